Background: an optimization exercise with open tools, aiming at small area. Do not read the settings as production practice.
RTL that was checked went through simulation tests only; none was proved equivalent to the original.
Order is by start time. A run may have started before the one above it ended, and the first run may already hold edits.
The series may have gaps, and a smaller design here may also do less where the tests do not look.
Function not checked in runs 6, 8 to 11, 25 and 34: the RTL went through the layout flow alone.
Power and IR drop assume default switching activity.

**flow/design.v**
```verilog
module iobus(
	input clk_sys,
	input rst,
	input rxd,
	output txd,
	output zg,
	input zw,
	input rcl,
	output dpa,
	input rs,
	input rf,
	input rok,
	input rpe,
	input rqb,
	input rpn,
	input [0:3] rnb,
	input [0:15] rad,
	input [0:15] rdt,
	output dw,
	output dr,
	output din,
	output dok,
	output den,
	output dpe,
	output dpn,
	output [0:3] dnb,
	output [0:15] dad,
	output [0:15] ddt,
	input [0:15] w,
	input [0:3] rotary_pos,
	input [0:9] indicators,
	output [0:3] rotary_out,
	output rotary_trig,
	output [0:15] keys,
	output keys_trig,
	output [0:3] fn,
	output fn_v,
	output fn_trig
);
	parameter CLK_UART_HZ = 50_000_000;
	parameter UART_BAUD = 1_000_000;
	wire uart_tx_ready;
	wire uart_rx_ready;
	wire uart_tx_send;
	wire [0:7] uart_rx_byte;
	wire [0:7] uart_tx_byte;
	uart #(
		.baud(UART_BAUD),
		.clk_speed(CLK_UART_HZ)
	) UART_IOB(
		.clk(clk_sys),
		.rst(rst),
		.rx_byte(uart_rx_byte),
		.rx_ready(uart_rx_ready),
		.rxd(rxd),
		.send(uart_tx_send),
		.tx_byte(uart_tx_byte),
		.tx_ready(uart_tx_ready),
		.txd(txd)
	);
	wire rx_ready;
	wire rx_r, rx_w, rx_in, rx_pa, rx_ok, rx_pe, rx_en;
	wire rx_cpd, rx_cpr, rx_cpf, rx_cps;
	wire [0:7] rx_a1;
	wire [0:15] rx_a2;
	wire [0:15] rx_a3;
	msg_rx MSG_RX(
		.clk_sys(clk_sys),
		.rst(rst),
		.data_in(uart_rx_byte),
		.data_in_ready(uart_rx_ready),
		.ready(rx_ready),
		.r(rx_r),
		.w(rx_w),
		.in(rx_in),
		.pa(rx_pa),
		.ok(rx_ok),
		.pe(rx_pe),
		.en(rx_en),
		.cpd(rx_cpd),
		.cpr(rx_cpr),
		.cpf(rx_cpf),
		.cps(rx_cps),
		.a1(rx_a1),
		.a2(rx_a2),
		.a3(rx_a3)
	);
	assign dpa = rx_ready & rx_pa;
	drv_cp_in DRV_CP_IN(
		.ready(rx_ready),
		.cpd(rx_cpd),
		.cpr(rx_cpr),
		.cpf(rx_cpf),
		.a1(rx_a1),
		.a3(rx_a3),
		.rotary_out(rotary_out),
		.rotary_trig(rotary_trig),
		.keys(keys),
		.keys_trig(keys_trig),
		.fn(fn),
		.fn_v(fn_v),
		.fn_trig(fn_trig)
	);
	wire send_cp = rx_ready & rx_cps;
	reg [0:4] timeout_cnt;
	always @ (posedge clk_sys) begin
		if (rst) begin
			timeout_cnt <= 5'd0;
		end else if (rok) begin
			timeout_cnt <= 5'd0;
		end else if (dw | dr | din) begin
			if (timeout_cnt != 5'b11111) begin
				timeout_cnt <= timeout_cnt + 1'd1;
			end
		end else begin
			timeout_cnt <= 5'd0;
		end
	end
	wire timeout = (timeout_cnt == 5'b11111);
	wire [0:15] ddt_req;
	drv_bus_req DRV_BUS_REQ(
		.clk_sys(clk_sys),
		.rst(rst),
		.ready(rx_ready),
		.r(rx_r),
		.w(rx_w),
		.in(rx_in),
		.a1(rx_a1),
		.a2(rx_a2),
		.a3(rx_a3),
		.zw(zw),
		.zg(zg),
		.ans_any(rok | timeout),
		.dw(dw),
		.dr(dr),
		.din(din),
		.dpn(dpn),
		.dnb(dnb),
		.dad(dad),
		.ddt(ddt_req)
	);
	wire io_req = (rs | rf) & ~rad[15];
	wire [0:15] ddt_resp;
	drv_bus_resp DRV_BUS_RESP(
		.clk_sys(clk_sys),
		.rst(rst),
		.ready(rx_ready),
		.ok(rx_ok),
		.en(rx_en),
		.pe(rx_pe),
		.a3(rx_a3),
		.req(io_req),
		.dok(dok),
		.den(den),
		.dpe(dpe),
		.ddt(ddt_resp)
	);
	wire [0:7] enc_cmd;
	msg_cmd_enc MSG_CMD_ENC(
		.cmd(enc_cmd),
		.f(rf),
		.s(rs),
		.r(dr),
		.w(dw),
		.in(din),
		.ok(rok),
		.timeout(timeout),
		.pe(rpe)
	);
	wire send_req = io_req;
	wire send_resp = (rok | timeout) & (dw | dr | din);
	wire tx_ena_bus;
	wire tx_trig_bus;
	wire [0:7] tx_bus_cmd;
	wire [0:7] tx_bus_a1;
	wire [0:15] tx_bus_a2;
	wire [0:15] tx_bus_a3;
	recv_bus RECV_BUS(
		.clk_sys(clk_sys),
		.rst(rst),
		.send_req(send_req),
		.send_resp(send_resp),
		.tx_ena_bus(tx_ena_bus),
		.tx_trig_bus(tx_trig_bus),
		.rqb(rqb),
		.rpn(rpn),
		.rnb(rnb),
		.rad(rad),
		.rdt(rdt),
		.enc_cmd(enc_cmd),
		.tx_bus_cmd(tx_bus_cmd),
		.tx_bus_a1(tx_bus_a1),
		.tx_bus_a2(tx_bus_a2),
		.tx_bus_a3(tx_bus_a3)
	);
	wire tx_ena_cp;
	wire tx_trig_cp;
	wire [0:7] tx_cp_cmd;
	wire [0:15] tx_cp_a2;
	wire [0:15] tx_cp_a3;
	recv_cp RECV_CP(
		.clk_sys(clk_sys),
		.rst(rst),
		.send_cp(send_cp),
		.tx_ena_cp(tx_ena_cp),
		.w(w),
		.indicators(indicators),
		.rotary_pos(rotary_pos),
		.tx_trig_cp(tx_trig_cp),
		.tx_cp_cmd(tx_cp_cmd),
		.tx_cp_a2(tx_cp_a2),
		.tx_cp_a3(tx_cp_a3)
	);
	wire tx_ena_cl;
	wire tx_trig_cl;
	wire [0:7] tx_reset_cmd;
	recv_cl RECV_CL(
		.clk_sys(clk_sys),
		.rst(rst),
		.rcl(rcl),
		.tx_ena_cl(tx_ena_cl),
		.tx_trig_cl(tx_trig_cl),
		.tx_reset_cmd(tx_reset_cmd)
	);
	wire [0:7] tx_cmd = tx_bus_cmd | tx_cp_cmd | tx_reset_cmd;
	wire [0:7]  tx_a1 = tx_bus_a1;
	wire [0:15] tx_a2 = tx_bus_a2 | tx_cp_a2;
	wire [0:15] tx_a3 = tx_bus_a3 | tx_cp_a3;
	msg_tx MSG_TX(
		.clk_sys(clk_sys),
		.rst(rst),
		.uart_data(uart_tx_byte),
		.uart_send(uart_tx_send),
		.uart_ready(uart_tx_ready),
		.trig({tx_trig_cl, tx_trig_cp, tx_trig_bus}),
		.ena({tx_ena_cl, tx_ena_cp, tx_ena_bus}),
		.cmd(tx_cmd),
		.a1(tx_a1),
		.a2(tx_a2),
		.a3(tx_a3)
	);
	assign ddt = ddt_req | ddt_resp;
endmodule
module uart(
	input clk,
	input rst,
	input send,
	input [7:0] tx_byte,
	output [7:0] rx_byte,
	output tx_ready,
	output rx_ready,
	output txd,
	input rxd
);
	parameter baud = 1_000_000;
	parameter clk_speed = 50_000_000;
	localparam prescale = clk_speed/baud;
	localparam width = $clog2(prescale+1);
	localparam [width-1:0] period = prescale[width-1:0] - 1'b1;
	uart_tx #(
		.width(width),
		.period(period)
	) tx(
		.clk(clk),
		.rst(rst),
		.d(tx_byte),
		.txd(txd),
		.send(send),
		.ready(tx_ready)
	);
	uart_rx #(
		.width(width),
		.period(period)
	) rx(
		.clk(clk),
		.rst(rst),
		.d(rx_byte),
		.rxd(rxd),
		.ready(rx_ready)
	);
endmodule
module uart_tx(
	input clk,
	input rst,
	input [7:0] d,
	input send,
	output reg ready,
	output txd
);
	parameter width = 6;
	parameter period = 49;
	localparam TX_IDLE	= 2'd0;
	localparam TX_SEND	= 2'd1;
	localparam TX_WAIT	= 2'd2;
	reg [1:0] txstate;
	reg [width-1:0] divcnt;
	reg [3:0] bitcnt;
	reg [0:10] txbuf;
	always @ (posedge clk) begin
		if (rst) begin
			txstate <= TX_IDLE;
			divcnt <= 0;
			bitcnt <= 4'd0;
			txbuf <= 11'b11111111111;
			ready <= 0;
		end else begin
			ready <= 0;
			case (txstate)
				TX_IDLE:
					if (send) begin
						bitcnt <= 4'd10;
						txbuf <= {1'b1, 1'b1, d, 1'b0};
						divcnt <= period;
						txstate <= TX_WAIT;
					end
				TX_SEND: begin
					txbuf <= {1'b1, txbuf[0:9]};
					divcnt <= period;
					txstate <= TX_WAIT;
				end
				TX_WAIT:
					if (divcnt != 0) begin
						divcnt <= divcnt - 1'd1;
					end else begin
						if (bitcnt == 1) begin
							ready <= 1;
							txstate <= TX_IDLE;
						end else begin
							bitcnt <= bitcnt - 1'd1;
							txstate <= TX_SEND;
						end
					end
			endcase
		end
	end
	assign txd = txbuf[10];
endmodule
module uart_rx(
	input clk,
	input rst,
	output reg [7:0] d,
	output reg ready,
	input rxd
);
	parameter width = 6;
	parameter period = 49;
	localparam halfperiod = period / 2;
	localparam RX_IDLE	= 2'd0;
	localparam RX_START	= 2'd1;
	localparam RX_DATA	= 2'd3;
	reg [1:0] rxstate;
	reg [width-1:0] divcnt;
	reg [3:0] bitcnt;
	reg [8:0] rxbuf;
	always @ (posedge clk) begin
		if (rst) begin
			rxstate <= RX_IDLE;
			divcnt <= 0;
			bitcnt <= 4'd0;
			rxbuf <= 9'd0;
			d <= 8'd0;
			ready <= 0;
		end else begin
			ready <= 0;
			case (rxstate)
				RX_IDLE:
					if (!rxd) begin
						divcnt <= period;
						rxstate <= RX_START;
					end
				RX_START:
					if (rxd) begin  
						rxstate <= RX_IDLE;
					end else if (divcnt > halfperiod) begin
						divcnt <= divcnt - 1'd1;
					end else begin
						divcnt <= period;
						bitcnt <= 4'd9;
						rxstate <= RX_DATA;
					end
				RX_DATA:
					if (bitcnt == 0) begin
						rxstate <= RX_IDLE;
						if (rxd) begin  
							d <= rxbuf[7:0];
							ready <= 1;
						end
					end else if (divcnt != 0) begin
						divcnt <= divcnt - 1'd1;
					end else begin
						divcnt <= period;
						bitcnt <= bitcnt - 1'd1;
						rxbuf <= {rxd, rxbuf[8:1]};
					end
			endcase
		end
	end
endmodule
module msg_cmd_dec(
	input [0:7] cmd,
	output r, w, in, pa, ok, pe, en,
	output cpd, cpr, cpf, cps
);
	reg [0:10] bus;
	always @ (*) begin
		case (cmd)
			{ 1'b1,  4'b0011,   3'b110 } : bus = 11'b10000000000;
			{ 1'b1,  4'b0010,   3'b111 } : bus = 11'b01000000000;
			{ 1'b1,  4'b0110,  3'b101 } : bus = 11'b00100000000;
			{ 1'b1,  4'b0000,  3'b000 } : bus = 11'b00010000000;
			{ 1'b0, 4'b0010,  3'b000 } : bus = 11'b00001000000;
			{ 1'b0, 4'b0010,  3'b001 } : bus = 11'b00001000000;
			{ 1'b0, 4'b0011,  3'b000 } : bus = 11'b00001100000;
			{ 1'b0, 4'b0011,  3'b001 } : bus = 11'b00001100000;
			{ 1'b0, 4'b0001,  3'b000 } : bus = 11'b00000010000;
			{ 1'b1,  4'b1000, 3'b001 } : bus = 11'b00000001000;
			{ 1'b1,  4'b1001, 3'b100 } : bus = 11'b00000000100;
			{ 1'b1,  4'b1010, 3'b100 } : bus = 11'b00000000010;
			{ 1'b1,  4'b1011, 3'b000 } : bus = 11'b00000000001;
			default: bus = 11'd0;
		endcase
	end
	assign { r, w, in, pa, ok, pe, en, cpd, cpr, cpf, cps } = bus;
endmodule
module msg_rx(
	input clk_sys,
	input rst,
	input [0:7] data_in,
	input data_in_ready,
	output reg ready,
	output reg r,
	output reg w,
	output reg in,
	output reg pa,
	output reg ok,
	output reg pe,
	output reg en,
	output reg cpd,
	output reg cpr,
	output reg cpf,
	output reg cps,
	output reg [0:7] a1,
	output reg [0:15] a2,
	output reg [0:15] a3
);
	reg [0:7] tcmd;
	reg [0:7] ta1;
	reg [0:15] ta2;
	reg [0:15] ta3;
	wire [1:3] arg = tcmd[5:7];
	wire xr, xw, xin, xpa, xok, xpe, xen, xcpd, xcpr, xcpf, xcps;
	msg_cmd_dec MSG_CMD_DEC(
		.cmd(tcmd),
		.r(xr),
		.w(xw),
		.in(xin),
		.pa(xpa),
		.ok(xok),
		.pe(xpe),
		.en(xen),
		.cpd(xcpd),
		.cpr(xcpr),
		.cpf(xcpf),
		.cps(xcps)
	);
	localparam IDLE = 4'd0;
	localparam ARG  = 4'd1;
	localparam A1   = 4'd2;
	localparam A2H  = 4'd3;
	localparam A2L  = 4'd4;
	localparam A3H  = 4'd5;
	localparam A3L  = 4'd6;
	localparam DONE	= 4'd7;
	reg [0:2] state;
	always @ (posedge clk_sys) begin
		if (rst) begin
			state <= IDLE;
			ready <= 0;
			{ r, w, in, pa, ok, pe, en } <= 7'd0;
			{ cpd, cpr, cpf, cps } <= 4'd0;
			a1 <= 8'd0;
			a2 <= 16'd0;
			a3 <= 16'd0;
			tcmd <= 8'd0;
			ta1 <= 8'd0;
			ta2 <= 16'd0;
			ta3 <= 16'd0;
		end else begin
			ready <= 0;
			case (state)
				IDLE: begin
					if (data_in_ready) begin
						tcmd <= data_in;
						state <= ARG;
					end
				end
				ARG: begin
					if (arg[1]) state <= A1;
					else if (arg[2]) state <= A2H;
					else if (arg[3]) state <= A3H;
					else state <= DONE;
				end
				A1: begin
					if (data_in_ready) begin
						ta1 <= data_in;
						if (arg[2]) state <= A2H;
						else if (arg[3]) state <= A3H;
						else state <= DONE;
					end
				end
				A2H: begin
					if (data_in_ready) begin
						ta2[0:7] <= data_in;
						state <= A2L;
					end
				end
				A2L: begin
					if (data_in_ready) begin
						ta2[8:15] <= data_in;
						if (arg[3]) state <= A3H;
						else state <= DONE;
					end
				end
				A3H: begin
					if (data_in_ready) begin
						ta3[0:7] <= data_in;
						state <= A3L;
					end
				end
				A3L: begin
					if (data_in_ready) begin
						ta3[8:15] <= data_in;
						state <= DONE;
					end
				end
				DONE: begin
					{ r, w, in, pa, ok, pe, en } <= { xr, xw, xin, xpa, xok, xpe, xen };
					{ cpd, cpr, cpf, cps } <= { xcpd, xcpr, xcpf, xcps };
					a1 <= ta1;
					a2 <= ta2;
					a3 <= ta3;
					ready <= 1;
					state <= IDLE;
				end
			endcase
		end
	end
endmodule
module msg_tx(
	input clk_sys,
	input rst,
	output reg [0:7] uart_data,
	output reg uart_send,
	input uart_ready,
	input [0:2] trig,
	output reg [0:2] ena,
	input [0:7] cmd,
	input [0:7] a1,
	input [0:15] a2,
	input [0:15] a3
);
	localparam IDLE	= 3'd0;
	localparam LOAD	= 3'd1;
	localparam A1	  = 3'd2;
	localparam A2H	= 3'd3;
	localparam A2L	= 3'd4;
	localparam A3H	= 3'd5;
	localparam A3L	= 3'd6;
	localparam WAIT	= 3'd7;
	reg [0:2] state;
	reg [1:3] a;
	reg [0:7] ia1;
	reg [0:15] ia2;
	reg [0:15] ia3;
	always @ (posedge clk_sys) begin
		if (rst) begin
			state <= IDLE;
			a <= 3'd0;
			ia1 <= 8'd0;
			ia2 <= 16'd0;
			ia3 <= 16'd0;
			uart_data <= 8'd0;
			uart_send <= 0;
			ena <= 3'd0;
		end else begin
			uart_send <= 0;
			case (state)
				IDLE: begin
					if (trig != 3'b0) begin
						ena[0] <= trig[0];
						ena[1] <= trig[1] & ~trig[0];
						ena[2] <= trig[2] & ~trig[1] & ~trig[0];
						state <= LOAD;
					end
				end
				LOAD: begin
					a <= cmd[5:7];
					ia1 <= a1;
					ia2 <= a2;
					ia3 <= a3;
					uart_data <= cmd;
					uart_send <= 1;
					if (cmd[5]) state <= A1;
					else if (cmd[6]) state <= A2H;
					else if (cmd[7]) state <= A3H;
					else state <= WAIT;
				end
				A1: begin
					if (uart_ready) begin
						uart_data <= ia1;
						uart_send <= 1;
						if (a[2]) state <= A2H;
						else if (a[3]) state <= A3H;
						else state <= WAIT;
					end
				end
				A2H: begin
					if (uart_ready) begin
						uart_data <= ia2[0:7];
						uart_send <= 1;
						state <= A2L;
					end
				end
				A2L: begin
					if (uart_ready) begin
						uart_data <= ia2[8:15];
						uart_send <= 1;
						if (a[3]) state <= A3H;
						else state <= WAIT;
					end
				end
				A3H: begin
					if (uart_ready) begin
						uart_data <= ia3[0:7];
						uart_send <= 1;
						state <= A3L;
					end
				end
				A3L: begin
					if (uart_ready) begin
						uart_data <= ia3[8:15];
						uart_send <= 1;
						state <= WAIT;
					end
				end
				WAIT: begin
					if (uart_ready) begin
						ena <= 3'd0;
						state <= IDLE;
					end
				end
			endcase
		end
	end
endmodule
module msg_cmd_enc(
	input f, s, r, w, in, ok, timeout, pe,
	output reg [0:7] cmd
);
	always @ (*) begin
		case ({f, s, r, w, in, ok, timeout, pe})
			8'b10000000 : cmd = { 1'b1,  4'b0101,  3'b110 };  
			8'b01000000 : cmd = { 1'b1,  4'b0100,  3'b111 };  
			8'b00100100 : cmd = { 1'b0, 4'b0010, 3'b001 };  
			8'b00100101 : cmd = { 1'b0, 4'b0011, 3'b000 };  
			8'b00010100 : cmd = { 1'b0, 4'b0010, 3'b000 };  
			8'b00001100 : cmd = { 1'b0, 4'b0010, 3'b000 };  
			8'b00100010 : cmd = { 1'b0, 4'b0100, 3'b000 };  
			8'b00010010 : cmd = { 1'b0, 4'b0100, 3'b000 };  
			8'b00001010 : cmd = { 1'b0, 4'b0100, 3'b000 };  
			default     : cmd = 8'd0;
		endcase
	end
endmodule
module drv_cp_in(
	input ready,
	input cpd,
	input cpr,
	input cpf,
	input [0:7] a1,
	input [0:15] a3,
	output [0:3] rotary_out,
	output rotary_trig,
	output [0:15] keys,
	output keys_trig,
	output [0:3] fn,
	output fn_v,
	output fn_trig
);
	assign keys = a3;
	assign rotary_out = a1[4:7];
	assign fn = a1[4:7];
	assign fn_v = a1[3];
	assign fn_trig = ready & cpf;
	assign rotary_trig = ready & cpr;
	assign keys_trig = ready & cpd;
endmodule
module drv_bus_req(
	input clk_sys,
	input rst,
	input ready,
	input r,
	input w,
	input in,
	input [0:7] a1,
	input [0:15] a2,
	input [0:15] a3,
	input zw,
	output reg zg,
	input ans_any,
	output dw,
	output dr,
	output din,
	output dpn,
	output [0:3] dnb,
	output [0:15] dad,
	output [0:15] ddt
);
	reg ir, iw, iin;
	reg [0:7] ia1;
	reg [0:15] ia2;
	reg [0:15] ia3;
	wire req = ready & (r | w | in);
	localparam IDLE = 4'd0;
	localparam REQ  = 4'd1;
	reg [0:0] state;
	always @ (posedge clk_sys) begin
		if (rst) begin
			state <= IDLE;
			{ir, iw, iin} <= 3'd0;
			ia1 <= 8'd0;
			ia2 <= 16'd0;
			ia3 <= 16'd0;
			zg <= 0;
		end else begin
			case (state)
				IDLE: begin
					if (req) begin
						ir <= r;
						iw <= w;
						iin <= in;
						ia1 <= a1;
						ia2 <= a2;
						ia3 <= a3;
						zg <= 1;
						state <= REQ;
					end
				end
				REQ: begin
					if (zw & ans_any) begin
						zg <= 0;
						state <= IDLE;
					end
				end
			endcase
		end
	end
	wire zwzg = zw & zg;
	assign dw  = zwzg ? iw       :  1'd0;
	assign dr  = zwzg ? ir       :  1'd0;
	assign din = zwzg ? iin      :  1'd0;
	assign dpn = zwzg ? ia1[3]   :  1'd0;
	assign dnb = zwzg ? ia1[4:7] :  4'd0;
	assign dad = zwzg ? ia2      : 16'd0;
	assign ddt = zwzg ? ia3      : 16'd0;
endmodule
module drv_bus_resp(
	input clk_sys,
	input rst,
	input ready,
	input ok,
	input en,
	input pe,
	input [0:15] a3,
	input req,
	output reg dok,
	output reg den,
	output reg dpe,
	output reg [0:15] ddt
);
	wire resp = req & ready & (ok | en);
	localparam IDLE = 4'd0;
	localparam RESP = 4'd1;
	reg [0:0] state;
	always @ (posedge clk_sys) begin
		if (rst) begin
			state <= IDLE;
			dok <= 0;
			den <= 0;
			dpe <= 0;
			ddt <= 16'd0;
		end else begin
			case (state)
				IDLE: begin
					if (resp) begin
						dok <= ok;
						den <= en;
						dpe <= pe;
						ddt <= a3;
						state <= RESP;
					end
				end
				RESP: begin
					if (!req) begin
						dok <= 0;
						den <= 0;
						dpe <= 0;
						ddt <= 16'd0;
						state <= IDLE;
					end
				end
			endcase
		end
	end
endmodule
module recv_bus(
	input clk_sys,
	input rst,
	input send_req,
	input send_resp,
	input tx_ena_bus,
	output reg tx_trig_bus,
	input rqb,
	input rpn,
	input [0:3] rnb,
	input [0:15] rad,
	input [0:15] rdt,
	input [0:7] enc_cmd,
	output [0:7] tx_bus_cmd,
	output [0:7] tx_bus_a1,
	output [0:15] tx_bus_a2,
	output [0:15] tx_bus_a3
);
	reg [0:7] reg_cmd;
	reg [0:7] reg_a1;
	reg [0:15] reg_a2;
	reg [0:15] reg_a3;
	localparam IDLE = 2'd0;
	localparam ACCESS = 2'd1;
	localparam WAIT = 2'd2;
	reg [0:1] bus_state;
	reg is_req;
	always @ (posedge clk_sys) begin
		if (rst) begin
			bus_state <= IDLE;
			is_req <= 0;
			reg_cmd <= 8'd0;
			reg_a1 <= 8'd0;
			reg_a2 <= 16'd0;
			reg_a3 <= 16'd0;
			tx_trig_bus <= 0;
		end else begin
			case (bus_state)
				IDLE: begin
					if (send_req | send_resp) begin
						is_req <= send_req;
						reg_cmd <= enc_cmd;
						reg_a1 <= {2'd0, rqb, rpn, rnb};
						reg_a2 <= rad;
						reg_a3 <= rdt;
						tx_trig_bus <= 1;
						bus_state <= ACCESS;
					end
				end
				ACCESS: begin
					if (tx_ena_bus) begin
						tx_trig_bus <= 0;
						bus_state <= WAIT;
					end
				end
				WAIT: begin
					if (!tx_ena_bus && ((!send_req && is_req) || (!send_resp && !is_req))) begin
						bus_state <= IDLE;
					end
				end
			endcase
		end
	end
	assign tx_bus_cmd= tx_ena_bus ? reg_cmd : 8'd0;
	assign tx_bus_a1 = tx_ena_bus ? reg_a1  : 8'd0;
	assign tx_bus_a2 = tx_ena_bus ? reg_a2  : 16'd0;
	assign tx_bus_a3 = tx_ena_bus ? reg_a3  : 16'd0;
endmodule
module recv_cp(
	input clk_sys,
	input rst,
	input send_cp,
	input tx_ena_cp,
	input [0:15] w,
	input [0:9] indicators,
	input [0:3] rotary_pos,
	output reg tx_trig_cp,
	output [0:7] tx_cp_cmd,
	output [0:15] tx_cp_a2,
	output [0:15] tx_cp_a3
);
	localparam IDLE = 2'd0;
	localparam ACCESS = 2'd1;
	localparam WAIT = 2'd2;
	reg [0:1] cp_state;
	always @ (posedge clk_sys) begin
		if (rst) begin
			cp_state <= IDLE;
			tx_trig_cp <= 0;
		end else begin
			case (cp_state)
				IDLE: begin
					if (send_cp) begin
						tx_trig_cp <= 1;
						cp_state <= ACCESS;
					end
				end
				ACCESS: begin
					if (tx_ena_cp) begin
						tx_trig_cp <= 0;
						cp_state <= WAIT;
					end
				end
				WAIT: begin
					if (!tx_ena_cp & !send_cp) begin
						cp_state <= IDLE;
					end
				end
			endcase
		end
	end
	assign tx_cp_cmd = tx_ena_cp ? { 1'b0, 4'b0010, 3'b011 } : 8'd0;
	assign tx_cp_a2  = tx_ena_cp ? w : 16'd0;
	assign tx_cp_a3  = tx_ena_cp ? { indicators, 2'b00, rotary_pos } : 16'd0;
endmodule
module recv_cl(
	input clk_sys,
	input rst,
	input rcl,
	input tx_ena_cl,
	output reg tx_trig_cl,
	output [0:7] tx_reset_cmd
);
	localparam IDLE = 2'd0;
	localparam ACCESS = 2'd1;
	localparam WAIT = 2'd2;
	reg [0:1] rstate;
	always @ (posedge clk_sys) begin
		if (rst) begin
			rstate <= IDLE;
			tx_trig_cl <= 0;
		end else begin
			case (rstate)
				IDLE: begin
					if (rcl) begin
						tx_trig_cl <= 1;
						rstate <= ACCESS;
					end
				end
				ACCESS: begin
					if (tx_ena_cl) begin
						tx_trig_cl <= 0;
						rstate <= WAIT;
					end
				end
				WAIT: begin
					if (!tx_ena_cl & !rcl) begin
						rstate <= IDLE;
					end
				end
			endcase
		end
	end
	assign tx_reset_cmd = tx_ena_cl ? { 1'b1, 4'b0001, 3'b000 } : 8'd0;
endmodule
```
**flow/run.sh**
```bash
#!/bin/bash
# synth_recipe.tcl (not shown) runs the flow's synth.tcl, then flattens the netlist and writes it again
# the make line also repeats each setting of config.mk as NAME=value (left out here)
make -C /OpenROAD-flow-scripts/flow DESIGN_CONFIG=/design/flow/config.mk WORK_HOME=/design/flow/orfs CLKGATE_MAP_FILE= SYNTH_SCRIPT=/design/flow/synth_recipe.tcl finish
```
**flow/config.mk**
```make
export PLATFORM = sky130hd
export DESIGN_NAME = iobus
export DESIGN_NICKNAME = iobus
export VERILOG_FILES = /design/flow/design.v
export SDC_FILE = /design/flow/constraint.sdc
export NUM_CORES = 4
export LEC_CHECK = 0
export CAP_MARGIN = 20
export CORE_MARGIN = 2
export CORE_UTILIZATION = 40
export SLEW_MARGIN = 20
```
**flow/constraint.sdc**
```tcl
create_clock -name core_clock -period 10.0 [get_ports {clk_sys}]
set_input_delay 2.0000 -clock core_clock [delete_from_list [all_inputs] [get_ports {clk_sys}]]
set_output_delay 2.0000 -clock core_clock [all_outputs]
set_load 0.01 [all_outputs]
```
==> summary.txt, run 1 <==
Clock tree
  • Root Buffer: clkbuf_16
  • CTS Buf Count: 36
  • Clock buffer depth: 3
  • Clock sinks: ~320
  • Worst-skew pair later-pin latency: 0.51 ns
  • H-tree levels: 2
  • Post-CTS setup buffer count: 0
  • CTS Hold Buffers Added: 0
  • Clock Pin Slew Worst Setup and Hold Paths: 0.06 ns
  • CTS tree: done
  • Post_cts resized: 0

STA
  • Worst Max-Slew Pin Slew: 1.036 ns
  • Fmax: 150.6 MHz
  • Hold Worst Slack: 0.4460 ns
  • Minimum clock period: 6.638 ns
  • Final setup vio count: 0
  • TNS Setup: 0 ns
  • Final Hold Vio Count: 0
  • Setup Skew: about 0.022 ns
  • Slew Viols, Final: 0
  • Rel. slew slack: between 30% and 40%
  • Final Cycle Share: 66.38%
  • RSZ-0062 raised after global routing: no

Synth
  • Number of flops mapped to enable cells by yosys: 0
  • Fraction of registers with async set/reset: 0%
  • Yosys reg bits: roughly 320
  • Syn avg cell area: 8.165 sq um
  • Yosys top cell area share: 47.68%
  • Synthesis warning total: 12
  • Distinct cells, synth: 76
  • Top cells by area, synth: dfxtp_1, nand2_1, a21oi_1
  • Sequential-to-total area share from yosys stat: between 40% and 50%
  • Yosys top cell by area: dfxtp_1
  • Post-synth top cells: nand2_1, dfxtp_1, a21oi_1
  • Prevailing post-synth register cell: dfxtp_1
  • Cells after Synth: 1666
  • Mapped Area: 0.01360 sq mm
  • Most common cell in the netlist: nand2_1

GRT
  • First-pass GRT wire length: 55800 um
  • GRT Residual Overflow: 0
  • Antenna violations before repair: 0
  • Largest net degree at the start of global routing: 125
  • M3 GR Usage: around 2.9%
  • Total GRT Usage: 18.78%
  • Most used routing layer: met2
  • GR Util met1: 26.80%
  • Vias in the first global route: 10.98k
  • Routing usage on met2: a little under a third

Critical path
  • Crit path kind: in -> out
  • Worst Path Arrival: 4.64 ns
  • WP data required: 8.00 ns
  • Crit-path max FO: 28
  • Crit end category: output pin
  • Critical path startpoint category: primary input

Cells and area
  • Ant. Diodes: 0
  • Layout Area Growth over Synthesis: 20.40%
  • Layout cells sized above 1: 5.385%
  • Post-layout util: approximately half
  • Final-layout fill cell count: 3305
  • Final #Nets: 1844

Die
  • Die Ht: approximately 190 um
  • I/O pin cnt: 151
  • Starting Density: 40.57%
  • Area of the core: 0.03353 sq mm
  • Die X: roughly 190 um
  • Die area: 0.03550 sq mm
  • # rows: 67

Power and ir drop
  • Leak pwr: 5.838 nW
  • Peak VDD IR: ~0.14 mV
  • Power density over the cells: 220.5 mW/mm^2

Outcome
  • Outcome: timing/DRC/antenna clean

Route
  • # DRC: 0
  • DR vias/cell: between 5 and 6
  • Post-DRT Antenna Nets: 0
  • Via count: around 12k
  • DR WL/cell: 15.26 um
  • WL final: 33750 um
  • Drt initial violations: 742
  • Drt first pass iters: 4

Flow run
  • Max-Cap Viols: 0

Place
  • Routability Congestion: around 0.8
  • Detail Placement HPWL: ~21000 um
  • Port Buf Inserts: 150

Min path
  • Hold Path Class: reg -> reg
## final cells by class
cell class | count | area (sq um) | area share (%)
inverter | 30 | 112.6 | 0.6875
clock buffer | 54 | 1070 | 6.532
tap | 448 | 560.5 | 3.422
sequential | 324 | 6486 | 39.60
multi-input combinational | 1184 | 6462 | 39.46
clock inverter | 7 | 67.56 | 0.4125
timing repair buffer | 165 | 1619 | 9.885
## where the power goes
part	switching [W]	internal, W
clock	0.000509	0.000763
sequential	0.000138	0.00144
combinational	0.000449	0.000311
total	0.00110	0.00252
## critical path: stages
cell	delay, ns
clkdlybuf4s50_1	1.11
and2_1	0.76
a21o_1	0.22
clkdlybuf4s50_1	0.53
## state kept, by name, indices dropped and copies added, names as in the netlist, 6 cells and up
register / flops
MSG_TX.ia3: 16
UART_IOB.rx.d: 8
UART_IOB.rx.rxbuf: 9
MSG_TX.ia2: 16
MSG_RX.ta3: 16
RECV_BUS.reg_a3: 16
UART_IOB.tx.txbuf: 9
UART_IOB.rx.divcnt: 6
DRV_BUS_REQ.ia2: 16
MSG_RX.tcmd: 8
MSG_RX.a2: 16
UART_IOB.tx.divcnt: 6
MSG_RX.a3: 16
RECV_BUS.reg_a2: 16
DRV_BUS_REQ.ia3: 16
MSG_TX.uart_data: 8
MSG_TX.ia1: 6
MSG_RX.ta2: 16
RECV_BUS.reg_a1: 6
DRV_BUS_RESP.ddt: 16
## worst paths after layout
path,cells past startpoint,to,startpoint,slack (ns)
max,4,ddt[1],zw,3.36
min reg2reg,2,MSG_RX.cpr$_SDFFE_PP0P_,MSG_RX.cpr$_SDFFE_PP0P_,0.45
max reg2reg,6,RECV_BUS.reg_a2[13]$_SDFFE_PP0P_,DRV_BUS_REQ.zg$_SDFFE_PP0P_,7.26
min,2,MSG_RX.cpr$_SDFFE_PP0P_,MSG_RX.cpr$_SDFFE_PP0P_,0.45
## routing by layer
metal / vias up / part of all wire [%]
met3: 36 / 3.8
li1: 5858 / -
met5: - / 0
met4: 0 / 1.3
met1: 5461 / 50
met2: 197 / 45
## cell usage in the layout, fill, tap and decap left out, types with 4 or more instances in the layout
cell type | Yosys | final
nand2_1 | 360 | 360
dfxtp_1 | 324 | 324
a21oi_1 | 213 | 213
nor2_1 | 160 | 160
clkdlybuf4s50_1 | 0 | 149
nor3_1 | 51 | 50
mux2i_1 | 42 | 42
o21ai_0 | 37 | 37
clkbuf_16 | 0 | 37
a221oi_1 | 35 | 35
a22oi_1 | 33 | 33
and3_1 | 28 | 28
inv_1 | 28 | 28
ha_1 | 26 | 26
nand3_1 | 24 | 24
a21o_1 | 17 | 17
buf_4 | 9 | 15
nor2b_1 | 14 | 14
nand2b_1 | 14 | 14
a211oi_1 | 12 | 12
and2_1 | 9 | 9
clkbuf_1 | 81 | 9
clkbuf_8 | 0 | 8
xor2_1 | 6 | 6
or3_1 | 5 | 5
a211o_1 | 5 | 5
o22ai_1 | 5 | 5
nand4_1 | 5 | 5
or2_2 | 4 | 4
mux2_2 | 4 | 4
xnor2_1 | 4 | 4
nor3b_1 | 4 | 4
a2bb2oi_1 | 4 | 4
clkinv_2 | 0 | 4
## cells by family (layout without fill, tap and decap cells)
| group | Yosys count | in the layout | share of synthesized area (%) |
|---|---|---|---|
| adder cells (fa/ha/maj) | 26 | 26 | 2.391 |
| AND/OR/NAND/NOR | 702 | 702 | 22.63 |
| buffers and inverters | 158 | 256 | 4.948 |
| AO/OA/AOI/OAI | 399 | 399 | 18.20 |
| flip-flops | 324 | 324 | 47.68 |
| multiplexers | 47 | 47 | 3.504 |
| XOR/XNOR | 10 | 10 | 0.6438 |
## stage by stage
| stage | std cells | power (W) | worst slack [ns] | cell area [sq um] |
|---|---|---|---|---|
| 4_1_cts | 2212 | 0.003646 | 3.405 | 16380 |
| 3_5_place_dp | 2151 | 0.002361 | 3.416 | 15240 |
| 3_3_place_gp | 2151 | 0.002345 | 3.483 | 15240 |
| 2_1_floorplan | 1666 | 0.002165 | 5.103 | 13600 |
| 5_1_grt | 2212 | 0.003826 | 3.222 | 16380 |
| 6_report | 2212 | 0.003611 | 3.362 | 16380 |
==> run 2, diff against run 1 <==
==> flow/design.v (replaced) <==
module iobus(
	input clk_sys,
	input rst,
	input rxd,
	output txd,
	output zg,
	input zw,
	input rcl,
	output dpa,
	input rs,
	input rf,
	input rok,
	input rpe,
	input rqb,
	input rpn,
	input [0:3] rnb,
	input [0:15] rad,
	input [0:15] rdt,
	output dw,
	output dr,
	output din,
	output dok,
	output den,
	output dpe,
	output dpn,
	output [0:3] dnb,
	output [0:15] dad,
	output [0:15] ddt,
	input [0:15] w,
	input [0:3] rotary_pos,
	input [0:9] indicators,
	output [0:3] rotary_out,
	output rotary_trig,
	output [0:15] keys,
	output keys_trig,
	output [0:3] fn,
	output fn_v,
	output fn_trig
);
	reg [1:0] rxs;
	reg [5:0] rdiv;
	reg [8:0] rsr;		 
	reg rx_rdy;
	always @ (posedge clk_sys) begin
		if (rst) begin
			rxs <= 2'd0;
			rx_rdy <= 1'b0;
		end else begin
			rx_rdy <= 1'b0;
			case (rxs)
				2'd0: begin
					rsr <= 9'h100;
					if (!rxd) begin
						rdiv <= 6'd49;
						rxs <= 2'd1;
					end
				end
				2'd1: begin
					if (rxd) rxs <= 2'd0;
					else if (rdiv != 6'd24) rdiv <= rdiv - 1'b1;
					else begin
						rdiv <= 6'd49;
						rxs <= 2'd2;
					end
				end
				2'd2: begin
					if (rdiv != 6'd0) rdiv <= rdiv - 1'b1;
					else begin
						rdiv <= 6'd49;
						if (rsr[0]) rxs <= 2'd3;
						else rsr <= {rxd, rsr[8:1]};
					end
				end
				2'd3: begin
					rxs <= 2'd0;
					rx_rdy <= rxd;
				end
			endcase
		end
	end
	wire [7:0] rbyte = rsr[8:1];
	localparam M_IDLE = 3'd0;
	localparam M_ARG  = 3'd1;
	localparam M_A1   = 3'd2;
	localparam M_A2H  = 3'd3;
	localparam M_A2L  = 3'd4;
	localparam M_A3H  = 3'd5;
	localparam M_A3L  = 3'd6;
	localparam M_DONE = 3'd7;
	reg [2:0] ms;
	reg m_rdy;
	reg [7:0] tcmd;
	reg [4:0] ta1;
	reg [15:0] ta2;
	reg [15:0] ta3;
	always @ (posedge clk_sys) begin
		if (rst) begin
			ms <= M_IDLE;
			m_rdy <= 1'b0;
			ta2 <= 16'd0;
			ta3 <= 16'd0;
		end else begin
			m_rdy <= (ms == M_DONE);
			case (ms)
				M_IDLE: if (rx_rdy) begin
					tcmd <= rbyte;
					ms <= M_ARG;
				end
				M_ARG: ms <= tcmd[2] ? M_A1 : tcmd[1] ? M_A2H : tcmd[0] ? M_A3H : M_DONE;
				M_A1: if (rx_rdy) begin
					ta1 <= rbyte[4:0];
					ms <= tcmd[1] ? M_A2H : tcmd[0] ? M_A3H : M_DONE;
				end
				M_A2H: if (rx_rdy) begin
					ta2[15:8] <= rbyte;
					ms <= M_A2L;
				end
				M_A2L: if (rx_rdy) begin
					ta2[7:0] <= rbyte;
					ms <= tcmd[0] ? M_A3H : M_DONE;
				end
				M_A3H: if (rx_rdy) begin
					ta3[15:8] <= rbyte;
					ms <= M_A3L;
				end
				M_A3L: if (rx_rdy) begin
					ta3[7:0] <= rbyte;
					ms <= M_DONE;
				end
				M_DONE: ms <= M_IDLE;
			endcase
		end
	end
	wire c_r   = (tcmd == 8'h9e);
	wire c_w   = (tcmd == 8'h97);
	wire c_in  = (tcmd == 8'hb5);
	wire c_pa  = (tcmd == 8'h80);
	wire c_pe  = (tcmd[7:1] == 7'b0001100);
	wire c_ok  = (tcmd[7:1] == 7'b0001000) | c_pe;
	wire c_en  = (tcmd == 8'h08);
	wire c_cpd = (tcmd == 8'hc1);
	wire c_cpr = (tcmd == 8'hcc);
	wire c_cpf = (tcmd == 8'hd4);
	wire c_cps = (tcmd == 8'hd8);
	assign dpa = m_rdy & c_pa;
	assign keys = ta3;
	assign rotary_out = ta1[3:0];
	assign fn = ta1[3:0];
	assign fn_v = ta1[4];
	assign keys_trig = m_rdy & c_cpd;
	assign rotary_trig = m_rdy & c_cpr;
	assign fn_trig = m_rdy & c_cpf;
	reg zg_r;
	reg ir, iw;
	reg [4:0] ia1;
	reg [15:0] ia2;
	reg [15:0] ia3;
	reg [4:0] tcnt5;
	wire timeout = &tcnt5;
	wire zwzg = zw & zg_r;
	always @ (posedge clk_sys) begin
		if (rst) begin
			zg_r <= 1'b0;
		end else if (!zg_r) begin
			if (m_rdy & (c_r | c_w | c_in)) begin
				zg_r <= 1'b1;
				ir <= c_r;
				iw <= c_w;
				ia1 <= ta1;
				ia2 <= ta2;
				ia3 <= ta3;
			end
		end else if (zw & (rok | timeout)) begin
			zg_r <= 1'b0;
		end
	end
	always @ (posedge clk_sys) begin
		if (rst | rok | !zwzg) tcnt5 <= 5'd0;
		else if (!timeout) tcnt5 <= tcnt5 + 1'b1;
	end
	assign zg = zg_r;
	assign dr = zwzg & ir;
	assign dw = zwzg & iw;
	assign din = zwzg & ~ir & ~iw;
	assign dpn = zwzg & ia1[4];
	assign dnb = zwzg ? ia1[3:0] : 4'd0;
	assign dad = zwzg ? ia2 : 16'd0;
	wire io_req = (rs | rf) & ~rad[15];
	reg dok_r, den_r, dpe_r;
	reg [15:0] rddt;
	wire resp_act = dok_r | den_r;
	always @ (posedge clk_sys) begin
		if (rst) begin
			dok_r <= 1'b0;
			den_r <= 1'b0;
			dpe_r <= 1'b0;
		end else if (!resp_act) begin
			if (io_req & m_rdy & (c_ok | c_en)) begin
				dok_r <= c_ok;
				den_r <= c_en;
				dpe_r <= c_pe;
				rddt <= ta3;
			end
		end else if (!io_req) begin
			dok_r <= 1'b0;
			den_r <= 1'b0;
			dpe_r <= 1'b0;
		end
	end
	assign dok = dok_r;
	assign den = den_r;
	assign dpe = dpe_r;
	assign ddt = (zwzg ? ia3 : 16'd0) | (resp_act ? rddt : 16'd0);
	reg ena_cl, ena_cp, ena_bus;
	reg [7:0] enc_cmd;
	always @ (*) begin
		case ({rf, rs, dr, dw, din, rok, timeout, rpe})
			8'b10000000 : enc_cmd = { 1'b1,  4'b0101,  3'b110 };
			8'b01000000 : enc_cmd = { 1'b1,  4'b0100,  3'b111 };
			8'b00100100 : enc_cmd = { 1'b0, 4'b0010, 3'b001 };
			8'b00100101 : enc_cmd = { 1'b0, 4'b0011, 3'b000 };
			8'b00010100 : enc_cmd = { 1'b0, 4'b0010, 3'b000 };
			8'b00001100 : enc_cmd = { 1'b0, 4'b0010, 3'b000 };
			8'b00100010 : enc_cmd = { 1'b0, 4'b0100, 3'b000 };
			8'b00010010 : enc_cmd = { 1'b0, 4'b0100, 3'b000 };
			8'b00001010 : enc_cmd = { 1'b0, 4'b0100, 3'b000 };
			default     : enc_cmd = 8'd0;
		endcase
	end
	wire send_req = io_req;
	wire send_resp = (rok | timeout) & zwzg;
	reg [1:0] bst;		 
	reg is_req;
	reg [4:0] bc;		 
	reg [5:0] ba1;
	reg [15:0] ba2;
	reg [15:0] ba3;
	always @ (posedge clk_sys) begin
		if (rst) begin
			bst <= 2'd0;
		end else begin
			case (bst)
				2'd0: if (send_req | send_resp) begin
					is_req <= send_req;
					bc <= {enc_cmd[7], enc_cmd[5], enc_cmd[4], enc_cmd[3], enc_cmd[0]};
					ba1 <= {rqb, rpn, rnb};
					ba2 <= rad;
					ba3 <= rdt;
					bst <= 2'd1;
				end
				2'd1: if (ena_bus) bst <= 2'd2;
				default: if (!ena_bus && (is_req ? !send_req : !send_resp)) bst <= 2'd0;
			endcase
		end
	end
	wire [7:0] bcmd = {bc[4], 1'b0, bc[3], bc[2], bc[1], bc[4], bc[4], bc[0]};
	wire trig_bus = (bst == 2'd1);
	wire send_cp = m_rdy & c_cps;
	reg [1:0] cst;
	always @ (posedge clk_sys) begin
		if (rst) begin
			cst <= 2'd0;
		end else begin
			case (cst)
				2'd0: if (send_cp) cst <= 2'd1;
				2'd1: if (ena_cp) cst <= 2'd2;
				default: if (!ena_cp & !send_cp) cst <= 2'd0;
			endcase
		end
	end
	wire trig_cp = (cst == 2'd1);
	reg [1:0] lst;
	always @ (posedge clk_sys) begin
		if (rst) begin
			lst <= 2'd0;
		end else begin
			case (lst)
				2'd0: if (rcl) lst <= 2'd1;
				2'd1: if (ena_cl) lst <= 2'd2;
				default: if (!ena_cl & !rcl) lst <= 2'd0;
			endcase
		end
	end
	wire trig_cl = (lst == 2'd1);
	localparam T_STOP = 4'd0;
	localparam T_RDY  = 4'd1;
	localparam T_IDLE = 4'd4;
	localparam T_LOAD = 4'd5;
	localparam T_SEND = 4'd6;
	localparam T_START = 4'd7;
	reg [3:0] tp;
	reg [5:0] tdiv;
	reg [2:0] idx;
	reg [15:0] sw;
	reg [9:0] sind;
	reg [3:0] srot;
	wire [2:0] targ = ena_bus ? {bc[4], bc[4], bc[0]} : {1'b0, ena_cp, ena_cp};
	reg [2:0] nidx;
	reg nlast;
	always @ (*) begin
		nidx = 3'd0;
		nlast = 1'b0;
		case (idx)
			3'd0: if (targ[2]) nidx = 3'd1; else if (targ[1]) nidx = 3'd2; else if (targ[0]) nidx = 3'd4; else nlast = 1'b1;
			3'd1: if (targ[1]) nidx = 3'd2; else if (targ[0]) nidx = 3'd4; else nlast = 1'b1;
			3'd2: nidx = 3'd3;
			3'd3: if (targ[0]) nidx = 3'd4; else nlast = 1'b1;
			3'd4: nidx = 3'd5;
			default: nlast = 1'b1;
		endcase
	end
	always @ (posedge clk_sys) begin
		if (rst) begin
			tp <= T_IDLE;
			ena_cl <= 1'b0;
			ena_cp <= 1'b0;
			ena_bus <= 1'b0;
		end else begin
			case (tp)
				T_IDLE: if (trig_cl | trig_cp | trig_bus) begin
					ena_cl <= trig_cl;
					ena_cp <= trig_cp & ~trig_cl;
					ena_bus <= trig_bus & ~trig_cp & ~trig_cl;
					tp <= T_LOAD;
				end
				T_LOAD: begin
					sw <= w;
					sind <= indicators;
					srot <= rotary_pos;
					idx <= 3'd0;
					tp <= T_SEND;
				end
				T_SEND: begin
					tdiv <= 6'd0;
					tp <= T_START;
				end
				T_STOP: begin
					if (tdiv == 6'd49) tp <= T_RDY;
					else tdiv <= tdiv + 1'b1;
				end
				T_RDY: begin
					if (nlast) begin
						ena_cl <= 1'b0;
						ena_cp <= 1'b0;
						ena_bus <= 1'b0;
						tp <= T_IDLE;
					end else begin
						idx <= nidx;
						tp <= T_SEND;
					end
				end
				default: begin		 
					if (tdiv == 6'd50) begin
						tdiv <= 6'd0;
						tp <= tp + 1'b1;
					end else tdiv <= tdiv + 1'b1;
				end
			endcase
		end
	end
	wire [15:0] a2 = ena_bus ? ba2 : sw;
	wire [15:0] a3 = ena_bus ? ba3 : {sind, 2'b00, srot};
	wire [7:0] cmdb = ena_bus ? bcmd : ena_cp ? 8'h13 : 8'h88;
	reg [7:0] tbyte;
	always @ (*) begin
		case (idx)
			3'd0: tbyte = cmdb;
			3'd1: tbyte = {2'b00, ba1};
			3'd2: tbyte = a2[15:8];
			3'd3: tbyte = a2[7:0];
			3'd4: tbyte = a3[15:8];
			default: tbyte = a3[7:0];
		endcase
	end
	assign txd = tp[3] ? tbyte[tp[2:0]] : (tp != T_START);
endmodule
==> run 2 against run 1 <==
  * Register-to-register slack worse by 0.08 ns
  * Die area down 28%
  * Worst setup slack better by 0.092 ns
  * Area after synthesis fell by 29%
  * Worst hold slack got worse by 0.011 ns
  * Final cell count decreased by 41%
  * Critical endpoint is now ddt[11]
  * Largest cell class unchanged
==> summary.txt, run 2 <==
Outcome
  • Outcome: timing/DRC/antenna clean (unchanged)

Clock tree
  • CTS Buf Count: 25 (was 36)
  • Post_cts resized: 0 (unchanged)
  • Worst-skew pair later-pin latency: 0.53 ns (was 0.51 ns)
  • Clock buffer depth: 3 (unchanged)
  • Clock Pin Slew Worst Setup and Hold Paths: 0.06 ns (about the same)
  • CTS Hold Buffers Added: 0 (unchanged)
  • Root Buffer: clkbuf_16 (unchanged)
  • Clock sinks: 227 (was 324)
  • Post-CTS setup buffer count: 0 (unchanged)
  • H-tree levels: 1 (was 2)
  • CTS tree: done (unchanged)

Die
  • Die area: 0.02543 sq mm (was 0.03550 sq mm)
  • Starting Density: 40.95% (was 40.57%)
  • # rows: 56 (was 67)
  • I/O pin cnt: 151 (unchanged)
  • Area of the core: 0.02361 sq mm (was 0.03353 sq mm)
  • Die X: 159.5 um (was 188.4 um)
  • Die Ht: 159.5 um (was 188.4 um)

Synth
  • Sequential-to-total area share from yosys stat: 64.18% (was 47.68%)
  • Cells after Synth: 819 (was 1666)
  • Yosys reg bits: 227 (was 324)
  • Synthesis warning total: 1 (was 12)
  • Top cells by area, synth: edfxtp_1, dfxtp_1, nand2_1 (was dfxtp_1, nand2_1, a21oi_1)
  • Fraction of registers with async set/reset: 0% (unchanged)
  • Syn avg cell area: 11.81 sq um (was 8.165 sq um)
  • Most common cell in the netlist: edfxtp_1 (was nand2_1)
  • Yosys top cell by area: edfxtp_1 (was dfxtp_1)
  • Prevailing post-synth register cell: edfxtp_1 (was dfxtp_1)
  • Number of flops mapped to enable cells by yosys: 166 (was 0)
  • Yosys top cell area share: 51.55% (was 47.68%)
  • Distinct cells, synth: 64 (was 76)
  • Mapped Area: 0.009669 sq mm (was 0.01360 sq mm)
  • Post-synth top cells: edfxtp_1, nand2_1, a21oi_1 (was nand2_1, dfxtp_1, a21oi_1)

Critical path
  • Crit path kind: in -> out (unchanged)
  • CP Buf/Inv Count: 2 (unchanged)
  • Crit-path slowest cell: clkdlybuf4s50_1 (unchanged)
  • Crit-path max FO: 26 (was 28)
  • CP max stage delay: 1.02 ns (was 1.11 ns)
  • Critical path's most frequent cell: clkdlybuf4s50_1 (unchanged)
  • Critical path startpoint category: primary input (unchanged)
  • Worst Path Arrival: 4.55 ns (was 4.64 ns)
  • Crit end category: output pin (unchanged)
  • WP data required: 8.00 ns (about the same)
  • CP Cell Sequence: clkdlybuf4s50_1 -> and2_1 -> a22o_1 -> clkdlybuf4s50_1 (was clkdlybuf4s50_1 -> and2_1 -> a21o_1 -> clkdlybuf4s50_1)
  • Delay-heaviest family, CP: buffers and inverters (unchanged)

Route
  • Via count: 6745 (was 11.55k)
  • WL final: 23170 um (was 33750 um)
  • DR vias/cell: 5.188 (was 5.222)
  • Drt first pass iters: 4 (unchanged)
  • # DRC: 0 (unchanged)
  • Post-DRT Antenna Nets: 0 (unchanged)
  • Drt initial violations: 365 (was 742)
  • DR WL/cell: 17.82 um (was 15.26 um)

STA
  • Fmax: 152.8 MHz (was 150.6 MHz)
  • Final Hold Vio Count: 0 (unchanged)
  • Final setup vio count: 0 (unchanged)
  • Rel. slew slack: 43.48% (was 30.92%)
  • RSZ-0062 raised after global routing: no (unchanged)
  • TNS Setup: 0 ns (unchanged)
  • Slew Viols, Final: 0 (unchanged)
  • Hold Worst Slack: 0.4354 ns (was 0.4460 ns)
  • Minimum clock period: 6.546 ns (was 6.638 ns)
  • Final Cycle Share: 65.46% (was 66.38%)
  • Worst Max-Slew Pin Slew: 0.8451 ns (was 1.036 ns)
  • Setup Skew: 0.01581 ns (was 0.02176 ns)

Power and ir drop
  • Leak pwr: 4.183 nW (was 5.838 nW)
  • Peak VDD IR: 0.1544 mV (was 0.1378 mV)
  • Power density over the cells: 188.8 mW/mm^2 (was 220.5 mW/mm^2)

Cells and area
  • Layout cells sized above 1: 6.932% (was 5.385%)
  • Most common cell after layout, fill and taps aside: edfxtp_1 (was nand2_1)
  • Final #Nets: 1054 (was 1844)
  • Final-layout fill cell count: 2140 (was 3305)
  • Most frequent cells in the layout: edfxtp_1, clkdlybuf4s50_1, nand2_1, a21oi_1 (was nand2_1, dfxtp_1, a21oi_1, nor2_1, clkdlybuf4s50_1)
  • Layout Area Growth over Synthesis: 26.94% (was 20.40%)
  • Post-route non-filler standard cell count: 1300 (was 2212)
  • Ant. Diodes: 0 (unchanged)

Place
  • Port Buf Inserts: 150 (unchanged)
  • Routability Congestion: 0.8400 (was 0.7977)
  • Detail Placement HPWL: 15850 um (was 21490 um)
  • Placed cells: 1254 (was 2151)

GRT
  • Total GRT Usage: 18.01% (was 18.78%)
  • Antenna violations before repair: 0 (unchanged)
  • Largest net degree at the start of global routing: 62 (was 125)
  • Vias in the first global route: 6748 (was 10.98k)
  • First-pass GRT wire length: 36850 um (was 55800 um)
  • GRT Residual Overflow: 0 (unchanged)

Flow run
  • Max-Cap Viols: 0 (unchanged)

Min path
  • Hold Path Class: reg -> reg (unchanged)
[run 2: cell count changes after synthesis, moves of 25 or more]
cell,previous run,this run
a21oi_1,213,70
a221oi_1,35,2
edfxtp_1,0,166
clkbuf_1,81,26
dfxtp_1,324,61
buf_2,31,6
nand2_1,360,98
nor2_1,160,60
a22oi_1,33,3
nor3_1,51,15
[run 2: metrics by stage]
stage	area (sq um)	power [W]	utilization (%)	worst slack, ns
3_3_place_gp	11450	0.001419	48.50	3.431
4_1_cts	12270	0.002338	51.98	3.374
2_1_floorplan	9671	0.001323	-	2.167
6_report	12270	0.002317	51.98	3.454
3_5_place_dp	11450	0.001422	48.50	3.379
5_1_grt	12270	0.002416	51.98	3.271
[run 2: power by group]
group | leakage [nW] | total, W | switching (W) | internal (W)
registers | 2.03 | 0.00112 | 0.0000480 | 0.00107
logic | 1.75 | 0.000280 | 0.000156 | 0.000125
clock network | 0.407 | 0.000917 | 0.000373 | 0.000543
total | 4.18 | 0.00232 | 0.000577 | 0.00174
[run 2: path summary, 6_finish.rpt]
kind	startpoint	slack, ns	to	cells after the start
worst max-delay path	zw	3.45	ddt[11]	4
worst min-delay path	ta2[9]$_SDFFE_PP0P_	0.44	ia2[9]$_DFFE_PP_	0
worst max register to register	tcnt5[0]$_SDFFE_PP0N_	7.18	ba1[3]$_DFFE_PP_	6
worst min register to register	ta2[9]$_SDFFE_PP0P_	0.44	ia2[9]$_DFFE_PP_	0
[run 2: layout make-up]
| class | instances | area [sq um] | share of cell area, % |
|---|---|---|---|
| timing repair buffer | 158 | 1556 | 12.68 |
| sequential | 227 | 6207 | 50.57 |
| inverter | 22 | 82.58 | 0.6728 |
| clock inverter | 15 | 173.9 | 1.417 |
| clock buffer | 31 | 648.1 | 5.280 |
| multi-input combinational | 528 | 3207 | 26.13 |
| tap | 319 | 399.1 | 3.252 |
[run 2: cells by family (layout without fill, tap and decap cells)]
| family | count (synthesis) | count (layout) | synth area share (%) |
|---|---|---|---|
| fa+ha+maj | 15 | 15 | 1.941 |
| mux | 34 | 34 | 3.753 |
| xor+xnor | 13 | 13 | 1.178 |
| flops | 227 | 227 | 64.18 |
| simple gates | 292 | 292 | 14.80 |
| compound gates | 174 | 174 | 11.27 |
| buf+inv | 64 | 226 | 2.873 |
[run 2: routing by layer]
| metal | part of all wire [%] | track usage, % | wire length (um) | vias up |
|---|---|---|---|---|
| li1 | - | - | - | 3306 |
| met1 | 43 | 22.58 | 9947 | 3252 |
| met2 | 50 | 32.19 | 11690 | 141 |
| met3 | 3.9 | 2.709 | 900 | 46 |
| met4 | 2.7 | 5.248 | 631 | 0 |
| met5 | 0 | 0 | 0 | - |
[run 2: worst register-to-register path: cells and delay by family (launching register included)]
kind / cells / cell delay, ns
compound gates: 2 / 0.74
fa+ha+maj: 2 / 0.60
buf+inv: 1 / 0.57
flops: 1 / 0.37
simple gates: 1 / 0.15
==> run 3, diff against run 2 <==
--- a/flow/config.mk
+++ b/flow/config.mk
@@ -8,4 +8,7 @@
 export CAP_MARGIN = 20
 export CORE_MARGIN = 2
 export CORE_UTILIZATION = 40
+export CTS_BUF_LIST = sky130_fd_sc_hd__clkbuf_16
+export CTS_CLUSTER_DIAMETER = 80
+export CTS_CLUSTER_SIZE = 30
 export SLEW_MARGIN = 20
==> run 3 against run 2 <==
  * Core utilization is 1.6 points lower
  * Count of clock-buffer cells in the layout is 18 lower
  * Final cell count is 1.9% lower
  * Via count is 0.86% lower
  * Clock power is 35% lower
  * Critical path depth stayed put
  * Largest power group unchanged
  * Design area is 3.1% lower
==> summary.txt, run 3 <==
Die
  • Die Ht: 159.5 um (unchanged)
  • # rows: 56 (unchanged)
  • Die area: 0.02543 sq mm (unchanged)
  • Starting Density: 40.95% (unchanged)
  • Area of the core: 0.02361 sq mm (unchanged)
  • Die X: 159.5 um (unchanged)
  • I/O pin cnt: 151 (unchanged)

Synth
  • Most common cell in the netlist: edfxtp_1 (unchanged)
  • Prevailing post-synth register cell: edfxtp_1 (unchanged)
  • Post-synth top cells: edfxtp_1, nand2_1, a21oi_1 (unchanged)
  • Syn avg cell area: 11.81 sq um (unchanged)
  • Distinct cells, synth: 64 (unchanged)
  • Largest family of logic cells by synthesized area: simple AND/OR/NAND/NOR gates (unchanged)
  • Compound-gate portion of the synthesized area: 11.27% (unchanged)
  • Simple-Gate Fraction of Synth Area: 14.80% (unchanged)
  • Multiplexer share of the synthesized area: 3.753% (unchanged)
  • Synthesis warning total: 1 (unchanged)
  • Top cells by area, synth: edfxtp_1, dfxtp_1, nand2_1 (unchanged)
  • Yosys top cell area share: 51.55% (unchanged)
  • Yosys reg bits: 227 (unchanged)
  • Cells after Synth: 819 (unchanged)
  • Post-Synth XOR/XNOR Area: 1.178% (unchanged)
  • Number of flops mapped to enable cells by yosys: 166 (unchanged)
  • Fraction of registers with async set/reset: 0% (unchanged)
  • Adder-cell share of the synthesized area: 1.941% (unchanged)
  • Mapped Area: 0.009669 sq mm (unchanged)
  • Yosys top cell by area: edfxtp_1 (unchanged)
  • Sequential-to-total area share from yosys stat: 64.18% (unchanged)

Critical path
  • Critical path's most frequent cell: clkdlybuf4s50_1 (unchanged)
  • Crit end category: output pin (unchanged)
  • Worst Path Arrival: 4.55 ns (about the same)
  • R2R Path End: ba2[9]$_DFFE_PP_ (was ba1[3]$_DFFE_PP_)
  • Internal reg-to-reg setup slack: 7.15 ns (was 7.18 ns)
  • Crit-path slowest cell: clkdlybuf4s50_1 (unchanged)
  • CP Cell Sequence: clkdlybuf4s50_1 -> and2_1 -> a22o_1 -> clkdlybuf4s50_1 (unchanged)
  • Critical R2R Launch: tcnt5[0]$_SDFFE_PP0N_ (unchanged)
  • Critical path startpoint category: primary input (unchanged)
  • Crit path kind: in -> out (unchanged)
  • Crit-path max FO: 26 (unchanged)
  • WP data required: 8.00 ns (about the same)
  • CP max stage delay: 1.02 ns (about the same)
  • Worst reg2reg path depth: 6 (unchanged)

Route
  • DR WL/cell: 18.04 um (was 17.82 um)
  • Drt initial violations: 427 (was 365)
  • # DRC: 0 (unchanged)
  • Drt first pass iters: 4 (unchanged)
  • Via count: 6687 (was 6745)
  • DR vias/cell: 5.245 (was 5.188)
  • WL final: 23010 um (was 23170 um)
  • Post-DRT Antenna Nets: 0 (unchanged)

Clock tree
  • CTS tree: done (unchanged)
  • CTS Hold Buffers Added: 0 (unchanged)
  • Clock sinks: 227 (unchanged)
  • Clock buffer depth: 3 (unchanged)
  • H-tree levels: 1 (unchanged)
  • Worst-skew pair later-pin latency: 0.48 ns (was 0.53 ns)
  • Post-CTS setup buffer count: 0 (unchanged)
  • CTS Buf Count: 13 (was 25)
  • Root Buffer: clkbuf_16 (unchanged)
  • Post_cts resized: 0 (unchanged)
  • Clock Pin Slew Worst Setup and Hold Paths: 0.11 ns (was 0.06 ns)

STA
  • RSZ-0062 raised after global routing: no (unchanged)
  • Setup Skew: 0.03181 ns (was 0.01581 ns)
  • Final setup vio count: 0 (unchanged)
  • Rel. slew slack: 44.10% (was 43.48%)
  • Minimum clock period: 6.551 ns (was 6.546 ns)
  • Final Cycle Share: 65.51% (was 65.46%)
  • Worst Max-Slew Pin Slew: 0.8359 ns (was 0.8451 ns)
  • TNS Setup: 0 ns (unchanged)
  • Slew Viols, Final: 0 (unchanged)
  • Final Hold Vio Count: 0 (unchanged)
  • Fmax: 152.6 MHz (was 152.8 MHz)

Cells and area
  • Final #Nets: 1042 (was 1054)
  • Post-layout util: 50.37% (was 51.98%)
  • Post-route non-filler standard cell count: 1275 (was 1300)
  • Layout cells sized above 1: 5.230% (was 6.932%)
  • Most frequent cells in the layout: edfxtp_1, clkdlybuf4s50_1, nand2_1, a21oi_1 (unchanged)
  • Most common cell after layout, fill and taps aside: edfxtp_1 (unchanged)
  • Final-layout fill cell count: 2167 (was 2140)
  • Layout Area Growth over Synthesis: 23.01% (was 26.94%)
  • Ant. Diodes: 0 (unchanged)

Min path
  • Hold path depth: 0 (unchanged)
  • Hold Path Class: reg -> reg (unchanged)
  • Worst Min Path Start: ta2[7]$_SDFFE_PP0P_ (was ta2[9]$_SDFFE_PP0P_)
  • Hold EP: ia2[7]$_DFFE_PP_ (was ia2[9]$_DFFE_PP_)

GRT
  • Vias in the first global route: 6654 (was 6748)
  • Antenna violations before repair: 0 (unchanged)
  • First-pass GRT wire length: 36600 um (was 36850 um)
  • Total GRT Usage: 17.87% (was 18.01%)
  • Largest net degree at the start of global routing: 62 (unchanged)
  • GRT Residual Overflow: 0 (unchanged)

Power and ir drop
  • Power density over the cells: 167.9 mW/mm^2 (was 188.8 mW/mm^2)
  • Leak pwr: 3.993 nW (was 4.183 nW)
  • Peak VDD IR: 0.09626 mV (was 0.1544 mV)

Place
  • Routability Congestion: 0.8400 (unchanged)
  • Placed cells: 1254 (unchanged)
  • Detail Placement HPWL: 15850 um (unchanged)
  • Port Buf Inserts: 150 (unchanged)

Flow run
  • Max-Cap Viols: 0 (unchanged)

Outcome
  • Outcome: timing/DRC/antenna clean (unchanged)
run 3: kinds of logic after synthesis:
group	Yosys count
AO/OA/AOI/OAI	174
XOR/XNOR	13
adder cells (fa/ha/maj)	15
buffers and inverters	64
flip-flops	227
multiplexers	34
AND/OR/NAND/NOR	292
run 3: where the power goes:
part           internal, W  switching (W)  total, W
logic             0.000125       0.000155  0.000280
clock network     0.000279       0.000320  0.000599
registers          0.00107      0.0000482   0.00112
run 3: per-stage QoR:
| step | worst slack, ns | power (W) | hold WS, ns | cell area, sq um |
|---|---|---|---|---|
| floorplan | 2.167 | 0.001323 | 0.4081 | 9671 |
| global placement | 3.431 | 0.001419 | 0.4164 | 11450 |
| detailed placement | 3.379 | 0.001422 | 0.4190 | 11450 |
| CTS | 3.374 | 0.002024 | 0.4460 | 11890 |
| global route | 3.271 | 0.002093 | 0.4581 | 11890 |
| finish | 3.449 | 0.001997 | 0.4425 | 11890 |
run 3: worst max-delay path, delay by kind of cell:
kind / cells / cell delay, ns
buf+inv: 2 / 1.56
simple gates: 1 / 0.73
compound gates: 1 / 0.26
run 3: worst max-delay path by stage:
stage | from | end | depth (start not counted)
floorplan | rf | ba1[0]$_DFFE_PP_ | 4
global placement | zw | ddt[10] | 4
detailed placement | zw | ddt[15] | 4
CTS | zw | ddt[12] | 4
global route | zw | ddt[7] | 4
finish | zw | ddt[11] | 4
run 3: metal layers:
layer  global-route usage, %  wire [um]
met1                   22.70      10060
met2                   32.31      11700
met3                   2.084        792
met4                   4.669        460
met5                       0          0
run 3: area by class of cell:
type	count	area [sq um]	share of cell area, %
clock buffers	13	325.3	2.735
clock inverters	8	116.4	0.9783
inverters	22	82.58	0.6943
multi-input cells	528	3207	26.96
flip-flops and latches	227	6207	52.19
well taps	319	399.1	3.356
repair buffers	158	1556	13.09
==> run 4, diff against run 3 <==
--- a/flow/config.mk
+++ b/flow/config.mk
@@ -8,7 +8,7 @@
 export CAP_MARGIN = 20
 export CORE_MARGIN = 2
 export CORE_UTILIZATION = 40
-export CTS_BUF_LIST = sky130_fd_sc_hd__clkbuf_16
-export CTS_CLUSTER_DIAMETER = 80
-export CTS_CLUSTER_SIZE = 30
+export CTS_BUF_LIST = sky130_fd_sc_hd__clkbuf_8
+export CTS_CLUSTER_DIAMETER = 60
+export CTS_CLUSTER_SIZE = 16
 export SLEW_MARGIN = 20
==> run 4 against run 3 <==
  * Largest power group unchanged
  * Sequential cell count unchanged
  * Combinational power is essentially flat
  * Register-to-register slack is essentially flat
  * Final cell count up 1.2%
==> summary.txt, run 4 <==
Place
  • Port Buf Inserts: 150 (unchanged)
  • Detail Placement HPWL: 15850 um (unchanged)
  • Setup WS pre-CTS: 3.379 ns (unchanged)
  • Placed cells: 1254 (unchanged)
  • Routability Congestion: 0.8400 (unchanged)

Critical path
  • Crit-path max FO: 26 (unchanged)
  • Crit end category: output pin (unchanged)
  • Worst Path Arrival: 4.55 ns (about the same)
  • Critical path startpoint category: primary input (unchanged)
  • Crit path kind: in -> out (unchanged)
  • WP data required: 8.00 ns (about the same)

Clock tree
  • Post-CTS setup buffer count: 0 (unchanged)
  • CTS Buf Count: 21 (was 13)
  • Clock buffer depth: 3 (unchanged)
  • Worst-skew pair later-pin latency: 0.54 ns (was 0.48 ns)
  • CTS Hold Buffers Added: 0 (unchanged)
  • H-tree levels: 1 (unchanged)
  • Clock sinks: 227 (unchanged)
  • Clock Pin Slew Worst Setup and Hold Paths: 0.10 ns (was 0.11 ns)
  • Post_cts resized: 0 (unchanged)
  • Root Buffer: clkbuf_8 (was clkbuf_16)
  • CTS tree: done (unchanged)

Cells and area
  • Post-route non-filler standard cell count: 1290 (was 1275)
  • Most frequent cells in the layout: edfxtp_1, clkdlybuf4s50_1, nand2_1, a21oi_1 (unchanged)
  • Final #Nets: 1050 (was 1042)
  • Layout cells sized above 1: 6.282% (was 5.230%)
  • Most common cell after layout, fill and taps aside: edfxtp_1 (unchanged)
  • Ant. Diodes: 0 (unchanged)
  • Layout Area Growth over Synthesis: 23.02% (was 23.01%)

STA
  • TNS Setup: 0 ns (unchanged)
  • Worst Max-Slew Pin Slew: 0.8467 ns (was 0.8359 ns)
  • Fmax: 152.8 MHz (was 152.6 MHz)
  • Minimum clock period: 6.547 ns (was 6.551 ns)
  • Slew Viols, Final: 0 (unchanged)
  • Fin worst setup slack: 3.453 ns (was 3.449 ns)
  • RSZ-0062 raised after global routing: no (unchanged)
  • Final Cycle Share: 65.47% (was 65.51%)
  • Final setup vio count: 0 (unchanged)
  • Hold Worst Slack: 0.4198 ns (was 0.4425 ns)
  • Setup Skew: 0.02192 ns (was 0.03181 ns)
  • Rel. slew slack: 43.38% (was 44.10%)
  • Final Hold Vio Count: 0 (unchanged)

Synth
  • Fraction of registers with async set/reset: 0% (unchanged)
  • Mapped Area: 0.009669 sq mm (unchanged)
  • Yosys reg bits: 227 (unchanged)
  • Yosys top cell area share: 51.55% (unchanged)
  • Most common cell in the netlist: edfxtp_1 (unchanged)
  • Number of flops mapped to enable cells by yosys: 166 (unchanged)
  • Synthesis warning total: 1 (unchanged)
  • Cells after Synth: 819 (unchanged)
  • Distinct cells, synth: 64 (unchanged)
  • Post-synth top cells: edfxtp_1, nand2_1, a21oi_1 (unchanged)
  • Sequential-to-total area share from yosys stat: 64.18% (unchanged)
  • Syn avg cell area: 11.81 sq um (unchanged)
  • Prevailing post-synth register cell: edfxtp_1 (unchanged)
  • Top cells by area, synth: edfxtp_1, dfxtp_1, nand2_1 (unchanged)
  • Yosys top cell by area: edfxtp_1 (unchanged)

GRT
  • Total GRT Usage: 17.96% (was 17.87%)
  • First-pass GRT wire length: 36690 um (was 36600 um)
  • GRT Residual Overflow: 0 (unchanged)
  • Antenna violations before repair: 0 (unchanged)
  • Largest net degree at the start of global routing: 62 (unchanged)
  • Vias in the first global route: 6690 (was 6654)

Route
  • DR vias/cell: 5.193 (was 5.245)
  • Drt initial violations: 374 (was 427)
  • Post-DRT Antenna Nets: 0 (unchanged)
  • # DRC: 0 (unchanged)
  • DR WL/cell: 17.93 um (was 18.04 um)
  • Via count: 6699 (was 6687)
  • Drt first pass iters: 4 (unchanged)
  • WL final: 23130 um (was 23010 um)

Power and ir drop
  • Power density over the cells: 167.9 mW/mm^2 (about the same)
  • Leak pwr: 4.013 nW (was 3.993 nW)
  • Peak VDD IR: 0.09247 mV (was 0.09626 mV)

Outcome
  • Outcome: timing/DRC/antenna clean (unchanged)

Die
  • Die Ht: 159.5 um (unchanged)
  • # rows: 56 (unchanged)
  • I/O pin cnt: 151 (unchanged)
  • Die area: 0.02543 sq mm (unchanged)
  • Die X: 159.5 um (unchanged)
  • Starting Density: 40.95% (unchanged)
  • Area of the core: 0.02361 sq mm (unchanged)

Flow run
  • Max-Cap Viols: 0 (unchanged)

Min path
  • Hold Path Class: reg -> reg (unchanged)
[run 4: cell counts after synthesis]
Identical to the previous run, type by type.
[run 4: power by group]
part	internal, W	switching, W	leakage (nW)
clock network	0.000262	0.000337	0.238
logic	0.000125	0.000156	1.75
registers	0.00107	0.0000481	2.03
total	0.00146	0.000540	4.01
[run 4: worst paths after layout]
kind	start	to	slack, ns	cells after the start
max reg2reg	tcnt5[0]$_SDFFE_PP0N_	ba1[3]$_DFFE_PP_	7.16	6
min reg2reg	ta2[9]$_SDFFE_PP0P_	ia2[9]$_DFFE_PP_	0.42	0
max	zw	ddt[12]	3.45	4
min	ta2[9]$_SDFFE_PP0P_	ia2[9]$_DFFE_PP_	0.42	0
[run 4: final cells by class]
type | instances | area, sq um
sequential | 227 | 6207
fill | 2174 | 11720
clock buffer | 21 | 289.0
clock inverter | 15 | 153.9
multi-input combinational | 528 | 3207
tap | 319 | 399.1
timing repair buffer | 158 | 1556
inverter | 22 | 82.58
[run 4: cell families after synthesis]
| family | count (synthesis) | synth area share [%] |
|---|---|---|
| mux | 34 | 3.753 |
| compound gates | 174 | 11.27 |
| xor+xnor | 13 | 1.178 |
| flops | 227 | 64.18 |
| buf+inv | 64 | 2.873 |
| simple gates | 292 | 14.80 |
| fa+ha+maj | 15 | 1.941 |
[run 4: routing by layer]
metal,track usage [%],vias up,wire [um]
met5,0,-,0
met4,4.917,0,566
met3,2.605,37,823
met2,32.21,133,11660
met1,22.62,3237,10070
li1,-,3292,-
[run 4: worst max-delay path, stage by stage]
cell and delay (ns):
clkdlybuf4s50_1 1.02, and2_1 0.72, a22o_1 0.25, clkdlybuf4s50_1 0.53
[run 4: stage by stage]
stage	cell area (sq um)	utilization, %	power, W
3_5_place_dp	11450	48.50	0.001422
6_report	11900	50.38	0.001997
4_1_cts	11900	50.38	0.002018
3_3_place_gp	11450	48.50	0.001419
2_1_floorplan	9671	-	0.001323
5_1_grt	11900	50.38	0.002094
==> run 5, diff against run 4 <==
==> flow/flow/run.sh (new file) <==
#!/bin/bash
# Standard layout, with smaller port buffers and no CTS dummy loads.
set -e
cp standard.sh flow/standard.sh.copy 2>/dev/null || true
export BUFFER_PORTS_ARGS="-buffer_cell sky130_fd_sc_hd__buf_1"
bash standard.sh > standard.log 2>&1
==> flow/flow/standard.sh.copy (new file) <==
#!/bin/bash
# The standard flow's own layout of this design, on the ORFS make targets given (by default finish). After
# finish it leaves the final layout's DEF at /design/flow/out/final.def.
set -euo pipefail
make -C /OpenROAD-flow-scripts/flow DESIGN_CONFIG=/design/flow/config.mk WORK_HOME=/design/flow/orfs CLKGATE_MAP_FILE= SYNTH_SCRIPT=/design/flow/synth_recipe.tcl CAP_MARGIN=20 CORE_MARGIN=2 CORE_UTILIZATION=40 SLEW_MARGIN=20 "${@:-finish}"
if [[ -f /design/flow/orfs/results/sky130hd/iobus/base/6_final.odb ]]; then
  : # left out here: write the final layout as DEF
fi
==> flow/standard.sh (new file) <==
#!/bin/bash
# synth_recipe.tcl (not shown) runs the flow's synth.tcl, then flattens the netlist and writes it again
# the make line also repeats each setting of config.mk as NAME=value (left out here)
make -C /OpenROAD-flow-scripts/flow DESIGN_CONFIG=/design/flow/config.mk WORK_HOME=/design/flow/orfs CLKGATE_MAP_FILE= SYNTH_SCRIPT=/design/flow/synth_recipe.tcl "${@:-finish}"
--- a/flow/config.mk
+++ b/flow/config.mk
@@ -8,7 +8,4 @@
 export CAP_MARGIN = 20
 export CORE_MARGIN = 2
 export CORE_UTILIZATION = 40
-export CTS_BUF_LIST = sky130_fd_sc_hd__clkbuf_8
-export CTS_CLUSTER_DIAMETER = 60
-export CTS_CLUSTER_SIZE = 16
 export SLEW_MARGIN = 20
removed: flow/run.sh
==> run 5 against run 4 <==
  * Still clean on timing, DRC and antenna
  * First-iteration DRC count rose by 2.7%
  * Combinational power fell by 7%
  * Via count rose by 0.52%
  * Register-to-register slack barely moved
  * Clock skew fell by 0.016 ns
  * Design area fell by 3.7%
  * Count of clock-buffer cells in the layout rose by 10
  * Synthesized cell count did not move
  * Sequential cell count did not move
  * Die area did not move
  * Largest cell class unchanged
==> summary.txt, run 5 <==
Synth
  • Syn avg cell area: 11.81 sq um (unchanged)
  • Mapped Area: 0.009669 sq mm (unchanged)
  • Distinct cells, synth: 64 (unchanged)
  • Fraction of registers with async set/reset: 0% (unchanged)
  • Prevailing post-synth register cell: edfxtp_1 (unchanged)
  • Number of flops mapped to enable cells by yosys: 166 (unchanged)
  • Yosys top cell area share: 51.55% (unchanged)
  • Sequential-to-total area share from yosys stat: 64.18% (unchanged)
  • Post-synth top cells: edfxtp_1, nand2_1, a21oi_1 (unchanged)
  • Synthesis warning total: 1 (unchanged)
  • Top cells by area, synth: edfxtp_1, dfxtp_1, nand2_1 (unchanged)
  • Yosys reg bits: 227 (unchanged)
  • Cells after Synth: 819 (unchanged)
  • Yosys top cell by area: edfxtp_1 (unchanged)
  • Most common cell in the netlist: edfxtp_1 (unchanged)

Cells and area
  • Final #Nets: 1054 (was 1050)
  • Most frequent cells in the layout: edfxtp_1, buf_1, nand2_1, a21oi_1 (was edfxtp_1, clkdlybuf4s50_1, nand2_1, a21oi_1)
  • Layout cells sized above 1: 7.332% (was 6.282%)
  • Ant. Diodes: 0 (unchanged)
  • Most common cell after layout, fill and taps aside: edfxtp_1 (unchanged)
  • Layout Area Growth over Synthesis: 18.52% (was 23.02%)

Route
  • Drt first pass iters: 5 (was 4)
  • Post-DRT Antenna Nets: 0 (unchanged)
  • Via count: 6734 (was 6699)
  • DR WL/cell: 17.29 um (was 17.93 um)
  • # DRC: 0 (unchanged)
  • Drt initial violations: 384 (was 374)
  • DR vias/cell: 5.176 (was 5.193)
  • WL final: 22500 um (was 23130 um)

STA
  • Hold Worst Slack: 0.4320 ns (was 0.4198 ns)
  • Slew Viols, Final: 0 (unchanged)
  • TNS Setup: 0 ns (unchanged)
  • Rel. slew slack: 35.54% (was 43.38%)
  • Fmax: 170.0 MHz (was 152.8 MHz)
  • Worst Max-Slew Pin Slew: 0.9670 ns (was 0.8467 ns)
  • Setup Skew: 0.005644 ns (was 0.02192 ns)
  • Minimum clock period: 5.882 ns (was 6.547 ns)
  • RSZ-0062 raised after global routing: no (unchanged)
  • Final Cycle Share: 58.82% (was 65.47%)
  • Final setup vio count: 0 (unchanged)
  • Final Hold Vio Count: 0 (unchanged)

Clock tree
  • CTS Hold Buffers Added: 0 (unchanged)
  • Worst-skew pair later-pin latency: 0.51 ns (was 0.54 ns)
  • Clock Pin Slew Worst Setup and Hold Paths: 0.06 ns (was 0.10 ns)
  • Post-CTS setup buffer count: 0 (unchanged)
  • CTS tree: done (unchanged)
  • CTS Buf Count: 26 (was 21)
  • Root Buffer: clkbuf_16 (was clkbuf_8)
  • Post_cts resized: 0 (unchanged)
  • Clock sinks: 227 (unchanged)
  • H-tree levels: 1 (unchanged)
  • Clock buffer depth: 3 (unchanged)

Power and ir drop
  • Power density over the cells: 210.1 mW/mm^2 (was 167.9 mW/mm^2)
  • Peak VDD IR: 0.1284 mV (was 0.09247 mV)
  • Leak pwr: 3.849 nW (was 4.013 nW)

GRT
  • Largest net degree at the start of global routing: 62 (unchanged)
  • GRT Residual Overflow: 0 (unchanged)
  • Antenna violations before repair: 0 (unchanged)
  • Total GRT Usage: 17.26% (was 17.96%)
  • First-pass GRT wire length: 35520 um (was 36690 um)
  • Vias in the first global route: 6641 (was 6690)

Place
  • Routability Congestion: 0.8200 (was 0.8400)
  • Port Buf Inserts: 150 (unchanged)
  • Detail Placement HPWL: 15230 um (was 15850 um)

Critical path
  • Crit-path max FO: 26 (unchanged)
  • Crit end category: output pin (unchanged)
  • Critical path's most frequent cell: buf_1 (was clkdlybuf4s50_1)
  • Worst Path Arrival: 3.88 ns (was 4.55 ns)
  • Crit-path slowest cell: and2_1 (was clkdlybuf4s50_1)
  • WP data required: 8.00 ns (about the same)
  • CP Cell Sequence: buf_1 -> and2_1 -> a22o_1 -> buf_1 (was clkdlybuf4s50_1 -> and2_1 -> a22o_1 -> clkdlybuf4s50_1)
  • CP max stage delay: 0.76 ns (was 1.02 ns)
  • Critical path startpoint category: primary input (unchanged)
  • Crit path kind: in -> out (unchanged)

Die
  • Area of the core: 0.02361 sq mm (unchanged)
  • # rows: 56 (unchanged)
  • Die area: 0.02543 sq mm (unchanged)
  • Die Ht: 159.5 um (unchanged)
  • I/O pin cnt: 151 (unchanged)
  • Die X: 159.5 um (unchanged)
  • Starting Density: 40.95% (unchanged)

Min path
  • Hold Path Class: reg -> reg (unchanged)

Flow run
  • Max-Cap Viols: 0 (unchanged)

Outcome
  • Outcome: timing/DRC/antenna clean (unchanged)
run 5: where the power goes:
part	internal, W	switching [W]	total (W)
Clock	0.000650	0.000377	0.00103
Combinational	0.000105	0.000156	0.000261
Sequential	0.00107	0.0000480	0.00112
Total	0.00183	0.000581	0.00241
run 5: layout make-up:
| type | count | area, sq um |
|---|---|---|
| flip-flops and latches | 227 | 6207 |
| fillers | 2163 | 12150 |
| clock buffers | 31 | 690.7 |
| multi-input cells | 528 | 3213 |
| well taps | 319 | 399.1 |
| clock inverters | 17 | 250.2 |
| repair buffers | 157 | 616.8 |
| inverters | 22 | 82.58 |
run 5: worst max-delay path, delay by kind of cell:
kind                   cells  cell delay [ns]
AOI/OAI and AO/OA          1             0.25
buffers and inverters      2             0.86
and+or+nand+nor            1             0.76
run 5: kinds of logic (layout without fill, tap and decap cells):
logic type,after synthesis,in the layout,share of synthesized area [%]
AND/OR/NAND/NOR,292,292,14.80
flip-flops,227,227,64.18
AO/OA/AOI/OAI,174,174,11.27
buffers and inverters,64,227,2.873
multiplexers,34,34,3.753
adder cells (fa/ha/maj),15,15,1.941
XOR/XNOR,13,13,1.178
run 5: per-stage QoR:
| step | total power, W | worst slack (ns) | cells | instance area [sq um] | util, % |
|---|---|---|---|---|---|
| 2_1_floorplan | 0.001323 | 2.167 | 819 | 9671 | - |
| 3_3_place_gp | 0.001398 | 4.142 | 1253 | 10510 | 44.52 |
| 3_5_place_dp | 0.001402 | 4.031 | 1253 | 10510 | 44.52 |
| 4_1_cts | 0.002432 | 4.022 | 1301 | 11450 | 48.51 |
| 5_1_grt | 0.002511 | 3.947 | 1301 | 11460 | 48.53 |
| 6_report | 0.002408 | 4.118 | 1301 | 11460 | 48.53 |
run 5: final timing paths:
check                                      startpoint                to  slack (ns)  cells after the start
worst min register to register    ta2[6]$_SDFFE_PP0P_  ia2[6]$_DFFE_PP_        0.43                      0
worst min-delay path              ta2[6]$_SDFFE_PP0P_  ia2[6]$_DFFE_PP_        0.43                      0
worst max register to register  tcnt5[0]$_SDFFE_PP0N_  ba3[4]$_DFFE_PP_        7.15                      6
worst max-delay path                               zw           ddt[12]        4.12                      4
run 5: routing by layer:
metal / part of all wire (%) / track usage, %
met2: 49 / 30.36
met1: 42 / 21.69
met4: 2.6 / 5.207
met3: 5.7 / 3.100
met5: 0 / 0
==> run 6, diff against run 5 <==
--- a/flow/design.v
+++ b/flow/design.v
@@ -37,8 +37,12 @@
 	output fn_v,
 	output fn_trig
 );
+	localparam [5:0] L25 = 6'b100001;
+	localparam [5:0] L49 = 6'b001001;
+	localparam [5:0] L50 = 6'b010011;
 	reg [1:0] rxs;
 	reg [5:0] rdiv;
+	wire [5:0] rdiv_nx = {rdiv[4:0], ~(rdiv[5] ^ rdiv[4])};
 	reg [8:0] rsr;		 
 	reg rx_rdy;
 	always @ (posedge clk_sys) begin
@@ -51,22 +55,22 @@
 				2'd0: begin
 					rsr <= 9'h100;
 					if (!rxd) begin
-						rdiv <= 6'd49;
+						rdiv <= 6'd0;
 						rxs <= 2'd1;
 					end
 				end
 				2'd1: begin
 					if (rxd) rxs <= 2'd0;
-					else if (rdiv != 6'd24) rdiv <= rdiv - 1'b1;
+					else if (rdiv != L25) rdiv <= rdiv_nx;
 					else begin
-						rdiv <= 6'd49;
+						rdiv <= 6'd0;
 						rxs <= 2'd2;
 					end
 				end
 				2'd2: begin
-					if (rdiv != 6'd0) rdiv <= rdiv - 1'b1;
+					if (rdiv != L49) rdiv <= rdiv_nx;
 					else begin
-						rdiv <= 6'd49;
+						rdiv <= 6'd0;
 						if (rsr[0]) rxs <= 2'd3;
 						else rsr <= {rxd, rsr[8:1]};
 					end
@@ -78,7 +82,7 @@
 			endcase
 		end
 	end
-	wire [7:0] rbyte = rsr[8:1];
+	wire [7:0] rbyte = rsr[8:1] & {8{~rst}};
 	localparam M_IDLE = 3'd0;
 	localparam M_ARG  = 3'd1;
 	localparam M_A1   = 3'd2;
@@ -97,8 +101,6 @@
 		if (rst) begin
 			ms <= M_IDLE;
 			m_rdy <= 1'b0;
-			ta2 <= 16'd0;
-			ta3 <= 16'd0;
 		end else begin
 			m_rdy <= (ms == M_DONE);
 			case (ms)
@@ -112,25 +114,31 @@
 					ms <= tcmd[1] ? M_A2H : tcmd[0] ? M_A3H : M_DONE;
 				end
 				M_A2H: if (rx_rdy) begin
-					ta2[15:8] <= rbyte;
 					ms <= M_A2L;
 				end
 				M_A2L: if (rx_rdy) begin
-					ta2[7:0] <= rbyte;
 					ms <= tcmd[0] ? M_A3H : M_DONE;
 				end
 				M_A3H: if (rx_rdy) begin
-					ta3[15:8] <= rbyte;
 					ms <= M_A3L;
 				end
 				M_A3L: if (rx_rdy) begin
-					ta3[7:0] <= rbyte;
 					ms <= M_DONE;
 				end
 				M_DONE: ms <= M_IDLE;
 			endcase
 		end
 	end
+	wire rx_a2h = rst | (rx_rdy & (ms == M_A2H));
+	wire rx_a2l = rst | (rx_rdy & (ms == M_A2L));
+	wire rx_a3h = rst | (rx_rdy & (ms == M_A3H));
+	wire rx_a3l = rst | (rx_rdy & (ms == M_A3L));
+	always @ (posedge clk_sys) begin
+		if (rx_a2h) ta2[15:8] <= rbyte;
+		if (rx_a2l) ta2[7:0] <= rbyte;
+		if (rx_a3h) ta3[15:8] <= rbyte;
+		if (rx_a3l) ta3[7:0] <= rbyte;
+	end
 	wire c_r   = (tcmd == 8'h9e);
 	wire c_w   = (tcmd == 8'h97);
 	wire c_in  = (tcmd == 8'hb5);
@@ -290,6 +298,7 @@
 	localparam T_START = 4'd7;
 	reg [3:0] tp;
 	reg [5:0] tdiv;
+	wire [5:0] tdiv_nx = {tdiv[4:0], ~(tdiv[5] ^ tdiv[4])};
 	reg [2:0] idx;
 	reg [15:0] sw;
 	reg [9:0] sind;
@@ -335,8 +344,8 @@
 					tp <= T_START;
 				end
 				T_STOP: begin
-					if (tdiv == 6'd49) tp <= T_RDY;
-					else tdiv <= tdiv + 1'b1;
+					if (tdiv == L49) tp <= T_RDY;
+					else tdiv <= tdiv_nx;
 				end
 				T_RDY: begin
 					if (nlast) begin
@@ -350,10 +359,10 @@
 					end
 				end
 				default: begin		 
-					if (tdiv == 6'd50) begin
+					if (tdiv == L50) begin
 						tdiv <= 6'd0;
 						tp <= tp + 1'b1;
-					end else tdiv <= tdiv + 1'b1;
+					end else tdiv <= tdiv_nx;
 				end
 			endcase
 		end
==> flow/flow/run.sh (replaced) <==
#!/bin/bash
# The standard layout (standard.sh, standard synthesis unchanged), with two changes:
# - every input and output port still gets its own buffer, but a buf_1 instead of the
#   larger cell buffer_ports picks by default;
# - clock tree synthesis clusters the registers under clkbuf_16 buffers and adds no
#   dummy loads.
# make's full output goes to standard.log in this folder; ORFS keeps its per-step logs
# under orfs/logs.
set -euo pipefail
bash standard.sh \
  BUFFER_PORTS_ARGS="-buffer_cell sky130_fd_sc_hd__buf_1" \
  CTS_ARGS="-sink_clustering_enable -repair_clock_nets -dont_use_dummy_load -sink_clustering_size 30 -sink_clustering_max_diameter 80 -buf_list sky130_fd_sc_hd__clkbuf_16" \
  finish > standard.log 2>&1
removed: flow/flow/standard.sh.copy
==> run 6 against run 5 <==
  * Final cell count down 11%
  * Critical endpoint is now ddt[7]
  * Sequential cell count unchanged
  * Die area down 0.29%
  * Routed wire length down 9.6%
  * Critical path type unchanged
==> summary.txt, run 6 <==
Clock tree
  • CTS tree: done (unchanged)
  • CTS Buf Count: 14 (was 26)
  • Clock sinks: 227 (unchanged)
  • CTS Hold Buffers Added: 0 (unchanged)
  • Root Buffer: clkbuf_16 (unchanged)
  • Worst-skew pair later-pin latency: 0.48 ns (was 0.51 ns)
  • Clock Pin Slew Worst Setup and Hold Paths: 0.10 ns (was 0.06 ns)
  • Post_cts resized: 0 (unchanged)
  • H-tree levels: 1 (unchanged)
  • Clock buffer depth: 3 (unchanged)
  • Post-CTS setup buffer count: 0 (unchanged)

Synth
  • Largest family of logic cells by synthesized area: simple AND/OR/NAND/NOR gates (unchanged)
  • Synthesis warning total: 1 (unchanged)
  • Syn avg cell area: 13.71 sq um (was 11.81 sq um)
  • Prevailing post-synth register cell: edfxtp_1 (unchanged)
  • Top cells by area, synth: edfxtp_1, dfxtp_1, mux2i_1 (was edfxtp_1, dfxtp_1, nand2_1)
  • Yosys top cell area share: 61.67% (was 51.55%)
  • Sequential-to-total area share from yosys stat: 67.70% (was 64.18%)
  • Post-synth top cells: edfxtp_1, nor2_1, a21oi_1 (was edfxtp_1, nand2_1, a21oi_1)
  • Cells after Synth: 703 (was 819)
  • Mapped Area: 0.009640 sq mm (was 0.009669 sq mm)
  • Yosys top cell by area: edfxtp_1 (unchanged)
  • Fraction of registers with async set/reset: 0% (unchanged)
  • Yosys reg bits: 227 (unchanged)
  • Number of flops mapped to enable cells by yosys: 198 (was 166)
  • Distinct cells, synth: 79 (was 64)
  • Post-Synth XOR/XNOR Area: 0.2726% (was 1.178%)
  • Compound-gate portion of the synthesized area: 10.23% (was 11.27%)
  • Multiplexer share of the synthesized area: 4.568% (was 3.753%)
  • Adder-cell share of the synthesized area: 1.817% (was 1.941%)
  • Most common cell in the netlist: edfxtp_1 (unchanged)
  • Simple-Gate Fraction of Synth Area: 12.13% (was 14.80%)

GRT
  • Total GRT Usage: 15.54% (was 17.26%)
  • Largest net degree at the start of global routing: 46 (was 62)
  • First-pass GRT wire length: 31270 um (was 35520 um)
  • GRT Residual Overflow: 0 (unchanged)
  • Vias in the first global route: 5587 (was 6641)
  • Antenna violations before repair: 1 (was 0)

Die
  • Die X: 159.2 um (was 159.5 um)
  • Starting Density: 40.95% (about the same)
  • Die area: 0.02536 sq mm (was 0.02543 sq mm)
  • # rows: 56 (unchanged)
  • I/O pin cnt: 151 (unchanged)
  • Die Ht: 159.2 um (was 159.5 um)
  • Area of the core: 0.02354 sq mm (was 0.02361 sq mm)

Route
  • Drt initial violations: 404 (was 384)
  • # DRC: 0 (unchanged)
  • DR WL/cell: 17.57 um (was 17.29 um)
  • Post-DRT Antenna Nets: 0 (unchanged)
  • DR vias/cell: 5.149 (was 5.176)
  • Drt first pass iters: 6 (was 5)
  • Via count: 5963 (was 6734)
  • WL final: 20340 um (was 22500 um)

Critical path
  • Crit-path max FO: 25 (was 26)
  • Worst Path Arrival: 3.58 ns (was 3.88 ns)
  • Crit end category: output pin (unchanged)
  • Crit path kind: in -> out (unchanged)
  • CP Cell Sequence: buf_1 -> and2_1 -> a22o_1 -> buf_1 (unchanged)
  • WP data required: 8.00 ns (about the same)
  • Internal reg-to-reg setup slack: 6.85 ns (was 7.15 ns)
  • Critical path's most frequent cell: buf_1 (unchanged)
  • Delay-heaviest family, CP: simple AND/OR/NAND/NOR gates (was buffers and inverters)
  • CP Buf/Inv Count: 2 (unchanged)
  • Critical path startpoint category: primary input (unchanged)
  • Crit-path slowest cell: and2_1 (unchanged)
  • CP max stage delay: 0.69 ns (was 0.76 ns)

Cells and area
  • Most common cell after layout, fill and taps aside: edfxtp_1 (unchanged)
  • Layout cells sized above 1: 5.728% (was 7.332%)
  • Most frequent cells in the layout: edfxtp_1, buf_1, nor2_1, a21oi_1, nand2_1 (was edfxtp_1, buf_1, nand2_1, a21oi_1)
  • Final-layout fill cell count: 2228 (was 2163)
  • Final #Nets: 931 (was 1054)
  • Seq. cell area: 0.006528 sq mm (was 0.006207 sq mm)
  • Post-layout util: 46.00% (was 48.53%)
  • Final instance area: 0.01083 sq mm (was 0.01146 sq mm)
  • Multi-input logic area: 0.002820 sq mm (was 0.003213 sq mm)
  • Layout Area Growth over Synthesis: 12.33% (was 18.52%)

STA
  • Setup Skew: 0.05155 ns (was 0.005644 ns)
  • Worst Max-Slew Pin Slew: 0.8332 ns (was 0.9670 ns)
  • Final Hold Vio Count: 0 (unchanged)
  • Minimum clock period: 5.580 ns (was 5.882 ns)
  • RSZ-0062 raised after global routing: no (unchanged)
  • Final setup vio count: 0 (unchanged)
  • Slew Viols, Final: 0 (unchanged)
  • Final Cycle Share: 55.80% (was 58.82%)
  • TNS Setup: 0 ns (unchanged)
  • Fmax: 179.2 MHz (was 170.0 MHz)
  • Hold Worst Slack: 0.3933 ns (was 0.4320 ns)
  • Rel. slew slack: 44.45% (was 35.54%)

Place
  • Post-Place Cell Area: 0.01048 sq mm (was 0.01051 sq mm)
  • Routability Congestion: 0.8093 (was 0.8200)
  • Detail Placement HPWL: 14370 um (was 15230 um)
  • Port Buf Inserts: 150 (unchanged)

Power and ir drop
  • Leak pwr: 3.604 nW (was 3.849 nW)
  • Power density over the cells: 185.2 mW/mm^2 (was 210.1 mW/mm^2)
  • Peak VDD IR: 0.09768 mV (was 0.1284 mV)

Flow run
  • Max-Cap Viols: 0 (unchanged)

Min path
  • Hold Path Class: reg -> reg (unchanged)

Outcome
  • Outcome: timing/DRC/antenna clean (unchanged)
run 6: worst register-to-register path, stage by stage (launching register included):
cell and delay, ns:
dfxtp_1 0.81, and2_1 0.70, o21ai_1 0.26, a2111oi_2 0.40, buf_4 0.54
run 6: path summary, 6_finish.rpt:
| path | from | to | cells past startpoint |
|---|---|---|---|
| setup / recovery | zw | ddt[7] | 4 |
| hold / removal | ta2[6]$_DFFE_PP_ | ia2[6]$_DFFE_PP_ | 0 |
| setup reg to reg | zg_r$_SDFF_PP0_ | ba3[14]$_DFFE_PP_ | 4 |
| hold reg to reg | ta2[6]$_DFFE_PP_ | ia2[6]$_DFFE_PP_ | 0 |
run 6: logic make-up (layout without fill, tap and decap cells):
| kind of cell | after synthesis | after routing |
|---|---|---|
| adder cells (fa/ha/maj) | 14 | 14 |
| other | 0 | 1 |
| AO/OA/AOI/OAI | 140 | 140 |
| AND/OR/NAND/NOR | 215 | 215 |
| buffers and inverters | 64 | 199 |
| multiplexers | 40 | 40 |
| XOR/XNOR | 3 | 3 |
| flip-flops | 227 | 227 |
run 6: per-layer routing:
metal	part of all wire, %	vias to the layer above	track usage [%]	routed length [um]
li1	-	2928	-	-
met1	46	2905	22.28	9452
met2	48	109	24.51	9667
met3	4.7	21	3.152	954
met4	1.3	0	3.554	267
met5	0	-	0	0
run 6: layout make-up:
class,instances,area share [%]
Sequential cell,227,60.28
Inverter,26,0.9012
Tap cell,319,3.686
Multi-Input combinational cell,412,26.04
Antenna cell,1,0.02311
Clock buffer,14,3.235
Timing Repair Buffer,159,5.835
run 6: where the power goes:
part	switching [W]	internal, W	total [W]
Clock	0.000280	0.000251	0.000530
Sequential	0.0000475	0.00112	0.00117
Combinational	0.000187	0.000121	0.000308
run 6: per-stage QoR:
stage | setup WS [ns] | total power (W) | instances
CTS | 4.364 | 0.002031 | 1157
detailed placement | 4.371 | 0.001498 | 1143
finish | 4.420 | 0.002005 | 1158
global route | 4.198 | 0.002104 | 1157
global placement | 4.476 | 0.001493 | 1143
floorplan | 2.018 | 0.001408 | 703
==> run 7, diff against run 6 <==
--- a/flow/design.v
+++ b/flow/design.v
@@ -194,30 +194,27 @@
 	assign dnb = zwzg ? ia1[3:0] : 4'd0;
 	assign dad = zwzg ? ia2 : 16'd0;
 	wire io_req = (rs | rf) & ~rad[15];
-	reg dok_r, den_r, dpe_r;
+	reg rsa, rsb;
 	reg [15:0] rddt;
-	wire resp_act = dok_r | den_r;
+	wire resp_act = rsa | rsb;
 	always @ (posedge clk_sys) begin
 		if (rst) begin
-			dok_r <= 1'b0;
-			den_r <= 1'b0;
-			dpe_r <= 1'b0;
+			rsa <= 1'b0;
+			rsb <= 1'b0;
 		end else if (!resp_act) begin
 			if (io_req & m_rdy & (c_ok | c_en)) begin
-				dok_r <= c_ok;
-				den_r <= c_en;
-				dpe_r <= c_pe;
+				rsa <= c_ok;
+				rsb <= c_en | c_pe;
 				rddt <= ta3;
 			end
 		end else if (!io_req) begin
-			dok_r <= 1'b0;
-			den_r <= 1'b0;
-			dpe_r <= 1'b0;
+			rsa <= 1'b0;
+			rsb <= 1'b0;
 		end
 	end
-	assign dok = dok_r;
-	assign den = den_r;
-	assign dpe = dpe_r;
+	assign dok = rsa;
+	assign den = ~rsa & rsb;
+	assign dpe = rsa & rsb;
 	assign ddt = (zwzg ? ia3 : 16'd0) | (resp_act ? rddt : 16'd0);
 	reg ena_cl, ena_cp, ena_bus;
 	reg [7:0] enc_cmd;
@@ -238,19 +235,30 @@
 	wire send_req = io_req;
 	wire send_resp = (rok | timeout) & zwzg;
 	reg [1:0] bst;		 
-	reg is_req;
-	reg [4:0] bc;		 
+	reg [2:0] bk;
 	reg [5:0] ba1;
 	reg [15:0] ba2;
 	reg [15:0] ba3;
+	reg [2:0] bk_nx;
+	always @ (*) begin
+		case (enc_cmd)
+			8'h10: bk_nx = 3'd1;
+			8'h11: bk_nx = 3'd2;
+			8'h18: bk_nx = 3'd3;
+			8'h20: bk_nx = 3'd4;
+			8'hae: bk_nx = 3'd6;
+			8'ha7: bk_nx = 3'd7;
+			default: bk_nx = send_req ? 3'd5 : 3'd0;
+		endcase
+	end
+	wire is_req = bk[2] & (bk[1] | bk[0]);
 	always @ (posedge clk_sys) begin
 		if (rst) begin
 			bst <= 2'd0;
 		end else begin
 			case (bst)
 				2'd0: if (send_req | send_resp) begin
-					is_req <= send_req;
-					bc <= {enc_cmd[7], enc_cmd[5], enc_cmd[4], enc_cmd[3], enc_cmd[0]};
+					bk <= bk_nx;
 					ba1 <= {rqb, rpn, rnb};
 					ba2 <= rad;
 					ba3 <= rdt;
@@ -261,7 +269,18 @@
 			endcase
 		end
 	end
-	wire [7:0] bcmd = {bc[4], 1'b0, bc[3], bc[2], bc[1], bc[4], bc[4], bc[0]};
+	reg [7:0] bcmd;
+	always @ (*) begin
+		case (bk)
+			3'd1: bcmd = 8'h10;
+			3'd2: bcmd = 8'h11;
+			3'd3: bcmd = 8'h18;
+			3'd4: bcmd = 8'h20;
+			3'd6: bcmd = 8'hae;
+			3'd7: bcmd = 8'ha7;
+			default: bcmd = 8'h00;
+		endcase
+	end
 	wire trig_bus = (bst == 2'd1);
 	wire send_cp = m_rdy & c_cps;
 	reg [1:0] cst;
@@ -303,7 +322,7 @@
 	reg [15:0] sw;
 	reg [9:0] sind;
 	reg [3:0] srot;
-	wire [2:0] targ = ena_bus ? {bc[4], bc[4], bc[0]} : {1'b0, ena_cp, ena_cp};
+	wire [2:0] targ = ena_bus ? bcmd[2:0] : {1'b0, ena_cp, ena_cp};
 	reg [2:0] nidx;
 	reg nlast;
 	always @ (*) begin
==> run 7 against run 6 <==
  * Largest cell class unchanged
  * Largest power group unchanged
  * Total power shrank 1.0%
  * Synthesized cell count decreased by 0.43%
  * Highest routed layer unchanged
  * Sequential share of layout area fell by 0.39 points
==> summary.txt, run 7 <==
Cells and area
  • Layout Area Growth over Synthesis: 11.86% (was 12.33%)
  • Final-layout fill cell count: 2108 (was 2228)
  • Most frequent cells in the layout: edfxtp_1, buf_1, nor2_1, inv_1, and3_1 (was edfxtp_1, buf_1, nor2_1, a21oi_1, nand2_1)
  • Seq. cell area: 0.006417 sq mm (was 0.006528 sq mm)
  • Most common cell after layout, fill and taps aside: edfxtp_1 (unchanged)
  • Layout cells sized above 1: 5.415% (was 5.728%)
  • Multi-input logic area: 0.002854 sq mm (was 0.002820 sq mm)
  • Final #Nets: 924 (was 931)
  • Final instance area: 0.01072 sq mm (was 0.01083 sq mm)

Clock tree
  • Clock sinks: 223 (was 227)
  • Worst-skew pair later-pin latency: 0.50 ns (was 0.48 ns)
  • Root Buffer: clkbuf_16 (unchanged)
  • Clock buffer depth: 3 (unchanged)
  • Clock Pin Slew Worst Setup and Hold Paths: 0.09 ns (was 0.10 ns)
  • H-tree levels: 1 (unchanged)
  • Post-CTS setup buffer count: 0 (unchanged)
  • CTS Buf Count: 13 (was 14)
  • CTS Hold Buffers Added: 0 (unchanged)
  • CTS tree: done (unchanged)
  • Post_cts resized: 0 (unchanged)

Synth
  • Sequential-to-total area share from yosys stat: 66.97% (was 67.70%)
  • Prevailing post-synth register cell: edfxtp_1 (unchanged)
  • Cells after Synth: 700 (was 703)
  • Distinct cells, synth: 79 (unchanged)
  • Syn avg cell area: 13.69 sq um (was 13.71 sq um)
  • Simple-Gate Fraction of Synth Area: 12.37% (was 12.13%)
  • Post-Synth XOR/XNOR Area: 0.4571% (was 0.2726%)
  • Multiplexer share of the synthesized area: 3.918% (was 4.568%)
  • Synthesis warning total: 1 (unchanged)
  • Most common cell in the netlist: edfxtp_1 (unchanged)
  • Post-synth top cells: edfxtp_1, nor2_1, inv_1 (was edfxtp_1, nor2_1, a21oi_1)
  • Largest family of logic cells by synthesized area: simple AND/OR/NAND/NOR gates (unchanged)
  • Mapped Area: 0.009580 sq mm (was 0.009640 sq mm)
  • Number of flops mapped to enable cells by yosys: 195 (was 198)
  • Fraction of registers with async set/reset: 0% (unchanged)
  • Yosys top cell area share: 61.12% (was 61.67%)
  • Top cells by area, synth: edfxtp_1, dfxtp_1, and3_1 (was edfxtp_1, dfxtp_1, mux2i_1)
  • Yosys top cell by area: edfxtp_1 (unchanged)
  • Yosys reg bits: 223 (was 227)
  • Compound-gate portion of the synthesized area: 11.00% (was 10.23%)
  • Adder-cell share of the synthesized area: 1.933% (was 1.817%)

Place
  • Setup WS pre-CTS: 4.410 ns (was 4.371 ns)
  • Port Buf Inserts: 150 (unchanged)
  • Detail Placement HPWL: 13680 um (was 14370 um)
  • Routability Congestion: 0.8707 (was 0.8093)
  • Post-Place Cell Area: 0.01039 sq mm (was 0.01048 sq mm)

Power and ir drop
  • Total power: 0.001985 W (was 0.002005 W)
  • Leak pwr: 3.560 nW (was 3.604 nW)
  • Peak VDD IR: 0.1318 mV (was 0.09768 mV)
  • Power density over the cells: 185.2 mW/mm^2 (about the same)

GRT
  • Total GRT Usage: 15.08% (was 15.54%)
  • Vias in the first global route: 5694 (was 5587)
  • First-pass GRT wire length: 30870 um (was 31270 um)
  • Largest net degree at the start of global routing: 43 (was 46)
  • GRT Residual Overflow: 0 (unchanged)
  • Antenna violations before repair: 1 (unchanged)

STA
  • Setup Skew: 0.09163 ns (was 0.05155 ns)
  • Final setup vio count: 0 (unchanged)
  • Fmax: 180.1 MHz (was 179.2 MHz)
  • Rel. slew slack: 34.55% (was 44.45%)
  • TNS Setup: 0 ns (unchanged)
  • Slew Viols, Final: 0 (unchanged)
  • Final Cycle Share: 55.54% (was 55.80%)
  • RSZ-0062 raised after global routing: no (unchanged)
  • Worst Max-Slew Pin Slew: 0.9817 ns (was 0.8332 ns)
  • Hold Worst Slack: 0.3940 ns (was 0.3933 ns)
  • Fin worst setup slack: 4.446 ns (was 4.420 ns)
  • Final Hold Vio Count: 0 (unchanged)
  • Minimum clock period: 5.554 ns (was 5.580 ns)

Min path
  • Worst Min Path Start: ta2[11]$_DFFE_PP_ (was ta2[6]$_DFFE_PP_)
  • Hold Path Class: reg -> reg (unchanged)
  • Hold path depth: 0 (unchanged)

Die
  • # rows: 56 (unchanged)
  • Die area: 0.02520 sq mm (was 0.02536 sq mm)
  • I/O pin cnt: 151 (unchanged)
  • Die X: 158.8 um (was 159.2 um)
  • Die Ht: 158.8 um (was 159.2 um)
  • Area of the core: 0.02347 sq mm (was 0.02354 sq mm)
  • Starting Density: 40.82% (was 40.95%)

Route
  • DR vias/cell: 5.263 (was 5.149)
  • Drt initial violations: 490 (was 404)
  • Post-DRT Antenna Nets: 0 (unchanged)
  • Via count: 6058 (was 5963)
  • Drt first pass iters: 4 (was 6)
  • # DRC: 0 (unchanged)
  • DR WL/cell: 17.02 um (was 17.57 um)
  • WL final: 19590 um (was 20340 um)

Critical path
  • CP Cell Sequence: buf_1 -> and2_1 -> a22o_1 -> buf_1 (unchanged)
  • Critical R2R Launch: tcnt5[0]$_SDFFE_PP0N_ (was zg_r$_SDFF_PP0_)
  • Crit-path slowest cell: and2_1 (unchanged)
  • Critical path startpoint category: primary input (unchanged)
  • CP max stage delay: 0.66 ns (was 0.69 ns)
  • WP data required: 8.00 ns (about the same)
  • Worst reg2reg path depth: 8 (was 4)
  • Worst Path Arrival: 3.55 ns (was 3.58 ns)
  • Crit-path max FO: 24 (was 25)
  • CP startpoint: zw (unchanged)
  • Critical path's most frequent cell: buf_1 (unchanged)
  • Crit path kind: in -> out (unchanged)
  • Crit end category: output pin (unchanged)

Outcome
  • Outcome: timing/DRC/antenna clean (unchanged)

Flow run
  • Max-Cap Viols: 0 (unchanged)
## run 7: through the flow
step	util, %	instances
finish	45.66	1151
CTS	45.65	1150
detailed placement	44.26	1137
global placement	44.26	1137
global route	45.65	1150
floorplan	-	700
## run 7: final cells by class
| type | count | area share, % |
|---|---|---|
| flip-flops and latches | 223 | 59.88 |
| multi-input cells | 409 | 26.63 |
| repair buffers | 155 | 5.616 |
| well taps | 319 | 3.724 |
| clock buffers | 13 | 3.036 |
| inverters | 31 | 1.086 |
| diodes | 1 | 0.02335 |
## run 7: critical path: cells and delay by family
| kind | cells | cell delay [ns] |
|---|---|---|
| AO/OA/AOI/OAI | 1 | 0.25 |
| buffers and inverters | 2 | 0.63 |
| AND/OR/NAND/NOR | 1 | 0.66 |
## run 7: cells by family after synthesis
kind of cell             Yosys count
XOR/XNOR                           5
AO/OA/AOI/OAI                    143
adder cells (fa/ha/maj)           15
AND/OR/NAND/NOR                  215
flip-flops                       223
buffers and inverters             68
multiplexers                      31
## run 7: power breakdown
group / switching (W) / internal [W] / leakage (nW)
Clock: 0.000274 / 0.000233 / 0.160
Combinational: 0.000186 / 0.000129 / 1.35
Sequential: 0.0000595 / 0.00110 / 2.05
Total: 0.000519 / 0.00147 / 3.56
## run 7: final timing paths
| path | to | slack (ns) |
|---|---|---|
| setup / recovery | ddt[12] | 4.45 |
| hold / removal | ia2[11]$_DFFE_PP_ | 0.39 |
| setup reg to reg | ba3[8]$_DFFE_PP_ | 7.37 |
| hold reg to reg | ia2[11]$_DFFE_PP_ | 0.39 |
## run 7: layer usage
metal / global-route usage [%] / part of all wire (%) / vias to the layer above
li1: - / - / 2933
met1: 21.79 / 47 / 2933
met2: 23.72 / 46 / 176
met3: 3.030 / 5.8 / 16
met4: 3.128 / 1.4 / 0
met5: 0 / 0 / -
==> run 8, diff against run 7 <==
--- a/flow/design.v
+++ b/flow/design.v
@@ -43,8 +43,10 @@
 	reg [1:0] rxs;
 	reg [5:0] rdiv;
 	wire [5:0] rdiv_nx = {rdiv[4:0], ~(rdiv[5] ^ rdiv[4])};
-	reg [8:0] rsr;		 
+	reg [3:0] rcnt;		 
 	reg rx_rdy;
+	wire rx_smp = (rxs == 2'd2) & (rdiv == L49);
+	wire rx_bit = rx_smp & ~rcnt[3];
 	always @ (posedge clk_sys) begin
 		if (rst) begin
 			rxs <= 2'd0;
@@ -53,7 +55,6 @@
 			rx_rdy <= 1'b0;
 			case (rxs)
 				2'd0: begin
-					rsr <= 9'h100;
 					if (!rxd) begin
 						rdiv <= 6'd0;
 						rxs <= 2'd1;
@@ -64,6 +65,7 @@
 					else if (rdiv != L25) rdiv <= rdiv_nx;
 					else begin
 						rdiv <= 6'd0;
+						rcnt <= 4'd0;
 						rxs <= 2'd2;
 					end
 				end
@@ -71,8 +73,8 @@
 					if (rdiv != L49) rdiv <= rdiv_nx;
 					else begin
 						rdiv <= 6'd0;
-						if (rsr[0]) rxs <= 2'd3;
-						else rsr <= {rxd, rsr[8:1]};
+						rcnt <= rcnt + 1'b1;
+						if (rcnt[3]) rxs <= 2'd3;
 					end
 				end
 				2'd3: begin
@@ -82,7 +84,6 @@
 			endcase
 		end
 	end
-	wire [7:0] rbyte = rsr[8:1] & {8{~rst}};
 	localparam M_IDLE = 3'd0;
 	localparam M_ARG  = 3'd1;
 	localparam M_A1   = 3'd2;
@@ -104,15 +105,9 @@
 		end else begin
 			m_rdy <= (ms == M_DONE);
 			case (ms)
-				M_IDLE: if (rx_rdy) begin
-					tcmd <= rbyte;
-					ms <= M_ARG;
-				end
+				M_IDLE: if (rx_rdy) ms <= M_ARG;
 				M_ARG: ms <= tcmd[2] ? M_A1 : tcmd[1] ? M_A2H : tcmd[0] ? M_A3H : M_DONE;
-				M_A1: if (rx_rdy) begin
-					ta1 <= rbyte[4:0];
-					ms <= tcmd[1] ? M_A2H : tcmd[0] ? M_A3H : M_DONE;
-				end
+				M_A1: if (rx_rdy) ms <= tcmd[1] ? M_A2H : tcmd[0] ? M_A3H : M_DONE;
 				M_A2H: if (rx_rdy) begin
 					ms <= M_A2L;
 				end
@@ -129,15 +124,24 @@
 			endcase
 		end
 	end
-	wire rx_a2h = rst | (rx_rdy & (ms == M_A2H));
-	wire rx_a2l = rst | (rx_rdy & (ms == M_A2L));
-	wire rx_a3h = rst | (rx_rdy & (ms == M_A3H));
-	wire rx_a3l = rst | (rx_rdy & (ms == M_A3L));
+	wire sh_cmd = rx_bit & (ms == M_IDLE);
+	wire sh_a1  = rx_bit & (ms == M_A1) & (rcnt < 4'd5);
+	wire sh_a2h = rx_bit & (ms == M_A2H);
+	wire sh_a2l = rx_bit & (ms == M_A2L);
+	wire sh_a3h = rx_bit & (ms == M_A3H);
+	wire sh_a3l = rx_bit & (ms == M_A3L);
 	always @ (posedge clk_sys) begin
-		if (rx_a2h) ta2[15:8] <= rbyte;
-		if (rx_a2l) ta2[7:0] <= rbyte;
-		if (rx_a3h) ta3[15:8] <= rbyte;
-		if (rx_a3l) ta3[7:0] <= rbyte;
+		if (sh_cmd) tcmd <= {rxd, tcmd[7:1]};
+		if (sh_a1) ta1 <= {rxd, ta1[4:1]};
+		if (rst) begin
+			ta2 <= 16'd0;
+			ta3 <= 16'd0;
+		end else begin
+			if (sh_a2h) ta2[15:8] <= {rxd, ta2[15:9]};
+			if (sh_a2l) ta2[7:0] <= {rxd, ta2[7:1]};
+			if (sh_a3h) ta3[15:8] <= {rxd, ta3[15:9]};
+			if (sh_a3l) ta3[7:0] <= {rxd, ta3[7:1]};
+		end
 	end
 	wire c_r   = (tcmd == 8'h9e);
 	wire c_w   = (tcmd == 8'h97);
==> run 8 against run 7 <==
  * Still clean on timing, DRC and antenna
  * Register-to-register slack got worse by 0.78 ns
  * Clock power is 4% higher
  * Combinational power fell by 9.8%
  * Worst hold slack better by 0.047 ns
  * Final cell count rose by 4.2%
  * Sequential power decreased by 8%
  * Area after synthesis shrank 1.9%
  * Clock skew is 0.055 ns lower
  * Highest routed layer unchanged
==> summary.txt, run 8 <==
GRT
  • Vias in the first global route: 5965 (was 5694)
  • GRT Residual Overflow: 0 (unchanged)
  • Largest net degree at the start of global routing: 55 (was 43)
  • Routing usage on met2: 25.04% (was 23.72%)
  • GR Util met1: 22.79% (was 21.79%)
  • M3 GR Usage: 3.579% (was 3.030%)
  • Most used routing layer: met2 (unchanged)
  • First-pass GRT wire length: 31830 um (was 30870 um)
  • Total GRT Usage: 16.20% (was 15.08%)
  • Antenna violations before repair: 2 (was 1)

Route
  • Drt first pass iters: 5 (was 4)
  • Via count: 6267 (was 6058)
  • # DRC: 0 (unchanged)
  • DR WL/cell: 17.14 um (was 17.02 um)
  • Post-DRT Antenna Nets: 0 (unchanged)
  • DR vias/cell: 5.227 (was 5.263)
  • WL final: 20550 um (was 19590 um)
  • Drt initial violations: 351 (was 490)

STA
  • RSZ-0062 raised after global routing: no (unchanged)
  • Rel. slew slack: 29.09% (was 34.55%)
  • Slew Viols, Final: 0 (unchanged)
  • Setup Skew: 0.03693 ns (was 0.09163 ns)
  • Final Cycle Share: 57.46% (was 55.54%)
  • Final setup vio count: 0 (unchanged)
  • Fin worst setup slack: 4.254 ns (was 4.446 ns)
  • Worst Max-Slew Pin Slew: 1.056 ns (was 0.9817 ns)
  • Minimum clock period: 5.746 ns (was 5.554 ns)
  • Hold Worst Slack: 0.4407 ns (was 0.3940 ns)
  • Final Hold Vio Count: 0 (unchanged)
  • Fmax: 174.0 MHz (was 180.1 MHz)
  • TNS Setup: 0 ns (unchanged)

Synth
  • Post-synth top cells: edfxtp_1, nor2_1, dfxtp_1 (was edfxtp_1, nor2_1, inv_1)
  • Most common cell in the netlist: edfxtp_1 (unchanged)
  • Mapped Area: 0.009394 sq mm (was 0.009580 sq mm)
  • Fraction of registers with async set/reset: 0% (unchanged)
  • Cells after Synth: 747 (was 700)
  • Synthesis warning total: 1 (unchanged)
  • Yosys reg bits: 218 (was 223)
  • Number of flops mapped to enable cells by yosys: 158 (was 195)
  • Top cells by area, synth: edfxtp_1, dfxtp_1, mux2i_1 (was edfxtp_1, dfxtp_1, and3_1)
  • Syn avg cell area: 12.58 sq um (was 13.69 sq um)
  • Yosys top cell area share: 50.51% (was 61.12%)
  • Distinct cells, synth: 71 (was 79)
  • Sequential-to-total area share from yosys stat: 63.29% (was 66.97%)
  • Yosys top cell by area: edfxtp_1 (unchanged)
  • Prevailing post-synth register cell: edfxtp_1 (unchanged)

Min path
  • Hold Path Class: reg -> reg (unchanged)
  • Hold path depth: 0 (unchanged)
  • Hold EP: ia2[0]$_DFFE_PP_ (was ia2[11]$_DFFE_PP_)
  • Worst Min Path Start: ta2[0]$_SDFFE_PP0P_ (was ta2[11]$_DFFE_PP_)

Critical path
  • Crit-path max FO: 25 (was 24)
  • Worst Path Arrival: 3.75 ns (was 3.55 ns)
  • Critical R2R Launch: zg_r$_SDFF_PP0_ (was tcnt5[0]$_SDFFE_PP0N_)
  • WP data required: 8.00 ns (about the same)
  • Critical path startpoint category: primary input (unchanged)
  • Internal reg-to-reg setup slack: 6.59 ns (was 7.37 ns)
  • Worst reg2reg path depth: 4 (was 8)
  • Crit end category: output pin (unchanged)
  • Crit path kind: in -> out (unchanged)
  • R2R Path End: ba1[5]$_DFFE_PP_ (was ba3[8]$_DFFE_PP_)

Die
  • Die Ht: 157.3 um (was 158.8 um)
  • Starting Density: 40.38% (was 40.82%)
  • Die X: 157.3 um (was 158.8 um)
  • I/O pin cnt: 151 (unchanged)
  • # rows: 56 (unchanged)
  • Area of the core: 0.02326 sq mm (was 0.02347 sq mm)
  • Die area: 0.02473 sq mm (was 0.02520 sq mm)

Clock tree
  • Clock Pin Slew Worst Setup and Hold Paths: 0.09 ns (about the same)
  • Clock sinks: 218 (was 223)
  • Worst-skew pair later-pin latency: 0.49 ns (was 0.50 ns)
  • Root Buffer: clkbuf_16 (unchanged)
  • Post_cts resized: 0 (unchanged)
  • CTS Hold Buffers Added: 0 (unchanged)
  • Post-CTS setup buffer count: 0 (unchanged)
  • H-tree levels: 1 (unchanged)
  • CTS tree: done (unchanged)
  • Clock buffer depth: 3 (unchanged)
  • CTS Buf Count: 14 (was 13)

Power and ir drop
  • Peak VDD IR: 0.1063 mV (was 0.1318 mV)
  • Power density over the cells: 176.9 mW/mm^2 (was 185.2 mW/mm^2)
  • Leak pwr: 3.635 nW (was 3.560 nW)

Cells and area
  • Most common cell after layout, fill and taps aside: edfxtp_1 (unchanged)
  • Layout Area Growth over Synthesis: 12.88% (was 11.86%)
  • Layout cells sized above 1: 5.581% (was 5.415%)
  • Most frequent cells in the layout: edfxtp_1, buf_1, nor2_1, dfxtp_1, mux2i_1 (was edfxtp_1, buf_1, nor2_1, inv_1, and3_1)
  • Final #Nets: 973 (was 924)

Place
  • Setup WS pre-CTS: 4.234 ns (was 4.410 ns)
  • Routability Congestion: 0.7975 (was 0.8707)
  • Detail Placement HPWL: 14010 um (was 13680 um)
  • Port Buf Inserts: 150 (unchanged)

Flow run
  • Max-Cap Viols: 0 (unchanged)

Outcome
  • Outcome: timing/DRC/antenna clean (unchanged)
[run 8: cell types whose count changed after synthesis, moves of 8 or more]
| cell | previous run | this run |
|---|---|---|
| edfxtp_1 | 195 | 158 |
| dfxtp_1 | 28 | 60 |
| mux2i_1 | 18 | 49 |
| nor2_1 | 44 | 71 |
| nand2_1 | 27 | 37 |
| a21oi_1 | 19 | 27 |
[run 8: worst max-delay path, cell delays in order]
cell    delay [ns]
buf_1         0.51
and2_1        0.79
a22o_1        0.27
buf_1         0.15
[run 8: logic make-up (layout without fill, tap and decap cells)]
family | Yosys count | after routing | synth area share (%)
AOI/OAI and AO/OA | 149 | 149 | 11.39
xor gates and xnor gates | 7 | 7 | 0.6526
adders and majority gates | 16 | 16 | 2.131
buffers and inverters | 65 | 196 | 2.957
DFF | 218 | 218 | 63.29
muxes | 57 | 57 | 6.420
other | 0 | 2 | 0
and+or+nand+nor | 235 | 235 | 13.16
[run 8: metal layers]
| layer | wire (um) | vias to the layer above |
|---|---|---|
| met2 | 9278 | 149 |
| met1 | 9509 | 3029 |
| li1 | - | 3058 |
| met3 | 1122 | 31 |
| met4 | 634 | 0 |
| met5 | 0 | - |
[run 8: where the power goes]
group / switching (W) / internal, W / total, W / leakage [nW]
clock: 0.000274 / 0.000250 / 0.000525 / 0.173
sequential: 0.0000378 / 0.00103 / 0.00107 / 1.94
combinational: 0.000174 / 0.000110 / 0.000284 / 1.52
total: 0.000486 / 0.00139 / 0.00188 / 3.64
[run 8: layout make-up]
class | instances | area, sq um
Timing Repair Buffer | 158 | 624.3
Inverter | 24 | 90.09
Tap cell | 319 | 399.1
Antenna cell | 2 | 5.005
Clock buffer | 14 | 350.3
Sequential cell | 218 | 5947
Fill cell | 2182 | 12660
Multi-Input combinational cell | 464 | 3188
[run 8: metrics by stage]
| step | instance area (sq um) | util, % | instances | power (W) |
|---|---|---|---|---|
| 2_1_floorplan | 9394 | - | 747 | 0.001292 |
| 3_3_place_gp | 10250 | 44.06 | 1183 | 0.001370 |
| 3_5_place_dp | 10250 | 44.06 | 1183 | 0.001370 |
| 4_1_cts | 10600 | 45.56 | 1197 | 0.001897 |
| 5_1_grt | 10600 | 45.57 | 1198 | 0.001961 |
| 6_report | 10600 | 45.58 | 1199 | 0.001875 |
[run 8: worst max path at each step]
stage | startpoint | to | slack (ns) | cells past startpoint
2_1_floorplan | zw | ba1[0]$_DFFE_PP_ | 0.30 | 4
3_3_place_gp | zw | ddt[9] | 4.29 | 4
3_5_place_dp | zw | ddt[7] | 4.23 | 4
4_1_cts | zw | ddt[7] | 4.23 | 4
5_1_grt | zw | ddt[9] | 3.99 | 4
6_report | zw | ddt[9] | 4.25 | 4
==> run 9, diff against run 8 <==
==> flow/flow/run.sh (replaced) <==
#!/bin/bash
# The standard layout (standard.sh, standard synthesis unchanged), with two changes:
# - every input and output port still gets its own buffer, but a buf_1 instead of the
#   larger cell buffer_ports picks by default;
# - clock tree synthesis adds no dummy loads and uses the clustering given below.
# make's full output goes to standard.log in this folder; ORFS keeps its per-step logs
# under orfs/logs.
set -euo pipefail
bash standard.sh \
  BUFFER_PORTS_ARGS="-buffer_cell sky130_fd_sc_hd__buf_1" \
  CTS_ARGS="-sink_clustering_enable -repair_clock_nets -dont_use_dummy_load -sink_clustering_size 18 -sink_clustering_max_diameter 60 -buf_list sky130_fd_sc_hd__clkbuf_8" \
   finish > standard.log 2>&1
==> run 9 against run 8 <==
  * Count of clock-buffer cells in the layout increased by 5
  * Non-clock buffer count is the same
  * Global-route usage grew 0.18 points
  * Sequential power about the same
  * Register-to-register slack about the same
  * Core utilization fell by 0.38 points
  * Final cell count is 0.42% higher
  * Sequential share of layout area is 0.47 points higher
  * Sequential cell count did not move
  * Maximum frequency down 0.25%
  * First-iteration DRC count is 37% higher
==> summary.txt, run 9 <==
Clock tree
  • Clock sinks: 218 (unchanged)
  • Clock Pin Slew Worst Setup and Hold Paths: 0.08 ns (was 0.09 ns)
  • Worst-skew pair later-pin latency: 0.54 ns (was 0.49 ns)
  • CTS Hold Buffers Added: 0 (unchanged)
  • Clock buffer depth: 3 (unchanged)
  • H-tree levels: 1 (unchanged)
  • CTS tree: done (unchanged)
  • Post_cts resized: 0 (unchanged)
  • CTS Buf Count: 19 (was 14)
  • Root Buffer: clkbuf_8 (was clkbuf_16)
  • Post-CTS setup buffer count: 0 (unchanged)

Route
  • DR WL/cell: 17.15 um (was 17.14 um)
  • Drt initial violations: 480 (was 351)
  • Via count: 6292 (was 6267)
  • Drt first pass iters: 5 (unchanged)
  • # DRC: 0 (unchanged)
  • Post-DRT Antenna Nets: 0 (unchanged)
  • WL final: 20650 um (was 20550 um)
  • DR vias/cell: 5.226 (was 5.227)

STA
  • Slew Viols, Final: 0 (unchanged)
  • Final Cycle Share: 57.61% (was 57.46%)
  • Final Hold Vio Count: 0 (unchanged)
  • Fmax: 173.6 MHz (was 174.0 MHz)
  • TNS Setup: 0 ns (unchanged)
  • Minimum clock period: 5.761 ns (was 5.746 ns)
  • Final setup vio count: 0 (unchanged)
  • Rel. slew slack: 29.36% (was 29.09%)
  • Worst Max-Slew Pin Slew: 1.052 ns (was 1.056 ns)
  • RSZ-0062 raised after global routing: no (unchanged)
  • Setup Skew: 0.05172 ns (was 0.03693 ns)

Critical path
  • Critical path startpoint category: primary input (unchanged)
  • Crit-path slowest cell: and2_1 (unchanged)
  • Crit end category: output pin (unchanged)
  • WP data required: 8.00 ns (about the same)
  • Crit path kind: in -> out (unchanged)
  • Critical path's most frequent cell: buf_1 (unchanged)
  • CP Cell Sequence: buf_1 -> and2_1 -> a22o_1 -> buf_1 (unchanged)
  • Crit-path max FO: 25 (unchanged)
  • Worst Path Arrival: 3.76 ns (was 3.75 ns)
  • CP max stage delay: 0.80 ns (was 0.79 ns)

Min path
  • Hold Path Class: reg -> reg (unchanged)

Cells and area
  • Final #Nets: 978 (was 973)
  • Seq. cell area: 0.005947 sq mm (unchanged)
  • Most common cell after layout, fill and taps aside: edfxtp_1 (unchanged)
  • Final-layout fill cell count: 2198 (was 2182)
  • Layout cells sized above 1: 6.116% (was 5.581%)
  • Multi-input logic area: 0.003188 sq mm (unchanged)
  • Most frequent cells in the layout: edfxtp_1, buf_1, nor2_1, dfxtp_1, mux2i_1 (unchanged)
  • Layout Area Growth over Synthesis: 11.93% (was 12.88%)

GRT
  • Vias in the first global route: 6071 (was 5965)
  • Antenna violations before repair: 2 (unchanged)
  • Largest net degree at the start of global routing: 55 (unchanged)
  • GRT Residual Overflow: 0 (unchanged)
  • Total GRT Usage: 16.38% (was 16.20%)
  • First-pass GRT wire length: 32120 um (was 31830 um)

Die
  • Die Ht: 157.3 um (unchanged)
  • Die X: 157.3 um (unchanged)
  • Starting Density: 40.38% (unchanged)
  • Area of the core: 0.02326 sq mm (unchanged)
  • Die area: 0.02473 sq mm (unchanged)
  • I/O pin cnt: 151 (unchanged)
  • # rows: 56 (unchanged)

Synth
  • Number of flops mapped to enable cells by yosys: 158 (unchanged)
  • Cells after Synth: 747 (unchanged)
  • Top cells by area, synth: edfxtp_1, dfxtp_1, mux2i_1 (unchanged)
  • Yosys reg bits: 218 (unchanged)
  • Most common cell in the netlist: edfxtp_1 (unchanged)
  • Mapped Area: 0.009394 sq mm (unchanged)
  • Fraction of registers with async set/reset: 0% (unchanged)
  • Yosys top cell area share: 50.51% (unchanged)
  • Post-synth top cells: edfxtp_1, nor2_1, dfxtp_1 (unchanged)
  • Prevailing post-synth register cell: edfxtp_1 (unchanged)
  • Syn avg cell area: 12.58 sq um (unchanged)
  • Synthesis warning total: 1 (unchanged)
  • Yosys top cell by area: edfxtp_1 (unchanged)
  • Sequential-to-total area share from yosys stat: 63.29% (unchanged)
  • Distinct cells, synth: 71 (unchanged)

Place
  • Routability Congestion: 0.7975 (unchanged)
  • Port Buf Inserts: 150 (unchanged)
  • Detail Placement HPWL: 14010 um (unchanged)

Power and ir drop
  • P_int: 0.001309 W (was 0.001389 W)
  • Net Switching: 0.0004838 W (was 0.0004865 W)
  • Clock share of power: 24.7% (was 28.0%)
  • Register share of total power: 59.5% (was 56.9%)
  • Power density over the cells: 170.5 mW/mm^2 (was 176.9 mW/mm^2)
  • Total power: 0.001793 W (was 0.001875 W)
  • Peak VDD IR: 0.09990 mV (was 0.1063 mV)
  • Leak pwr: 3.599 nW (was 3.635 nW)
  • Logic gate share of total power: 15.8% (was 15.1%)
  • Sw Ratio: 26.98% (was 25.94%)

Outcome
  • Outcome: timing/DRC/antenna clean (unchanged)

Flow run
  • Max-Cap Viols: 0 (unchanged)
[run 9: changes by cell type in the layout (fill, tap and decap cells not counted), sizes merged]
cell / change
clkbuf: +5
[run 9: area by class of cell]
| cell class | count | share of cell area, % |
|---|---|---|
| timing repair buffer | 158 | 5.938 |
| sequential | 218 | 56.56 |
| antenna | 2 | 0.04760 |
| tap | 319 | 3.796 |
| inverter | 24 | 0.8567 |
| clock buffer | 19 | 2.487 |
| multi-input combinational | 464 | 30.32 |
[run 9: power groups by stage]
stage | Clock, W | Sequential [W] | Combinational [W]
after floorplan | 0 | 0.00107 | 0.000219
after global placement | 0 | 0.00109 | 0.000283
after detailed placement | 0 | 0.00109 | 0.000282
after CTS | 0.000464 | 0.00107 | 0.000285
after global routing | 0.000493 | 0.00107 | 0.000316
final | 0.000443 | 0.00107 | 0.000284
[run 9: kinds of logic after synthesis]
family                     after synthesis  share of synthesized area [%]
and+or+nand+nor                        235                          13.16
DFF                                    218                          63.29
AOI/OAI and AO/OA                      149                          11.39
buffers and inverters                   65                          2.957
muxes                                   57                          6.420
adders and majority gates               16                          2.131
xor gates and xnor gates                 7                         0.6526
[run 9: final timing paths]
kind | from | end | slack (ns) | depth (start not counted)
worst max-delay path | zw | ddt[7] | 4.24 | 4
worst min-delay path | ta2[0]$_SDFFE_PP0P_ | ia2[0]$_DFFE_PP_ | 0.44 | 0
worst max register to register | zg_r$_SDFF_PP0_ | ba3[0]$_DFFE_PP_ | 6.59 | 4
worst min register to register | ta2[0]$_SDFFE_PP0P_ | ia2[0]$_DFFE_PP_ | 0.44 | 0
[run 9: critical path: cells and delay by family]
family                 cells  cell delay [ns]
AO/OA/AOI/OAI              1             0.27
buffers and inverters      2             0.68
AND/OR/NAND/NOR            1             0.80
[run 9: layer usage]
| layer | wire [um] | track usage, % | part of all wire [%] |
|---|---|---|---|
| met5 | 0 | 0 | 0 |
| met4 | 638 | 5.455 | 3.1 |
| met3 | 1312 | 3.937 | 6.4 |
| met2 | 9304 | 25.22 | 45 |
| met1 | 9392 | 22.79 | 45 |
[run 9: through the flow]
step | area [sq um] | utilization [%] | cells | setup slack, ns | hold WS, ns
5_1_grt | 10510 | 45.19 | 1203 | 3.992 | 0.4613
6_report | 10520 | 45.20 | 1204 | 4.239 | 0.4387
4_1_cts | 10510 | 45.18 | 1202 | 4.224 | 0.4394
3_3_place_gp | 10250 | 44.06 | 1183 | 4.293 | 0.4178
2_1_floorplan | 9394 | - | 747 | 0.2982 | 0.4076
3_5_place_dp | 10250 | 44.06 | 1183 | 4.234 | 0.4164
==> run 10, diff against run 9 <==
--- a/flow/flow/run.sh
+++ b/flow/flow/run.sh
@@ -8,5 +8,5 @@
 set -euo pipefail
 bash standard.sh \
   BUFFER_PORTS_ARGS="-buffer_cell sky130_fd_sc_hd__buf_1" \
-  CTS_ARGS="-sink_clustering_enable -repair_clock_nets -dont_use_dummy_load -sink_clustering_size 18 -sink_clustering_max_diameter 60 -buf_list sky130_fd_sc_hd__clkbuf_8" \
+  CTS_ARGS="-sink_clustering_enable -repair_clock_nets -dont_use_dummy_load -sink_clustering_size 10 -sink_clustering_max_diameter 50 -buf_list sky130_fd_sc_hd__clkbuf_4" \
    finish > standard.log 2>&1
==> run 10 against run 9 <==
  * Maximum frequency increased by 0.34%
  * Count of clock-buffer cells in the layout increased by 9
  * Sequential share of layout area increased by 0.26 points
  * Routed wire length increased by 0.76%
  * Critical path type unchanged
  * Final cell count increased by 0.83%
  * Non-clock buffer count unchanged
  * First-iteration DRC count decreased by 14%
  * Worst hold slack got worse by 0.027 ns
  * Core utilization decreased by 0.21 points
==> summary.txt, run 10 <==
Power and ir drop
  • Leak pwr: 3.592 nW (was 3.599 nW)
  • Peak VDD IR: 0.09211 mV (was 0.09990 mV)
  • Total power: 0.001752 W (was 0.001793 W)
  • Power density over the cells: 167.4 mW/mm^2 (was 170.5 mW/mm^2)

Clock tree
  • H-tree levels: 1 (unchanged)
  • CTS Hold Buffers Added: 0 (unchanged)
  • Clock sinks: 218 (unchanged)
  • Post_cts resized: 0 (unchanged)
  • Clock buffer depth: 3 (unchanged)
  • Worst-skew pair later-pin latency: 0.70 ns (was 0.54 ns)
  • CTS Buf Count: 28 (was 19)
  • Post-CTS setup buffer count: 0 (unchanged)
  • CTS tree: done (unchanged)
  • Root Buffer: clkbuf_4 (was clkbuf_8)
  • Clock Pin Slew Worst Setup and Hold Paths: 0.10 ns (was 0.08 ns)

Min path
  • Hold EP: ia2[0]$_DFFE_PP_ (unchanged)
  • Worst Min Path Start: ta2[0]$_SDFFE_PP0P_ (unchanged)
  • Hold Path Class: reg -> reg (unchanged)
  • Hold path depth: 0 (unchanged)

Synth
  • Sequential-to-total area share from yosys stat: 63.29% (unchanged)
  • Post-synth top cells: edfxtp_1, nor2_1, dfxtp_1 (unchanged)
  • Number of flops mapped to enable cells by yosys: 158 (unchanged)
  • Yosys top cell area share: 50.51% (unchanged)
  • Synthesis warning total: 1 (unchanged)
  • Distinct cells, synth: 71 (unchanged)
  • Fraction of registers with async set/reset: 0% (unchanged)
  • Yosys top cell by area: edfxtp_1 (unchanged)
  • Most common cell in the netlist: edfxtp_1 (unchanged)
  • Cells after Synth: 747 (unchanged)
  • Yosys reg bits: 218 (unchanged)
  • Mapped Area: 0.009394 sq mm (unchanged)
  • Syn avg cell area: 12.58 sq um (unchanged)
  • Prevailing post-synth register cell: edfxtp_1 (unchanged)
  • Top cells by area, synth: edfxtp_1, dfxtp_1, mux2i_1 (unchanged)

Cells and area
  • Post-route non-filler standard cell count: 1214 (was 1204)
  • Most frequent cells in the layout: edfxtp_1, buf_1, nor2_1, dfxtp_1, mux2i_1 (unchanged)
  • Final #Nets: 987 (was 978)
  • Layout Area Growth over Synthesis: 11.41% (was 11.93%)
  • Most common cell after layout, fill and taps aside: edfxtp_1 (unchanged)
  • Final instance area: 0.01047 sq mm (was 0.01052 sq mm)
  • Layout cells sized above 1: 7.063% (was 6.116%)

Critical path
  • Critical path startpoint category: primary input (unchanged)
  • WP data required: 8.00 ns (about the same)
  • Crit-path max FO: 25 (unchanged)
  • Critical R2R Launch: zg_r$_SDFF_PP0_ (unchanged)
  • Crit path kind: in -> out (unchanged)
  • Worst Path Arrival: 3.74 ns (was 3.76 ns)
  • Internal reg-to-reg setup slack: 6.58 ns (was 6.59 ns)
  • Crit end category: output pin (unchanged)
  • Worst reg2reg path depth: 4 (unchanged)
  • R2R Path End: ba2[13]$_DFFE_PP_ (was ba3[0]$_DFFE_PP_)

Die
  • Starting Density: 40.38% (unchanged)
  • # rows: 56 (unchanged)
  • Die Ht: 157.3 um (unchanged)
  • Area of the core: 0.02326 sq mm (unchanged)
  • I/O pin cnt: 151 (unchanged)
  • Die area: 0.02473 sq mm (unchanged)
  • Die X: 157.3 um (unchanged)

STA
  • Hold Worst Slack: 0.4113 ns (was 0.4387 ns)
  • Final Hold Vio Count: 0 (unchanged)
  • Final setup vio count: 0 (unchanged)
  • Minimum clock period: 5.741 ns (was 5.761 ns)
  • Slew Viols, Final: 0 (unchanged)
  • TNS Setup: 0 ns (unchanged)
  • Fmax: 174.2 MHz (was 173.6 MHz)
  • Final Cycle Share: 57.41% (was 57.61%)
  • RSZ-0062 raised after global routing: no (unchanged)
  • Worst Max-Slew Pin Slew: 1.027 ns (was 1.052 ns)
  • Setup Skew: 0.07819 ns (was 0.05172 ns)
  • Rel. slew slack: 31.03% (was 29.36%)

GRT
  • Total GRT Usage: 16.49% (was 16.38%)
  • Vias in the first global route: 6118 (was 6071)
  • First-pass GRT wire length: 32380 um (was 32120 um)
  • Antenna violations before repair: 3 (was 2)
  • Largest net degree at the start of global routing: 55 (unchanged)
  • GRT Residual Overflow: 0 (unchanged)

Route
  • Post-DRT Antenna Nets: 0 (unchanged)
  • Drt initial violations: 414 (was 480)
  • WL final: 20810 um (was 20650 um)
  • DR WL/cell: 17.14 um (was 17.15 um)
  • Via count: 6334 (was 6292)
  • Drt first pass iters: 5 (unchanged)
  • DR vias/cell: 5.217 (was 5.226)
  • # DRC: 0 (unchanged)

Flow run
  • Max-Cap Viols: 0 (unchanged)

Place
  • Detail Placement HPWL: 14010 um (unchanged)
  • Placed cells: 1183 (unchanged)
  • Routability Congestion: 0.7975 (unchanged)
  • Port Buf Inserts: 150 (unchanged)
  • Post-Place Cell Area: 0.01025 sq mm (unchanged)

Outcome
  • Outcome: timing/DRC/antenna clean (unchanged)
-- run 10: cell counts after synthesis --
No cell type changed its count.
-- run 10: cells by family (layout without fill, tap and decap cells) --
kind of cell               Yosys count  in the layout  share of synthesized area, %
AOI/OAI and AO/OA                  149            149                         11.39
xor gates and xnor gates             7              7                        0.6526
adders and majority gates           16             16                         2.131
buffers and inverters               65            210                         2.957
DFF                                218            218                         63.29
muxes                               57             57                         6.420
other                                0              3                             0
and+or+nand+nor                    235            235                         13.16
-- run 10: how the worst max path moves through the flow --
stage | start | end | slack [ns] | cells past startpoint
2_1_floorplan | zw | ba1[0]$_DFFE_PP_ | 0.30 | 4
3_3_place_gp | zw | ddt[9] | 4.29 | 4
3_5_place_dp | zw | ddt[7] | 4.23 | 4
4_1_cts | zw | ddt[7] | 4.23 | 4
5_1_grt | zw | ddt[9] | 3.99 | 4
6_report | zw | ddt[5] | 4.26 | 4
-- run 10: final cells by class --
cell class                 count  area, sq um
antenna                        3        7.507
clock buffer                  28        210.2
fill                        2215        12800
inverter                      24        90.09
multi-input combinational    464         3188
sequential                   218         5947
tap                          319        399.1
timing repair buffer         158        624.3
-- run 10: worst max-delay path, cell delays in order --
cell and delay, ns:
buf_1 0.51, and2_1 0.79, a22o_1 0.28, buf_1 0.15
-- run 10: power by group --
part	internal (W)	switching, W
registers	0.00103	0.0000377
logic	0.000110	0.000174
clock network	0.000128	0.000274
-- run 10: stage by stage --
stage          utilization [%]  setup slack (ns)
2_1_floorplan                -            0.2982
5_1_grt                  44.98             3.990
3_3_place_gp             44.06             4.293
4_1_cts                  44.96             4.226
6_report                 44.99             4.259
3_5_place_dp             44.06             4.234
-- run 10: layer usage --
metal	vias up	track usage (%)	share of wire (%)
met5	-	0	0
met4	0	5.758	3.4
met3	48	3.882	6.0
met2	176	25.56	45
met1	3017	22.75	46
li1	3093	-	-
==> run 11, diff against run 10 <==
--- a/flow/design.v
+++ b/flow/design.v
@@ -366,10 +366,6 @@
 					tdiv <= 6'd0;
 					tp <= T_START;
 				end
-				T_STOP: begin
-					if (tdiv == L49) tp <= T_RDY;
-					else tdiv <= tdiv_nx;
-				end
 				T_RDY: begin
 					if (nlast) begin
 						ena_cl <= 1'b0;
@@ -383,26 +379,49 @@
 				end
 				default: begin		 
 					if (tdiv == L50) begin
-						tdiv <= 6'd0;
+						tdiv <= {5'd0, tp == 4'd15};
 						tp <= tp + 1'b1;
 					end else tdiv <= tdiv_nx;
 				end
 			endcase
 		end
 	end
-	wire [15:0] a2 = ena_bus ? ba2 : sw;
-	wire [15:0] a3 = ena_bus ? ba3 : {sind, 2'b00, srot};
+	wire [3:0] wsel = {~idx[0], tp[2:0]};
+	wire [15:0] s3 = {sind, 2'b00, srot};
+	wire b2, b3, c2, c3;
+	tx_sel16 SEL_B2(.d(ba2), .s(wsel), .y(b2));
+	tx_sel16 SEL_B3(.d(ba3), .s(wsel), .y(b3));
+	tx_sel16 SEL_C2(.d(sw), .s(wsel), .y(c2));
+	tx_sel16 SEL_C3(.d(s3), .s(wsel), .y(c3));
 	wire [7:0] cmdb = ena_bus ? bcmd : ena_cp ? 8'h13 : 8'h88;
-	reg [7:0] tbyte;
-	always @ (*) begin
-		case (idx)
-			3'd0: tbyte = cmdb;
-			3'd1: tbyte = {2'b00, ba1};
-			3'd2: tbyte = a2[15:8];
-			3'd3: tbyte = a2[7:0];
-			3'd4: tbyte = a3[15:8];
-			default: tbyte = a3[7:0];
-		endcase
-	end
-	assign txd = tp[3] ? tbyte[tp[2:0]] : (tp != T_START);
+	wire [7:0] a1b = {2'b00, ba1};
+	wire k0, k1, ka0, wsel23;
+	tx_mux4 SEL_K0(.d(cmdb[3:0]), .s(tp[1:0]), .y(k0));
+	tx_mux4 SEL_K1(.d(cmdb[7:4]), .s(tp[1:0]), .y(k1));
+	tx_mux4 SEL_A0(.d(a1b[3:0]), .s(tp[1:0]), .y(ka0));
+	wire ka1 = ~tp[1] & (tp[0] ? a1b[5] : a1b[4]);
+	wire w01 = idx[0] ? (tp[2] ? ka1 : ka0) : (tp[2] ? k1 : k0);
+	wire tbit;
+	tx_mux4 SEL_W(.d({b3, c3, b2, c2} ), .s({idx[2], ena_bus}), .y(wsel23));
+	assign tbit = (idx[2] | idx[1]) ? wsel23 : w01;
+	assign txd = tp[3] ? tbit : (tp != T_START);
+endmodule
+module tx_mux4(
+	input [3:0] d,
+	input [1:0] s,
+	output y
+);
+	assign y = d[s];
+endmodule
+module tx_sel16(
+	input [15:0] d,
+	input [3:0] s,
+	output y
+);
+	wire [3:0] m;
+	tx_mux4 M0(.d(d[3:0]), .s(s[1:0]), .y(m[0]));
+	tx_mux4 M1(.d(d[7:4]), .s(s[1:0]), .y(m[1]));
+	tx_mux4 M2(.d(d[11:8]), .s(s[1:0]), .y(m[2]));
+	tx_mux4 M3(.d(d[15:12]), .s(s[1:0]), .y(m[3]));
+	tx_mux4 M4(.d(m), .s(s[3:2]), .y(y));
 endmodule
--- a/flow/flow/run.sh
+++ b/flow/flow/run.sh
@@ -8,5 +8,5 @@
 set -euo pipefail
 bash standard.sh \
   BUFFER_PORTS_ARGS="-buffer_cell sky130_fd_sc_hd__buf_1" \
-  CTS_ARGS="-sink_clustering_enable -repair_clock_nets -dont_use_dummy_load -sink_clustering_size 10 -sink_clustering_max_diameter 50 -buf_list sky130_fd_sc_hd__clkbuf_4" \
+  CTS_ARGS="-sink_clustering_enable -repair_clock_nets -dont_use_dummy_load -sink_clustering_size 18 -sink_clustering_max_diameter 60 -buf_list sky130_fd_sc_hd__clkbuf_8" \
    finish > standard.log 2>&1
--- a/flow/config.mk
+++ b/flow/config.mk
@@ -9,3 +9,4 @@
 export CORE_MARGIN = 2
 export CORE_UTILIZATION = 40
 export SLEW_MARGIN = 20
+export SYNTH_HIERARCHICAL = 1
==> run 11 against run 10 <==
  * Non-clock buffer count is 3 higher
  * Still clean
  * Sequential cell count is the same
  * Critical path type unchanged
  * Routed wire length fell by 17%
  * Via count is 8.4% lower
  * Largest power group unchanged
  * Clock power rose by 9.0%
==> summary.txt, run 11 <==
Outcome
  • Outcome: timing/DRC/antenna clean (unchanged)

STA
  • Slew Viols, Final: 0 (unchanged)
  • Final Hold Vio Count: 0 (unchanged)
  • RSZ-0062 raised after global routing: no (unchanged)
  • Fmax: 178.1 MHz (was 174.2 MHz)
  • Worst Max-Slew Pin Slew: 0.7552 ns (was 1.027 ns)
  • Rel. slew slack: 49.59% (was 31.03%)
  • Setup Skew: 0.05867 ns (was 0.07819 ns)
  • Final Cycle Share: 56.14% (was 57.41%)
  • Final setup vio count: 0 (unchanged)
  • Fin worst setup slack: 4.386 ns (was 4.259 ns)
  • TNS Setup: 0 ns (unchanged)
  • Minimum clock period: 5.614 ns (was 5.741 ns)

GRT
  • Antenna violations before repair: 0 (was 3)
  • First-pass GRT wire length: 27310 um (was 32380 um)
  • Largest net degree at the start of global routing: 58 (was 55)
  • Vias in the first global route: 5328 (was 6118)
  • GRT Residual Overflow: 0 (unchanged)
  • Total GRT Usage: 13.78% (was 16.49%)

Route
  • Drt initial violations: 343 (was 414)
  • WL final: 17240 um (was 20810 um)
  • Drt first pass iters: 5 (unchanged)
  • Post-DRT Antenna Nets: 0 (unchanged)
  • DR vias/cell: 5.170 (was 5.217)
  • Via count: 5801 (was 6334)
  • DR WL/cell: 15.37 um (was 17.14 um)
  • # DRC: 0 (unchanged)

Power and ir drop
  • Leak pwr: 3.549 nW (was 3.592 nW)
  • Power density over the cells: 176.0 mW/mm^2 (was 167.4 mW/mm^2)
  • Peak VDD IR: 0.1127 mV (was 0.09211 mV)

Synth
  • Syn avg cell area: 13.46 sq um (was 12.58 sq um)
  • Post-synth top cells: edfxtp_1, nor2_1, dfxtp_1 (unchanged)
  • Most common cell in the netlist: edfxtp_1 (unchanged)
  • Yosys reg bits: 218 (unchanged)
  • Cells after Synth: 688 (was 747)
  • Number of flops mapped to enable cells by yosys: 158 (unchanged)
  • Distinct cells, synth: 55 (was 71)
  • Yosys top cell area share: 51.22% (was 50.51%)
  • Synthesis warning total: 7 (was 1)
  • Fraction of registers with async set/reset: 0% (unchanged)
  • Mapped Area: 0.009264 sq mm (was 0.009394 sq mm)
  • Top cells by area, synth: edfxtp_1, dfxtp_1, mux4_2 (was edfxtp_1, dfxtp_1, mux2i_1)
  • Yosys top cell by area: edfxtp_1 (unchanged)
  • Prevailing post-synth register cell: edfxtp_1 (unchanged)
  • Sequential-to-total area share from yosys stat: 64.18% (was 63.29%)

Critical path
  • CP startpoint: zw (unchanged)
  • Critical path's most frequent cell: buf_1 (unchanged)
  • Worst Path Arrival: 3.61 ns (was 3.74 ns)
  • CP max stage delay: 0.67 ns (was 0.79 ns)
  • Crit end category: output pin (unchanged)
  • CP Cell Sequence: buf_1 -> and2_1 -> a22o_1 -> buf_1 (unchanged)
  • WP data required: 8.00 ns (about the same)
  • Crit-path max FO: 24 (was 25)
  • Crit-path slowest cell: and2_1 (unchanged)
  • Critical path startpoint category: primary input (unchanged)
  • Critical R2R Launch: tp[0]$_SDFFE_PP0P_ (was zg_r$_SDFF_PP0_)
  • Crit path kind: in -> out (unchanged)

Place
  • Setup WS pre-CTS: 4.393 ns (was 4.234 ns)
  • Routability Congestion: 0.7909 (was 0.7975)
  • Detail Placement HPWL: 11890 um (was 14010 um)
  • Port Buf Inserts: 150 (unchanged)

Clock tree
  • H-tree levels: 1 (unchanged)
  • CTS Buf Count: 19 (was 28)
  • CTS Hold Buffers Added: 0 (unchanged)
  • Worst-skew pair later-pin latency: 0.52 ns (was 0.70 ns)
  • CTS tree: done (unchanged)
  • Clock Pin Slew Worst Setup and Hold Paths: 0.10 ns (about the same)
  • Clock buffer depth: 3 (unchanged)
  • Post_cts resized: 0 (unchanged)
  • Root Buffer: clkbuf_8 (was clkbuf_4)
  • Clock sinks: 218 (unchanged)
  • Post-CTS setup buffer count: 0 (unchanged)

Cells and area
  • Most common cell after layout, fill and taps aside: edfxtp_1 (unchanged)
  • Layout Area Growth over Synthesis: 12.56% (was 11.41%)
  • Final-layout fill cell count: 2094 (was 2215)
  • Most frequent cells in the layout: edfxtp_1, buf_1, nor2_1, dfxtp_1, mux2i_1 (unchanged)
  • Seq. cell area: 0.005946 sq mm (was 0.005947 sq mm)
  • Multi-input logic area: 0.003127 sq mm (was 0.003188 sq mm)
  • Layout cells sized above 1: 8.363% (was 7.063%)
  • Final #Nets: 931 (was 987)
  • Post-layout util: 45.92% (was 44.99%)
  • Ant. Diodes: 0 (was 3)

Die
  • Die X: 156.2 um (was 157.3 um)
  • Die area: 0.02439 sq mm (was 0.02473 sq mm)
  • Area of the core: 0.02271 sq mm (was 0.02326 sq mm)
  • Die Ht: 156.2 um (was 157.3 um)
  • Starting Density: 40.79% (was 40.38%)
  • I/O pin cnt: 151 (unchanged)
  • # rows: 55 (was 56)

Min path
  • Hold Path Class: reg -> reg (unchanged)
  • Worst Min Path Start: ta2[12]$_SDFFE_PP0P_ (was ta2[0]$_SDFFE_PP0P_)

Flow run
  • Max-Cap Viols: 0 (unchanged)
run 11: per-stage QoR:
| stage | std cells | instance area (sq um) | total power (W) | hold slack (ns) |
|---|---|---|---|---|
| after global placement | 1103 | 10160 | 0.001419 | 0.4190 |
| final | 1122 | 10430 | 0.001835 | 0.4032 |
| after floorplan | 690 | 9271 | 0.001337 | 0.4076 |
| after CTS | 1122 | 10420 | 0.001865 | 0.4050 |
| after detailed placement | 1103 | 10160 | 0.001422 | 0.4172 |
| after global routing | 1122 | 10430 | 0.001937 | 0.4196 |
run 11: worst paths after layout:
path,endpoint,cells after the start,slack (ns)
setup / recovery,ddt[1],4,4.39
setup reg to reg,ena_cl$_SDFFE_PP0P_,7,7.26
hold / removal,ia2[12]$_DFFE_PP_,0,0.40
hold reg to reg,ia2[12]$_DFFE_PP_,0,0.40
run 11: kinds of logic (layout without fill, tap and decap cells):
logic type                 after synthesis  count (layout)  synth area share (%)
AOI/OAI and AO/OA                       96              96                 6.929
other                                    1               3               0.04048
and+or+nand+nor                        227             227                 13.05
DFF                                    218             218                 64.18
xor gates and xnor gates                 9               9                0.8508
muxes                                   65              65                 10.40
adders and majority gates               15              15                 2.026
buffers and inverters                   57             204                 2.526
run 11: final cells by class:
| class | instances | share of cell area [%] |
|---|---|---|
| Inverter | 24 | 0.8639 |
| Tap cell | 285 | 3.420 |
| Multi-Input combinational cell | 415 | 29.99 |
| Timing Repair Buffer | 161 | 6.204 |
| Clock buffer | 19 | 2.508 |
| Sequential cell | 218 | 57.02 |
run 11: modules after synthesis (local to each module, per instance), a selection:
module,area (sq um),cells
iobus,8723,664
tx_mux4,22.52,1
run 11: worst max-delay path, delay by kind of cell:
family / cells / cell delay [ns]
compound gates: 1 / 0.25
buf+inv: 2 / 0.68
simple gates: 1 / 0.67
run 11: report_power, final:
part           leakage [nW]  total [W]  switching (W)  internal, W
clock network         0.137   0.000438       0.000267     0.000171
registers              1.94    0.00107      0.0000359      0.00103
logic                  1.47   0.000330       0.000171     0.000159
total                  3.55    0.00183       0.000474      0.00136
run 11: routing by layer:
| metal | routed length (um) | track usage [%] | vias up |
|---|---|---|---|
| met5 | 0 | 0 | - |
| met2 | 7647 | 20.67 | 154 |
| li1 | - | - | 2864 |
| met3 | 990 | 2.667 | 15 |
| met4 | 208 | 3.014 | 0 |
| met1 | 8396 | 20.81 | 2768 |
==> run 12, diff against run 11 <==
--- a/flow/design.v
+++ b/flow/design.v
@@ -37,50 +37,58 @@
 	output fn_v,
 	output fn_trig
 );
+	localparam [5:0] L8  = 6'b111011;
 	localparam [5:0] L25 = 6'b100001;
 	localparam [5:0] L49 = 6'b001001;
 	localparam [5:0] L50 = 6'b010011;
-	reg [1:0] rxs;
+	localparam [3:0] R_STOP  = 4'd9;
+	localparam [3:0] R_IDLE  = 4'd10;
+	localparam [3:0] R_START = 4'd11;
+	reg [3:0] rxs;
 	reg [5:0] rdiv;
 	wire [5:0] rdiv_nx = {rdiv[4:0], ~(rdiv[5] ^ rdiv[4])};
-	reg [3:0] rcnt;		 
 	reg rx_rdy;
-	wire rx_smp = (rxs == 2'd2) & (rdiv == L49);
-	wire rx_bit = rx_smp & ~rcnt[3];
+	reg clr;		 
+	wire rx_data = ~rxs[3] | (rxs == 4'd8);
+	wire rx_smp = rx_data & (rdiv == L49);
+	wire rx_bit = rx_smp & ~rxs[3];	 
 	always @ (posedge clk_sys) begin
 		if (rst) begin
-			rxs <= 2'd0;
+			rxs <= R_IDLE;
+			rdiv <= 6'd0;
+			clr <= 1'b1;
 			rx_rdy <= 1'b0;
 		end else begin
 			rx_rdy <= 1'b0;
+			if (rdiv == L8) clr <= 1'b0;
 			case (rxs)
-				2'd0: begin
+				R_IDLE: begin
 					if (!rxd) begin
 						rdiv <= 6'd0;
-						rxs <= 2'd1;
-					end
+						rxs <= R_START;
+					end else rdiv <= rdiv_nx;
 				end
-				2'd1: begin
-					if (rxd) rxs <= 2'd0;
-					else if (rdiv != L25) rdiv <= rdiv_nx;
+				R_START: begin
+					if (rxd) begin
+						rxs <= R_IDLE;
+						rdiv <= rdiv_nx;
+					end else if (rdiv != L25) rdiv <= rdiv_nx;
 					else begin
 						rdiv <= 6'd0;
-						rcnt <= 4'd0;
-						rxs <= 2'd2;
+						rxs <= 4'd0;
 					end
 				end
-				2'd2: begin
+				R_STOP: begin
+					rxs <= R_IDLE;
+					rx_rdy <= rxd;
+				end
+				default: begin
 					if (rdiv != L49) rdiv <= rdiv_nx;
 					else begin
 						rdiv <= 6'd0;
-						rcnt <= rcnt + 1'b1;
-						if (rcnt[3]) rxs <= 2'd3;
+						rxs <= rxs + 1'b1;
 					end
 				end
-				2'd3: begin
-					rxs <= 2'd0;
-					rx_rdy <= rxd;
-				end
 			endcase
 		end
 	end
@@ -125,23 +133,19 @@
 		end
 	end
 	wire sh_cmd = rx_bit & (ms == M_IDLE);
-	wire sh_a1  = rx_bit & (ms == M_A1) & (rcnt < 4'd5);
+	wire sh_a1  = rx_bit & (ms == M_A1) & (rxs < 4'd5);
 	wire sh_a2h = rx_bit & (ms == M_A2H);
 	wire sh_a2l = rx_bit & (ms == M_A2L);
 	wire sh_a3h = rx_bit & (ms == M_A3H);
 	wire sh_a3l = rx_bit & (ms == M_A3L);
+	wire rx_in = rxd & ~clr;
 	always @ (posedge clk_sys) begin
 		if (sh_cmd) tcmd <= {rxd, tcmd[7:1]};
 		if (sh_a1) ta1 <= {rxd, ta1[4:1]};
-		if (rst) begin
-			ta2 <= 16'd0;
-			ta3 <= 16'd0;
-		end else begin
-			if (sh_a2h) ta2[15:8] <= {rxd, ta2[15:9]};
-			if (sh_a2l) ta2[7:0] <= {rxd, ta2[7:1]};
-			if (sh_a3h) ta3[15:8] <= {rxd, ta3[15:9]};
-			if (sh_a3l) ta3[7:0] <= {rxd, ta3[7:1]};
-		end
+		if (sh_a2h | clr) ta2[15:8] <= {rx_in, ta2[15:9]};
+		if (sh_a2l | clr) ta2[7:0] <= {rx_in, ta2[7:1]};
+		if (sh_a3h | clr) ta3[15:8] <= {rx_in, ta3[15:9]};
+		if (sh_a3l | clr) ta3[7:0] <= {rx_in, ta3[7:1]};
 	end
 	wire c_r   = (tcmd == 8'h9e);
 	wire c_w   = (tcmd == 8'h97);
--- a/flow/flow/run.sh
+++ b/flow/flow/run.sh
@@ -8,5 +8,5 @@
 set -euo pipefail
 bash standard.sh \
   BUFFER_PORTS_ARGS="-buffer_cell sky130_fd_sc_hd__buf_1" \
-  CTS_ARGS="-sink_clustering_enable -repair_clock_nets -dont_use_dummy_load -sink_clustering_size 18 -sink_clustering_max_diameter 60 -buf_list sky130_fd_sc_hd__clkbuf_8" \
+  CTS_ARGS="-sink_clustering_enable -repair_clock_nets -dont_use_dummy_load -sink_clustering_size 8 -sink_clustering_max_diameter 40 -buf_list sky130_fd_sc_hd__clkbuf_4" \
    finish > standard.log 2>&1
==> run 12 against run 11 <==
  * Synthesized cell count fell by 9.0%
  * Worst hold slack improved by 0.025 ns
  * Sequential cell count fell by 1
  * Largest cell class unchanged
  * Critical endpoint is now ddt[8]
  * Clock skew rose by 0.031 ns
  * Still clean
  * First-iteration DRC count rose by 19%
==> summary.txt, run 12 <==
Clock tree
  • CTS Buf Count: 37 (was 19)
  • Clock buffer depth: 3 (unchanged)
  • Clock sinks: 217 (was 218)
  • CTS Hold Buffers Added: 0 (unchanged)
  • CTS tree: done (unchanged)
  • Worst-skew pair later-pin latency: 0.62 ns (was 0.52 ns)
  • Post_cts resized: 0 (unchanged)
  • H-tree levels: 2 (was 1)
  • Clock Pin Slew Worst Setup and Hold Paths: 0.08 ns (was 0.10 ns)
  • Root Buffer: clkbuf_4 (was clkbuf_8)
  • Post-CTS setup buffer count: 0 (unchanged)

Synth
  • Cells after Synth: 626 (was 688)
  • Fraction of registers with async set/reset: 0% (unchanged)
  • Number of flops mapped to enable cells by yosys: 180 (was 158)
  • Top cells by area, synth: edfxtp_1, dfxtp_1, mux4_2 (unchanged)
  • Post-synth top cells: edfxtp_1, nor2_1, dfxtp_1 (unchanged)
  • Prevailing post-synth register cell: edfxtp_1 (unchanged)
  • Syn avg cell area: 14.51 sq um (was 13.46 sq um)
  • Synthesis warning total: 7 (unchanged)
  • Yosys top cell by area: edfxtp_1 (unchanged)
  • Most common cell in the netlist: edfxtp_1 (unchanged)
  • Yosys top cell area share: 59.50% (was 51.22%)
  • Mapped Area: 0.009084 sq mm (was 0.009264 sq mm)
  • Yosys reg bits: 217 (was 218)
  • Sequential-to-total area share from yosys stat: 67.66% (was 64.18%)
  • Distinct cells, synth: 65 (was 55)

Die
  • I/O pin cnt: 151 (unchanged)
  • Die X: 154.7 um (was 156.2 um)
  • Die Ht: 154.7 um (was 156.2 um)
  • Area of the core: 0.02243 sq mm (was 0.02271 sq mm)
  • Starting Density: 40.49% (was 40.79%)
  • Die area: 0.02393 sq mm (was 0.02439 sq mm)
  • # rows: 55 (unchanged)

Flow run
  • Max-Cap Viols: 0 (unchanged)

GRT
  • Total GRT Usage: 14.07% (was 13.78%)
  • Largest net degree at the start of global routing: 43 (was 58)
  • GRT Residual Overflow: 0 (unchanged)
  • Vias in the first global route: 5376 (was 5328)
  • First-pass GRT wire length: 27300 um (was 27310 um)
  • Antenna violations before repair: 2 (was 0)

Cells and area
  • Final #Nets: 893 (was 931)
  • Layout cells sized above 1: 11.38% (was 8.363%)
  • Most common cell after layout, fill and taps aside: edfxtp_1 (unchanged)
  • Final instance area: 0.01027 sq mm (was 0.01043 sq mm)
  • Layout Area Growth over Synthesis: 13.09% (was 12.56%)
  • Most frequent cells in the layout: edfxtp_1, buf_1, nor2_1, dfxtp_1, clkbuf_4 (was edfxtp_1, buf_1, nor2_1, dfxtp_1, mux2i_1)
  • Post-route non-filler standard cell count: 1086 (was 1122)
  • Final-layout fill cell count: 2013 (was 2094)

STA
  • Final setup vio count: 0 (unchanged)
  • RSZ-0062 raised after global routing: no (unchanged)
  • TNS Setup: 0 ns (unchanged)
  • Minimum clock period: 5.328 ns (was 5.614 ns)
  • Slew Viols, Final: 0 (unchanged)
  • Final Hold Vio Count: 0 (unchanged)
  • Rel. slew slack: 47.22% (was 49.59%)
  • Worst Max-Slew Pin Slew: 0.7907 ns (was 0.7552 ns)
  • Fmax: 187.7 MHz (was 178.1 MHz)
  • Setup Skew: 0.08957 ns (was 0.05867 ns)
  • Final Cycle Share: 53.28% (was 56.14%)

Critical path
  • WP data required: 8.00 ns (about the same)
  • Critical path's most frequent cell: buf_1 (unchanged)
  • Critical path startpoint category: primary input (unchanged)
  • CP max stage delay: 0.62 ns (was 0.67 ns)
  • Worst Path Arrival: 3.33 ns (was 3.61 ns)
  • Crit-path slowest cell: and2_1 (unchanged)
  • Crit end category: output pin (unchanged)
  • Worst reg2reg path depth: 4 (was 7)
  • CP Cell Sequence: buf_1 -> buf_4 -> and2_1 -> a22o_1 -> buf_1 (was buf_1 -> and2_1 -> a22o_1 -> buf_1)
  • Crit-path max FO: 25 (was 24)
  • Crit path kind: in -> out (unchanged)
  • Critical R2R Launch: zg_r$_SDFF_PP0_ (was tp[0]$_SDFFE_PP0P_)
  • CP startpoint: zw (unchanged)

Place
  • Port Buf Inserts: 150 (unchanged)
  • Post-Place Cell Area: 0.009992 sq mm (was 0.01016 sq mm)
  • Detail Placement HPWL: 11510 um (was 11890 um)
  • Routability Congestion: 0.7854 (was 0.7909)
  • Placed cells: 1048 (was 1103)

Power and ir drop
  • Clock share of power: 23.9% (about the same)
  • Leak pwr: 3.557 nW (was 3.549 nW)
  • Logic gate share of total power: 18.3% (was 18.0%)
  • Sw Ratio: 26.14% (was 25.84%)
  • P_int: 0.001366 W (was 0.001361 W)
  • Total power: 0.001849 W (was 0.001835 W)
  • Peak VDD IR: 0.1081 mV (was 0.1127 mV)
  • Net Switching: 0.0004834 W (was 0.0004741 W)
  • Power density over the cells: 180.0 mW/mm^2 (was 176.0 mW/mm^2)
  • Register share of total power: 57.8% (was 58.2%)

Min path
  • Worst Min Path Start: ta2[8]$_DFFE_PP_ (was ta2[12]$_SDFFE_PP0P_)
  • Hold Path Class: reg -> reg (unchanged)
  • Hold path depth: 0 (unchanged)

Route
  • Drt initial violations: 407 (was 343)
  • Post-DRT Antenna Nets: 0 (unchanged)
  • Via count: 5618 (was 5801)
  • # DRC: 0 (unchanged)
  • DR vias/cell: 5.173 (was 5.170)
  • WL final: 16730 um (was 17240 um)
  • Drt first pass iters: 4 (was 5)
  • DR WL/cell: 15.41 um (was 15.37 um)

Outcome
  • Outcome: timing/DRC/antenna clean (unchanged)
## run 12: modules after synthesis (local to each module, per instance), a selection
module / area (sq um) / cells
iobus: 8543 / 602
tx_mux4: 22.52 / 1
## run 12: critical path, delay by kind of cell
kind | cells | cell delay (ns)
AND/OR/NAND/NOR | 1 | 0.62
buffers and inverters | 3 | 0.44
AO/OA/AOI/OAI | 1 | 0.25
## run 12: logic make-up (layout without fill, tap and decap cells)
family | Yosys count | after routing | share of synthesized area (%)
compound gates | 108 | 108 | 8.416
xor+xnor | 7 | 7 | 0.6749
fa+ha+maj | 14 | 14 | 1.928
buf+inv | 46 | 218 | 2.162
flops | 217 | 217 | 67.66
mux | 33 | 33 | 7.094
other cells | 1 | 4 | 0.04128
simple gates | 200 | 200 | 12.02
## run 12: final timing paths
kind / to / slack, ns
setup reg to reg: bk[0]$_DFFE_PP_ / 7.31
hold reg to reg: ia2[8]$_DFFE_PP_ / 0.43
setup / recovery: ddt[8] / 4.67
hold / removal: ia2[8]$_DFFE_PP_ / 0.43
## run 12: cell type report
type / count / area, sq um / area share [%]
Sequential cell: 217 / 6146 / 59.83
Multi-Input combinational cell: 365 / 2773 / 26.99
Timing Repair Buffer: 160 / 638.1 / 6.212
Tap cell: 285 / 356.6 / 3.471
Clock buffer: 37 / 277.8 / 2.704
Inverter: 21 / 78.83 / 0.7674
Antenna cell: 1 / 2.502 / 0.02436
## run 12: through the flow
step / hold WS [ns] / utilization [%] / setup slack [ns]
2_1_floorplan: 0.4003 / - / 3.020
3_5_place_dp: 0.4065 / 44.54 / 4.650
6_report: 0.4285 / 45.79 / 4.672
5_1_grt: 0.4478 / 45.79 / 4.515
3_3_place_gp: 0.4029 / 44.54 / 4.721
4_1_cts: 0.4257 / 45.78 / 4.624
## run 12: power by group through the flow
stage / sequential, W / combinational (W) / clock, W
final: 0.00107 / 0.000339 / 0.000442
after global routing: 0.00108 / 0.000379 / 0.000502
after CTS: 0.00107 / 0.000345 / 0.000464
after detailed placement: 0.00109 / 0.000343 / 0
after global placement: 0.00109 / 0.000342 / 0
after floorplan: 0.00110 / 0.000251 / 0
## run 12: metal layers
| layer | wire [um] | up-vias | global-route usage [%] | part of all wire [%] |
|---|---|---|---|---|
| li1 | - | 2763 | - | - |
| met1 | 7933 | 2650 | 19.82 | 47 |
| met2 | 7506 | 170 | 21.39 | 45 |
| met3 | 935 | 33 | 3.334 | 5.6 |
| met4 | 344 | 2 | 5.159 | 2.1 |
| met5 | 13 | - | 0 | 0.078 |
==> run 13, diff against run 12 <==
--- a/flow/flow/run.sh
+++ b/flow/flow/run.sh
@@ -8,5 +8,5 @@
 set -euo pipefail
 bash standard.sh \
   BUFFER_PORTS_ARGS="-buffer_cell sky130_fd_sc_hd__buf_1" \
-  CTS_ARGS="-sink_clustering_enable -repair_clock_nets -dont_use_dummy_load -sink_clustering_size 8 -sink_clustering_max_diameter 40 -buf_list sky130_fd_sc_hd__clkbuf_4" \
+  CTS_ARGS="-sink_clustering_enable -repair_clock_nets -dont_use_dummy_load -sink_clustering_size 10 -sink_clustering_max_diameter 50 -buf_list sky130_fd_sc_hd__clkbuf_4" \
    finish > standard.log 2>&1
==> run 13 against run 12 <==
  * Total power shrank 2.2%
  * Final cell count shrank 0.64%
  * Core utilization shrank 0.23 points
  * Register-to-register slack gained 0.04 ns
  * Still clean on timing, DRC and antenna
  * Worst hold slack gained 0.0019 ns
  * Synthesized cell count is the same
  * Sequential power is essentially flat
  * First-iteration DRC count shrank 8.8%
==> summary.txt, run 13 <==
Critical path
  • Worst Path Arrival: 3.32 ns (was 3.33 ns)
  • Crit-path max FO: 25 (unchanged)
  • R2R Path End: bk[0]$_DFFE_PP_ (unchanged)
  • Internal reg-to-reg setup slack: 7.35 ns (was 7.31 ns)
  • Crit-path slowest cell: and2_1 (unchanged)
  • Critical path's most frequent cell: buf_1 (unchanged)
  • CP Buf/Inv Count: 3 (unchanged)
  • Crit path kind: in -> out (unchanged)
  • Delay-heaviest family, CP: simple AND/OR/NAND/NOR gates (unchanged)
  • Crit end category: output pin (unchanged)
  • Worst reg2reg path depth: 4 (unchanged)
  • WP data required: 8.00 ns (about the same)
  • CP max stage delay: 0.62 ns (about the same)
  • CP Cell Sequence: buf_1 -> buf_4 -> and2_1 -> a22o_1 -> buf_1 (unchanged)
  • Critical R2R Launch: zg_r$_SDFF_PP0_ (unchanged)
  • Critical path startpoint category: primary input (unchanged)

Synth
  • Sequential-to-total area share from yosys stat: 67.66% (unchanged)
  • Yosys reg bits: 217 (unchanged)
  • Fraction of registers with async set/reset: 0% (unchanged)
  • Prevailing post-synth register cell: edfxtp_1 (unchanged)
  • Distinct cells, synth: 65 (unchanged)
  • Most common cell in the netlist: edfxtp_1 (unchanged)
  • Post-synth top cells: edfxtp_1, nor2_1, dfxtp_1 (unchanged)
  • Yosys top cell area share: 59.50% (unchanged)
  • Cells after Synth: 626 (unchanged)
  • Mapped Area: 0.009084 sq mm (unchanged)
  • Syn avg cell area: 14.51 sq um (unchanged)
  • Number of flops mapped to enable cells by yosys: 180 (unchanged)
  • Yosys top cell by area: edfxtp_1 (unchanged)
  • Top cells by area, synth: edfxtp_1, dfxtp_1, mux4_2 (unchanged)
  • Synthesis warning total: 7 (unchanged)

Min path
  • Hold EP: ia2[8]$_DFFE_PP_ (unchanged)
  • Hold path depth: 0 (unchanged)
  • Hold Path Class: reg -> reg (unchanged)
  • Worst Min Path Start: ta2[8]$_DFFE_PP_ (unchanged)

STA
  • TNS Setup: 0 ns (unchanged)
  • Final Cycle Share: 53.21% (was 53.28%)
  • Rel. slew slack: 48.26% (was 47.22%)
  • Slew Viols, Final: 0 (unchanged)
  • Fmax: 187.9 MHz (was 187.7 MHz)
  • Final setup vio count: 0 (unchanged)
  • Final Hold Vio Count: 0 (unchanged)
  • Minimum clock period: 5.321 ns (was 5.328 ns)
  • Setup Skew: 0.05327 ns (was 0.08957 ns)
  • Worst Max-Slew Pin Slew: 0.7750 ns (was 0.7907 ns)
  • RSZ-0062 raised after global routing: no (unchanged)

Cells and area
  • Seq. cell area: 0.006146 sq mm (unchanged)
  • Layout Area Growth over Synthesis: 12.51% (was 13.09%)
  • Most frequent cells in the layout: edfxtp_1, buf_1, nor2_1, dfxtp_1 (was edfxtp_1, buf_1, nor2_1, dfxtp_1, clkbuf_4)
  • Layout cells sized above 1: 10.59% (was 11.38%)
  • Final-layout fill cell count: 2019 (was 2013)
  • Most common cell after layout, fill and taps aside: edfxtp_1 (unchanged)
  • Final #Nets: 886 (was 893)
  • Multi-input logic area: 0.002773 sq mm (unchanged)

Place
  • Routability Congestion: 0.7854 (unchanged)
  • Detail Placement HPWL: 11510 um (unchanged)
  • Port Buf Inserts: 150 (unchanged)

GRT
  • First-pass GRT wire length: 27310 um (was 27300 um)
  • Total GRT Usage: 13.93% (was 14.07%)
  • Largest net degree at the start of global routing: 43 (unchanged)
  • GRT Residual Overflow: 0 (unchanged)
  • Antenna violations before repair: 2 (unchanged)
  • Vias in the first global route: 5335 (was 5376)

Power and ir drop
  • Peak VDD IR: 0.1156 mV (was 0.1081 mV)
  • Register share of total power: 59.1% (was 57.8%)
  • Power density over the cells: 176.9 mW/mm^2 (was 180.0 mW/mm^2)
  • Leak pwr: 3.524 nW (was 3.557 nW)
  • Net Switching: 0.0004760 W (was 0.0004834 W)
  • P_int: 0.001332 W (was 0.001366 W)
  • Logic gate share of total power: 18.7% (was 18.3%)
  • Total power: 0.001808 W (was 0.001849 W)
  • Clock share of power: 22.2% (was 23.9%)
  • Sw Ratio: 26.32% (was 26.14%)

Route
  • Post-DRT Antenna Nets: 0 (unchanged)
  • Drt first pass iters: 4 (unchanged)
  • Drt initial violations: 371 (was 407)
  • WL final: 16690 um (was 16730 um)
  • DR vias/cell: 5.150 (was 5.173)
  • Via count: 5557 (was 5618)
  • DR WL/cell: 15.47 um (was 15.41 um)
  • # DRC: 0 (unchanged)

Clock tree
  • CTS Buf Count: 30 (was 37)
  • Clock Pin Slew Worst Setup and Hold Paths: 0.09 ns (was 0.08 ns)
  • Worst-skew pair later-pin latency: 0.65 ns (was 0.62 ns)
  • Clock sinks: 217 (unchanged)
  • CTS tree: done (unchanged)
  • Post-CTS setup buffer count: 0 (unchanged)
  • Root Buffer: clkbuf_4 (unchanged)
  • Post_cts resized: 0 (unchanged)
  • Clock buffer depth: 3 (unchanged)
  • H-tree levels: 1 (was 2)
  • CTS Hold Buffers Added: 0 (unchanged)

Die
  • # rows: 55 (unchanged)
  • Die Ht: 154.7 um (unchanged)
  • Area of the core: 0.02243 sq mm (unchanged)
  • Starting Density: 40.49% (unchanged)
  • Die area: 0.02393 sq mm (unchanged)
  • I/O pin cnt: 151 (unchanged)
  • Die X: 154.7 um (unchanged)

Flow run
  • Max-Cap Viols: 0 (unchanged)

Outcome
  • Outcome: timing/DRC/antenna clean (unchanged)
[run 13: cell counts after synthesis]
No cell type changed its count.
[run 13: power by group through the flow]
stage | clock network (W) | registers (W) | logic [W]
floorplan | 0 | 0.00110 | 0.000251
global placement | 0 | 0.00109 | 0.000342
detailed placement | 0 | 0.00109 | 0.000343
CTS | 0.000425 | 0.00107 | 0.000345
global route | 0.000461 | 0.00108 | 0.000380
finish | 0.000402 | 0.00107 | 0.000339
[run 13: how the worst max path moves through the flow]
stage                       startpoint               end  slack, ns  cells after the start
finish                              zw            ddt[8]       4.68                      5
detailed placement                  zw            ddt[8]       4.65                      5
global route        tp[0]$_SDFFE_PP0P_               txd       4.45                      7
CTS                 tp[0]$_SDFFE_PP0P_               txd       4.56                      7
floorplan                           rf  ba1[0]$_DFFE_PP_       3.02                      5
global placement                    zw            ddt[7]       4.72                      5
[run 13: final cells by class]
cell class              count  area share [%]
diodes                      1         0.02449
multi-input cells         365           27.13
clock buffers              30           2.204
flip-flops and latches    217           60.14
repair buffers            160           6.244
inverters                  21          0.7713
well taps                 285           3.489
[run 13: worst reg2reg max path, cell delays in order (launching register included)]
cell	delay [ns]
dfxtp_1	0.82
and2_1	0.69
nand4b_1	0.19
a2111oi_1	0.51
o21ai_0	0.15
[run 13: metrics by stage]
stage / setup WS (ns) / area, sq um / hold WS [ns] / util, % / instances
final: 4.679 / 10220 / 0.4304 / 45.55 / 1079
after floorplan: 3.020 / 9091 / 0.4003 / - / 628
after global routing: 4.447 / 10220 / 0.4507 / 45.55 / 1079
after detailed placement: 4.650 / 9992 / 0.4065 / 44.54 / 1048
after CTS: 4.561 / 10220 / 0.4285 / 45.54 / 1078
after global placement: 4.721 / 9992 / 0.4029 / 44.54 / 1048
[run 13: Yosys stat by module, one instance, submodules excluded, a selection]
module	flip-flops and latches	cell area, sq um	cells	times used
tx_mux4	0	22.52	1	24
iobus	217	8543	602	1
[run 13: layer usage]
| layer | vias to the layer above | track usage (%) | wire, um |
|---|---|---|---|
| li1 | 2748 | - | - |
| met1 | 2602 | 20.05 | 7833 |
| met2 | 178 | 21.39 | 7460 |
| met3 | 27 | 3.138 | 1058 |
| met4 | 2 | 3.924 | 327 |
| met5 | - | 0 | 13 |
[run 13: logic make-up (layout without fill, tap and decap cells)]
| kind of cell | count (synthesis) | in the layout | share of synthesized area [%] |
|---|---|---|---|
| simple gates | 200 | 200 | 12.02 |
| buf+inv | 46 | 211 | 2.162 |
| fa+ha+maj | 14 | 14 | 1.928 |
| other cells | 1 | 4 | 0.04128 |
| compound gates | 108 | 108 | 8.416 |
| flops | 217 | 217 | 67.66 |
| mux | 33 | 33 | 7.094 |
| xor+xnor | 7 | 7 | 0.6749 |
==> run 14, diff against run 13 <==
--- a/flow/design.v
+++ b/flow/design.v
@@ -104,7 +104,7 @@
 	reg m_rdy;
 	reg [7:0] tcmd;
 	reg [4:0] ta1;
-	reg [15:0] ta2;
+	reg [15:0] ta2n;		 
 	reg [15:0] ta3;
 	always @ (posedge clk_sys) begin
 		if (rst) begin
@@ -142,8 +142,8 @@
 	always @ (posedge clk_sys) begin
 		if (sh_cmd) tcmd <= {rxd, tcmd[7:1]};
 		if (sh_a1) ta1 <= {rxd, ta1[4:1]};
-		if (sh_a2h | clr) ta2[15:8] <= {rx_in, ta2[15:9]};
-		if (sh_a2l | clr) ta2[7:0] <= {rx_in, ta2[7:1]};
+		if (sh_a2h | clr) ta2n[15:8] <= {~rx_in, ta2n[15:9]};
+		if (sh_a2l | clr) ta2n[7:0] <= {~rx_in, ta2n[7:1]};
 		if (sh_a3h | clr) ta3[15:8] <= {rx_in, ta3[15:9]};
 		if (sh_a3l | clr) ta3[7:0] <= {rx_in, ta3[7:1]};
 	end
@@ -169,7 +169,7 @@
 	reg zg_r;
 	reg ir, iw;
 	reg [4:0] ia1;
-	reg [15:0] ia2;
+	reg [15:0] ia2n;		 
 	reg [15:0] ia3;
 	reg [4:0] tcnt5;
 	wire timeout = &tcnt5;
@@ -183,7 +183,7 @@
 				ir <= c_r;
 				iw <= c_w;
 				ia1 <= ta1;
-				ia2 <= ta2;
+				ia2n <= ta2n;
 				ia3 <= ta3;
 			end
 		end else if (zw & (rok | timeout)) begin
@@ -200,7 +200,7 @@
 	assign din = zwzg & ~ir & ~iw;
 	assign dpn = zwzg & ia1[4];
 	assign dnb = zwzg ? ia1[3:0] : 4'd0;
-	assign dad = zwzg ? ia2 : 16'd0;
+	assign dad = ~(ia2n | {16{~zwzg}});
 	wire io_req = (rs | rf) & ~rad[15];
 	reg rsa, rsb;
 	reg [15:0] rddt;
==> flow/flow/run.sh (replaced) <==
#!/bin/bash
# The standard layout (standard.sh) with these changes:
# - synthesis is ORFS's (through synth_recipe.tcl, so without the fsm and share passes,
#   then flattened and renamed as standard.sh does), but ABC maps the combinational
#   logic with flow/abc.script, an area-oriented script, in place of ORFS's
#   abc_speed.script; flip-flops are mapped before ABC runs, so the registers, their
#   names and cell types are those of the standard synthesis;
# - every input and output port still gets its own buffer, but a buf_1 instead of the
#   larger cell buffer_ports picks by default;
# - clock tree synthesis adds no dummy loads and uses the clustering given below.
# make's full output goes to standard.log in this folder; ORFS keeps its per-step logs
# under orfs/logs.
set -euo pipefail
here=$(pwd)
rm -rf "$here/orfs_scripts"
cp -r "$FLOW_HOME/scripts" "$here/orfs_scripts"
cp "$here/flow/abc.script" "$here/orfs_scripts/abc_speed.script"
bash standard.sh \
  SCRIPTS_DIR="$here/orfs_scripts" \
  BUFFER_PORTS_ARGS="-buffer_cell sky130_fd_sc_hd__buf_1" \
  CTS_ARGS="-sink_clustering_enable -repair_clock_nets -dont_use_dummy_load -sink_clustering_size 10 -sink_clustering_max_diameter 50 -buf_list sky130_fd_sc_hd__clkbuf_4" \
  finish > standard.log 2>&1
==> flow/flow/abc.script (new file) <==
strash
dc2
&get -n
&dch -f
&nf -R 1000 -p
&put
mfs3 -a
topo
==> run 14 against run 13 <==
  * Worst hold slack worse by 0.048 ns
  * Sequential share of layout area up 1.7 points
  * Maximum frequency is 3.1% lower
  * Area after synthesis decreased by 3.6%
  * Critical path type unchanged
  * Highest routed layer is now met4
==> summary.txt, run 14 <==
Clock tree
  • CTS tree: done (unchanged)
  • CTS Hold Buffers Added: 0 (unchanged)
  • Post-CTS setup buffer count: 0 (unchanged)
  • H-tree levels: 1 (unchanged)
  • Clock sinks: 217 (unchanged)
  • CTS Buf Count: 28 (was 30)
  • Clock Pin Slew Worst Setup and Hold Paths: 0.10 ns (was 0.09 ns)
  • Post_cts resized: 0 (unchanged)
  • Worst-skew pair later-pin latency: 0.64 ns (was 0.65 ns)
  • Clock buffer depth: 3 (unchanged)
  • Root Buffer: clkbuf_4 (unchanged)

Synth
  • Top cells by area, synth: edfxtp_1, dfxtp_1, mux4_2 (unchanged)
  • Prevailing post-synth register cell: edfxtp_1 (unchanged)
  • Number of flops mapped to enable cells by yosys: 180 (unchanged)
  • Yosys top cell by area: edfxtp_1 (unchanged)
  • Fraction of registers with async set/reset: 0% (unchanged)
  • Sequential-to-total area share from yosys stat: 70.16% (was 67.66%)
  • Most common cell in the netlist: edfxtp_1 (unchanged)
  • Syn avg cell area: 14.60 sq um (was 14.51 sq um)
  • Yosys top cell area share: 61.71% (was 59.50%)
  • Post-synth top cells: edfxtp_1, nor2_1, nand2_1 (was edfxtp_1, nor2_1, dfxtp_1)
  • Distinct cells, synth: 46 (was 65)
  • Mapped Area: 0.008760 sq mm (was 0.009084 sq mm)
  • Yosys reg bits: 217 (unchanged)
  • Cells after Synth: 600 (was 626)
  • Synthesis warning total: 7 (unchanged)

STA
  • Setup Skew: 0.06507 ns (was 0.05327 ns)
  • TNS Setup: 0 ns (unchanged)
  • Rel. slew slack: 36.19% (was 48.26%)
  • Final Hold Vio Count: 0 (unchanged)
  • Slew Viols, Final: 0 (unchanged)
  • Final Cycle Share: 54.90% (was 53.21%)
  • Minimum clock period: 5.490 ns (was 5.321 ns)
  • Worst Max-Slew Pin Slew: 0.9572 ns (was 0.7750 ns)
  • Fmax: 182.2 MHz (was 187.9 MHz)
  • Final setup vio count: 0 (unchanged)
  • RSZ-0062 raised after global routing: no (unchanged)

Power and ir drop
  • Leak pwr: 3.277 nW (was 3.524 nW)
  • Power density over the cells: 187.4 mW/mm^2 (was 176.9 mW/mm^2)
  • Peak VDD IR: 0.1072 mV (was 0.1156 mV)

Route
  • Drt initial violations: 379 (was 371)
  • WL final: 17630 um (was 16690 um)
  • DR vias/cell: 5.237 (was 5.150)
  • DR WL/cell: 16.55 um (was 15.47 um)
  • Drt first pass iters: 4 (unchanged)
  • Post-DRT Antenna Nets: 0 (unchanged)
  • Via count: 5577 (was 5557)
  • # DRC: 0 (unchanged)

Cells and area
  • Final-layout fill cell count: 1948 (was 2019)
  • Layout cells sized above 1: 8.174% (was 10.59%)
  • Post-layout util: 45.82% (was 45.55%)
  • Seq. cell area: 0.006146 sq mm (unchanged)
  • Multi-input logic area: 0.002539 sq mm (was 0.002773 sq mm)
  • Final instance area: 0.009937 sq mm (was 0.01022 sq mm)
  • Most common cell after layout, fill and taps aside: edfxtp_1 (unchanged)
  • Most frequent cells in the layout: edfxtp_1, buf_1, nor2_1, nand2_1, dfxtp_1 (was edfxtp_1, buf_1, nor2_1, dfxtp_1)
  • Layout Area Growth over Synthesis: 13.44% (was 12.51%)
  • Final #Nets: 876 (was 886)

Outcome
  • Outcome: timing/DRC/antenna clean (unchanged)

Critical path
  • R2R Path End: tp[2]$_SDFFE_PP1P_ (was bk[0]$_DFFE_PP_)
  • WP data required: 8.00 ns (about the same)
  • Crit end category: output pin (unchanged)
  • Critical R2R Launch: tp[2]$_SDFFE_PP1P_ (was zg_r$_SDFF_PP0_)
  • Crit-path max FO: 16 (was 25)
  • CP startpoint: zw (unchanged)
  • Crit path capture: ddt[10] (was ddt[8])
  • Critical path startpoint category: primary input (unchanged)
  • Worst reg2reg path depth: 8 (was 4)
  • Crit path kind: in -> out (unchanged)
  • Internal reg-to-reg setup slack: 7.29 ns (was 7.35 ns)
  • Worst Path Arrival: 3.49 ns (was 3.32 ns)

Min path
  • Hold Path Class: reg -> reg (unchanged)

GRT
  • GRT Residual Overflow: 0 (unchanged)
  • First-pass GRT wire length: 28190 um (was 27310 um)
  • Total GRT Usage: 14.95% (was 13.93%)
  • Antenna violations before repair: 1 (was 2)
  • Vias in the first global route: 5601 (was 5335)
  • Largest net degree at the start of global routing: 43 (unchanged)

Die
  • # rows: 54 (was 55)
  • Area of the core: 0.02169 sq mm (was 0.02243 sq mm)
  • I/O pin cnt: 151 (unchanged)
  • Die area: 0.02310 sq mm (was 0.02393 sq mm)
  • Die Ht: 152.0 um (was 154.7 um)
  • Die X: 152.0 um (was 154.7 um)
  • Starting Density: 40.39% (was 40.49%)

Place
  • Port Buf Inserts: 150 (unchanged)
  • Post-Place Cell Area: 0.009722 sq mm (was 0.009992 sq mm)
  • Detail Placement HPWL: 12440 um (was 11510 um)
  • Routability Congestion: 0.7898 (was 0.7854)

Flow run
  • Max-Cap Viols: 0 (unchanged)
run 14: cell types whose count changed in the layout (fill, tap and decap cells not counted), sizes merged, moves of 9 or more:
cell and change:
nor2 +26, inv -20, and3 -19, clkinv +18, nand2 +9, nand3 +9
run 14: per-layer routing:
layer	global-route usage (%)	vias to the layer above	routed length (um)
met5	0	-	0
met3	2.824	25	878
met2	25.76	155	8890
met4	4.584	0	346
met1	19.28	2704	7514
li1	-	2693	-
run 14: cell families (layout without fill, tap and decap cells):
| logic type | after synthesis | in the layout | share of synthesized area [%] |
|---|---|---|---|
| mux | 29 | 29 | 6.899 |
| buf+inv | 23 | 204 | 1.157 |
| fa+ha+maj | 14 | 14 | 2.000 |
| other cells | 1 | 5 | 0.04281 |
| simple gates | 213 | 213 | 11.70 |
| xor+xnor | 6 | 6 | 0.6000 |
| flops | 217 | 217 | 70.16 |
| compound gates | 97 | 97 | 7.442 |
run 14: worst min path at each step:
stage / startpoint / endpoint / depth (start not counted) / slack, ns
2_1_floorplan: ta2n[0]$_DFFE_PP_ / ia2n[0]$_DFFE_PP_ / 0 / 0.40
3_3_place_gp: ta2n[8]$_DFFE_PP_ / ia2n[8]$_DFFE_PP_ / 0 / 0.40
3_5_place_dp: ta2n[8]$_DFFE_PP_ / ia2n[8]$_DFFE_PP_ / 0 / 0.43
4_1_cts: ta2n[11]$_DFFE_PP_ / ia2n[11]$_DFFE_PP_ / 0 / 0.38
5_1_grt: ta2n[11]$_DFFE_PP_ / ia2n[11]$_DFFE_PP_ / 0 / 0.38
6_report: ta2n[11]$_DFFE_PP_ / ia2n[11]$_DFFE_PP_ / 0 / 0.38
run 14: area by class of cell:
type                    count  area share [%]
flip-flops and latches    217           61.85
multi-input cells         362           25.55
repair buffers            157           6.195
well taps                 280           3.526
clock buffers              28           2.115
inverters                  19          0.7177
diodes                      2         0.05037
run 14: through the flow:
stage	total power [W]	std cells	worst slack [ns]	hold slack, ns
after floorplan	0.001393	602	2.900	0.4003
after global placement	0.001485	1035	4.570	0.4036
after detailed placement	0.001502	1035	4.459	0.4261
after CTS	0.001890	1063	4.455	0.3791
after global routing	0.001974	1065	4.315	0.3785
final	0.001862	1065	4.510	0.3820
run 14: worst max-delay path: stages:
cell and delay (ns):
buf_1 0.26, and2_0 0.79, a22o_1 0.28, buf_1 0.15
run 14: per-module statistics from Yosys (local to each module, per instance), excerpt:
module | cell area [sq um] | cells | copies in the design
iobus | 8219 | 576 | 1
tx_mux4 | 22.52 | 1 | 24
run 14: power by group:
part	internal (W)	switching [W]	leakage [nW]
clock network	0.000128	0.000256	0.129
logic	0.000185	0.000221	1.17
registers	0.00104	0.0000338	1.98
total	0.00135	0.000511	3.28
==> run 15, diff against run 14 <==
==> flow/flow/abc.script (replaced) <==
strash
dc2
&get -n
&dch -f
&nf -R 1000 -p
&put
mfs3 -ae
strash
dc2
&get -n
&dch -f
&nf -R 1000 -p
&put
mfs3 -ae
topo
==> run 15 against run 14 <==
  * Still clean
  * Sequential cell count unchanged
  * Via count increased by 0.27%
  * Count of clock-buffer cells in the layout did not move
  * Design area fell by 0.38%
  * Global-route usage is 0.30 points higher
  * Register-to-register slack worse by 0.59 ns
  * Critical path depth stayed put
  * Maximum frequency decreased by 1.5%
  * Worst setup slack got worse by 0.082 ns
  * Synthesized cell count down 1.7%
  * Largest power group unchanged
==> summary.txt, run 15 <==
Cells and area
  • Most common cell after layout, fill and taps aside: edfxtp_1 (unchanged)
  • Post-route non-filler standard cell count: 1056 (was 1065)
  • Final #Nets: 867 (was 876)
  • Layout cells sized above 1: 8.398% (was 8.174%)
  • Most frequent cells in the layout: edfxtp_1, buf_1, nor2_1, dfxtp_1, nand2_1 (was edfxtp_1, buf_1, nor2_1, nand2_1, dfxtp_1)
  • Layout Area Growth over Synthesis: 13.60% (was 13.44%)

GRT
  • Antenna violations before repair: 1 (unchanged)
  • Total GRT Usage: 15.26% (was 14.95%)
  • GRT Residual Overflow: 0 (unchanged)
  • Vias in the first global route: 5479 (was 5601)
  • First-pass GRT wire length: 27620 um (was 28190 um)
  • Largest net degree at the start of global routing: 43 (unchanged)

Critical path
  • Crit end category: output pin (unchanged)
  • Crit-path max FO: 18 (was 16)
  • Worst Path Arrival: 3.57 ns (was 3.49 ns)
  • CP Cell Sequence: buf_1 -> and2_0 -> a22o_1 -> buf_1 (unchanged)
  • Crit-path slowest cell: and2_0 (unchanged)
  • Delay-heaviest family, CP: simple AND/OR/NAND/NOR gates (unchanged)
  • Internal reg-to-reg setup slack: 6.70 ns (was 7.29 ns)
  • Critical path startpoint category: primary input (unchanged)
  • Crit path kind: in -> out (unchanged)
  • WP data required: 8.00 ns (about the same)
  • CP Buf/Inv Count: 2 (unchanged)
  • CP max stage delay: 0.90 ns (was 0.79 ns)
  • Critical path's most frequent cell: buf_1 (unchanged)

Synth
  • Post-synth top cells: edfxtp_1, nor2_1, dfxtp_1 (was edfxtp_1, nor2_1, nand2_1)
  • Sequential-to-total area share from yosys stat: 70.52% (was 70.16%)
  • Fraction of registers with async set/reset: 0% (unchanged)
  • Mapped Area: 0.008715 sq mm (was 0.008760 sq mm)
  • Distinct cells, synth: 44 (was 46)
  • Yosys top cell by area: edfxtp_1 (unchanged)
  • Most common cell in the netlist: edfxtp_1 (unchanged)
  • Synthesis warning total: 7 (unchanged)
  • Prevailing post-synth register cell: edfxtp_1 (unchanged)
  • Cells after Synth: 590 (was 600)
  • Top cells by area, synth: edfxtp_1, dfxtp_1, mux4_2 (unchanged)
  • Syn avg cell area: 14.77 sq um (was 14.60 sq um)
  • Yosys reg bits: 217 (unchanged)
  • Number of flops mapped to enable cells by yosys: 180 (unchanged)
  • Yosys top cell area share: 62.02% (was 61.71%)

Route
  • Post-DRT Antenna Nets: 0 (unchanged)
  • # DRC: 0 (unchanged)
  • Via count: 5592 (was 5577)
  • Drt initial violations: 371 (was 379)
  • DR vias/cell: 5.295 (was 5.237)
  • WL final: 17860 um (was 17630 um)
  • Drt first pass iters: 5 (was 4)
  • DR WL/cell: 16.91 um (was 16.55 um)

Power and ir drop
  • Leak pwr: 3.256 nW (was 3.277 nW)
  • Peak VDD IR: 0.1143 mV (was 0.1072 mV)
  • Power density over the cells: 184.4 mW/mm^2 (was 187.4 mW/mm^2)

Clock tree
  • Clock sinks: 217 (unchanged)
  • Worst-skew pair later-pin latency: 0.65 ns (was 0.64 ns)
  • Post-CTS setup buffer count: 0 (unchanged)
  • H-tree levels: 1 (unchanged)
  • CTS Hold Buffers Added: 0 (unchanged)
  • Clock buffer depth: 3 (unchanged)
  • CTS tree: done (unchanged)
  • Post_cts resized: 0 (unchanged)
  • Clock Pin Slew Worst Setup and Hold Paths: 0.11 ns (was 0.10 ns)
  • CTS Buf Count: 28 (unchanged)
  • Root Buffer: clkbuf_4 (unchanged)

Place
  • Port Buf Inserts: 150 (unchanged)
  • Placed cells: 1026 (was 1035)
  • Routability Congestion: 0.8523 (was 0.7898)
  • Detail Placement HPWL: 12610 um (was 12440 um)

STA
  • Fmax: 179.5 MHz (was 182.2 MHz)
  • TNS Setup: 0 ns (unchanged)
  • RSZ-0062 raised after global routing: no (unchanged)
  • Slew Viols, Final: 0 (unchanged)
  • Final setup vio count: 0 (unchanged)
  • Final Cycle Share: 55.72% (was 54.90%)
  • Setup Skew: 0.04542 ns (was 0.06507 ns)
  • Rel. slew slack: 26.76% (was 36.19%)
  • Minimum clock period: 5.572 ns (was 5.490 ns)
  • Worst Max-Slew Pin Slew: 1.098 ns (was 0.9572 ns)
  • Final Hold Vio Count: 0 (unchanged)

Min path
  • Hold Path Class: reg -> reg (unchanged)

Die
  • Die Ht: 151.6 um (was 152.0 um)
  • Area of the core: 0.02162 sq mm (was 0.02169 sq mm)
  • I/O pin cnt: 151 (unchanged)
  • Starting Density: 40.31% (was 40.39%)
  • # rows: 54 (unchanged)
  • Die area: 0.02298 sq mm (was 0.02310 sq mm)
  • Die X: 151.6 um (was 152.0 um)

Outcome
  • Outcome: timing/DRC/antenna clean (unchanged)

Flow run
  • Max-Cap Viols: 0 (unchanged)
run 15: changes by cell type after synthesis, sizes merged, moves of 3 or more:
cell / before / now
nand2: 40 / 35
a211oi: 11 / 3
nor2b: 9 / 12
nor2: 73 / 59
a21oi: 21 / 25
o21ai: 22 / 31
run 15: cells by family (layout without fill, tap and decap cells):
family          count (synthesis)  count (layout)  share of synthesized area [%]
flops                         217             217                          70.52
buf+inv                        23             205                          1.163
compound gates                105             105                          7.854
other cells                     1               5                        0.04303
simple gates                  198             198                          11.20
mux                            28              28                          6.805
fa+ha+maj                      14              14                          2.010
xor+xnor                        4               4                         0.4021
run 15: layer usage:
| layer | track usage (%) | vias to the layer above | part of all wire (%) |
|---|---|---|---|
| met3 | 2.814 | 28 | 5.3 |
| met1 | 20.02 | 2733 | 42 |
| met5 | 0 | - | 0 |
| li1 | - | 2660 | - |
| met4 | 5.278 | 0 | 2.0 |
| met2 | 25.63 | 171 | 50 |
run 15: Yosys stat by module (local to each module, per instance), excerpt:
module | flops+latches | cell area, sq um | times used
tx_mux4 | 0 | 22.52 | 24
iobus | 217 | 8174 | 1
run 15: stage by stage:
step           worst slack, ns  hold slack, ns  area [sq um]  util (%)  power [W]
2_1_floorplan            1.939          0.4003          8723         -   0.001358
3_3_place_gp             4.541          0.4066          9684     44.79   0.001440
3_5_place_dp             4.442          0.4113          9684     44.79   0.001457
4_1_cts                  4.442          0.4114          9894     45.76   0.001850
5_1_grt                  4.365          0.4273          9897     45.78   0.001931
6_report                 4.428          0.4081          9899     45.79   0.001826
run 15: where the power goes:
group | internal [W] | switching, W
logic | 0.000161 | 0.000200
registers | 0.00104 | 0.0000361
clock network | 0.000128 | 0.000261
run 15: area by class of cell:
type | instances | area (sq um)
flip-flops and latches | 217 | 6146
well taps | 280 | 350.3
inverters | 19 | 71.32
repair buffers | 158 | 623.1
multi-input cells | 352 | 2494
clock buffers | 28 | 210.2
fillers | 1924 | 11720
diodes | 2 | 5.005
run 15: worst paths after layout:
kind | start | end | depth (start not counted)
max | zw | ddt[4] | 4
min | ta2n[11]$_DFFE_PP_ | ia2n[11]$_DFFE_PP_ | 0
min reg2reg | ta2n[11]$_DFFE_PP_ | ia2n[11]$_DFFE_PP_ | 0
max reg2reg | zg_r$_SDFF_PP0_ | ba2[2]$_DFFE_PP_ | 4
run 15: worst reg2reg max path: cells and delay by family, from the launching register on:
family                 cells  cell delay, ns
buffers and inverters      1            0.50
AOI/OAI and AO/OA          2            0.89
DFF                        1            0.56
and+or+nand+nor            1            0.91
==> run 16, diff against run 15 <==
--- a/flow/config.mk
+++ b/flow/config.mk
@@ -9,4 +9,3 @@
 export CORE_MARGIN = 2
 export CORE_UTILIZATION = 40
 export SLEW_MARGIN = 20
-export SYNTH_HIERARCHICAL = 1
==> run 16 against run 15 <==
  * Design area decreased by 0.34%
  * Sequential cell count unchanged
  * Sequential power about the same
  * Largest cell class unchanged
  * Worst hold slack improved by 0.030 ns
  * Critical endpoint is now txd
  * Core utilization increased by 0.85 points
  * Routed wire length increased by 1.9%
  * Largest power group unchanged
  * Final cell count increased by 3.2%
  * Worst setup slack improved by 0.17 ns
  * First-iteration DRC count decreased by 4.0%
==> summary.txt, run 16 <==
Route
  • Highest routed layer: met4 (unchanged)
  • Met1 wire length: 8209 um (was 7531 um)
  • Via count: 5683 (was 5592)
  • Met3 routed WL: 716 um (was 953 um)
  • DR WL/cell: 16.69 um (was 16.91 um)
  • WL final: 18190 um (was 17860 um)
  • Drt initial violations: 356 (was 371)
  • # DRC: 0 (unchanged)
  • Metal2 WL: 8913 um (was 9007 um)
  • Post-DRT Antenna Nets: 0 (unchanged)
  • Drt first pass iters: 4 (was 5)
  • DR vias/cell: 5.214 (was 5.295)

Critical path
  • Crit-path slowest cell: dfxtp_1 (was and2_0)
  • Worst Path Arrival: 3.40 ns (was 3.57 ns)
  • Crit end category: output pin (unchanged)
  • WP data required: 8.00 ns (about the same)
  • Worst reg2reg path depth: 4 (unchanged)
  • Critical path's most frequent cell: o311a_1 (was buf_1)
  • Crit path kind: reg -> out (was in -> out)
  • CP Cell Sequence: nand2_1 -> clkinv_1 -> o21ai_0 -> o22ai_1 -> a211o_1 -> o311ai_0 -> o311a_1 -> o311a_1 -> a21oi_1 -> buf_1 (was buf_1 -> and2_0 -> a22o_1 -> buf_1)
  • CP max stage delay: 0.86 ns (was 0.90 ns)
  • Critical path startpoint category: flip-flop (was primary input)
  • Crit-path max FO: 16 (was 18)

Power and ir drop
  • Sw Ratio: 29.40% (was 27.26%)
  • Clock share of power: 21.2% (was 21.3%)
  • Power density over the cells: 188.5 mW/mm^2 (was 184.4 mW/mm^2)
  • Peak VDD IR: 0.07922 mV (was 0.1143 mV)
  • Register share of total power: 58.8% (was 58.9%)
  • P_int: 0.001313 W (was 0.001328 W)
  • Logic gate share of total power: 20.0% (was 19.8%)
  • Leak pwr: 3.277 nW (was 3.256 nW)
  • Net Switching: 0.0005467 W (was 0.0004976 W)

Synth
  • Top cells by area, synth: edfxtp_1, dfxtp_1, nor2_1 (was edfxtp_1, dfxtp_1, mux4_2)
  • Syn avg cell area: 13.82 sq um (was 14.77 sq um)
  • Yosys reg bits: 217 (unchanged)
  • Yosys top cell by area: edfxtp_1 (unchanged)
  • Mapped Area: 0.008693 sq mm (was 0.008715 sq mm)
  • Post-synth top cells: edfxtp_1, nor2_1, nand2_1 (was edfxtp_1, nor2_1, dfxtp_1)
  • Largest family of logic cells by synthesized area: simple AND/OR/NAND/NOR gates (unchanged)
  • Sequential-to-total area share from yosys stat: 70.70% (was 70.52%)
  • Post-Synth XOR/XNOR Area: 0.6045% (was 0.4020%)
  • Synthesis warning total: 1 (was 7)
  • Number of flops mapped to enable cells by yosys: 180 (unchanged)
  • Most common cell in the netlist: edfxtp_1 (unchanged)
  • Fraction of registers with async set/reset: 0% (unchanged)
  • Multiplexer share of the synthesized area: 3.253% (was 6.805%)
  • Yosys top cell area share: 62.18% (was 62.02%)
  • Distinct cells, synth: 52 (was 44)
  • Adder-cell share of the synthesized area: 2.015% (was 2.010%)
  • Prevailing post-synth register cell: edfxtp_1 (unchanged)
  • Compound-gate portion of the synthesized area: 10.46% (was 7.854%)
  • Simple-Gate Fraction of Synth Area: 11.67% (was 11.20%)
  • Cells after Synth: 629 (was 590)

GRT
  • First-pass GRT wire length: 27950 um (was 27620 um)
  • Antenna violations before repair: 1 (unchanged)
  • Vias in the first global route: 5341 (was 5479)
  • GRT Residual Overflow: 0 (unchanged)
  • Largest net degree at the start of global routing: 43 (unchanged)
  • Total GRT Usage: 15.57% (was 15.26%)

Place
  • Detail Placement HPWL: 12690 um (was 12610 um)
  • Routability Congestion: 0.8473 (was 0.8523)
  • Port Buf Inserts: 150 (unchanged)
  • Post-Place Cell Area: 0.009643 sq mm (was 0.009684 sq mm)
  • Setup WS pre-CTS: 4.381 ns (was 4.442 ns)
  • Placed cells: 1057 (was 1026)

Cells and area
  • Layout cells sized above 1: 5.926% (was 8.398%)
  • Most common cell after layout, fill and taps aside: edfxtp_1 (unchanged)
  • Post-route non-filler standard cell count: 1090 (was 1056)
  • Final instance area: 0.009866 sq mm (was 0.009899 sq mm)
  • Final #Nets: 903 (was 867)
  • Most frequent cells in the layout: edfxtp_1, buf_1, nor2_1, nand2_1, dfxtp_1 (was edfxtp_1, buf_1, nor2_1, dfxtp_1, nand2_1)
  • Layout Area Growth over Synthesis: 13.49% (was 13.60%)

STA
  • Final Hold Vio Count: 0 (unchanged)
  • Final setup vio count: 0 (unchanged)
  • Minimum clock period: 5.401 ns (was 5.572 ns)
  • TNS Setup: 0 ns (unchanged)
  • Hold Worst Slack: 0.4377 ns (was 0.4081 ns)
  • RSZ-0062 raised after global routing: no (unchanged)
  • Rel. slew slack: 42.11% (was 26.76%)
  • Final Cycle Share: 54.01% (was 55.72%)
  • Slew Viols, Final: 0 (unchanged)
  • Fin worst setup slack: 4.599 ns (was 4.428 ns)
  • Fmax: 185.1 MHz (was 179.5 MHz)
  • Setup Skew: 0.05840 ns (was 0.04542 ns)
  • Worst Max-Slew Pin Slew: 0.8666 ns (was 1.098 ns)

Clock tree
  • Clock buffer depth: 3 (unchanged)
  • Post-CTS setup buffer count: 0 (unchanged)
  • Post_cts resized: 0 (unchanged)
  • CTS tree: done (unchanged)
  • CTS Buf Count: 28 (unchanged)
  • Worst-skew pair later-pin latency: 0.66 ns (was 0.65 ns)
  • CTS Hold Buffers Added: 0 (unchanged)
  • Clock Pin Slew Worst Setup and Hold Paths: 0.10 ns (was 0.11 ns)
  • H-tree levels: 1 (unchanged)
  • Clock sinks: 217 (unchanged)
  • Root Buffer: clkbuf_4 (unchanged)

Die
  • Die X: 151.4 um (was 151.6 um)
  • I/O pin cnt: 151 (unchanged)
  • Die Ht: 151.4 um (was 151.6 um)
  • # rows: 53 (was 54)
  • Die area: 0.02293 sq mm (was 0.02298 sq mm)
  • Area of the core: 0.02115 sq mm (was 0.02162 sq mm)
  • Starting Density: 41.10% (was 40.31%)

Min path
  • Hold path depth: 0 (unchanged)
  • Hold Path Class: reg -> reg (unchanged)

Outcome
  • Outcome: timing/DRC/antenna clean (unchanged)

Flow run
  • Max-Cap Viols: 0 (unchanged)
==> run 16: changes by cell type after synthesis, sizes merged, moves of 5 or more <==
cell,previous run,this run
nor2,59,70
nand3,16,22
a21oi,25,36
mux4,25,9
mux2i,3,8
a211oi,3,8
nand2,35,41
o22ai,0,5
==> run 16: cells by family (layout without fill, tap and decap cells) <==
| family | count (synthesis) | count (layout) |
|---|---|---|
| AO/OA/AOI/OAI | 137 | 137 |
| other | 0 | 5 |
| flip-flops | 217 | 217 |
| adder cells (fa/ha/maj) | 14 | 14 |
| XOR/XNOR | 6 | 6 |
| AND/OR/NAND/NOR | 212 | 212 |
| buffers and inverters | 26 | 207 |
| multiplexers | 17 | 17 |
==> run 16: final timing paths <==
kind                                    startpoint           endpoint  slack [ns]
worst max-delay path            tp[1]$_SDFFE_PP0P_                txd        4.60
worst min register to register   ta2n[8]$_DFFE_PP_  ia2n[8]$_DFFE_PP_        0.44
worst min-delay path             ta2n[8]$_DFFE_PP_  ia2n[8]$_DFFE_PP_        0.44
worst max register to register     zg_r$_SDFF_PP0_   ba2[1]$_DFFE_PP_        7.04
==> run 16: per-layer routing <==
layer	track usage [%]	vias up
met5	0	-
met2	24.80	104
met3	2.922	28
met4	3.692	0
met1	22.22	2756
li1	-	2795
==> run 16: worst max-delay path: cells and delay by family (launching register included) <==
kind,cells,cell delay [ns]
AOI/OAI and AO/OA,7,1.26
DFF,1,0.86
and+or+nand+nor,1,0.23
buffers and inverters,2,0.42
==> run 16: power by group through the flow <==
stage	clock, W	sequential, W	combinational [W]
global route	0.000448	0.00110	0.000422
floorplan	0	0.00111	0.000261
global placement	0	0.00111	0.000371
finish	0.000395	0.00109	0.000372
CTS	0.000417	0.00109	0.000375
detailed placement	0	0.00111	0.000374
==> run 16: stage by stage <==
step,total power (W),util [%]
2_1_floorplan,0.001374,-
3_3_place_gp,0.001483,45.58
3_5_place_dp,0.001486,45.58
4_1_cts,0.001885,46.58
5_1_grt,0.001972,46.64
6_report,0.001859,46.64
==> run 16: layout make-up <==
class	count	area (sq um)
sequential	217	6146
clock buffer	28	210.2
fill	1958	11290
tap	275	344.1
timing repair buffer	157	615.6
multi-input combinational	386	2455
antenna	5	12.51
inverter	22	82.58
==> run 17, diff against run 16 <==
--- a/flow/design.v
+++ b/flow/design.v
@@ -172,6 +172,7 @@
 	reg [15:0] ia2n;		 
 	reg [15:0] ia3;
 	reg [4:0] tcnt5;
+	wire [4:0] tcnt5_nx = {tcnt5[3:0], ~(tcnt5[4] ^ tcnt5[2])} | {5{tcnt5 == 5'b10000}};
 	wire timeout = &tcnt5;
 	wire zwzg = zw & zg_r;
 	always @ (posedge clk_sys) begin
@@ -192,7 +193,7 @@
 	end
 	always @ (posedge clk_sys) begin
 		if (rst | rok | !zwzg) tcnt5 <= 5'd0;
-		else if (!timeout) tcnt5 <= tcnt5 + 1'b1;
+		else tcnt5 <= tcnt5_nx;
 	end
 	assign zg = zg_r;
 	assign dr = zwzg & ir;
==> flow/flow/run.sh (replaced) <==
#!/bin/bash
# The standard layout (standard.sh) with these changes:
# - synthesis is ORFS's, run through standard.sh and synth_recipe.tcl (so without the fsm
#   and share passes, then flattened and renamed as standard.sh does), but ABC maps the
#   combinational logic with an area-oriented script: each flow/abc_*.script is tried in
#   place of ORFS's abc_speed.script, and the one giving the smallest synthesized area is
#   kept (ORFS's own script is the fallback if none of them completes). Flip-flops are
#   mapped before ABC runs, so the registers, their names and cell types are those of the
#   standard synthesis;
# - every input and output port still gets its own buffer, but a buf_1 instead of the
#   larger cell buffer_ports picks by default;
# - clock tree synthesis adds no dummy loads and uses the clustering given below.
# Each make run's full output goes to a log in this folder (synth_*.log for the trial
# syntheses, standard.log for the final run); ORFS keeps its per-step logs under orfs/logs.
set -uo pipefail
here=$(pwd)
stat="$here/orfs/reports/sky130hd/iobus/base/synth_stat.txt"
best=""
best_area=""
for f in "$here"/flow/abc_*.script; do
  name=$(basename "$f" .script)
  dir="$here/scripts_$name"
  rm -rf "$dir" "$here/orfs"
  cp -r "$FLOW_HOME/scripts" "$dir"
  cp "$f" "$dir/abc_speed.script"
  if bash standard.sh SCRIPTS_DIR="$dir" synth > "$here/synth_$name.log" 2>&1 && [[ -f "$stat" ]]; then
    area=$(awk '/Chip area for/ {print $NF}' "$stat" | head -1)
    echo "$name: $area" >> "$here/synth_areas.log"
    if [[ -z "$best" ]] || awk -v a="$area" -v b="$best_area" 'BEGIN {exit !(a < b)}'; then
      best="$dir"
      best_area="$area"
    fi
  else
    echo "$name: failed" >> "$here/synth_areas.log"
  fi
done
rm -rf "$here/orfs"
args=()
if [[ -n "$best" ]]; then
  args+=(SCRIPTS_DIR="$best")
fi
echo "chosen: ${best:-ORFS default}" >> "$here/synth_areas.log"
set -e
bash standard.sh "${args[@]}" \
  BUFFER_PORTS_ARGS="-buffer_cell sky130_fd_sc_hd__buf_1" \
  CTS_ARGS="-sink_clustering_enable -repair_clock_nets -dont_use_dummy_load -sink_clustering_size 10 -sink_clustering_max_diameter 50 -buf_list sky130_fd_sc_hd__clkbuf_4" \
  finish > "$here/standard.log" 2>&1
==> flow/flow/abc_s10.script (new file) <==
strash
dc2
&get -n
&dch -f
&nf -R 1000 -p
&put
mfs3 -ae
strash
dc2
&get -n
&dch -f
&nf -R 1000 -p
&put
mfs3 -ae
topo
==> flow/flow/abc_t3.script (new file) <==
strash
&get -n
&dch -f
&nf -R 1000
&put
mfs3 -ae
strash
&get -n
&dch -f
&nf -R 1000
&put
mfs3 -ae
topo
==> flow/flow/abc_t4.script (new file) <==
strash
&get -n
&dch -f
&nf -R 1000
&put
mfs3 -ae
strash
&get -n
&dch -f
&nf -R 1000
&put
mfs3 -ae
strash
&get -n
&dch -f
&nf -R 1000
&put
mfs3 -ae
topo
==> flow/flow/abc_t5.script (new file) <==
strash
&get -n
&dch -f
&nf -R 1000 -p
&put
mfs3 -ae
strash
&get -n
&dch -f
&nf -R 1000 -p
&put
mfs3 -ae
topo
--- a/flow/config.mk
+++ b/flow/config.mk
@@ -5,7 +5,7 @@
 export SDC_FILE = /design/flow/constraint.sdc
 export NUM_CORES = 4
 export LEC_CHECK = 0
-export CAP_MARGIN = 20
+export CAP_MARGIN = 0
 export CORE_MARGIN = 2
 export CORE_UTILIZATION = 40
-export SLEW_MARGIN = 20
+export SLEW_MARGIN = 0
removed: flow/flow/abc.script
==> run 17 against run 16 <==
  * Via count is 1.6% lower
  * Die area is 0.57% lower
  * Synthesized cell count shrank 6.4%
  * Final cell count shrank 4.0%
  * Routed wire length fell by 4.8%
  * Worst setup slack worse by 0.16 ns
  * Sequential cell count did not move
  * Maximum frequency down 2.9%
  * Highest routed layer unchanged
==> summary.txt, run 17 <==
Min path
  • Hold Path Class: reg -> reg (unchanged)

Clock tree
  • Worst-skew pair later-pin latency: 0.65 ns (was 0.66 ns)
  • Root Buffer: clkbuf_4 (unchanged)
  • Post-CTS setup buffer count: 0 (unchanged)
  • Post_cts resized: 0 (unchanged)
  • Clock Pin Slew Worst Setup and Hold Paths: 0.10 ns (about the same)
  • Clock sinks: 217 (unchanged)
  • Clock buffer depth: 3 (unchanged)
  • CTS Buf Count: 27 (was 28)
  • H-tree levels: 1 (unchanged)
  • CTS tree: done (unchanged)
  • CTS Hold Buffers Added: 0 (unchanged)

Synth
  • Fraction of registers with async set/reset: 0% (unchanged)
  • Syn avg cell area: 14.67 sq um (was 13.82 sq um)
  • Yosys top cell area share: 62.55% (was 62.18%)
  • Yosys top cell by area: edfxtp_1 (unchanged)
  • Prevailing post-synth register cell: edfxtp_1 (unchanged)
  • Mapped Area: 0.008642 sq mm (was 0.008693 sq mm)
  • Top cells by area, synth: edfxtp_1, dfxtp_1, mux4_2 (was edfxtp_1, dfxtp_1, nor2_1)
  • Distinct cells, synth: 49 (was 52)
  • Post-synth top cells: edfxtp_1, nor2_1, nand2_1 (unchanged)
  • Synthesis warning total: 1 (unchanged)
  • Cells after Synth: 589 (was 629)
  • Number of flops mapped to enable cells by yosys: 180 (unchanged)
  • Sequential-to-total area share from yosys stat: 71.12% (was 70.70%)
  • Most common cell in the netlist: edfxtp_1 (unchanged)
  • Yosys reg bits: 217 (unchanged)

Cells and area
  • Final #Nets: 861 (was 903)
  • Most common cell after layout, fill and taps aside: edfxtp_1 (unchanged)
  • Layout cells sized above 1: 7.792% (was 5.926%)
  • Layout Area Growth over Synthesis: 13.45% (was 13.49%)
  • Post-route non-filler standard cell count: 1046 (was 1090)
  • Most frequent cells in the layout: edfxtp_1, buf_1, nor2_1, nand2_1, dfxtp_1 (unchanged)
  • Final-layout fill cell count: 1925 (was 1958)

Place
  • Routability Congestion: 0.8163 (was 0.8473)
  • Detail Placement HPWL: 12220 um (was 12690 um)
  • Setup WS pre-CTS: 4.505 ns (was 4.381 ns)
  • Port Buf Inserts: 150 (unchanged)
  • Placed cells: 1018 (was 1057)

Critical path
  • Critical path startpoint category: flip-flop (unchanged)
  • Crit-path max FO: 24 (was 16)
  • Critical path's most frequent cell: mux4_2 (was o311a_1)
  • Crit path kind: reg -> out (unchanged)
  • CP Cell Sequence: mux4_2 -> mux4_2 -> mux4_2 -> o21ai_0 -> a32oi_1 -> buf_1 (was nand2_1 -> clkinv_1 -> o21ai_0 -> o22ai_1 -> a211o_1 -> o311ai_0 -> o311a_1 -> o311a_1 -> a21oi_1 -> buf_1)
  • Crit-path slowest cell: dfxtp_1 (unchanged)
  • Crit end category: output pin (unchanged)
  • CP max stage delay: 1.09 ns (was 0.86 ns)
  • WP data required: 8.00 ns (about the same)
  • Worst Path Arrival: 3.56 ns (was 3.40 ns)

STA
  • RSZ-0062 raised after global routing: no (unchanged)
  • Final Hold Vio Count: 0 (unchanged)
  • Final setup vio count: 0 (unchanged)
  • Fmax: 179.7 MHz (was 185.1 MHz)
  • Minimum clock period: 5.565 ns (was 5.401 ns)
  • Setup Skew: 0.03209 ns (was 0.05840 ns)
  • Slew Viols, Final: 0 (unchanged)
  • Rel. slew slack: 23.82% (was 42.11%)
  • Final Cycle Share: 55.65% (was 54.01%)
  • Worst Max-Slew Pin Slew: 1.141 ns (was 0.8666 ns)
  • TNS Setup: 0 ns (unchanged)
  • Fin worst setup slack: 4.435 ns (was 4.599 ns)

Power and ir drop
  • Sw Ratio: 27.87% (was 29.40%)
  • Clock share of power: 20.9% (was 21.2%)
  • Net Switching: 0.0005116 W (was 0.0005467 W)
  • P_int: 0.001324 W (was 0.001313 W)
  • Leak pwr: 3.184 nW (was 3.277 nW)
  • Power density over the cells: 187.2 mW/mm^2 (was 188.5 mW/mm^2)
  • Logic gate share of total power: 19.2% (was 20.0%)
  • Register share of total power: 59.8% (was 58.8%)
  • Peak VDD IR: 0.09266 mV (was 0.07922 mV)

Route
  • DR WL/cell: 16.55 um (was 16.69 um)
  • WL final: 17310 um (was 18190 um)
  • Drt initial violations: 394 (was 356)
  • # DRC: 0 (unchanged)
  • Post-DRT Antenna Nets: 0 (unchanged)
  • DR vias/cell: 5.347 (was 5.214)
  • Drt first pass iters: 5 (was 4)
  • Via count: 5593 (was 5683)

GRT
  • GRT Residual Overflow: 0 (unchanged)
  • Antenna violations before repair: 1 (unchanged)
  • Vias in the first global route: 5507 (was 5341)
  • Total GRT Usage: 14.97% (was 15.57%)
  • First-pass GRT wire length: 27120 um (was 27950 um)
  • Largest net degree at the start of global routing: 40 (was 43)

Die
  • Die area: 0.02280 sq mm (was 0.02293 sq mm)
  • # rows: 53 (unchanged)
  • Area of the core: 0.02109 sq mm (was 0.02115 sq mm)
  • Die X: 151.0 um (was 151.4 um)
  • I/O pin cnt: 151 (unchanged)
  • Die Ht: 151.0 um (was 151.4 um)
  • Starting Density: 40.98% (was 41.10%)

Flow run
  • Max-Cap Viols: 0 (unchanged)

Outcome
  • Outcome: timing/DRC/antenna clean (unchanged)
## run 17: changes by cell type after synthesis, moves of 4 or more
| cell | delta |
|---|---|
| nor4_1 | +4 |
| and3_1 | -5 |
| a21oi_1 | -7 |
| o21a_1 | +4 |
| nand3_1 | -6 |
| clkinv_1 | -5 |
| o22ai_1 | -5 |
| mux4_2 | +12 |
| nor2_1 | -10 |
| nor2b_1 | +6 |
| mux2i_1 | -5 |
| o21ai_0 | -9 |
## run 17: final cells by class
| type | instances | area [sq um] | share of cell area, % |
|---|---|---|---|
| well taps | 275 | 344.1 | 3.509 |
| clock buffers | 27 | 202.7 | 2.067 |
| repair buffers | 158 | 623.1 | 6.355 |
| flip-flops and latches | 217 | 6146 | 62.69 |
| multi-input cells | 351 | 2422 | 24.71 |
| inverters | 17 | 63.81 | 0.6508 |
| diodes | 1 | 2.502 | 0.02552 |
## run 17: critical path, delay by kind of cell, from the launching register on
kind	cells	cell delay (ns)
buffers and inverters	1	0.16
multiplexers	3	1.44
AO/OA/AOI/OAI	2	0.22
flip-flops	1	1.09
## run 17: power groups by stage
stage / registers (W) / logic, W / clock network [W]
global route: 0.00111 / 0.000393 / 0.000440
floorplan: 0.00112 / 0.000251 / 0
global placement: 0.00111 / 0.000336 / 0
CTS: 0.00110 / 0.000354 / 0.000405
detailed placement: 0.00112 / 0.000352 / 0
finish: 0.00110 / 0.000353 / 0.000384
## run 17: per-layer routing
metal / vias up / GRT usage, % / part of all wire (%) / wire (um)
met5: - / 0 / 0 / 0
met3: 33 / 2.982 / 6.6 / 1146
met4: 0 / 4.813 / 2.1 / 369
li1: 2645 / - / - / -
met2: 203 / 25.57 / 47 / 8192
met1: 2712 / 19.27 / 44 / 7605
## run 17: worst paths after layout
kind | startpoint | to | slack (ns) | cells past startpoint
setup / recovery | tp[1]$_SDFFE_PP0P_ | txd | 4.44 | 6
hold / removal | ta2n[8]$_DFFE_PP_ | ia2n[8]$_DFFE_PP_ | 0.44 | 0
setup reg to reg | zg_r$_SDFF_PP0_ | ba2[9]$_DFFE_PP_ | 6.98 | 5
hold reg to reg | ta2n[8]$_DFFE_PP_ | ia2n[8]$_DFFE_PP_ | 0.44 | 0
## run 17: stage by stage
| stage | power (W) | cell area (sq um) | utilization [%] | hold slack (ns) |
|---|---|---|---|---|
| after floorplan | 0.001366 | 8642 | - | 0.4003 |
| after global placement | 0.001450 | 9599 | 45.52 | 0.4032 |
| after detailed placement | 0.001471 | 9599 | 45.52 | 0.4257 |
| after CTS | 0.001858 | 9802 | 46.48 | 0.4393 |
| after global routing | 0.001940 | 9804 | 46.49 | 0.4477 |
| final | 0.001835 | 9804 | 46.49 | 0.4373 |
## run 17: cells by family after synthesis
logic type / count (synthesis) / synth area share (%)
DFF: 217 / 71.12
and+or+nand+nor: 203 / 11.41
AOI/OAI and AO/OA: 108 / 8.397
muxes: 25 / 5.950
buffers and inverters: 21 / 1.086
adders and majority gates: 12 / 1.737
xor gates and xnor gates: 3 / 0.3041
==> run 18, diff against run 17 <==
--- a/flow/config.mk
+++ b/flow/config.mk
@@ -5,7 +5,7 @@
 export SDC_FILE = /design/flow/constraint.sdc
 export NUM_CORES = 4
 export LEC_CHECK = 0
-export CAP_MARGIN = 0
+export CAP_MARGIN = 20
 export CORE_MARGIN = 2
 export CORE_UTILIZATION = 40
-export SLEW_MARGIN = 0
+export SLEW_MARGIN = 20
==> run 18 against run 17 <==
  * Synthesized cell count is the same
  * Still clean on timing, DRC and antenna
  * Sequential share of layout area is essentially flat
  * Clock power is essentially flat
  * Maximum frequency grew 1.9%
  * Area after synthesis is the same
  * Critical path type is now in -> out
  * Worst setup slack gained 0.10 ns
  * Routed wire length is the same
==> summary.txt, run 18 <==
GRT
  • First-pass GRT wire length: 27120 um (unchanged)
  • Largest net degree at the start of global routing: 40 (unchanged)
  • Antenna violations before repair: 1 (unchanged)
  • GRT Residual Overflow: 0 (unchanged)
  • Vias in the first global route: 5507 (unchanged)
  • Total GRT Usage: 14.97% (unchanged)

Synth
  • Mapped Area: 0.008642 sq mm (unchanged)
  • Cells after Synth: 589 (unchanged)
  • Post-synth top cells: edfxtp_1, nor2_1, nand2_1 (unchanged)
  • Yosys top cell by area: edfxtp_1 (unchanged)
  • Largest family of logic cells by synthesized area: simple AND/OR/NAND/NOR gates (unchanged)
  • Syn avg cell area: 14.67 sq um (unchanged)
  • Post-Synth XOR/XNOR Area: 0.3040% (unchanged)
  • Distinct cells, synth: 49 (unchanged)
  • Adder-cell share of the synthesized area: 1.737% (unchanged)
  • Simple-Gate Fraction of Synth Area: 11.41% (unchanged)
  • Top cells by area, synth: edfxtp_1, dfxtp_1, mux4_2 (unchanged)
  • Sequential-to-total area share from yosys stat: 71.12% (unchanged)
  • Yosys top cell area share: 62.55% (unchanged)
  • Multiplexer share of the synthesized area: 5.950% (unchanged)
  • Fraction of registers with async set/reset: 0% (unchanged)
  • Most common cell in the netlist: edfxtp_1 (unchanged)
  • Prevailing post-synth register cell: edfxtp_1 (unchanged)
  • Compound-gate portion of the synthesized area: 8.397% (unchanged)
  • Number of flops mapped to enable cells by yosys: 180 (unchanged)
  • Synthesis warning total: 1 (unchanged)
  • Yosys reg bits: 217 (unchanged)

Clock tree
  • CTS Buf Count: 27 (unchanged)
  • Clock sinks: 217 (unchanged)
  • H-tree levels: 1 (unchanged)
  • CTS Hold Buffers Added: 0 (unchanged)
  • Root Buffer: clkbuf_4 (unchanged)
  • Worst-skew pair later-pin latency: 0.65 ns (about the same)
  • Post-CTS setup buffer count: 0 (unchanged)
  • Clock buffer depth: 3 (unchanged)
  • Post_cts resized: 0 (unchanged)
  • CTS tree: done (unchanged)
  • Clock Pin Slew Worst Setup and Hold Paths: 0.10 ns (about the same)

Place
  • Detail Placement HPWL: 12220 um (unchanged)
  • Port Buf Inserts: 150 (unchanged)
  • Routability Congestion: 0.8163 (unchanged)

Cells and area
  • Final-layout fill cell count: 1924 (was 1925)
  • Most common cell after layout, fill and taps aside: edfxtp_1 (unchanged)
  • Final #Nets: 861 (unchanged)
  • Most frequent cells in the layout: edfxtp_1, buf_1, nor2_1, nand2_1, dfxtp_1 (unchanged)
  • Layout cells sized above 1: 7.922% (was 7.792%)
  • Layout Area Growth over Synthesis: 13.46% (was 13.45%)

Critical path
  • Critical path startpoint category: primary input (was flip-flop)
  • Critical path depth: 4 (was 6)
  • WP data required: 8.00 ns (about the same)
  • Critical path's most frequent cell: buf_1 (was mux4_2)
  • Crit path kind: in -> out (was reg -> out)
  • Crit-path max FO: 16 (was 24)
  • Delay-heaviest family, CP: simple AND/OR/NAND/NOR gates (was multiplexers)
  • CP Buf/Inv Count: 2 (was 1)
  • Worst Path Arrival: 3.46 ns (was 3.56 ns)
  • CP Cell Sequence: buf_1 -> and2_0 -> a22o_1 -> buf_1 (was mux4_2 -> mux4_2 -> mux4_2 -> o21ai_0 -> a32oi_1 -> buf_1)
  • CP max stage delay: 0.74 ns (was 1.09 ns)
  • Crit end category: output pin (unchanged)
  • Crit-path slowest cell: and2_0 (was dfxtp_1)
  • Worst reg2reg path depth: 5 (unchanged)

Flow run
  • Max-Cap Viols: 0 (unchanged)

STA
  • TNS Setup: 0 ns (unchanged)
  • Minimum clock period: 5.462 ns (was 5.565 ns)
  • Final setup vio count: 0 (unchanged)
  • Rel. slew slack: 30.61% (was 23.82%)
  • Worst Max-Slew Pin Slew: 1.041 ns (was 1.141 ns)
  • Final Cycle Share: 54.62% (was 55.65%)
  • Hold Worst Slack: 0.4373 ns (unchanged)
  • Fmax: 183.1 MHz (was 179.7 MHz)
  • Slew Viols, Final: 0 (unchanged)
  • Final Hold Vio Count: 0 (unchanged)
  • RSZ-0062 raised after global routing: no (unchanged)
  • Setup Skew: 0.03209 ns (unchanged)

Min path
  • Hold path depth: 0 (unchanged)
  • Hold Path Class: reg -> reg (unchanged)

Die
  • # rows: 53 (unchanged)
  • Die Ht: 151.0 um (unchanged)
  • Area of the core: 0.02109 sq mm (unchanged)
  • Die X: 151.0 um (unchanged)
  • Starting Density: 40.98% (unchanged)
  • I/O pin cnt: 151 (unchanged)
  • Die area: 0.02280 sq mm (unchanged)

Route
  • Post-DRT Antenna Nets: 0 (unchanged)
  • Drt first pass iters: 5 (unchanged)
  • DR vias/cell: 5.347 (unchanged)
  • Drt initial violations: 394 (unchanged)
  • Via count: 5593 (unchanged)
  • DR WL/cell: 16.55 um (unchanged)
  • WL final: 17310 um (unchanged)
  • # DRC: 0 (unchanged)

Power and ir drop
  • Power density over the cells: 187.1 mW/mm^2 (was 187.2 mW/mm^2)
  • Peak VDD IR: 0.09253 mV (was 0.09266 mV)
  • Leak pwr: 3.184 nW (about the same)

Outcome
  • Outcome: timing/DRC/antenna clean (unchanged)
[run 18: cell counts after synthesis]
Identical to the previous run, type by type.
[run 18: cells by family (layout without fill, tap and decap cells)]
| logic type | after synthesis | count (layout) |
|---|---|---|
| buffers and inverters | 21 | 202 |
| AND/OR/NAND/NOR | 203 | 203 |
| multiplexers | 25 | 25 |
| flip-flops | 217 | 217 |
| XOR/XNOR | 3 | 3 |
| adder cells (fa/ha/maj) | 12 | 12 |
| other | 0 | 1 |
| AO/OA/AOI/OAI | 108 | 108 |
[run 18: metrics by stage]
| stage | power, W | setup slack (ns) | cell area [sq um] | util, % | cells |
|---|---|---|---|---|---|
| final | 0.001835 | 4.538 | 9806 | 46.50 | 1046 |
| after global placement | 0.001450 | 4.616 | 9599 | 45.52 | 1018 |
| after global routing | 0.001939 | 4.355 | 9806 | 46.50 | 1046 |
| after floorplan | 0.001366 | 2.891 | 8642 | - | 589 |
| after detailed placement | 0.001471 | 4.505 | 9599 | 45.52 | 1018 |
| after CTS | 0.001858 | 4.327 | 9802 | 46.48 | 1045 |
[run 18: final cells by class]
type	instances	area (sq um)	share of cell area, %
sequential	217	6147	62.69
multi-input combinational	351	2422	24.70
timing repair buffer	158	623.1	6.354
tap	275	344.1	3.509
clock buffer	27	202.7	2.067
inverter	17	63.81	0.6508
antenna	1	2.502	0.02552
[run 18: final timing paths]
check                     from           endpoint  slack, ns
min reg2reg  ta2n[8]$_DFFE_PP_  ia2n[8]$_DFFE_PP_       0.44
max reg2reg    zg_r$_SDFF_PP0_   ba2[9]$_DFFE_PP_       6.98
max                         zw            ddt[13]       4.54
min          ta2n[8]$_DFFE_PP_  ia2n[8]$_DFFE_PP_       0.44
[run 18: report_power, final]
group / total [W] / switching, W / internal [W]
registers: 0.00110 / 0.0000543 / 0.00104
clock network: 0.000384 / 0.000260 / 0.000124
logic: 0.000352 / 0.000197 / 0.000155
total: 0.00183 / 0.000512 / 0.00132
[run 18: routing by layer]
layer / share of wire [%] / wire [um] / GRT usage [%]
met1: 44 / 7605 / 19.27
met2: 47 / 8192 / 25.57
met3: 6.6 / 1146 / 2.982
met4: 2.1 / 369 / 4.813
met5: 0 / 0 / 0
==> run 19, diff against run 18 <==
--- a/flow/design.v
+++ b/flow/design.v
@@ -37,8 +37,7 @@
 	output fn_v,
 	output fn_trig
 );
-	localparam [5:0] L8  = 6'b111011;
-	localparam [5:0] L25 = 6'b100001;
+	localparam [5:0] L24 = 6'b110000;
 	localparam [5:0] L49 = 6'b001001;
 	localparam [5:0] L50 = 6'b010011;
 	localparam [3:0] R_STOP  = 4'd9;
@@ -46,49 +45,37 @@
 	localparam [3:0] R_START = 4'd11;
 	reg [3:0] rxs;
 	reg [5:0] rdiv;
-	wire [5:0] rdiv_nx = {rdiv[4:0], ~(rdiv[5] ^ rdiv[4])};
+	wire rdiv_end = (rdiv == L49);
 	reg rx_rdy;
 	reg clr;		 
 	wire rx_data = ~rxs[3] | (rxs == 4'd8);
-	wire rx_smp = rx_data & (rdiv == L49);
+	wire rx_smp = rx_data & rdiv_end;
 	wire rx_bit = rx_smp & ~rxs[3];	 
 	always @ (posedge clk_sys) begin
+		if (rst) rdiv <= 6'd0;
+		else if ((rxs == R_IDLE) & ~rxd) rdiv <= L24;
+		else if (rdiv_end) rdiv <= 6'd0;
+		else rdiv <= {rdiv[4:0], ~(rdiv[5] ^ rdiv[4])};
+	end
+	always @ (posedge clk_sys) begin
 		if (rst) begin
 			rxs <= R_IDLE;
-			rdiv <= 6'd0;
 			clr <= 1'b1;
 			rx_rdy <= 1'b0;
 		end else begin
 			rx_rdy <= 1'b0;
-			if (rdiv == L8) clr <= 1'b0;
+			if (rdiv_end) clr <= 1'b0;
 			case (rxs)
-				R_IDLE: begin
-					if (!rxd) begin
-						rdiv <= 6'd0;
-						rxs <= R_START;
-					end else rdiv <= rdiv_nx;
-				end
+				R_IDLE: if (!rxd) rxs <= R_START;
 				R_START: begin
-					if (rxd) begin
-						rxs <= R_IDLE;
-						rdiv <= rdiv_nx;
-					end else if (rdiv != L25) rdiv <= rdiv_nx;
-					else begin
-						rdiv <= 6'd0;
-						rxs <= 4'd0;
-					end
+					if (rxd) rxs <= R_IDLE;
+					else if (rdiv_end) rxs <= 4'd0;
 				end
 				R_STOP: begin
 					rxs <= R_IDLE;
 					rx_rdy <= rxd;
 				end
-				default: begin
-					if (rdiv != L49) rdiv <= rdiv_nx;
-					else begin
-						rdiv <= 6'd0;
-						rxs <= rxs + 1'b1;
-					end
-				end
+				default: if (rdiv_end) rxs <= rxs + 1'b1;
 			endcase
 		end
 	end
--- a/flow/config.mk
+++ b/flow/config.mk
@@ -7,5 +7,5 @@
 export LEC_CHECK = 0
 export CAP_MARGIN = 20
 export CORE_MARGIN = 2
-export CORE_UTILIZATION = 40
+export CORE_UTILIZATION = 60
 export SLEW_MARGIN = 20
==> run 19 against run 18 <==
  * Via count shrank 1.9%
  * First-iteration DRC count shrank 7.9%
  * Die area shrank 33%
  * Critical path type unchanged
  * Critical endpoint is now ddt[12]
  * Largest power group unchanged
  * Highest routed layer unchanged
==> summary.txt, run 19 <==
GRT
  • GR Util met1: 32.84% (was 19.27%)
  • Vias in the first global route: 5387 (was 5507)
  • GRT Residual Overflow: 0 (unchanged)
  • M3 GR Usage: 4.059% (was 2.982%)
  • Antenna violations before repair: 0 (was 1)
  • Largest net degree at the start of global routing: 43 (was 40)
  • Routing usage on met2: 34.75% (was 25.57%)
  • Total GRT Usage: 22.27% (was 14.97%)
  • Most used routing layer: met2 (unchanged)
  • First-pass GRT wire length: 26380 um (was 27120 um)

Critical path
  • Critical R2R Launch: zg_r$_SDFF_PP0_ (unchanged)
  • Crit-path max FO: 17 (was 16)
  • Crit end category: output pin (unchanged)
  • Crit path kind: in -> out (unchanged)
  • Worst Path Arrival: 3.64 ns (was 3.46 ns)
  • WP data required: 8.00 ns (about the same)
  • Critical path startpoint category: primary input (unchanged)
  • CP startpoint: zw (unchanged)

STA
  • RSZ-0062 raised after global routing: no (unchanged)
  • Worst Max-Slew Pin Slew: 1.077 ns (was 1.041 ns)
  • Rel. slew slack: 28.19% (was 30.61%)
  • Final setup vio count: 0 (unchanged)
  • TNS Setup: 0 ns (unchanged)
  • Setup Skew: 0.06449 ns (was 0.03209 ns)
  • Final Hold Vio Count: 0 (unchanged)
  • Fin worst setup slack: 4.359 ns (was 4.538 ns)
  • Final Cycle Share: 56.41% (was 54.62%)
  • Minimum clock period: 5.641 ns (was 5.462 ns)
  • Slew Viols, Final: 0 (unchanged)
  • Fmax: 177.3 MHz (was 183.1 MHz)

Synth
  • Cells after Synth: 584 (was 589)
  • Yosys reg bits: 217 (unchanged)
  • Compound-gate portion of the synthesized area: 8.521% (was 8.397%)
  • Multiplexer share of the synthesized area: 5.142% (was 5.950%)
  • Simple-Gate Fraction of Synth Area: 10.93% (was 11.41%)
  • Yosys top cell by area: edfxtp_1 (unchanged)
  • Distinct cells, synth: 46 (was 49)
  • Yosys top cell area share: 63.46% (was 62.55%)
  • Adder-cell share of the synthesized area: 1.469% (was 1.737%)
  • Post-Synth XOR/XNOR Area: 0.4113% (was 0.3040%)
  • Syn avg cell area: 14.58 sq um (was 14.67 sq um)
  • Mapped Area: 0.008517 sq mm (was 0.008642 sq mm)
  • Prevailing post-synth register cell: edfxtp_1 (unchanged)
  • Synthesis warning total: 1 (unchanged)
  • Most common cell in the netlist: edfxtp_1 (unchanged)
  • Sequential-to-total area share from yosys stat: 72.16% (was 71.12%)
  • Number of flops mapped to enable cells by yosys: 180 (unchanged)
  • Largest family of logic cells by synthesized area: simple AND/OR/NAND/NOR gates (unchanged)
  • Fraction of registers with async set/reset: 0% (unchanged)
  • Top cells by area, synth: edfxtp_1, dfxtp_1, mux4_2 (unchanged)
  • Post-synth top cells: edfxtp_1, nor2_1, nand2_1 (unchanged)

Power and ir drop
  • Net Switching: 0.0005027 W (was 0.0005116 W)
  • Leak pwr: 3.154 nW (was 3.184 nW)
  • Logic gate share of total power: 18.9% (was 19.2%)
  • Power density over the cells: 191.0 mW/mm^2 (was 187.1 mW/mm^2)
  • P_int: 0.001322 W (was 0.001323 W)
  • Sw Ratio: 27.56% (was 27.88%)
  • Register share of total power: 60.5% (was 59.9%)
  • Peak VDD IR: 0.09345 mV (was 0.09253 mV)
  • Clock share of power: 20.5% (was 20.9%)

Cells and area
  • Layout Area Growth over Synthesis: 12.12% (was 13.46%)
  • Final instance area: 0.009549 sq mm (was 0.009806 sq mm)
  • Post-layout util: 68.79% (was 46.50%)
  • Most frequent cells in the layout: edfxtp_1, buf_1, nor2_1, nand2_1, dfxtp_1 (unchanged)
  • Final-layout fill cell count: 1019 (was 1924)
  • Final #Nets: 853 (was 861)
  • Most common cell after layout, fill and taps aside: edfxtp_1 (unchanged)
  • Ant. Diodes: 0 (was 1)
  • Layout cells sized above 1: 7.461% (was 7.922%)

Route
  • Drt initial violations: 363 (was 394)
  • WL final: 16540 um (was 17310 um)
  • DR WL/cell: 17.52 um (was 16.55 um)
  • Drt first pass iters: 5 (unchanged)
  • DR vias/cell: 5.815 (was 5.347)
  • # DRC: 0 (unchanged)
  • Post-DRT Antenna Nets: 0 (unchanged)
  • Via count: 5489 (was 5593)

Die
  • Area of the core: 0.01388 sq mm (was 0.02109 sq mm)
  • Die Ht: 123.1 um (was 151.0 um)
  • Die X: 123.1 um (was 151.0 um)
  • I/O pin cnt: 151 (unchanged)
  • Starting Density: 61.36% (was 40.98%)
  • # rows: 43 (was 53)
  • Die area: 0.01516 sq mm (was 0.02280 sq mm)

Clock tree
  • Worst-skew pair later-pin latency: 0.62 ns (was 0.65 ns)
  • Clock sinks: 217 (unchanged)
  • Post-CTS setup buffer count: 0 (unchanged)
  • CTS Hold Buffers Added: 0 (unchanged)
  • CTS Buf Count: 26 (was 27)
  • CTS tree: done (unchanged)
  • Root Buffer: clkbuf_4 (unchanged)
  • Post_cts resized: 0 (unchanged)
  • H-tree levels: 1 (unchanged)
  • Clock Pin Slew Worst Setup and Hold Paths: 0.10 ns (about the same)
  • Clock buffer depth: 3 (unchanged)

Place
  • Port Buf Inserts: 150 (unchanged)
  • Detail Placement HPWL: 11510 um (was 12220 um)
  • Setup WS pre-CTS: 4.331 ns (was 4.505 ns)
  • Routability Congestion: 0.8767 (was 0.8163)
  • Post-Place Cell Area: 0.009354 sq mm (was 0.009599 sq mm)

Flow run
  • Max-Cap Viols: 0 (unchanged)

Min path
  • Worst Min Path Start: ta2n[8]$_DFFE_PP_ (unchanged)
  • Hold Path Class: reg -> reg (unchanged)

Outcome
  • Outcome: timing/DRC/antenna clean (unchanged)
-- run 19: cell count changes in the layout (fill, tap and decap cells not counted), sizes merged, moves of 4 or more --
cell    delta
nor2b      -5
clkinv     +6
a211oi     -4
nor3       +7
nor4       -4
o22ai      +4
nor2       -6
nand2      +5
o21ai      +4
-- run 19: area by class of cell --
| cell class | count | area (sq um) | area share [%] |
|---|---|---|---|
| clock buffers | 26 | 195.2 | 2.044 |
| inverters | 23 | 86.33 | 0.9041 |
| multi-input cells | 340 | 2273 | 23.81 |
| repair buffers | 158 | 623.1 | 6.525 |
| flip-flops and latches | 217 | 6146 | 64.36 |
| well taps | 180 | 225.2 | 2.358 |
-- run 19: worst max-delay path, cell delays in order --
cell and delay [ns]:
buf_1 0.29, and2_0 0.90, a22o_1 0.28, buf_1 0.16
-- run 19: cell families (layout without fill, tap and decap cells) --
family / count (synthesis) / after routing
AO/OA/AOI/OAI: 110 / 110
AND/OR/NAND/NOR: 196 / 196
multiplexers: 20 / 20
XOR/XNOR: 4 / 4
buffers and inverters: 27 / 207
adder cells (fa/ha/maj): 10 / 10
flip-flops: 217 / 217
-- run 19: power by group through the flow --
stage / Clock [W] / Sequential (W) / Combinational [W]
2_1_floorplan: 0 / 0.00113 / 0.000237
4_1_cts: 0.000391 / 0.00110 / 0.000345
5_1_grt: 0.000422 / 0.00112 / 0.000391
3_5_place_dp: 0 / 0.00113 / 0.000342
6_report: 0.000375 / 0.00110 / 0.000345
3_3_place_gp: 0 / 0.00112 / 0.000332
-- run 19: through the flow --
step / instances / hold WS (ns) / power [W]
after CTS: 944 / 0.4327 / 0.001841
after floorplan: 584 / 0.4003 / 0.001366
after global routing: 944 / 0.4526 / 0.001929
final: 944 / 0.4417 / 0.001824
after global placement: 918 / 0.4051 / 0.001453
after detailed placement: 918 / 0.4061 / 0.001468
-- run 19: routing by layer --
metal  vias to the layer above  share of wire, %
li1                       2602                 -
met3                        30               6.0
met4                         0               2.2
met1                      2660                45
met2                       197                47
met5                         -                 0
-- run 19: path summary, 6_finish.rpt --
kind	endpoint	slack [ns]	depth (start not counted)
worst max-delay path	ddt[12]	4.36	4
worst min-delay path	ia2n[8]$_DFFE_PP_	0.44	0
worst max register to register	ba3[5]$_DFFE_PP_	7.27	5
worst min register to register	ia2n[8]$_DFFE_PP_	0.44	0
==> run 20, diff against run 19 <==
--- a/flow/config.mk
+++ b/flow/config.mk
@@ -7,5 +7,5 @@
 export LEC_CHECK = 0
 export CAP_MARGIN = 20
 export CORE_MARGIN = 2
-export CORE_UTILIZATION = 60
+export CORE_UTILIZATION = 40
 export SLEW_MARGIN = 20
==> run 20 against run 19 <==
  * Design area grew 1.3%
  * Non-clock buffer count shrank 1
  * First-iteration DRC count shrank 6.9%
  * Total power grew 0.17%
  * Final cell count grew 10%
  * Core utilization shrank 23 points
  * Die area grew 48%
  * Sequential share of layout area shrank 0.81 points
  * Still clean on timing, DRC and antenna
  * Critical path depth grew 2
  * Register-to-register slack lost 0.64 ns
==> summary.txt, run 20 <==
Power and ir drop
  • Peak VDD IR: 0.08023 mV (was 0.09345 mV)
  • Power density over the cells: 189.0 mW/mm^2 (was 191.0 mW/mm^2)
  • Leak pwr: 3.154 nW (about the same)

Die
  • Die area: 0.02248 sq mm (was 0.01516 sq mm)
  • Die Ht: 149.9 um (was 123.1 um)
  • Die X: 149.9 um (was 123.1 um)
  • Area of the core: 0.02096 sq mm (was 0.01388 sq mm)
  • Starting Density: 40.64% (was 61.36%)
  • I/O pin cnt: 151 (unchanged)
  • # rows: 53 (was 43)

Synth
  • Yosys top cell by area: edfxtp_1 (unchanged)
  • Post-synth top cells: edfxtp_1, nor2_1, nand2_1 (unchanged)
  • Fraction of registers with async set/reset: 0% (unchanged)
  • Syn avg cell area: 14.58 sq um (unchanged)
  • Sequential-to-total area share from yosys stat: 72.16% (unchanged)
  • Distinct cells, synth: 46 (unchanged)
  • Number of flops mapped to enable cells by yosys: 180 (unchanged)
  • Yosys reg bits: 217 (unchanged)
  • Yosys top cell area share: 63.46% (unchanged)
  • Cells after Synth: 584 (unchanged)
  • Prevailing post-synth register cell: edfxtp_1 (unchanged)
  • Mapped Area: 0.008517 sq mm (unchanged)
  • Synthesis warning total: 1 (unchanged)
  • Most common cell in the netlist: edfxtp_1 (unchanged)
  • Top cells by area, synth: edfxtp_1, dfxtp_1, mux4_2 (unchanged)

Cells and area
  • Final-layout fill cell count: 1893 (was 1019)
  • Most frequent cells in the layout: edfxtp_1, buf_1, nor2_1, nand2_1, dfxtp_1 (unchanged)
  • Most common cell after layout, fill and taps aside: edfxtp_1 (unchanged)
  • Layout Area Growth over Synthesis: 13.54% (was 12.12%)
  • Multi-input logic area: 0.002273 sq mm (unchanged)
  • Seq. cell area: 0.006146 sq mm (unchanged)
  • Final #Nets: 853 (unchanged)
  • Post-layout util: 46.15% (was 68.79%)
  • Layout cells sized above 1: 7.461% (unchanged)
  • Final instance area: 0.009671 sq mm (was 0.009549 sq mm)
  • Post-route non-filler standard cell count: 1040 (was 944)

GRT
  • First-pass GRT wire length: 27340 um (was 26380 um)
  • GRT Residual Overflow: 0 (unchanged)
  • Total GRT Usage: 15.25% (was 22.27%)
  • Antenna violations before repair: 1 (was 0)
  • Largest net degree at the start of global routing: 43 (unchanged)
  • Vias in the first global route: 5397 (was 5387)

STA
  • Final setup vio count: 0 (unchanged)
  • Final Cycle Share: 54.09% (was 56.41%)
  • Slew Viols, Final: 0 (unchanged)
  • RSZ-0062 raised after global routing: no (unchanged)
  • Final Hold Vio Count: 0 (unchanged)
  • Rel. slew slack: 32.12% (was 28.19%)
  • Setup Skew: 0.04477 ns (was 0.06449 ns)
  • Fmax: 184.9 MHz (was 177.3 MHz)
  • TNS Setup: 0 ns (unchanged)
  • Worst Max-Slew Pin Slew: 1.017 ns (was 1.077 ns)
  • Minimum clock period: 5.409 ns (was 5.641 ns)
  • Fin worst setup slack: 4.591 ns (was 4.359 ns)

Place
  • Placed cells: 1012 (was 918)
  • Detail Placement HPWL: 12330 um (was 11510 um)
  • Routability Congestion: 0.8603 (was 0.8767)
  • Port Buf Inserts: 150 (unchanged)
  • Post-Place Cell Area: 0.009465 sq mm (was 0.009354 sq mm)
  • Setup WS pre-CTS: 4.333 ns (was 4.331 ns)

Clock tree
  • Post-CTS setup buffer count: 0 (unchanged)
  • Root Buffer: clkbuf_4 (unchanged)
  • CTS tree: done (unchanged)
  • H-tree levels: 1 (unchanged)
  • Clock Pin Slew Worst Setup and Hold Paths: 0.10 ns (about the same)
  • Clock sinks: 217 (unchanged)
  • Worst-skew pair later-pin latency: 0.63 ns (was 0.62 ns)
  • CTS Buf Count: 27 (was 26)
  • Clock buffer depth: 3 (unchanged)
  • CTS Hold Buffers Added: 0 (unchanged)
  • Post_cts resized: 0 (unchanged)

Critical path
  • Worst Path Arrival: 3.41 ns (was 3.64 ns)
  • Crit-path max FO: 21 (was 17)
  • Critical path startpoint category: flip-flop (was primary input)
  • Crit end category: output pin (unchanged)
  • WP data required: 8.00 ns (about the same)
  • Crit path kind: reg -> out (was in -> out)

Flow run
  • Max-Cap Viols: 0 (unchanged)

Outcome
  • Outcome: timing/DRC/antenna clean (unchanged)

Route
  • Via count: 5406 (was 5489)
  • Drt first pass iters: 5 (unchanged)
  • DR vias/cell: 5.198 (was 5.815)
  • Drt initial violations: 338 (was 363)
  • WL final: 17270 um (was 16540 um)
  • # DRC: 0 (unchanged)
  • Post-DRT Antenna Nets: 0 (unchanged)
  • DR WL/cell: 16.61 um (was 17.52 um)

Min path
  • Hold Path Class: reg -> reg (unchanged)
-- run 20: worst paths after layout --
path                    endpoint  slack (ns)                from  depth (start not counted)
max                          txd        4.59  tp[1]$_SDFFE_PP0P_                          6
min            ia2n[8]$_DFFE_PP_        0.43   ta2n[8]$_DFFE_PP_                          0
max reg2reg  ena_cp$_SDFFE_PP0P_        6.63  tp[1]$_SDFFE_PP0P_                         10
min reg2reg    ia2n[8]$_DFFE_PP_        0.43   ta2n[8]$_DFFE_PP_                          0
-- run 20: worst max-delay path, cell delays in order, from the launching register on --
cell and delay (ns):
dfxtp_1 1.00, mux4_2 0.42, mux4_2 0.50, mux4_2 0.45, o21ai_0 0.10, a32oi_1 0.13
buf_1 0.16
-- run 20: logic make-up after synthesis --
logic type	synth area share (%)
flops	72.16
compound gates	8.521
mux	5.142
simple gates	10.93
buf+inv	1.366
xor+xnor	0.4114
fa+ha+maj	1.469
-- run 20: power breakdown --
part | leakage [nW] | switching, W | total [W] | internal (W)
combinational | 1.05 | 0.000186 | 0.000334 | 0.000148
sequential | 1.98 | 0.0000579 | 0.00111 | 0.00105
clock | 0.124 | 0.000258 | 0.000382 | 0.000124
total | 3.15 | 0.000502 | 0.00183 | 0.00133
-- run 20: through the flow --
| stage | hold slack, ns | total power (W) |
|---|---|---|
| floorplan | 0.4003 | 0.001366 |
| global placement | 0.4045 | 0.001453 |
| detailed placement | 0.4063 | 0.001466 |
| CTS | 0.4301 | 0.001853 |
| global route | 0.4441 | 0.001942 |
| finish | 0.4279 | 0.001827 |
-- run 20: per-layer routing --
metal	track usage (%)	vias to the layer above	part of all wire (%)
li1	-	2602	-
met1	20.25	2625	43
met2	25.55	162	50
met3	3.567	17	6.3
met4	3.538	0	1.3
met5	0	-	0
-- run 20: cell type report --
type | count | share of cell area [%]
flip-flops and latches | 217 | 63.55
multi-input cells | 340 | 23.51
repair buffers | 157 | 6.366
well taps | 275 | 3.558
clock buffers | 27 | 2.096
inverters | 23 | 0.8927
diodes | 1 | 0.02588
==> run 21, diff against run 20 <==
--- a/flow/flow/run.sh
+++ b/flow/flow/run.sh
@@ -43,5 +43,5 @@
 set -e
 bash standard.sh "${args[@]}" \
   BUFFER_PORTS_ARGS="-buffer_cell sky130_fd_sc_hd__buf_1" \
-  CTS_ARGS="-sink_clustering_enable -repair_clock_nets -dont_use_dummy_load -sink_clustering_size 10 -sink_clustering_max_diameter 50 -buf_list sky130_fd_sc_hd__clkbuf_4" \
+  CTS_ARGS="-sink_clustering_enable -repair_clock_nets -dont_use_dummy_load -sink_clustering_size 12 -sink_clustering_max_diameter 50 -buf_list sky130_fd_sc_hd__clkbuf_4" \
   finish > "$here/standard.log" 2>&1
==> run 21 against run 20 <==
  * Non-clock buffer count unchanged
  * Synthesized cell count unchanged
  * Core utilization down 0.11 points
  * Sequential share of layout area up 0.15 points
  * Critical endpoint unchanged
==> summary.txt, run 21 <==
Synth
  • Post-synth top cells: edfxtp_1, nor2_1, nand2_1 (unchanged)
  • Distinct cells, synth: 46 (unchanged)
  • Fraction of registers with async set/reset: 0% (unchanged)
  • Number of flops mapped to enable cells by yosys: 180 (unchanged)
  • Post-Synth XOR/XNOR Area: 0.4113% (unchanged)
  • Cells after Synth: 584 (unchanged)
  • Compound-gate portion of the synthesized area: 8.521% (unchanged)
  • Top cells by area, synth: edfxtp_1, dfxtp_1, mux4_2 (unchanged)
  • Adder-cell share of the synthesized area: 1.469% (unchanged)
  • Simple-Gate Fraction of Synth Area: 10.93% (unchanged)
  • Prevailing post-synth register cell: edfxtp_1 (unchanged)
  • Mapped Area: 0.008517 sq mm (unchanged)
  • Sequential-to-total area share from yosys stat: 72.16% (unchanged)
  • Yosys top cell area share: 63.46% (unchanged)
  • Largest family of logic cells by synthesized area: simple AND/OR/NAND/NOR gates (unchanged)
  • Multiplexer share of the synthesized area: 5.142% (unchanged)
  • Yosys top cell by area: edfxtp_1 (unchanged)
  • Most common cell in the netlist: edfxtp_1 (unchanged)
  • Syn avg cell area: 14.58 sq um (unchanged)
  • Yosys reg bits: 217 (unchanged)
  • Synthesis warning total: 1 (unchanged)

Power and ir drop
  • P_int: 0.001312 W (was 0.001325 W)
  • Sw Ratio: 27.71% (was 27.48%)
  • Logic gate share of total power: 18.4% (was 18.3%)
  • Net Switching: 0.0005028 W (was 0.0005022 W)
  • Clock share of power: 20.4% (was 20.9%)
  • Register share of total power: 61.2% (was 60.8%)
  • Power density over the cells: 188.1 mW/mm^2 (was 189.0 mW/mm^2)
  • Peak VDD IR: 0.07765 mV (was 0.08023 mV)
  • Leak pwr: 3.140 nW (was 3.154 nW)

Route
  • Post-DRT Antenna Nets: 0 (unchanged)
  • Drt initial violations: 420 (was 338)
  • Drt first pass iters: 5 (unchanged)
  • WL final: 17260 um (was 17270 um)
  • DR vias/cell: 5.208 (was 5.198)
  • # DRC: 0 (unchanged)
  • Via count: 5401 (was 5406)
  • DR WL/cell: 16.64 um (was 16.61 um)

Die
  • Starting Density: 40.64% (unchanged)
  • # rows: 53 (unchanged)
  • Die area: 0.02248 sq mm (unchanged)
  • Die Ht: 149.9 um (unchanged)
  • I/O pin cnt: 151 (unchanged)
  • Area of the core: 0.02096 sq mm (unchanged)
  • Die X: 149.9 um (unchanged)

STA
  • Final Hold Vio Count: 0 (unchanged)
  • Setup Skew: 0.06335 ns (was 0.04477 ns)
  • TNS Setup: 0 ns (unchanged)
  • Rel. slew slack: 32.08% (was 32.12%)
  • Minimum clock period: 5.421 ns (was 5.409 ns)
  • Final Cycle Share: 54.21% (was 54.09%)
  • Fin worst setup slack: 4.579 ns (was 4.591 ns)
  • Final setup vio count: 0 (unchanged)
  • Worst Max-Slew Pin Slew: 1.017 ns (about the same)
  • RSZ-0062 raised after global routing: no (unchanged)
  • Slew Viols, Final: 0 (unchanged)
  • Fmax: 184.5 MHz (was 184.9 MHz)

GRT
  • GRT Residual Overflow: 0 (unchanged)
  • Total GRT Usage: 15.26% (was 15.25%)
  • Largest net degree at the start of global routing: 43 (unchanged)
  • First-pass GRT wire length: 27320 um (was 27340 um)
  • Vias in the first global route: 5342 (was 5397)
  • Antenna violations before repair: 1 (unchanged)

Clock tree
  • CTS tree: done (unchanged)
  • CTS Hold Buffers Added: 0 (unchanged)
  • Post_cts resized: 0 (unchanged)
  • CTS Buf Count: 24 (was 27)
  • Clock sinks: 217 (unchanged)
  • Clock buffer depth: 3 (unchanged)
  • Worst-skew pair later-pin latency: 0.64 ns (was 0.63 ns)
  • H-tree levels: 1 (unchanged)
  • Root Buffer: clkbuf_4 (unchanged)
  • Post-CTS setup buffer count: 0 (unchanged)
  • Clock Pin Slew Worst Setup and Hold Paths: 0.12 ns (was 0.10 ns)

Critical path
  • CP Buf/Inv Count: 1 (unchanged)
  • Critical path's most frequent cell: mux4_2 (unchanged)
  • WP data required: 8.00 ns (about the same)
  • Delay-heaviest family, CP: multiplexers (unchanged)
  • Crit path kind: reg -> out (unchanged)
  • Crit-path max FO: 21 (unchanged)
  • CP Cell Sequence: mux4_2 -> mux4_2 -> mux4_2 -> o21ai_0 -> a32oi_1 -> buf_1 (unchanged)
  • Crit end category: output pin (unchanged)
  • Internal reg-to-reg setup slack: 6.62 ns (was 6.63 ns)
  • CP max stage delay: 1.01 ns (was 1.00 ns)
  • Worst Path Arrival: 3.42 ns (was 3.41 ns)
  • Crit-path slowest cell: dfxtp_1 (unchanged)
  • Critical path startpoint category: flip-flop (unchanged)

Place
  • Port Buf Inserts: 150 (unchanged)
  • Routability Congestion: 0.8603 (unchanged)
  • Detail Placement HPWL: 12330 um (unchanged)
  • Setup WS pre-CTS: 4.333 ns (unchanged)

Cells and area
  • Seq. cell area: 0.006146 sq mm (unchanged)
  • Multi-input logic area: 0.002273 sq mm (unchanged)
  • Layout cells sized above 1: 7.096% (was 7.461%)
  • Final-layout fill cell count: 1899 (was 1893)
  • Most frequent cells in the layout: edfxtp_1, buf_1, nor2_1, nand2_1, dfxtp_1 (unchanged)
  • Final #Nets: 850 (was 853)
  • Most common cell after layout, fill and taps aside: edfxtp_1 (unchanged)
  • Post-layout util: 46.04% (was 46.15%)
  • Layout Area Growth over Synthesis: 13.28% (was 13.54%)

Flow run
  • Max-Cap Viols: 0 (unchanged)

Outcome
  • Outcome: timing/DRC/antenna clean (unchanged)

Min path
  • Hold Path Class: reg -> reg (unchanged)
==> run 21: layout make-up <==
type | count | share of cell area, %
diodes | 1 | 0.02594
clock buffers | 24 | 1.867
inverters | 23 | 0.8948
multi-input cells | 340 | 23.56
flip-flops and latches | 217 | 63.70
well taps | 275 | 3.566
repair buffers | 157 | 6.380
==> run 21: cells by family after synthesis <==
group	count (synthesis)
compound gates	110
xor+xnor	4
fa+ha+maj	10
buf+inv	27
flops	217
mux	20
simple gates	196
==> run 21: final timing paths <==
path | from | to | cells past startpoint
worst min register to register | ta2n[8]$_DFFE_PP_ | ia2n[8]$_DFFE_PP_ | 0
worst max register to register | tp[1]$_SDFFE_PP0P_ | ena_cp$_SDFFE_PP0P_ | 10
worst max-delay path | tp[1]$_SDFFE_PP0P_ | txd | 6
worst min-delay path | ta2n[8]$_DFFE_PP_ | ia2n[8]$_DFFE_PP_ | 0
==> run 21: worst reg2reg max path, cell delays in order (launching register included) <==
cell and delay [ns]:
dfxtp_1 1.01, clkinv_1 0.49, ha_1 0.34, nand2b_1 0.18, nand2b_1 0.23, clkinv_1 0.12, nand2_1 0.12, nor2_1 0.07
a21oi_1 0.33, o21ai_0 0.16, o211a_1 0.16
==> run 21: metrics by stage <==
step                instances  hold slack (ns)  power [W]  instance area [sq um]
finish                   1037           0.4156   0.001815                   9648
global placement         1012           0.4045   0.001453                   9465
global route             1037           0.4381   0.001926                   9648
floorplan                 584           0.4003   0.001366                   8517
CTS                      1036           0.4240   0.001836                   9646
detailed placement       1012           0.4063   0.001466                   9465
==> run 21: power groups by stage <==
stage / combinational (W) / clock, W / sequential [W]
6_report: 0.000333 / 0.000370 / 0.00111
2_1_floorplan: 0.000237 / 0 / 0.00113
4_1_cts: 0.000336 / 0.000388 / 0.00111
3_5_place_dp: 0.000334 / 0 / 0.00113
5_1_grt: 0.000380 / 0.000424 / 0.00112
3_3_place_gp: 0.000325 / 0 / 0.00113
==> run 21: layer usage <==
metal | GRT usage (%) | up-vias | share of wire [%]
met2 | 25.59 | 148 | 49
met5 | 0 | - | 0
met4 | 3.868 | 0 | 1.8
met3 | 3.232 | 26 | 5.7
met1 | 20.32 | 2633 | 43
li1 | - | 2594 | -
==> run 22, diff against run 21 <==
--- a/flow/flow/run.sh
+++ b/flow/flow/run.sh
@@ -4,9 +4,10 @@
 #   and share passes, then flattened and renamed as standard.sh does), but ABC maps the
 #   combinational logic with an area-oriented script: each flow/abc_*.script is tried in
 #   place of ORFS's abc_speed.script, and the one giving the smallest synthesized area is
-#   kept (ORFS's own script is the fallback if none of them completes). Flip-flops are
-#   mapped before ABC runs, so the registers, their names and cell types are those of the
-#   standard synthesis;
+#   kept (ORFS's own script is the fallback if none of them completes). These syntheses
+#   also leave adders to ABC instead of mapping them to the platform's adder cells first
+#   (ADDER_MAP_FILE empty). Flip-flops are mapped before either step, so the registers,
+#   their names and cell types are those of the standard synthesis;
 # - every input and output port still gets its own buffer, but a buf_1 instead of the
 #   larger cell buffer_ports picks by default;
 # - clock tree synthesis adds no dummy loads and uses the clustering given below.
@@ -23,7 +24,7 @@
   rm -rf "$dir" "$here/orfs"
   cp -r "$FLOW_HOME/scripts" "$dir"
   cp "$f" "$dir/abc_speed.script"
-  if bash standard.sh SCRIPTS_DIR="$dir" synth > "$here/synth_$name.log" 2>&1 && [[ -f "$stat" ]]; then
+  if bash standard.sh SCRIPTS_DIR="$dir" ADDER_MAP_FILE= synth > "$here/synth_$name.log" 2>&1 && [[ -f "$stat" ]]; then
     area=$(awk '/Chip area for/ {print $NF}' "$stat" | head -1)
     echo "$name: $area" >> "$here/synth_areas.log"
     if [[ -z "$best" ]] || awk -v a="$area" -v b="$best_area" 'BEGIN {exit !(a < b)}'; then
@@ -37,11 +38,11 @@
 rm -rf "$here/orfs"
 args=()
 if [[ -n "$best" ]]; then
-  args+=(SCRIPTS_DIR="$best")
+  args+=(SCRIPTS_DIR="$best" ADDER_MAP_FILE=)
 fi
 echo "chosen: ${best:-ORFS default}" >> "$here/synth_areas.log"
 set -e
 bash standard.sh "${args[@]}" \
   BUFFER_PORTS_ARGS="-buffer_cell sky130_fd_sc_hd__buf_1" \
-  CTS_ARGS="-sink_clustering_enable -repair_clock_nets -dont_use_dummy_load -sink_clustering_size 12 -sink_clustering_max_diameter 50 -buf_list sky130_fd_sc_hd__clkbuf_4" \
+  CTS_ARGS="-sink_clustering_enable -repair_clock_nets -dont_use_dummy_load -sink_clustering_size 10 -sink_clustering_max_diameter 50 -buf_list sky130_fd_sc_hd__clkbuf_4" \
   finish > "$here/standard.log" 2>&1
==> run 22 against run 21 <==
  * Register-to-register slack improved by 0.51 ns
  * Core utilization rose by 0.69 points
  * Clock skew about the same
  * Non-clock buffer count rose by 2
  * Highest routed layer unchanged
  * Via count is 3.9% higher
  * Clock power increased by 4%
==> summary.txt, run 22 <==
Clock tree
  • Post_cts resized: 0 (unchanged)
  • Root Buffer: clkbuf_4 (unchanged)
  • Clock sinks: 217 (unchanged)
  • Worst-skew pair later-pin latency: 0.65 ns (was 0.64 ns)
  • Clock Pin Slew Worst Setup and Hold Paths: 0.11 ns (was 0.12 ns)
  • CTS tree: done (unchanged)
  • Post-CTS setup buffer count: 0 (unchanged)
  • CTS Hold Buffers Added: 0 (unchanged)
  • Clock buffer depth: 3 (unchanged)
  • H-tree levels: 1 (unchanged)
  • CTS Buf Count: 27 (was 24)

Place
  • Placed cells: 1012 (unchanged)
  • Setup WS pre-CTS: 4.413 ns (was 4.333 ns)
  • Routability Congestion: 0.8225 (was 0.8603)
  • Port Buf Inserts: 150 (unchanged)
  • Detail Placement HPWL: 12440 um (was 12330 um)

Route
  • DR vias/cell: 5.395 (was 5.208)
  • Met3 routed WL: 1401 um (was 984 um)
  • Post-DRT Antenna Nets: 0 (unchanged)
  • # DRC: 0 (unchanged)
  • Drt first pass iters: 5 (unchanged)
  • WL final: 18390 um (was 17260 um)
  • Met1 wire length: 7629 um (was 7461 um)
  • DR WL/cell: 17.68 um (was 16.64 um)
  • Drt initial violations: 497 (was 420)
  • Highest routed layer: met4 (unchanged)
  • Via count: 5611 (was 5401)
  • Metal2 WL: 8944 um (was 8502 um)

Synth
  • Yosys reg bits: 217 (unchanged)
  • Post-synth top cells: edfxtp_1, nor2_1, nand2_1 (unchanged)
  • Syn avg cell area: 14.06 sq um (was 14.58 sq um)
  • Fraction of registers with async set/reset: 0% (unchanged)
  • Yosys top cell by area: edfxtp_1 (unchanged)
  • Most common cell in the netlist: edfxtp_1 (unchanged)
  • Top cells by area, synth: edfxtp_1, dfxtp_1, nor2_1 (was edfxtp_1, dfxtp_1, mux4_2)
  • Mapped Area: 0.008267 sq mm (was 0.008517 sq mm)
  • Sequential-to-total area share from yosys stat: 74.35% (was 72.16%)
  • Number of flops mapped to enable cells by yosys: 180 (unchanged)
  • Synthesis warning total: 1 (unchanged)
  • Prevailing post-synth register cell: edfxtp_1 (unchanged)
  • Distinct cells, synth: 47 (was 46)
  • Yosys top cell area share: 65.39% (was 63.46%)
  • Cells after Synth: 588 (was 584)

Critical path
  • WP data required: 8.00 ns (about the same)
  • Critical path's most frequent cell: buf_1 (was mux4_2)
  • Crit path kind: in -> out (was reg -> out)
  • Crit-path max FO: 16 (was 21)
  • Crit-path slowest cell: and2_0 (was dfxtp_1)
  • Internal reg-to-reg setup slack: 7.13 ns (was 6.62 ns)
  • CP Cell Sequence: buf_1 -> and2_0 -> a22o_1 -> buf_1 (was mux4_2 -> mux4_2 -> mux4_2 -> o21ai_0 -> a32oi_1 -> buf_1)
  • Crit end category: output pin (unchanged)
  • CP max stage delay: 0.85 ns (was 1.01 ns)
  • Critical path startpoint category: primary input (was flip-flop)
  • Worst Path Arrival: 3.55 ns (was 3.42 ns)

Die
  • Die X: 147.8 um (was 149.9 um)
  • Area of the core: 0.02023 sq mm (was 0.02096 sq mm)
  • Die area: 0.02183 sq mm (was 0.02248 sq mm)
  • Die Ht: 147.8 um (was 149.9 um)
  • Starting Density: 40.85% (was 40.64%)
  • I/O pin cnt: 151 (unchanged)
  • # rows: 52 (was 53)

STA
  • Final Hold Vio Count: 0 (unchanged)
  • Fin worst setup slack: 4.453 ns (was 4.579 ns)
  • Fmax: 180.3 MHz (was 184.5 MHz)
  • RSZ-0062 raised after global routing: no (unchanged)
  • Final Cycle Share: 55.47% (was 54.21%)
  • Rel. slew slack: 32.10% (was 32.08%)
  • Hold Worst Slack: 0.4022 ns (was 0.4156 ns)
  • Final setup vio count: 0 (unchanged)
  • Slew Viols, Final: 0 (unchanged)
  • TNS Setup: 0 ns (unchanged)
  • Worst Max-Slew Pin Slew: 1.018 ns (was 1.017 ns)
  • Minimum clock period: 5.547 ns (was 5.421 ns)
  • Setup Skew: 0.06347 ns (was 0.06335 ns)

Min path
  • Hold Path Class: reg -> reg (unchanged)

Flow run
  • Max-Cap Viols: 0 (unchanged)

GRT
  • Total GRT Usage: 16.70% (was 15.26%)
  • First-pass GRT wire length: 29240 um (was 27320 um)
  • Antenna violations before repair: 0 (was 1)
  • Vias in the first global route: 5740 (was 5342)
  • GRT Residual Overflow: 0 (unchanged)
  • Largest net degree at the start of global routing: 42 (was 43)

Cells and area
  • Ant. Diodes: 0 (was 1)
  • Layout Area Growth over Synthesis: 14.38% (was 13.28%)
  • Final #Nets: 849 (was 850)
  • Final-layout fill cell count: 1840 (was 1899)
  • Most common cell after layout, fill and taps aside: edfxtp_1 (unchanged)
  • Layout cells sized above 1: 5.455% (was 7.096%)
  • Most frequent cells in the layout: edfxtp_1, buf_1, nor2_1, nand2_1, dfxtp_1 (unchanged)
  • Post-route non-filler standard cell count: 1040 (was 1037)

Outcome
  • Outcome: timing/DRC/antenna clean (unchanged)

Power and ir drop
  • Peak VDD IR: 0.07828 mV (was 0.07765 mV)
  • Total power: 0.001767 W (was 0.001815 W)
  • Power density over the cells: 186.9 mW/mm^2 (was 188.1 mW/mm^2)
  • Leak pwr: 3.022 nW (was 3.140 nW)
## run 22: cell count changes in the layout (fill, tap and decap cells not counted), sizes merged, moves of 7 or more
| cell | before | now |
|---|---|---|
| nor3 | 27 | 20 |
| nor2 | 54 | 64 |
| clkinv | 23 | 11 |
| a22oi | 2 | 11 |
| ha | 10 | 0 |
| a222oi | 0 | 10 |
| mux4 | 19 | 0 |
## run 22: final cells by class
type	count	area (sq um)	share of cell area [%]
Timing Repair Buffer	159	650.6	6.881
Inverter	11	41.29	0.4367
Clock buffer	27	202.7	2.144
Multi-Input combinational cell	356	2076	21.95
Tap cell	270	337.8	3.573
Sequential cell	217	6147	65.01
## run 22: kinds of logic after synthesis
| family | synth area share [%] |
|---|---|
| xor gates and xnor gates | 0.3179 |
| AOI/OAI and AO/OA | 12.11 |
| muxes | 0.1362 |
| buffers and inverters | 0.8627 |
| and+or+nand+nor | 12.23 |
| DFF | 74.35 |
## run 22: path summary, 6_finish.rpt
path / start / to / depth (start not counted)
max: zw / ddt[3] / 4
min: ta2n[0]$_DFFE_PP_ / ia2n[0]$_DFFE_PP_ / 0
max reg2reg: tp[1]$_SDFFE_PP0P_ / tp[3]$_SDFFE_PP0P_ / 10
min reg2reg: ta2n[0]$_DFFE_PP_ / ia2n[0]$_DFFE_PP_ / 0
## run 22: critical path, delay by kind of cell
kind	cells	cell delay (ns)
AND/OR/NAND/NOR	1	0.85
AO/OA/AOI/OAI	1	0.28
buffers and inverters	2	0.40
## run 22: power breakdown
part	switching, W	internal (W)
sequential	0.0000485	0.00104
clock	0.000263	0.000124
combinational	0.000178	0.000113
total	0.000489	0.00128
## run 22: stage by stage
stage	utilization (%)	area (sq um)
3_5_place_dp	45.59	9224
6_report	46.73	9455
5_1_grt	46.73	9455
4_1_cts	46.59	9427
2_1_floorplan	-	8267
3_3_place_gp	45.59	9224
## run 22: layer usage
metal  GRT usage, %  up-vias
met2          29.16      206
met4          4.519        0
met1          20.97     2706
li1               -     2662
met3          3.827       37
met5              0        -
==> run 23, diff against run 22 <==
--- a/flow/config.mk
+++ b/flow/config.mk
@@ -8,4 +8,5 @@
 export CAP_MARGIN = 20
 export CORE_MARGIN = 2
 export CORE_UTILIZATION = 40
+export PLACE_DENSITY = 0.8
 export SLEW_MARGIN = 20
==> run 23 against run 22 <==
  * Non-clock buffer count up 1
  * Critical path depth did not move
  * Count of clock-buffer cells in the layout is 1 higher
  * Worst hold slack better by 0.028 ns
  * Critical path type unchanged
  * Largest cell class unchanged
==> summary.txt, run 23 <==
GRT
  • Vias in the first global route: 5635 (was 5740)
  • Antenna violations before repair: 0 (unchanged)
  • Largest net degree at the start of global routing: 42 (unchanged)
  • GRT Residual Overflow: 0 (unchanged)
  • First-pass GRT wire length: 28440 um (was 29240 um)
  • Total GRT Usage: 16.27% (was 16.70%)

Clock tree
  • Clock Pin Slew Worst Setup and Hold Paths: 0.09 ns (was 0.11 ns)
  • Clock sinks: 217 (unchanged)
  • Post_cts resized: 0 (unchanged)
  • CTS Hold Buffers Added: 0 (unchanged)
  • CTS Buf Count: 28 (was 27)
  • H-tree levels: 1 (unchanged)
  • CTS tree: done (unchanged)
  • Worst-skew pair later-pin latency: 0.66 ns (was 0.65 ns)
  • Post-CTS setup buffer count: 0 (unchanged)
  • Root Buffer: clkbuf_4 (unchanged)
  • Clock buffer depth: 3 (unchanged)

Place
  • Post-Place Cell Area: 0.009235 sq mm (was 0.009224 sq mm)
  • Setup WS pre-CTS: 4.370 ns (was 4.413 ns)
  • Routability Congestion: 0.8274 (was 0.8225)
  • Port Buf Inserts: 150 (unchanged)
  • Detail Placement HPWL: 12360 um (was 12440 um)

Synth
  • Post-synth top cells: edfxtp_1, nor2_1, nand2_1 (unchanged)
  • Multiplexer share of the synthesized area: 0.1362% (unchanged)
  • Cells after Synth: 588 (unchanged)
  • Prevailing post-synth register cell: edfxtp_1 (unchanged)
  • Simple-Gate Fraction of Synth Area: 12.23% (unchanged)
  • Yosys top cell by area: edfxtp_1 (unchanged)
  • Number of flops mapped to enable cells by yosys: 180 (unchanged)
  • Most common cell in the netlist: edfxtp_1 (unchanged)
  • Post-Synth XOR/XNOR Area: 0.3178% (unchanged)
  • Top cells by area, synth: edfxtp_1, dfxtp_1, nor2_1 (unchanged)
  • Yosys top cell area share: 65.39% (unchanged)
  • Sequential-to-total area share from yosys stat: 74.35% (unchanged)
  • Fraction of registers with async set/reset: 0% (unchanged)
  • Syn avg cell area: 14.06 sq um (unchanged)
  • Distinct cells, synth: 47 (unchanged)
  • Compound-gate portion of the synthesized area: 12.11% (unchanged)
  • Mapped Area: 0.008267 sq mm (unchanged)
  • Adder-cell share of the synthesized area: 0% (unchanged)
  • Largest family of logic cells by synthesized area: simple AND/OR/NAND/NOR gates (unchanged)
  • Yosys reg bits: 217 (unchanged)
  • Synthesis warning total: 1 (unchanged)

Cells and area
  • Seq. cell area: 0.006146 sq mm (was 0.006147 sq mm)
  • Final #Nets: 851 (was 849)
  • Most frequent cells in the layout: edfxtp_1, buf_1, nor2_1, nand2_1, dfxtp_1 (unchanged)
  • Most common cell after layout, fill and taps aside: edfxtp_1 (unchanged)
  • Layout Area Growth over Synthesis: 14.59% (was 14.38%)
  • Final-layout fill cell count: 1854 (was 1840)
  • Ant. Diodes: 0 (unchanged)
  • Final instance area: 0.009473 sq mm (was 0.009455 sq mm)
  • Multi-input logic area: 0.002079 sq mm (was 0.002076 sq mm)
  • Post-layout util: 46.82% (was 46.73%)
  • Layout cells sized above 1: 5.570% (was 5.455%)

Outcome
  • Outcome: timing/DRC/antenna clean (unchanged)

Min path
  • Hold path depth: 0 (unchanged)
  • Hold Path Class: reg -> reg (unchanged)

Route
  • Metal2 WL: 8440 um (was 8944 um)
  • WL final: 17910 um (was 18390 um)
  • DR WL/cell: 17.19 um (was 17.68 um)
  • Post-DRT Antenna Nets: 0 (unchanged)
  • Met1 wire length: 7497 um (was 7629 um)
  • Met3 routed WL: 1597 um (was 1401 um)
  • Drt initial violations: 351 (was 497)
  • Highest routed layer: met4 (unchanged)
  • Drt first pass iters: 7 (was 5)
  • Via count: 5607 (was 5611)
  • DR vias/cell: 5.381 (was 5.395)
  • # DRC: 0 (unchanged)

Die
  • Die Ht: 147.8 um (unchanged)
  • Die X: 147.8 um (unchanged)
  • Die area: 0.02183 sq mm (unchanged)
  • # rows: 52 (unchanged)
  • Area of the core: 0.02023 sq mm (unchanged)
  • I/O pin cnt: 151 (unchanged)
  • Starting Density: 40.85% (unchanged)

Critical path
  • Worst reg2reg path depth: 6 (was 10)
  • Crit end category: output pin (unchanged)
  • Worst Path Arrival: 3.34 ns (was 3.55 ns)
  • Critical path startpoint category: primary input (unchanged)
  • Crit path kind: in -> out (unchanged)
  • Crit-path max FO: 16 (unchanged)
  • WP data required: 8.00 ns (about the same)

Power and ir drop
  • Total power: 0.001771 W (was 0.001767 W)
  • Peak VDD IR: 0.09335 mV (was 0.07828 mV)
  • Power density over the cells: 186.9 mW/mm^2 (about the same)
  • Leak pwr: 3.032 nW (was 3.022 nW)

STA
  • Final Hold Vio Count: 0 (unchanged)
  • Setup Skew: 0.08526 ns (was 0.06347 ns)
  • Slew Viols, Final: 0 (unchanged)
  • Worst Max-Slew Pin Slew: 0.9809 ns (was 1.018 ns)
  • RSZ-0062 raised after global routing: no (unchanged)
  • Fin worst setup slack: 4.658 ns (was 4.453 ns)
  • Final setup vio count: 0 (unchanged)
  • Rel. slew slack: 34.06% (was 32.10%)
  • Fmax: 187.2 MHz (was 180.3 MHz)
  • Final Cycle Share: 53.42% (was 55.47%)
  • Minimum clock period: 5.342 ns (was 5.547 ns)
  • TNS Setup: 0 ns (unchanged)

Flow run
  • Max-Cap Viols: 0 (unchanged)
[run 23: cell count changes in the layout (fill, tap and decap cells not counted), sizes merged]
cell / before / now
buf: 159 / 160
clkbuf: 27 / 28
[run 23: path summary, 6_finish.rpt]
kind,to,from,slack [ns]
min reg2reg,ta2n[1]$_DFFE_PP_,ta2n[2]$_DFFE_PP_,0.43
max reg2reg,ia2n[4]$_DFFE_PP_,tcmd[6]$_DFFE_PP_,6.98
max,ddt[11],zw,4.66
min,ta2n[1]$_DFFE_PP_,ta2n[2]$_DFFE_PP_,0.43
[run 23: power breakdown]
part	leakage, nW	total [W]	internal [W]	switching [W]
sequential	1.98	0.00109	0.00104	0.0000436
combinational	0.926	0.000298	0.000116	0.000182
clock	0.129	0.000387	0.000128	0.000259
total	3.03	0.00177	0.00129	0.000485
[run 23: logic make-up after synthesis]
| kind of cell | Yosys count |
|---|---|
| AOI/OAI and AO/OA | 141 |
| xor gates and xnor gates | 3 |
| buffers and inverters | 15 |
| DFF | 217 |
| muxes | 1 |
| and+or+nand+nor | 211 |
[run 23: metal layers]
layer  global-route usage (%)  vias up
met4                    4.279        0
met1                    20.86     2704
met5                        0        -
met3                    4.259       33
li1                         -     2669
met2                    27.58      201
[run 23: worst max-delay path, cell delays in order]
cell	delay [ns]
buf_1	0.21
and2_1	0.68
a22o_1	0.28
buf_1	0.16
[run 23: area by class of cell]
cell class | instances | area share, %
sequential | 217 | 64.88
multi-input combinational | 356 | 21.95
timing repair buffer | 160 | 6.948
tap | 270 | 3.566
clock buffer | 28 | 2.219
inverter | 11 | 0.4359
[run 23: metrics by stage]
| stage | hold WS (ns) | cells |
|---|---|---|
| after floorplan | 0.4003 | 588 |
| after global placement | 0.4003 | 1013 |
| after detailed placement | 0.4137 | 1013 |
| after CTS | 0.4294 | 1041 |
| after global routing | 0.4240 | 1042 |
| final | 0.4297 | 1042 |
==> run 24, diff against run 23 <==
--- a/flow/flow/run.sh
+++ b/flow/flow/run.sh
@@ -44,5 +44,5 @@
 set -e
 bash standard.sh "${args[@]}" \
   BUFFER_PORTS_ARGS="-buffer_cell sky130_fd_sc_hd__buf_1" \
-  CTS_ARGS="-sink_clustering_enable -repair_clock_nets -dont_use_dummy_load -sink_clustering_size 10 -sink_clustering_max_diameter 50 -buf_list sky130_fd_sc_hd__clkbuf_4" \
+  CTS_ARGS="-sink_clustering_enable -repair_clock_nets -dont_use_dummy_load -sink_clustering_size 12 -sink_clustering_max_diameter 40 -buf_list sky130_fd_sc_hd__clkbuf_4" \
   finish > "$here/standard.log" 2>&1
==> run 24 against run 23 <==
  * First-iteration DRC count increased by 2.8%
  * Register-to-register slack hardly changed
  * Maximum frequency up 0.16%
  * Still clean on timing, DRC and antenna
  * Largest power group unchanged
  * Core utilization is 0.11 points higher
  * Clock power grew 5.2%
  * Worst setup slack improved by 0.0084 ns
  * Highest routed layer unchanged
  * Design area grew 0.24%
  * Final cell count is 0.29% higher
  * Non-clock buffer count is the same
==> summary.txt, run 24 <==
Outcome
  • Outcome: timing/DRC/antenna clean (unchanged)

Clock tree
  • Clock Pin Slew Worst Setup and Hold Paths: 0.11 ns (was 0.09 ns)
  • Worst-skew pair later-pin latency: 0.70 ns (was 0.66 ns)
  • Post_cts resized: 0 (unchanged)
  • Root Buffer: clkbuf_4 (unchanged)
  • CTS Hold Buffers Added: 0 (unchanged)
  • Clock buffer depth: 3 (unchanged)
  • CTS Buf Count: 31 (was 28)
  • CTS tree: done (unchanged)
  • Clock sinks: 217 (unchanged)
  • H-tree levels: 1 (unchanged)
  • Post-CTS setup buffer count: 0 (unchanged)

GRT
  • Vias in the first global route: 5687 (was 5635)
  • Largest net degree at the start of global routing: 42 (unchanged)
  • Total GRT Usage: 16.30% (was 16.27%)
  • First-pass GRT wire length: 28560 um (was 28440 um)
  • Antenna violations before repair: 0 (unchanged)
  • GRT Residual Overflow: 0 (unchanged)

Critical path
  • CP Cell Sequence: buf_1 -> and2_1 -> a22o_1 -> buf_1 (unchanged)
  • Worst Path Arrival: 3.33 ns (was 3.34 ns)
  • Crit path kind: in -> out (unchanged)
  • Crit-path max FO: 16 (unchanged)
  • Critical path's most frequent cell: buf_1 (unchanged)
  • Crit end category: output pin (unchanged)
  • Critical path startpoint category: primary input (unchanged)
  • Critical R2R Launch: tcmd[6]$_DFFE_PP_ (unchanged)
  • Crit-path slowest cell: and2_1 (unchanged)
  • Internal reg-to-reg setup slack: 6.98 ns (about the same)
  • Worst reg2reg path depth: 6 (unchanged)
  • WP data required: 8.00 ns (about the same)
  • R2R Path End: ia2n[1]$_DFFE_PP_ (was ia2n[4]$_DFFE_PP_)
  • CP max stage delay: 0.67 ns (was 0.68 ns)

Cells and area
  • Layout Area Growth over Synthesis: 14.86% (was 14.59%)
  • Ant. Diodes: 0 (unchanged)
  • Post-layout util: 46.93% (was 46.82%)
  • Most common cell after layout, fill and taps aside: edfxtp_1 (unchanged)
  • Most frequent cells in the layout: edfxtp_1, buf_1, nor2_1, nand2_1, dfxtp_1 (unchanged)
  • Layout cells sized above 1: 5.935% (was 5.570%)
  • Final #Nets: 854 (was 851)

Synth
  • Post-synth top cells: edfxtp_1, nor2_1, nand2_1 (unchanged)
  • Synthesis warning total: 1 (unchanged)
  • Adder-cell share of the synthesized area: 0% (unchanged)
  • Largest family of logic cells by synthesized area: simple AND/OR/NAND/NOR gates (unchanged)
  • Most common cell in the netlist: edfxtp_1 (unchanged)
  • Number of flops mapped to enable cells by yosys: 180 (unchanged)
  • Yosys top cell area share: 65.39% (unchanged)
  • Cells after Synth: 588 (unchanged)
  • Distinct cells, synth: 47 (unchanged)
  • Yosys reg bits: 217 (unchanged)
  • Syn avg cell area: 14.06 sq um (unchanged)
  • Sequential-to-total area share from yosys stat: 74.35% (unchanged)
  • Post-Synth XOR/XNOR Area: 0.3178% (unchanged)
  • Compound-gate portion of the synthesized area: 12.11% (unchanged)
  • Yosys top cell by area: edfxtp_1 (unchanged)
  • Simple-Gate Fraction of Synth Area: 12.23% (unchanged)
  • Multiplexer share of the synthesized area: 0.1362% (unchanged)
  • Prevailing post-synth register cell: edfxtp_1 (unchanged)
  • Fraction of registers with async set/reset: 0% (unchanged)
  • Top cells by area, synth: edfxtp_1, dfxtp_1, nor2_1 (unchanged)
  • Mapped Area: 0.008267 sq mm (unchanged)

Route
  • DR vias/cell: 5.356 (was 5.381)
  • Via count: 5597 (was 5607)
  • DR WL/cell: 17.21 um (was 17.19 um)
  • Drt initial violations: 361 (was 351)
  • WL final: 17980 um (was 17910 um)
  • # DRC: 0 (unchanged)
  • Post-DRT Antenna Nets: 0 (unchanged)
  • Drt first pass iters: 5 (was 7)

STA
  • Rel. slew slack: 32.92% (was 34.06%)
  • Final Hold Vio Count: 0 (unchanged)
  • Fmax: 187.5 MHz (was 187.2 MHz)
  • TNS Setup: 0 ns (unchanged)
  • Worst Max-Slew Pin Slew: 0.9978 ns (was 0.9809 ns)
  • Final setup vio count: 0 (unchanged)
  • Slew Viols, Final: 0 (unchanged)
  • RSZ-0062 raised after global routing: no (unchanged)
  • Hold Worst Slack: 0.4023 ns (was 0.4297 ns)
  • Minimum clock period: 5.334 ns (was 5.342 ns)
  • Final Cycle Share: 53.34% (was 53.42%)
  • Setup Skew: 0.08412 ns (was 0.08526 ns)

Flow run
  • Max-Cap Viols: 0 (unchanged)

Power and ir drop
  • Leak pwr: 3.046 nW (was 3.032 nW)
  • Peak VDD IR: 0.08735 mV (was 0.09335 mV)
  • Power density over the cells: 188.6 mW/mm^2 (was 186.9 mW/mm^2)

Die
  • Die Ht: 147.8 um (unchanged)
  • Die X: 147.8 um (unchanged)
  • I/O pin cnt: 151 (unchanged)
  • Area of the core: 0.02023 sq mm (unchanged)
  • Starting Density: 40.85% (unchanged)
  • # rows: 52 (unchanged)
  • Die area: 0.02183 sq mm (unchanged)

Place
  • Detail Placement HPWL: 12360 um (unchanged)
  • Port Buf Inserts: 150 (unchanged)
  • Routability Congestion: 0.8274 (unchanged)

Min path
  • Hold path depth: 0 (unchanged)
  • Hold EP: ta2n[0]$_DFFE_PP_ (was ta2n[1]$_DFFE_PP_)
  • Hold Path Class: reg -> reg (unchanged)
  • Worst Min Path Start: ta2n[1]$_DFFE_PP_ (was ta2n[2]$_DFFE_PP_)
## run 24: cell types whose count changed in the layout (fill, tap and decap cells not counted)
cell      before  now
clkbuf_4      28   31
## run 24: layer usage
metal | vias up | wire length, um | track usage (%)
met5 | - | 0 | 0
met4 | 0 | 413 | 4.760
met3 | 32 | 1655 | 4.167
met2 | 206 | 8474 | 27.51
met1 | 2686 | 7440 | 20.88
li1 | 2673 | - | -
## run 24: logic make-up after synthesis
logic type | after synthesis
compound gates | 141
buf+inv | 15
flops | 217
mux | 1
xor+xnor | 3
simple gates | 211
## run 24: worst max-delay path: cells and delay by family
| kind | cells | cell delay (ns) |
|---|---|---|
| AO/OA/AOI/OAI | 1 | 0.27 |
| buffers and inverters | 2 | 0.37 |
| AND/OR/NAND/NOR | 1 | 0.67 |
## run 24: layout make-up
cell class                 instances  area (sq um)
tap                              270         337.8
fill                            1843         10740
multi-input combinational        356          2079
timing repair buffer             160         658.1
sequential                       217          6146
clock buffer                      31         232.7
inverter                          11         41.29
## run 24: report_power, final
group	leakage, nW	total, W	internal, W	switching, W
clock	0.143	0.000407	0.000141	0.000266
combinational	0.926	0.000298	0.000116	0.000182
sequential	1.98	0.00109	0.00104	0.0000439
## run 24: through the flow
step | power (W) | setup slack [ns] | cells | area [sq um]
2_1_floorplan | 0.001296 | 4.803 | 588 | 8267
3_3_place_gp | 0.001389 | 4.454 | 1013 | 9235
3_5_place_dp | 0.001403 | 4.370 | 1013 | 9235
4_1_cts | 0.001812 | 4.359 | 1044 | 9468
5_1_grt | 0.001892 | 4.431 | 1045 | 9495
6_report | 0.001791 | 4.666 | 1045 | 9495
## run 24: how the worst max path moves through the flow
stage	startpoint	slack, ns	depth (start not counted)	to
3_3_place_gp	zw	4.45	4	ddt[0]
4_1_cts	zw	4.36	4	ddt[11]
6_report	zw	4.67	4	ddt[11]
5_1_grt	tp[0]$_SDFFE_PP0P_	4.43	11	txd
3_5_place_dp	zw	4.37	4	ddt[11]
2_1_floorplan	rst	4.80	1	ia1[0]$_DFFE_PP_
==> run 25, diff against run 24 <==
--- a/flow/design.v
+++ b/flow/design.v
@@ -212,7 +212,10 @@
 	assign den = ~rsa & rsb;
 	assign dpe = rsa & rsb;
 	assign ddt = (zwzg ? ia3 : 16'd0) | (resp_act ? rddt : 16'd0);
-	reg ena_cl, ena_cp, ena_bus;
+	reg [1:0] ena;
+	wire ena_cl = ~ena[1] & ena[0];
+	wire ena_cp = ena[1] & ~ena[0];
+	wire ena_bus = ena[1] & ena[0];
 	reg [7:0] enc_cmd;
 	always @ (*) begin
 		case ({rf, rs, dr, dw, din, rok, timeout, rpe})
@@ -260,7 +263,7 @@
 					ba3 <= rdt;
 					bst <= 2'd1;
 				end
-				2'd1: if (ena_bus) bst <= 2'd2;
+				2'd1, 2'd3: if (ena_bus) bst <= 2'd2;
 				default: if (!ena_bus && (is_req ? !send_req : !send_resp)) bst <= 2'd0;
 			endcase
 		end
@@ -277,7 +280,7 @@
 			default: bcmd = 8'h00;
 		endcase
 	end
-	wire trig_bus = (bst == 2'd1);
+	wire trig_bus = bst[0];
 	wire send_cp = m_rdy & c_cps;
 	reg [1:0] cst;
 	always @ (posedge clk_sys) begin
@@ -286,12 +289,12 @@
 		end else begin
 			case (cst)
 				2'd0: if (send_cp) cst <= 2'd1;
-				2'd1: if (ena_cp) cst <= 2'd2;
+				2'd1, 2'd3: if (ena_cp) cst <= 2'd2;
 				default: if (!ena_cp & !send_cp) cst <= 2'd0;
 			endcase
 		end
 	end
-	wire trig_cp = (cst == 2'd1);
+	wire trig_cp = cst[0];
 	reg [1:0] lst;
 	always @ (posedge clk_sys) begin
 		if (rst) begin
@@ -299,18 +302,18 @@
 		end else begin
 			case (lst)
 				2'd0: if (rcl) lst <= 2'd1;
-				2'd1: if (ena_cl) lst <= 2'd2;
+				2'd1, 2'd3: if (ena_cl) lst <= 2'd2;
 				default: if (!ena_cl & !rcl) lst <= 2'd0;
 			endcase
 		end
 	end
-	wire trig_cl = (lst == 2'd1);
-	localparam T_STOP = 4'd0;
-	localparam T_RDY  = 4'd1;
-	localparam T_IDLE = 4'd4;
-	localparam T_LOAD = 4'd5;
-	localparam T_SEND = 4'd6;
-	localparam T_START = 4'd7;
+	wire trig_cl = lst[0];
+	localparam T_STOP = 4'd8;
+	localparam T_RDY  = 4'd9;
+	localparam T_IDLE = 4'd12;
+	localparam T_LOAD = 4'd13;
+	localparam T_SEND = 4'd14;
+	localparam T_START = 4'd15;
 	reg [3:0] tp;
 	reg [5:0] tdiv;
 	wire [5:0] tdiv_nx = {tdiv[4:0], ~(tdiv[5] ^ tdiv[4])};
@@ -336,15 +339,11 @@
 	always @ (posedge clk_sys) begin
 		if (rst) begin
 			tp <= T_IDLE;
-			ena_cl <= 1'b0;
-			ena_cp <= 1'b0;
-			ena_bus <= 1'b0;
+			ena <= 2'b00;
 		end else begin
 			case (tp)
 				T_IDLE: if (trig_cl | trig_cp | trig_bus) begin
-					ena_cl <= trig_cl;
-					ena_cp <= trig_cp & ~trig_cl;
-					ena_bus <= trig_bus & ~trig_cp & ~trig_cl;
+					ena <= trig_cl ? 2'b01 : trig_cp ? 2'b10 : 2'b11;
 					tp <= T_LOAD;
 				end
 				T_LOAD: begin
@@ -360,9 +359,7 @@
 				end
 				T_RDY: begin
 					if (nlast) begin
-						ena_cl <= 1'b0;
-						ena_cp <= 1'b0;
-						ena_bus <= 1'b0;
+						ena <= 2'b00;
 						tp <= T_IDLE;
 					end else begin
 						idx <= nidx;
@@ -371,7 +368,7 @@
 				end
 				default: begin		 
 					if (tdiv == L50) begin
-						tdiv <= {5'd0, tp == 4'd15};
+						tdiv <= {5'd0, tp == 4'd7};
 						tp <= tp + 1'b1;
 					end else tdiv <= tdiv_nx;
 				end
@@ -396,7 +393,7 @@
 	wire tbit;
 	tx_mux4 SEL_W(.d({b3, c3, b2, c2} ), .s({idx[2], ena_bus}), .y(wsel23));
 	assign tbit = (idx[2] | idx[1]) ? wsel23 : w01;
-	assign txd = tp[3] ? tbit : (tp != T_START);
+	assign txd = ~tp[3] ? tbit : (tp != T_START);
 endmodule
 module tx_mux4(
 	input [3:0] d,
--- a/flow/flow/run.sh
+++ b/flow/flow/run.sh
@@ -44,5 +44,5 @@
 set -e
 bash standard.sh "${args[@]}" \
   BUFFER_PORTS_ARGS="-buffer_cell sky130_fd_sc_hd__buf_1" \
-  CTS_ARGS="-sink_clustering_enable -repair_clock_nets -dont_use_dummy_load -sink_clustering_size 12 -sink_clustering_max_diameter 40 -buf_list sky130_fd_sc_hd__clkbuf_4" \
+  CTS_ARGS="-sink_clustering_enable -repair_clock_nets -dont_use_dummy_load -sink_clustering_size 10 -sink_clustering_max_diameter 50 -buf_list sky130_fd_sc_hd__clkbuf_4" \
   finish > "$here/standard.log" 2>&1
--- a/flow/config.mk
+++ b/flow/config.mk
@@ -8,5 +8,4 @@
 export CAP_MARGIN = 20
 export CORE_MARGIN = 2
 export CORE_UTILIZATION = 40
-export PLACE_DENSITY = 0.8
 export SLEW_MARGIN = 20
==> run 25 against run 24 <==
  * Design area shrank 1.1%
  * Via count shrank 1.8%
  * Maximum frequency down 4.0%
  * Clock skew is 0.055 ns lower
  * Critical path type unchanged
  * Largest power group unchanged
  * Highest routed layer unchanged
==> summary.txt, run 25 <==
Outcome
  • Outcome: timing/DRC/antenna clean (unchanged)

Synth
  • Yosys top cell area share: 65.94% (was 65.39%)
  • Top cells by area, synth: edfxtp_1, dfxtp_1, nor2_1 (unchanged)
  • Syn avg cell area: 14.16 sq um (was 14.06 sq um)
  • Cells after Synth: 579 (was 588)
  • Prevailing post-synth register cell: edfxtp_1 (unchanged)
  • Yosys top cell by area: edfxtp_1 (unchanged)
  • Yosys reg bits: 216 (was 217)
  • Post-synth top cells: edfxtp_1, nor2_1, nand2_1 (unchanged)
  • Number of flops mapped to enable cells by yosys: 180 (unchanged)
  • Sequential-to-total area share from yosys stat: 74.74% (was 74.35%)
  • Fraction of registers with async set/reset: 0% (unchanged)
  • Mapped Area: 0.008197 sq mm (was 0.008267 sq mm)
  • Synthesis warning total: 1 (unchanged)
  • Distinct cells, synth: 47 (unchanged)
  • Most common cell in the netlist: edfxtp_1 (unchanged)

STA
  • Hold Worst Slack: 0.4352 ns (was 0.4023 ns)
  • RSZ-0062 raised after global routing: no (unchanged)
  • Fmax: 180.0 MHz (was 187.5 MHz)
  • TNS Setup: 0 ns (unchanged)
  • Minimum clock period: 5.557 ns (was 5.334 ns)
  • Final Hold Vio Count: 0 (unchanged)
  • Setup Skew: 0.02925 ns (was 0.08412 ns)
  • Final Cycle Share: 55.57% (was 53.34%)
  • Slew Viols, Final: 0 (unchanged)
  • Final setup vio count: 0 (unchanged)
  • Fin worst setup slack: 4.443 ns (was 4.666 ns)
  • Rel. slew slack: 34.35% (was 32.92%)
  • Worst Max-Slew Pin Slew: 0.9842 ns (was 0.9978 ns)

Place
  • Port Buf Inserts: 150 (unchanged)
  • Placed cells: 1004 (was 1013)
  • Setup WS pre-CTS: 4.440 ns (was 4.370 ns)
  • Routability Congestion: 0.8646 (was 0.8274)
  • Detail Placement HPWL: 12200 um (was 12360 um)

Die
  • # rows: 52 (unchanged)
  • Die X: 147.2 um (was 147.8 um)
  • Die area: 0.02165 sq mm (was 0.02183 sq mm)
  • Starting Density: 40.64% (was 40.85%)
  • Die Ht: 147.2 um (was 147.8 um)
  • Area of the core: 0.02017 sq mm (was 0.02023 sq mm)
  • I/O pin cnt: 151 (unchanged)

Clock tree
  • CTS Hold Buffers Added: 0 (unchanged)
  • Post_cts resized: 0 (unchanged)
  • Clock buffer depth: 3 (unchanged)
  • Root Buffer: clkbuf_4 (unchanged)
  • H-tree levels: 1 (unchanged)
  • Worst-skew pair later-pin latency: 0.64 ns (was 0.70 ns)
  • Post-CTS setup buffer count: 0 (unchanged)
  • Clock Pin Slew Worst Setup and Hold Paths: 0.10 ns (was 0.11 ns)
  • Clock sinks: 216 (was 217)
  • CTS Buf Count: 26 (was 31)
  • CTS tree: done (unchanged)

Route
  • Drt initial violations: 460 (was 361)
  • Met3 routed WL: 967 um (was 1655 um)
  • Highest routed layer: met4 (unchanged)
  • Metal2 WL: 8686 um (was 8474 um)
  • Drt first pass iters: 7 (was 5)
  • Post-DRT Antenna Nets: 0 (unchanged)
  • WL final: 17720 um (was 17980 um)
  • DR WL/cell: 17.17 um (was 17.21 um)
  • Via count: 5498 (was 5597)
  • # DRC: 0 (unchanged)
  • DR vias/cell: 5.328 (was 5.356)
  • Met1 wire length: 7681 um (was 7440 um)

GRT
  • Vias in the first global route: 5548 (was 5687)
  • Total GRT Usage: 15.86% (was 16.30%)
  • Antenna violations before repair: 1 (was 0)
  • First-pass GRT wire length: 27890 um (was 28560 um)
  • GRT Residual Overflow: 0 (unchanged)
  • Largest net degree at the start of global routing: 42 (unchanged)

Flow run
  • Max-Cap Viols: 0 (unchanged)

Cells and area
  • Layout Area Growth over Synthesis: 14.56% (was 14.86%)
  • Post-route non-filler standard cell count: 1032 (was 1045)
  • Most frequent cells in the layout: edfxtp_1, buf_1, nor2_1, nand2_1, dfxtp_1 (unchanged)
  • Most common cell after layout, fill and taps aside: edfxtp_1 (unchanged)
  • Layout cells sized above 1: 5.388% (was 5.935%)
  • Final #Nets: 840 (was 854)

Power and ir drop
  • Sw Ratio: 26.14% (was 27.48%)
  • Leak pwr: 2.993 nW (was 3.046 nW)
  • Logic gate share of total power: 14.2% (was 16.7%)
  • Clock share of power: 22.6% (was 22.7%)
  • Net Switching: 0.0004365 W (was 0.0004921 W)
  • Power density over the cells: 177.9 mW/mm^2 (was 188.6 mW/mm^2)
  • Peak VDD IR: 0.08516 mV (was 0.08735 mV)
  • Total power: 0.001670 W (was 0.001791 W)
  • Register share of total power: 63.2% (was 60.6%)
  • P_int: 0.001234 W (was 0.001299 W)

Min path
  • Worst Min Path Start: ta2n[0]$_DFFE_PP_ (was ta2n[1]$_DFFE_PP_)
  • Hold Path Class: reg -> reg (unchanged)

Critical path
  • Crit path kind: in -> out (unchanged)
  • Critical R2R Launch: tp[1]$_SDFFE_PP0P_ (was tcmd[6]$_DFFE_PP_)
  • Crit-path max FO: 16 (unchanged)
  • Critical path startpoint category: primary input (unchanged)
  • CP startpoint: zw (unchanged)
  • Worst Path Arrival: 3.56 ns (was 3.33 ns)
  • Crit end category: output pin (unchanged)
  • WP data required: 8.00 ns (about the same)
run 25: path summary, 6_finish.rpt:
path / to / slack [ns] / cells past startpoint
min: ia2n[0]$_DFFE_PP_ / 0.44 / 0
min reg2reg: ia2n[0]$_DFFE_PP_ / 0.44 / 0
max: ddt[12] / 4.44 / 4
max reg2reg: tp[2]$_SDFFE_PP1P_ / 7.23 / 8
run 25: power groups by stage:
stage,Combinational [W],Sequential [W],Clock (W)
after floorplan,0.000157,0.00107,0
after global placement,0.000224,0.00107,0
after detailed placement,0.000233,0.00108,0
after CTS,0.000234,0.00106,0.000396
after global routing,0.000262,0.00106,0.000433
final,0.000237,0.00106,0.000377
run 25: stage by stage:
step	utilization (%)	area (sq um)
finish	46.56	9390
detailed placement	45.41	9159
floorplan	-	8197
global route	46.56	9390
CTS	46.38	9354
global placement	45.41	9159
run 25: cells by family (layout without fill, tap and decap cells):
logic type	after synthesis	after routing	synth area share, %
AND/OR/NAND/NOR	211	211	12.46
AO/OA/AOI/OAI	137	137	11.74
buffers and inverters	12	194	0.7327
multiplexers	1	1	0.1221
flip-flops	216	216	74.74
XOR/XNOR	2	2	0.2137
other	0	1	0
run 25: area by class of cell:
type	instances	area (sq um)
Inverter	8	30.03
Multi-Input combinational cell	351	2041
Clock buffer	26	195.2
Fill cell	1860	10780
Tap cell	270	337.8
Antenna cell	1	2.502
Sequential cell	216	6126
Timing Repair Buffer	160	658.1
run 25: critical path: stages:
cell and delay, ns:
buf_1 0.28, and2_0 0.83, a22o_1 0.28, buf_1 0.15
run 25: per-layer routing:
layer	GRT usage (%)	vias to the layer above
li1	-	2628
met1	20.64	2678
met2	26.71	159
met3	3.261	33
met4	5.240	0
met5	0	-
==> run 26, diff against run 25 <==
--- a/flow/design.v
+++ b/flow/design.v
@@ -316,7 +316,12 @@
 	localparam T_START = 4'd15;
 	reg [3:0] tp;
 	reg [5:0] tdiv;
-	wire [5:0] tdiv_nx = {tdiv[4:0], ~(tdiv[5] ^ tdiv[4])};
+	wire tdiv_end = (tdiv == L50);
+	always @ (posedge clk_sys) begin
+		if (tp == T_SEND) tdiv <= 6'd0;
+		else if (tdiv_end) tdiv <= {5'd0, tp == 4'd7};
+		else tdiv <= {tdiv[4:0], ~(tdiv[5] ^ tdiv[4])};
+	end
 	reg [2:0] idx;
 	reg [15:0] sw;
 	reg [9:0] sind;
@@ -354,7 +359,6 @@
 					tp <= T_SEND;
 				end
 				T_SEND: begin
-					tdiv <= 6'd0;
 					tp <= T_START;
 				end
 				T_RDY: begin
@@ -367,10 +371,7 @@
 					end
 				end
 				default: begin		 
-					if (tdiv == L50) begin
-						tdiv <= {5'd0, tp == 4'd7};
-						tp <= tp + 1'b1;
-					end else tdiv <= tdiv_nx;
+					if (tdiv_end) tp <= tp + 1'b1;
 				end
 			endcase
 		end
==> run 26 against run 25 <==
  * Maximum frequency is 0.28% higher
  * Global-route usage is 1.1 points higher
  * Total power is 5.1% higher
  * Final cell count is 0.19% lower
  * Sequential cell count stayed put
  * Design area is 0.64% lower
  * Synthesized cell count is 1.2% lower
  * Critical endpoint unchanged
  * First-iteration DRC count is 4.1% lower
  * Routed wire length is 3.6% higher
  * Still clean
  * Count of clock-buffer cells in the layout is 1 higher
  * Area after synthesis is 1.1% lower
  * Core utilization hardly changed
==> summary.txt, run 26 <==
STA
  • Final Cycle Share: 55.42% (was 55.57%)
  • RSZ-0062 raised after global routing: no (unchanged)
  • Hold Worst Slack: 0.4160 ns (was 0.4352 ns)
  • Final Hold Vio Count: 0 (unchanged)
  • Slew Viols, Final: 0 (unchanged)
  • Worst Max-Slew Pin Slew: 1.032 ns (was 0.9842 ns)
  • Minimum clock period: 5.542 ns (was 5.557 ns)
  • Final setup vio count: 0 (unchanged)
  • Setup Skew: 0.07114 ns (was 0.02925 ns)
  • Rel. slew slack: 31.16% (was 34.35%)
  • Fmax: 180.4 MHz (was 180.0 MHz)
  • TNS Setup: 0 ns (unchanged)

Route
  • DR vias/cell: 5.371 (was 5.328)
  • Drt first pass iters: 7 (unchanged)
  • Highest routed layer: met4 (unchanged)
  • WL final: 18360 um (was 17720 um)
  • Post-DRT Antenna Nets: 0 (unchanged)
  • Met1 wire length: 7932 um (was 7681 um)
  • Drt initial violations: 441 (was 460)
  • Via count: 5532 (was 5498)
  • Metal2 WL: 8709 um (was 8686 um)
  • # DRC: 0 (unchanged)
  • Met3 routed WL: 1217 um (was 967 um)
  • DR WL/cell: 17.82 um (was 17.17 um)

Synth
  • Synthesis warning total: 1 (unchanged)
  • Post-synth top cells: edfxtp_1, nor2_1, dfxtp_1 (was edfxtp_1, nor2_1, nand2_1)
  • Fraction of registers with async set/reset: 0% (unchanged)
  • Prevailing post-synth register cell: edfxtp_1 (unchanged)
  • Top cells by area, synth: edfxtp_1, dfxtp_1, nor2_1 (unchanged)
  • Distinct cells, synth: 44 (was 47)
  • Number of flops mapped to enable cells by yosys: 174 (was 180)
  • Most common cell in the netlist: edfxtp_1 (unchanged)
  • Yosys reg bits: 216 (unchanged)
  • Syn avg cell area: 14.17 sq um (was 14.16 sq um)
  • Sequential-to-total area share from yosys stat: 74.81% (was 74.74%)
  • Mapped Area: 0.008108 sq mm (was 0.008197 sq mm)
  • Yosys top cell by area: edfxtp_1 (unchanged)
  • Cells after Synth: 572 (was 579)
  • Yosys top cell area share: 64.44% (was 65.94%)

Cells and area
  • Most common cell after layout, fill and taps aside: edfxtp_1 (unchanged)
  • Ant. Diodes: 0 (was 1)
  • Final instance area: 0.009330 sq mm (was 0.009390 sq mm)
  • Final-layout fill cell count: 1844 (was 1860)
  • Layout cells sized above 1: 6.053% (was 5.388%)
  • Most frequent cells in the layout: edfxtp_1, buf_1, nor2_1, dfxtp_1, nand2_1 (was edfxtp_1, buf_1, nor2_1, nand2_1, dfxtp_1)
  • Layout Area Growth over Synthesis: 15.08% (was 14.56%)
  • Seq. cell area: 0.006066 sq mm (was 0.006126 sq mm)
  • Multi-input logic area: 0.001987 sq mm (was 0.002041 sq mm)
  • Final #Nets: 839 (was 840)

Critical path
  • Delay-heaviest family, CP: simple AND/OR/NAND/NOR gates (unchanged)
  • Crit-path max FO: 18 (was 16)
  • Crit path capture: ddt[12] (unchanged)
  • CP max stage delay: 0.86 ns (was 0.83 ns)
  • CP Cell Sequence: buf_1 -> and2_0 -> a22o_1 -> buf_1 (unchanged)
  • CP startpoint: zw (unchanged)
  • R2R Path End: ba2[10]$_DFFE_PP_ (was tp[2]$_SDFFE_PP1P_)
  • Critical path startpoint category: primary input (unchanged)
  • Critical path's most frequent cell: buf_1 (unchanged)
  • Worst reg2reg path depth: 5 (was 8)
  • WP data required: 8.00 ns (about the same)
  • Critical R2R Launch: zg_r$_SDFF_PP0_ (was tp[1]$_SDFFE_PP0P_)
  • Internal reg-to-reg setup slack: 7.27 ns (was 7.23 ns)
  • Critical path depth: 4 (unchanged)
  • Crit end category: output pin (unchanged)
  • CP Buf/Inv Count: 2 (unchanged)
  • Crit-path slowest cell: and2_0 (unchanged)
  • Crit path kind: in -> out (unchanged)
  • Worst Path Arrival: 3.54 ns (was 3.56 ns)

Die
  • I/O pin cnt: 151 (unchanged)
  • # rows: 52 (unchanged)
  • Area of the core: 0.02004 sq mm (was 0.02017 sq mm)
  • Die Ht: 146.4 um (was 147.2 um)
  • Die X: 146.4 um (was 147.2 um)
  • Starting Density: 40.46% (was 40.64%)
  • Die area: 0.02142 sq mm (was 0.02165 sq mm)

GRT
  • Total GRT Usage: 17.00% (was 15.86%)
  • Vias in the first global route: 5706 (was 5548)
  • First-pass GRT wire length: 29550 um (was 27890 um)
  • Largest net degree at the start of global routing: 42 (unchanged)
  • Antenna violations before repair: 0 (was 1)
  • GRT Residual Overflow: 0 (unchanged)

Outcome
  • Outcome: timing/DRC/antenna clean (unchanged)

Clock tree
  • Clock buffer depth: 3 (unchanged)
  • H-tree levels: 1 (unchanged)
  • Clock sinks: 216 (unchanged)
  • Post_cts resized: 0 (unchanged)
  • Post-CTS setup buffer count: 0 (unchanged)
  • Root Buffer: clkbuf_4 (unchanged)
  • CTS Hold Buffers Added: 0 (unchanged)
  • CTS tree: done (unchanged)
  • Worst-skew pair later-pin latency: 0.68 ns (was 0.64 ns)
  • Clock Pin Slew Worst Setup and Hold Paths: 0.10 ns (about the same)
  • CTS Buf Count: 27 (was 26)

Place
  • Detail Placement HPWL: 12620 um (was 12200 um)
  • Port Buf Inserts: 150 (unchanged)
  • Post-Place Cell Area: 0.009107 sq mm (was 0.009159 sq mm)
  • Routability Congestion: 0.8475 (was 0.8646)

Power and ir drop
  • Peak VDD IR: 0.07983 mV (was 0.08516 mV)
  • Power density over the cells: 188.1 mW/mm^2 (was 177.9 mW/mm^2)
  • Total power: 0.001755 W (was 0.001670 W)
  • Leak pwr: 3.007 nW (was 2.993 nW)

Min path
  • Worst Min Path Start: ta2n[4]$_DFFE_PP_ (was ta2n[0]$_DFFE_PP_)
  • Hold Path Class: reg -> reg (unchanged)

Flow run
  • Max-Cap Viols: 0 (unchanged)
[run 26: stage by stage]
step / setup slack [ns] / utilization [%] / instances
floorplan: 4.803 / - / 572
global placement: 4.483 / 45.45 / 1002
detailed placement: 4.416 / 45.45 / 1002
CTS: 4.412 / 46.46 / 1029
global route: 4.323 / 46.56 / 1030
finish: 4.458 / 46.56 / 1030
[run 26: cell families after synthesis]
logic type      synth area share (%)
compound gates                 11.71
xor+xnor                      0.5401
buf+inv                       0.9723
flops                          74.81
mux                           0.1235
simple gates                   11.84
[run 26: where the power goes]
| part | internal [W] | switching [W] |
|---|---|---|
| sequential | 0.00104 | 0.0000436 |
| combinational | 0.000108 | 0.000176 |
| clock | 0.000124 | 0.000267 |
| total | 0.00127 | 0.000486 |
[run 26: worst min path at each step]
| stage | endpoint | slack, ns | cells after the start |
|---|---|---|---|
| after floorplan | ia2n[0]$_DFFE_PP_ | 0.40 | 0 |
| after global placement | ia2n[8]$_DFFE_PP_ | 0.41 | 0 |
| after detailed placement | ia2n[8]$_DFFE_PP_ | 0.42 | 0 |
| after CTS | ta2n[3]$_DFFE_PP_ | 0.41 | 0 |
| after global routing | ia2n[4]$_DFFE_PP_ | 0.42 | 0 |
| final | ia2n[4]$_DFFE_PP_ | 0.42 | 0 |
[run 26: per-layer routing]
| layer | vias up | GRT usage (%) |
|---|---|---|
| li1 | 2624 | - |
| met1 | 2669 | 21.92 |
| met2 | 199 | 29.34 |
| met3 | 40 | 3.344 |
| met4 | 0 | 4.951 |
| met5 | - | 0 |
[run 26: layout make-up]
cell class | instances | share of cell area [%]
flip-flops and latches | 216 | 65.01
well taps | 270 | 3.621
clock buffers | 27 | 2.172
repair buffers | 165 | 7.376
multi-input cells | 339 | 21.30
inverters | 13 | 0.5230
[run 26: worst register-to-register path, delay by kind of cell (launching register included)]
kind,cells,cell delay (ns)
AOI/OAI and AO/OA,1,0.23
and+or+nand+nor,3,1.32
DFF,1,0.56
buffers and inverters,1,0.26
==> run 27, diff against run 26 <==
--- a/flow/flow/run.sh
+++ b/flow/flow/run.sh
@@ -10,11 +10,15 @@
 #   their names and cell types are those of the standard synthesis;
 # - every input and output port still gets its own buffer, but a buf_1 instead of the
 #   larger cell buffer_ports picks by default;
-# - clock tree synthesis adds no dummy loads and uses the clustering given below.
+# - clock tree synthesis adds no dummy loads and uses the clustering given below;
+# - the platform's don't-use list is extended with the largest buffers, so that repairs
+#   of high-fanout nets use several small buffers instead (DONT_USE_CELLS below repeats
+#   the platform's list and adds these).
 # Each make run's full output goes to a log in this folder (synth_*.log for the trial
 # syntheses, standard.log for the final run); ORFS keeps its per-step logs under orfs/logs.
 set -uo pipefail
 here=$(pwd)
+dont_use="sky130_fd_sc_hd__probe_p_8 sky130_fd_sc_hd__probec_p_8 sky130_fd_sc_hd__lpflow_bleeder_1 sky130_fd_sc_hd__lpflow_clkbufkapwr_1 sky130_fd_sc_hd__lpflow_clkbufkapwr_16 sky130_fd_sc_hd__lpflow_clkbufkapwr_2 sky130_fd_sc_hd__lpflow_clkbufkapwr_4 sky130_fd_sc_hd__lpflow_clkbufkapwr_8 sky130_fd_sc_hd__lpflow_clkinvkapwr_1 sky130_fd_sc_hd__lpflow_clkinvkapwr_16 sky130_fd_sc_hd__lpflow_clkinvkapwr_2 sky130_fd_sc_hd__lpflow_clkinvkapwr_4 sky130_fd_sc_hd__lpflow_clkinvkapwr_8 sky130_fd_sc_hd__lpflow_decapkapwr_12 sky130_fd_sc_hd__lpflow_decapkapwr_3 sky130_fd_sc_hd__lpflow_decapkapwr_4 sky130_fd_sc_hd__lpflow_decapkapwr_6 sky130_fd_sc_hd__lpflow_decapkapwr_8 sky130_fd_sc_hd__lpflow_inputiso0n_1 sky130_fd_sc_hd__lpflow_inputiso0p_1 sky130_fd_sc_hd__lpflow_inputiso1n_1 sky130_fd_sc_hd__lpflow_inputiso1p_1 sky130_fd_sc_hd__lpflow_inputisolatch_1 sky130_fd_sc_hd__lpflow_isobufsrc_1 sky130_fd_sc_hd__lpflow_isobufsrc_16 sky130_fd_sc_hd__lpflow_isobufsrc_2 sky130_fd_sc_hd__lpflow_isobufsrc_4 sky130_fd_sc_hd__lpflow_isobufsrc_8 sky130_fd_sc_hd__lpflow_isobufsrckapwr_16 sky130_fd_sc_hd__lpflow_lsbuf_lh_hl_isowell_tap_1 sky130_fd_sc_hd__lpflow_lsbuf_lh_hl_isowell_tap_2 sky130_fd_sc_hd__lpflow_lsbuf_lh_hl_isowell_tap_4 sky130_fd_sc_hd__lpflow_lsbuf_lh_isowell_4 sky130_fd_sc_hd__lpflow_lsbuf_lh_isowell_tap_1 sky130_fd_sc_hd__lpflow_lsbuf_lh_isowell_tap_2 sky130_fd_sc_hd__lpflow_lsbuf_lh_isowell_tap_4 sky130_fd_sc_hd__buf_6 sky130_fd_sc_hd__buf_8 sky130_fd_sc_hd__buf_12 sky130_fd_sc_hd__buf_16 sky130_fd_sc_hd__bufbuf_8 sky130_fd_sc_hd__bufbuf_16"
 stat="$here/orfs/reports/sky130hd/iobus/base/synth_stat.txt"
 best=""
 best_area=""
@@ -24,7 +28,7 @@
   rm -rf "$dir" "$here/orfs"
   cp -r "$FLOW_HOME/scripts" "$dir"
   cp "$f" "$dir/abc_speed.script"
-  if bash standard.sh SCRIPTS_DIR="$dir" ADDER_MAP_FILE= synth > "$here/synth_$name.log" 2>&1 && [[ -f "$stat" ]]; then
+  if bash standard.sh SCRIPTS_DIR="$dir" ADDER_MAP_FILE= DONT_USE_CELLS="$dont_use" synth > "$here/synth_$name.log" 2>&1 && [[ -f "$stat" ]]; then
     area=$(awk '/Chip area for/ {print $NF}' "$stat" | head -1)
     echo "$name: $area" >> "$here/synth_areas.log"
     if [[ -z "$best" ]] || awk -v a="$area" -v b="$best_area" 'BEGIN {exit !(a < b)}'; then
@@ -42,7 +46,7 @@
 fi
 echo "chosen: ${best:-ORFS default}" >> "$here/synth_areas.log"
 set -e
-bash standard.sh "${args[@]}" \
+bash standard.sh "${args[@]}" DONT_USE_CELLS="$dont_use" \
   BUFFER_PORTS_ARGS="-buffer_cell sky130_fd_sc_hd__buf_1" \
   CTS_ARGS="-sink_clustering_enable -repair_clock_nets -dont_use_dummy_load -sink_clustering_size 10 -sink_clustering_max_diameter 50 -buf_list sky130_fd_sc_hd__clkbuf_4" \
   finish > "$here/standard.log" 2>&1
==> run 27 against run 26 <==
  * Register-to-register slack worse by 0.30 ns
  * Via count is 0.16% lower
  * Largest cell class unchanged
  * Core utilization is 0.18 points lower
  * Sequential share of layout area is 0.25 points higher
  * Still clean
==> summary.txt, run 27 <==
Outcome
  • Outcome: timing/DRC/antenna clean (unchanged)

STA
  • RSZ-0062 raised after global routing: no (unchanged)
  • TNS Setup: 0 ns (unchanged)
  • Worst Max-Slew Pin Slew: 1.070 ns (was 1.032 ns)
  • Minimum clock period: 5.540 ns (was 5.542 ns)
  • Final Hold Vio Count: 0 (unchanged)
  • Final Cycle Share: 55.40% (was 55.42%)
  • Rel. slew slack: 28.65% (was 31.16%)
  • Slew Viols, Final: 0 (unchanged)
  • Setup Skew: 0.1016 ns (was 0.07114 ns)
  • Hold Worst Slack: 0.4296 ns (was 0.4160 ns)
  • Fmax: 180.5 MHz (was 180.4 MHz)
  • Final setup vio count: 0 (unchanged)

Synth
  • Syn avg cell area: 14.17 sq um (unchanged)
  • Most common cell in the netlist: edfxtp_1 (unchanged)
  • Synthesis warning total: 1 (unchanged)
  • Distinct cells, synth: 44 (unchanged)
  • Yosys top cell by area: edfxtp_1 (unchanged)
  • Number of flops mapped to enable cells by yosys: 174 (unchanged)
  • Prevailing post-synth register cell: edfxtp_1 (unchanged)
  • Fraction of registers with async set/reset: 0% (unchanged)
  • Yosys reg bits: 216 (unchanged)
  • Yosys top cell area share: 64.44% (unchanged)
  • Cells after Synth: 572 (unchanged)
  • Top cells by area, synth: edfxtp_1, dfxtp_1, nor2_1 (unchanged)
  • Post-synth top cells: edfxtp_1, nor2_1, dfxtp_1 (unchanged)
  • Mapped Area: 0.008108 sq mm (unchanged)
  • Sequential-to-total area share from yosys stat: 74.81% (unchanged)

Power and ir drop
  • Power density over the cells: 187.4 mW/mm^2 (was 188.1 mW/mm^2)
  • P_int: 0.001263 W (was 0.001268 W)
  • Sw Ratio: 27.45% (was 27.73%)
  • Peak VDD IR: 0.09690 mV (was 0.07983 mV)
  • Clock share of power: 22.0% (was 22.3%)
  • Net Switching: 0.0004781 W (was 0.0004865 W)
  • Logic gate share of total power: 16.0% (was 16.2%)
  • Register share of total power: 62.0% (was 61.6%)
  • Leak pwr: 2.976 nW (was 3.007 nW)

Critical path
  • Critical path startpoint category: primary input (unchanged)
  • Worst Path Arrival: 3.54 ns (about the same)
  • Internal reg-to-reg setup slack: 6.97 ns (was 7.27 ns)
  • WP data required: 8.00 ns (about the same)
  • Crit path kind: in -> out (unchanged)
  • Crit-path max FO: 18 (unchanged)
  • Critical R2R Launch: tp[2]$_SDFFE_PP1P_ (was zg_r$_SDFF_PP0_)
  • Crit-path slowest cell: and2_0 (unchanged)
  • CP Cell Sequence: buf_1 -> and2_0 -> a22o_1 -> buf_1 (unchanged)
  • CP Buf/Inv Count: 2 (unchanged)
  • CP max stage delay: 0.88 ns (was 0.86 ns)
  • Worst reg2reg path depth: 3 (was 5)
  • R2R Path End: srot[2]$_DFFE_PP_ (was ba2[10]$_DFFE_PP_)
  • Delay-heaviest family, CP: simple AND/OR/NAND/NOR gates (unchanged)
  • Critical path's most frequent cell: buf_1 (unchanged)
  • Crit end category: output pin (unchanged)

Min path
  • Hold EP: ia2n[0]$_DFFE_PP_ (was ia2n[4]$_DFFE_PP_)
  • Hold Path Class: reg -> reg (unchanged)
  • Hold path depth: 0 (unchanged)
  • Worst Min Path Start: ta2n[0]$_DFFE_PP_ (was ta2n[4]$_DFFE_PP_)

Clock tree
  • Root Buffer: clkbuf_4 (unchanged)
  • Post_cts resized: 0 (unchanged)
  • CTS Buf Count: 27 (unchanged)
  • Clock sinks: 216 (unchanged)
  • Clock buffer depth: 3 (unchanged)
  • Post-CTS setup buffer count: 0 (unchanged)
  • CTS tree: done (unchanged)
  • Worst-skew pair later-pin latency: 0.67 ns (was 0.68 ns)
  • CTS Hold Buffers Added: 0 (unchanged)
  • H-tree levels: 1 (unchanged)
  • Clock Pin Slew Worst Setup and Hold Paths: 0.10 ns (about the same)

Cells and area
  • Final #Nets: 839 (unchanged)
  • Most common cell after layout, fill and taps aside: edfxtp_1 (unchanged)
  • Layout Area Growth over Synthesis: 14.63% (was 15.08%)
  • Layout cells sized above 1: 4.868% (was 6.053%)
  • Final instance area: 0.009294 sq mm (was 0.009330 sq mm)
  • Most frequent cells in the layout: edfxtp_1, buf_1, nor2_1, dfxtp_1, nand2_1 (unchanged)
  • Post-route non-filler standard cell count: 1032 (was 1030)

Die
  • Die Ht: 146.4 um (unchanged)
  • Area of the core: 0.02004 sq mm (unchanged)
  • # rows: 52 (unchanged)
  • Starting Density: 40.46% (unchanged)
  • Die area: 0.02142 sq mm (unchanged)
  • Die X: 146.4 um (unchanged)
  • I/O pin cnt: 151 (unchanged)

Flow run
  • Max-Cap Viols: 0 (unchanged)

Route
  • # DRC: 0 (unchanged)
  • DR vias/cell: 5.352 (was 5.371)
  • Via count: 5523 (was 5532)
  • Drt initial violations: 466 (was 441)
  • Drt first pass iters: 4 (was 7)
  • Post-DRT Antenna Nets: 0 (unchanged)
  • DR WL/cell: 17.58 um (was 17.82 um)
  • WL final: 18140 um (was 18360 um)

Place
  • Routability Congestion: 0.8429 (was 0.8475)
  • Detail Placement HPWL: 12370 um (was 12620 um)
  • Post-Place Cell Area: 0.009057 sq mm (was 0.009107 sq mm)
  • Placed cells: 1002 (unchanged)
  • Port Buf Inserts: 150 (unchanged)

GRT
  • First-pass GRT wire length: 28260 um (was 29550 um)
  • Total GRT Usage: 16.49% (was 17.00%)
  • Antenna violations before repair: 2 (was 0)
  • Largest net degree at the start of global routing: 42 (unchanged)
  • GRT Residual Overflow: 0 (unchanged)
  • Vias in the first global route: 5445 (was 5706)
==> run 27: stage by stage <==
stage | setup WS [ns] | power (W) | utilization [%]
2_1_floorplan | 4.803 | 0.001280 | -
3_3_place_gp | 4.501 | 0.001363 | 45.20
3_5_place_dp | 4.394 | 0.001379 | 45.20
4_1_cts | 4.395 | 0.001765 | 46.21
5_1_grt | 4.210 | 0.001844 | 46.38
6_report | 4.460 | 0.001742 | 46.38
==> run 27: layout make-up <==
type | instances | area, sq um
Antenna cell | 2 | 5.005
Clock buffer | 27 | 202.7
Fill cell | 1878 | 10750
Inverter | 13 | 48.80
Multi-Input combinational cell | 339 | 1987
Sequential cell | 216 | 6066
Tap cell | 270 | 337.8
Timing Repair Buffer | 165 | 646.9
==> run 27: logic make-up after synthesis <==
group | after synthesis | synth area share [%]
compound gates | 134 | 11.71
xor+xnor | 5 | 0.5401
buf+inv | 17 | 0.9723
flops | 216 | 74.81
mux | 1 | 0.1235
simple gates | 199 | 11.84
==> run 27: worst register-to-register path, stage by stage (launching register included) <==
cell and delay, ns:
dfxtp_1 0.56, buf_1 0.78, nor3b_2 0.81, clkbuf_2 0.56
==> run 27: power groups by stage <==
stage               sequential [W]  clock, W  combinational, W
global placement           0.00110         0          0.000267
CTS                        0.00108  0.000404          0.000280
floorplan                  0.00109         0          0.000189
detailed placement         0.00110         0          0.000278
global route               0.00109  0.000442          0.000313
finish                     0.00108  0.000383          0.000278
==> run 27: how the worst max path moves through the flow <==
stage | from | to | slack, ns | cells past startpoint
after CTS | zw | ddt[6] | 4.39 | 4
after global routing | tp[0]$_SDFFE_PP0P_ | txd | 4.21 | 11
after floorplan | rst | ia1[0]$_DFFE_PP_ | 4.80 | 1
after global placement | zw | ddt[0] | 4.50 | 4
final | zw | ddt[6] | 4.46 | 4
after detailed placement | zw | ddt[6] | 4.39 | 4
==> run 27: layer usage <==
metal,track usage [%],wire length [um],vias to the layer above,share of wire (%)
met4,5.340,382,0,2.1
met3,3.031,1300,36,7.2
met5,0,0,-,0
met1,22.00,7867,2665,43
li1,-,-,2629,-
met2,27.55,8587,193,47
==> run 28, diff against run 27 <==
--- a/flow/flow/run.sh
+++ b/flow/flow/run.sh
@@ -18,7 +18,7 @@
 # syntheses, standard.log for the final run); ORFS keeps its per-step logs under orfs/logs.
 set -uo pipefail
 here=$(pwd)
-dont_use="sky130_fd_sc_hd__probe_p_8 sky130_fd_sc_hd__probec_p_8 sky130_fd_sc_hd__lpflow_bleeder_1 sky130_fd_sc_hd__lpflow_clkbufkapwr_1 sky130_fd_sc_hd__lpflow_clkbufkapwr_16 sky130_fd_sc_hd__lpflow_clkbufkapwr_2 sky130_fd_sc_hd__lpflow_clkbufkapwr_4 sky130_fd_sc_hd__lpflow_clkbufkapwr_8 sky130_fd_sc_hd__lpflow_clkinvkapwr_1 sky130_fd_sc_hd__lpflow_clkinvkapwr_16 sky130_fd_sc_hd__lpflow_clkinvkapwr_2 sky130_fd_sc_hd__lpflow_clkinvkapwr_4 sky130_fd_sc_hd__lpflow_clkinvkapwr_8 sky130_fd_sc_hd__lpflow_decapkapwr_12 sky130_fd_sc_hd__lpflow_decapkapwr_3 sky130_fd_sc_hd__lpflow_decapkapwr_4 sky130_fd_sc_hd__lpflow_decapkapwr_6 sky130_fd_sc_hd__lpflow_decapkapwr_8 sky130_fd_sc_hd__lpflow_inputiso0n_1 sky130_fd_sc_hd__lpflow_inputiso0p_1 sky130_fd_sc_hd__lpflow_inputiso1n_1 sky130_fd_sc_hd__lpflow_inputiso1p_1 sky130_fd_sc_hd__lpflow_inputisolatch_1 sky130_fd_sc_hd__lpflow_isobufsrc_1 sky130_fd_sc_hd__lpflow_isobufsrc_16 sky130_fd_sc_hd__lpflow_isobufsrc_2 sky130_fd_sc_hd__lpflow_isobufsrc_4 sky130_fd_sc_hd__lpflow_isobufsrc_8 sky130_fd_sc_hd__lpflow_isobufsrckapwr_16 sky130_fd_sc_hd__lpflow_lsbuf_lh_hl_isowell_tap_1 sky130_fd_sc_hd__lpflow_lsbuf_lh_hl_isowell_tap_2 sky130_fd_sc_hd__lpflow_lsbuf_lh_hl_isowell_tap_4 sky130_fd_sc_hd__lpflow_lsbuf_lh_isowell_4 sky130_fd_sc_hd__lpflow_lsbuf_lh_isowell_tap_1 sky130_fd_sc_hd__lpflow_lsbuf_lh_isowell_tap_2 sky130_fd_sc_hd__lpflow_lsbuf_lh_isowell_tap_4 sky130_fd_sc_hd__buf_6 sky130_fd_sc_hd__buf_8 sky130_fd_sc_hd__buf_12 sky130_fd_sc_hd__buf_16 sky130_fd_sc_hd__bufbuf_8 sky130_fd_sc_hd__bufbuf_16"
+dont_use="sky130_fd_sc_hd__probe_p_8 sky130_fd_sc_hd__probec_p_8 sky130_fd_sc_hd__lpflow_bleeder_1 sky130_fd_sc_hd__lpflow_clkbufkapwr_1 sky130_fd_sc_hd__lpflow_clkbufkapwr_16 sky130_fd_sc_hd__lpflow_clkbufkapwr_2 sky130_fd_sc_hd__lpflow_clkbufkapwr_4 sky130_fd_sc_hd__lpflow_clkbufkapwr_8 sky130_fd_sc_hd__lpflow_clkinvkapwr_1 sky130_fd_sc_hd__lpflow_clkinvkapwr_16 sky130_fd_sc_hd__lpflow_clkinvkapwr_2 sky130_fd_sc_hd__lpflow_clkinvkapwr_4 sky130_fd_sc_hd__lpflow_clkinvkapwr_8 sky130_fd_sc_hd__lpflow_decapkapwr_12 sky130_fd_sc_hd__lpflow_decapkapwr_3 sky130_fd_sc_hd__lpflow_decapkapwr_4 sky130_fd_sc_hd__lpflow_decapkapwr_6 sky130_fd_sc_hd__lpflow_decapkapwr_8 sky130_fd_sc_hd__lpflow_inputiso0n_1 sky130_fd_sc_hd__lpflow_inputiso0p_1 sky130_fd_sc_hd__lpflow_inputiso1n_1 sky130_fd_sc_hd__lpflow_inputiso1p_1 sky130_fd_sc_hd__lpflow_inputisolatch_1 sky130_fd_sc_hd__lpflow_isobufsrc_1 sky130_fd_sc_hd__lpflow_isobufsrc_16 sky130_fd_sc_hd__lpflow_isobufsrc_2 sky130_fd_sc_hd__lpflow_isobufsrc_4 sky130_fd_sc_hd__lpflow_isobufsrc_8 sky130_fd_sc_hd__lpflow_isobufsrckapwr_16 sky130_fd_sc_hd__lpflow_lsbuf_lh_hl_isowell_tap_1 sky130_fd_sc_hd__lpflow_lsbuf_lh_hl_isowell_tap_2 sky130_fd_sc_hd__lpflow_lsbuf_lh_hl_isowell_tap_4 sky130_fd_sc_hd__lpflow_lsbuf_lh_isowell_4 sky130_fd_sc_hd__lpflow_lsbuf_lh_isowell_tap_1 sky130_fd_sc_hd__lpflow_lsbuf_lh_isowell_tap_2 sky130_fd_sc_hd__lpflow_lsbuf_lh_isowell_tap_4 sky130_fd_sc_hd__buf_6 sky130_fd_sc_hd__buf_8 sky130_fd_sc_hd__buf_12 sky130_fd_sc_hd__buf_16 sky130_fd_sc_hd__bufbuf_8 sky130_fd_sc_hd__bufbuf_16 sky130_fd_sc_hd__clkbuf_8 sky130_fd_sc_hd__clkbuf_16"
 stat="$here/orfs/reports/sky130hd/iobus/base/synth_stat.txt"
 best=""
 best_area=""
==> run 28 against run 27 <==
  * Core utilization shrank 0.087 points
  * Register-to-register slack lost 0.04 ns
  * Area after synthesis is the same
  * Still clean
  * Largest power group unchanged
  * Total power is essentially flat
  * Critical path depth is the same
  * First-iteration DRC count shrank 0.64%
  * Worst setup slack lost 0.014 ns
  * Design area shrank 0.19%
  * Highest routed layer unchanged
  * Routed wire length grew 0.19%
  * Non-clock buffer count is the same
  * Via count grew 0.76%
==> summary.txt, run 28 <==
Outcome
  • Outcome: timing/DRC/antenna clean (unchanged)

Synth
  • Multiplexer share of the synthesized area: 0.1235% (unchanged)
  • Most common cell in the netlist: edfxtp_1 (unchanged)
  • Yosys top cell area share: 64.44% (unchanged)
  • Top cells by area, synth: edfxtp_1, dfxtp_1, nor2_1 (unchanged)
  • Number of flops mapped to enable cells by yosys: 174 (unchanged)
  • Compound-gate portion of the synthesized area: 11.71% (unchanged)
  • Mapped Area: 0.008108 sq mm (unchanged)
  • Distinct cells, synth: 44 (unchanged)
  • Post-Synth XOR/XNOR Area: 0.5401% (unchanged)
  • Largest family of logic cells by synthesized area: simple AND/OR/NAND/NOR gates (unchanged)
  • Yosys reg bits: 216 (unchanged)
  • Simple-Gate Fraction of Synth Area: 11.84% (unchanged)
  • Adder-cell share of the synthesized area: 0% (unchanged)
  • Post-synth top cells: edfxtp_1, nor2_1, dfxtp_1 (unchanged)
  • Yosys top cell by area: edfxtp_1 (unchanged)
  • Synthesis warning total: 1 (unchanged)
  • Syn avg cell area: 14.17 sq um (unchanged)
  • Sequential-to-total area share from yosys stat: 74.81% (unchanged)
  • Prevailing post-synth register cell: edfxtp_1 (unchanged)
  • Fraction of registers with async set/reset: 0% (unchanged)
  • Cells after Synth: 572 (unchanged)

Route
  • DR WL/cell: 17.61 um (was 17.58 um)
  • WL final: 18170 um (was 18140 um)
  • DR vias/cell: 5.392 (was 5.352)
  • Via count: 5565 (was 5523)
  • Post-DRT Antenna Nets: 0 (unchanged)
  • Drt first pass iters: 5 (was 4)
  • # DRC: 0 (unchanged)
  • Drt initial violations: 463 (was 466)

Critical path
  • Crit end category: output pin (unchanged)
  • Delay-heaviest family, CP: simple AND/OR/NAND/NOR gates (unchanged)
  • WP data required: 8.00 ns (about the same)
  • Critical path's most frequent cell: buf_1 (unchanged)
  • Crit-path max FO: 18 (unchanged)
  • CP Buf/Inv Count: 2 (unchanged)
  • Worst Path Arrival: 3.55 ns (was 3.54 ns)
  • CP max stage delay: 0.88 ns (about the same)
  • Critical path startpoint category: primary input (unchanged)
  • Crit-path slowest cell: and2_0 (unchanged)
  • CP Cell Sequence: buf_1 -> and2_0 -> a22o_1 -> buf_1 (unchanged)
  • Crit path kind: in -> out (unchanged)

GRT
  • GRT Residual Overflow: 0 (unchanged)
  • Antenna violations before repair: 2 (unchanged)
  • First-pass GRT wire length: 28260 um (unchanged)
  • Vias in the first global route: 5445 (unchanged)
  • Total GRT Usage: 16.49% (unchanged)
  • Largest net degree at the start of global routing: 42 (unchanged)

STA
  • Final Hold Vio Count: 0 (unchanged)
  • Fmax: 180.0 MHz (was 180.5 MHz)
  • Slew Viols, Final: 0 (unchanged)
  • RSZ-0062 raised after global routing: no (unchanged)
  • Setup Skew: 0.09223 ns (was 0.1016 ns)
  • Final setup vio count: 0 (unchanged)
  • Final Cycle Share: 55.54% (was 55.40%)
  • Worst Max-Slew Pin Slew: 1.075 ns (was 1.070 ns)
  • Minimum clock period: 5.554 ns (was 5.540 ns)
  • Rel. slew slack: 28.33% (was 28.65%)
  • TNS Setup: 0 ns (unchanged)

Die
  • # rows: 52 (unchanged)
  • Die Ht: 146.4 um (unchanged)
  • Die area: 0.02142 sq mm (unchanged)
  • Starting Density: 40.46% (unchanged)
  • Area of the core: 0.02004 sq mm (unchanged)
  • Die X: 146.4 um (unchanged)
  • I/O pin cnt: 151 (unchanged)

Clock tree
  • Post-CTS setup buffer count: 0 (unchanged)
  • CTS Buf Count: 27 (unchanged)
  • CTS tree: done (unchanged)
  • Root Buffer: clkbuf_4 (unchanged)
  • Clock Pin Slew Worst Setup and Hold Paths: 0.10 ns (about the same)
  • H-tree levels: 1 (unchanged)
  • Clock sinks: 216 (unchanged)
  • Worst-skew pair later-pin latency: 0.67 ns (about the same)
  • Post_cts resized: 0 (unchanged)
  • Clock buffer depth: 3 (unchanged)
  • CTS Hold Buffers Added: 0 (unchanged)

Place
  • Routability Congestion: 0.8429 (unchanged)
  • Post-Place Cell Area: 0.009057 sq mm (unchanged)
  • Detail Placement HPWL: 12370 um (unchanged)
  • Port Buf Inserts: 150 (unchanged)

Power and ir drop
  • Leak pwr: 2.970 nW (was 2.976 nW)
  • Clock share of power: 22.0% (about the same)
  • Net Switching: 0.0004800 W (was 0.0004781 W)
  • P_int: 0.001263 W (about the same)
  • Power density over the cells: 187.9 mW/mm^2 (was 187.4 mW/mm^2)
  • Peak VDD IR: 0.09576 mV (was 0.09690 mV)
  • Sw Ratio: 27.54% (was 27.45%)
  • Register share of total power: 62.0% (about the same)
  • Logic gate share of total power: 16.0% (about the same)

Flow run
  • Max-Cap Viols: 0 (unchanged)

Cells and area
  • Final #Nets: 839 (unchanged)
  • Layout Area Growth over Synthesis: 14.41% (was 14.63%)
  • Most frequent cells in the layout: edfxtp_1, buf_1, nor2_1, dfxtp_1, nand2_1 (unchanged)
  • Layout cells sized above 1: 4.868% (unchanged)
  • Final-layout fill cell count: 1881 (was 1878)
  • Most common cell after layout, fill and taps aside: edfxtp_1 (unchanged)
  • Final instance area: 0.009276 sq mm (was 0.009294 sq mm)

Min path
  • Hold Path Class: reg -> reg (unchanged)
run 28: cell counts after synthesis:
Identical to the previous run, type by type.
run 28: final timing paths:
kind,startpoint,to,slack (ns),cells after the start
worst min register to register,ta2n[0]$_DFFE_PP_,ia2n[0]$_DFFE_PP_,0.43,0
worst max register to register,tp[2]$_SDFFE_PP1P_,srot[2]$_DFFE_PP_,6.93,3
worst max-delay path,zw,ddt[6],4.45,4
worst min-delay path,ta2n[0]$_DFFE_PP_,ia2n[0]$_DFFE_PP_,0.43,0
run 28: per-layer routing:
metal	global-route usage, %	vias up	routed length, um
li1	-	2625	-
met1	22.00	2687	7785
met2	27.55	216	8656
met3	3.031	37	1348
met4	5.340	0	381
met5	0	-	0
run 28: stage by stage:
| step | worst slack (ns) | total power, W | instances | utilization, % | hold slack (ns) |
|---|---|---|---|---|---|
| global route | 4.210 | 0.001843 | 1032 | 46.29 | 0.4462 |
| detailed placement | 4.394 | 0.001379 | 1002 | 45.20 | 0.4061 |
| global placement | 4.501 | 0.001363 | 1002 | 45.20 | 0.4064 |
| CTS | 4.395 | 0.001765 | 1029 | 46.21 | 0.4315 |
| finish | 4.446 | 0.001743 | 1032 | 46.29 | 0.4319 |
| floorplan | 4.803 | 0.001280 | 572 | - | 0.4003 |
run 28: area by class of cell:
type                            instances  area [sq um]  area share [%]
Sequential cell                       216          6066           65.39
Antenna cell                            2         5.005         0.05395
Clock buffer                           27         202.7           2.185
Tap cell                              270         337.8           3.642
Timing Repair Buffer                  165         629.4           6.784
Inverter                               13         48.80          0.5260
Multi-Input combinational cell        339          1987           21.42
run 28: cells by family after synthesis:
family                    Yosys count
AOI/OAI and AO/OA                 134
xor gates and xnor gates            5
buffers and inverters              17
DFF                               216
muxes                               1
and+or+nand+nor                   199
run 28: power by group through the flow:
| stage | combinational, W | clock [W] | sequential (W) |
|---|---|---|---|
| global route | 0.000312 | 0.000442 | 0.00109 |
| finish | 0.000279 | 0.000383 | 0.00108 |
| global placement | 0.000267 | 0 | 0.00110 |
| CTS | 0.000280 | 0.000404 | 0.00108 |
| detailed placement | 0.000278 | 0 | 0.00110 |
| floorplan | 0.000189 | 0 | 0.00109 |
==> run 29, diff against run 28 <==
--- a/flow/design.v
+++ b/flow/design.v
@@ -370,9 +370,7 @@
 						tp <= T_SEND;
 					end
 				end
-				default: begin		 
-					if (tdiv_end) tp <= tp + 1'b1;
-				end
+				default: if (tdiv_end) tp <= tp + 1'b1;	 
 			endcase
 		end
 	end
--- a/flow/flow/run.sh
+++ b/flow/flow/run.sh
@@ -46,7 +46,7 @@
 fi
 echo "chosen: ${best:-ORFS default}" >> "$here/synth_areas.log"
 set -e
-bash standard.sh "${args[@]}" DONT_USE_CELLS="$dont_use" \
+bash standard.sh ${args[@]+"${args[@]}"} DONT_USE_CELLS="$dont_use" \
   BUFFER_PORTS_ARGS="-buffer_cell sky130_fd_sc_hd__buf_1" \
   CTS_ARGS="-sink_clustering_enable -repair_clock_nets -dont_use_dummy_load -sink_clustering_size 10 -sink_clustering_max_diameter 50 -buf_list sky130_fd_sc_hd__clkbuf_4" \
   finish > "$here/standard.log" 2>&1
==> run 29 against run 28 <==
  * Synthesized cell count unchanged
  * Via count unchanged
  * Worst setup slack unchanged
  * Die area unchanged
  * Combinational power about the same
  * Non-clock buffer count unchanged
  * Clock power about the same
  * Global-route usage unchanged
  * Worst hold slack unchanged
  * Critical path depth unchanged
  * Largest power group unchanged
==> summary.txt, run 29 <==
Power and ir drop
  • Leak pwr: 2.970 nW (unchanged)
  • Peak VDD IR: 0.09576 mV (unchanged)
  • Net Switching: 0.0004800 W (unchanged)
  • Sw Ratio: 27.54% (unchanged)
  • P_int: 0.001263 W (unchanged)
  • Total power: 0.001743 W (unchanged)
  • Power density over the cells: 187.9 mW/mm^2 (unchanged)
  • Logic gate share of total power: 16.0% (about the same)
  • Clock share of power: 22.0% (about the same)
  • Register share of total power: 62.0% (about the same)

Critical path
  • Critical R2R Launch: tp[2]$_SDFFE_PP1P_ (unchanged)
  • Crit path kind: in -> out (unchanged)
  • CP startpoint: zw (unchanged)
  • WP data required: 8.00 ns (about the same)
  • Crit end category: output pin (unchanged)
  • Crit-path max FO: 18 (unchanged)
  • Critical path startpoint category: primary input (unchanged)
  • Worst Path Arrival: 3.55 ns (about the same)

Die
  • I/O pin cnt: 151 (unchanged)
  • Area of the core: 0.02004 sq mm (unchanged)
  • Die Ht: 146.4 um (unchanged)
  • Die X: 146.4 um (unchanged)
  • Die area: 0.02142 sq mm (unchanged)
  • # rows: 52 (unchanged)
  • Starting Density: 40.46% (unchanged)

Route
  • # DRC: 0 (unchanged)
  • WL final: 18170 um (unchanged)
  • DR WL/cell: 17.61 um (unchanged)
  • Drt initial violations: 463 (unchanged)
  • Post-DRT Antenna Nets: 0 (unchanged)
  • DR vias/cell: 5.392 (unchanged)
  • Via count: 5565 (unchanged)
  • Drt first pass iters: 5 (unchanged)

Place
  • Port Buf Inserts: 150 (unchanged)
  • Detail Placement HPWL: 12370 um (unchanged)
  • Routability Congestion: 0.8429 (unchanged)

Clock tree
  • Root Buffer: clkbuf_4 (unchanged)
  • H-tree levels: 1 (unchanged)
  • Post-CTS setup buffer count: 0 (unchanged)
  • Clock Pin Slew Worst Setup and Hold Paths: 0.10 ns (about the same)
  • Clock buffer depth: 3 (unchanged)
  • Post_cts resized: 0 (unchanged)
  • Clock sinks: 216 (unchanged)
  • CTS tree: done (unchanged)
  • CTS Buf Count: 27 (unchanged)
  • CTS Hold Buffers Added: 0 (unchanged)
  • Worst-skew pair later-pin latency: 0.67 ns (about the same)

Cells and area
  • Layout cells sized above 1: 4.868% (unchanged)
  • Layout Area Growth over Synthesis: 14.41% (unchanged)
  • Most frequent cells in the layout: edfxtp_1, buf_1, nor2_1, dfxtp_1, nand2_1 (unchanged)
  • Most common cell after layout, fill and taps aside: edfxtp_1 (unchanged)
  • Final #Nets: 839 (unchanged)
  • Final-layout fill cell count: 1881 (unchanged)

GRT
  • GRT Residual Overflow: 0 (unchanged)
  • Largest net degree at the start of global routing: 42 (unchanged)
  • Vias in the first global route: 5445 (unchanged)
  • First-pass GRT wire length: 28260 um (unchanged)
  • Antenna violations before repair: 2 (unchanged)
  • Total GRT Usage: 16.49% (unchanged)

Min path
  • Hold Path Class: reg -> reg (unchanged)
  • Worst Min Path Start: ta2n[0]$_DFFE_PP_ (unchanged)

Synth
  • Post-synth top cells: edfxtp_1, nor2_1, dfxtp_1 (unchanged)
  • Most common cell in the netlist: edfxtp_1 (unchanged)
  • Sequential-to-total area share from yosys stat: 74.81% (unchanged)
  • Number of flops mapped to enable cells by yosys: 174 (unchanged)
  • Yosys top cell area share: 64.44% (unchanged)
  • Prevailing post-synth register cell: edfxtp_1 (unchanged)
  • Yosys top cell by area: edfxtp_1 (unchanged)
  • Yosys reg bits: 216 (unchanged)
  • Fraction of registers with async set/reset: 0% (unchanged)
  • Distinct cells, synth: 44 (unchanged)
  • Mapped Area: 0.008108 sq mm (unchanged)
  • Top cells by area, synth: edfxtp_1, dfxtp_1, nor2_1 (unchanged)
  • Cells after Synth: 572 (unchanged)
  • Synthesis warning total: 1 (unchanged)
  • Syn avg cell area: 14.17 sq um (unchanged)

STA
  • Setup Skew: 0.09223 ns (unchanged)
  • Final Hold Vio Count: 0 (unchanged)
  • Final Cycle Share: 55.54% (unchanged)
  • Worst Max-Slew Pin Slew: 1.075 ns (unchanged)
  • TNS Setup: 0 ns (unchanged)
  • Minimum clock period: 5.554 ns (unchanged)
  • Fmax: 180.0 MHz (unchanged)
  • Rel. slew slack: 28.33% (unchanged)
  • RSZ-0062 raised after global routing: no (unchanged)
  • Slew Viols, Final: 0 (unchanged)
  • Final setup vio count: 0 (unchanged)

Flow run
  • Max-Cap Viols: 0 (unchanged)

Outcome
  • Outcome: timing/DRC/antenna clean (unchanged)
==> run 29: metrics by stage <==
| step | cell area, sq um | utilization [%] | hold WS (ns) | cells | setup WS [ns] |
|---|---|---|---|---|---|
| 6_report | 9276 | 46.29 | 0.4319 | 1032 | 4.446 |
| 5_1_grt | 9276 | 46.29 | 0.4462 | 1032 | 4.210 |
| 4_1_cts | 9260 | 46.21 | 0.4315 | 1029 | 4.395 |
| 3_5_place_dp | 9057 | 45.20 | 0.4061 | 1002 | 4.394 |
| 3_3_place_gp | 9057 | 45.20 | 0.4064 | 1002 | 4.501 |
| 2_1_floorplan | 8108 | - | 0.4003 | 572 | 4.803 |
==> run 29: power groups by stage <==
stage | Sequential [W] | Combinational, W | Clock, W
5_1_grt | 0.00109 | 0.000312 | 0.000442
3_5_place_dp | 0.00110 | 0.000278 | 0
3_3_place_gp | 0.00110 | 0.000267 | 0
2_1_floorplan | 0.00109 | 0.000189 | 0
4_1_cts | 0.00108 | 0.000280 | 0.000404
6_report | 0.00108 | 0.000279 | 0.000383
==> run 29: layer usage <==
layer  share of wire (%)  global-route usage (%)
met5                   0                       0
met4                 2.1                   5.340
met3                 7.4                   3.031
met2                  48                   27.55
met1                  43                   22.00
==> run 29: cell families after synthesis <==
logic type	count (synthesis)	synth area share [%]
buf+inv	17	0.9723
compound gates	134	11.71
flops	216	74.81
mux	1	0.1235
simple gates	199	11.84
xor+xnor	5	0.5401
==> run 29: area by class of cell <==
cell class,count,area [sq um],share of cell area [%]
inverters,13,48.80,0.5260
repair buffers,165,629.4,6.784
multi-input cells,339,1987,21.42
flip-flops and latches,216,6066,65.39
well taps,270,337.8,3.642
clock buffers,27,202.7,2.185
diodes,2,5.005,0.05395
==> run 29: final timing paths <==
| kind | end | slack [ns] | cells after the start |
|---|---|---|---|
| worst max-delay path | ddt[6] | 4.45 | 4 |
| worst min register to register | ia2n[0]$_DFFE_PP_ | 0.43 | 0 |
| worst min-delay path | ia2n[0]$_DFFE_PP_ | 0.43 | 0 |
| worst max register to register | srot[2]$_DFFE_PP_ | 6.93 | 3 |
==> run 29: critical path: stages <==
cell,delay (ns)
buf_1,0.23
and2_0,0.88
a22o_1,0.27
buf_1,0.16
==> run 30, diff against run 29 <==
--- a/flow/flow/run.sh
+++ b/flow/flow/run.sh
@@ -48,5 +48,5 @@
 set -e
 bash standard.sh ${args[@]+"${args[@]}"} DONT_USE_CELLS="$dont_use" \
   BUFFER_PORTS_ARGS="-buffer_cell sky130_fd_sc_hd__buf_1" \
-  CTS_ARGS="-sink_clustering_enable -repair_clock_nets -dont_use_dummy_load -sink_clustering_size 10 -sink_clustering_max_diameter 50 -buf_list sky130_fd_sc_hd__clkbuf_4" \
+  CTS_ARGS="-sink_clustering_enable -repair_clock_nets -dont_use_dummy_load -sink_clustering_size 11 -sink_clustering_max_diameter 50 -buf_list sky130_fd_sc_hd__clkbuf_4" \
   finish > "$here/standard.log" 2>&1
==> run 30 against run 29 <==
  * Still clean
  * Worst setup slack better by 0.011 ns
  * Worst hold slack lost 0.0065 ns
  * Count of clock-buffer cells in the layout fell by 1
  * Core utilization hardly changed
  * Total power decreased by 0.46%
  * Critical path depth is 5 higher
  * Maximum frequency rose by 0.20%
  * Final cell count about the same
  * Non-clock buffer count stayed put
  * Sequential share of layout area grew 0.053 points
  * Global-route usage down 0.068 points
  * Sequential power about the same
  * Largest cell class unchanged
==> summary.txt, run 30 <==
Place
  • Detail Placement HPWL: 12370 um (unchanged)
  • Placed cells: 1002 (unchanged)
  • Port Buf Inserts: 150 (unchanged)
  • Routability Congestion: 0.8429 (unchanged)

Clock tree
  • Root Buffer: clkbuf_4 (unchanged)
  • Worst-skew pair later-pin latency: 0.66 ns (was 0.67 ns)
  • Post_cts resized: 0 (unchanged)
  • CTS tree: done (unchanged)
  • CTS Hold Buffers Added: 0 (unchanged)
  • Clock buffer depth: 3 (unchanged)
  • Clock sinks: 216 (unchanged)
  • Post-CTS setup buffer count: 0 (unchanged)
  • Clock Pin Slew Worst Setup and Hold Paths: 0.11 ns (was 0.10 ns)
  • H-tree levels: 1 (unchanged)
  • CTS Buf Count: 26 (was 27)

STA
  • Final setup vio count: 0 (unchanged)
  • Minimum clock period: 5.543 ns (was 5.554 ns)
  • Worst Max-Slew Pin Slew: 1.056 ns (was 1.075 ns)
  • Fmax: 180.4 MHz (was 180.0 MHz)
  • Final Cycle Share: 55.43% (was 55.54%)
  • Hold Worst Slack: 0.4253 ns (was 0.4319 ns)
  • Final Hold Vio Count: 0 (unchanged)
  • TNS Setup: 0 ns (unchanged)
  • Slew Viols, Final: 0 (unchanged)
  • Rel. slew slack: 29.58% (was 28.33%)
  • Setup Skew: 0.07469 ns (was 0.09223 ns)
  • RSZ-0062 raised after global routing: no (unchanged)

Synth
  • Fraction of registers with async set/reset: 0% (unchanged)
  • Most common cell in the netlist: edfxtp_1 (unchanged)
  • Number of flops mapped to enable cells by yosys: 174 (unchanged)
  • Syn avg cell area: 14.17 sq um (unchanged)
  • Distinct cells, synth: 44 (unchanged)
  • Post-synth top cells: edfxtp_1, nor2_1, dfxtp_1 (unchanged)
  • Synthesis warning total: 1 (unchanged)
  • Yosys reg bits: 216 (unchanged)
  • Yosys top cell by area: edfxtp_1 (unchanged)
  • Mapped Area: 0.008108 sq mm (unchanged)
  • Cells after Synth: 572 (unchanged)
  • Yosys top cell area share: 64.44% (unchanged)
  • Prevailing post-synth register cell: edfxtp_1 (unchanged)
  • Top cells by area, synth: edfxtp_1, dfxtp_1, nor2_1 (unchanged)
  • Sequential-to-total area share from yosys stat: 74.81% (unchanged)

Cells and area
  • Final-layout fill cell count: 1879 (was 1881)
  • Layout cells sized above 1: 4.743% (was 4.868%)
  • Most frequent cells in the layout: edfxtp_1, buf_1, nor2_1, dfxtp_1, nand2_1 (unchanged)
  • Layout Area Growth over Synthesis: 14.32% (was 14.41%)
  • Final #Nets: 838 (was 839)
  • Most common cell after layout, fill and taps aside: edfxtp_1 (unchanged)
  • Post-route non-filler standard cell count: 1031 (was 1032)

Critical path
  • CP Buf/Inv Count: 2 (unchanged)
  • Critical R2R Launch: tp[2]$_SDFFE_PP1P_ (unchanged)
  • Worst Path Arrival: 3.54 ns (was 3.55 ns)
  • R2R Path End: srot[2]$_DFFE_PP_ (unchanged)
  • Crit-path max FO: 11 (was 18)
  • Internal reg-to-reg setup slack: 6.96 ns (was 6.93 ns)
  • Critical path's most frequent cell: buf_1 (unchanged)
  • Worst reg2reg path depth: 3 (unchanged)
  • Delay-heaviest family, CP: compound AO/OA/AOI/OAI gates (was simple AND/OR/NAND/NOR gates)
  • Crit path kind: reg -> out (was in -> out)
  • Critical path startpoint category: flip-flop (was primary input)
  • WP data required: 8.00 ns (about the same)
  • Crit-path slowest cell: nor2b_1 (was and2_0)
  • Crit end category: output pin (unchanged)
  • CP startpoint: tp[1]$_SDFFE_PP0P_ (was zw)
  • CP max stage delay: 0.68 ns (was 0.88 ns)
  • CP Cell Sequence: nor2b_1 -> buf_1 -> a222oi_1 -> a31oi_1 -> a221oi_1 -> o21ai_0 -> nand2_1 -> a32oi_1 -> buf_1 (was buf_1 -> and2_0 -> a22o_1 -> buf_1)

GRT
  • First-pass GRT wire length: 28100 um (was 28260 um)
  • Total GRT Usage: 16.43% (was 16.49%)
  • GRT Residual Overflow: 0 (unchanged)
  • Antenna violations before repair: 1 (was 2)
  • Vias in the first global route: 5397 (was 5445)
  • Largest net degree at the start of global routing: 42 (unchanged)

Min path
  • Hold EP: ia2n[0]$_DFFE_PP_ (unchanged)
  • Hold path depth: 0 (unchanged)
  • Hold Path Class: reg -> reg (unchanged)
  • Worst Min Path Start: ta2n[0]$_DFFE_PP_ (unchanged)

Power and ir drop
  • Peak VDD IR: 0.08911 mV (was 0.09576 mV)
  • Net Switching: 0.0004766 W (was 0.0004800 W)
  • Logic gate share of total power: 16.0% (about the same)
  • Leak pwr: 2.965 nW (was 2.970 nW)
  • Clock share of power: 21.7% (was 22.0%)
  • Register share of total power: 62.3% (was 62.0%)
  • Sw Ratio: 27.48% (was 27.54%)
  • Power density over the cells: 187.2 mW/mm^2 (was 187.9 mW/mm^2)
  • P_int: 0.001258 W (was 0.001263 W)

Die
  • Die area: 0.02142 sq mm (unchanged)
  • # rows: 52 (unchanged)
  • I/O pin cnt: 151 (unchanged)
  • Die X: 146.4 um (unchanged)
  • Die Ht: 146.4 um (unchanged)
  • Area of the core: 0.02004 sq mm (unchanged)
  • Starting Density: 40.46% (unchanged)

Route
  • Drt first pass iters: 6 (was 5)
  • DR vias/cell: 5.402 (was 5.392)
  • DR WL/cell: 17.59 um (was 17.61 um)
  • Via count: 5569 (was 5565)
  • Drt initial violations: 442 (was 463)
  • Post-DRT Antenna Nets: 0 (unchanged)
  • # DRC: 0 (unchanged)
  • WL final: 18140 um (was 18170 um)

Outcome
  • Outcome: timing/DRC/antenna clean (unchanged)

Flow run
  • Max-Cap Viols: 0 (unchanged)
run 30: worst max-delay path by stage:
stage / to / slack [ns] / depth (start not counted)
after global placement: ddt[0] / 4.50 / 4
after global routing: txd / 4.22 / 9
final: txd / 4.46 / 9
after detailed placement: ddt[6] / 4.39 / 4
after CTS: txd / 4.39 / 9
after floorplan: ia1[0]$_DFFE_PP_ / 4.80 / 1
run 30: routing by layer:
layer	global-route usage, %	wire [um]	vias to the layer above
li1	-	-	2625
met1	21.73	7800	2691
met2	27.78	8559	212
met3	3.031	1261	41
met4	5.000	514	0
met5	0	0	-
run 30: final cells by class:
cell class	count	area, sq um	share of cell area [%]
Inverter	13	48.80	0.5265
Multi-Input combinational cell	339	1987	21.44
Antenna cell	2	5.005	0.05400
Timing Repair Buffer	165	629.4	6.790
Sequential cell	216	6066	65.44
Clock buffer	26	195.2	2.106
Tap cell	270	337.8	3.645
run 30: logic make-up (layout without fill, tap and decap cells):
kind of cell / Yosys count / in the layout / share of synthesized area (%)
AOI/OAI and AO/OA: 134 / 134 / 11.71
other: 0 / 2 / 0
muxes: 1 / 1 / 0.1235
buffers and inverters: 17 / 204 / 0.9723
xor gates and xnor gates: 5 / 5 / 0.5401
DFF: 216 / 216 / 74.81
and+or+nand+nor: 199 / 199 / 11.84
run 30: power by group through the flow:
stage | clock network [W] | registers (W) | logic (W)
6_report | 0.000376 | 0.00108 | 0.000278
3_3_place_gp | 0 | 0.00110 | 0.000267
3_5_place_dp | 0 | 0.00110 | 0.000278
2_1_floorplan | 0 | 0.00109 | 0.000189
4_1_cts | 0.000398 | 0.00108 | 0.000280
5_1_grt | 0.000428 | 0.00109 | 0.000312
run 30: stage by stage:
| step | utilization, % | total power [W] | setup slack [ns] | instance area [sq um] |
|---|---|---|---|---|
| floorplan | - | 0.001280 | 4.803 | 8108 |
| global placement | 45.20 | 0.001363 | 4.501 | 9057 |
| detailed placement | 45.20 | 0.001379 | 4.394 | 9057 |
| CTS | 46.17 | 0.001758 | 4.392 | 9253 |
| global route | 46.25 | 0.001829 | 4.220 | 9269 |
| finish | 46.25 | 0.001735 | 4.457 | 9269 |
==> run 31, diff against run 30 <==
--- a/flow/flow/run.sh
+++ b/flow/flow/run.sh
@@ -48,5 +48,5 @@
 set -e
 bash standard.sh ${args[@]+"${args[@]}"} DONT_USE_CELLS="$dont_use" \
   BUFFER_PORTS_ARGS="-buffer_cell sky130_fd_sc_hd__buf_1" \
-  CTS_ARGS="-sink_clustering_enable -repair_clock_nets -dont_use_dummy_load -sink_clustering_size 11 -sink_clustering_max_diameter 50 -buf_list sky130_fd_sc_hd__clkbuf_4" \
+  CTS_ARGS="-sink_clustering_enable -repair_clock_nets -dont_use_dummy_load -sink_clustering_size 10 -sink_clustering_max_diameter 90 -buf_list sky130_fd_sc_hd__clkbuf_4" \
   finish > "$here/standard.log" 2>&1
==> run 31 against run 30 <==
  * Still clean
  * Design area shrank 0.11%
  * Synthesized cell count is the same
  * Critical path depth decreased by 5
  * Maximum frequency shrank 0.53%
  * Register-to-register slack worse by 0.05 ns
  * Worst hold slack got worse by 0.0059 ns
  * Critical path type is now in -> out
  * Critical endpoint is now ddt[6]
  * Largest cell class unchanged
  * Highest routed layer unchanged
==> summary.txt, run 31 <==
Outcome
  • Outcome: timing/DRC/antenna clean (unchanged)

GRT
  • First-pass GRT wire length: 28080 um (was 28100 um)
  • Largest net degree at the start of global routing: 42 (unchanged)
  • Vias in the first global route: 5385 (was 5397)
  • Total GRT Usage: 16.45% (was 16.43%)
  • GRT Residual Overflow: 0 (unchanged)
  • Antenna violations before repair: 1 (unchanged)

Clock tree
  • Clock buffer depth: 3 (unchanged)
  • CTS Hold Buffers Added: 0 (unchanged)
  • Post-CTS setup buffer count: 0 (unchanged)
  • Post_cts resized: 0 (unchanged)
  • Worst-skew pair later-pin latency: 0.66 ns (about the same)
  • CTS Buf Count: 25 (was 26)
  • CTS tree: done (unchanged)
  • Clock sinks: 216 (unchanged)
  • Clock Pin Slew Worst Setup and Hold Paths: 0.11 ns (about the same)
  • H-tree levels: 1 (unchanged)
  • Root Buffer: clkbuf_4 (unchanged)

STA
  • Final Hold Vio Count: 0 (unchanged)
  • RSZ-0062 raised after global routing: no (unchanged)
  • Minimum clock period: 5.573 ns (was 5.543 ns)
  • Fmax: 179.5 MHz (was 180.4 MHz)
  • Final setup vio count: 0 (unchanged)
  • Setup Skew: 0.06847 ns (was 0.07469 ns)
  • Final Cycle Share: 55.73% (was 55.43%)
  • Hold Worst Slack: 0.4195 ns (was 0.4253 ns)
  • Worst Max-Slew Pin Slew: 1.111 ns (was 1.056 ns)
  • TNS Setup: 0 ns (unchanged)
  • Slew Viols, Final: 0 (unchanged)
  • Rel. slew slack: 25.91% (was 29.58%)

Synth
  • Number of flops mapped to enable cells by yosys: 174 (unchanged)
  • Multiplexer share of the synthesized area: 0.1235% (unchanged)
  • Most common cell in the netlist: edfxtp_1 (unchanged)
  • Largest family of logic cells by synthesized area: simple AND/OR/NAND/NOR gates (unchanged)
  • Syn avg cell area: 14.17 sq um (unchanged)
  • Yosys reg bits: 216 (unchanged)
  • Synthesis warning total: 1 (unchanged)
  • Prevailing post-synth register cell: edfxtp_1 (unchanged)
  • Sequential-to-total area share from yosys stat: 74.81% (unchanged)
  • Distinct cells, synth: 44 (unchanged)
  • Compound-gate portion of the synthesized area: 11.71% (unchanged)
  • Post-Synth XOR/XNOR Area: 0.5401% (unchanged)
  • Adder-cell share of the synthesized area: 0% (unchanged)
  • Mapped Area: 0.008108 sq mm (unchanged)
  • Top cells by area, synth: edfxtp_1, dfxtp_1, nor2_1 (unchanged)
  • Yosys top cell area share: 64.44% (unchanged)
  • Simple-Gate Fraction of Synth Area: 11.84% (unchanged)
  • Post-synth top cells: edfxtp_1, nor2_1, dfxtp_1 (unchanged)
  • Cells after Synth: 572 (unchanged)
  • Fraction of registers with async set/reset: 0% (unchanged)
  • Yosys top cell by area: edfxtp_1 (unchanged)

Route
  • Post-DRT Antenna Nets: 0 (unchanged)
  • # DRC: 0 (unchanged)
  • DR vias/cell: 5.355 (was 5.402)
  • Drt initial violations: 415 (was 442)
  • Drt first pass iters: 5 (was 6)
  • DR WL/cell: 17.68 um (was 17.59 um)
  • WL final: 18190 um (was 18140 um)
  • Via count: 5510 (was 5569)

Die
  • Starting Density: 40.46% (unchanged)
  • Area of the core: 0.02004 sq mm (unchanged)
  • Die X: 146.4 um (unchanged)
  • I/O pin cnt: 151 (unchanged)
  • Die Ht: 146.4 um (unchanged)
  • # rows: 52 (unchanged)
  • Die area: 0.02142 sq mm (unchanged)

Critical path
  • Worst Path Arrival: 3.57 ns (was 3.54 ns)
  • WP data required: 8.00 ns (about the same)
  • Crit end category: output pin (unchanged)
  • Crit-path max FO: 18 (was 11)
  • Critical path startpoint category: primary input (was flip-flop)
  • Crit path kind: in -> out (was reg -> out)

Cells and area
  • Final-layout fill cell count: 1885 (was 1879)
  • Most common cell after layout, fill and taps aside: edfxtp_1 (unchanged)
  • Final #Nets: 837 (was 838)
  • Multi-input logic area: 0.001987 sq mm (unchanged)
  • Seq. cell area: 0.006066 sq mm (unchanged)
  • Most frequent cells in the layout: edfxtp_1, buf_1, nor2_1, dfxtp_1, nand2_1 (unchanged)
  • Layout cells sized above 1: 4.617% (was 4.743%)
  • Layout Area Growth over Synthesis: 14.20% (was 14.32%)

Place
  • Detail Placement HPWL: 12370 um (unchanged)
  • Routability Congestion: 0.8429 (unchanged)
  • Port Buf Inserts: 150 (unchanged)

Flow run
  • Max-Cap Viols: 0 (unchanged)

Min path
  • Hold Path Class: reg -> reg (unchanged)

Power and ir drop
  • Leak pwr: 2.961 nW (was 2.965 nW)
  • Power density over the cells: 187.0 mW/mm^2 (was 187.2 mW/mm^2)
  • Peak VDD IR: 0.1063 mV (was 0.08911 mV)
-- run 31: cell counts after synthesis --
Identical to the previous run, type by type.
-- run 31: area by class of cell --
cell class                      count  area share [%]
Multi-Input combinational cell    339           21.46
Tap cell                          270           3.649
Clock buffer                       25           2.027
Sequential cell                   216           65.51
Antenna cell                        1         0.02703
Inverter                           13          0.5270
Timing Repair Buffer              165           6.797
-- run 31: path summary, 6_finish.rpt --
path / startpoint / end / slack [ns] / cells past startpoint
setup / recovery: zw / ddt[6] / 4.43 / 4
hold / removal: ta2n[15]$_DFFE_PP_ / ta2n[14]$_DFFE_PP_ / 0.42 / 0
hold reg to reg: ta2n[15]$_DFFE_PP_ / ta2n[14]$_DFFE_PP_ / 0.42 / 0
setup reg to reg: tp[2]$_SDFFE_PP1P_ / sw[4]$_DFFE_PP_ / 6.91 / 3
-- run 31: logic make-up after synthesis --
| family | after synthesis |
|---|---|
| mux | 1 |
| xor+xnor | 5 |
| compound gates | 134 |
| buf+inv | 17 |
| flops | 216 |
| simple gates | 199 |
-- run 31: per-stage QoR --
stage          utilization (%)  worst slack (ns)  cell area (sq um)  power, W  cells
2_1_floorplan                -             4.803               8108  0.001280    572
3_3_place_gp             45.20             4.501               9057  0.001363   1002
3_5_place_dp             45.20             4.394               9057  0.001379   1002
4_1_cts                  46.14             4.395               9245  0.001753   1027
5_1_grt                  46.20             4.287               9259  0.001823   1029
6_report                 46.20             4.427               9259  0.001732   1029
-- run 31: critical path, cell delays in order --
cell and delay (ns):
buf_1 0.22, and2_0 0.91, a22o_1 0.27, buf_1 0.16
-- run 31: metal layers --
layer	vias up	track usage [%]	share of wire (%)
met5	-	0	0
met2	193	27.62	47
li1	2623	-	-
met4	0	5.485	2.9
met1	2655	21.98	44
met3	39	2.688	6.4
-- run 31: report_power, final --
| group | total, W | switching, W | internal, W | leakage [nW] |
|---|---|---|---|---|
| Sequential | 0.00108 | 0.0000435 | 0.00104 | 1.97 |
| Combinational | 0.000278 | 0.000176 | 0.000102 | 0.880 |
| Clock | 0.000374 | 0.000259 | 0.000115 | 0.115 |
| Total | 0.00173 | 0.000478 | 0.00125 | 2.96 |
==> run 32, diff against run 31 <==
--- a/flow/flow/run.sh
+++ b/flow/flow/run.sh
@@ -48,5 +48,5 @@
 set -e
 bash standard.sh ${args[@]+"${args[@]}"} DONT_USE_CELLS="$dont_use" \
   BUFFER_PORTS_ARGS="-buffer_cell sky130_fd_sc_hd__buf_1" \
-  CTS_ARGS="-sink_clustering_enable -repair_clock_nets -dont_use_dummy_load -sink_clustering_size 10 -sink_clustering_max_diameter 90 -buf_list sky130_fd_sc_hd__clkbuf_4" \
+  CTS_ARGS="-sink_clustering_enable -repair_clock_nets -dont_use_dummy_load -sink_clustering_size 11 -sink_clustering_max_diameter 70 -buf_list sky130_fd_sc_hd__clkbuf_4" \
   finish > "$here/standard.log" 2>&1
==> run 32 against run 31 <==
  * Still clean on timing, DRC and antenna
  * Sequential cell count stayed put
  * Global-route usage is essentially flat
  * Final cell count hardly changed
  * Critical path depth did not move
  * Register-to-register slack got worse by 0.03 ns
  * Maximum frequency grew 0.60%
  * Routed wire length is 0.35% lower
  * Non-clock buffer count unchanged
  * Largest cell class unchanged
  * Largest power group unchanged
==> summary.txt, run 32 <==
Outcome
  • Outcome: timing/DRC/antenna clean (unchanged)

Power and ir drop
  • Peak VDD IR: 0.08470 mV (was 0.1063 mV)
  • Power density over the cells: 186.4 mW/mm^2 (was 187.0 mW/mm^2)
  • Leak pwr: 2.952 nW (was 2.961 nW)

GRT
  • GRT Residual Overflow: 0 (unchanged)
  • Vias in the first global route: 5424 (was 5385)
  • First-pass GRT wire length: 28110 um (was 28080 um)
  • Largest net degree at the start of global routing: 42 (unchanged)
  • Antenna violations before repair: 1 (unchanged)
  • Total GRT Usage: 16.44% (was 16.45%)

Critical path
  • Critical path startpoint category: primary input (unchanged)
  • Crit path kind: in -> out (unchanged)
  • Worst reg2reg path depth: 3 (unchanged)
  • Internal reg-to-reg setup slack: 6.88 ns (was 6.91 ns)
  • Crit-path slowest cell: and2_0 (unchanged)
  • CP max stage delay: 0.88 ns (was 0.91 ns)
  • R2R Path End: srot[1]$_DFFE_PP_ (was sw[4]$_DFFE_PP_)
  • Crit-path max FO: 18 (unchanged)
  • Critical path's most frequent cell: buf_1 (unchanged)
  • Worst Path Arrival: 3.54 ns (was 3.57 ns)
  • Critical R2R Launch: tp[2]$_SDFFE_PP1P_ (unchanged)
  • CP Cell Sequence: buf_1 -> and2_0 -> a22o_1 -> buf_1 (unchanged)
  • Crit end category: output pin (unchanged)
  • WP data required: 8.00 ns (about the same)

Place
  • Port Buf Inserts: 150 (unchanged)
  • Post-Place Cell Area: 0.009057 sq mm (unchanged)
  • Routability Congestion: 0.8429 (unchanged)
  • Detail Placement HPWL: 12370 um (unchanged)

Clock tree
  • Clock Pin Slew Worst Setup and Hold Paths: 0.11 ns (about the same)
  • CTS Hold Buffers Added: 0 (unchanged)
  • Post_cts resized: 0 (unchanged)
  • H-tree levels: 1 (unchanged)
  • Post-CTS setup buffer count: 0 (unchanged)
  • Root Buffer: clkbuf_4 (unchanged)
  • CTS Buf Count: 23 (was 25)
  • Worst-skew pair later-pin latency: 0.64 ns (was 0.66 ns)
  • Clock sinks: 216 (unchanged)
  • Clock buffer depth: 3 (unchanged)
  • CTS tree: done (unchanged)

Flow run
  • Max-Cap Viols: 0 (unchanged)

Min path
  • Hold path depth: 0 (unchanged)
  • Hold EP: ia2n[3]$_DFFE_PP_ (was ta2n[14]$_DFFE_PP_)
  • Worst Min Path Start: ta2n[3]$_DFFE_PP_ (was ta2n[15]$_DFFE_PP_)
  • Hold Path Class: reg -> reg (unchanged)

Die
  • # rows: 52 (unchanged)
  • Die area: 0.02142 sq mm (unchanged)
  • Area of the core: 0.02004 sq mm (unchanged)
  • Starting Density: 40.46% (unchanged)
  • Die X: 146.4 um (unchanged)
  • I/O pin cnt: 151 (unchanged)
  • Die Ht: 146.4 um (unchanged)

STA
  • Rel. slew slack: 28.86% (was 25.91%)
  • Worst Max-Slew Pin Slew: 1.066 ns (was 1.111 ns)
  • Final Cycle Share: 55.39% (was 55.73%)
  • Setup Skew: 0.03574 ns (was 0.06847 ns)
  • Slew Viols, Final: 0 (unchanged)
  • RSZ-0062 raised after global routing: no (unchanged)
  • Final setup vio count: 0 (unchanged)
  • Final Hold Vio Count: 0 (unchanged)
  • TNS Setup: 0 ns (unchanged)
  • Fmax: 180.5 MHz (was 179.5 MHz)
  • Minimum clock period: 5.539 ns (was 5.573 ns)

Synth
  • Mapped Area: 0.008108 sq mm (unchanged)
  • Distinct cells, synth: 44 (unchanged)
  • Most common cell in the netlist: edfxtp_1 (unchanged)
  • Number of flops mapped to enable cells by yosys: 174 (unchanged)
  • Yosys reg bits: 216 (unchanged)
  • Prevailing post-synth register cell: edfxtp_1 (unchanged)
  • Cells after Synth: 572 (unchanged)
  • Synthesis warning total: 1 (unchanged)
  • Top cells by area, synth: edfxtp_1, dfxtp_1, nor2_1 (unchanged)
  • Sequential-to-total area share from yosys stat: 74.81% (unchanged)
  • Post-synth top cells: edfxtp_1, nor2_1, dfxtp_1 (unchanged)
  • Yosys top cell area share: 64.44% (unchanged)
  • Yosys top cell by area: edfxtp_1 (unchanged)
  • Fraction of registers with async set/reset: 0% (unchanged)
  • Syn avg cell area: 14.17 sq um (unchanged)

Route
  • Post-DRT Antenna Nets: 0 (unchanged)
  • Drt initial violations: 434 (was 415)
  • Via count: 5497 (was 5510)
  • DR WL/cell: 17.63 um (was 17.68 um)
  • DR vias/cell: 5.347 (was 5.355)
  • WL final: 18130 um (was 18190 um)
  • # DRC: 0 (unchanged)
  • Drt first pass iters: 5 (unchanged)

Cells and area
  • Layout Area Growth over Synthesis: 14.04% (was 14.20%)
  • Most common cell after layout, fill and taps aside: edfxtp_1 (unchanged)
  • Final instance area: 0.009246 sq mm (was 0.009259 sq mm)
  • Most frequent cells in the layout: edfxtp_1, buf_1, nor2_1, dfxtp_1, nand2_1 (unchanged)
  • Layout cells sized above 1: 4.365% (was 4.617%)
  • Final #Nets: 835 (was 837)
==> run 32: cell counts after synthesis <==
No cell type changed its count.
==> run 32: stage by stage <==
stage | worst slack [ns] | cells | hold WS, ns | total power, W | util, %
floorplan | 4.803 | 572 | 0.4003 | 0.001280 | -
global placement | 4.501 | 1002 | 0.4064 | 0.001363 | 45.20
detailed placement | 4.394 | 1002 | 0.4061 | 0.001379 | 45.20
CTS | 4.390 | 1025 | 0.4232 | 0.001746 | 46.06
global route | 4.228 | 1028 | 0.4234 | 0.001816 | 46.14
finish | 4.461 | 1028 | 0.4243 | 0.001724 | 46.14
==> run 32: critical path, delay by kind of cell <==
family	cells	cell delay, ns
simple gates	1	0.88
buf+inv	2	0.38
compound gates	1	0.27
==> run 32: final cells by class <==
class / instances / area (sq um)
flip-flops and latches: 216 / 6066
inverters: 13 / 48.80
repair buffers: 165 / 629.4
multi-input cells: 339 / 1987
clock buffers: 23 / 172.7
well taps: 270 / 337.8
diodes: 2 / 5.005
fillers: 1883 / 10790
==> run 32: where the power goes <==
part           switching, W  total [W]  internal, W
Combinational      0.000176   0.000279     0.000102
Clock              0.000258   0.000365     0.000106
Sequential        0.0000438    0.00108      0.00104
==> run 32: metal layers <==
metal | track usage [%] | vias to the layer above | wire length (um) | share of wire (%)
met5 | 0 | - | 0 | 0
met4 | 4.951 | 0 | 476 | 2.6
met2 | 27.71 | 185 | 8481 | 47
met1 | 21.79 | 2662 | 7937 | 44
met3 | 3.125 | 40 | 1230 | 6.8
li1 | - | 2610 | - | -
==> run 32: worst max path at each step <==
stage                                  end  slack, ns  cells past startpoint          startpoint
after detailed placement            ddt[6]       4.39                      4                  zw
after global placement              ddt[0]       4.50                      4                  zw
after global routing                   txd       4.23                      9  tp[1]$_SDFFE_PP0P_
final                               ddt[6]       4.46                      4                  zw
after CTS                              txd       4.39                      9  tp[1]$_SDFFE_PP0P_
after floorplan           ia1[0]$_DFFE_PP_       4.80                      1                 rst
==> run 32: cell families after synthesis <==
family	count (synthesis)	synth area share, %
muxes	1	0.1235
AOI/OAI and AO/OA	134	11.71
and+or+nand+nor	199	11.84
DFF	216	74.81
buffers and inverters	17	0.9723
xor gates and xnor gates	5	0.5401
==> run 33, diff against run 32 <==
--- a/flow/flow/run.sh
+++ b/flow/flow/run.sh
@@ -48,5 +48,5 @@
 set -e
 bash standard.sh ${args[@]+"${args[@]}"} DONT_USE_CELLS="$dont_use" \
   BUFFER_PORTS_ARGS="-buffer_cell sky130_fd_sc_hd__buf_1" \
-  CTS_ARGS="-sink_clustering_enable -repair_clock_nets -dont_use_dummy_load -sink_clustering_size 11 -sink_clustering_max_diameter 70 -buf_list sky130_fd_sc_hd__clkbuf_4" \
+  CTS_ARGS="-sink_clustering_enable -repair_clock_nets -dont_use_dummy_load -sink_clustering_size 10 -sink_clustering_max_diameter 70 -buf_list sky130_fd_sc_hd__clkbuf_4" \
   finish > "$here/standard.log" 2>&1
==> run 33 against run 32 <==
  * Still clean on timing, DRC and antenna
  * Worst hold slack got worse by 0.0048 ns
  * Clock skew is 0.033 ns higher
  * Worst setup slack got worse by 0.033 ns
  * Register-to-register slack improved by 0.03 ns
  * Critical path depth unchanged
  * Global-route usage barely moved
  * Area after synthesis stayed put
  * Design area rose by 0.14%
  * Largest power group unchanged
==> summary.txt, run 33 <==
STA
  • Worst Max-Slew Pin Slew: 1.111 ns (was 1.066 ns)
  • TNS Setup: 0 ns (unchanged)
  • Fmax: 179.5 MHz (was 180.5 MHz)
  • Hold Worst Slack: 0.4195 ns (was 0.4243 ns)
  • Setup Skew: 0.06847 ns (was 0.03574 ns)
  • Fin worst setup slack: 4.427 ns (was 4.461 ns)
  • Final Hold Vio Count: 0 (unchanged)
  • Final setup vio count: 0 (unchanged)
  • RSZ-0062 raised after global routing: no (unchanged)
  • Rel. slew slack: 25.91% (was 28.86%)
  • Slew Viols, Final: 0 (unchanged)
  • Final Cycle Share: 55.73% (was 55.39%)
  • Minimum clock period: 5.573 ns (was 5.539 ns)

Route
  • # DRC: 0 (unchanged)
  • Post-DRT Antenna Nets: 0 (unchanged)
  • DR vias/cell: 5.355 (was 5.347)
  • DR WL/cell: 17.68 um (was 17.63 um)
  • Via count: 5510 (was 5497)
  • Drt first pass iters: 5 (unchanged)
  • Drt initial violations: 415 (was 434)
  • WL final: 18190 um (was 18130 um)

Synth
  • Post-synth top cells: edfxtp_1, nor2_1, dfxtp_1 (unchanged)
  • Top cells by area, synth: edfxtp_1, dfxtp_1, nor2_1 (unchanged)
  • Distinct cells, synth: 44 (unchanged)
  • Yosys top cell area share: 64.44% (unchanged)
  • Mapped Area: 0.008108 sq mm (unchanged)
  • Yosys reg bits: 216 (unchanged)
  • Syn avg cell area: 14.17 sq um (unchanged)
  • Cells after Synth: 572 (unchanged)
  • Prevailing post-synth register cell: edfxtp_1 (unchanged)
  • Most common cell in the netlist: edfxtp_1 (unchanged)
  • Number of flops mapped to enable cells by yosys: 174 (unchanged)
  • Synthesis warning total: 1 (unchanged)
  • Fraction of registers with async set/reset: 0% (unchanged)
  • Sequential-to-total area share from yosys stat: 74.81% (unchanged)
  • Yosys top cell by area: edfxtp_1 (unchanged)

Die
  • Die Ht: 146.4 um (unchanged)
  • # rows: 52 (unchanged)
  • Die area: 0.02142 sq mm (unchanged)
  • Die X: 146.4 um (unchanged)
  • Starting Density: 40.46% (unchanged)
  • Area of the core: 0.02004 sq mm (unchanged)
  • I/O pin cnt: 151 (unchanged)

Cells and area
  • Most common cell after layout, fill and taps aside: edfxtp_1 (unchanged)
  • Post-route non-filler standard cell count: 1029 (was 1028)
  • Layout Area Growth over Synthesis: 14.20% (was 14.04%)
  • Final #Nets: 837 (was 835)
  • Layout cells sized above 1: 4.617% (was 4.365%)
  • Most frequent cells in the layout: edfxtp_1, buf_1, nor2_1, dfxtp_1, nand2_1 (unchanged)

Power and ir drop
  • Register share of total power: 62.4% (was 62.7%)
  • Leak pwr: 2.961 nW (was 2.952 nW)
  • Clock share of power: 21.6% (was 21.1%)
  • Sw Ratio: 27.59% (was 27.77%)
  • Peak VDD IR: 0.1063 mV (was 0.08470 mV)
  • P_int: 0.001254 W (was 0.001245 W)
  • Power density over the cells: 187.0 mW/mm^2 (was 186.4 mW/mm^2)
  • Net Switching: 0.0004778 W (was 0.0004786 W)
  • Logic gate share of total power: 16.0% (was 16.2%)

Critical path
  • Worst Path Arrival: 3.57 ns (was 3.54 ns)
  • Crit path kind: in -> out (unchanged)
  • Critical path's most frequent cell: buf_1 (unchanged)
  • Critical path startpoint category: primary input (unchanged)
  • Crit-path max FO: 18 (unchanged)
  • WP data required: 8.00 ns (about the same)
  • CP Cell Sequence: buf_1 -> and2_0 -> a22o_1 -> buf_1 (unchanged)
  • Crit-path slowest cell: and2_0 (unchanged)
  • CP max stage delay: 0.91 ns (was 0.88 ns)
  • Crit end category: output pin (unchanged)

Place
  • Placed cells: 1002 (unchanged)
  • Detail Placement HPWL: 12370 um (unchanged)
  • Setup WS pre-CTS: 4.394 ns (unchanged)
  • Port Buf Inserts: 150 (unchanged)
  • Routability Congestion: 0.8429 (unchanged)

Clock tree
  • Post_cts resized: 0 (unchanged)
  • CTS Buf Count: 25 (was 23)
  • Post-CTS setup buffer count: 0 (unchanged)
  • CTS Hold Buffers Added: 0 (unchanged)
  • Clock sinks: 216 (unchanged)
  • Root Buffer: clkbuf_4 (unchanged)
  • Worst-skew pair later-pin latency: 0.66 ns (was 0.64 ns)
  • Clock Pin Slew Worst Setup and Hold Paths: 0.11 ns (about the same)
  • Clock buffer depth: 3 (unchanged)
  • H-tree levels: 1 (unchanged)
  • CTS tree: done (unchanged)

GRT
  • Antenna violations before repair: 1 (unchanged)
  • Total GRT Usage: 16.45% (was 16.44%)
  • Largest net degree at the start of global routing: 42 (unchanged)
  • First-pass GRT wire length: 28080 um (was 28110 um)
  • GRT Residual Overflow: 0 (unchanged)
  • Vias in the first global route: 5385 (was 5424)

Min path
  • Hold Path Class: reg -> reg (unchanged)

Outcome
  • Outcome: timing/DRC/antenna clean (unchanged)

Flow run
  • Max-Cap Viols: 0 (unchanged)
run 33: cell types whose count changed in the layout (fill, tap and decap cells not counted):
| cell | change |
|---|---|
| clkbuf_4 | +2 |
| diode_2 | -1 |
run 33: per-layer routing:
layer | vias up | part of all wire, % | track usage [%]
li1 | 2623 | - | -
met1 | 2655 | 44 | 21.98
met2 | 193 | 47 | 27.62
met3 | 39 | 6.4 | 2.688
met4 | 0 | 2.9 | 5.485
met5 | - | 0 | 0
run 33: cells by family after synthesis:
group	Yosys count	synth area share, %
AOI/OAI and AO/OA	134	11.71
muxes	1	0.1235
xor gates and xnor gates	5	0.5401
DFF	216	74.81
buffers and inverters	17	0.9723
and+or+nand+nor	199	11.84
run 33: cell type report:
class	instances	area, sq um
Antenna cell	1	2.502
Clock buffer	25	187.7
Fill cell	1885	10780
Inverter	13	48.80
Multi-Input combinational cell	339	1987
Sequential cell	216	6066
Tap cell	270	337.8
Timing Repair Buffer	165	629.4
run 33: power groups by stage:
stage / logic (W) / clock network, W / registers [W]
after floorplan: 0.000189 / 0 / 0.00109
after CTS: 0.000280 / 0.000392 / 0.00108
final: 0.000278 / 0.000374 / 0.00108
after global placement: 0.000267 / 0 / 0.00110
after detailed placement: 0.000278 / 0 / 0.00110
after global routing: 0.000313 / 0.000422 / 0.00109
run 33: critical path, delay by kind of cell:
family                 cells  cell delay (ns)
and+or+nand+nor            1             0.91
buffers and inverters      2             0.38
AOI/OAI and AO/OA          1             0.27
run 33: per-stage QoR:
stage,total power [W],area [sq um],util [%]
finish,0.001732,9259,46.20
detailed placement,0.001379,9057,45.20
global placement,0.001363,9057,45.20
CTS,0.001753,9245,46.14
floorplan,0.001280,8108,-
global route,0.001823,9259,46.20
run 33: final timing paths:
| path | startpoint | to | slack [ns] | depth (start not counted) |
|---|---|---|---|---|
| setup / recovery | zw | ddt[6] | 4.43 | 4 |
| hold / removal | ta2n[15]$_DFFE_PP_ | ta2n[14]$_DFFE_PP_ | 0.42 | 0 |
| setup reg to reg | tp[2]$_SDFFE_PP1P_ | sw[4]$_DFFE_PP_ | 6.91 | 3 |
| hold reg to reg | ta2n[15]$_DFFE_PP_ | ta2n[14]$_DFFE_PP_ | 0.42 | 0 |
==> run 34, diff against run 33 <==
--- a/flow/design.v
+++ b/flow/design.v
@@ -166,19 +166,21 @@
 		if (rst) begin
 			zg_r <= 1'b0;
 		end else if (!zg_r) begin
-			if (m_rdy & (c_r | c_w | c_in)) begin
-				zg_r <= 1'b1;
-				ir <= c_r;
-				iw <= c_w;
-				ia1 <= ta1;
-				ia2n <= ta2n;
-				ia3 <= ta3;
-			end
+			if (m_rdy & (c_r | c_w | c_in)) zg_r <= 1'b1;
 		end else if (zw & (rok | timeout)) begin
 			zg_r <= 1'b0;
 		end
 	end
 	always @ (posedge clk_sys) begin
+		if (!zg_r) begin
+			ir <= c_r;
+			iw <= c_w;
+			ia1 <= ta1;
+			ia2n <= ta2n;
+			ia3 <= ta3;
+		end
+	end
+	always @ (posedge clk_sys) begin
 		if (rst | rok | !zwzg) tcnt5 <= 5'd0;
 		else tcnt5 <= tcnt5_nx;
 	end
@@ -201,13 +203,15 @@
 			if (io_req & m_rdy & (c_ok | c_en)) begin
 				rsa <= c_ok;
 				rsb <= c_en | c_pe;
-				rddt <= ta3;
 			end
 		end else if (!io_req) begin
 			rsa <= 1'b0;
 			rsb <= 1'b0;
 		end
 	end
+	always @ (posedge clk_sys) begin
+		if (!resp_act) rddt <= ta3;
+	end
 	assign dok = rsa;
 	assign den = ~rsa & rsb;
 	assign dpe = rsa & rsb;
@@ -256,18 +260,20 @@
 			bst <= 2'd0;
 		end else begin
 			case (bst)
-				2'd0: if (send_req | send_resp) begin
-					bk <= bk_nx;
-					ba1 <= {rqb, rpn, rnb};
-					ba2 <= rad;
-					ba3 <= rdt;
-					bst <= 2'd1;
-				end
+				2'd0: if (send_req | send_resp) bst <= 2'd1;
 				2'd1, 2'd3: if (ena_bus) bst <= 2'd2;
 				default: if (!ena_bus && (is_req ? !send_req : !send_resp)) bst <= 2'd0;
 			endcase
 		end
 	end
+	always @ (posedge clk_sys) begin
+		if (bst == 2'd0) begin
+			bk <= bk_nx;
+			ba1 <= {rqb, rpn, rnb};
+			ba2 <= rad;
+			ba3 <= rdt;
+		end
+	end
 	reg [7:0] bcmd;
 	always @ (*) begin
 		case (bk)
@@ -352,9 +358,6 @@
 					tp <= T_LOAD;
 				end
 				T_LOAD: begin
-					sw <= w;
-					sind <= indicators;
-					srot <= rotary_pos;
 					idx <= 3'd0;
 					tp <= T_SEND;
 				end
@@ -370,10 +373,19 @@
 						tp <= T_SEND;
 					end
 				end
-				default: if (tdiv_end) tp <= tp + 1'b1;	 
+				default: begin		 
+					if (tdiv_end) tp <= tp + 1'b1;
+				end
 			endcase
 		end
 	end
+	always @ (posedge clk_sys) begin
+		if (tp[3:1] == 3'b110) begin
+			sw <= w;
+			sind <= indicators;
+			srot <= rotary_pos;
+		end
+	end
 	wire [3:0] wsel = {~idx[0], tp[2:0]};
 	wire [15:0] s3 = {sind, 2'b00, srot};
 	wire b2, b3, c2, c3;
==> run 34 against run 33 <==
  * Largest power group unchanged
  * Maximum frequency fell by 1.5%
  * Clock skew fell by 0.018 ns
  * Sequential cell count did not move
  * Routed wire length fell by 2.0%
  * Die area did not move
  * First-iteration DRC count fell by 6.3%
  * Worst setup slack got worse by 0.086 ns
  * Non-clock buffer count fell by 2
  * Critical path depth rose by 6
==> summary.txt, run 34 <==
Outcome
  • Outcome: timing/DRC/antenna clean (unchanged)

Die
  • Die X: 146.4 um (unchanged)
  • Starting Density: 40.46% (unchanged)
  • # rows: 52 (unchanged)
  • I/O pin cnt: 151 (unchanged)
  • Die Ht: 146.4 um (unchanged)
  • Die area: 0.02142 sq mm (unchanged)
  • Area of the core: 0.02004 sq mm (unchanged)

Min path
  • Hold Path Class: reg -> reg (unchanged)
  • Hold EP: ia2n[14]$_DFFE_PN_ (was ta2n[14]$_DFFE_PP_)
  • Hold path depth: 0 (unchanged)
  • Worst Min Path Start: ta2n[14]$_DFFE_PP_ (was ta2n[15]$_DFFE_PP_)

Place
  • Routability Congestion: 0.8370 (was 0.8429)
  • Detail Placement HPWL: 12460 um (was 12370 um)
  • Port Buf Inserts: 150 (unchanged)
  • Setup WS pre-CTS: 4.546 ns (was 4.394 ns)
  • Placed cells: 1001 (was 1002)

Synth
  • Synthesis warning total: 1 (unchanged)
  • Post-synth top cells: edfxtp_1, nor2_1, nand2_1 (was edfxtp_1, nor2_1, dfxtp_1)
  • Syn avg cell area: 14.15 sq um (was 14.17 sq um)
  • Number of flops mapped to enable cells by yosys: 174 (unchanged)
  • Top cells by area, synth: edfxtp_1, dfxtp_1, nor2_1 (unchanged)
  • Compound-gate portion of the synthesized area: 11.67% (was 11.71%)
  • Mapped Area: 0.008108 sq mm (unchanged)
  • Yosys top cell area share: 64.44% (unchanged)
  • Prevailing post-synth register cell: edfxtp_1 (unchanged)
  • Yosys top cell by area: edfxtp_1 (unchanged)
  • Most common cell in the netlist: edfxtp_1 (unchanged)
  • Simple-Gate Fraction of Synth Area: 12.41% (was 11.84%)
  • Adder-cell share of the synthesized area: 0% (unchanged)
  • Yosys reg bits: 216 (unchanged)
  • Fraction of registers with async set/reset: 0% (unchanged)
  • Sequential-to-total area share from yosys stat: 74.81% (unchanged)
  • Post-Synth XOR/XNOR Area: 0.3241% (was 0.5401%)
  • Largest family of logic cells by synthesized area: simple AND/OR/NAND/NOR gates (unchanged)
  • Multiplexer share of the synthesized area: 0% (was 0.1235%)
  • Cells after Synth: 573 (was 572)
  • Distinct cells, synth: 48 (was 44)

Clock tree
  • Post-CTS setup buffer count: 0 (unchanged)
  • Root Buffer: clkbuf_4 (unchanged)
  • Clock buffer depth: 3 (unchanged)
  • Worst-skew pair later-pin latency: 0.64 ns (was 0.66 ns)
  • Clock Pin Slew Worst Setup and Hold Paths: 0.12 ns (was 0.11 ns)
  • CTS Hold Buffers Added: 0 (unchanged)
  • CTS tree: done (unchanged)
  • Clock sinks: 216 (unchanged)
  • CTS Buf Count: 25 (unchanged)
  • Post_cts resized: 0 (unchanged)
  • H-tree levels: 1 (unchanged)

Cells and area
  • Post-route non-filler standard cell count: 1027 (was 1029)
  • Most common cell after layout, fill and taps aside: edfxtp_1 (unchanged)
  • Ant. Diodes: 0 (was 1)
  • Most frequent cells in the layout: edfxtp_1, buf_1, nor2_1, nand2_1, dfxtp_1 (was edfxtp_1, buf_1, nor2_1, dfxtp_1, nand2_1)
  • Layout cells sized above 1: 4.227% (was 4.617%)
  • Layout Area Growth over Synthesis: 13.95% (was 14.20%)
  • Final #Nets: 836 (was 837)
  • Post-layout util: 46.10% (was 46.20%)

Critical path
  • WP data required: 8.00 ns (about the same)
  • R2R Path End: sw[13]$_DFFE_PN_ (was sw[4]$_DFFE_PP_)
  • Critical R2R Launch: tp[2]$_SDFFE_PP1P_ (unchanged)
  • Crit-path max FO: 14 (was 18)
  • CP startpoint: tp[1]$_SDFFE_PP0P_ (was zw)
  • Crit path kind: reg -> out (was in -> out)
  • Worst Path Arrival: 3.66 ns (was 3.57 ns)
  • Worst reg2reg path depth: 4 (was 3)
  • Crit end category: output pin (unchanged)
  • Critical path startpoint category: flip-flop (was primary input)
  • Internal reg-to-reg setup slack: 7.24 ns (was 6.91 ns)

Power and ir drop
  • Sw Ratio: 29.23% (was 27.59%)
  • Total power: 0.001876 W (was 0.001732 W)
  • Power density over the cells: 203.0 mW/mm^2 (was 187.0 mW/mm^2)
  • Peak VDD IR: 0.07814 mV (was 0.1063 mV)
  • Net Switching: 0.0005482 W (was 0.0004778 W)
  • Leak pwr: 3.111 nW (was 2.961 nW)
  • Clock share of power: 20.1% (was 21.6%)
  • Logic gate share of total power: 18.5% (was 16.0%)
  • Register share of total power: 61.4% (was 62.4%)
  • P_int: 0.001327 W (was 0.001254 W)

STA
  • Final Cycle Share: 56.59% (was 55.73%)
  • RSZ-0062 raised after global routing: no (unchanged)
  • Slew Viols, Final: 0 (unchanged)
  • TNS Setup: 0 ns (unchanged)
  • Rel. slew slack: 32.92% (was 25.91%)
  • Final Hold Vio Count: 0 (unchanged)
  • Setup Skew: 0.05041 ns (was 0.06847 ns)
  • Worst Max-Slew Pin Slew: 1.006 ns (was 1.111 ns)
  • Final setup vio count: 0 (unchanged)
  • Minimum clock period: 5.659 ns (was 5.573 ns)
  • Fmax: 176.7 MHz (was 179.5 MHz)
  • Fin worst setup slack: 4.341 ns (was 4.427 ns)

Route
  • Post-DRT Antenna Nets: 0 (unchanged)
  • DR vias/cell: 5.313 (was 5.355)
  • Drt initial violations: 389 (was 415)
  • DR WL/cell: 17.35 um (was 17.68 um)
  • Drt first pass iters: 5 (unchanged)
  • # DRC: 0 (unchanged)
  • WL final: 17820 um (was 18190 um)
  • Via count: 5456 (was 5510)

GRT
  • Vias in the first global route: 5372 (was 5385)
  • Antenna violations before repair: 0 (was 1)
  • Largest net degree at the start of global routing: 44 (was 42)
  • Total GRT Usage: 15.99% (was 16.45%)
  • GRT Residual Overflow: 0 (unchanged)
  • First-pass GRT wire length: 27830 um (was 28080 um)

Flow run
  • Max-Cap Viols: 0 (unchanged)
## run 34: cell families (layout without fill, tap and decap cells)
family | after synthesis | after routing
flops | 216 | 216
simple gates | 210 | 210
compound gates | 131 | 131
buf+inv | 13 | 197
xor+xnor | 3 | 3
## run 34: critical path: stages (launching register included)
cell and delay [ns]:
dfxtp_1 0.45, nor2b_1 0.52, buf_1 0.66, a222oi_1 0.19
a31o_1 0.26, a21oi_1 0.17, o31ai_1 0.12, a31oi_1 0.17
a2111oi_0 0.09, a2bb2oi_1 0.18, buf_1 0.23
## run 34: worst max-delay path by stage
stage	endpoint	cells past startpoint	slack [ns]
3_3_place_gp	ddt[3]	4	4.63
6_report	txd	10	4.34
2_1_floorplan	ddt[0]	2	5.23
5_1_grt	txd	10	4.05
4_1_cts	txd	10	4.35
3_5_place_dp	ddt[3]	4	4.55
## run 34: metrics by stage
| stage | area [sq um] | hold WS (ns) |
|---|---|---|
| 4_1_cts | 9224 | 0.4334 |
| 2_1_floorplan | 8108 | 0.4003 |
| 3_5_place_dp | 9036 | 0.4210 |
| 5_1_grt | 9239 | 0.4416 |
| 3_3_place_gp | 9036 | 0.4012 |
| 6_report | 9239 | 0.4219 |
## run 34: power by group through the flow
stage / Clock, W / Combinational [W] / Sequential (W)
finish: 0.000378 / 0.000347 / 0.00115
global route: 0.000423 / 0.000386 / 0.00116
CTS: 0.000391 / 0.000344 / 0.00115
detailed placement: 0 / 0.000343 / 0.00117
global placement: 0 / 0.000328 / 0.00117
floorplan: 0 / 0.000238 / 0.00116
## run 34: area by class of cell
class,instances,area (sq um)
Fill cell,1855,10800
Sequential cell,216,6066
Multi-Input combinational cell,344,1996
Timing Repair Buffer,163,618.1
Tap cell,270,337.8
Clock buffer,25,187.7
Inverter,9,33.78
## run 34: per-layer routing
metal  vias to the layer above  wire (um)  GRT usage, %
met5                         -          0             0
met3                        17        937         2.625
met4                         0        215         3.738
li1                       2603          -             -
met2                       159       8899         26.91
met1                      2677       7770         21.97
==> run 35, diff against run 34 <==
--- a/flow/design.v
+++ b/flow/design.v
@@ -373,9 +373,7 @@
 						tp <= T_SEND;
 					end
 				end
-				default: begin		 
-					if (tdiv_end) tp <= tp + 1'b1;
-				end
+				default: if (tdiv_end) tp <= tp + 1'b1;	 
 			endcase
 		end
 	end
--- a/flow/flow/run.sh
+++ b/flow/flow/run.sh
@@ -48,5 +48,5 @@
 set -e
 bash standard.sh ${args[@]+"${args[@]}"} DONT_USE_CELLS="$dont_use" \
   BUFFER_PORTS_ARGS="-buffer_cell sky130_fd_sc_hd__buf_1" \
-  CTS_ARGS="-sink_clustering_enable -repair_clock_nets -dont_use_dummy_load -sink_clustering_size 10 -sink_clustering_max_diameter 70 -buf_list sky130_fd_sc_hd__clkbuf_4" \
+  CTS_ARGS="-sink_clustering_enable -repair_clock_nets -dont_use_dummy_load -sink_clustering_size 10 -sink_clustering_max_diameter 50 -buf_list sky130_fd_sc_hd__clkbuf_4" \
   finish > "$here/standard.log" 2>&1
==> run 35 against run 34 <==
  * Die area unchanged
  * Area after synthesis unchanged
  * Clock power increased by 2%
  * Count of clock-buffer cells in the layout increased by 2
  * Routed wire length decreased by 0.76%
  * Still clean on timing, DRC and antenna
  * Clock skew decreased by 0.0017 ns
  * Total power increased by 0.26%
  * Non-clock buffer count unchanged
==> summary.txt, run 35 <==
Outcome
  • Outcome: timing/DRC/antenna clean (unchanged)

Synth
  • Sequential-to-total area share from yosys stat: 74.81% (unchanged)
  • Yosys top cell area share: 64.44% (unchanged)
  • Distinct cells, synth: 48 (unchanged)
  • Post-synth top cells: edfxtp_1, nor2_1, nand2_1 (unchanged)
  • Number of flops mapped to enable cells by yosys: 174 (unchanged)
  • Yosys reg bits: 216 (unchanged)
  • Mapped Area: 0.008108 sq mm (unchanged)
  • Top cells by area, synth: edfxtp_1, dfxtp_1, nor2_1 (unchanged)
  • Syn avg cell area: 14.15 sq um (unchanged)
  • Most common cell in the netlist: edfxtp_1 (unchanged)
  • Fraction of registers with async set/reset: 0% (unchanged)
  • Yosys top cell by area: edfxtp_1 (unchanged)
  • Synthesis warning total: 1 (unchanged)
  • Cells after Synth: 573 (unchanged)
  • Prevailing post-synth register cell: edfxtp_1 (unchanged)

Min path
  • Hold EP: ia2n[14]$_DFFE_PN_ (unchanged)
  • Hold path depth: 0 (unchanged)
  • Worst Min Path Start: ta2n[14]$_DFFE_PP_ (unchanged)
  • Hold Path Class: reg -> reg (unchanged)

Critical path
  • WP data required: 8.00 ns (about the same)
  • Crit path kind: reg -> out (unchanged)
  • Critical R2R Launch: tp[2]$_SDFFE_PP1P_ (unchanged)
  • Crit-path max FO: 14 (unchanged)
  • Worst Path Arrival: 3.70 ns (was 3.66 ns)
  • Internal reg-to-reg setup slack: 7.28 ns (was 7.24 ns)
  • Critical path startpoint category: flip-flop (unchanged)
  • Critical path's most frequent cell: buf_1 (unchanged)
  • CP max stage delay: 0.66 ns (about the same)
  • CP Buf/Inv Count: 2 (unchanged)
  • Delay-heaviest family, CP: compound AO/OA/AOI/OAI gates (unchanged)
  • CP Cell Sequence: nor2b_1 -> buf_1 -> a222oi_1 -> a31o_1 -> a21oi_1 -> o31ai_1 -> a31oi_1 -> a2111oi_0 -> a2bb2oi_1 -> buf_1 (unchanged)
  • R2R Path End: sw[12]$_DFFE_PN_ (was sw[13]$_DFFE_PN_)
  • Worst reg2reg path depth: 4 (unchanged)
  • Crit-path slowest cell: buf_1 (unchanged)
  • Crit end category: output pin (unchanged)

GRT
  • GRT Residual Overflow: 0 (unchanged)
  • Largest net degree at the start of global routing: 44 (unchanged)
  • First-pass GRT wire length: 27830 um (unchanged)
  • Antenna violations before repair: 0 (unchanged)
  • Vias in the first global route: 5370 (was 5372)
  • Total GRT Usage: 15.95% (was 15.99%)

Cells and area
  • Most frequent cells in the layout: edfxtp_1, buf_1, nor2_1, nand2_1, dfxtp_1 (unchanged)
  • Ant. Diodes: 0 (unchanged)
  • Final instance area: 0.009254 sq mm (was 0.009239 sq mm)
  • Layout Area Growth over Synthesis: 14.14% (was 13.95%)
  • Most common cell after layout, fill and taps aside: edfxtp_1 (unchanged)
  • Final #Nets: 838 (was 836)
  • Layout cells sized above 1: 4.480% (was 4.227%)

Route
  • Metal2 WL: 8849 um (was 8899 um)
  • WL final: 17690 um (was 17820 um)
  • Highest routed layer: met4 (unchanged)
  • # DRC: 0 (unchanged)
  • Drt first pass iters: 6 (was 5)
  • Met1 wire length: 7678 um (was 7770 um)
  • Via count: 5509 (was 5456)
  • Met3 routed WL: 952 um (was 937 um)
  • Post-DRT Antenna Nets: 0 (unchanged)
  • DR WL/cell: 17.19 um (was 17.35 um)
  • DR vias/cell: 5.354 (was 5.313)
  • Drt initial violations: 376 (was 389)

Die
  • Die Ht: 146.4 um (unchanged)
  • I/O pin cnt: 151 (unchanged)
  • Die area: 0.02142 sq mm (unchanged)
  • Die X: 146.4 um (unchanged)
  • Starting Density: 40.46% (unchanged)
  • # rows: 52 (unchanged)
  • Area of the core: 0.02004 sq mm (unchanged)

Place
  • Setup WS pre-CTS: 4.546 ns (unchanged)
  • Port Buf Inserts: 150 (unchanged)
  • Post-Place Cell Area: 0.009036 sq mm (unchanged)
  • Routability Congestion: 0.8370 (unchanged)
  • Detail Placement HPWL: 12460 um (unchanged)

Power and ir drop
  • Peak VDD IR: 0.07293 mV (was 0.07814 mV)
  • Power density over the cells: 203.2 mW/mm^2 (was 203.0 mW/mm^2)
  • Leak pwr: 3.120 nW (was 3.111 nW)

STA
  • Worst Max-Slew Pin Slew: 1.037 ns (was 1.006 ns)
  • Final Hold Vio Count: 0 (unchanged)
  • RSZ-0062 raised after global routing: no (unchanged)
  • Rel. slew slack: 30.84% (was 32.92%)
  • Final setup vio count: 0 (unchanged)
  • Minimum clock period: 5.701 ns (was 5.659 ns)
  • Setup Skew: 0.04867 ns (was 0.05041 ns)
  • Fmax: 175.4 MHz (was 176.7 MHz)
  • Slew Viols, Final: 0 (unchanged)
  • Fin worst setup slack: 4.299 ns (was 4.341 ns)
  • TNS Setup: 0 ns (unchanged)
  • Final Cycle Share: 57.01% (was 56.59%)

Clock tree
  • Post-CTS setup buffer count: 0 (unchanged)
  • Worst-skew pair later-pin latency: 0.65 ns (was 0.64 ns)
  • Post_cts resized: 0 (unchanged)
  • Clock Pin Slew Worst Setup and Hold Paths: 0.11 ns (was 0.12 ns)
  • H-tree levels: 1 (unchanged)
  • CTS tree: done (unchanged)
  • Clock sinks: 216 (unchanged)
  • Root Buffer: clkbuf_4 (unchanged)
  • CTS Buf Count: 27 (was 25)
  • CTS Hold Buffers Added: 0 (unchanged)
  • Clock buffer depth: 3 (unchanged)

Flow run
  • Max-Cap Viols: 0 (unchanged)
-- run 35: cell types whose count changed in the layout (fill, tap and decap cells not counted), sizes merged --
cell / delta
clkbuf: +2
-- run 35: logic make-up (layout without fill, tap and decap cells) --
kind of cell    Yosys count  after routing  synth area share [%]
simple gates            210            210                 12.41
buf+inv                  13            199                0.7870
compound gates          131            131                 11.67
xor+xnor                  3              3                0.3241
flops                   216            216                 74.81
-- run 35: metrics by stage --
step	power (W)	cells	utilization, %	hold slack, ns
floorplan	0.001393	573	-	0.4003
global placement	0.001493	1001	45.09	0.4012
finish	0.001881	1029	46.18	0.4320
CTS	0.001895	1028	46.10	0.4396
global route	0.001982	1029	46.18	0.4464
detailed placement	0.001514	1001	45.09	0.4210
-- run 35: cell type report --
| class | count | area, sq um |
|---|---|---|
| Multi-Input combinational cell | 344 | 1996 |
| Sequential cell | 216 | 6066 |
| Inverter | 9 | 33.78 |
| Tap cell | 270 | 337.8 |
| Fill cell | 1853 | 10790 |
| Timing Repair Buffer | 163 | 618.1 |
| Clock buffer | 27 | 202.7 |
-- run 35: worst max-delay path by stage --
| stage | from | cells after the start | to |
|---|---|---|---|
| finish | tp[1]$_SDFFE_PP0P_ | 10 | txd |
| global route | tp[1]$_SDFFE_PP0P_ | 10 | txd |
| CTS | tp[1]$_SDFFE_PP0P_ | 10 | txd |
| detailed placement | zw | 4 | ddt[3] |
| global placement | zw | 4 | ddt[3] |
| floorplan | zw | 2 | ddt[0] |
-- run 35: per-layer routing --
layer,vias to the layer above,global-route usage [%]
li1,2614,-
met1,2719,21.84
met2,154,26.79
met3,22,2.750
met4,0,3.835
met5,-,0
-- run 35: report_power, final --
| part | switching [W] | internal, W |
|---|---|---|
| Sequential | 0.0000641 | 0.00109 |
| Clock | 0.000260 | 0.000124 |
| Combinational | 0.000220 | 0.000125 |
==> run 36, diff against run 35 <==
--- a/flow/flow/run.sh
+++ b/flow/flow/run.sh
@@ -48,5 +48,5 @@
 set -e
 bash standard.sh ${args[@]+"${args[@]}"} DONT_USE_CELLS="$dont_use" \
   BUFFER_PORTS_ARGS="-buffer_cell sky130_fd_sc_hd__buf_1" \
-  CTS_ARGS="-sink_clustering_enable -repair_clock_nets -dont_use_dummy_load -sink_clustering_size 10 -sink_clustering_max_diameter 50 -buf_list sky130_fd_sc_hd__clkbuf_4" \
+  CTS_ARGS="-sink_clustering_enable -repair_clock_nets -dont_use_dummy_load -sink_clustering_size 10 -sink_clustering_max_diameter 70 -buf_list sky130_fd_sc_hd__clkbuf_4" \
   finish > "$here/standard.log" 2>&1
==> run 36 against run 35 <==
  * Combinational power is essentially flat
  * Register-to-register slack lost 0.04 ns
  * Via count decreased by 0.96%
  * Non-clock buffer count did not move
  * Worst hold slack got worse by 0.010 ns
  * Clock skew rose by 0.0017 ns
  * Design area fell by 0.16%
  * Maximum frequency rose by 0.75%
  * Synthesized cell count unchanged
  * Area after synthesis unchanged
  * Total power shrank 0.26%
  * Global-route usage hardly changed
  * Largest power group unchanged
==> summary.txt, run 36 <==
Place
  • Detail Placement HPWL: 12460 um (unchanged)
  • Port Buf Inserts: 150 (unchanged)
  • Routability Congestion: 0.8370 (unchanged)

Clock tree
  • H-tree levels: 1 (unchanged)
  • Clock buffer depth: 3 (unchanged)
  • Post-CTS setup buffer count: 0 (unchanged)
  • Clock Pin Slew Worst Setup and Hold Paths: 0.12 ns (was 0.11 ns)
  • Clock sinks: 216 (unchanged)
  • Worst-skew pair later-pin latency: 0.64 ns (was 0.65 ns)
  • Post_cts resized: 0 (unchanged)
  • CTS Buf Count: 25 (was 27)
  • Root Buffer: clkbuf_4 (unchanged)
  • CTS Hold Buffers Added: 0 (unchanged)
  • CTS tree: done (unchanged)

STA
  • RSZ-0062 raised after global routing: no (unchanged)
  • Final setup vio count: 0 (unchanged)
  • Worst Max-Slew Pin Slew: 1.006 ns (was 1.037 ns)
  • Final Hold Vio Count: 0 (unchanged)
  • Final Cycle Share: 56.59% (was 57.01%)
  • TNS Setup: 0 ns (unchanged)
  • Minimum clock period: 5.659 ns (was 5.701 ns)
  • Slew Viols, Final: 0 (unchanged)
  • Fmax: 176.7 MHz (was 175.4 MHz)
  • Setup Skew: 0.05041 ns (was 0.04867 ns)
  • Rel. slew slack: 32.92% (was 30.84%)

Synth
  • Yosys top cell by area: edfxtp_1 (unchanged)
  • Synthesis warning total: 1 (unchanged)
  • Syn avg cell area: 14.15 sq um (unchanged)
  • Yosys top cell area share: 64.44% (unchanged)
  • Sequential-to-total area share from yosys stat: 74.81% (unchanged)
  • Distinct cells, synth: 48 (unchanged)
  • Cells after Synth: 573 (unchanged)
  • Number of flops mapped to enable cells by yosys: 174 (unchanged)
  • Fraction of registers with async set/reset: 0% (unchanged)
  • Mapped Area: 0.008108 sq mm (unchanged)
  • Prevailing post-synth register cell: edfxtp_1 (unchanged)
  • Yosys reg bits: 216 (unchanged)
  • Top cells by area, synth: edfxtp_1, dfxtp_1, nor2_1 (unchanged)
  • Most common cell in the netlist: edfxtp_1 (unchanged)
  • Post-synth top cells: edfxtp_1, nor2_1, nand2_1 (unchanged)

Die
  • # rows: 52 (unchanged)
  • Area of the core: 0.02004 sq mm (unchanged)
  • Die area: 0.02142 sq mm (unchanged)
  • Die Ht: 146.4 um (unchanged)
  • Die X: 146.4 um (unchanged)
  • I/O pin cnt: 151 (unchanged)
  • Starting Density: 40.46% (unchanged)

Outcome
  • Outcome: timing/DRC/antenna clean (unchanged)

Critical path
  • CP Buf/Inv Count: 2 (unchanged)
  • Internal reg-to-reg setup slack: 7.24 ns (was 7.28 ns)
  • Critical path startpoint category: flip-flop (unchanged)
  • Delay-heaviest family, CP: compound AO/OA/AOI/OAI gates (unchanged)
  • Worst Path Arrival: 3.66 ns (was 3.70 ns)
  • WP data required: 8.00 ns (about the same)
  • Crit end category: output pin (unchanged)
  • CP Cell Sequence: nor2b_1 -> buf_1 -> a222oi_1 -> a31o_1 -> a21oi_1 -> o31ai_1 -> a31oi_1 -> a2111oi_0 -> a2bb2oi_1 -> buf_1 (unchanged)
  • Critical path's most frequent cell: buf_1 (unchanged)
  • Crit-path max FO: 14 (unchanged)
  • CP max stage delay: 0.66 ns (about the same)
  • Crit path kind: reg -> out (unchanged)
  • Crit-path slowest cell: buf_1 (unchanged)

Route
  • WL final: 17820 um (was 17690 um)
  • Post-DRT Antenna Nets: 0 (unchanged)
  • DR WL/cell: 17.35 um (was 17.19 um)
  • # DRC: 0 (unchanged)
  • Drt first pass iters: 5 (was 6)
  • Via count: 5456 (was 5509)
  • DR vias/cell: 5.313 (was 5.354)
  • Drt initial violations: 389 (was 376)

Cells and area
  • Layout Area Growth over Synthesis: 13.95% (was 14.14%)
  • Layout cells sized above 1: 4.227% (was 4.480%)
  • Final-layout fill cell count: 1855 (was 1853)
  • Final #Nets: 836 (was 838)
  • Most frequent cells in the layout: edfxtp_1, buf_1, nor2_1, nand2_1, dfxtp_1 (unchanged)
  • Seq. cell area: 0.006066 sq mm (unchanged)
  • Most common cell after layout, fill and taps aside: edfxtp_1 (unchanged)
  • Post-layout util: 46.10% (was 46.18%)
  • Multi-input logic area: 0.001996 sq mm (unchanged)
  • Ant. Diodes: 0 (unchanged)

GRT
  • Largest net degree at the start of global routing: 44 (unchanged)
  • Vias in the first global route: 5372 (was 5370)
  • First-pass GRT wire length: 27830 um (unchanged)
  • GRT Residual Overflow: 0 (unchanged)
  • Total GRT Usage: 15.99% (was 15.95%)
  • Antenna violations before repair: 0 (unchanged)

Flow run
  • Max-Cap Viols: 0 (unchanged)

Power and ir drop
  • Leak pwr: 3.111 nW (was 3.120 nW)
  • Power density over the cells: 203.0 mW/mm^2 (was 203.2 mW/mm^2)
  • Peak VDD IR: 0.07814 mV (was 0.07293 mV)

Min path
  • Hold Path Class: reg -> reg (unchanged)
-- run 36: cell types whose count changed in the layout (fill, tap and decap cells not counted), sizes merged --
cell / previous run / this run
clkbuf: 29 / 27
-- run 36: final timing paths --
check	from	end	depth (start not counted)
worst max-delay path	tp[1]$_SDFFE_PP0P_	txd	10
worst min-delay path	ta2n[14]$_DFFE_PP_	ia2n[14]$_DFFE_PN_	0
worst max register to register	tp[2]$_SDFFE_PP1P_	sw[13]$_DFFE_PN_	4
worst min register to register	ta2n[14]$_DFFE_PP_	ia2n[14]$_DFFE_PN_	0
-- run 36: stage by stage --
| step | hold slack [ns] | setup WS, ns | total power [W] | area [sq um] | std cells |
|---|---|---|---|---|---|
| detailed placement | 0.4210 | 4.546 | 0.001514 | 9036 | 1001 |
| CTS | 0.4334 | 4.346 | 0.001887 | 9224 | 1026 |
| global route | 0.4416 | 4.051 | 0.001973 | 9239 | 1027 |
| finish | 0.4219 | 4.341 | 0.001876 | 9239 | 1027 |
| floorplan | 0.4003 | 5.228 | 0.001393 | 8108 | 573 |
| global placement | 0.4012 | 4.633 | 0.001493 | 9036 | 1001 |
-- run 36: cell families after synthesis --
logic type	after synthesis	share of synthesized area, %
buffers and inverters	13	0.7870
AND/OR/NAND/NOR	210	12.41
AO/OA/AOI/OAI	131	11.67
XOR/XNOR	3	0.3241
flip-flops	216	74.81
-- run 36: where the power goes --
part	leakage (nW)	switching (W)	internal [W]
Clock	0.115	0.000262	0.000115
Sequential	2.14	0.0000640	0.00109
Combinational	0.854	0.000222	0.000125
Total	3.11	0.000548	0.00133
-- run 36: area by class of cell --
type                            count  share of cell area (%)
Clock buffer                       25                   2.031
Inverter                            9                  0.3657
Multi-Input combinational cell    344                   21.60
Sequential cell                   216                   65.66
Tap cell                          270                   3.657
Timing Repair Buffer              163                   6.690
-- run 36: routing by layer --
| layer | vias to the layer above | wire length (um) | global-route usage, % |
|---|---|---|---|
| li1 | 2603 | - | - |
| met1 | 2677 | 7770 | 21.97 |
| met2 | 159 | 8899 | 26.91 |
| met3 | 17 | 937 | 2.625 |
| met4 | 0 | 215 | 3.738 |
| met5 | - | 0 | 0 |

re-timing with driven ports:
In the flow no input, the clock included, has a driving cell. The finished layouts below were timed again as built, in two steps. Step 1, drivers: a clkbuf_16 drives clk_sys and a buf_2 each remaining input, both assumed. Step 2, shift: input delay + t, output delay - t, t = (earliest + latest rising clock arrival at the registers) / 2. This alone moves slack from input paths to output paths. a / b / c = ideal ports / drivers / drivers and shift; a / b = the first two.
run	t (ns)	setup slack, ns	latest minus earliest clock arrival (ns)
run 1	0.556	3.362 / 3.337 / 3.337	0.021 / 0.022
run 2	0.570	3.454 / 3.425 / 3.425	0.016 / 0.016
run 3	0.516	3.449 / 3.420 / 3.420	0.033 / 0.033
run 4	0.575	3.453 / 3.421 / 3.421	0.023 / 0.023
run 5	0.556	4.118 / 4.091 / 4.091	0.008 / 0.007
run 6	0.506	4.420 / 4.396 / 4.396	0.059 / 0.059
run 7	0.495	4.446 / 4.422 / 4.422	0.093 / 0.093
run 8	0.512	4.254 / 4.230 / 4.230	0.039 / 0.039
run 9	0.552	4.239 / 4.215 / 4.215	0.067 / 0.067
run 10	0.675	4.259 / 4.235 / 4.235	0.120 / 0.119
run 11	0.535	4.386 / 4.363 / 4.363	0.061 / 0.060
run 12	0.617	4.672 / 4.649 / 4.649	0.090 / 0.089
run 13	0.662	4.679 / 4.642 / 4.656	0.061 / 0.061
run 14	0.655	4.510 / 4.482 / 4.482	0.070 / 0.070
run 15	0.666	4.428 / 4.403 / 4.403	0.049 / 0.049
run 16	0.670	4.599 / 4.556 / 4.629	0.059 / 0.059
run 17	0.669	4.435 / 4.395 / 4.513	0.034 / 0.033
run 18	0.669	4.538 / 4.513 / 4.513	0.034 / 0.033
run 19	0.625	4.359 / 4.336 / 4.336	0.065 / 0.065
run 20	0.641	4.591 / 4.554 / 4.595	0.045 / 0.045
run 21	0.641	4.579 / 4.542 / 4.591	0.063 / 0.063
run 22	0.661	4.453 / 4.431 / 4.431	0.072 / 0.072
run 23	0.653	4.658 / 4.631 / 4.631	0.088 / 0.087
run 24	0.689	4.666 / 4.637 / 4.639	0.086 / 0.086
run 25	0.657	4.443 / 4.420 / 4.420	0.039 / 0.039
run 26	0.677	4.458 / 4.438 / 4.438	0.071 / 0.071
run 27	0.659	4.460 / 4.436 / 4.436	0.103 / 0.103
run 28	0.660	4.446 / 4.421 / 4.421	0.093 / 0.092
run 29	0.660	4.446 / 4.421 / 4.421	0.093 / 0.092
run 30	0.654	4.457 / 4.420 / 4.444	0.075 / 0.075
run 31	0.659	4.427 / 4.404 / 4.404	0.071 / 0.071
run 32	0.655	4.461 / 4.431 / 4.437	0.036 / 0.036
run 33	0.659	4.427 / 4.404 / 4.404	0.071 / 0.071
run 34	0.653	4.341 / 4.305 / 4.517	0.054 / 0.053
run 35	0.661	4.299 / 4.263 / 4.520	0.051 / 0.051
run 36	0.653	4.341 / 4.305 / 4.517	0.054 / 0.053
After both steps setup and hold are still met in every run listed. For run 4, which loses most, drivers alone change the setup slack by -0.032 ns; drivers and shift together by -0.032 ns.
